Context: an optimization exercise on an open-source flow, tuned for a short achievable clock period and few clock cycles. The choices shown serve that exercise and are no tape-out recipe.
Function was checked by simulation only, so behaviour that the tests miss may differ from the original.
The runs stand in the order in which they began. Some may have run side by side, so a run need not build on the results above it, and the first need not be the original design.
Some runs may be left out. An edit can pass the tests and still lose a function that they never use.
Power figures rest on the tool's default switching activity, not on a simulated workload.

[design/flow/design.v]
module ALU (
	input [3:0] exe_cmd,
	input c_in,
	input signed [31:0] val1 , val2,
	output reg [32:0] result_alu,
  output n, z, c, v
	);
	always @(*) begin
    case (exe_cmd)  
      4'b0001   : result_alu = val2;
      4'b1001   : result_alu = ~val2;
      4'b0010   : result_alu = val1 + val2;
      4'b0101   : result_alu = val1 - val2 - 1;
      4'b0110   : result_alu = val1 & val2;
      4'b0111   : result_alu = val1 | val2;
      4'b0011   : result_alu = val1 + val2 + c_in;
      4'b0100   : result_alu = val1 - val2;
      4'b1000   : result_alu = val1 ^ val2;
      default: 
        result_alu = 33'd0;
    endcase
		end
  assign n = result_alu[31];
	assign z = (result_alu == 33'd0);
	assign c = result_alu[32];
	assign v = result_alu[31] ^ c ;
endmodule
module Val2Generator (
  input [31:0]val_rm,
  input [11:0]shift_operand,
  input imm,
  input or_out,
  output reg[31:0] val2
);
  reg[63:0] temp_data;
  reg[63:0] shift_temp;
  wire[4:0] rotate_imm_mul2;
  assign rotate_imm_mul2 = (shift_operand[11:8] << 1);
  always @(*) begin
    temp_data = 64'd0;
    shift_temp = 64'd0;
    val2 = 32'd0;
    if(or_out == 1) begin
      val2 = {{20{shift_operand[11]}},shift_operand};
    end
    else if(imm == 1) begin
      val2 = {{24{1'b0}},shift_operand[7:0]};
      temp_data[63:32] = val2;
      shift_temp = temp_data >> rotate_imm_mul2;
      val2 = (shift_temp[63:32] | shift_temp[31:0]);
    end
    else if(imm == 0 && shift_operand[4] == 0) begin
      case(shift_operand[6:5])
        2'b00: val2 = val_rm << (shift_operand[11:7]);
        2'b01: val2 = val_rm >> (shift_operand[11:7]);
        2'b10: val2 = val_rm >>> (shift_operand[11:7]);
        2'b11: begin
          temp_data[63:32] = val_rm;
          shift_temp = temp_data >> shift_operand[11:7];
          val2 = (shift_temp[63:32] | shift_temp[31:0]);
        end
      endcase
    end
  end
endmodule 
module StatusRegister (
	input wr_en ,n, z, c, v, clk, rst,
  output[3:0] sr
);
	reg[31:0] status_reg;
	assign sr = status_reg[31:28];
	always @(negedge clk) begin
		if(rst == 1)
			status_reg <= 0;
		else if(wr_en == 1) begin
			status_reg[31  ] <= n;
			status_reg[30  ] <= z;
			status_reg[29  ] <= c;
			status_reg[28  ] <= v;
		end
	end
endmodule
module RegisterFile (
	input clk, rst, 
  input [3:0] src1, src2, dest_wb,
	input[31:0] result_wb,
  input write_back_en,
	output [31:0] reg1, reg2
);
  integer counter;
  reg[31:0] reg_file[0:14];
  assign reg1 = reg_file[src1];
  assign reg2 = reg_file[src2];
  always @(negedge clk, posedge rst) begin
    if (rst) begin
      for(counter=0; counter<15; counter=counter+1)
        reg_file[counter] <= counter;
    end
    else if (write_back_en) reg_file[dest_wb] <= result_wb;
	end
endmodule
module ConditionCheck (
	input[3:0] sr,
	input[3:0] condition,
	output reg cond_check
);
	always @(*) begin
		cond_check = 1'b1;
		case(condition) 
			4'd0   : begin
				if(sr[2 ] == 1'b1)
					cond_check = 1'b0;
			end
			4'd1   : begin
				if(sr[2 ] == 1'b0)
					cond_check = 1'b0;
			end
			4'd2  : begin
				if(sr[1 ] == 1'b1)
					cond_check = 1'b0;
			end
			4'd3   : begin
				if(sr[1 ] == 1'b0)
					cond_check = 1'b0;
			end
			4'd4   : begin
				if(sr[3 ] == 1'b1)
					cond_check = 1'b0;
			end
			4'd5   : begin
				if(sr[3 ] == 1'b0)
					cond_check = 1'b0;
			end
			4'd6   : begin
				if(sr[0 ] == 1'b1)
					cond_check = 1'b0;
			end
			4'd7   : begin
				if(sr[0 ] == 1'b0)
					cond_check = 1'b0;
			end
			4'd8   : begin
				if((sr[1 ] == 1'b1) && (sr[2 ] == 1'b0))
					cond_check = 1'b0;
			end
			4'd9   : begin
				if((sr[1 ] == 1'b0) || (sr[2 ] == 1'b1))
					cond_check = 1'b0;
			end
			4'd10   : begin
				if(sr[3 ] == sr[0 ])
					cond_check = 1'b0;
			end
			4'd11   : begin
				if(sr[3 ] != sr[0 ])
					cond_check = 1'b0;
			end
			4'd12   : begin
				if((sr[2 ] == 1'b0) && (sr[3 ] == sr[0 ]))
					cond_check = 1'b0;
			end
			4'd13   : begin
				if((sr[2 ] == 1'b1) || (sr[3 ] != sr[0 ]))
					cond_check = 1'b0;
			end
			4'd14   : begin
				cond_check = 1'b0;
			end
			default : 
				cond_check = 1'b1;
		endcase
	end
endmodule
module ControlUnitCore (
	input [1:0] mode,
	input [3:0] opcode,
	input s_in,
	output reg [3:0] cmd_exe,
	output reg mem_r_en,
	output reg mem_w_en,
	output reg wb_en,
	output reg b_out,
	output reg s_out
);
	always @(*) begin
		{wb_en,b_out,s_out,cmd_exe,mem_r_en,mem_w_en} = 0;
		case (mode)
			2'b00  	: begin 
				case (opcode)
					4'b1101	: begin 
						cmd_exe = 1 ;
						s_out = s_in ;
						wb_en = 1;
					end
					4'b0100	: begin 
						cmd_exe = 2 ;
						s_out = s_in ;
						wb_en = 1;
					end
					4'b0101	: begin 
						cmd_exe = 3 ;
						s_out = s_in ;
						wb_en = 1;
					end
					4'b0010	: begin 
						cmd_exe = 4 ;
						s_out = s_in ;
						wb_en = 1;
					end
					4'b1111	: begin 
						cmd_exe = 9 ;
						s_out = s_in ;
						wb_en = 1;
					end
					4'b0110	: begin 
						cmd_exe = 5 ;
						s_out = s_in ;
						wb_en = 1;
					end
					4'b0000	: begin 
						cmd_exe = 6 ;
						s_out = s_in ;
						wb_en = 1;
					end
					4'b1100	: begin 
						cmd_exe = 7 ;
						s_out = s_in ;
						wb_en = 1;
					end
					4'b0001	: begin 
						cmd_exe = 8 ;
						s_out = s_in ;
						wb_en = 1;
					end
					4'b1010	: begin 
						if (s_in) begin 
							cmd_exe = 4 ;
							s_out = 1 ;
							wb_en = 0;
						end
					end
					4'b1000	: begin 
						if (s_in) begin 
							cmd_exe = 6 ;
							s_out = 1 ;
							wb_en = 0;
						end
					end
					default : begin
						cmd_exe = 1 ;
						s_out = 1'b0 ;
						wb_en = 0;
					end
				endcase
			end
			2'b01	: begin 
				if (s_in) begin 
					cmd_exe = 2 ;
					s_out = 1'b1 ;
					mem_r_en = 1'b1 ;
					wb_en = 1'b1 ;
				end
				else if(~s_in) begin 
					cmd_exe = 2 ;
					s_out = 0;
					mem_w_en = 1;
				end	
			end
			2'b10	: begin 
				if (opcode[3] == 0) begin 
					b_out = 1;
				end
			end
		endcase
	end
endmodule
module ControlUnit (
	input sel_mux,
	input [1:0] mode,
	input [3:0] opcode,
	input s_in,
	output [3:0] cmd_exe,
	output memory_r_en,
	output memory_w_en,
	output wb_en,
	output b_out,
	output s_out
);
	wire [3:0] exe_cmd_temp ;
	ControlUnitCore Core (
		.mode(mode),
		.opcode(opcode),
		.s_in(s_in),
		.cmd_exe(exe_cmd_temp),
		.mem_r_en(mem_r_en_temp),
		.mem_w_en(mem_w_en_temp),
		.wb_en(wb_en_temp),
		.b_out(b_out_temp),
		.s_out(s_out_temp)
	);
	assign wb_en = sel_mux == 1 ? 0 : wb_en_temp ;
	assign b_out = sel_mux == 1 ? 0 : b_out_temp ;
	assign s_out = sel_mux == 1 ? 0 : s_out_temp ;
	assign cmd_exe = sel_mux == 1 ? 0 : exe_cmd_temp ;
	assign memory_r_en = sel_mux == 1 ? 0 : mem_r_en_temp ;
	assign memory_w_en = sel_mux == 1 ? 0 : mem_w_en_temp ;
endmodule
module HazardDetectionUnit(
	input[3:0] rn_ID, 
  input[3:0] src2_ID,
  input[3:0] dst_exe, 
  input[3:0] dst_memmory,
	input two_src_ID,
	input memory_read_en_exe,
	input wb_en_memory,
	input wb_en_exe,
	input forwarding_en,
	output reg freeze
);
	always @(*) begin
		freeze = 1'b0;
		if (memory_read_en_exe == 1'b1)begin
			if (dst_exe == rn_ID)
				freeze = 1'b1;
			else if (two_src_ID == 1'b1 && dst_exe==src2_ID) begin
				freeze = 1'b1;
			end
		end
		else if(forwarding_en == 1'b0) begin
			if(wb_en_exe == 1'b1) begin
				if(rn_ID == dst_exe)
					freeze = 1'b1;
			end
			if(wb_en_memory == 1'b1) begin
				if(rn_ID == dst_memmory)
					freeze = 1'b1;
			end
			if(two_src_ID == 1'b1) begin
				if(wb_en_exe == 1'b1) begin
					if(src2_ID == dst_exe)
						freeze = 1'b1;
				end
			end
			if(wb_en_memory == 1'b1) begin
					if(src2_ID == dst_memmory)
						freeze = 1'b1;
			end
	    end
	end
endmodule
module ForwardingUnit (
	input[3:0] dst_memmory, 
	input[3:0] dst_wb,
	input[3:0] src1,
	input[3:0] src2,
	input wb_en_memory, 
	input wb_en_wback, 
	output reg[1:0] select_src_1,
	output reg[1:0] select_src_2
);
	always @(*) begin
		select_src_1 = 2'd0;
		select_src_2 = 2'd0;
		case({wb_en_memory, wb_en_wback})
			2'b00 : begin
				select_src_1 = 2'd0;
				select_src_2 = 2'd0;
			end
			2'b01 : begin
				if(dst_wb == src1)
					select_src_1 = 2'd2;
				if(dst_wb == src2)
					select_src_2 = 2'd2;
			end
			2'b10 : begin
				if(dst_memmory == src1)
					select_src_1 = 2'd1;
				if(dst_memmory == src2)
					select_src_2 = 2'd1;
			end
			2'b11 : begin
				if(dst_memmory == src1)
					select_src_1 = 2'd1;
				else if(dst_wb == src1)
					select_src_1 = 2'd2;
				if(dst_memmory == src2)
					select_src_2 = 2'd1;
				else if(dst_wb == src2)
					select_src_2 = 2'd2;
			end
			default : begin
				select_src_1 = 2'd0;
				select_src_2 = 2'd0;
			end
		endcase
	end
endmodule
module IF_stage (
  input clk,
  input rst,
  input freeze,
  input branch_taken,
  input [31:0] branch_addr,
  input mem_freeze,
  input [31:0] imem_rdata,
  output [31:0] imem_addr,
  output [31:0] PC,
  output [31:0] instruction
);
  wire [31:0] mux_out;
  reg [31:0] pc_reg_out;
  assign mux_out = branch_taken ? branch_addr : PC;
  always @(posedge clk, posedge rst) begin
		if (rst)
			pc_reg_out <= 32'd0;
    else if(mem_freeze)
      pc_reg_out <= pc_reg_out;
		else if(~freeze)
			pc_reg_out <= mux_out;
	end
  assign PC = pc_reg_out + 32'd1;
  assign imem_addr = pc_reg_out;
  assign instruction = imem_rdata;
endmodule
module IF_ID_reg (
  input clk,
	input rst,
	input freeze,
	input flush,
  input [31:0] PC_in,
	input [31:0] instruction_in,
	input mem_freeze,
  output reg [31:0] PC,
	output reg [31:0] instruction
);
  always @(posedge clk, posedge rst) begin
		if(rst)
			PC <= 32'd0;
		else if(mem_freeze)
			PC <= PC;
    else if(flush)
    	PC <= 32'd0;
		else if(~freeze)
			PC <= PC_in;
	end
  always @(posedge clk, posedge rst) begin
		if (rst)
			instruction <= 32'hE0000000;
		else if (mem_freeze)
			instruction <= instruction;
    else if(flush)
    	instruction <= 32'hE0000000;
		else if(~freeze)
			instruction <= instruction_in;
	end
endmodule
module ID_stage (
  input clk, rst,
  input [31:0] pc_in,
  input [31:0] instruction,
  input [31:0] result_wb,
  input wb_en_in,
  input [3:0] dest_wb,
  input hazard,
  input [3:0] sr,
	output wb_en_out,
	output mem_write_en_out,
	output mem_read_en_out,
	output s_out,
	output b_out,
	output [3:0] exe_cmd_out,
	output [31:0] val_rn_out, val_rm_out,
	output imm_out,
	output [23:0] signed_imm_24_out,
	output [11:0] shift_operand_out,
  output [3:0] dst_out,
  output [3:0]	src1, src2,
	output two_src,
  output c_out,
  output [31:0] pc_out
);
	wire sel_mux;
	wire wb_en_temp;
	wire cond_check;
	wire s;
	wire b;
	wire mem_write_en;
	wire mem_read_en;
	wire[3:0] cmd_exe;
	wire[3:0] src2_regfile_addr;
	wire[31:0] val_rn;
	wire[31:0] val_rm;
	wire is_store = (instruction[27:26] == 2'b01) & ~instruction[20];
	assign src2_regfile_addr = (is_store == 1'b0) ? instruction[3:0] : instruction[15:12];
	assign two_src = (is_store | (~instruction[25]));
  RegisterFile register_file (
		.reg1(val_rn), 
		.reg2(val_rm),
		.src1(instruction[19:16]), 
		.src2(src2_regfile_addr),
		.result_wb(result_wb), 
		.dest_wb(dest_wb),
		.write_back_en(wb_en_in), 
		.clk(clk), 
		.rst(rst) 
	);
	ConditionCheck condition_check (
		.cond_check(cond_check),
		.sr(sr),
		.condition(instruction[31:28]) 
	);
	ControlUnit contorl_unit (
		.sel_mux(sel_mux),
		.mode(instruction[27:26]),
		.opcode(instruction[24:21]),
		.s_in(instruction[20]),
		.cmd_exe(cmd_exe),
		.memory_r_en(mem_read_en),
		.memory_w_en(mem_write_en),
		.wb_en(wb_en_temp),
		.b_out(b),
		.s_out(s)
	);
	assign sel_mux = cond_check | hazard;
	assign imm_out = instruction[25];
	assign  c_out = sr[1]; 
	assign src1 = instruction[19:16];
	assign src2 = src2_regfile_addr;
	assign pc_out = pc_in;
	assign val_rn_out = val_rn ;
	assign val_rm_out = val_rm ;
	assign signed_imm_24_out = instruction[23:0];
	assign shift_operand_out = instruction[11:0];
	assign exe_cmd_out = cmd_exe;
	assign dst_out = instruction[15:12]; 
	assign wb_en_out = wb_en_temp;
	assign mem_write_en_out = mem_write_en;
	assign mem_read_en_out = mem_read_en;
	assign s_out = s;
	assign b_out = b;
endmodule
module ID_EXE_reg (
  input clk, rst, flush,
  input wb_en, memory_r_en, memory_w_en,
  input b, s,
  input [3:0] cmd_exe,
  input [31:0] PC_in,
  input [31:0] val_rn, val_rm,
  input imm,
  input [11:0] shift_operand,
  input [23:0] signed_imm_24,
  input [3:0] dest,
  input c_in,
  input[3:0] src_1_i,
  input[3:0] src_2_i,
  input freeze_in,
  output reg[3:0] src_1_o,
  output reg[3:0] src_2_o,
  output reg c_out,
  output reg wb_en_out,
  output reg mem_r_en_out,
  output reg mem_w_en_out,
  output reg b_out,
  output reg s_out,
  output reg [3:0] exe_cmd_out,
  output reg [31:0] PC,
  output reg [31:0] val_rn_out,
  output reg [31:0] val_rm_out,
  output reg imm_out,
  output reg [11:0] shift_operand_out,
  output reg [23:0] signed_imm_24_out,
  output reg [3:0] dest_out
);
always @(posedge clk) begin
  if(rst) begin
    exe_cmd_out <= 0;
    b_out <= 0;
    s_out <= 0;
    PC <= 0;
    val_rn_out <= 0;
    val_rm_out <= 0;
    shift_operand_out <= 0;
    imm_out <= 0;
    signed_imm_24_out <= 0;
    dest_out <= 0;
    c_out <= 0;
    src_1_o <= 0;
    src_2_o <= 0;
    wb_en_out<=0;
    mem_r_en_out <= 0;
    mem_w_en_out <= 0;
  end
  else if(flush & ~freeze_in) begin
    exe_cmd_out <= 0;
    b_out <= 0;
    s_out <= 0;
    PC <= 0;
    val_rn_out <= 0;
    val_rm_out <= 0;
    shift_operand_out <= 0;
    imm_out <= 0;
    signed_imm_24_out <= 0;
    dest_out <= 0;
    c_out <= 0;
    src_1_o <= 0;
    src_2_o <= 0;
    wb_en_out<=0;
    mem_r_en_out <= 0;
    mem_w_en_out <= 0;
  end
  else if(~freeze_in) begin
    src_2_o <= src_2_i;
    src_1_o <= src_1_i;
    wb_en_out<= wb_en;
    mem_r_en_out <= memory_r_en;
    mem_w_en_out <= memory_w_en;
    exe_cmd_out <= cmd_exe;
    b_out <= b;
    s_out <= s;
    PC <= PC_in;
    val_rn_out <= val_rn;
    val_rm_out <= val_rm;
    shift_operand_out <= shift_operand;
    imm_out <= imm;
    signed_imm_24_out <= signed_imm_24;
    dest_out <= dest;
    c_out <= c_in;
  end
end
endmodule
module EXE_stage (
	input clk, rst,
  input[3:0] exe_cmd_ID_EXE,
	input mem_read_en_ID_EXE,
	input mem_write_en_ID_EXE,
  input[31:0] pc_ID_EXE,
  input[31:0] val_rn_ID_EXE,
	input[31:0] val_rm_ID_EXE,
  input imm_ID_EXE,
	input[11:0] shift_operand_ID_EXE,
	input[23:0] signed_imm_24_ID_EXE,
  input c_in,
	input wb_en_ID_EXE,
	input b_ID_EXE,
	input s_ID_EXE,
	input[31:0] alu_result_mem,
	input[31:0] data_wb_wb,
	input[1:0] select_src_1,
	input[1:0] select_src_2,
	input[3:0] dst_ID_EXE,
	input forwarding_en,
	output wb_en_EXE_MEM,
	output mem_read_en_EXE_MEM,
	output mem_write_en_EXE_MEM,
	output [31:0] alu_result_EXE_MEM,
	output [31:0] EXE_MEM_val_rm,
	output [31:0] EXE_IF_branch_addr,
	output [3:0] EXE_MEM_dst,
	output[3:0] exe_IF_sr
);
	wire or_out;
	wire signed [31:0] val1, val2;
	wire [31:0] imm_signed_extend;
	reg[31:0] src1_mux_out;
	reg[31:0] src2_mux_out;
	wire [32:0] result_alu;
	wire n, z, c, v;
	assign val1 = src1_mux_out;	
	always @(*) begin  
		if(forwarding_en == 0)
			src1_mux_out = val_rn_ID_EXE;
		else begin
			if (select_src_1 == 0)
				src1_mux_out = val_rn_ID_EXE;
			else if (select_src_1 == 1)
				src1_mux_out = alu_result_mem;
			else if (select_src_1 == 2)
				src1_mux_out = data_wb_wb;
			else
				src1_mux_out = val_rn_ID_EXE;
		end
	end
	always @(*) begin  
		if(forwarding_en == 0)
			src2_mux_out = val_rm_ID_EXE;
		else begin
			if (select_src_2 == 0)
				src2_mux_out = val_rm_ID_EXE;
			else if (select_src_2 == 1)
				src2_mux_out = alu_result_mem;
			else if (select_src_2 == 2)
				src2_mux_out = data_wb_wb;
			else
				src2_mux_out = val_rm_ID_EXE;
		end
	end
  assign imm_signed_extend = {{8{signed_imm_24_ID_EXE[23]}}, signed_imm_24_ID_EXE};
	assign EXE_IF_branch_addr = pc_ID_EXE + imm_signed_extend;
  assign or_out = mem_read_en_ID_EXE | mem_write_en_ID_EXE;
	Val2Generator val2_generator (
	  .val_rm(src2_mux_out),
    .shift_operand(shift_operand_ID_EXE),
    .imm(imm_ID_EXE),
    .or_out(or_out),
    .val2(val2)
	);
	ALU alu (
		.exe_cmd(exe_cmd_ID_EXE),
    .n(n), .z(z), .c(c), .v(v),
		.val1(val1),
		.val2(val2),
		.result_alu(result_alu),
		.c_in(c_in)
	);
	StatusRegister status_register (
		.sr(exe_IF_sr),
		.wr_en(s_ID_EXE),
		.n(n), 
		.z(z), 
		.c(c), 
		.v(v), 
		.clk(clk), 
		.rst(rst)
	);
  assign wb_en_EXE_MEM = wb_en_ID_EXE;
	assign mem_read_en_EXE_MEM = mem_read_en_ID_EXE;
	assign mem_write_en_EXE_MEM = mem_write_en_ID_EXE;
	assign alu_result_EXE_MEM = result_alu[31:0];
	assign EXE_MEM_val_rm = src2_mux_out;
	assign EXE_MEM_dst = dst_ID_EXE;
endmodule
module EXE_MEM_reg (
	input clk, rst,
	input wb_en_EXE_MEM_input,
	input mem_read_en_EXE_MEM_input,
	input mem_write_en_EXE_MEM_input,
	input[31:0] alu_result_EXE_MEM_input,
	input[31:0] val_rm_EXE_MEM_input,
	input[3:0] dst_EXE_MEM_input,
	input freeze_in,
	output reg wb_en_EXE_MEM_output,
	output reg mem_read_en_EXE_MEM_output,
	output reg mem_write_en_EXE_MEM_output,
	output reg [31:0] alu_result_EXE_MEM_output,
	output reg [31:0] val_rm_EXE_MEM_output,
	output reg [3:0] dst_EXE_MEM_ouput
);
	always @(posedge clk, posedge rst) begin
		if (rst == 1) begin
			wb_en_EXE_MEM_output <= 0;
			mem_write_en_EXE_MEM_output <= 0;
			mem_read_en_EXE_MEM_output <= 0;
		end
		else if(~freeze_in) begin
			{wb_en_EXE_MEM_output,mem_read_en_EXE_MEM_output,mem_write_en_EXE_MEM_output,alu_result_EXE_MEM_output,val_rm_EXE_MEM_output,dst_EXE_MEM_ouput} <= {wb_en_EXE_MEM_input,mem_read_en_EXE_MEM_input,mem_write_en_EXE_MEM_input,alu_result_EXE_MEM_input,val_rm_EXE_MEM_input,dst_EXE_MEM_input};
		end
	end
endmodule
module MEM_stage (
	input clk,
	input rst,
	input mem_w_en_input,
	input mem_r_en_input,
	input wb_en_input,
	input [31:0] val_rm_i,
	input [3:0] dest_input,
	input [31:0] alu_res_input,
	output wb_en_output,
	output mem_r_en_output,
	output [3:0] dest_output,
	output [31:0] alu_res_output,
	output [31:0] data_mem_output,
	output mem_freeze,
	output [31:0] dmem_addr,
	output [31:0] dmem_wdata,
	output dmem_rd_en,
	output dmem_wr_en,
	input [31:0] dmem_rdata,
	input dmem_ready
);
	wire [31:0] data_mem_w_in;
	wire ready;
	assign dmem_addr = alu_res_input;
	assign dmem_wdata = val_rm_i;
	assign dmem_rd_en = mem_r_en_input;
	assign dmem_wr_en = mem_w_en_input;
	assign data_mem_w_in = dmem_rdata;
	assign ready = dmem_ready | ~(mem_r_en_input | mem_w_en_input);
	assign wb_en_output = mem_freeze ? 1'b0 : wb_en_input;
	assign mem_r_en_output = mem_r_en_input;
	assign dest_output = dest_input;
	assign alu_res_output = alu_res_input;
	assign data_mem_output = data_mem_w_in;
	assign mem_freeze = ~ready;
endmodule 
module MEM_WB_reg(
  input clk,
	input rst,
	input [31:0] alu_res_input,
	input [31:0] data_mem_input,
	input [3:0] dst_input,
	input mem_read_en_input,
	input wb_en_input,
	input freeze_in,
	output reg wb_en_output,
	output reg mem_read_en_output,
	output reg [31:0] alu_res_output,
	output reg [31:0] data_mem_output,
	output reg [3:0] dst_output
);
	always @ (posedge clk, posedge rst)begin
		if (rst)
			{wb_en_output,mem_read_en_output,alu_res_output,data_mem_output,dst_output} <= 0;
		else if(~freeze_in)
			{wb_en_output, mem_read_en_output, alu_res_output, data_mem_output, dst_output} <= 
        {wb_en_input, mem_read_en_input, alu_res_input, data_mem_input, dst_input};
	end
endmodule
module WB_stage (
	input clk,
	input rst,
	input wb_en_input,
	input mem_r_en_input,
	input [3:0] dest_input,
	input [31:0] alu_res_input,
	input [31:0] data_mem_i,
	output wb_en_output,
	output [3:0] wb_dest_o,
	output [31:0] wb_val_o
);
  assign wb_val_o = mem_r_en_input ? data_mem_i : alu_res_input;
	assign wb_dest_o = dest_input;
	assign wb_en_output = wb_en_input;
endmodule
module ARM (
	input clk,
	input rst,
	output [31:0] imem_addr,
	input  [31:0] imem_rdata,
	output [31:0] dmem_addr,
	output [31:0] dmem_wdata,
	output dmem_rd_en,
	output dmem_wr_en,
	input  [31:0] dmem_rdata,
	input  dmem_ready
);
wire forwarding_en = 1'b1;
wire[31:0] pc_IF_ID;
wire[31:0] instruction_IF_ID;
wire freeze, mem_freeze;
wire final_freeze = freeze | mem_freeze;
wire c_ID_EXE;
wire wb_en_ID_EXE;
wire mem_write_en_ID_EXE;
wire mem_read_en_ID_EXE;
wire s_ID_EXE;
wire b_ID_EXE;
wire imm_ID_EXE;
wire two_src_ID;
wire[3:0] exe_cmd_ID_EXE;
wire[3:0] dst_ID_EXE;
wire[3:0] src2_ID;
wire[11:0] shift_operand_ID_EXE;
wire[23:0] signed_imm_24_ID_EXE;
wire[31:0] pc_ID_EXE;
wire[31:0] val_rn_ID_EXE;
wire[31:0] val_rm_ID_EXE;
wire[1:0] select_src_1;
wire[1:0] select_src_2;
wire[3:0] src_1_ID_forwarding;
wire[3:0] src_2_ID_forwarding;
wire[31:0] EXE_IF_branch_addr;
wire wb_en_EXE_MEM;
wire mem_read_en_EXE_MEM;
wire mem_write_en_EXE_MEM;
wire[3:0] EXE_MEM_dst;
wire[31:0] EXE_MEM_val_rm;
wire wb_en_MEM_WB;
wire mem_read_en_MEM_WB;
wire[3:0] dst_MEM_WB;
wire[31:0] result_MEM_WB;
wire[31:0] data_mem_MEM_WB;
wire wb_en_WB_ID;
wire[3:0] dst_WB_ID;
wire[31:0] result_WB_ID;
wire[3:0] sr_status_ID;
wire[31:0] alu_result_EXE_MEM;
wire[31:0] pc_IF_ID_to_reg;
wire[31:0] instruction_IF_ID_to_reg;
IF_stage IF_stage_instance (
	.clk(clk),
	.rst(rst),
	.freeze(freeze), 
	.branch_taken(b_ID_EXE),
	.branch_addr(EXE_IF_branch_addr),
	.mem_freeze(mem_freeze),
	.imem_rdata(imem_rdata),
	.imem_addr(imem_addr),
	.PC(pc_IF_ID_to_reg),
	.instruction(instruction_IF_ID_to_reg)
);
IF_ID_reg IF_ID_reg_instance (
	.clk(clk),
	.rst(rst),
	.freeze(freeze),
	.flush(b_ID_EXE),
	.PC_in(pc_IF_ID_to_reg),
	.instruction_in(instruction_IF_ID_to_reg),
	.mem_freeze(mem_freeze),
	.PC(pc_IF_ID),
	.instruction(instruction_IF_ID)
);
wire [31:0] pc_out_to_reg;
wire [31:0] val_rn_out_to_reg;
wire [31:0] val_rm_out_to_reg;
wire[23:0] signed_imm_24_out_to_reg;
wire [11:0] shift_operand_out_to_reg;
wire [3:0] exe_cmd_out_to_reg;
wire [3:0] dst_out_to_reg;
wire [3:0] src_1_to_reg;
wire [3:0] src_2_to_reg;
wire wb_en_out_to_reg;
wire mem_write_en_out_to_reg;
wire mem_read_en_out_to_reg;
wire s_out_to_reg;
wire b_out_to_reg;
wire imm_out_to_reg;
wire two_src_to_reg;
wire c_out_to_reg;
ID_stage ID_stage_instance (
	.clk(clk), 
	.rst(rst),
	.pc_in(pc_IF_ID),
	.instruction(instruction_IF_ID),
	.result_wb(result_WB_ID),
	.wb_en_in(wb_en_WB_ID), 
	.dest_wb(dst_WB_ID),
	.hazard(freeze), 
	.sr(sr_status_ID),
	.wb_en_out(wb_en_out_to_reg),
	.mem_write_en_out(mem_write_en_out_to_reg),
	.mem_read_en_out(mem_read_en_out_to_reg),
	.s_out(s_out_to_reg),
	.b_out(b_out_to_reg),
	.exe_cmd_out(exe_cmd_out_to_reg),
	.val_rn_out(val_rn_out_to_reg), 
	.val_rm_out(val_rm_out_to_reg),
	.imm_out(imm_out_to_reg),
	.signed_imm_24_out(signed_imm_24_out_to_reg),
	.shift_operand_out(shift_operand_out_to_reg),
	.dst_out(dst_out_to_reg), 
	.src1(src_1_to_reg),
	.src2(src_2_to_reg),
	.two_src(two_src_ID),
	.c_out(c_out_to_reg),
	.pc_out(pc_out_to_reg)
);
assign src2_ID = src_2_to_reg;
ID_EXE_reg ID_EXE_reg_instance ( 
	.clk(clk),
	.rst(rst),
	.flush(b_ID_EXE),
	.wb_en(wb_en_out_to_reg),
	.memory_r_en(mem_read_en_out_to_reg),
	.memory_w_en(mem_write_en_out_to_reg),
	.b(b_out_to_reg),
	.s(s_out_to_reg),
	.cmd_exe(exe_cmd_out_to_reg),
	.PC_in(pc_out_to_reg),
	.val_rn(val_rn_out_to_reg),
	.val_rm(val_rm_out_to_reg),
	.imm(imm_out_to_reg),
	.shift_operand(shift_operand_out_to_reg),
	.signed_imm_24(signed_imm_24_out_to_reg),
	.dest(dst_out_to_reg),
	.c_in(c_out_to_reg),
	.src_1_i(src_1_to_reg),
	.src_2_i(src_2_to_reg),
	.freeze_in(mem_freeze),
	.src_1_o(src_1_ID_forwarding),
	.src_2_o(src_2_ID_forwarding),
	.c_out(c_ID_EXE),
	.wb_en_out(wb_en_ID_EXE),
	.mem_r_en_out(mem_read_en_ID_EXE),
	.mem_w_en_out(mem_write_en_ID_EXE),
	.b_out(b_ID_EXE),
	.s_out(s_ID_EXE),
	.exe_cmd_out(exe_cmd_ID_EXE),
	.PC(pc_ID_EXE),
	.val_rn_out(val_rn_ID_EXE),
	.val_rm_out(val_rm_ID_EXE),
	.imm_out(imm_ID_EXE),
	.shift_operand_out(shift_operand_ID_EXE),
	.signed_imm_24_out(signed_imm_24_ID_EXE),
	.dest_out(dst_ID_EXE)
);
wire wb_en_EXE_MEM_to_reg;
wire mem_read_en_EXE_MEM_to_reg;
wire mem_write_en_EXE_MEM_to_reg;
wire [31:0] alu_result_EXE_MEM_to_reg;
wire [31:0] val_rm_EXE_MEM_to_reg;
wire [3:0] dst_EXE_MEM_to_reg;
EXE_stage EXE_stage_instance (
	.clk(clk),
	.rst(rst),
	.exe_cmd_ID_EXE(exe_cmd_ID_EXE),
	.mem_read_en_ID_EXE(mem_read_en_ID_EXE),
	.mem_write_en_ID_EXE(mem_write_en_ID_EXE),
	.pc_ID_EXE(pc_ID_EXE),
	.val_rn_ID_EXE(val_rn_ID_EXE),
	.val_rm_ID_EXE(val_rm_ID_EXE),
	.imm_ID_EXE(imm_ID_EXE), 
	.shift_operand_ID_EXE(shift_operand_ID_EXE),
	.signed_imm_24_ID_EXE(signed_imm_24_ID_EXE),
	.c_in(c_ID_EXE),
	.wb_en_ID_EXE(wb_en_ID_EXE),
	.b_ID_EXE(b_ID_EXE),
	.s_ID_EXE(s_ID_EXE),
	.alu_result_mem(alu_result_EXE_MEM),
	.data_wb_wb(result_WB_ID), 
	.select_src_1(select_src_1),
	.select_src_2(select_src_2),
	.dst_ID_EXE(dst_ID_EXE),
	.forwarding_en(forwarding_en),
	.wb_en_EXE_MEM(wb_en_EXE_MEM_to_reg),
	.mem_read_en_EXE_MEM(mem_read_en_EXE_MEM_to_reg),
	.mem_write_en_EXE_MEM(mem_write_en_EXE_MEM_to_reg),
	.alu_result_EXE_MEM(alu_result_EXE_MEM_to_reg),
	.EXE_MEM_val_rm(val_rm_EXE_MEM_to_reg),
	.EXE_IF_branch_addr(EXE_IF_branch_addr),
	.EXE_MEM_dst(dst_EXE_MEM_to_reg),
	.exe_IF_sr(sr_status_ID)
);
EXE_MEM_reg EXE_MEM_reg_instance (
	.clk(clk), 
	.rst(rst),
	.wb_en_EXE_MEM_input(wb_en_EXE_MEM_to_reg),
	.mem_read_en_EXE_MEM_input(mem_read_en_EXE_MEM_to_reg),
	.mem_write_en_EXE_MEM_input(mem_write_en_EXE_MEM_to_reg),
	.alu_result_EXE_MEM_input(alu_result_EXE_MEM_to_reg),
	.val_rm_EXE_MEM_input(val_rm_EXE_MEM_to_reg),
	.dst_EXE_MEM_input(dst_EXE_MEM_to_reg),
	.freeze_in(mem_freeze),
	.wb_en_EXE_MEM_output(wb_en_EXE_MEM),
	.mem_read_en_EXE_MEM_output(mem_read_en_EXE_MEM),
	.mem_write_en_EXE_MEM_output(mem_write_en_EXE_MEM),
	.alu_result_EXE_MEM_output(alu_result_EXE_MEM),
	.val_rm_EXE_MEM_output(EXE_MEM_val_rm),
	.dst_EXE_MEM_ouput(EXE_MEM_dst)
);
wire wb_en_MEM_WB_to_reg;
wire mem_read_en_MEM_WB_to_reg;
wire [31:0] result_MEM_WB_to_reg;
wire [31:0] data_mem_MEM_WB_to_reg;
wire [3:0] dst_MEM_WB_to_reg;
MEM_stage MEM_stage_instance (
	.clk(clk),
	.rst(rst),
	.mem_w_en_input(mem_write_en_EXE_MEM),
	.mem_r_en_input(mem_read_en_EXE_MEM),
	.wb_en_input(wb_en_EXE_MEM),
	.val_rm_i(EXE_MEM_val_rm),
	.dest_input(EXE_MEM_dst),
	.alu_res_input(alu_result_EXE_MEM),
	.wb_en_output(wb_en_MEM_WB_to_reg),
	.mem_r_en_output(mem_read_en_MEM_WB_to_reg),
	.dest_output(dst_MEM_WB_to_reg),
	.alu_res_output(result_MEM_WB_to_reg),
	.data_mem_output(data_mem_MEM_WB_to_reg),
	.mem_freeze(mem_freeze),
	.dmem_addr(dmem_addr),
	.dmem_wdata(dmem_wdata),
	.dmem_rd_en(dmem_rd_en),
	.dmem_wr_en(dmem_wr_en),
	.dmem_rdata(dmem_rdata),
	.dmem_ready(dmem_ready)
);
 MEM_WB_reg MEM_WB_reg_instance (
	.clk(clk),
	.rst(rst),
	.alu_res_input(result_MEM_WB_to_reg),
	.data_mem_input(data_mem_MEM_WB_to_reg),
	.dst_input(dst_MEM_WB_to_reg),
	.mem_read_en_input(mem_read_en_MEM_WB_to_reg),
	.wb_en_input(wb_en_MEM_WB_to_reg),
	.freeze_in(mem_freeze),
	.wb_en_output(wb_en_MEM_WB),
	.mem_read_en_output(mem_read_en_MEM_WB),
	.alu_res_output(result_MEM_WB),
	.data_mem_output(data_mem_MEM_WB),
	.dst_output(dst_MEM_WB)
);
WB_stage WB_stage_instance (
	.clk(clk),
	.rst(rst),
	.wb_en_input(wb_en_MEM_WB),
	.mem_r_en_input(mem_read_en_MEM_WB),
	.dest_input(dst_MEM_WB),
	.alu_res_input(result_MEM_WB),
	.data_mem_i(data_mem_MEM_WB),
	.wb_en_output(wb_en_WB_ID),
	.wb_dest_o(dst_WB_ID),
	.wb_val_o(result_WB_ID)
);
HazardDetectionUnit HazardDetectionUnit_instance (
	.rn_ID(instruction_IF_ID[19:16]), 
	.src2_ID(src2_ID),
	.dst_exe(dst_ID_EXE), 
	.dst_memmory(EXE_MEM_dst),
	.two_src_ID(two_src_ID), 
	.memory_read_en_exe(mem_read_en_ID_EXE),
	.wb_en_memory(wb_en_EXE_MEM), 
	.wb_en_exe(wb_en_ID_EXE),
	.forwarding_en(forwarding_en),
	.freeze(freeze)
);
ForwardingUnit ForwardingUnit_instance
(
	.dst_memmory(EXE_MEM_dst), 
	.dst_wb(dst_MEM_WB),
	.src1(src_1_ID_forwarding),
	.src2(src_2_ID_forwarding),
	.wb_en_memory(wb_en_EXE_MEM), 
	.wb_en_wback(wb_en_MEM_WB),
	.select_src_1(select_src_1),
	.select_src_2(select_src_2)
);
endmodule
[design/flow/run.sh]
#!/bin/bash
# synth_recipe.tcl (not shown) runs the flow's synth.tcl, then flattens the netlist and writes it again
# the make line also repeats each setting of config.mk as NAME=value (left out here)
make -C /OpenROAD-flow-scripts/flow DESIGN_CONFIG=/design/flow/config.mk WORK_HOME=/design/flow/orfs CLKGATE_MAP_FILE= SYNTH_SCRIPT=/design/flow/synth_recipe.tcl finish
[design/flow/config.mk]
export PLATFORM = sky130hd
export DESIGN_NAME = ARM
export DESIGN_NICKNAME = ARM
export VERILOG_FILES = /design/flow/design.v
export SDC_FILE = /design/flow/constraint.sdc
export NUM_CORES = 8
export LEC_CHECK = 0
export CAP_MARGIN = 20
export CORE_MARGIN = 2
export CORE_UTILIZATION = 40
export SETUP_SLACK_MARGIN = 0.4
export SLEW_MARGIN = 20
[design/flow/constraint.sdc]
create_clock -name core_clock -period 18.0 [get_ports {clk}]
set_input_delay 3.6000 -clock core_clock [delete_from_list [all_inputs] [get_ports {clk}]]
set_output_delay 3.6000 -clock core_clock [all_outputs]
set_load 0.01 [all_outputs]
==> impl_metrics.tcl, run 1 <==
set metrics [dict create \
    status "no timing/DRC/antenna violations" \
    setup_viol 0 \
    synth_area_sq_um 52640 \
    wl_per_cell_um 30.39 \
    cp_slowest_cell "a2111oi_1" \
    ys_seq_area_share_pct 40.09 \
    largest_reg_flops 480 \
    p_leak_nw 25.61 \
    maxCapViolCount 0 \
    worstPathRequired_ns 9.64 \
    crit_arrival_ns 9.06 \
    drcViolationCount 0 \
    yosysWarnings 20 \
    synthArstFlopShare_pct 75.82 \
    dr.pass1.iters 8 \
    stdcell_area_sq_um 61780 \
    cts-buffers-inserted 96 \
    skew_ns 0.08363 \
    mostFrequentLayoutCells "nand2_1, a21oi_1, nor2_1" \
    hpwl_mm 169.1 \
    num_io_pins 165 \
    numClockSinks 856 \
    grt_usage_pct 35.73 \
    gp_congestion 1.047 \
    placed_cell_area_sq_um 57490 \
    r2r_setup_slack_ns 0.59 \
    coreArea_sq_um 131000 \
    mostFrequentLayoutCell "nand2_1" \
    num_vias 53800 \
    vias_per_cell 6.563 \
    synth_edf_count 68 \
    drive_gt1_share_pct 13.10 \
    drt-total-wl_mm 249.2 \
    htree_levels 3 \
    grt_pass1_wl_mm 356.5 \
    synth_flop_cell "dfrtn_1" \
    hold_ws_ns 0.4374 \
    hold_start "ID_EXE_reg_instance.wb_en_out" \
    synth_cell_types 97 \
    finalHoldViolations 0 \
    initial_core_util_pct 40.19 \
    start_kind "register" \
    die_w_um 366.8 \
    avgSynthCellArea_sq_um 8.475 \
    ir_drop_uv 99.87 \
    grt_pass1_vias 50040 \
    clkTransAtPathRegs_ns 0.06 \
    drtIter0Drc 7727 \
    slew_headroom_pct 10.52 \
    crit_top_cell "buf_4" \
    area_growth_pct 17.37 \
    crit_fanout 19 \
    slowest_delay_ns 0.51 \
    num_rows 133 \
    worst-setup-path-type "register to register" \
    dieArea_sq_um 134500 \
    antenna_found_initial 18 \
    top_register "ID_stage_instance.register_file.reg_file" \
    timing.setup.tns_ns 0 \
    die_h_um 366.8 \
    endpoint_kind "register" \
    cts-root-buf "clkbuf_16" \
    grt_max_degree 185 \
    cts_tree "built" \
    r2r-start "MEM_WB_reg_instance.dst_output[0]" \
    nNetsFinal 6554 \
    hold_class "register to register" \
    io_buffers 164 \
    r2r_cells 34 \
    hold_depth 2 \
    slew_violations 0 \
    rsz0062_at_grt "false" \
    worst_pin_slew_ns 1.305 \
    clock_path_buffers 3 \
    min_to "EXE_MEM_reg_instance.wb_en_EXE_MEM_output" \
    grt-ovfl-total 0 \
    insertion_delay_ns 0.76 \
    synthCells 6211 \
    p_per_area_nw_per_um2 164.9 \
    ant_nets 0 \
    ys_ff_latch 856 \
]
## through the flow
step / cells / setup WS (ns) / power (mW) / utilization (%)
2_1_floorplan: 6211 / -4.549 / 5.757 / -
3_3_place_gp: 7947 / 0.1884 / 7.681 / 43.88
3_5_place_dp: 7948 / 0.2164 / 7.724 / 43.90
4_1_cts: 8169 / 0.4079 / 9.889 / 46.68
5_1_grt: 8192 / 0.3761 / 10.65 / 47.16
6_report: 8198 / 0.5870 / 10.19 / 47.18
## Yosys cell counts, types with 32 or more instances
| library cell | number | area share, % |
|---|---|---|
| o22ai_1 | 38 | 0.45 |
| nand2_1 | 881 | 6.3 |
| clkbuf_1 | 437 | 3.1 |
| dfrtp_1 | 166 | 7.9 |
| a22o_1 | 67 | 1.1 |
| mux2i_1 | 133 | 2.5 |
| nand4_1 | 87 | 1.0 |
| a222oi_1 | 67 | 1.3 |
| xnor2_1 | 75 | 1.2 |
| dfrtn_1 | 452 | 21 |
| a21oi_1 | 679 | 6.5 |
| nand3_1 | 187 | 1.8 |
| buf_1 | 42 | 0.30 |
| and4_1 | 39 | 0.65 |
| dfxtp_1 | 139 | 5.3 |
| ha_1 | 129 | 3.1 |
| o211ai_1 | 33 | 0.47 |
| a22oi_1 | 277 | 4.0 |
| o221ai_1 | 87 | 1.4 |
| nand2b_1 | 38 | 0.45 |
| a221oi_1 | 70 | 1.2 |
| xor2_1 | 52 | 0.87 |
| nor2_1 | 609 | 4.3 |
| mux4_2 | 66 | 2.8 |
| inv_1 | 153 | 1.1 |
| edfxtp_1 | 68 | 3.9 |
| o21ai_0 | 355 | 3.4 |
| a211oi_1 | 41 | 0.58 |
| nor3_1 | 104 | 0.99 |
| o31ai_1 | 59 | 0.84 |
| nor4_1 | 32 | 0.38 |
| a31oi_1 | 54 | 0.64 |
## power by group
part / internal, mW / leakage [nW] / switching [mW]
registers: 2.66 / 10.3 / 0.657
logic: 1.78 / 13.5 / 2.95
clock network: 1.22 / 1.83 / 0.928
total: 5.65 / 25.6 / 4.53
## layer usage
layer  global-route usage (%)  share of wire (%)  vias up
li1                         -                  -    23200
met1                    48.61                 41    26360
met2                    52.02                 42     3486
met3                    9.783                 12      748
met4                    17.78                5.8       10
met5                        0              0.026        -
## worst max-delay path by stage
stage,start,to,slack [ns]
5_1_grt,MEM_WB_reg_instance.dst_output[0],register,0.38
2_1_floorplan,rst,register,-4.55
3_5_place_dp,MEM_WB_reg_instance.dst_output[0],register,0.22
3_3_place_gp,MEM_WB_reg_instance.dst_output[0],register,0.19
4_1_cts,MEM_WB_reg_instance.dst_output[0],register,0.41
6_report,MEM_WB_reg_instance.dst_output[0],register,0.59
## final cells by class
type,instances,area (sq um)
sequential,856,21120
tap,1755,2196
timing repair buffer,523,4556
clock inverter,90,807.0
inverter,159,604.3
fill,12760,69180
multi-input combinational,4685,29780
antenna,6,15.01
clock buffer,124,2711
## what timing repair did
action	in CTS	in global routing
hold buffers	0	0
setup buffers	7	20
pin swaps	2	24
gates cloned	1	1
endpoints found under the setup margin	2	3
gates resized for setup	13	90
## worst max-delay path, delay by kind of cell (launching register included)
kind | cells | cell delay (ns)
AOI/OAI and AO/OA | 14 | 3.68
adders and majority gates | 1 | 0.24
buffers and inverters | 9 | 1.74
DFF | 1 | 0.36
muxes | 1 | 0.18
and+or+nand+nor | 9 | 2.09
## cells by family (layout without fill, tap and decap cells)
group                      Yosys count  count (layout)  synth area share (%)
AOI/OAI and AO/OA                 2084            2084                 25.99
xor gates and xnor gates           128             128                 2.144
adders and majority gates          135             135                 3.276
buffers and inverters              671             896                 4.947
DFF                                856             856                 40.09
muxes                              221             221                 5.824
other                                0               6                     0
and+or+nand+nor                   2116            2117                 17.73
Testbench counts, summed over its fixed seeds: cycles 56,359.
==> run 2, diff against run 1 <==
==> design/flow/design.v (replaced) <==
module ARM (
	input clk,
	input rst,
	output [31:0] imem_addr,
	input  [31:0] imem_rdata,
	output [31:0] dmem_addr,
	output [31:0] dmem_wdata,
	output dmem_rd_en,
	output dmem_wr_en,
	input  [31:0] dmem_rdata,
	input  dmem_ready
);
	reg  [9:0]  pc;
	reg         fd_v;
	reg  [31:0] fd_ins;
	reg  [14:0] fd_oha, fd_ohb;    
	reg         fd_pred;           
	reg         fd_zoff;           
	reg  [9:0]  fd_alt;            
	reg         de_v;
	reg  [3:0]  de_cond;
	reg         de_wr;             
	reg         de_ld, de_st, de_br, de_setf;
	reg  [3:0]  de_rd, de_ra, de_rm;
	reg         de_pred, de_zoff;
	reg  [9:0]  de_alt;
	reg         de_arith, de_invb, de_cin1, de_cinc, de_zext, de_linv;
	reg  [1:0]  de_lsel;
	reg  [31:0] de_a, de_b, de_sd;
	reg         de_fa, de_fb, de_fs;    
	reg         de_pa, de_pb, de_ps;    
	reg         de_pbs;                 
	reg  [6:0]  de_shf;                 
	reg         de_lch;                 
	reg         x_wr;
	reg  [3:0]  x_dst;
	reg  [31:0] x_val;
	reg  [3:0]  flg;
	reg  [31:0] rf [0:14];
	reg  [14:0] virgin;        
	reg  [14:0] pend;          
	reg  [3:0]  ptag [0:14];   
	reg  [3:0]  l_seq;         
	reg         o_rd, o_wr;
	reg  [31:0] o_addr, o_wdata;
	reg  [3:0]  o_dst, o_tag;
	reg         q_wr   [0:7];
	reg  [31:0] q_addr [0:7];
	reg  [31:0] q_data [0:7];
	reg  [3:0]  q_dst  [0:7];
	reg  [3:0]  q_tag  [0:7];
	reg  [2:0]  q_rp, q_wp;
	reg  [3:0]  q_cnt;
	reg         ld_v;              
	reg         ld_live;           
	reg  [3:0]  ld_dst;
	reg  [31:0] ld_q;
	reg  [31:0] ld_qs;             
	wire fN = flg[3], fZ = flg[2], fC = flg[1], fV = flg[0];
	wire [15:0] ctab = {
		1'b0,                       
		1'b1,                       
		fZ | (fN != fV),            
		~fZ & (fN == fV),           
		fN != fV,                   
		fN == fV,                   
		~fC | fZ,                   
		fC & ~fZ,                   
		~fV, fV, ~fN, fN, ~fC, fC, ~fZ, fZ };
	wire        ld_wr = ld_v & ld_live;
	wire        e_cond = ctab[de_cond];
	wire        e_go   = de_v & e_cond;           
	wire        ma = ld_wr & (ld_dst == de_ra);
	wire        mb = ld_wr & (ld_dst == de_rm);
	wire        ms = ld_wr & (ld_dst == de_rd);
	wire        e_hold = e_go & ((de_pa & ~ma) | (de_pb & ~mb) | (de_ps & ~ms));
	wire        e_ok   = e_go & ~e_hold;
	wire [31:0] ea = de_fa ? x_val : de_pa ? ld_q : de_a;
	wire [31:0] eb = de_fb ? x_val : de_pb ? (de_pbs ? ld_qs : ld_q) : de_b;
	wire [31:0] es = de_fs ? x_val : de_ps ? ld_q : de_sd;
	wire [32:0] A33 = {~de_zext & ea[31], ea};
	wire [32:0] Bs  = {~de_zext & eb[31], eb};
	wire [32:0] B33 = de_invb ? ~Bs : Bs;
	wire        cin = de_cin1 | (de_cinc & fC);
	wire [32:0] sum = A33 + B33 + {32'd0, cin};
	wire [32:0] zc  = {A33[31:0] | B33[31:0], cin};
	wire        zsum = &(~(A33 ^ B33 ^ zc));
	reg  [31:0] lres;
	always @(*) begin
		case (de_lsel)
			2'd0: lres = ea & eb;
			2'd1: lres = ea | eb;
			2'd2: lres = ea ^ eb;
			default: lres = eb;
		endcase
		if (de_linv) lres = ~lres;
	end
	wire [31:0] res  = de_arith ? sum[31:0] : lres;
	wire        nN   = res[31];
	wire        nC   = de_arith ? sum[32] : lres[31];
	wire        nZ   = de_arith ? zsum : ~|lres;
	wire        nV   = de_arith ? (sum[31] ^ sum[32]) : 1'b0;
	wire        e_qmem = e_go & (de_ld | de_st) & ~de_lch;    
	wire        e_mem  = e_qmem & ~e_hold;
	wire        e_ldw  = e_mem & de_ld;
	wire        e_aluw = e_ok & de_wr;
	wire        e_sets = e_go & de_setf;
	wire        mispredict = de_v & de_br & ~de_zoff & (e_cond != de_pred);
	wire [31:0] di   = fd_ins;
	wire [1:0]  dmode = di[27:26];
	wire        dI   = di[25];
	wire [3:0]  dop  = di[24:21];
	wire        dS   = di[20];
	wire [3:0]  drn  = di[19:16];
	wire [3:0]  drd  = di[15:12];
	wire [3:0]  drm  = di[3:0];
	wire d_dp    = dmode == 2'b00;
	wire d_mov   = dop == 4'b1101;
	wire d_mvn   = dop == 4'b1111;
	wire d_add   = dop == 4'b0100;
	wire d_adc   = dop == 4'b0101;
	wire d_sub   = dop == 4'b0010;
	wire d_sbc   = dop == 4'b0110;
	wire d_and   = dop == 4'b0000;
	wire d_orr   = dop == 4'b1100;
	wire d_eor   = dop == 4'b0001;
	wire d_cmp   = dop == 4'b1010;
	wire d_tst   = dop == 4'b1000;
	wire d_wrop  = d_mov | d_mvn | d_add | d_adc | d_sub | d_sbc | d_and | d_orr | d_eor;
	wire d_alu_w = d_dp & d_wrop;
	wire d_cmpt  = d_dp & dS & (d_cmp | d_tst);
	wire d_alu   = d_alu_w | d_cmpt;
	wire d_ld    = (dmode == 2'b01) & dS;
	wire d_st    = (dmode == 2'b01) & ~dS;
	wire d_mem   = dmode == 2'b01;
	wire d_br    = (dmode == 2'b10) & ~di[24];
	wire d_setf  = (d_alu_w & dS) | d_cmpt | d_ld;
	wire d_use_a = (d_alu & ~d_mov & ~d_mvn) | d_mem;
	wire d_use_b = d_alu & ~dI & ~di[4];
	wire d_shift = d_use_b & (di[11:7] != 5'd0);
	wire [3:0] d_rbsel = d_st ? drd : drm;
	reg  [31:0] rfv [0:14];
	integer i;
	always @(*)
		for (i = 0; i < 15; i = i + 1)
			rfv[i] = virgin[i] ? i : rf[i];
	function [31:0] rdreg(input [3:0] r, input [14:0] oh);
		integer j;
		begin
			if (x_wr && x_dst == r)
				rdreg = x_val;
			else if (ld_wr && ld_dst == r)
				rdreg = ld_q;
			else begin
				rdreg = 32'd0;
				for (j = 0; j < 15; j = j + 1)
					rdreg = rdreg | (rfv[j] & {32{oh[j]}});
			end
		end
	endfunction
	wire [31:0] d_va = rdreg(drn, fd_oha);
	wire [31:0] d_vb = rdreg(d_rbsel, fd_ohb);
	wire [4:0]  d_sh  = di[11:7];
	wire [1:0]  d_sty = di[6:5];
	wire [63:0] d_ror = {d_vb, d_vb} >> d_sh;
	wire [4:0]  d_rot = {di[11:8], 1'b0};
	wire [63:0] d_iror = {24'd0, di[7:0], 24'd0, di[7:0]} >> d_rot;
	reg  [31:0] d_op2;
	always @(*) begin
		if (d_mem)
			d_op2 = {{20{di[11]}}, di[11:0]};
		else if (dI)
			d_op2 = d_iror[31:0];
		else if (di[4])
			d_op2 = 32'd0;
		else case (d_sty)
			2'b00: d_op2 = d_vb << d_sh;
			2'b11: d_op2 = d_ror[31:0];
			default: d_op2 = d_vb >> d_sh;
		endcase
	end
	function fwd(input [3:0] r);
		fwd = e_go & de_wr & (de_rd == r);
	endfunction
	function pl(input [3:0] r, input [14:0] oh);
		pl = (|(pend & oh) & ~(ld_wr & (ld_dst == r)) & ~fwd(r)) |
		     (e_qmem & de_ld & (de_rd == r) & (r != 4'd15));
	endfunction
	wire d_pla = pl(drn, fd_oha);
	wire d_plb = pl(d_rbsel, fd_ohb);
	wire d_fwa = fwd(drn);
	wire d_fwb = fwd(d_rbsel);
	wire d_fa = d_use_a & d_fwa;
	wire d_fb = d_use_b & ~d_shift & d_fwb;
	wire d_fs = d_st & d_fwb;
	wire d_pa = d_use_a & d_pla;
	wire d_pb = d_use_b & d_plb;
	wire d_ps = d_st & d_plb;
	wire head_busy = o_rd | o_wr;
	wire served    = head_busy & dmem_ready;
	wire head_free = ~head_busy | served;
	wire q_nonempty = q_cnt != 4'd0;
	wire [4:0] q_tot = {1'b0, q_cnt} + {4'd0, head_busy} + {4'd0, e_qmem};
	wire stall = fd_v & (
		(d_shift & d_fwb) |
		(d_mem & (q_tot >= 5'd9)));
	wire [31:0] d_addr = d_va + {{20{di[11]}}, di[11:0]};
	wire d_ctrue = (di[31:28] == 4'd14) | (~e_sets & ctab[di[31:28]]);
	wire d_lok = fd_v & d_mem & d_ctrue & ~stall & ~mispredict &
	             ~d_pla & ~d_fwa & (d_ld | (~d_plb & ~d_fwb)) &
	             ~q_nonempty & ~e_qmem;
	wire launch = d_lok & ~e_hold & head_free;
	wire        ls_e = e_hold & de_pb & de_pbs & ~mb;
	wire [4:0]  ls_sh = ls_e ? de_shf[6:2] : di[11:7];
	wire [1:0]  ls_ty = ls_e ? de_shf[1:0] : di[6:5];
	wire [31:0] ls_in = dmem_rdata;
	wire [63:0] ls_ror = {ls_in, ls_in} >> ls_sh;
	reg  [31:0] ls_out;
	always @(*) begin
		case (ls_ty)
			2'b00: ls_out = ls_in << ls_sh;
			2'b11: ls_out = ls_ror[31:0];
			default: ls_out = ls_in >> ls_sh;
		endcase
	end
	wire launch_ld = launch & d_ld;
	wire [3:0] dcnd = di[31:28];
	wire zf = e_sets ? nZ : fZ;
	wire d_zcond = (dcnd == 4'd0) | (dcnd == 4'd1);
	wire d_known = ~e_sets | d_zcond;
	wire d_taken = d_zcond ? (zf ^ dcnd[0]) : ctab[dcnd];
	wire d_fix = fd_v & d_br & ~fd_zoff & d_known & (d_taken != fd_pred);
	wire [31:0] fi = imem_rdata;
	wire        f_br = (fi[27:26] == 2'b10) & ~fi[24];
	wire        d_sets = fd_v & d_setf;
	wire        stable = ~d_sets & ~e_sets;
	wire [3:0]  fc = fi[31:28];
	wire        f_guess = (fc == 4'd14) | ((fc != 4'd15) & fi[23]);
	wire        f_zcond = (fc == 4'd0) | (fc == 4'd1);
	wire        f_pred = f_br & ((f_zcond & ~d_sets) ? (zf ^ fc[0]) :
	                             stable ? ctab[fc] : f_guess);
	wire [9:0]  pc1 = pc + 10'd1;
	wire [9:0]  f_tgt = pc1 + fi[9:0];
	wire [9:0]  f_next = f_pred ? f_tgt : pc1;
	wire [9:0]  f_alt  = f_pred ? pc1 : f_tgt;
	wire        f_st = (fi[27:26] == 2'b01) & ~fi[20];
	wire [3:0]  f_rb = f_st ? fi[15:12] : fi[3:0];
	wire [15:0] f_oha = 16'd1 << fi[19:16];
	wire [15:0] f_ohb = 16'd1 << f_rb;
	assign imem_addr = {22'd0, pc};
	assign dmem_addr  = o_addr;
	assign dmem_wdata = o_wdata;
	assign dmem_rd_en = o_rd;
	assign dmem_wr_en = o_wr;
	wire bypass_q  = head_free & ~q_nonempty & e_mem;    
	wire q_push    = e_mem & ~bypass_q;
	wire q_pop     = head_free & q_nonempty;
	wire [15:0] o_oh = 16'd1 << o_dst;
	wire head_latest = |(pend & o_oh[14:0]) & (ptag[o_dst] == o_tag);
	wire head_kill = ((e_aluw | e_ldw) & (de_rd == o_dst)) | (launch_ld & (drd == o_dst));
	wire advance = ~e_hold;           
	wire f_hold  = e_hold | stall;
	always @(posedge clk or posedge rst) begin
		if (rst) begin
			pc <= 10'd0;
			fd_v <= 1'b0;
			de_v <= 1'b0;
			x_wr <= 1'b0;
			flg <= 4'd0;
			virgin <= 15'h7fff;
			pend <= 15'd0;
			l_seq <= 4'd0;
			o_rd <= 1'b0; o_wr <= 1'b0;
			q_rp <= 3'd0; q_wp <= 3'd0; q_cnt <= 4'd0;
			ld_v <= 1'b0;
		end else begin
			if (mispredict) begin
				pc <= de_alt;
				fd_v <= 1'b0;
			end else if (f_hold) begin
			end else if (d_fix) begin
				pc <= fd_alt;
				fd_v <= 1'b0;
			end else begin
				pc <= f_next;
				fd_v <= 1'b1;
			end
			if (advance)
				de_v <= fd_v & ~stall & ~mispredict;
			if (advance)
				x_wr <= e_aluw;
			if (e_ok & de_setf)
				flg <= {nN, nZ, nC, nV};
			if (x_wr && x_dst != 4'd15) virgin[x_dst] <= 1'b0;
			if (ld_wr) virgin[ld_dst] <= 1'b0;
			if (ld_wr) pend[ld_dst] <= 1'b0;
			if (e_aluw && de_rd != 4'd15) pend[de_rd] <= 1'b0;
			if (e_ldw && de_rd != 4'd15) pend[de_rd] <= 1'b1;
			if (launch_ld && drd != 4'd15) pend[drd] <= 1'b1;
			if (e_ldw | launch_ld) l_seq <= l_seq + 4'd1;
			if (head_free) begin
				if (q_nonempty) begin
					o_rd <= ~q_wr[q_rp];
					o_wr <= q_wr[q_rp];
				end else if (e_mem) begin
					o_rd <= de_ld;
					o_wr <= de_st;
				end else begin
					o_rd <= launch & d_ld;
					o_wr <= launch & d_st;
				end
			end
			if (q_push) q_wp <= q_wp + 3'd1;
			if (q_pop)  q_rp <= q_rp + 3'd1;
			q_cnt <= q_cnt + {3'd0, q_push} - {3'd0, q_pop};
			ld_v <= o_rd & dmem_ready;
		end
	end
	always @(posedge clk) begin
		if (~(f_hold | mispredict)) begin
			fd_ins  <= fi;
			fd_oha  <= f_oha[14:0];
			fd_ohb  <= f_ohb[14:0];
			fd_pred <= f_pred;
			fd_zoff <= fi[23:0] == 24'd0;
			fd_alt  <= f_alt;
		end
		if (advance) begin
			de_cond  <= di[31:28];
			de_wr    <= d_alu_w;
			de_ld    <= d_ld;
			de_st    <= d_st;
			de_br    <= d_br;
			de_setf  <= d_setf;
			de_rd    <= drd;
			de_ra    <= drn;
			de_rm    <= drm;
			de_pred  <= d_br & (fd_pred ^ d_fix);
			de_alt   <= fd_alt;
			de_zoff  <= fd_zoff;
			de_arith <= d_mem | (d_dp & (d_add | d_adc | d_sub | d_sbc | d_cmp));
			de_invb  <= d_dp & (d_sub | d_sbc | d_cmp);
			de_cin1  <= d_dp & (d_sub | d_cmp);
			de_cinc  <= d_dp & d_adc;
			de_zext  <= d_dp & d_adc;
			de_lsel  <= (d_and | d_tst) ? 2'd0 : d_orr ? 2'd1 : d_eor ? 2'd2 : 2'd3;
			de_linv  <= d_mvn;
			de_a     <= d_va;
			de_b     <= d_op2;
			de_sd    <= d_vb;
			de_fa    <= d_fa;
			de_fb    <= d_fb;
			de_fs    <= d_fs;
			de_pa    <= d_pa;
			de_pb    <= d_pb;
			de_ps    <= d_ps;
			de_pbs   <= d_shift;
			de_shf   <= di[11:5];
			de_lch   <= launch;
			x_dst    <= de_rd;
			x_val    <= res;
		end else begin
			if (de_pa & ma) begin de_a  <= ld_q; de_pa <= 1'b0; end
			if (de_pb & mb) begin de_b  <= de_pbs ? ld_qs : ld_q; de_pb <= 1'b0; end
			if (de_ps & ms) begin de_sd <= ld_q; de_ps <= 1'b0; end
		end
		if (x_wr) rf[x_dst] <= x_val;
		if (ld_wr) rf[ld_dst] <= ld_q;
		if (e_ldw) ptag[de_rd] <= l_seq;
		if (launch_ld) ptag[drd] <= l_seq;
		if (e_mem) begin
			q_wr[q_wp]   <= de_st;
			q_addr[q_wp] <= sum[31:0];
			q_data[q_wp] <= es;
			q_dst[q_wp]  <= de_rd;
			q_tag[q_wp]  <= l_seq;
		end
		if (head_free) begin
			o_addr  <= q_nonempty ? q_addr[q_rp] : e_mem ? sum[31:0] : d_addr;
			o_wdata <= q_nonempty ? q_data[q_rp] : e_mem ? es : d_vb;
			o_dst   <= q_nonempty ? q_dst[q_rp]  : e_mem ? de_rd : drd;
			o_tag   <= q_nonempty ? q_tag[q_rp]  : l_seq;
		end
		ld_dst  <= o_dst;
		ld_live <= head_latest & ~head_kill;
		ld_q    <= dmem_rdata;
		ld_qs   <= ls_out;
	end
endmodule
==> design/flow/flow/run.sh (new file) <==
#!/bin/bash
# Layout flow: the standard ORFS flow (standard.sh, unchanged synthesis),
# with repair_timing asked for a setup margin so that it optimises the layout
# for a shorter period than the constraint's 18 ns. The clock period, the SDC
# and every other setting stay the design's and config.mk's.
set -euo pipefail
cd "$(dirname "${BASH_SOURCE[0]}")/.."
bash standard.sh SETUP_SLACK_MARGIN=13.2 finish > flow_make.log 2>&1
==> design/flow/standard.sh (new file) <==
#!/bin/bash
# synth_recipe.tcl (not shown) runs the flow's synth.tcl, then flattens the netlist and writes it again
# the make line also repeats each setting of config.mk as NAME=value (left out here)
make -C /OpenROAD-flow-scripts/flow DESIGN_CONFIG=/design/flow/config.mk WORK_HOME=/design/flow/orfs CLKGATE_MAP_FILE= SYNTH_SCRIPT=/design/flow/synth_recipe.tcl "${@:-finish}"
removed: design/flow/run.sh
==> run 2 against run 1 <==
Effect of this change:
- still clean
- clock skew shrank 0.0076 ns
- setup slack better by 12 ns
- first-iteration DRC count increased by 80%
- hold slack better by 0.020 ns
- area after synthesis increased by 73%
- sequential share of layout area is 8.4 points higher
- die area rose by 72%
- clock-buffer cell count rose by 81
- final cell count is 37% higher
- via count rose by 42%
- wire length is 64% higher
- critical path type unchanged
==> impl_metrics.tcl, run 2 <==
set metrics [dict create \
    worst_pin_slew_ns 1.409 \
    die_h_um 481.5 \
    grt_pass1_wl_mm 554.9 \
    dr.pass1.iters 13 \
    synth_flop_cell "edfxtp_1" \
    r2r_cells 30 \
    synthCells 7774 \
    insertion_delay_ns 0.88 \
    slowest_delay_ns 0.44 \
    mostFrequentLayoutCell "edfxtp_1" \
    hold_depth 0 \
    num_vias 76590 \
    finalHoldViolations 0 \
    rsz0062_at_grt "true" \
    htree_levels 4 \
    drcViolationCount 0 \
    antenna_found_initial 37 \
    top_register "rf" \
    r2r_setup_slack_ns 12.59 \
    clock_path_buffers 3 \
    worst-setup-path-type "register to register" \
    synth_area_leaders "edfxtp_1, mux4_2, mux2_2" \
    wl_met3_mm 59.94 \
    yosysTopAreaCell "edfxtp_1" \
    mostFrequentLayoutCells "edfxtp_1, nand2_1, buf_4" \
    gp_congestion 1.036 \
    grt_max_degree 86 \
    drtIter0Drc 13940 \
    io_buffers 142 \
    endpoint_kind "register" \
    die_w_um 481.5 \
    hold_class "register to register" \
    crit_fanout 8 \
    slew_headroom_pct 5.613 \
    crit_top_cell "buf_4" \
    synthArstFlopShare_pct 4.015 \
    synth_edf_count 1457 \
    max_freq_mhz 184.9 \
    synthTopCellsByCount "edfxtp_1, nand2_1, o21ai_0" \
    synth_cell_types 104 \
    clkTransAtPathRegs_ns 0.06 \
    timing.rr.end "l_seq[1]" \
    hpwl_mm 259.3 \
    synth_area_sq_um 91190 \
    r2r-start "flg[3]" \
    fin_crit_ns 5.407 \
    drive_gt1_share_pct 28.37 \
    num_rows 175 \
    ys_ff_latch 1594 \
    ys_seq_area_share_pct 51.36 \
    fillers 19740 \
    grt_pass1_vias 70550 \
    cts-buffers-inserted 171 \
    ant_nets 0 \
    timing.setup.tns_ns 0 \
    nNetsFinal 8358 \
    wl_met2_mm 167.3 \
    avgSynthCellArea_sq_um 11.73 \
    top_regs "rf (480), q_addr (256), q_data (256)" \
    yosysWarnings 2 \
    grt_usage_pct 33.75 \
    yosys.cell_count.top_type "edfxtp_1" \
    dieArea_sq_um 231800 \
    wl_per_cell_um 36.32 \
    timing.final.crit_share_pct 30.04 \
    initial_core_util_pct 40.16 \
    coreArea_sq_um 227100 \
    grt-ovfl-total 0 \
    slew_violations 0 \
    status "no timing/DRC/antenna violations" \
    cp_slowest_cell "dfrtp_2" \
    hold_start "fd_alt[1]" \
    largest_reg_flops 480 \
    numClockSinks 1594 \
    skew_ns 0.07604 \
    synth_top_cell_area_share_pct 47.98 \
    setup_viol 0 \
    min_to "de_alt[1]" \
    maxCapViolCount 0 \
    highest_layer "met5" \
    area_growth_pct 20.76 \
    crit_arrival_ns 6.13 \
    cts-root-buf "clkbuf_16" \
    drt-met1-wl_mm 149.7 \
    num_io_pins 165 \
    worstPathRequired_ns 18.72 \
    start_kind "register" \
    drt-total-wl_mm 409.0 \
    vias_per_cell 6.802 \
    cts_tree "built" \
]
[run 2: cell count changes after synthesis, moves of 69 or more]
| cell | previous run | this run |
|---|---|---|
| mux4_2 | 66 | 249 |
| mux2_2 | 22 | 383 |
| ha_1 | 129 | 201 |
| buf_1 | 42 | 111 |
| nor2b_1 | 18 | 113 |
| edfxtp_1 | 68 | 1457 |
| o21ai_0 | 355 | 508 |
| xnor2_1 | 75 | 156 |
| nand2_1 | 881 | 712 |
| dfrtp_1 | 166 | 49 |
| dfrtn_1 | 452 | 0 |
| a21oi_1 | 679 | 288 |
| nor2_1 | 609 | 412 |
| mux2i_1 | 133 | 363 |
[run 2: critical path: cells and delay by family (launching register included)]
| kind | cells | cell delay, ns |
|---|---|---|
| simple gates | 7 | 1.35 |
| mux | 1 | 0.31 |
| compound gates | 3 | 0.82 |
| buf+inv | 19 | 2.26 |
| flops | 1 | 0.44 |
[run 2: kinds of logic after synthesis]
group	after synthesis	share of synthesized area (%)
buffers and inverters	887	3.936
flip-flops	1594	51.36
AND/OR/NAND/NOR	1794	9.094
XOR/XNOR	240	2.305
adder cells (fa/ha/maj)	206	2.868
multiplexers	1010	15.11
other	1	0.004112
AO/OA/AOI/OAI	2042	15.33
[run 2: final cells by class]
class                           instances  area, sq um  area share [%]
Tap cell                             3009         3765           3.419
Clock buffer                          205         4479           4.068
Clock inverter                        113         1167           1.060
Antenna cell                           21        52.55         0.04772
Sequential cell                      1594        46880           42.57
Timing Repair inverter                  2        15.01         0.01363
Timing Repair Buffer                  805         7690           6.983
Inverter                              194        777.0          0.7056
Multi-Input combinational cell       5317        45290           41.13
[run 2: routing by layer]
layer | GRT usage, % | vias up
li1 | - | 30690
met5 | 0 | -
met2 | 47.65 | 6500
met1 | 44.31 | 37780
met3 | 11.69 | 1586
met4 | 20.72 | 36
[run 2: repair_timing]
action / in CTS / in global routing
setup buffers: 171 / 177
hold buffers: 0 / 0
pin swaps: 117 / 164
cloned: 19 / 15
setup endpoints to repair: 1228 / 640
endpoints found under the hold margin: 0 / 0
resized for setup: 834 / 452
[run 2: worst max-delay path by stage]
stage | from | end | slack [ns] | cells past startpoint
after global placement | imem_rdata[29] | pc[1] | 11.15 | 14
after detailed placement | imem_rdata[29] | pc[5] | 11.12 | 14
final | flg[3] | l_seq[1] | 12.59 | 30
after global routing | de_cond[3] | fd_oha[5] | 12.47 | 23
after CTS | flg[3] | ptag[12][2] | 12.66 | 23
after floorplan | imem_rdata[30] | pc[1] | 12.18 | 14
[run 2: metrics by stage]
step           instances  worst slack, ns  utilization (%)  hold WS, ns  instance area (sq um)
3_5_place_dp       10540            11.12            42.72       0.4376                  97000
5_1_grt            11240            12.47            48.48       0.4646                 110100
6_report           11260            12.59            48.50       0.4570                 110100
2_1_floorplan       7795            12.18                -       0.3462                  92150
3_3_place_gp       10540            11.15            42.71       0.4349                  96990
4_1_cts            11050            12.66            46.83       0.4531                 106300
Testbench counts for the RTL of run 2, summed over its fixed seeds: cycles 39,559.
Power of run 2 is not shown: the default activity estimate is doubtful for this run.
==> run 3, diff against run 2 <==
--- a/design/flow/design.v
+++ b/design/flow/design.v
@@ -16,2 +16,4 @@
 	reg  [14:0] fd_oha, fd_ohb;    
+	reg         fd_xa, fd_xb;      
+	reg         fd_la, fd_lb;      
 	reg         fd_pred;           
@@ -28,4 +30,5 @@
 	reg  [1:0]  de_lsel;
-	reg  [31:0] de_a, de_b, de_sd;
-	reg         de_fa, de_fb, de_fs;    
+	reg  [32:0] de_a;              
+	reg  [32:0] de_b;              
+	reg  [31:0] de_sd;             
 	reg         de_pa, de_pb, de_ps;    
@@ -37,2 +40,6 @@
 	reg  [31:0] x_val;
+	reg         ld_v;
+	reg  [3:0]  ld_dst;
+	reg  [31:0] ld_q;
+	reg  [31:0] ld_qs;             
 	reg  [3:0]  flg;
@@ -46,14 +53,9 @@
 	reg  [3:0]  o_dst, o_tag;
-	reg         q_wr   [0:7];
-	reg  [31:0] q_addr [0:7];
-	reg  [31:0] q_data [0:7];
-	reg  [3:0]  q_dst  [0:7];
-	reg  [3:0]  q_tag  [0:7];
-	reg  [2:0]  q_rp, q_wp;
-	reg  [3:0]  q_cnt;
-	reg         ld_v;              
-	reg         ld_live;           
-	reg  [3:0]  ld_dst;
-	reg  [31:0] ld_q;
-	reg  [31:0] ld_qs;             
+	reg         q_wr   [0:3];
+	reg  [31:0] q_addr [0:3];
+	reg  [31:0] q_data [0:3];
+	reg  [3:0]  q_dst  [0:3];
+	reg  [3:0]  q_tag  [0:3];
+	reg  [1:0]  q_rp, q_wp;
+	reg  [2:0]  q_cnt;
 	wire fN = flg[3], fZ = flg[2], fC = flg[1], fV = flg[0];
@@ -69,20 +71,11 @@
 		~fV, fV, ~fN, fN, ~fC, fC, ~fZ, fZ };
-	wire        ld_wr = ld_v & ld_live;
 	wire        e_cond = ctab[de_cond];
 	wire        e_go   = de_v & e_cond;           
-	wire        ma = ld_wr & (ld_dst == de_ra);
-	wire        mb = ld_wr & (ld_dst == de_rm);
-	wire        ms = ld_wr & (ld_dst == de_rd);
-	wire        e_hold = e_go & ((de_pa & ~ma) | (de_pb & ~mb) | (de_ps & ~ms));
+	wire        e_hold = e_go & (de_pa | de_pb | de_ps);
 	wire        e_ok   = e_go & ~e_hold;
-	wire [31:0] ea = de_fa ? x_val : de_pa ? ld_q : de_a;
-	wire [31:0] eb = de_fb ? x_val : de_pb ? (de_pbs ? ld_qs : ld_q) : de_b;
-	wire [31:0] es = de_fs ? x_val : de_ps ? ld_q : de_sd;
-	wire [32:0] A33 = {~de_zext & ea[31], ea};
-	wire [32:0] Bs  = {~de_zext & eb[31], eb};
-	wire [32:0] B33 = de_invb ? ~Bs : Bs;
 	wire        cin = de_cin1 | (de_cinc & fC);
-	wire [32:0] sum = A33 + B33 + {32'd0, cin};
-	wire [32:0] zc  = {A33[31:0] | B33[31:0], cin};
-	wire        zsum = &(~(A33 ^ B33 ^ zc));
+	wire [33:0] sum34 = {de_a, 1'b1} + {de_b, cin};
+	wire [32:0] sum = sum34[33:1];
+	wire [32:0] zc  = {de_a[31:0] | de_b[31:0], cin};
+	wire        zsum = &(~(de_a ^ de_b ^ zc));
 	reg  [31:0] lres;
@@ -90,6 +83,6 @@
 		case (de_lsel)
-			2'd0: lres = ea & eb;
-			2'd1: lres = ea | eb;
-			2'd2: lres = ea ^ eb;
-			default: lres = eb;
+			2'd0: lres = de_a[31:0] & de_b[31:0];
+			2'd1: lres = de_a[31:0] | de_b[31:0];
+			2'd2: lres = de_a[31:0] ^ de_b[31:0];
+			default: lres = de_b[31:0];
 		endcase
@@ -137,2 +130,4 @@
 	wire d_setf  = (d_alu_w & dS) | d_cmpt | d_ld;
+	wire d_invb  = d_dp & (d_sub | d_sbc | d_cmp);
+	wire d_zext  = d_dp & d_adc;
 	wire d_use_a = (d_alu & ~d_mov & ~d_mvn) | d_mem;
@@ -146,18 +141,12 @@
 			rfv[i] = virgin[i] ? i : rf[i];
-	function [31:0] rdreg(input [3:0] r, input [14:0] oh);
+	function [31:0] rdreg(input [14:0] oh);
 		integer j;
 		begin
-			if (x_wr && x_dst == r)
-				rdreg = x_val;
-			else if (ld_wr && ld_dst == r)
-				rdreg = ld_q;
-			else begin
-				rdreg = 32'd0;
-				for (j = 0; j < 15; j = j + 1)
-					rdreg = rdreg | (rfv[j] & {32{oh[j]}});
-			end
+			rdreg = 32'd0;
+			for (j = 0; j < 15; j = j + 1)
+				rdreg = rdreg | (rfv[j] & {32{oh[j]}});
 		end
 	endfunction
-	wire [31:0] d_va = rdreg(drn, fd_oha);
-	wire [31:0] d_vb = rdreg(d_rbsel, fd_ohb);
+	wire [31:0] d_va = fd_xa ? x_val : fd_la ? ld_q : rdreg(fd_oha);
+	wire [31:0] d_vb = fd_xb ? x_val : fd_lb ? ld_q : rdreg(fd_ohb);
 	wire [4:0]  d_sh  = di[11:7];
@@ -185,3 +174,3 @@
 	function pl(input [3:0] r, input [14:0] oh);
-		pl = (|(pend & oh) & ~(ld_wr & (ld_dst == r)) & ~fwd(r)) |
+		pl = (|(pend & oh) & ~fwd(r)) |
 		     (e_qmem & de_ld & (de_rd == r) & (r != 4'd15));
@@ -201,9 +190,10 @@
 	wire head_free = ~head_busy | served;
-	wire q_nonempty = q_cnt != 4'd0;
-	wire [4:0] q_tot = {1'b0, q_cnt} + {4'd0, head_busy} + {4'd0, e_qmem};
+	wire q_nonempty = q_cnt != 3'd0;
+	wire [3:0] q_tot = {1'b0, q_cnt} + {3'd0, head_busy} + {3'd0, e_qmem};
 	wire stall = fd_v & (
 		(d_shift & d_fwb) |
-		(d_mem & (q_tot >= 5'd9)));
+		(d_mem & (q_tot >= 4'd5)));
 	wire [31:0] d_addr = d_va + {{20{di[11]}}, di[11:0]};
-	wire d_ctrue = (di[31:28] == 4'd14) | (~e_sets & ctab[di[31:28]]);
+	wire [3:0] dcnd = di[31:28];
+	wire d_ctrue = (dcnd == 4'd14) | (~e_sets & ctab[dcnd]);
 	wire d_lok = fd_v & d_mem & d_ctrue & ~stall & ~mispredict &
@@ -212,17 +202,3 @@
 	wire launch = d_lok & ~e_hold & head_free;
-	wire        ls_e = e_hold & de_pb & de_pbs & ~mb;
-	wire [4:0]  ls_sh = ls_e ? de_shf[6:2] : di[11:7];
-	wire [1:0]  ls_ty = ls_e ? de_shf[1:0] : di[6:5];
-	wire [31:0] ls_in = dmem_rdata;
-	wire [63:0] ls_ror = {ls_in, ls_in} >> ls_sh;
-	reg  [31:0] ls_out;
-	always @(*) begin
-		case (ls_ty)
-			2'b00: ls_out = ls_in << ls_sh;
-			2'b11: ls_out = ls_ror[31:0];
-			default: ls_out = ls_in >> ls_sh;
-		endcase
-	end
 	wire launch_ld = launch & d_ld;
-	wire [3:0] dcnd = di[31:28];
 	wire zf = e_sets ? nZ : fZ;
@@ -248,2 +224,4 @@
 	wire [15:0] f_oha = 16'd1 << fi[19:16];
+	wire [3:0]  n_ra = f_hold ? drn : fi[19:16];
+	wire [3:0]  n_rb = f_hold ? d_rbsel : f_rb;
 	wire [15:0] f_ohb = 16'd1 << f_rb;
@@ -259,34 +237,63 @@
 	wire head_latest = |(pend & o_oh[14:0]) & (ptag[o_dst] == o_tag);
-	wire head_kill = ((e_aluw | e_ldw) & (de_rd == o_dst)) | (launch_ld & (drd == o_dst));
+	wire launch_ldn = d_lok & ~e_hold & d_ld;
+	wire head_kill = ((e_aluw | e_ldw) & (de_rd == o_dst)) | (launch_ldn & (drd == o_dst));
+	wire head_wr = o_rd & head_latest & ~head_kill;    
+	wire ld_wr = dmem_ready & head_wr;                  
+	wire cap_da = dmem_ready & (head_wr & (o_dst == drn));
+	wire cap_db = dmem_ready & (head_wr & (o_dst == d_rbsel));
+	wire cap_ea = dmem_ready & (head_wr & (o_dst == de_ra));
+	wire cap_eb = dmem_ready & (head_wr & (o_dst == de_rm));
+	wire cap_es = dmem_ready & (head_wr & (o_dst == de_rd));
+	wire        ls_e = e_hold & de_pb & de_pbs;
+	wire [4:0]  ls_sh = ls_e ? de_shf[6:2] : di[11:7];
+	wire [1:0]  ls_ty = ls_e ? de_shf[1:0] : di[6:5];
+	wire [31:0] ls_in = dmem_rdata;
+	wire [63:0] ls_ror = {ls_in, ls_in} >> ls_sh;
+	reg  [31:0] ls_out;
+	always @(*) begin
+		case (ls_ty)
+			2'b00: ls_out = ls_in << ls_sh;
+			2'b11: ls_out = ls_ror[31:0];
+			default: ls_out = ls_in >> ls_sh;
+		endcase
+	end
+	function [32:0] xa(input [31:0] v, input zext);
+		xa = {~zext & v[31], v};
+	endfunction
+	function [32:0] xb(input [31:0] v, input zext, input invb);
+		xb = {33{invb}} ^ {~zext & v[31], v};
+	endfunction
+	wire        n_rd   = q_nonempty ? ~q_wr[q_rp] : e_mem ? de_ld : launch & d_ld;
+	wire        n_wr   = q_nonempty ?  q_wr[q_rp] : e_mem ? de_st : launch & d_st;
+	wire [31:0] n_addr = q_nonempty ? q_addr[q_rp] : e_mem ? sum[31:0] : d_addr;
+	wire [31:0] n_data = q_nonempty ? q_data[q_rp] : e_mem ? de_sd : d_vb;
+	wire        pc_upd = mispredict | ~f_hold;
+	wire [9:0]  pc_n   = mispredict ? de_alt : d_fix ? fd_alt : f_next;
 	wire advance = ~e_hold;           
 	wire f_hold  = e_hold | stall;
+	always @(posedge clk) begin
+		pc      <= rst ? 10'd0 : pc ^ ({10{pc_upd}} & (pc_n ^ pc));
+		o_rd    <= ~rst & (o_rd ^ (head_free & (n_rd ^ o_rd)));
+		o_wr    <= ~rst & (o_wr ^ (head_free & (n_wr ^ o_wr)));
+		o_addr  <= o_addr  ^ ({32{head_free}} & (n_addr ^ o_addr));
+		o_wdata <= o_wdata ^ ({32{head_free}} & (n_data ^ o_wdata));
+	end
 	always @(posedge clk or posedge rst) begin
 		if (rst) begin
-			pc <= 10'd0;
 			fd_v <= 1'b0;
 			de_v <= 1'b0;
-			x_wr <= 1'b0;
 			flg <= 4'd0;
 			virgin <= 15'h7fff;
+			x_wr <= 1'b0;
+			ld_v <= 1'b0;
 			pend <= 15'd0;
 			l_seq <= 4'd0;
-			o_rd <= 1'b0; o_wr <= 1'b0;
-			q_rp <= 3'd0; q_wp <= 3'd0; q_cnt <= 4'd0;
-			ld_v <= 1'b0;
+			q_rp <= 2'd0; q_wp <= 2'd0; q_cnt <= 3'd0;
 		end else begin
-			if (mispredict) begin
-				pc <= de_alt;
-				fd_v <= 1'b0;
-			end else if (f_hold) begin
-			end else if (d_fix) begin
-				pc <= fd_alt;
+			if (mispredict)
 				fd_v <= 1'b0;
-			end else begin
-				pc <= f_next;
-				fd_v <= 1'b1;
-			end
+			else if (!f_hold)
+				fd_v <= ~d_fix;
 			if (advance)
 				de_v <= fd_v & ~stall & ~mispredict;
-			if (advance)
-				x_wr <= e_aluw;
 			if (e_ok & de_setf)
@@ -294,4 +301,6 @@
 			if (x_wr && x_dst != 4'd15) virgin[x_dst] <= 1'b0;
-			if (ld_wr) virgin[ld_dst] <= 1'b0;
-			if (ld_wr) pend[ld_dst] <= 1'b0;
+			if (ld_v && ld_dst != 4'd15) virgin[ld_dst] <= 1'b0;
+			x_wr <= e_aluw;
+			ld_v <= ld_wr;
+			if (ld_wr && o_dst != 4'd15) pend[o_dst] <= 1'b0;
 			if (e_aluw && de_rd != 4'd15) pend[de_rd] <= 1'b0;
@@ -300,18 +309,5 @@
 			if (e_ldw | launch_ld) l_seq <= l_seq + 4'd1;
-			if (head_free) begin
-				if (q_nonempty) begin
-					o_rd <= ~q_wr[q_rp];
-					o_wr <= q_wr[q_rp];
-				end else if (e_mem) begin
-					o_rd <= de_ld;
-					o_wr <= de_st;
-				end else begin
-					o_rd <= launch & d_ld;
-					o_wr <= launch & d_st;
-				end
-			end
-			if (q_push) q_wp <= q_wp + 3'd1;
-			if (q_pop)  q_rp <= q_rp + 3'd1;
-			q_cnt <= q_cnt + {3'd0, q_push} - {3'd0, q_pop};
-			ld_v <= o_rd & dmem_ready;
+			if (q_push) q_wp <= q_wp + 2'd1;
+			if (q_pop)  q_rp <= q_rp + 2'd1;
+			q_cnt <= q_cnt + {2'd0, q_push} - {2'd0, q_pop};
 		end
@@ -319,2 +315,6 @@
 	always @(posedge clk) begin
+		fd_xa <= e_aluw & (de_rd == n_ra);
+		fd_xb <= e_aluw & (de_rd == n_rb);
+		fd_la <= ld_wr & (o_dst == n_ra);
+		fd_lb <= ld_wr & (o_dst == n_rb);
 		if (~(f_hold | mispredict)) begin
@@ -338,20 +338,19 @@
 			de_pred  <= d_br & (fd_pred ^ d_fix);
-			de_alt   <= fd_alt;
 			de_zoff  <= fd_zoff;
+			de_alt   <= fd_alt;
 			de_arith <= d_mem | (d_dp & (d_add | d_adc | d_sub | d_sbc | d_cmp));
-			de_invb  <= d_dp & (d_sub | d_sbc | d_cmp);
+			de_invb  <= d_invb;
 			de_cin1  <= d_dp & (d_sub | d_cmp);
 			de_cinc  <= d_dp & d_adc;
-			de_zext  <= d_dp & d_adc;
+			de_zext  <= d_zext;
 			de_lsel  <= (d_and | d_tst) ? 2'd0 : d_orr ? 2'd1 : d_eor ? 2'd2 : 2'd3;
 			de_linv  <= d_mvn;
-			de_a     <= d_va;
-			de_b     <= d_op2;
-			de_sd    <= d_vb;
-			de_fa    <= d_fa;
-			de_fb    <= d_fb;
-			de_fs    <= d_fs;
-			de_pa    <= d_pa;
-			de_pb    <= d_pb;
-			de_ps    <= d_ps;
+			de_a     <= d_fa ? xa(res, d_zext) :
+			            (d_pa & cap_da) ? xa(dmem_rdata, d_zext) : xa(d_va, d_zext);
+			de_b     <= d_fb ? xb(res, d_zext, d_invb) :
+			            (d_pb & ~d_shift & cap_db) ? xb(dmem_rdata, d_zext, d_invb) : xb(d_op2, d_zext, d_invb);
+			de_sd    <= d_fs ? res : (d_ps & cap_db) ? dmem_rdata : d_vb;
+			de_pa    <= d_pa & ~cap_da;
+			de_pb    <= d_pb & ~(cap_db & ~d_shift);
+			de_ps    <= d_ps & ~cap_db;
 			de_pbs   <= d_shift;
@@ -359,11 +358,15 @@
 			de_lch   <= launch;
-			x_dst    <= de_rd;
-			x_val    <= res;
 		end else begin
-			if (de_pa & ma) begin de_a  <= ld_q; de_pa <= 1'b0; end
-			if (de_pb & mb) begin de_b  <= de_pbs ? ld_qs : ld_q; de_pb <= 1'b0; end
-			if (de_ps & ms) begin de_sd <= ld_q; de_ps <= 1'b0; end
+			if (de_pa & cap_ea) begin de_a  <= xa(dmem_rdata, de_zext); de_pa <= 1'b0; end
+			if (de_pb & ~de_pbs & cap_eb) begin de_b  <= xb(dmem_rdata, de_zext, de_invb); de_pb <= 1'b0; end
+			if (de_pb & de_pbs & ld_v & (ld_dst == de_rm)) begin de_b <= xb(ld_qs, de_zext, de_invb); de_pb <= 1'b0; end
+			if (de_ps & cap_es) begin de_sd <= dmem_rdata; de_ps <= 1'b0; end
 		end
 		if (x_wr) rf[x_dst] <= x_val;
-		if (ld_wr) rf[ld_dst] <= ld_q;
+		if (ld_v) rf[ld_dst] <= ld_q;
+		x_dst  <= de_rd;
+		x_val  <= res;
+		ld_dst <= o_dst;
+		ld_q   <= dmem_rdata;
+		ld_qs  <= ls_out;
 		if (e_ldw) ptag[de_rd] <= l_seq;
@@ -373,3 +376,3 @@
 			q_addr[q_wp] <= sum[31:0];
-			q_data[q_wp] <= es;
+			q_data[q_wp] <= de_sd;
 			q_dst[q_wp]  <= de_rd;
@@ -378,4 +381,2 @@
 		if (head_free) begin
-			o_addr  <= q_nonempty ? q_addr[q_rp] : e_mem ? sum[31:0] : d_addr;
-			o_wdata <= q_nonempty ? q_data[q_rp] : e_mem ? es : d_vb;
 			o_dst   <= q_nonempty ? q_dst[q_rp]  : e_mem ? de_rd : drd;
@@ -383,6 +384,2 @@
 		end
-		ld_dst  <= o_dst;
-		ld_live <= head_latest & ~head_kill;
-		ld_q    <= dmem_rdata;
-		ld_qs   <= ls_out;
 	end
==> design/flow/flow/run.sh (replaced) <==
#!/bin/bash
# Layout flow: the standard ORFS flow (standard.sh, unchanged synthesis),
# with repair_timing asked for a setup margin so that it optimises the layout
# for a shorter period than the constraint's 18 ns, and the port buffers made
# with a regular buffer cell. The clock period and the SDC stay the design's.
set -euo pipefail
cd "$(dirname "${BASH_SOURCE[0]}")/.."
bash standard.sh SETUP_SLACK_MARGIN=13.5 \
  "BUFFER_PORTS_ARGS=-buffer_cell sky130_fd_sc_hd__buf_4" \
  finish > flow_make.log 2>&1
--- a/design/flow/config.mk
+++ b/design/flow/config.mk
@@ -10,2 +10,4 @@
 export CORE_UTILIZATION = 40
+export CTS_CLUSTER_DIAMETER = 150
+export CTS_CLUSTER_SIZE = 20
 export SETUP_SLACK_MARGIN = 0.4
==> run 3 against run 2 <==
Effect of this change:
- wire length down 0.12%
- global-route usage rose by 4.5 points
- via count shrank 1.6%
- clock-buffer cell count down 82
- setup slack improved by 0.17 ns
- final cell count is 6.0% lower
- still clean
- sequential share of layout area down 3.0 points
- sequential cell count decreased by 293
- hold slack worse by 0.0020 ns
- synthesized cell count fell by 0.44%
- non-clock buffer count fell by 111
- critical path depth fell by 7
==> impl_metrics.tcl, run 3 <==
set metrics [dict create \
    status "no timing/DRC/antenna violations" \
    largest_reg_flops 480 \
    slew_headroom_pct 6.100 \
    io_buffers 142 \
    num_io_pins 165 \
    start_kind "register" \
    drive_gt1_share_pct 23.79 \
    yosys.cell_count.top_type "edfxtp_1" \
    synth_cell_types 113 \
    r2r-start "virgin[1]" \
    placed_cell_area_sq_um 84920 \
    ys_seq_area_share_pct 46.82 \
    hold_class "register to register" \
    clock_path_buffers 3 \
    synthCells 7740 \
    slowest_delay_ns 0.51 \
    mostFrequentLayoutCells "edfxtp_1, nand2_1, o21ai_0" \
    area_growth_pct 18.54 \
    min_to "de_alt[4]" \
    crit_top_cell "buf_6" \
    finalHoldViolations 0 \
    cts-root-buf "clkbuf_16" \
    top_register "rf" \
    grt_max_degree 100 \
    stdcell_area_sq_um 95200 \
    fin_crit_ns 5.237 \
    dr.pass1.iters 14 \
    cp_slowest_cell "dfstp_4" \
    clkTransAtPathRegs_ns 0.09 \
    r2r_cells 23 \
    yosysTopAreaCell "edfxtp_1" \
    synthTopCellsByCount "edfxtp_1, nand2_1, o21ai_0" \
    coreArea_sq_um 199700 \
    worst-setup-path-type "register to register" \
    die_w_um 452.1 \
    drtIter0Drc 15000 \
    num_rows 164 \
    synth_area_leaders "edfxtp_1, mux4_2, o21ai_0" \
    hold_depth 0 \
    nNetsFinal 8059 \
    crit_arrival_ns 5.72 \
    grt-ovfl-total 0 \
    insertion_delay_ns 0.82 \
    worst_pin_slew_ns 1.409 \
    top_regs "rf (480), q_addr (128), q_data (128)" \
    hpwl_mm 261.2 \
    cts-buffers-inserted 76 \
    grt_usage_pct 38.23 \
    setup_viol 0 \
    crit_fanout 11 \
    crit_chain "buf_4, buf_6, o21ai_1, nand4_1, o32ai_4, o21ai_4, ha_4, fa_2, a21o_4, a21oi_4, o21ai_4, a2111oi_4, nor2_2, o32a_1, a41oi_2, a21oi_2, buf_4, buf_6, buf_6, xnor2_2, nor2_1, a21oi_1, o21ai_1" \
    cts_tree "built" \
    wl_per_cell_um 38.57 \
    initial_core_util_pct 40.22 \
    die_h_um 452.1 \
    synthArstFlopShare_pct 3.766 \
    drt-total-wl_mm 408.5 \
    r2r_setup_slack_ns 12.76 \
    gp_congestion 1.111 \
    numClockSinks 1301 \
    endpoint_kind "register" \
    worstPathRequired_ns 18.48 \
    yosysWarnings 2 \
    maxCapViolCount 0 \
    vias_per_cell 7.113 \
    timing.setup.tns_ns 0 \
    instances_no_fill 10590 \
    num_vias 75330 \
    slew_violations 0 \
    synth_area_sq_um 80310 \
    timing.final.crit_share_pct 29.09 \
    hold_ws_ns 0.4550 \
    antenna_found_initial 51 \
    htree_levels 3 \
    ys_ff_latch 1301 \
    hold_start "fd_alt[4]" \
    drcViolationCount 0 \
    max_freq_mhz 191.0 \
    synth_top_cell_area_share_pct 42.18 \
    mostFrequentLayoutCell "edfxtp_1" \
    dieArea_sq_um 204400 \
    place_inst 10090 \
    grt_pass1_vias 68750 \
    synth_flop_cell "edfxtp_1" \
    avgSynthCellArea_sq_um 10.38 \
    grt_pass1_wl_mm 551.2 \
    synth_edf_count 1128 \
    skew_ns 0.07922 \
    rsz0062_at_grt "true" \
    ant_nets 0 \
]
==> run 3: cell types whose count changed after synthesis, sizes merged, moves of 61 or more <==
cell     before   now
nand2       713   833
a2111oi       7   113
mux2i       368   207
and3b         3   287
edfxtp     1457  1128
o22ai        53   153
a21oi       288   374
nand3b        6    68
nor2b       113    47
o21ai       529   723
a22oi       289   224
mux2        393   194
a222oi       73    12
==> run 3: layout make-up <==
type                            instances  area, sq um
Antenna cell                           36        90.09
Multi-Input combinational cell       5547        43520
Timing Repair Buffer                  694         7421
Sequential cell                      1301        37700
Inverter                              223        884.6
Clock inverter                         10        152.6
Fill cell                           18110       104500
Clock buffer                          123         2100
Tap cell                             2656         3323
==> run 3: worst max path at each step <==
stage / end / cells after the start / from / slack, ns
3_3_place_gp: de_b[20] / 10 / dmem_ready / 11.43
5_1_grt: register / 24 / fd_oha[4] / 12.67
2_1_floorplan: fd_alt[0] / 10 / imem_rdata[30] / 12.42
4_1_cts: fd_alt[3] / 11 / imem_rdata[30] / 12.81
3_5_place_dp: de_b[20] / 10 / dmem_ready / 11.44
6_report: register / 23 / virgin[1] / 12.76
==> run 3: through the flow <==
step	setup slack, ns	utilization, %
floorplan	12.42	-
global placement	11.43	42.52
detailed placement	11.44	42.53
CTS	12.81	45.92
global route	12.67	47.64
finish	12.76	47.68
==> run 3: cell families (layout without fill, tap and decap cells) <==
group | count (synthesis) | count (layout) | synth area share, %
other cells | 1 | 58 | 0.004670
simple gates | 2317 | 2325 | 14.93
flops | 1301 | 1301 | 46.82
xor+xnor | 253 | 253 | 2.776
compound gates | 2204 | 2207 | 17.77
mux | 591 | 591 | 10.63
buf+inv | 924 | 1050 | 4.694
fa+ha+maj | 149 | 149 | 2.368
==> run 3: critical path, delay by kind of cell, from the launching register on <==
kind | cells | cell delay (ns)
flops | 1 | 0.51
fa+ha+maj | 2 | 0.60
xor+xnor | 1 | 0.14
compound gates | 12 | 2.57
buf+inv | 5 | 0.73
simple gates | 3 | 0.35
==> run 3: repair_timing <==
item	CTS	global route
resized for setup	501	486
cloned	25	6
setup buffers	184	115
hold buffers	0	0
pin swaps	150	202
setup endpoints to repair	810	706
==> run 3: routing by layer <==
layer / global-route usage (%) / routed length [um] / vias up
met4: 24.90 / 33260 / 42
met2: 51.50 / 159400 / 7021
met3: 15.62 / 65480 / 1694
met5: 0.6763 / 570 / -
li1: - / - / 29670
met1: 50.07 / 149800 / 36890
Testbench counts for the RTL of run 3, summed over its fixed seeds: cycles 39,840.
Power of run 3 is not shown: the default activity estimate is doubtful for this run.
==> run 4, diff against run 3 <==
--- a/design/flow/design.v
+++ b/design/flow/design.v
@@ -46,3 +46,2 @@
 	reg  [31:0] rf [0:14];
-	reg  [14:0] virgin;        
 	reg  [14:0] pend;          
@@ -140,3 +139,3 @@
 		for (i = 0; i < 15; i = i + 1)
-			rfv[i] = virgin[i] ? i : rf[i];
+			rfv[i] = rf[i];
 	function [31:0] rdreg(input [14:0] oh);
@@ -213,6 +212,18 @@
 	wire [3:0]  fc = fi[31:28];
-	wire        f_guess = (fc == 4'd14) | ((fc != 4'd15) & fi[23]);
-	wire        f_zcond = (fc == 4'd0) | (fc == 4'd1);
-	wire        f_pred = f_br & ((f_zcond & ~d_sets) ? (zf ^ fc[0]) :
-	                             stable ? ctab[fc] : f_guess);
+	reg  [15:0] pk_b, pk_f;
+	integer c;
+	always @(*) begin
+		for (c = 0; c < 14; c = c + 1) begin
+			if (c < 2) begin
+				pk_b[c] = d_sets | (zf ^ c[0]);
+				pk_f[c] = ~d_sets & (zf ^ c[0]);
+			end else begin
+				pk_b[c] = ~stable | ctab[c];
+				pk_f[c] = stable & ctab[c];
+			end
+		end
+		pk_b[14] = 1'b1; pk_f[14] = 1'b1;
+		pk_b[15] = 1'b0; pk_f[15] = 1'b0;
+	end
+	wire        f_pred = f_br & (fi[23] ? pk_b[fc] : pk_f[fc]);
 	wire [9:0]  pc1 = pc + 10'd1;
@@ -269,4 +280,4 @@
 	wire [31:0] n_data = q_nonempty ? q_data[q_rp] : e_mem ? de_sd : d_vb;
-	wire        pc_upd = mispredict | ~f_hold;
-	wire [9:0]  pc_n   = mispredict ? de_alt : d_fix ? fd_alt : f_next;
+	wire        f_take = f_pred & ~mispredict & ~f_hold & ~d_fix;
+	wire [9:0]  pc_alt = mispredict ? de_alt : f_hold ? pc : d_fix ? fd_alt : pc1;
 	wire advance = ~e_hold;           
@@ -274,3 +285,3 @@
 	always @(posedge clk) begin
-		pc      <= rst ? 10'd0 : pc ^ ({10{pc_upd}} & (pc_n ^ pc));
+		pc      <= rst ? 10'd0 : f_take ? f_tgt : pc_alt;
 		o_rd    <= ~rst & (o_rd ^ (head_free & (n_rd ^ o_rd)));
@@ -280,2 +291,3 @@
 	end
+	integer k;
 	always @(posedge clk or posedge rst) begin
@@ -285,3 +297,4 @@
 			flg <= 4'd0;
-			virgin <= 15'h7fff;
+			for (k = 0; k < 15; k = k + 1)
+				rf[k] <= k;
 			x_wr <= 1'b0;
@@ -300,4 +313,4 @@
 				flg <= {nN, nZ, nC, nV};
-			if (x_wr && x_dst != 4'd15) virgin[x_dst] <= 1'b0;
-			if (ld_v && ld_dst != 4'd15) virgin[ld_dst] <= 1'b0;
+			if (x_wr && x_dst != 4'd15) rf[x_dst] <= x_val;
+			if (ld_v && ld_dst != 4'd15) rf[ld_dst] <= ld_q;
 			x_wr <= e_aluw;
@@ -364,4 +377,2 @@
 		end
-		if (x_wr) rf[x_dst] <= x_val;
-		if (ld_v) rf[ld_dst] <= ld_q;
 		x_dst  <= de_rd;
--- a/design/flow/config.mk
+++ b/design/flow/config.mk
@@ -9,5 +9,4 @@
 export CORE_MARGIN = 2
-export CORE_UTILIZATION = 40
-export CTS_CLUSTER_DIAMETER = 150
-export CTS_CLUSTER_SIZE = 20
+export CORE_UTILIZATION = 55
+export PLACE_DENSITY = 0.68
 export SETUP_SLACK_MARGIN = 0.4
==> run 4 against run 3 <==
Effect of this change:
- still clean
- via count grew 2.9%
- non-clock buffer count decreased by 53
- maximum frequency is 2.4% lower
- register-to-register slack worse by 0.13 ns
- critical path depth down 9
- sequential cell count decreased by 15
- synthesized cell count is 5.8% higher
- hold slack better by 0.0012 ns
- global-route usage up 13 points
- clock-buffer cell count rose by 64
- cell area down 1.7%
- die area is 28% lower
- critical path type unchanged
- largest cell class unchanged
==> impl_metrics.tcl, run 4 <==
set metrics [dict create \
    status "no timing/DRC/antenna violations" \
    die_w_um 383.3 \
    finalHoldViolations 0 \
    mostFrequentLayoutCell "nand2_1" \
    rsz0062_at_grt "true" \
    gp_congestion 1.041 \
    grt_max_degree 93 \
    ys_seq_area_share_pct 44.02 \
    cts_hold_buf 0 \
    skew_ns 0.08033 \
    num_vias 77520 \
    grt_pass1_vias 70800 \
    area_growth_pct 18.26 \
    grt_pass1_wl_mm 533.1 \
    synthSimpleGateAreaFrac_pct 12.26 \
    wl_per_cell_um 37.97 \
    clock_path_buffers 3 \
    nNetsFinal 8425 \
    setup_ws_ns 12.63 \
    synth_area_leaders "edfxtp_1, dfrtp_1, mux2i_1" \
    yosysTopAreaCell "edfxtp_1" \
    initial_core_util_pct 55.29 \
    mostFrequentLayoutCells "nand2_1, nor2_1, mux2i_1" \
    synth_compound_area_share_pct 19.72 \
    worst-setup-path-type "register to register" \
    grt-ovfl-total 0 \
    maxCapViolCount 0 \
    synthMuxAreaShare_pct 14.14 \
    cts-root-buf "clkbuf_16" \
    drtIter0Drc 14870 \
    fin_crit_ns 5.366 \
    yosysWarnings 3 \
    coreArea_sq_um 143100 \
    synth-xor-area-share_pct 2.784 \
    grt_usage_pct 50.96 \
    dieArea_sq_um 146900 \
    ant_nets 0 \
    die_h_um 383.3 \
    worst_pin_slew_ns 1.409 \
    endpoint_kind "register" \
    drive_gt1_share_pct 19.38 \
    synth_top_family_by_area "compound AO/OA/AOI/OAI gates" \
    top_register "rf" \
    synthTopCellsByCount "nor2_1, nand2_1, mux2i_1" \
    synth_cell_types 104 \
    post-place-ws_ns 10.74 \
    synthCells 8187 \
    hold_class "register to register" \
    timing.final.crit_share_pct 29.81 \
    ys_ff_latch 1286 \
    synth_flop_cell "edfxtp_1" \
    io_buffers 142 \
    yosys.cell_count.top_type "nor2_1" \
    crit_fanout 19 \
    htree_levels 4 \
    drt-total-wl_mm 390.4 \
    max_freq_mhz 186.4 \
    vias_per_cell 7.541 \
    largest_reg_flops 480 \
    cts_tree "built" \
    hpwl_mm 247.7 \
    antenna_found_initial 37 \
    slew_violations 0 \
    numClockSinks 1286 \
    dr.pass1.iters 13 \
    clkTransAtPathRegs_ns 0.06 \
    num_io_pins 165 \
    setup_viol 0 \
    worstPathRequired_ns 18.49 \
    crit_arrival_ns 5.86 \
    top_regs "rf (480), q_addr (128), q_data (128)" \
    start_kind "register" \
    synthAdderAreaFrac_pct 2.204 \
    avgSynthCellArea_sq_um 9.667 \
    num_rows 139 \
    slew_headroom_pct 5.436 \
    synth_edf_count 648 \
    timing.setup.tns_ns 0 \
    cts-buffers-inserted 143 \
    drcViolationCount 0 \
    insertion_delay_ns 0.83 \
    synthArstFlopShare_pct 39.97 \
    synth_area_sq_um 79140 \
    synth_top_cell_area_share_pct 24.59 \
]
run 4: cell count changes after synthesis, sizes merged, moves of 50 or more:
cell	before	now
dfrtp	34	486
o21ai	723	445
and3b	287	2
mux2i	207	721
nor2	459	777
clkbuf	474	559
a22oi	224	493
nand3b	68	18
mux2	194	44
nand2	833	760
edfxtp	1128	648
a21oi	374	702
a2111oi	113	18
run 4: per-stage QoR:
step           hold slack (ns)  instances  area [sq um]  utilization, %
6_report                0.4562      10280         93590           65.39
4_1_cts                 0.4556      10110         90330           63.11
3_5_place_dp            0.4413       9689         81590           57.00
2_1_floorplan           0.3462       8208         79220               -
3_3_place_gp            0.4298       9687         81560           56.98
5_1_grt                 0.4685      10250         93520           65.34
run 4: kinds of logic after synthesis:
group	Yosys count
buffers and inverters	973
AND/OR/NAND/NOR	2195
flip-flops	1286
multiplexers	919
other	1
AO/OA/AOI/OAI	2426
XOR/XNOR	250
adder cells (fa/ha/maj)	137
run 4: cell type report:
| type | count | area [sq um] |
|---|---|---|
| clock inverters | 75 | 863.3 |
| well taps | 1903 | 2381 |
| fillers | 11080 | 49550 |
| repair buffers | 641 | 6983 |
| multi-input cells | 5961 | 43760 |
| inverters | 188 | 734.5 |
| flip-flops and latches | 1286 | 34890 |
| clock buffers | 187 | 3875 |
| diodes | 39 | 97.59 |
run 4: metal layers:
metal | global-route usage, % | part of all wire, % | vias to the layer above
met3 | 22.94 | 17 | 2056
met4 | 32.98 | 8.5 | 39
li1 | - | - | 30650
met2 | 69.31 | 40 | 7517
met5 | 2.177 | 0.21 | -
met1 | 65.12 | 35 | 37260
run 4: path summary, 6_finish.rpt:
path | from | end | slack (ns) | cells after the start
setup / recovery | fd_lb | de_b[25] | 12.63 | 14
hold / removal | fd_alt[0] | de_alt[0] | 0.46 | 0
setup reg to reg | fd_lb | de_b[25] | 12.63 | 14
hold reg to reg | fd_alt[0] | de_alt[0] | 0.46 | 0
max in group asynchronous | rst | rf[4][12] | 13.59 | 6
min in group asynchronous | rst | de_v | 3.07 | 3
run 4: repair_timing:
item | in CTS | in global routing
buffers inserted | 130 | 114
setup endpoints to repair | 1215 | 937
pin swaps | 127 | 158
resized for setup | 561 | 401
cloned | 27 | 18
run 4: worst max-delay path: stages, from the launching register on:
cell,delay (ns)
dfxtp_2,0.35
clkinvlp_4,0.60
buf_4,0.54
o21a_1,0.23
o31ai_1,0.08
buf_4,0.24
nand2_1,0.43
o21ai_0,0.58
a221oi_1,0.35
a221oi_1,0.79
o211ai_1,0.15
o21ai_0,0.26
o221ai_1,0.21
xnor2_1,0.17
a21oi_1,0.08
Testbench counts for the RTL of run 4, summed over its fixed seeds: cycles 39,840.
Power of run 4 is not shown: the default activity estimate is doubtful for this run.
==> run 5, diff against run 4 <==
--- a/design/flow/design.v
+++ b/design/flow/design.v
@@ -41,2 +41,3 @@
 	reg         ld_v;
+	reg         ld_vk;             
 	reg  [3:0]  ld_dst;
@@ -248,8 +249,9 @@
 	wire head_latest = |(pend & o_oh[14:0]) & (ptag[o_dst] == o_tag);
-	wire launch_ldn = d_lok & ~e_hold & d_ld;
-	wire head_kill = ((e_aluw | e_ldw) & (de_rd == o_dst)) | (launch_ldn & (drd == o_dst));
-	wire head_wr = o_rd & head_latest & ~head_kill;    
+	wire head_wr = o_rd & head_latest;                  
 	wire ld_wr = dmem_ready & head_wr;                  
-	wire cap_da = dmem_ready & (head_wr & (o_dst == drn));
-	wire cap_db = dmem_ready & (head_wr & (o_dst == d_rbsel));
+	wire e_ld_to = e_qmem & de_ld;                      
+	wire launch_ldn = d_lok & ~e_hold & d_ld;
+	wire ld_keep = ~(((e_aluw | e_ldw) & (de_rd == o_dst)) | (launch_ldn & (drd == o_dst)));
+	wire cap_da = dmem_ready & (head_wr & (o_dst == drn) & ~(e_ld_to & (de_rd == drn)));
+	wire cap_db = dmem_ready & (head_wr & (o_dst == d_rbsel) & ~(e_ld_to & (de_rd == d_rbsel)));
 	wire cap_ea = dmem_ready & (head_wr & (o_dst == de_ra));
@@ -301,2 +303,3 @@
 			ld_v <= 1'b0;
+			ld_vk <= 1'b0;
 			pend <= 15'd0;
@@ -313,6 +316,7 @@
 				flg <= {nN, nZ, nC, nV};
-			if (x_wr && x_dst != 4'd15) rf[x_dst] <= x_val;
 			if (ld_v && ld_dst != 4'd15) rf[ld_dst] <= ld_q;
+			if (x_wr && x_dst != 4'd15) rf[x_dst] <= x_val;    
 			x_wr <= e_aluw;
 			ld_v <= ld_wr;
+			ld_vk <= ld_wr & ld_keep;
 			if (ld_wr && o_dst != 4'd15) pend[o_dst] <= 1'b0;
@@ -328,51 +332,94 @@
 	always @(posedge clk) begin
-		fd_xa <= e_aluw & (de_rd == n_ra);
-		fd_xb <= e_aluw & (de_rd == n_rb);
-		fd_la <= ld_wr & (o_dst == n_ra);
-		fd_lb <= ld_wr & (o_dst == n_rb);
-		if (~(f_hold | mispredict)) begin
-			fd_ins  <= fi;
-			fd_oha  <= f_oha[14:0];
-			fd_ohb  <= f_ohb[14:0];
-			fd_pred <= f_pred;
-			fd_zoff <= fi[23:0] == 24'd0;
-			fd_alt  <= f_alt;
-		end
-		if (advance) begin
-			de_cond  <= di[31:28];
-			de_wr    <= d_alu_w;
-			de_ld    <= d_ld;
-			de_st    <= d_st;
-			de_br    <= d_br;
-			de_setf  <= d_setf;
-			de_rd    <= drd;
-			de_ra    <= drn;
-			de_rm    <= drm;
-			de_pred  <= d_br & (fd_pred ^ d_fix);
-			de_zoff  <= fd_zoff;
-			de_alt   <= fd_alt;
-			de_arith <= d_mem | (d_dp & (d_add | d_adc | d_sub | d_sbc | d_cmp));
-			de_invb  <= d_invb;
-			de_cin1  <= d_dp & (d_sub | d_cmp);
-			de_cinc  <= d_dp & d_adc;
-			de_zext  <= d_zext;
-			de_lsel  <= (d_and | d_tst) ? 2'd0 : d_orr ? 2'd1 : d_eor ? 2'd2 : 2'd3;
-			de_linv  <= d_mvn;
-			de_a     <= d_fa ? xa(res, d_zext) :
-			            (d_pa & cap_da) ? xa(dmem_rdata, d_zext) : xa(d_va, d_zext);
-			de_b     <= d_fb ? xb(res, d_zext, d_invb) :
-			            (d_pb & ~d_shift & cap_db) ? xb(dmem_rdata, d_zext, d_invb) : xb(d_op2, d_zext, d_invb);
-			de_sd    <= d_fs ? res : (d_ps & cap_db) ? dmem_rdata : d_vb;
-			de_pa    <= d_pa & ~cap_da;
-			de_pb    <= d_pb & ~(cap_db & ~d_shift);
-			de_ps    <= d_ps & ~cap_db;
-			de_pbs   <= d_shift;
-			de_shf   <= di[11:5];
-			de_lch   <= launch;
+		if (rst) begin
+			de_a <= 0;
+			de_alt <= 0;
+			de_arith <= 0;
+			de_b <= 0;
+			de_br <= 0;
+			de_cin1 <= 0;
+			de_cinc <= 0;
+			de_cond <= 0;
+			de_invb <= 0;
+			de_lch <= 0;
+			de_ld <= 0;
+			de_linv <= 0;
+			de_lsel <= 0;
+			de_pa <= 0;
+			de_pb <= 0;
+			de_pbs <= 0;
+			de_pred <= 0;
+			de_ps <= 0;
+			de_ra <= 0;
+			de_rd <= 0;
+			de_rm <= 0;
+			de_sd <= 0;
+			de_setf <= 0;
+			de_shf <= 0;
+			de_st <= 0;
+			de_wr <= 0;
+			de_zext <= 0;
+			de_zoff <= 0;
+			fd_alt <= 0;
+			fd_ins <= 0;
+			fd_la <= 0;
+			fd_lb <= 0;
+			fd_oha <= 0;
+			fd_ohb <= 0;
+			fd_pred <= 0;
+			fd_xa <= 0;
+			fd_xb <= 0;
+			fd_zoff <= 0;
 		end else begin
-			if (de_pa & cap_ea) begin de_a  <= xa(dmem_rdata, de_zext); de_pa <= 1'b0; end
-			if (de_pb & ~de_pbs & cap_eb) begin de_b  <= xb(dmem_rdata, de_zext, de_invb); de_pb <= 1'b0; end
-			if (de_pb & de_pbs & ld_v & (ld_dst == de_rm)) begin de_b <= xb(ld_qs, de_zext, de_invb); de_pb <= 1'b0; end
-			if (de_ps & cap_es) begin de_sd <= dmem_rdata; de_ps <= 1'b0; end
+			fd_xa <= e_aluw & (de_rd == n_ra);
+			fd_xb <= e_aluw & (de_rd == n_rb);
+			fd_la <= ld_wr & (o_dst == n_ra);
+			fd_lb <= ld_wr & (o_dst == n_rb);
+			if (~(f_hold | mispredict)) begin
+				fd_ins  <= fi;
+				fd_oha  <= f_oha[14:0];
+				fd_ohb  <= f_ohb[14:0];
+				fd_pred <= f_pred;
+				fd_zoff <= fi[23:0] == 24'd0;
+				fd_alt  <= f_alt;
+			end
+			if (advance) begin
+				de_cond  <= di[31:28];
+				de_wr    <= d_alu_w;
+				de_ld    <= d_ld;
+				de_st    <= d_st;
+				de_br    <= d_br;
+				de_setf  <= d_setf;
+				de_rd    <= drd;
+				de_ra    <= drn;
+				de_rm    <= drm;
+				de_pred  <= d_br & (fd_pred ^ d_fix);
+				de_zoff  <= fd_zoff;
+				de_alt   <= fd_alt;
+				de_arith <= d_mem | (d_dp & (d_add | d_adc | d_sub | d_sbc | d_cmp));
+				de_invb  <= d_invb;
+				de_cin1  <= d_dp & (d_sub | d_cmp);
+				de_cinc  <= d_dp & d_adc;
+				de_zext  <= d_zext;
+				de_lsel  <= (d_and | d_tst) ? 2'd0 : d_orr ? 2'd1 : d_eor ? 2'd2 : 2'd3;
+				de_linv  <= d_mvn;
+				de_a     <= d_fa ? xa(res, d_zext) :
+				            (d_pa & cap_da) ? xa(dmem_rdata, d_zext) : xa(d_va, d_zext);
+				de_b     <= d_fb ? xb(res, d_zext, d_invb) :
+				            (d_pb & ~d_shift & cap_db) ? xb(dmem_rdata, d_zext, d_invb) : xb(d_op2, d_zext, d_invb);
+				de_sd    <= d_fs ? res : (d_ps & cap_db) ? dmem_rdata : d_vb;
+				de_pa    <= d_pa & ~cap_da;
+				de_pb    <= d_pb & ~(cap_db & ~d_shift);
+				de_ps    <= d_ps & ~cap_db;
+				de_pbs   <= d_shift;
+				de_shf   <= di[11:5];
+				de_lch   <= launch;
+			end else begin
+				if (de_pa & cap_ea) begin de_a  <= xa(dmem_rdata, de_zext); de_pa <= 1'b0; end
+				if (de_pb & ~de_pbs & cap_eb) begin de_b  <= xb(dmem_rdata, de_zext, de_invb); de_pb <= 1'b0; end
+				if (de_pb & de_pbs & ld_vk & (ld_dst == de_rm)) begin de_b <= xb(ld_qs, de_zext, de_invb); de_pb <= 1'b0; end
+				if (de_ps & cap_es) begin de_sd <= dmem_rdata; de_ps <= 1'b0; end
+			end
 		end
+	end
+	always @(posedge clk) begin
 		x_dst  <= de_rd;
--- a/design/flow/config.mk
+++ b/design/flow/config.mk
@@ -9,4 +9,3 @@
 export CORE_MARGIN = 2
-export CORE_UTILIZATION = 55
-export PLACE_DENSITY = 0.68
+export CORE_UTILIZATION = 40
 export SETUP_SLACK_MARGIN = 0.4
==> run 5 against run 4 <==
Effect of this change:
- clock-buffer cell count is 34 higher
- clock skew down 0.037 ns
- global-route usage fell by 13 points
- critical endpoint is now de_b[23]
- still clean
- sequential cell count up 1
- via count rose by 2.0%
- cell area grew 2.5%
- core utilization fell by 18 points
==> impl_metrics.tcl, run 5 <==
set metrics [dict create \
    grt_usage_pct 38.13 \
    num_rows 165 \
    rsz0062_at_grt "true" \
    slew_violations 0 \
    num_io_pins 165 \
    synth_flop_cell "dfrtp_1" \
    synth_edf_count 424 \
    insertion_delay_ns 0.86 \
    timing.rr.end "de_b[23]" \
    status "no timing/DRC/antenna violations" \
    dr.pass1.iters 9 \
    htree_levels 4 \
    area_growth_pct 18.11 \
    gp_congestion 1.047 \
    grt_max_degree 152 \
    ir_drop_uv 119.6 \
    yosysTopAreaCell "edfxtp_1" \
    hold_ws_ns 0.4503 \
    antenna_found_initial 32 \
    synth_area_sq_um 81180 \
    cts_hold_buf 0 \
    die_h_um 454.5 \
    finalHoldViolations 0 \
    drt-total-wl_mm 408.2 \
    r2r_cells 13 \
    slew_headroom_pct 16.90 \
    die_w_um 454.5 \
    hold_start "de_alt[3]" \
    cts-root-buf "clkbuf_16" \
    initial_core_util_pct 40.21 \
    coreArea_sq_um 201900 \
    crit_arrival_ns 6.10 \
    grt-ovfl-total 0 \
    num_vias 79040 \
    wl_per_cell_um 34.86 \
    crit_fanout 18 \
    ff_latch_area_sq_um 32770 \
    drcViolationCount 0 \
    synthTopCellsByCount "a21oi_1, nand2_1, nor2_1" \
    max_freq_mhz 185.6 \
    stdcell_area_sq_um 95880 \
    maxCapViolCount 0 \
    start_kind "register" \
    fin_util_pct 47.49 \
    numClockSinks 1287 \
    top_regs "rf (480), q_addr (128), q_data (128)" \
    p_leak_nw 38.06 \
    synthCells 8967 \
    setup_ws_ns 12.61 \
    synthArstFlopShare_pct 40.02 \
    p_per_area_nw_per_um2 124.6 \
    post-place-ws_ns 10.97 \
    hpwl_mm 260.9 \
    hold_depth 2 \
    nNetsFinal 9099 \
    synth_cell_types 102 \
    mostFrequentLayoutCells "a21oi_1, nand2_1, nor2_1" \
    clkTransAtPathRegs_ns 0.06 \
    place_inst 11160 \
    instances_no_fill 11710 \
    vias_per_cell 6.749 \
    worstPathRequired_ns 18.72 \
    io_buffers 142 \
    ant_nets 0 \
    fin_crit_ns 5.388 \
    timing.final.crit_share_pct 29.93 \
    grt_pass1_wl_mm 566.1 \
    ys_ff_latch 1287 \
    min_to "de_alt[3]" \
    drtIter0Drc 12950 \
    avgSynthCellArea_sq_um 9.053 \
    multi_input_area_sq_um 46970 \
    largest_reg_flops 480 \
    skew_ns 0.04319 \
    r2r_setup_slack_ns 12.61 \
    worst_pin_slew_ns 1.238 \
    yosys.cell_count.top_type "a21oi_1" \
    timing.setup.tns_ns 0 \
    cts-buffers-inserted 149 \
    fillers 18720 \
    grt_pass1_vias 73580 \
    worst-setup-path-type "register to register" \
    drive_gt1_share_pct 18.47 \
    placed_cell_area_sq_um 84540 \
    synth_top_cell_area_share_pct 15.68 \
    r2r-start "fd_ohb[12]" \
    clock_path_buffers 3 \
    hold_class "register to register" \
    dieArea_sq_um 206600 \
    cts_tree "built" \
    synth_area_leaders "edfxtp_1, dfrtp_1, dfxtp_1" \
    top_register "rf" \
    power_mw 11.95 \
    ys_seq_area_share_pct 40.18 \
    yosysWarnings 3 \
    endpoint_kind "register" \
    setup_viol 0 \
]
run 5: cells by family after synthesis:
kind of cell	after synthesis	synth area share [%]
multiplexers	930	14.86
buffers and inverters	1103	5.459
flip-flops	1287	40.18
XOR/XNOR	237	2.575
AND/OR/NAND/NOR	2519	13.39
adder cells (fa/ha/maj)	137	2.148
other	1	0.004619
AO/OA/AOI/OAI	2753	21.38
run 5: repair_timing:
action | in CTS | in global routing
buffers inserted | 159 | 54
resized for setup | 526 | 287
cloned | 39 | 8
pin swaps | 173 | 155
endpoints found under the setup margin | 924 | 713
run 5: cell type report:
type,count,area share [%]
Inverter,223,0.9461
Timing Repair Buffer,626,7.246
Tap cell,2672,3.487
Sequential cell,1287,34.17
Clock inverter,54,0.5872
Multi-Input combinational cell,6606,48.99
Timing Repair inverter,2,0.02349
Antenna cell,19,0.04959
Clock buffer,221,4.498
run 5: how the worst max path moves through the flow:
| stage | cells past startpoint | start | end | slack [ns] |
|---|---|---|---|---|
| global route | 15 | dmem_ready | de_b[21] | 12.71 |
| finish | 13 | fd_ohb[12] | de_b[23] | 12.61 |
| detailed placement | 5 | rst | rf[9][17] | 10.97 |
| CTS | 1 | register | dmem_addr[28] | 12.82 |
| global placement | 5 | rst | rf[6][15] | 11.00 |
| floorplan | 7 | rst | de_b[27] | 12.42 |
run 5: power breakdown:
group	switching [mW]	internal, mW
combinational	2.87	1.69
clock	1.33	1.78
sequential	0.684	3.61
total	4.88	7.07
run 5: per-layer routing:
layer	global-route usage [%]	share of wire [%]	vias up	wire length, um
met3	13.20	13	1526	54660
met1	50.66	39	38780	158700
li1	-	-	32860	-
met5	0.06996	0.10	-	421
met2	53.60	41	5854	165400
met4	21.72	7.1	22	29020
run 5: critical path, stage by stage (launching register included):
cell and delay [ns]:
dfxtp_2 0.80, buf_4 0.53, a22oi_1 0.20, nand4_1 0.20, nor3_1 0.14, nor4_2 0.69, nor2_1 0.37, o211ai_1 0.51
o21ai_0 0.36, a31oi_1 0.39, o21ai_0 0.32, o21ai_1 0.30, a21oi_1 0.11, a311o_1 0.34
Testbench counts for the RTL of run 5, summed over its fixed seeds: cycles 39,840.
==> run 6, diff against run 5 <==
--- a/design/flow/design.v
+++ b/design/flow/design.v
@@ -35,4 +35,6 @@
 	reg         de_pbs;                 
+	reg         use_a, use_b, use_s;    
 	reg  [6:0]  de_shf;                 
 	reg         de_lch;                 
+	reg  [3:0]  de_tag;                 
 	reg         x_wr;
@@ -41,3 +43,2 @@
 	reg         ld_v;
-	reg         ld_vk;             
 	reg  [3:0]  ld_dst;
@@ -76,6 +77,9 @@
 	wire        cin = de_cin1 | (de_cinc & fC);
-	wire [33:0] sum34 = {de_a, 1'b1} + {de_b, cin};
+	wire [32:0] ea = use_a ? xa(ld_q, de_zext) : de_a;
+	wire [32:0] eb = use_b ? xb(de_pbs ? ld_qs : ld_q, de_zext, de_invb) : de_b;
+	wire [31:0] es = use_s ? ld_q : de_sd;
+	wire [33:0] sum34 = {ea, 1'b1} + {eb, cin};
 	wire [32:0] sum = sum34[33:1];
-	wire [32:0] zc  = {de_a[31:0] | de_b[31:0], cin};
-	wire        zsum = &(~(de_a ^ de_b ^ zc));
+	wire [32:0] zc  = {ea[31:0] | eb[31:0], cin};
+	wire        zsum = &(~(ea ^ eb ^ zc));
 	reg  [31:0] lres;
@@ -83,6 +87,6 @@
 		case (de_lsel)
-			2'd0: lres = de_a[31:0] & de_b[31:0];
-			2'd1: lres = de_a[31:0] | de_b[31:0];
-			2'd2: lres = de_a[31:0] ^ de_b[31:0];
-			default: lres = de_b[31:0];
+			2'd0: lres = ea[31:0] & eb[31:0];
+			2'd1: lres = ea[31:0] | eb[31:0];
+			2'd2: lres = ea[31:0] ^ eb[31:0];
+			default: lres = eb[31:0];
 		endcase
@@ -175,3 +179,3 @@
 		pl = (|(pend & oh) & ~fwd(r)) |
-		     (e_qmem & de_ld & (de_rd == r) & (r != 4'd15));
+		     (e_go & de_ld & (de_rd == r) & (r != 4'd15));
 	endfunction
@@ -248,3 +252,5 @@
 	wire [15:0] o_oh = 16'd1 << o_dst;
-	wire head_latest = |(pend & o_oh[14:0]) & (ptag[o_dst] == o_tag);
+	wire e_lld = e_go & de_lch & de_ld;
+	wire head_latest = (|(pend & o_oh[14:0]) & (ptag[o_dst] == o_tag)) |
+	                   (e_lld & (de_tag == o_tag));
 	wire head_wr = o_rd & head_latest;                  
@@ -252,4 +258,2 @@
 	wire e_ld_to = e_qmem & de_ld;                      
-	wire launch_ldn = d_lok & ~e_hold & d_ld;
-	wire ld_keep = ~(((e_aluw | e_ldw) & (de_rd == o_dst)) | (launch_ldn & (drd == o_dst)));
 	wire cap_da = dmem_ready & (head_wr & (o_dst == drn) & ~(e_ld_to & (de_rd == drn)));
@@ -259,3 +263,3 @@
 	wire cap_es = dmem_ready & (head_wr & (o_dst == de_rd));
-	wire        ls_e = e_hold & de_pb & de_pbs;
+	wire        ls_e = e_hold & de_pb;
 	wire [4:0]  ls_sh = ls_e ? de_shf[6:2] : di[11:7];
@@ -281,3 +285,3 @@
 	wire [31:0] n_addr = q_nonempty ? q_addr[q_rp] : e_mem ? sum[31:0] : d_addr;
-	wire [31:0] n_data = q_nonempty ? q_data[q_rp] : e_mem ? de_sd : d_vb;
+	wire [31:0] n_data = q_nonempty ? q_data[q_rp] : e_mem ? es : d_vb;
 	wire        f_take = f_pred & ~mispredict & ~f_hold & ~d_fix;
@@ -287,7 +291,18 @@
 	always @(posedge clk) begin
-		pc      <= rst ? 10'd0 : f_take ? f_tgt : pc_alt;
-		o_rd    <= ~rst & (o_rd ^ (head_free & (n_rd ^ o_rd)));
-		o_wr    <= ~rst & (o_wr ^ (head_free & (n_wr ^ o_wr)));
-		o_addr  <= o_addr  ^ ({32{head_free}} & (n_addr ^ o_addr));
-		o_wdata <= o_wdata ^ ({32{head_free}} & (n_data ^ o_wdata));
+		if (rst) begin
+			pc <= 10'd0;
+			o_rd <= 1'b0; o_wr <= 1'b0;
+			o_addr <= 32'd0; o_wdata <= 32'd0;
+			o_dst <= 4'd0; o_tag <= 4'd0;
+		end else begin
+			pc <= f_take ? f_tgt : pc_alt;
+			if (head_free) begin
+				o_rd    <= n_rd;
+				o_wr    <= n_wr;
+				o_addr  <= n_addr;
+				o_wdata <= n_data;
+				o_dst   <= q_nonempty ? q_dst[q_rp]  : e_mem ? de_rd : drd;
+				o_tag   <= q_nonempty ? q_tag[q_rp]  : l_seq;
+			end
+		end
 	end
@@ -303,3 +318,2 @@
 			ld_v <= 1'b0;
-			ld_vk <= 1'b0;
 			pend <= 15'd0;
@@ -320,3 +334,2 @@
 			ld_v <= ld_wr;
-			ld_vk <= ld_wr & ld_keep;
 			if (ld_wr && o_dst != 4'd15) pend[o_dst] <= 1'b0;
@@ -324,3 +337,3 @@
 			if (e_ldw && de_rd != 4'd15) pend[de_rd] <= 1'b1;
-			if (launch_ld && drd != 4'd15) pend[drd] <= 1'b1;
+			if (e_lld && !dmem_ready && de_rd != 4'd15) pend[de_rd] <= 1'b1;
 			if (e_ldw | launch_ld) l_seq <= l_seq + 4'd1;
@@ -343,2 +356,3 @@
 			de_lch <= 0;
+			de_tag <= 0;
 			de_ld <= 0;
@@ -347,2 +361,5 @@
 			de_pa <= 0;
+			use_a <= 0;
+			use_b <= 0;
+			use_s <= 0;
 			de_pb <= 0;
@@ -404,10 +421,12 @@
 				de_linv  <= d_mvn;
-				de_a     <= d_fa ? xa(res, d_zext) :
-				            (d_pa & cap_da) ? xa(dmem_rdata, d_zext) : xa(d_va, d_zext);
+				de_a     <= d_fa ? xa(res, d_zext) : xa(d_va, d_zext);
 				de_b     <= d_fb ? xb(res, d_zext, d_invb) :
-				            (d_pb & ~d_shift & cap_db) ? xb(dmem_rdata, d_zext, d_invb) : xb(d_op2, d_zext, d_invb);
-				de_sd    <= d_fs ? res : (d_ps & cap_db) ? dmem_rdata : d_vb;
+				            xb(d_op2, d_zext, d_invb);
+				de_sd    <= d_fs ? res : d_vb;
 				de_pa    <= d_pa & ~cap_da;
-				de_pb    <= d_pb & ~(cap_db & ~d_shift);
+				de_pb    <= d_pb & ~cap_db;
 				de_ps    <= d_ps & ~cap_db;
+				use_a    <= d_pa & cap_da;
+				use_b    <= d_pb & cap_db;
+				use_s    <= d_ps & cap_db;
 				de_pbs   <= d_shift;
@@ -415,7 +434,13 @@
 				de_lch   <= launch;
+				de_tag   <= l_seq;
 			end else begin
-				if (de_pa & cap_ea) begin de_a  <= xa(dmem_rdata, de_zext); de_pa <= 1'b0; end
-				if (de_pb & ~de_pbs & cap_eb) begin de_b  <= xb(dmem_rdata, de_zext, de_invb); de_pb <= 1'b0; end
-				if (de_pb & de_pbs & ld_vk & (ld_dst == de_rm)) begin de_b <= xb(ld_qs, de_zext, de_invb); de_pb <= 1'b0; end
-				if (de_ps & cap_es) begin de_sd <= dmem_rdata; de_ps <= 1'b0; end
+				if (use_a) de_a  <= ea;
+				if (use_b) de_b  <= eb;
+				if (use_s) de_sd <= es;
+				use_a <= de_pa & cap_ea;
+				use_b <= de_pb & cap_eb;
+				use_s <= de_ps & cap_es;
+				if (de_pa & cap_ea) de_pa <= 1'b0;
+				if (de_pb & cap_eb) de_pb <= 1'b0;
+				if (de_ps & cap_es) de_ps <= 1'b0;
 			end
@@ -430,3 +455,3 @@
 		if (e_ldw) ptag[de_rd] <= l_seq;
-		if (launch_ld) ptag[drd] <= l_seq;
+		if (e_lld) ptag[de_rd] <= de_tag;
 		if (e_mem) begin
@@ -434,3 +459,3 @@
 			q_addr[q_wp] <= sum[31:0];
-			q_data[q_wp] <= de_sd;
+			q_data[q_wp] <= es;
 			q_dst[q_wp]  <= de_rd;
@@ -438,6 +463,2 @@
 		end
-		if (head_free) begin
-			o_dst   <= q_nonempty ? q_dst[q_rp]  : e_mem ? de_rd : drd;
-			o_tag   <= q_nonempty ? q_tag[q_rp]  : l_seq;
-		end
 	end
==> run 6 against run 5 <==
Effect of this change:
- sequential power decreased by 1%
- still clean on timing, DRC and antenna
- clock-buffer cell count decreased by 25
- combinational power increased by 11%
- die area decreased by 0.44%
- maximum frequency increased by 8.7%
- register-to-register slack improved by 0.59 ns
- critical path type is now register to output port
- setup slack improved by 0.43 ns
- cell area increased by 1.4%
- non-clock buffer count increased by 58
- global-route usage increased by 0.69 points
- area after synthesis decreased by 0.44%
- first-iteration DRC count increased by 3.3%
==> impl_metrics.tcl, run 6 <==
set metrics [dict create \
    num_rows 164 \
    grt_max_degree 135 \
    skew_ns 0.06372 \
    ys_seq_area_share_pct 39.61 \
    mostFrequentLayoutCell "nand2_1" \
    p_per_area_nw_per_um2 130.7 \
    slew_violations 0 \
    cts-root-buf "clkbuf_16" \
    slowest_delay_ns 0.39 \
    hold_start "de_br" \
    p_leak_nw 38.42 \
    worst_pin_slew_ns 1.139 \
    wl_per_cell_um 35.73 \
    htree_levels 4 \
    drcViolationCount 0 \
    finalHoldViolations 0 \
    r2r_setup_slack_ns 13.20 \
    die_w_um 453.5 \
    critPathBufInv 1 \
    crit_chain "buf_6" \
    ir_drop_uv 124.7 \
    hpwl_mm 278.3 \
    dr.pass1.iters 11 \
    grt_pass1_vias 73120 \
    synth_edf_count 352 \
    r2r_cells 21 \
    worst-setup-path-type "register to output port" \
    synthCells 8875 \
    cp_slowest_cell "dfxtp_4" \
    timing.rr.end "pc[9]" \
    status "no timing/DRC/antenna violations" \
    synth_top_cell_area_share_pct 15.05 \
    cts-buffers-inserted 152 \
    drt-total-wl_mm 416.6 \
    synth_cell_types 121 \
    ys_ff_latch 1293 \
    stdcell_area_sq_um 97230 \
    insertion_delay_ns 0.86 \
    hold_class "register to register" \
    start_kind "register" \
    die_h_um 453.5 \
    nNetsFinal 9043 \
    maxCapViolCount 0 \
    worstPathRequired_ns 14.40 \
    setup_viol 0 \
    crit_arrival_ns 1.36 \
    endpoint_kind "output port" \
    grt_usage_pct 38.82 \
    cts_tree "built" \
    num_vias 79470 \
    top_regs "rf (480), q_addr (128), q_data (128)" \
    top_register "rf" \
    vias_per_cell 6.816 \
    clkTransAtPathRegs_ns 0.06 \
    yosysTopAreaCell "dfrtp_1" \
    timing.final.crit_share_pct 27.53 \
    drtIter0Drc 13370 \
    hold_depth 2 \
    num_io_pins 165 \
    io_buffers 142 \
    synth_area_leaders "dfrtp_1, edfxtp_1, dfxtp_1" \
    timing.setup.tns_ns 0 \
    max_freq_mhz 201.8 \
    numClockSinks 1293 \
    synth_area_sq_um 80820 \
    placed_cell_area_sq_um 85030 \
    ant_nets 0 \
    fin_crit_ns 4.956 \
    crit_fanout 3 \
    antenna_found_initial 39 \
    largest_reg_flops 480 \
    coreArea_sq_um 200300 \
    synthTopCellsByCount "nand2_1, a21oi_1, nor2_1" \
    grt-ovfl-total 0 \
    initial_core_util_pct 40.36 \
    clock_path_buffers 3 \
    min_to "de_br" \
    grt_pass1_wl_mm 570.5 \
    cts_hold_buf 0 \
    slew_headroom_pct 23.58 \
    hold_ws_ns 0.4512 \
    dieArea_sq_um 205700 \
    path_delay_family "flip-flops" \
    avgSynthCellArea_sq_um 9.107 \
    post-place-ws_ns 10.77 \
    fin_util_pct 48.55 \
    setup_ws_ns 13.04 \
    gp_congestion 1.061 \
    rsz0062_at_grt "true" \
    yosys.cell_count.top_type "nand2_1" \
    synthArstFlopShare_pct 39.75 \
    synth_flop_cell "dfrtp_1" \
    area_growth_pct 20.30 \
    yosysWarnings 3 \
    fillers 18630 \
    mostFrequentLayoutCells "nand2_1, a21oi_1, nor2_1" \
    drive_gt1_share_pct 22.01 \
    r2r-start "de_pbs" \
]
## run 6: kinds of logic (layout without fill, tap and decap cells)
kind of cell | Yosys count | in the layout | synth area share, %
AND/OR/NAND/NOR | 2406 | 2408 | 13.37
adder cells (fa/ha/maj) | 133 | 133 | 2.096
buffers and inverters | 1067 | 1143 | 5.338
other | 1 | 50 | 0.004640
flip-flops | 1293 | 1293 | 39.61
multiplexers | 946 | 946 | 14.10
XOR/XNOR | 232 | 232 | 2.531
AO/OA/AOI/OAI | 2797 | 2798 | 22.95
## run 6: layer usage
metal  share of wire [%]  GRT usage, %  up-vias  routed length (um)
met3                  13         13.36     1547               55980
li1                    -             -    32970                   -
met4                 7.2         23.11       28               30060
met2                  41         54.37     6015              168800
met5               0.041             0        -                 171
met1                  39         51.38    38900              161600
## run 6: how the worst max path moves through the flow
stage                     startpoint    endpoint  slack [ns]  depth (start not counted)
final                           o_wr  dmem_wr_en       13.04                          1
after global placement           rst  rf[10][15]       10.82                          6
after CTS                       o_wr  dmem_wr_en       12.99                          1
after detailed placement         rst   rf[8][15]       10.77                          6
after floorplan                  rst  o_addr[31]       12.20                          5
after global routing            o_wr  dmem_wr_en       13.03                          1
## run 6: timing repair
action | 4_1_cts | 5_1_grt
resized for setup | 616 | 334
cloned | 11 | 11
setup buffers | 130 | 98
pin swaps | 76 | 133
setup endpoints to repair | 840 | 395
## run 6: where the power goes
part	internal [mW]	total, mW	switching [mW]
combinational	1.93	5.07	3.14
clock	2.00	3.41	1.41
sequential	3.53	4.23	0.701
total	7.46	12.7	5.25
## run 6: layout make-up
class / instances / area (sq um) / share of cell area, %
Tap cell: 2656 / 3323 / 3.418
Multi-Input combinational cell: 6539 / 48560 / 49.94
Antenna cell: 28 / 70.07 / 0.07206
Inverter: 173 / 688.2 / 0.7078
Sequential cell: 1293 / 32290 / 33.21
Clock buffer: 196 / 4151 / 4.270
Timing Repair Buffer: 684 / 6834 / 7.029
Clock inverter: 90 / 1318 / 1.355
## run 6: stage by stage
step                total power [mW]  std cells
floorplan                      6.613       8896
global placement               8.427      11090
detailed placement             8.455      11100
CTS                            12.24      11520
global route                   13.06      11640
finish                         12.71      11660
Testbench counts for the RTL of run 6, summed over its fixed seeds: cycles 39,596.
==> run 7, diff against run 6 <==
--- a/design/flow/design.v
+++ b/design/flow/design.v
@@ -234,3 +234,6 @@
 	wire [9:0]  pc1 = pc + 10'd1;
-	wire [9:0]  f_tgt = pc1 + fi[9:0];
+	wire [5:0]  ft_lo  = {1'b0, pc1[4:0]} + {1'b0, fi[4:0]};
+	wire [4:0]  ft_hi0 = pc1[9:5] + fi[9:5];
+	wire [4:0]  ft_hi1 = pc1[9:5] + fi[9:5] + 5'd1;
+	wire [9:0]  f_tgt = {ft_lo[5] ? ft_hi1 : ft_hi0, ft_lo[4:0]};
 	wire [9:0]  f_next = f_pred ? f_tgt : pc1;
==> run 7 against run 6 <==
Effect of this change:
- sequential cell count is the same
- via count shrank 2.2%
- setup slack lost 0.055 ns
- non-clock buffer count grew 32
- highest routed layer unchanged
- sequential share of layout area grew 0.33 points
- critical path depth grew 18
- clock skew shrank 0.028 ns
==> impl_metrics.tcl, run 7 <==
set metrics [dict create \
    placed_cell_area_sq_um 83420 \
    synth_flop_cell "dfrtp_1" \
    slew_violations 0 \
    cts_hold_buf 0 \
    cts-root-buf "clkbuf_16" \
    hold_ws_ns 0.4543 \
    worstPathRequired_ns 18.75 \
    synth_top_cell_area_share_pct 15.28 \
    vias_per_cell 6.745 \
    worst_pin_slew_ns 1.354 \
    slew_headroom_pct 9.137 \
    nNetsFinal 8927 \
    start_kind "register" \
    p_per_area_nw_per_um2 134.5 \
    ir_drop_uv 105.2 \
    synthCells 8693 \
    stdcell_area_sq_um 96340 \
    ys_seq_area_share_pct 40.23 \
    fin_crit_ns 5.011 \
    crit_fanout 8 \
    num_io_pins 165 \
    worst-setup-path-type "register to register" \
    setup_viol 0 \
    gp_congestion 1.057 \
    hpwl_mm 252.6 \
    drt-met1-wl_mm 150.1 \
    yosys.cell_count.top_type "nand2_1" \
    clkTransAtPathRegs_ns 0.06 \
    yosysWarnings 3 \
    drt-total-wl_mm 393.5 \
    grt_pass1_vias 71560 \
    drive_gt1_share_pct 22.36 \
    post-place-ws_ns 10.88 \
    grt_max_degree 121 \
    insertion_delay_ns 0.86 \
    die_h_um 450.0 \
    die_w_um 450.0 \
    grt_pass1_wl_mm 543.4 \
    yosysTopAreaCell "dfrtp_1" \
    clock_path_buffers 3 \
    cts_tree "built" \
    drtIter0Drc 12990 \
    power_mw 12.96 \
    coreArea_sq_um 197600 \
    highest_layer "met5" \
    crit_arrival_ns 5.76 \
    mostFrequentLayoutCell "nand2_1" \
    drcViolationCount 0 \
    cts-buffers-inserted 147 \
    num_rows 163 \
    setup_ws_ns 12.99 \
    grt-ovfl-total 0 \
    synth_edf_count 352 \
    wl_per_cell_um 34.15 \
    avgSynthCellArea_sq_um 9.155 \
    synth_area_leaders "dfrtp_1, edfxtp_1, dfxtp_1" \
    status "no timing/DRC/antenna violations" \
    skew_ns 0.03559 \
    ant_nets 0 \
    area_growth_pct 21.06 \
    timing.final.crit_share_pct 27.84 \
    htree_levels 4 \
    mostFrequentLayoutCells "nand2_1, nor2_1, mux2i_1" \
    num_vias 77730 \
    top_register "rf" \
    grt_usage_pct 37.06 \
    synth_cell_types 99 \
    finalHoldViolations 0 \
    synthArstFlopShare_pct 39.75 \
    initial_core_util_pct 40.27 \
    wl_met3_mm 53.48 \
    io_buffers 142 \
    dr.pass1.iters 9 \
    largest_reg_flops 480 \
    max_freq_mhz 199.6 \
    maxCapViolCount 0 \
    hold_class "register to register" \
    timing.setup.tns_ns 0 \
    synth_area_sq_um 79580 \
    p_leak_nw 38.19 \
    wl_met2_mm 158.8 \
    antenna_found_initial 37 \
    endpoint_kind "register" \
    synthTopCellsByCount "nand2_1, mux2i_1, nor2_1" \
    ys_ff_latch 1293 \
    top_regs "rf (480), q_addr (128), q_data (128)" \
    numClockSinks 1293 \
    dieArea_sq_um 202500 \
    rsz0062_at_grt "true" \
]
## run 7: path summary, 6_finish.rpt
| kind | start | to | slack [ns] | cells past startpoint |
|---|---|---|---|---|
| hold reg to reg | de_alt[8] | de_alt[8] | 0.45 | 2 |
| setup reg to reg | de_pbs | pc[5] | 12.99 | 19 |
| setup / recovery | de_pbs | pc[5] | 12.99 | 19 |
| min in group asynchronous | rst | q_wp[0] | 3.08 | 3 |
| hold / removal | de_alt[8] | de_alt[8] | 0.45 | 2 |
| max in group asynchronous | rst | rf[4][18] | 13.61 | 4 |
## run 7: critical path, cell delays in order (launching register included)
cell and delay [ns]:
dfxtp_4 0.42, buf_12 0.13, buf_16 0.15, buf_4 0.12, mux2i_1 0.29, xnor2_1 0.13, mux2_2 0.34, inv_1 0.11
ha_1 0.29, xnor2_1 0.15, nor4_1 0.29, nand4_1 0.27, or4_4 0.51, a21oi_4 0.18, a21o_1 0.16, nor2_4 0.06
a2111o_1 0.38, and3_4 0.23, a311o_4 0.40, o32ai_2 0.28
## run 7: cell families after synthesis
kind of cell             count (synthesis)  share of synthesized area, %
flip-flops                            1293                         40.23
other                                    1                      0.004712
AND/OR/NAND/NOR                       2407                         13.07
adder cells (fa/ha/maj)                135                         2.170
buffers and inverters                 1064                         5.229
XOR/XNOR                               230                         2.531
multiplexers                          1079                         16.67
AO/OA/AOI/OAI                         2484                         20.10
## run 7: layout make-up
type,instances,area (sq um)
clock inverter,73,1035
tap,2640,3303
timing repair inverter,1,5.005
multi-input combinational,6362,47530
clock buffer,201,4125
fill,18010,101300
sequential,1293,32310
inverter,204,790.8
timing repair buffer,716,7166
antenna,33,82.58
## run 7: routing by layer
layer	GRT usage (%)	vias up
met1	49.02	37910
met5	0	-
met4	23.56	24
met2	51.98	6249
met3	11.91	1501
li1	-	32040
## run 7: through the flow
step / util [%] / instances
3_5_place_dp: 42.21 / 10900
3_3_place_gp: 42.19 / 10900
5_1_grt: 48.72 / 11500
4_1_cts: 47.40 / 11370
6_report: 48.75 / 11520
2_1_floorplan: - / 8714
## run 7: repair_timing
action	4_1_cts	5_1_grt
pin swaps	126	120
gates cloned	16	8
buffers inserted	185	108
resized for setup	756	290
setup endpoints to repair	1006	455
## run 7: report_power, final
group / internal [mW] / switching [mW]
combinational: 2.07 / 3.24
sequential: 3.61 / 0.771
clock: 1.90 / 1.37
Testbench counts for the RTL of run 7, summed over its fixed seeds: cycles 39,596.
==> run 8, diff against run 7 <==
--- a/design/flow/config.mk
+++ b/design/flow/config.mk
@@ -9,3 +9,6 @@
 export CORE_MARGIN = 2
-export CORE_UTILIZATION = 40
+export CORE_UTILIZATION = 55
+export CTS_CLUSTER_DIAMETER = 120
+export CTS_CLUSTER_SIZE = 18
+export PLACE_DENSITY = 0.68
 export SETUP_SLACK_MARGIN = 0.4
==> run 8 against run 7 <==
Effect of this change:
- combinational power is 2% higher
- via count is 0.60% higher
- still clean
- critical endpoint unchanged
- sequential power about the same
- largest power group unchanged
- clock-buffer cell count is 62 lower
- non-clock buffer count decreased by 33
- sequential cell count did not move
==> impl_metrics.tcl, run 8 <==
set metrics [dict create \
    status "no timing/DRC/antenna violations" \
    rsz0062_at_grt "true" \
    place_inst 10160 \
    timing.final.crit_share_pct 28.24 \
    timing.setup.tns_ns 0 \
    mostFrequentLayoutCell "nand2_1" \
    crit_fanout 20 \
    synth_top_family_by_area "compound AO/OA/AOI/OAI gates" \
    htree_levels 3 \
    largest_reg_flops 480 \
    synth_cell_types 99 \
    gp_congestion 1.089 \
    num_vias 78190 \
    insertion_delay_ns 0.77 \
    ir_drop_uv 82.79 \
    endpoint "pc[5]" \
    synth-xor-area-share_pct 2.531 \
    crit_top_cell "xnor2_1" \
    io_buffers 142 \
    setup_viol 0 \
    ant_nets 0 \
    worstPathRequired_ns 18.65 \
    drcViolationCount 0 \
    num_io_pins 165 \
    antenna_found_initial 35 \
    die_h_um 384.4 \
    die_w_um 384.4 \
    initial_core_util_pct 55.40 \
    avgSynthCellArea_sq_um 9.155 \
    wl_per_cell_um 35.33 \
    crit_arrival_ns 5.73 \
    synthSimpleGateAreaFrac_pct 13.07 \
    worst-setup-path-type "register to register" \
    grt-ovfl-total 0 \
    post-place-ws_ns 10.85 \
    r2r_cells 18 \
    synth_area_sq_um 79580 \
    nNetsFinal 8827 \
    r2r_setup_slack_ns 12.92 \
    hold_depth 2 \
    top_register "rf" \
    dr.pass1.iters 29 \
    synth_top_cell_area_share_pct 15.28 \
    yosysTopAreaCell "dfrtp_1" \
    hpwl_mm 240.2 \
    drt-total-wl_mm 375.6 \
    dieArea_sq_um 147800 \
    grt_pass1_vias 71040 \
    drive_gt1_share_pct 20.78 \
    skew_ns 0.06086 \
    grt_max_degree 90 \
    grt_pass1_wl_mm 520.2 \
    endpoint_kind "register" \
    vias_per_cell 7.355 \
    r2r-start "ld_q[24]" \
    cts_tree "built" \
    drtIter0Drc 14250 \
    mostFrequentLayoutCells "nand2_1, nor2_1, mux2i_1" \
    synthTopCellsByCount "nand2_1, mux2i_1, nor2_1" \
    num_rows 139 \
    finalHoldViolations 0 \
    ys_seq_area_share_pct 40.23 \
    synthAdderAreaFrac_pct 2.170 \
    p_per_area_nw_per_um2 127.2 \
    numClockSinks 1293 \
    cp_slowest_cell "or4_4" \
    clkTransAtPathRegs_ns 0.09 \
    yosys.cell_count.top_type "nand2_1" \
    fillers 11670 \
    top_regs "rf (480), q_addr (128), q_data (128)" \
    synth_edf_count 352 \
    fin_crit_ns 5.083 \
    hold_class "register to register" \
    synthArstFlopShare_pct 39.75 \
    synth_compound_area_share_pct 20.10 \
    synthCells 8693 \
    instances_no_fill 10630 \
    ys_ff_latch 1293 \
    setup_ws_ns 12.92 \
    cts-buffers-inserted 82 \
    cts-root-buf "clkbuf_16" \
    coreArea_sq_um 143700 \
    slew_headroom_pct 13.92 \
    worst_pin_slew_ns 1.255 \
    cp-startpoint "ld_q[24]" \
    maxCapViolCount 0 \
    grt_usage_pct 48.69 \
    area_growth_pct 16.45 \
    timing.rr.end "pc[5]" \
    hold_ws_ns 0.4578 \
    slowest_delay_ns 0.56 \
    max_freq_mhz 196.7 \
    slew_violations 0 \
    start_kind "register" \
    synthMuxAreaShare_pct 16.67 \
    synth_area_leaders "dfrtp_1, edfxtp_1, dfxtp_1" \
    crit_chain "buf_4, mux2i_2, xnor2_1, mux2_4, inv_1, ha_1, xnor2_1, nor4_2, nand4_1, or4_4, a21oi_2, a21o_1, nor2_4, a2111o_1, buf_6, nand3_4, mux2_2, o32ai_2" \
    p_leak_nw 36.65 \
    fin_util_pct 64.51 \
    clock_path_buffers 3 \
    synth_flop_cell "dfrtp_1" \
    yosysWarnings 3 \
]
-- run 8: cell count changes in the layout (fill, tap and decap cells not counted), sizes merged --
cell and delta:
bufbuf -1, clkbuf -59, nand2 -1, buf -35
nand3 -1, nor2 +1, clkinvlp -8, bufinv -19
diode +5, inv -5, clkinv -32
-- run 8: metal layers --
metal / wire length [um] / vias up / global-route usage, %
li1: - / 31780 / -
met1: 131800 / 37530 / 62.66
met2: 150400 / 6965 / 66.94
met3: 61430 / 1864 / 20.78
met4: 31290 / 50 / 30.64
met5: 680 / - / 0
-- run 8: critical path, delay by kind of cell, from the launching register on --
family | cells | cell delay, ns
xor+xnor | 2 | 0.63
buf+inv | 3 | 0.59
fa+ha+maj | 1 | 0.30
flops | 1 | 0.31
mux | 3 | 0.82
simple gates | 5 | 1.38
compound gates | 4 | 0.92
-- run 8: final cells by class --
type / count / area [sq um] / share of cell area, %
multi-input cells: 6361 / 47650 / 51.42
flip-flops and latches: 1293 / 32290 / 34.84
repair buffers: 683 / 7038 / 7.594
well taps: 1903 / 2381 / 2.569
clock buffers: 139 / 2287 / 2.468
inverters: 204 / 780.7 / 0.8425
clock inverters: 10 / 150.1 / 0.1620
diodes: 38 / 95.09 / 0.1026
-- run 8: cell families (layout without fill, tap and decap cells) --
logic type	after synthesis	after routing
adders and majority gates	135	135
DFF	1293	1293
muxes	1079	1079
other	1	60
AOI/OAI and AO/OA	2484	2486
and+or+nand+nor	2407	2409
xor gates and xnor gates	230	230
buffers and inverters	1064	1036
-- run 8: power by group --
| group | internal (mW) | leakage [nW] | switching, mW |
|---|---|---|---|
| Clock | 0.883 | 1.15 | 1.10 |
| Combinational | 2.11 | 21.7 | 3.29 |
| Sequential | 3.60 | 13.8 | 0.808 |
| Total | 6.59 | 36.7 | 5.20 |
-- run 8: worst min-delay path by stage --
| stage | start | endpoint | slack, ns |
|---|---|---|---|
| 2_1_floorplan | o_dst[2] | ld_dst[2] | 0.35 |
| 3_3_place_gp | de_alt[1] | de_alt[1] | 0.44 |
| 3_5_place_dp | de_alt[7] | de_alt[7] | 0.45 |
| 4_1_cts | fd_alt[2] | de_alt[2] | 0.46 |
| 5_1_grt | de_alt[6] | de_alt[6] | 0.48 |
| 6_report | de_alt[7] | de_alt[7] | 0.46 |
-- run 8: stage by stage --
stage	total power, mW	instance area, sq um
after global placement	8.630	82400
after CTS	11.13	89630
after global routing	12.07	92590
final	11.79	92670
after detailed placement	8.700	82450
after floorplan	6.856	80130
-- run 8: timing repair --
action	in CTS	in global routing
hold buffers	0	0
setup buffers	149	115
pin swaps	131	146
gates resized for setup	727	336
cloned	14	10
setup endpoints to repair	956	503
==> run 9, diff against run 8 <==
--- a/design/flow/design.v
+++ b/design/flow/design.v
@@ -36,2 +36,3 @@
 	reg         use_a, use_b, use_s;    
+	reg  [3:0]  de_stag;                
 	reg  [6:0]  de_shf;                 
@@ -43,2 +44,4 @@
 	reg         ld_v;
+	reg         ld_any;            
+	reg  [3:0]  ld_tag;
 	reg  [3:0]  ld_dst;
@@ -58,3 +61,4 @@
 	reg  [3:0]  q_dst  [0:3];
-	reg  [3:0]  q_tag  [0:3];
+	reg  [3:0]  q_tag  [0:3];      
+	reg         q_pd   [0:3];      
 	reg  [1:0]  q_rp, q_wp;
@@ -74,3 +78,3 @@
 	wire        e_go   = de_v & e_cond;           
-	wire        e_hold = e_go & (de_pa | de_pb | de_ps);
+	wire        e_hold = e_go & (de_pa | de_pb);
 	wire        e_ok   = e_go & ~e_hold;
@@ -99,2 +103,15 @@
 	wire        nV   = de_arith ? (sum[31] ^ sum[32]) : 1'b0;
+	wire [32:0] zcf  = {de_a[31:0] | de_b[31:0], cin};
+	wire        zsf  = &(~(de_a ^ de_b ^ zcf));
+	reg  [31:0] lrf;
+	always @(*) begin
+		case (de_lsel)
+			2'd0: lrf = de_a[31:0] & de_b[31:0];
+			2'd1: lrf = de_a[31:0] | de_b[31:0];
+			2'd2: lrf = de_a[31:0] ^ de_b[31:0];
+			default: lrf = de_b[31:0];
+		endcase
+	end
+	wire        nZf2 = de_arith ? zsf : (de_linv ? &lrf : ~|lrf);    
+	wire        zk   = ~(use_a | use_b);
 	wire        e_qmem = e_go & (de_ld | de_st) & ~de_lch;    
@@ -191,2 +208,9 @@
 	wire d_ps = d_st & d_plb;
+	reg  [3:0]  d_stag;
+	always @(*) begin
+		if (e_go & de_ld & (de_rd == drd))
+			d_stag = de_lch ? de_tag : l_seq;
+		else
+			d_stag = ptag[drd];
+	end
 	wire head_busy = o_rd | o_wr;
@@ -207,5 +231,6 @@
 	wire launch_ld = launch & d_ld;
-	wire zf = e_sets ? nZ : fZ;
+	wire zf = e_sets ? nZf2 : fZ;
+	wire zfk = ~e_sets | zk;           
 	wire d_zcond = (dcnd == 4'd0) | (dcnd == 4'd1);
-	wire d_known = ~e_sets | d_zcond;
+	wire d_known = ~e_sets | (d_zcond & zk);
 	wire d_taken = d_zcond ? (zf ^ dcnd[0]) : ctab[dcnd];
@@ -222,4 +247,4 @@
 			if (c < 2) begin
-				pk_b[c] = d_sets | (zf ^ c[0]);
-				pk_f[c] = ~d_sets & (zf ^ c[0]);
+				pk_b[c] = 1'b1;
+				pk_f[c] = 1'b0;
 			end else begin
@@ -232,3 +257,4 @@
 	end
-	wire        f_pred = f_br & (fi[23] ? pk_b[fc] : pk_f[fc]);
+	wire        f_zc   = f_br & ~d_sets & zfk & (fc[3:1] == 3'd0);
+	wire        f_pred = f_zc ? (zf ^ fc[0]) : f_br & (fi[23] ? pk_b[fc] : pk_f[fc]);
 	wire [9:0]  pc1 = pc + 10'd1;
@@ -288,5 +314,10 @@
 	wire [31:0] n_addr = q_nonempty ? q_addr[q_rp] : e_mem ? sum[31:0] : d_addr;
-	wire [31:0] n_data = q_nonempty ? q_data[q_rp] : e_mem ? es : d_vb;
-	wire        f_take = f_pred & ~mispredict & ~f_hold & ~d_fix;
-	wire [9:0]  pc_alt = mispredict ? de_alt : f_hold ? pc : d_fix ? fd_alt : pc1;
+	wire        n_pd   = q_nonempty ? q_pd[q_rp] : e_mem & de_st & de_ps;
+	wire [3:0]  n_ptg  = q_nonempty ? q_tag[q_rp] : de_stag;
+	wire [31:0] n_pdat = (o_rd & (o_tag == n_ptg)) ? dmem_rdata : ld_q;
+	wire [31:0] n_data = n_pd ? n_pdat : q_nonempty ? q_data[q_rp] : e_mem ? es : d_vb;
+	wire        d_fix_e = d_fix & ~mispredict & ~f_hold;
+	wire        f_take = f_pred & ~mispredict & ~f_hold;
+	wire [9:0]  pc_alt = mispredict ? de_alt : f_hold ? pc : pc1;
+	wire [9:0]  pc_o   = f_take ? f_tgt : pc_alt;
 	wire advance = ~e_hold;           
@@ -300,3 +331,3 @@
 		end else begin
-			pc <= f_take ? f_tgt : pc_alt;
+			pc <= d_fix_e ? fd_alt : pc_o;
 			if (head_free) begin
@@ -321,2 +352,3 @@
 			ld_v <= 1'b0;
+			ld_any <= 1'b0;
 			pend <= 15'd0;
@@ -337,2 +369,3 @@
 			ld_v <= ld_wr;
+			ld_any <= o_rd & dmem_ready;
 			if (ld_wr && o_dst != 4'd15) pend[o_dst] <= 1'b0;
@@ -367,2 +400,3 @@
 			use_s <= 0;
+			de_stag <= 0;
 			de_pb <= 0;
@@ -434,2 +468,3 @@
 				use_s    <= d_ps & cap_db;
+				de_stag  <= d_stag;
 				de_pbs   <= d_shift;
@@ -456,2 +491,3 @@
 		ld_q   <= dmem_rdata;
+		ld_tag <= o_tag;
 		ld_qs  <= ls_out;
@@ -459,2 +495,7 @@
 		if (e_lld) ptag[de_rd] <= de_tag;
+		for (k = 0; k < 4; k = k + 1)
+			if (q_pd[k] && ld_any && q_tag[k] == ld_tag) begin
+				q_data[k] <= ld_q;
+				q_pd[k]   <= 1'b0;
+			end
 		if (e_mem) begin
@@ -464,3 +505,4 @@
 			q_dst[q_wp]  <= de_rd;
-			q_tag[q_wp]  <= l_seq;
+			q_tag[q_wp]  <= de_st ? de_stag : l_seq;
+			q_pd[q_wp]   <= de_st & de_ps;
 		end
--- a/design/flow/config.mk
+++ b/design/flow/config.mk
@@ -9,6 +9,3 @@
 export CORE_MARGIN = 2
-export CORE_UTILIZATION = 55
-export CTS_CLUSTER_DIAMETER = 120
-export CTS_CLUSTER_SIZE = 18
-export PLACE_DENSITY = 0.68
+export CORE_UTILIZATION = 40
 export SETUP_SLACK_MARGIN = 0.4
==> run 9 against run 8 <==
Effect of this change:
- register-to-register slack better by 0.28 ns
- non-clock buffer count is 96 higher
- final cell count is 21% higher
- largest power group unchanged
- critical path type is now input port to register
- clock-buffer cell count is 93 higher
- global-route usage is 9.4 points lower
- first-iteration DRC count is 2.1% lower
- clock power is 67% higher
- via count is 11% higher
==> impl_metrics.tcl, run 9 <==
set metrics [dict create \
    die_w_um 464.7 \
    fin_crit_ns 4.972 \
    max_freq_mhz 201.1 \
    r2r_cells 13 \
    skew_ns 0.08089 \
    clock_path_buffers 3 \
    dr.pass1.iters 11 \
    yosys.cell_count.top_type "nor2_1" \
    htree_levels 4 \
    antenna_found_initial 39 \
    path_delay_family "simple AND/OR/NAND/NOR gates" \
    synth_edf_count 356 \
    dieArea_sq_um 215900 \
    synthArstFlopShare_pct 39.31 \
    drcViolationCount 0 \
    cts_tree "built" \
    finalHoldViolations 0 \
    synth_area_leaders "dfrtp_1, edfxtp_1, dfxtp_1" \
    clkPwrFrac_pct 25.6 \
    vias_per_cell 6.735 \
    fillers 19790 \
    rsz0062_at_grt "true" \
    path_depth 12 \
    gp_congestion 1.054 \
    drtIter0Drc 13950 \
    drt-total-wl_mm 442.5 \
    synth_area_sq_um 84890 \
    num_io_pins 165 \
    drive_gt1_share_pct 20.26 \
    ant_nets 0 \
    ys_ff_latch 1310 \
    grt_pass1_wl_mm 614.0 \
    timing.final.crit_share_pct 27.62 \
    worstPathRequired_ns 18.79 \
    ff_latch_area_sq_um 32690 \
    setup_viol 0 \
    maxCapViolCount 0 \
    status "no timing/DRC/antenna violations" \
    numClockSinks 1310 \
    insertion_delay_ns 0.89 \
    hpwl_mm 289.1 \
    slew_violations 0 \
    power_mw 12.91 \
    grt_pass1_vias 80540 \
    slew_headroom_pct 21.09 \
    p_int_mw 7.473 \
    top_regs "rf (480), q_addr (128), q_data (128)" \
    p_per_area_nw_per_um2 126.6 \
    avgSynthCellArea_sq_um 8.602 \
    synthTopCellsByCount "nor2_1, a21oi_1, nand2_1" \
    ys_seq_area_share_pct 38.17 \
    synth_top_cell_area_share_pct 14.36 \
    timing.setup.tns_ns 0 \
    num_vias 86550 \
    synth_flop_cell "dfrtp_1" \
    hold_class "register to register" \
    multi_input_area_sq_um 51570 \
    mostFrequentLayoutCell "nor2_1" \
    crit_fanout 5 \
    cts-buffers-inserted 153 \
    start_kind "input port" \
    num_rows 169 \
    yosysWarnings 3 \
    wl_per_cell_um 34.43 \
    p_sw_mw 5.436 \
    initial_core_util_pct 40.14 \
    die_h_um 464.7 \
    critPathBufInv 4 \
    grt_usage_pct 39.28 \
    endpoint_kind "register" \
    mostFrequentLayoutCells "nor2_1, a21oi_1, nand2_1" \
    timing.rr.end "pc[9]" \
    r2r_setup_slack_ns 13.20 \
    crit_arrival_ns 5.76 \
    r2r-start "de_lsel[0]" \
    nNetsFinal 10140 \
    clkTransAtPathRegs_ns 0.06 \
    worst_pin_slew_ns 1.182 \
    cp-startpoint "imem_rdata[26]" \
    slowest_delay_ns 0.35 \
    worst-setup-path-type "input port to register" \
    synth_cell_types 115 \
    ir_drop_uv 108.7 \
    cts-root-buf "clkbuf_16" \
    crit_chain "buf_8, nor3b_4, nor2b_4, buf_6, buf_6, buf_4, o2111ai_4, and3_4, o2bb2ai_4, or2_4, mux2_4, o21ai_2" \
    top_register "rf" \
    largest_reg_flops 480 \
    endpoint "pc[9]" \
    io_buffers 142 \
    p_leak_nw 39.48 \
    crit_top_cell "buf_6" \
    synthCells 9868 \
    area_growth_pct 20.13 \
    switching_share_pct 42.11 \
    grt-ovfl-total 0 \
    yosysTopAreaCell "dfrtp_1" \
    cts_hold_buf 0 \
    hold_depth 0 \
    cp_slowest_cell "or2_4" \
    pwr-share-seq_pct 32.9 \
    coreArea_sq_um 211500 \
    pwr-share-comb_pct 41.5 \
    grt_max_degree 84 \
]
-- run 9: routing by layer --
| layer | vias up | part of all wire (%) | GRT usage [%] |
|---|---|---|---|
| met5 | - | 0.094 | 0 |
| met4 | 30 | 8.5 | 27.81 |
| met3 | 1833 | 13 | 13.38 |
| met2 | 6684 | 42 | 56.95 |
| met1 | 41930 | 36 | 48.69 |
| li1 | 36070 | - | - |
-- run 9: cells by family (layout without fill, tap and decap cells) --
logic type	count (synthesis)	count (layout)	synth area share [%]
AOI/OAI and AO/OA	3146	3148	23.24
xor gates and xnor gates	306	306	3.173
adders and majority gates	199	199	2.977
buffers and inverters	1248	1355	5.802
DFF	1310	1310	38.17
muxes	826	826	12.38
other	1	46	0.004418
and+or+nand+nor	2832	2840	14.25
-- run 9: how the worst min path moves through the flow --
stage | to | from | slack, ns
final | ld_tag[2] | o_tag[2] | 0.45
after floorplan | ld_dst[2] | o_dst[2] | 0.35
after global placement | ld_tag[1] | o_tag[1] | 0.44
after CTS | ld_tag[3] | o_tag[3] | 0.45
after global routing | ld_tag[2] | o_tag[2] | 0.47
after detailed placement | ld_tag[3] | o_tag[3] | 0.45
-- run 9: repair_timing --
item                                    4_1_cts  5_1_grt
pin swaps                                   128      139
resized for setup                           724      261
buffers inserted                            212       86
cloned                                       23        4
endpoints found under the setup margin      840      327
-- run 9: power groups by stage --
stage	Combinational [mW]	Sequential, mW	Clock, mW
floorplan	2.96	3.85	0
global placement	4.46	4.22	0
detailed placement	4.49	4.23	0
CTS	4.98	4.20	3.32
global route	5.55	4.27	3.44
finish	5.36	4.25	3.30
-- run 9: final cells by class --
| cell class | instances | share of cell area [%] |
|---|---|---|
| repair buffers | 779 | 7.545 |
| multi-input cells | 7341 | 50.57 |
| repair inverters | 1 | 0.008589 |
| well taps | 2821 | 3.461 |
| diodes | 24 | 0.05890 |
| clock inverters | 54 | 0.7804 |
| flip-flops and latches | 1310 | 32.06 |
| inverters | 289 | 1.096 |
| clock buffers | 232 | 4.422 |
-- run 9: per-stage QoR --
stage | cell area [sq um] | cells | worst slack, ns | hold slack (ns) | utilization, %
final | 102000 | 12850 | 13.03 | 0.4525 | 48.22
after global routing | 101900 | 12830 | 12.98 | 0.4665 | 48.20
after CTS | 99880 | 12740 | 13.00 | 0.4546 | 47.24
after detailed placement | 89190 | 12220 | 11.01 | 0.4461 | 42.18
after global placement | 89170 | 12220 | 11.04 | 0.4384 | 42.17
after floorplan | 85750 | 9889 | 12.21 | 0.3540 | -
Testbench counts for the RTL of run 9, summed over its fixed seeds: cycles 39,140.
==> run 10, diff against run 9 <==
--- a/design/flow/flow/run.sh
+++ b/design/flow/flow/run.sh
@@ -7,3 +7,3 @@
 cd "$(dirname "${BASH_SOURCE[0]}")/.."
-bash standard.sh SETUP_SLACK_MARGIN=13.5 \
+bash standard.sh SETUP_SLACK_MARGIN=13.2 \
   "BUFFER_PORTS_ARGS=-buffer_cell sky130_fd_sc_hd__buf_4" \
==> run 10 against run 9 <==
Effect of this change:
- via count is 2.3% lower
- critical path type is now register to register
- global-route usage is 0.99 points lower
- clock skew is 0.013 ns lower
- largest power group unchanged
- hold slack better by 0.0027 ns
- critical path depth is 2 higher
==> impl_metrics.tcl, run 10 <==
set metrics [dict create \
    cts-root-buf "clkbuf_16" \
    initial_core_util_pct 40.14 \
    cts_tree "built" \
    wl_met3_mm 52.97 \
    area_growth_pct 15.38 \
    switching_share_pct 42.36 \
    drcViolationCount 0 \
    wl_per_cell_um 34.25 \
    ir_drop_uv 104.9 \
    drt-total-wl_mm 432.8 \
    synth_cell_types 115 \
    synthCells 9868 \
    grt-ovfl-total 0 \
    htree_levels 4 \
    io_buffers 142 \
    worst-setup-path-type "register to register" \
    status "no timing/DRC/antenna violations" \
    worstPathRequired_ns 18.73 \
    synth_top_cell_area_share_pct 14.36 \
    synthTopCellsByCount "nor2_1, a21oi_1, nand2_1" \
    cts-buffers-inserted 153 \
    pwr-share-comb_pct 39.2 \
    clkTransAtPathRegs_ns 0.06 \
    synth_area_sq_um 84890 \
    p_leak_nw 37.99 \
    fin_crit_ns 5.145 \
    grt_pass1_wl_mm 598.4 \
    top_regs "rf (480), q_addr (128), q_data (128)" \
    ys_seq_area_share_pct 38.17 \
    gp_congestion 1.042 \
    highest_layer "met5" \
    insertion_delay_ns 0.90 \
    mostFrequentLayoutCell "nor2_1" \
    skew_ns 0.06753 \
    dr.pass1.iters 10 \
    p_per_area_nw_per_um2 126.9 \
    ant_nets 0 \
    coreArea_sq_um 211500 \
    hpwl_mm 287.7 \
    p_int_mw 7.167 \
    top_register "rf" \
    clkPwrFrac_pct 26.2 \
    setup_viol 0 \
    antenna_found_initial 33 \
    ys_ff_latch 1310 \
    maxCapViolCount 0 \
    grt_usage_pct 38.29 \
    yosysTopAreaCell "dfrtp_1" \
    numClockSinks 1310 \
    hold_class "register to register" \
    clock_path_buffers 3 \
    post-place-ws_ns 10.26 \
    synth_edf_count 356 \
    nNetsFinal 9945 \
    die_w_um 464.7 \
    synth_area_leaders "dfrtp_1, edfxtp_1, dfxtp_1" \
    start_kind "register" \
    finalHoldViolations 0 \
    slew_violations 0 \
    endpoint_kind "register" \
    rsz0062_at_grt "true" \
    yosys.cell_count.top_type "nor2_1" \
    yosysWarnings 3 \
    crit_arrival_ns 5.88 \
    grt_max_degree 167 \
    drive_gt1_share_pct 16.46 \
    worst_pin_slew_ns 1.323 \
    p_sw_mw 5.266 \
    max_freq_mhz 194.4 \
    pwr-share-seq_pct 34.5 \
    dieArea_sq_um 215900 \
    stdcell_area_sq_um 97940 \
    drt-met1-wl_mm 160.8 \
    slew_headroom_pct 11.19 \
    avgSynthCellArea_sq_um 8.602 \
    grt_pass1_vias 78690 \
    hold_ws_ns 0.4552 \
    die_h_um 464.7 \
    wl_met2_mm 182.5 \
    synth_flop_cell "dfrtp_1" \
    timing.setup.tns_ns 0 \
    largest_reg_flops 480 \
    vias_per_cell 6.690 \
    synthArstFlopShare_pct 39.31 \
    num_vias 84540 \
    placed_cell_area_sq_um 88620 \
    setup_ws_ns 12.85 \
    mostFrequentLayoutCells "nor2_1, a21oi_1, nand2_1" \
    timing.final.crit_share_pct 28.59 \
    num_io_pins 165 \
    num_rows 169 \
    drtIter0Drc 13280 \
    crit_fanout 18 \
]
-- run 10: cell counts after synthesis --
No cell type changed its count.
-- run 10: power by group through the flow --
stage / logic (mW) / clock network [mW] / registers [mW]
floorplan: 2.90 / 0 / 3.85
global placement: 4.33 / 0 / 4.28
detailed placement: 4.35 / 0 / 4.29
CTS: 4.59 / 3.27 / 4.26
global route: 5.08 / 3.39 / 4.32
finish: 4.88 / 3.26 / 4.29
-- run 10: area by class of cell --
cell class | count | area (sq um)
inverters | 289 | 1104
multi-input cells | 7335 | 49730
fillers | 20110 | 113500
repair buffers | 590 | 5700
well taps | 2821 | 3530
clock buffers | 212 | 4250
clock inverters | 70 | 917.1
diodes | 11 | 27.53
flip-flops and latches | 1310 | 32690
-- run 10: routing by layer --
layer / up-vias / track usage (%)
met3: 1750 / 11.21
met1: 41020 / 48.18
met2: 6108 / 56.58
li1: 35630 / -
met5: - / 0.08913
met4: 34 / 25.95
-- run 10: kinds of logic (layout without fill, tap and decap cells) --
family	count (synthesis)	count (layout)	synth area share, %
compound gates	3146	3146	23.24
flops	1310	1310	38.17
simple gates	2832	2836	14.25
fa+ha+maj	199	199	2.977
other cells	1	33	0.004418
buf+inv	1248	1161	5.802
mux	826	826	12.38
xor+xnor	306	306	3.173
-- run 10: critical path: stages (launching register included) --
cell and delay (ns):
dfxtp_2 0.81, buf_4 0.53, a22oi_1 0.16, nand2_1 0.09
o31ai_1 0.09, buf_4 0.19, a32oi_1 0.65, o221ai_1 0.24
nor3_1 0.99, a21oi_1 0.25, mux2i_1 0.25, a311oi_1 0.17
a21oi_1 0.23, xnor2_1 0.21, a21oi_1 0.11
-- run 10: repair_timing --
action | CTS | global route
hold buffers | 0 | 0
pin swaps | 24 | 49
cloned | 4 | 9
setup buffers | 68 | 81
endpoints found under the setup margin | 821 | 450
resized for setup | 453 | 175
-- run 10: worst paths after layout --
check                                  end  slack (ns)  startpoint  cells past startpoint
worst max-delay path              de_b[12]       12.85   fd_ohb[4]                     14
worst min-delay path             de_alt[0]        0.46   de_alt[0]                      2
worst max register to register    de_b[12]       12.85   fd_ohb[4]                     14
worst min register to register   de_alt[0]        0.46   de_alt[0]                      2
max in group asynchronous       rf[10][10]       13.35         rst                      6
min in group asynchronous          q_rp[0]        2.89         rst                      2
-- run 10: per-stage QoR --
step                cells  total power [mW]  util, %
floorplan            9889             6.751        -
global placement    12180             8.609    41.89
detailed placement  12180             8.648    41.91
CTS                 12540             12.12    45.49
global route        12630             12.79    46.31
finish              12640             12.43    46.32
==> run 11, diff against run 10 <==
--- a/design/flow/design.v
+++ b/design/flow/design.v
@@ -248,6 +248,6 @@
 				pk_b[c] = 1'b1;
-				pk_f[c] = 1'b0;
+				pk_f[c] = c[0];
 			end else begin
 				pk_b[c] = ~stable | ctab[c];
-				pk_f[c] = stable & ctab[c];
+				pk_f[c] = stable ? ctab[c] : ((c < 10) ? c[0] : ~c[0]);
 			end
--- a/design/flow/flow/run.sh
+++ b/design/flow/flow/run.sh
@@ -7,3 +7,3 @@
 cd "$(dirname "${BASH_SOURCE[0]}")/.."
-bash standard.sh SETUP_SLACK_MARGIN=13.2 \
+bash standard.sh SETUP_SLACK_MARGIN=13.5 \
   "BUFFER_PORTS_ARGS=-buffer_cell sky130_fd_sc_hd__buf_4" \
==> run 11 against run 10 <==
Effect of this change:
- wire length grew 1.7%
- via count grew 2.0%
- cell area grew 4.8%
- non-clock buffer count grew 175
- still clean
- hold slack lost 0.012 ns
- maximum frequency grew 4.7%
- setup slack gained 0.23 ns
- clock-buffer cell count grew 5
- global-route usage grew 0.48 points
==> impl_metrics.tcl, run 11 <==
set metrics [dict create \
    antenna_found_initial 23 \
    die_w_um 465.2 \
    synth_cell_types 109 \
    max_freq_mhz 203.4 \
    fin_util_pct 48.48 \
    setup_viol 0 \
    num_io_pins 165 \
    yosysTopAreaCell "dfrtp_1" \
    p_leak_nw 39.84 \
    timing.final.crit_share_pct 27.31 \
    crit_chain "buf_6" \
    synth_top_cell_area_share_pct 14.33 \
    cts-root-buf "clkbuf_16" \
    num_vias 86280 \
    htree_levels 4 \
    timing.setup.tns_ns 0 \
    ys_ff_latch 1310 \
    vias_per_cell 6.712 \
    stdcell_area_sq_um 102600 \
    clock_path_buffers 3 \
    maxCapViolCount 0 \
    grt_usage_pct 38.77 \
    die_h_um 465.2 \
    wl_per_cell_um 34.24 \
    cp-startpoint "pc[7]" \
    worst-setup-path-type "register to output port" \
    avgSynthCellArea_sq_um 8.595 \
    numClockSinks 1310 \
    crit_fanout 2 \
    drt-total-wl_mm 440.0 \
    rsz0062_at_grt "true" \
    drive_gt1_share_pct 20.74 \
    fin_crit_ns 4.915 \
    r2r_setup_slack_ns 13.20 \
    placed_cell_area_sq_um 89030 \
    critPathBufInv 1 \
    gp_congestion 1.058 \
    ys_seq_area_share_pct 38.09 \
    post-place-ws_ns 11.08 \
    grt_max_degree 84 \
    endpoint_kind "output port" \
    worst_pin_slew_ns 1.236 \
    r2r-start "de_b[4]" \
    cts-buffers-inserted 153 \
    dieArea_sq_um 216400 \
    synth_edf_count 356 \
    setup_ws_ns 13.08 \
    mostFrequentLayoutCells "nor2_1, a21oi_1, nand2_1" \
    clkTransAtPathRegs_ns 0.06 \
    p_per_area_nw_per_um2 121.4 \
    area_growth_pct 20.61 \
    r2r_cells 15 \
    drtIter0Drc 13170 \
    finalHoldViolations 0 \
    cts_tree "built" \
    io_buffers 142 \
    path_depth 1 \
    grt_pass1_wl_mm 606.8 \
    endpoint "imem_addr[7]" \
    crit_arrival_ns 1.32 \
    path_delay_family "flip-flops" \
    slew_violations 0 \
    synth_area_leaders "dfrtp_1, edfxtp_1, dfxtp_1" \
    status "no timing/DRC/antenna violations" \
    synthCells 9898 \
    nNetsFinal 10160 \
    synth_flop_cell "dfrtp_1" \
    top_regs "rf (480), q_addr (128), q_data (128)" \
    hpwl_mm 284.7 \
    largest_reg_flops 480 \
    coreArea_sq_um 211700 \
    ir_drop_uv 126.6 \
    hold_class "register to register" \
    worstPathRequired_ns 14.40 \
    timing.rr.end "pc[4]" \
    slowest_delay_ns 0.36 \
    top_register "rf" \
    synth_area_sq_um 85070 \
    cp_slowest_cell "dfxtp_4" \
    slew_headroom_pct 17.31 \
    skew_ns 0.06363 \
    yosysWarnings 3 \
    num_rows 169 \
    start_kind "register" \
    initial_core_util_pct 40.19 \
    power_mw 12.46 \
    synthTopCellsByCount "nor2_1, a21oi_1, nand2_1" \
    grt_pass1_vias 80240 \
    synthArstFlopShare_pct 39.31 \
    drcViolationCount 0 \
    cts_hold_buf 0 \
    mostFrequentLayoutCell "nor2_1" \
    yosys.cell_count.top_type "nor2_1" \
    grt-ovfl-total 0 \
    dr.pass1.iters 9 \
    ant_nets 0 \
    insertion_delay_ns 0.87 \
]
run 11: cell count changes after synthesis, moves of 10 or more:
cell / delta
a22oi_1: -13
buf_1: -16
clkbuf_1: +25
inv_1: +12
mux2_2: -36
mux2i_1: +42
nand2_1: -10
nand3_1: +19
nand4_1: +11
o31ai_1: -10
xnor2_1: -77
xor2_1: +80
run 11: layout make-up:
type | count | area (sq um)
repair buffers | 765 | 7752
flip-flops and latches | 1310 | 32650
clock buffers | 217 | 4314
clock inverters | 68 | 760.7
well taps | 2821 | 3530
diodes | 10 | 25.02
fillers | 19760 | 109100
multi-input cells | 7365 | 52390
inverters | 297 | 1182
run 11: repair_timing:
action                     in CTS  in global routing
setup endpoints to repair    1125                769
buffers inserted              148                142
gates cloned                   23                  4
pin swaps                     124                208
resized for setup             701                510
run 11: worst min path at each step:
stage,cells past startpoint,start,endpoint,slack [ns]
after floorplan,0,o_dst[3],ld_dst[3],0.33
final,0,o_dst[3],ld_dst[3],0.44
after detailed placement,0,o_dst[3],ld_dst[3],0.42
after CTS,0,o_dst[3],ld_dst[3],0.43
after global routing,0,o_dst[3],ld_dst[3],0.45
after global placement,2,de_invb,de_invb,0.44
run 11: layer usage:
metal | vias up | part of all wire, % | GRT usage [%]
met5 | - | 0.040 | 0.1757
met4 | 24 | 8.5 | 26.79
met3 | 1871 | 14 | 11.97
met2 | 6533 | 42 | 57.00
met1 | 41720 | 36 | 48.49
li1 | 36120 | - | -
run 11: kinds of logic (layout without fill, tap and decap cells):
kind of cell | count (synthesis) | count (layout) | share of synthesized area, %
multiplexers | 836 | 836 | 12.46
adder cells (fa/ha/maj) | 199 | 199 | 2.971
AND/OR/NAND/NOR | 2845 | 2853 | 14.33
AO/OA/AOI/OAI | 3144 | 3146 | 23.18
buffers and inverters | 1254 | 1347 | 5.767
XOR/XNOR | 309 | 309 | 3.197
other | 1 | 32 | 0.004408
flip-flops | 1310 | 1310 | 38.09
run 11: through the flow:
| stage | instances | hold slack, ns |
|---|---|---|
| floorplan | 9919 | 0.3290 |
| CTS | 12700 | 0.4324 |
| global route | 12850 | 0.4475 |
| finish | 12850 | 0.4433 |
| detailed placement | 12240 | 0.4235 |
| global placement | 12240 | 0.4373 |
run 11: power breakdown:
| part | switching, mW | total, mW | internal [mW] | leakage, nW |
|---|---|---|---|---|
| registers | 0.655 | 4.14 | 3.48 | 13.9 |
| clock network | 1.39 | 3.23 | 1.84 | 2.47 |
| logic | 3.17 | 5.09 | 1.92 | 23.5 |
| total | 5.21 | 12.5 | 7.24 | 39.8 |
Testbench counts for the RTL of run 11, summed over its fixed seeds: cycles 38,991.
==> run 12, diff against run 11 <==
--- a/design/flow/flow/run.sh
+++ b/design/flow/flow/run.sh
@@ -7,3 +7,3 @@
 cd "$(dirname "${BASH_SOURCE[0]}")/.."
-bash standard.sh SETUP_SLACK_MARGIN=13.5 \
+bash standard.sh SETUP_SLACK_MARGIN=14 \
   "BUFFER_PORTS_ARGS=-buffer_cell sky130_fd_sc_hd__buf_4" \
==> run 12 against run 11 <==
Effect of this change:
- via count rose by 3.6%
- sequential share of layout area fell by 2.3 points
- clock skew fell by 0.00051 ns
- critical path depth rose by 14
- still clean on timing, DRC and antenna
- global-route usage rose by 1.4 points
- sequential power barely moved
- combinational power rose by 19%
- final cell count rose by 2.8%
- sequential cell count did not move
- largest power group unchanged
- non-clock buffer count rose by 342
- hold slack improved by 0.011 ns
==> impl_metrics.tcl, run 12 <==
set metrics [dict create \
    status "no timing/DRC/antenna violations" \
    area_growth_pct 29.94 \
    setup_ws_ns 13.07 \
    rsz0062_at_grt "true" \
    avgSynthCellArea_sq_um 8.595 \
    die_h_um 465.2 \
    top_register "rf" \
    fin_crit_ns 4.933 \
    ir_drop_uv 112.3 \
    gp_congestion 1.058 \
    yosysTopAreaCell "dfrtp_1" \
    crit_fanout 6 \
    ys_ff_latch 1310 \
    insertion_delay_ns 0.87 \
    p_per_area_nw_per_um2 121.5 \
    cts_hold_buf 0 \
    timing.final.crit_share_pct 27.41 \
    vias_per_cell 6.767 \
    cts_tree "built" \
    clkTransAtPathRegs_ns 0.06 \
    max_freq_mhz 202.7 \
    nNetsFinal 10510 \
    endpoint_kind "register" \
    finalHoldViolations 0 \
    setup_viol 0 \
    grt_usage_pct 40.19 \
    synth_cell_types 109 \
    yosys.cell_count.top_type "nor2_1" \
    io_buffers 142 \
    clock_path_buffers 3 \
    synth_area_sq_um 85070 \
    ys_seq_area_share_pct 38.09 \
    initial_core_util_pct 40.19 \
    mostFrequentLayoutCell "nor2_1" \
    synthCells 9898 \
    coreArea_sq_um 211700 \
    hold_class "register to register" \
    dr.pass1.iters 9 \
    synthTopCellsByCount "nor2_1, a21oi_1, nand2_1" \
    start_kind "register" \
    num_rows 169 \
    p_leak_nw 43.02 \
    grt_pass1_vias 83150 \
    synthArstFlopShare_pct 39.31 \
    synth_flop_cell "dfrtp_1" \
    num_io_pins 165 \
    dieArea_sq_um 216400 \
    min_to "ld_dst[3]" \
    hold_start "o_dst[3]" \
    synth_area_leaders "dfrtp_1, edfxtp_1, dfxtp_1" \
    synth_top_cell_area_share_pct 14.33 \
    fin_util_pct 52.22 \
    drcViolationCount 0 \
    grt-ovfl-total 0 \
    slew_violations 0 \
    mostFrequentLayoutCells "nor2_1, a21oi_1, nand2_1" \
    die_w_um 465.2 \
    r2r_cells 15 \
    drive_gt1_share_pct 27.57 \
    cts-buffers-inserted 153 \
    top_regs "rf (480), q_addr (128), q_data (128)" \
    skew_ns 0.06312 \
    maxCapViolCount 0 \
    post-place-ws_ns 11.08 \
    worst-setup-path-type "register to register" \
    slew_headroom_pct 12.30 \
    grt_max_degree 84 \
    drtIter0Drc 14510 \
    wl_per_cell_um 34.99 \
    htree_levels 4 \
    yosysWarnings 3 \
    numClockSinks 1310 \
    num_vias 89380 \
    power_mw 13.43 \
    ant_nets 0 \
    r2r_setup_slack_ns 13.07 \
    antenna_found_initial 25 \
    crit_arrival_ns 5.66 \
    worst_pin_slew_ns 1.312 \
    hold_depth 0 \
    worstPathRequired_ns 18.72 \
    timing.rr.end "pc[5]" \
    hpwl_mm 284.7 \
    largest_reg_flops 480 \
    drt-total-wl_mm 462.1 \
    grt_pass1_wl_mm 628.8 \
    timing.setup.tns_ns 0 \
    cts-root-buf "clkbuf_16" \
    r2r-start "de_b[4]" \
    synth_edf_count 356 \
]
## run 12: critical path, stage by stage (launching register included)
cell and delay [ns]:
dfxtp_1 0.51, inv_1 0.09, ha_1 0.32, xor2_1 0.36, nand4_1 0.15, or4_1 0.51
nor3_1 0.52, nand4_1 0.52, nand2_1 0.26, o221ai_1 0.13, a211o_1 0.37, a21oi_4 0.28
buf_12 0.17, mux2i_1 0.22, a211oi_1 0.09, a221o_1 0.27
## run 12: per-layer routing
layer | up-vias | GRT usage [%] | wire length [um]
met5 | - | 0 | 176
met4 | 20 | 29.46 | 41340
met3 | 1967 | 13.60 | 64500
met2 | 7047 | 58.37 | 191900
met1 | 43490 | 49.50 | 164100
li1 | 36860 | - | -
## run 12: worst max path at each step
stage | slack [ns] | to | depth (start not counted) | startpoint
after floorplan | 12.36 | de_b[21] | 5 | rst
after global placement | 11.13 | rf[0][20] | 5 | rst
after detailed placement | 11.08 | rf[12][20] | 5 | rst
after CTS | 13.05 | dmem_addr[23] | 1 | o_addr[23]
after global routing | 12.99 | pc[5] | 14 | imem_rdata[0]
final | 13.07 | pc[5] | 15 | de_b[4]
## run 12: metrics by stage
| stage | instance area [sq um] | instances | hold slack, ns |
|---|---|---|---|
| 2_1_floorplan | 85450 | 9919 | 0.3290 |
| 3_3_place_gp | 89020 | 12240 | 0.4373 |
| 3_5_place_dp | 89030 | 12240 | 0.4235 |
| 4_1_cts | 105700 | 12980 | 0.4324 |
| 5_1_grt | 110500 | 13200 | 0.4455 |
| 6_report | 110500 | 13210 | 0.4543 |
## run 12: where the power goes
part	internal [mW]	switching [mW]
sequential	3.48	0.659
clock	1.84	1.40
combinational	2.46	3.59
total	7.78	5.65
## run 12: repair_timing
action	4_1_cts	5_1_grt
endpoints found under the setup margin	1378	968
gates cloned	57	20
buffers inserted	396	193
pin swaps	383	391
resized for setup	1575	615
## run 12: cells by family (layout without fill, tap and decap cells)
kind of cell	count (synthesis)	in the layout	synth area share [%]
compound gates	3144	3146	23.18
simple gates	2845	2858	14.33
flops	1310	1310	38.09
buf+inv	1254	1690	5.767
mux	836	837	12.46
xor+xnor	309	309	3.197
fa+ha+maj	199	199	2.971
other cells	1	37	0.004408
## run 12: area by class of cell
cell class	instances	area, sq um
Fill cell	18900	101100
Multi-Input combinational cell	7371	55350
Sequential cell	1310	32670
Timing Repair Buffer	1107	12650
Clock buffer	217	4314
Tap cell	2821	3530
Inverter	297	1215
Clock inverter	68	760.7
Antenna cell	15	37.54
Timing Repair inverter	1	16.27
==> run 13, diff against run 12 <==
==> design/flow/flow/run.sh (replaced) <==
#!/bin/bash
# Layout flow: the standard ORFS flow (standard.sh, unchanged synthesis),
# with repair_timing asked for a setup margin so that it optimises the layout
# for a shorter period than the constraint's 18 ns, the port buffers made
# with a regular buffer cell, and clock tree synthesis with smaller sink
# clusters and no dummy loads (a shorter clock tree). The clock period and the
# SDC stay the design's.
set -euo pipefail
cd "$(dirname "${BASH_SOURCE[0]}")/.."
bash standard.sh SETUP_SLACK_MARGIN=13.5 \
  "BUFFER_PORTS_ARGS=-buffer_cell sky130_fd_sc_hd__buf_4" \
  "CTS_ARGS=-sink_clustering_enable -repair_clock_nets -dont_use_dummy_load -sink_clustering_size 18 -sink_clustering_max_diameter 100" \
  finish > flow_make.log 2>&1
==> run 13 against run 12 <==
Effect of this change:
- still clean on timing, DRC and antenna
- hold slack better by 0.0017 ns
- final cell count down 4.1%
- clock power shrank 39%
- core utilization fell by 5.2 points
- power shrank 17%
- synthesized cell count unchanged
- die area unchanged
- critical path type is now input port to register
- sequential power is essentially flat
- first-iteration DRC count down 10%
- setup slack worse by 0.034 ns
==> impl_metrics.tcl, run 13 <==
set metrics [dict create \
    clkTransAtPathRegs_ns 0.08 \
    grt-ovfl-total 0 \
    crit_chain "buf_12, ha_4, a21o_1, a21oi_2, o21bai_1, a21oi_2, buf_4, nor4b_4, xnor2_1, buf_4, nand2_2, mux2i_1, nor3_1, a221o_1" \
    cts-buffers-inserted 89 \
    rsz0062_at_grt "true" \
    status "no timing/DRC/antenna violations" \
    synthArstFlopShare_pct 39.31 \
    grt_max_degree 84 \
    drt-total-wl_mm 437.0 \
    cp_slowest_cell "a221o_1" \
    num_io_pins 165 \
    wl_per_cell_um 34.52 \
    slowest_delay_ns 0.27 \
    cts-root-buf "clkbuf_16" \
    worst_pin_slew_ns 1.259 \
    grt_usage_pct 38.45 \
    drcViolationCount 0 \
    largest_reg_flops 480 \
    crit_arrival_ns 5.63 \
    synth_cell_types 109 \
    yosysTopAreaCell "dfrtp_1" \
    p_per_area_nw_per_um2 112.3 \
    fillers 20080 \
    antenna_found_initial 20 \
    post-place-ws_ns 11.08 \
    r2r_setup_slack_ns 13.05 \
    hpwl_mm 284.7 \
    area_growth_pct 16.99 \
    timing.final.crit_share_pct 27.60 \
    grt_pass1_wl_mm 602.4 \
    setup_viol 0 \
    vias_per_cell 6.732 \
    ys_ff_latch 1310 \
    finalHoldViolations 0 \
    ir_drop_uv 118.0 \
    multi_input_area_sq_um 52130 \
    htree_levels 3 \
    avgSynthCellArea_sq_um 8.595 \
    die_h_um 465.2 \
    dieArea_sq_um 216400 \
    synth_area_sq_um 85070 \
    initial_core_util_pct 40.19 \
    drive_gt1_share_pct 19.59 \
    dr.pass1.iters 7 \
    mostFrequentLayoutCells "nor2_1, a21oi_1, nand2_1" \
    insertion_delay_ns 0.80 \
    cp-startpoint "imem_rdata[1]" \
    timing.setup.tns_ns 0 \
    endpoint "pc[8]" \
    num_vias 85240 \
    ff_latch_area_sq_um 32660 \
    synth_flop_cell "dfrtp_1" \
    worstPathRequired_ns 18.66 \
    worst-setup-path-type "input port to register" \
    synth_top_cell_area_share_pct 14.33 \
    r2r-start "fd_ins[8]" \
    grt_pass1_vias 79660 \
    maxCapViolCount 0 \
    cts_hold_buf 0 \
    nNetsFinal 10100 \
    top_regs "rf (480), q_addr (128), q_data (128)" \
    start_kind "input port" \
    slew_headroom_pct 15.77 \
    yosysWarnings 3 \
    gp_congestion 1.058 \
    io_buffers 142 \
    cts_tree "built" \
    p_leak_nw 38.44 \
    ys_seq_area_share_pct 38.09 \
    yosys.cell_count.top_type "nor2_1" \
    skew_ns 0.08136 \
    synthTopCellsByCount "nor2_1, a21oi_1, nand2_1" \
    timing.rr.end "de_b[14]" \
    max_freq_mhz 201.3 \
    hold_class "register to register" \
    setup_ws_ns 13.03 \
    numClockSinks 1310 \
    synth_edf_count 356 \
    top_register "rf" \
    r2r_cells 13 \
    mostFrequentLayoutCell "nor2_1" \
    ant_nets 0 \
    drtIter0Drc 13070 \
    synthCells 9898 \
    fin_crit_ns 4.967 \
    coreArea_sq_um 211700 \
    crit_fanout 4 \
    die_w_um 465.2 \
    synth_area_leaders "dfrtp_1, edfxtp_1, dfxtp_1" \
    clock_path_buffers 3 \
    num_rows 169 \
    endpoint_kind "register" \
    slew_violations 0 \
]
## run 13: worst min-delay path by stage
| stage | start | end | slack (ns) | depth (start not counted) |
|---|---|---|---|---|
| finish | de_alt[4] | de_alt[4] | 0.46 | 2 |
| global route | de_alt[3] | de_alt[3] | 0.47 | 2 |
| CTS | de_alt[4] | de_alt[4] | 0.46 | 2 |
| detailed placement | o_dst[3] | ld_dst[3] | 0.42 | 0 |
| global placement | de_invb | de_invb | 0.44 | 2 |
| floorplan | o_dst[3] | ld_dst[3] | 0.33 | 0 |
## run 13: layout make-up
| cell class | count | area share [%] |
|---|---|---|
| antenna | 13 | 0.03269 |
| clock buffer | 89 | 2.238 |
| inverter | 297 | 1.202 |
| multi-input combinational | 7365 | 52.38 |
| sequential | 1310 | 32.82 |
| tap | 2821 | 3.546 |
| timing repair buffer | 767 | 7.784 |
## run 13: worst max-delay path, delay by kind of cell
family                     cells  cell delay [ns]
buffers and inverters          3             0.43
adders and majority gates      1             0.22
xor gates and xnor gates       1             0.14
and+or+nand+nor                3             0.16
muxes                          1             0.14
AOI/OAI and AO/OA              5             0.93
## run 13: per-stage QoR
stage	power (mW)	hold WS, ns	instances	util, %	instance area, sq um
finish	11.17	0.4560	12660	47.02	99530
global route	11.50	0.4716	12650	47.01	99500
CTS	10.73	0.4550	12510	45.52	96350
detailed placement	8.326	0.4235	12240	42.06	89030
global placement	8.299	0.4373	12240	42.06	89020
floorplan	6.504	0.3290	9919	-	85450
## run 13: logic make-up after synthesis
logic type / after synthesis / share of synthesized area, %
AO/OA/AOI/OAI: 3144 / 23.18
AND/OR/NAND/NOR: 2845 / 14.33
flip-flops: 1310 / 38.09
buffers and inverters: 1254 / 5.767
multiplexers: 836 / 12.46
XOR/XNOR: 309 / 3.197
adder cells (fa/ha/maj): 199 / 2.971
other: 1 / 0.004408
## run 13: metal layers
metal  part of all wire (%)  track usage [%]  vias to the layer above
met5                  0.097          0.04392                        -
met4                    8.6            26.34                       22
met3                     13            12.72                     1751
met2                     42            56.36                     6255
met1                     37            47.79                    41360
li1                       -                -                    35850
## run 13: what timing repair did
| item | 4_1_cts | 5_1_grt |
|---|---|---|
| buffers inserted | 162 | 129 |
| pin swaps | 136 | 175 |
| gates resized for setup | 788 | 416 |
| setup endpoints to repair | 1124 | 633 |
| gates cloned | 17 | 11 |
## run 13: where the power goes
group | leakage (nW) | internal [mW] | switching (mW) | total (mW)
combinational | 23.5 | 1.91 | 3.16 | 5.07
clock | 1.10 | 0.873 | 1.10 | 1.98
sequential | 13.9 | 3.48 | 0.651 | 4.13
total | 38.4 | 6.26 | 4.91 | 11.2
==> run 14, diff against run 13 <==
--- a/design/flow/design.v
+++ b/design/flow/design.v
@@ -260,5 +260,15 @@
 	wire [9:0]  pc1 = pc + 10'd1;
-	wire [5:0]  ft_lo  = {1'b0, pc1[4:0]} + {1'b0, fi[4:0]};
-	wire [4:0]  ft_hi0 = pc1[9:5] + fi[9:5];
-	wire [4:0]  ft_hi1 = pc1[9:5] + fi[9:5] + 5'd1;
+	reg  [5:0]  ft_lo_t  [0:31];
+	reg  [4:0]  ft_hi0_t [0:31];
+	reg  [4:0]  ft_hi1_t [0:31];
+	integer t;
+	always @(*)
+		for (t = 0; t < 32; t = t + 1) begin
+			ft_lo_t[t]  = {1'b0, pc1[4:0]} + t;
+			ft_hi0_t[t] = pc1[9:5] + t;
+			ft_hi1_t[t] = pc1[9:5] + t + 1;
+		end
+	wire [5:0]  ft_lo  = ft_lo_t[fi[4:0]];
+	wire [4:0]  ft_hi0 = ft_hi0_t[fi[9:5]];
+	wire [4:0]  ft_hi1 = ft_hi1_t[fi[9:5]];
 	wire [9:0]  f_tgt = {ft_lo[5] ? ft_hi1 : ft_hi0, ft_lo[4:0]};
@@ -319,5 +329,4 @@
 	wire        d_fix_e = d_fix & ~mispredict & ~f_hold;
-	wire        f_take = f_pred & ~mispredict & ~f_hold;
-	wire [9:0]  pc_alt = mispredict ? de_alt : f_hold ? pc : pc1;
-	wire [9:0]  pc_o   = f_take ? f_tgt : pc_alt;
+	wire        f_take = f_pred & ~mispredict & ~f_hold & ~d_fix;
+	wire [9:0]  pc_alt = mispredict ? de_alt : f_hold ? pc : d_fix ? fd_alt : pc1;
 	wire advance = ~e_hold;           
@@ -331,3 +340,3 @@
 		end else begin
-			pc <= d_fix_e ? fd_alt : pc_o;
+			pc <= f_take ? f_tgt : pc_alt;
 			if (head_free) begin
==> design/flow/flow/run.sh (replaced) <==
#!/bin/bash
# Layout flow: the standard ORFS flow (standard.sh, unchanged synthesis),
# with repair_timing asked for a setup margin so that it optimises the layout
# for a shorter period than the constraint's 18 ns, and the port buffers made
# with a regular buffer cell. The clock period and the SDC stay the design's.
set -euo pipefail
cd "$(dirname "${BASH_SOURCE[0]}")/.."
bash standard.sh SETUP_SLACK_MARGIN=13.5 \
  "BUFFER_PORTS_ARGS=-buffer_cell sky130_fd_sc_hd__buf_4" \
  finish > flow_make.log 2>&1
==> run 14 against run 13 <==
Effect of this change:
- still clean on timing, DRC and antenna
- core utilization rose by 1.0 points
- clock skew decreased by 0.049 ns
- die area increased by 2.6%
- sequential cell count unchanged
- critical endpoint unchanged
- largest power group unchanged
==> impl_metrics.tcl, run 14 <==
set metrics [dict create \
    pwr-share-seq_pct 33.5 \
    clkTransAtPathRegs_ns 0.06 \
    worst-setup-path-type "input port to register" \
    cts_tree "built" \
    grt_use_met3_pct 12.02 \
    yosys.cell_count.top_type "nor2_1" \
    dr.pass1.iters 9 \
    setup_viol 0 \
    grt-ovfl-total 0 \
    yosysWarnings 6 \
    drive_gt1_share_pct 20.63 \
    cts_hold_buf 0 \
    synthArstFlopShare_pct 39.31 \
    synth_edf_count 356 \
    drcViolationCount 0 \
    hold_class "register to register" \
    ir_drop_uv 101.6 \
    synthCells 9830 \
    max_freq_mhz 184.8 \
    synth_area_sq_um 87310 \
    placed_cell_area_sq_um 90790 \
    top_regs "rf (480), q_addr (128), q_data (128)" \
    nNetsFinal 10060 \
    clkPwrFrac_pct 26.2 \
    drtIter0Drc 12920 \
    crit_arrival_ns 6.14 \
    ys_ff_latch 1310 \
    fillers 20250 \
    die_h_um 471.2 \
    endpoint_kind "register" \
    p_leak_nw 41.63 \
    hpwl_mm 276.5 \
    numClockSinks 1310 \
    htree_levels 4 \
    insertion_delay_ns 0.85 \
    coreArea_sq_um 217000 \
    fin_util_pct 48.03 \
    timing.final.crit_share_pct 30.07 \
    rsz0062_at_grt "true" \
    grt_usage_pct 36.61 \
    p_sw_mw 5.095 \
    start_kind "input port" \
    worst_pin_slew_ns 1.374 \
    drt-total-wl_mm 429.4 \
    num_rows 171 \
    p_int_mw 7.338 \
    cts-root-buf "clkbuf_16" \
    area_growth_pct 19.36 \
    initial_core_util_pct 40.24 \
    synth_flop_cell "dfrtp_1" \
    synth_cell_types 115 \
    synthTopCellsByCount "nor2_1, nand2_1, a21oi_1" \
    setup_ws_ns 12.59 \
    grt_pass1_wl_mm 593.7 \
    grt_pass1_vias 79350 \
    busiest_layer "met2" \
    slew_violations 0 \
    num_io_pins 165 \
    num_vias 85810 \
    yosysTopAreaCell "dfrtp_1" \
    grtUsageMet2_pct 53.60 \
    worstPathRequired_ns 18.73 \
    finalHoldViolations 0 \
    fin_crit_ns 5.412 \
    wl_per_cell_um 33.58 \
    cts-buffers-inserted 153 \
    stdcell_area_sq_um 104200 \
    die_w_um 471.2 \
    top_register "rf" \
    mostFrequentLayoutCells "nor2_1, nand2_1, a21oi_1" \
    pwr-share-comb_pct 40.3 \
    p_per_area_nw_per_um2 119.3 \
    ant_nets 0 \
    power_mw 12.43 \
    instances_no_fill 12790 \
    met1_usage_pct 46.51 \
    maxCapViolCount 0 \
    place_inst 12170 \
    antenna_found_initial 26 \
    switching_share_pct 40.98 \
    io_buffers 142 \
    avgSynthCellArea_sq_um 8.882 \
    gp_congestion 1.044 \
    largest_reg_flops 480 \
    skew_ns 0.03208 \
    mostFrequentLayoutCell "nor2_1" \
    status "no timing/DRC/antenna violations" \
    clock_path_buffers 3 \
    timing.setup.tns_ns 0 \
    synth_area_leaders "dfrtp_1, edfxtp_1, dfxtp_1" \
    slew_headroom_pct 7.768 \
    dieArea_sq_um 222000 \
    grt_max_degree 131 \
    ys_seq_area_share_pct 37.11 \
    synth_top_cell_area_share_pct 13.96 \
    post-place-ws_ns 11.19 \
    hold_ws_ns 0.4574 \
    vias_per_cell 6.711 \
    crit_fanout 13 \
]
-- run 14: cell types whose count changed in the layout (fill, tap and decap cells not counted), moves of 42 or more --
| cell | previous run | this run |
|---|---|---|
| nor2_1 | 1177 | 989 |
| xnor2_1 | 150 | 197 |
| nand2_1 | 890 | 936 |
| mux2i_1 | 554 | 797 |
| a21oi_1 | 1163 | 902 |
| clkbuf_1 | 0 | 42 |
| o22ai_1 | 122 | 80 |
| nand3_1 | 135 | 88 |
| clkbuf_16 | 98 | 168 |
-- run 14: kinds of logic (layout without fill, tap and decap cells) --
logic type      after synthesis  in the layout  synth area share [%]
xor+xnor                    346            346                 3.535
flops                      1310           1310                 37.11
compound gates             2870           2870                 20.93
buf+inv                    1254           1309                 5.751
mux                        1126           1126                 15.98
simple gates               2714           2722                 13.64
fa+ha+maj                   209            209                 3.047
other cells                   1             41              0.004295
-- run 14: area by class of cell --
cell class | count | area [sq um] | area share, %
multi-input combinational | 7295 | 53830 | 51.66
timing repair buffer | 760 | 7828 | 7.511
clock inverter | 65 | 790.8 | 0.7588
antenna | 19 | 47.55 | 0.04562
timing repair inverter | 1 | 11.26 | 0.01081
inverter | 265 | 1069 | 1.025
clock buffer | 218 | 4344 | 4.169
tap | 2854 | 3571 | 3.427
sequential | 1310 | 32720 | 31.39
-- run 14: final timing paths --
path / startpoint / depth (start not counted) / to / slack (ns)
worst max-delay path: imem_rdata[2] / 15 / pc[8] / 12.59
worst min-delay path: o_addr[12] / 2 / o_addr[12] / 0.46
worst max register to register: pc[4] / 18 / fd_alt[8] / 12.98
worst min register to register: o_addr[12] / 2 / o_addr[12] / 0.46
max in group asynchronous: rst / 4 / rf[4][15] / 13.65
min in group asynchronous: rst / 2 / rf[2][0] / 2.90
-- run 14: power groups by stage --
stage          registers [mW]  clock network, mW  logic [mW]
2_1_floorplan            3.77                  0        2.81
5_1_grt                  4.19               3.39        5.22
3_5_place_dp             4.16                  0        4.11
6_report                 4.16               3.26        5.01
4_1_cts                  4.11               3.27        4.55
3_3_place_gp             4.15                  0        4.09
-- run 14: timing repair --
action,CTS,global route
setup endpoints to repair,969,701
pin swaps,102,185
gates cloned,19,18
resized for setup,690,459
setup buffers,144,139
-- run 14: critical path, cell delays in order --
cell and delay [ns]:
buf_4 0.18, nand4b_1 0.20, fa_2 0.35, inv_2 0.06
a21oi_2 0.05, a221o_1 0.34, a32oi_4 0.22, buf_12 0.17
inv_8 0.03, o31ai_4 0.19, xnor2_1 0.10, nand2_1 0.09
o221a_4 0.19, o21ai_2 0.05, o221a_2 0.30
-- run 14: routing by layer --
metal | wire (um) | share of wire (%)
met1 | 159500 | 37
met2 | 181000 | 42
met3 | 56600 | 13
met4 | 32280 | 7.5
met5 | 137 | 0.032
Testbench counts for the RTL of run 14, summed over its fixed seeds: cycles 38,991.
==> run 15, diff against run 14 <==
--- a/design/flow/design.v
+++ b/design/flow/design.v
@@ -57,10 +57,10 @@
 	reg  [3:0]  o_dst, o_tag;
-	reg         q_wr   [0:3];
-	reg  [31:0] q_addr [0:3];
-	reg  [31:0] q_data [0:3];
-	reg  [3:0]  q_dst  [0:3];
-	reg  [3:0]  q_tag  [0:3];      
-	reg         q_pd   [0:3];      
-	reg  [1:0]  q_rp, q_wp;
-	reg  [2:0]  q_cnt;
+	reg         q_wr   [0:7];
+	reg  [31:0] q_addr [0:7];
+	reg  [31:0] q_data [0:7];
+	reg  [3:0]  q_dst  [0:7];
+	reg  [3:0]  q_tag  [0:7];      
+	reg         q_pd   [0:7];      
+	reg  [2:0]  q_rp, q_wp;
+	reg  [3:0]  q_cnt;
 	wire fN = flg[3], fZ = flg[2], fC = flg[1], fV = flg[0];
@@ -218,7 +218,7 @@
 	wire head_free = ~head_busy | served;
-	wire q_nonempty = q_cnt != 3'd0;
-	wire [3:0] q_tot = {1'b0, q_cnt} + {3'd0, head_busy} + {3'd0, e_qmem};
+	wire q_nonempty = q_cnt != 4'd0;
+	wire [4:0] q_tot = {1'b0, q_cnt} + {4'd0, head_busy} + {4'd0, e_qmem};
 	wire stall = fd_v & (
 		(d_shift & d_fwb) |
-		(d_mem & (q_tot >= 4'd5)));
+		(d_mem & (q_tot >= 5'd9)));
 	wire [31:0] d_addr = d_va + {{20{di[11]}}, di[11:0]};
@@ -260,15 +260,5 @@
 	wire [9:0]  pc1 = pc + 10'd1;
-	reg  [5:0]  ft_lo_t  [0:31];
-	reg  [4:0]  ft_hi0_t [0:31];
-	reg  [4:0]  ft_hi1_t [0:31];
-	integer t;
-	always @(*)
-		for (t = 0; t < 32; t = t + 1) begin
-			ft_lo_t[t]  = {1'b0, pc1[4:0]} + t;
-			ft_hi0_t[t] = pc1[9:5] + t;
-			ft_hi1_t[t] = pc1[9:5] + t + 1;
-		end
-	wire [5:0]  ft_lo  = ft_lo_t[fi[4:0]];
-	wire [4:0]  ft_hi0 = ft_hi0_t[fi[9:5]];
-	wire [4:0]  ft_hi1 = ft_hi1_t[fi[9:5]];
+	wire [5:0]  ft_lo  = {1'b0, pc1[4:0]} + {1'b0, fi[4:0]};
+	wire [4:0]  ft_hi0 = pc1[9:5] + fi[9:5];
+	wire [4:0]  ft_hi1 = pc1[9:5] + fi[9:5] + 5'd1;
 	wire [9:0]  f_tgt = {ft_lo[5] ? ft_hi1 : ft_hi0, ft_lo[4:0]};
@@ -329,4 +319,5 @@
 	wire        d_fix_e = d_fix & ~mispredict & ~f_hold;
-	wire        f_take = f_pred & ~mispredict & ~f_hold & ~d_fix;
-	wire [9:0]  pc_alt = mispredict ? de_alt : f_hold ? pc : d_fix ? fd_alt : pc1;
+	wire        f_take = f_pred & ~mispredict & ~f_hold;
+	wire [9:0]  pc_alt = mispredict ? de_alt : f_hold ? pc : pc1;
+	wire [9:0]  pc_o   = f_take ? f_tgt : pc_alt;
 	wire advance = ~e_hold;           
@@ -340,3 +331,3 @@
 		end else begin
-			pc <= f_take ? f_tgt : pc_alt;
+			pc <= d_fix_e ? fd_alt : pc_o;
 			if (head_free) begin
@@ -364,3 +355,3 @@
 			l_seq <= 4'd0;
-			q_rp <= 2'd0; q_wp <= 2'd0; q_cnt <= 3'd0;
+			q_rp <= 3'd0; q_wp <= 3'd0; q_cnt <= 4'd0;
 		end else begin
@@ -384,5 +375,5 @@
 			if (e_ldw | launch_ld) l_seq <= l_seq + 4'd1;
-			if (q_push) q_wp <= q_wp + 2'd1;
-			if (q_pop)  q_rp <= q_rp + 2'd1;
-			q_cnt <= q_cnt + {2'd0, q_push} - {2'd0, q_pop};
+			if (q_push) q_wp <= q_wp + 3'd1;
+			if (q_pop)  q_rp <= q_rp + 3'd1;
+			q_cnt <= q_cnt + {3'd0, q_push} - {3'd0, q_pop};
 		end
@@ -504,3 +495,3 @@
 		if (e_lld) ptag[de_rd] <= de_tag;
-		for (k = 0; k < 4; k = k + 1)
+		for (k = 0; k < 8; k = k + 1)
 			if (q_pd[k] && ld_any && q_tag[k] == ld_tag) begin
==> run 15 against run 14 <==
Effect of this change:
- via count is 10% higher
- sequential share of layout area rose by 4.5 points
- critical path depth is 14 lower
- wire length is 17% higher
- global-route usage grew 2.0 points
- clock power increased by 17%
- still clean on timing, DRC and antenna
- critical endpoint is now dmem_addr[27]
- die area grew 12%
- power increased by 28%
==> impl_metrics.tcl, run 15 <==
set metrics [dict create \
    status "no timing/DRC/antenna violations" \
    synth_edf_count 652 \
    mostFrequentLayoutCells "a21oi_1, nand2_1, nor2_1" \
    switching_share_pct 42.60 \
    highest_layer "met5" \
    synthArstFlopShare_pct 32.19 \
    nNetsFinal 10900 \
    synth_top_cell_area_share_pct 20.02 \
    antenna_found_initial 36 \
    grt_pass1_vias 88200 \
    worstPathRequired_ns 14.40 \
    slew_headroom_pct 15.95 \
    maxCapViolCount 0 \
    coreArea_sq_um 243200 \
    ys_ff_latch 1609 \
    clkPwrFrac_pct 24.1 \
    grt-ovfl-total 0 \
    largest_reg_flops 480 \
    ir_drop_uv 112.1 \
    drcViolationCount 0 \
    area_growth_pct 18.85 \
    num_rows 181 \
    dieArea_sq_um 248400 \
    fin_crit_ns 4.989 \
    hold_class "register to register" \
    die_h_um 498.4 \
    synth_cell_types 106 \
    r2r_cells 15 \
    synth_flop_cell "edfxtp_1" \
    drtIter0Drc 15850 \
    worst_pin_slew_ns 1.261 \
    yosysWarnings 3 \
    synthCells 10670 \
    timing.final.crit_share_pct 27.72 \
    ant_nets 0 \
    wl_met2_mm 208.9 \
    vias_per_cell 6.740 \
    skew_ns 0.06565 \
    p_per_area_nw_per_um2 136.7 \
    slowest_delay_ns 0.38 \
    p_sw_mw 6.767 \
    crit_arrival_ns 1.39 \
    top_register "rf" \
    mostFrequentLayoutCell "a21oi_1" \
    p_int_mw 9.117 \
    crit_chain "buf_6" \
    cts_tree "built" \
    top_regs "rf (480), q_addr (256), q_data (256)" \
    path_depth 1 \
    endpoint_kind "output port" \
    gp_congestion 1.060 \
    critPathBufInv 1 \
    numClockSinks 1609 \
    initial_core_util_pct 40.21 \
    synth_area_leaders "edfxtp_1, dfrtp_1, dfxtp_1" \
    htree_levels 4 \
    die_w_um 498.4 \
    crit_fanout 2 \
    yosys.cell_count.top_type "a21oi_1" \
    worst-setup-path-type "register to output port" \
    drt-total-wl_mm 500.8 \
    grt_max_degree 173 \
    start_kind "register" \
    avgSynthCellArea_sq_um 9.164 \
    cts-root-buf "clkbuf_16" \
    finalHoldViolations 0 \
    drt-met1-wl_mm 184.8 \
    wl_per_cell_um 35.76 \
    wl_met3_mm 70.40 \
    num_vias 94390 \
    p_leak_nw 44.10 \
    ys_seq_area_share_pct 42.30 \
    fin_util_pct 47.78 \
    timing.setup.tns_ns 0 \
    cts-buffers-inserted 180 \
    setup_viol 0 \
    rsz0062_at_grt "true" \
    grt_usage_pct 38.60 \
    grt_pass1_wl_mm 687.2 \
    drive_gt1_share_pct 19.75 \
    max_freq_mhz 200.4 \
    yosysTopAreaCell "edfxtp_1" \
    clock_path_buffers 3 \
    dr.pass1.iters 9 \
    path_delay_family "flip-flops" \
    num_io_pins 165 \
    io_buffers 142 \
    insertion_delay_ns 0.90 \
    clkTransAtPathRegs_ns 0.06 \
    power_mw 15.88 \
    hold_depth 2 \
    cp_slowest_cell "dfxtp_4" \
    slew_violations 0 \
    pwr-share-seq_pct 34.1 \
    hpwl_mm 328.5 \
    synth_area_sq_um 97790 \
    synthTopCellsByCount "a21oi_1, nand2_1, nor2_1" \
    pwr-share-comb_pct 41.7 \
]
## run 15: cell count changes after synthesis, moves of 30 or more
| cell | change |
|---|---|
| mux4_2 | +42 |
| o211ai_1 | +36 |
| clkbuf_1 | +69 |
| nor2_1 | +127 |
| o221ai_1 | +34 |
| nand2_1 | +211 |
| o21ai_0 | +135 |
| mux2i_1 | -182 |
| o22ai_1 | +30 |
| a211oi_1 | -78 |
| edfxtp_1 | +296 |
| a21oi_1 | +232 |
## run 15: cells by family (layout without fill, tap and decap cells)
kind of cell    Yosys count  in the layout  synth area share, %
simple gates           3024           3031                13.17
fa+ha+maj               201            201                2.618
compound gates         3238           3238                20.53
flops                  1609           1609                42.30
buf+inv                1294           1379                5.152
xor+xnor                309            310                2.789
other cells               1             39             0.003835
mux                     995            995                13.44
## run 15: path summary, 6_finish.rpt
kind	from	to	slack (ns)
worst min register to register	fd_alt[2]	de_alt[2]	0.44
min in group asynchronous	rst	rf[4][25]	2.76
worst max-delay path	o_addr[27]	dmem_addr[27]	13.01
worst min-delay path	fd_alt[2]	de_alt[2]	0.44
max in group asynchronous	rst	rf[2][6]	13.64
worst max register to register	de_b[27]	pc[1]	13.18
## run 15: final cells by class
class	instances	area, sq um
sequential	1609	41700
clock inverter	78	993.5
inverter	283	1120
antenna	17	42.54
tap	3202	4006
multi-input combinational	7797	55620
clock buffer	261	5087
timing repair inverter	1	16.27
fill	22620	127000
timing repair buffer	756	7634
## run 15: per-stage QoR
stage	cell area [sq um]	setup slack (ns)	instances	hold WS, ns
6_report	116200	13.01	14000	0.4389
5_1_grt	116200	12.99	13990	0.4690
3_3_place_gp	102600	11.34	13370	0.4424
4_1_cts	113600	12.98	13880	0.4217
2_1_floorplan	98530	12.21	10690	0.3290
3_5_place_dp	102700	11.42	13370	0.4475
## run 15: timing repair
action                                  4_1_cts  5_1_grt
endpoints found under the setup margin     1511      784
setup buffers                               153      100
gates cloned                                 12       10
pin swaps                                   105      108
hold buffers                                  0        0
resized for setup                           739      340
## run 15: worst min-delay path: stages (launching register included)
cell and delay, ns:
dfxtp_1 0.32, nand2_1 0.06, a21oi_1 0.06
## run 15: power groups by stage
stage               Sequential [mW]  Combinational [mW]  Clock, mW
finish                         5.42                6.63       3.83
global route                   5.44                6.88       3.99
CTS                            5.35                6.12       3.85
detailed placement             5.40                5.61          0
global placement               5.39                5.57          0
floorplan                      4.82                3.68          0
## run 15: routing by layer
layer,vias up,global-route usage [%]
li1,39090,-
met1,46190,49.48
met2,7248,55.66
met3,1838,13.35
met4,30,23.85
met5,-,0.05788
Testbench counts for the RTL of run 15, summed over its fixed seeds: cycles 38,892.
==> run 16, diff against run 15 <==
--- a/design/flow/design.v
+++ b/design/flow/design.v
@@ -20,2 +20,3 @@
 	reg         fd_zoff;           
+	reg  [31:0] fd_imm;            
 	reg  [9:0]  fd_alt;            
@@ -175,10 +176,6 @@
 	wire [63:0] d_ror = {d_vb, d_vb} >> d_sh;
-	wire [4:0]  d_rot = {di[11:8], 1'b0};
-	wire [63:0] d_iror = {24'd0, di[7:0], 24'd0, di[7:0]} >> d_rot;
 	reg  [31:0] d_op2;
 	always @(*) begin
-		if (d_mem)
-			d_op2 = {{20{di[11]}}, di[11:0]};
-		else if (dI)
-			d_op2 = d_iror[31:0];
+		if (d_mem | dI)
+			d_op2 = fd_imm;
 		else if (di[4])
@@ -226,2 +223,27 @@
 	wire d_ctrue = (dcnd == 4'd14) | (~e_sets & ctab[dcnd]);
+	wire        d_arith = d_mem | (d_dp & (d_add | d_adc | d_sub | d_sbc | d_cmp));
+	wire        dz_bimm = d_mem | dI;
+	wire [31:0] dz_b   = dz_bimm ? fd_imm : di[4] ? 32'd0 : d_vb;
+	wire        dz_eq  = d_va == dz_b;
+	wire [32:0] dz_sa  = {d_va[31], d_va};
+	wire [32:0] dz_sb  = {fd_imm[31], fd_imm};
+	wire        dz_neq = &(~(dz_sa ^ dz_sb ^ {dz_sa[31:0] | dz_sb[31:0], 1'b0}));
+	wire        dz_and = ~|(d_va & dz_b);
+	wire        dz_orr = ~|(d_va | dz_b);
+	wire        dz_mov = ~|dz_b;
+	wire        dz_mvn = &dz_b;
+	reg         dz, dz_ok;
+	always @(*) begin
+		dz = 1'b0; dz_ok = 1'b1;
+		if (d_mem | (d_dp & d_add)) begin dz = dz_neq; dz_ok = dz_bimm; end
+		else if (d_sub | d_cmp | d_eor) dz = dz_eq;
+		else if (d_and | d_tst) dz = dz_and;
+		else if (d_orr) dz = dz_orr;
+		else if (d_mov) dz = dz_mov;
+		else if (d_mvn) dz = dz_mvn;
+		else dz_ok = 1'b0;                     
+	end
+	wire        dz_known = dz_ok & d_ctrue & ~d_shift &
+	                       (~d_use_a | (~d_pla & ~d_fwa)) &
+	                       (~d_use_b | (~d_plb & ~d_fwb));
 	wire d_lok = fd_v & d_mem & d_ctrue & ~stall & ~mispredict &
@@ -242,2 +264,4 @@
 	wire [3:0]  fc = fi[31:28];
+	wire        f_zk   = d_sets ? dz_known : zfk;    
+	wire        f_zv   = d_sets ? dz : zf;
 	reg  [15:0] pk_b, pk_f;
@@ -247,4 +271,4 @@
 			if (c < 2) begin
-				pk_b[c] = 1'b1;
-				pk_f[c] = c[0];
+				pk_b[c] = f_zk ? (f_zv ^ c[0]) : 1'b1;
+				pk_f[c] = f_zk ? (f_zv ^ c[0]) : c[0];
 			end else begin
@@ -257,4 +281,3 @@
 	end
-	wire        f_zc   = f_br & ~d_sets & zfk & (fc[3:1] == 3'd0);
-	wire        f_pred = f_zc ? (zf ^ fc[0]) : f_br & (fi[23] ? pk_b[fc] : pk_f[fc]);
+	wire        f_pred = f_br & (fi[23] ? pk_b[fc] : pk_f[fc]);
 	wire [9:0]  pc1 = pc + 10'd1;
@@ -269,2 +292,4 @@
 	wire [15:0] f_oha = 16'd1 << fi[19:16];
+	wire [63:0] f_iror = {24'd0, fi[7:0], 24'd0, fi[7:0]} >> {fi[11:8], 1'b0};
+	wire [31:0] f_imm  = (fi[27:26] == 2'b01) ? {{20{fi[11]}}, fi[11:0]} : f_iror[31:0];
 	wire [3:0]  n_ra = f_hold ? drn : fi[19:16];
@@ -425,2 +450,3 @@
 			fd_zoff <= 0;
+			fd_imm <= 0;
 		end else begin
@@ -436,2 +462,3 @@
 				fd_zoff <= fi[23:0] == 24'd0;
+				fd_imm  <= f_imm;
 				fd_alt  <= f_alt;
@@ -451,3 +478,3 @@
 				de_alt   <= fd_alt;
-				de_arith <= d_mem | (d_dp & (d_add | d_adc | d_sub | d_sbc | d_cmp));
+				de_arith <= d_arith;
 				de_invb  <= d_invb;
==> run 16 against run 15 <==
Effect of this change:
- still clean
- non-clock buffer count rose by 35
- maximum frequency barely moved
- wire length fell by 3.0%
- clock power rose by 4%
- final cell count rose by 0.31%
- sequential share of layout area fell by 0.56 points
- clock skew rose by 0.0035 ns
- area after synthesis rose by 2.4%
- largest cell class unchanged
==> impl_metrics.tcl, run 16 <==
set metrics [dict create \
    initial_core_util_pct 40.23 \
    crit_arrival_ns 1.39 \
    drive_gt1_share_pct 21.46 \
    ys_ff_latch 1641 \
    synthArstFlopShare_pct 31.57 \
    slew_headroom_pct 17.96 \
    rsz0062_at_grt "true" \
    numClockSinks 1641 \
    die_w_um 504.3 \
    num_vias 93110 \
    top_regs "rf (480), q_addr (256), q_data (256)" \
    nNetsFinal 10860 \
    dr.pass1.iters 10 \
    cp_slowest_cell "dfxtp_4" \
    coreArea_sq_um 248900 \
    cts-root-buf "clkbuf_16" \
    setup_viol 0 \
    status "no timing/DRC/antenna violations" \
    synth_top_cell_area_share_pct 19.55 \
    gp_congestion 1.036 \
    hpwl_mm 307.6 \
    cts-buffers-inserted 184 \
    drcViolationCount 0 \
    grt_max_degree 124 \
    clkTransAtPathRegs_ns 0.06 \
    fin_crit_ns 4.990 \
    insertion_delay_ns 0.89 \
    yosysWarnings 3 \
    drt-total-wl_mm 485.9 \
    synth_edf_count 652 \
    grt_pass1_vias 86760 \
    htree_levels 4 \
    yosys.cell_count.top_type "nand2_1" \
    max_freq_mhz 200.4 \
    synth_cell_types 97 \
    crit_fanout 2 \
    largest_reg_flops 480 \
    p_per_area_nw_per_um2 126.8 \
    die_h_um 504.3 \
    stdcell_area_sq_um 119800 \
    worst-setup-path-type "register to output port" \
    synth_area_sq_um 100100 \
    placed_cell_area_sq_um 105100 \
    timing.final.crit_share_pct 27.72 \
    top_register "rf" \
    yosysTopAreaCell "edfxtp_1" \
    synthTopCellsByCount "nand2_1, nor2_1, a21oi_1" \
    crit_chain "buf_6" \
    hold_depth 2 \
    ant_nets 0 \
    vias_per_cell 6.628 \
    r2r_setup_slack_ns 13.11 \
    hold_class "register to register" \
    mostFrequentLayoutCell "nand2_1" \
    worstPathRequired_ns 14.40 \
    maxCapViolCount 0 \
    mostFrequentLayoutCells "nand2_1, nor2_1, a21oi_1" \
    fillers 22870 \
    antenna_found_initial 51 \
    synthCells 10530 \
    cts_tree "built" \
    area_growth_pct 19.65 \
    worst_pin_slew_ns 1.212 \
    num_io_pins 165 \
    skew_ns 0.06913 \
    p_leak_nw 46.43 \
    io_buffers 142 \
    slowest_delay_ns 0.39 \
    ir_drop_uv 117.7 \
    drtIter0Drc 14890 \
    path_depth 1 \
    r2r_cells 19 \
    path_delay_family "flip-flops" \
    synth_flop_cell "edfxtp_1" \
    avgSynthCellArea_sq_um 9.508 \
    grt_usage_pct 36.62 \
    wl_per_cell_um 34.59 \
    timing.setup.tns_ns 0 \
    num_rows 183 \
    critPathBufInv 1 \
    clock_path_buffers 3 \
    slew_violations 0 \
    grt-ovfl-total 0 \
    dieArea_sq_um 254300 \
    endpoint_kind "output port" \
    ys_seq_area_share_pct 41.95 \
    start_kind "register" \
    finalHoldViolations 0 \
    grt_pass1_wl_mm 671.0 \
    synth_area_leaders "edfxtp_1, dfrtp_1, dfxtp_1" \
]
==> run 16: final timing paths <==
kind | from | end
min | o_wdata[9] | o_wdata[9]
min reg2reg | o_wdata[9] | o_wdata[9]
max in group asynchronous | rst | rf[2][14]
max | o_addr[31] | dmem_addr[31]
max reg2reg | fd_ohb[3] | pc[0]
min in group asynchronous | rst | rf[3][17]
==> run 16: logic make-up (layout without fill, tap and decap cells) <==
logic type | Yosys count | count (layout) | share of synthesized area [%]
compound gates | 2881 | 2881 | 17.67
simple gates | 2822 | 2828 | 12.07
flops | 1641 | 1641 | 41.95
buf+inv | 1379 | 1512 | 5.333
mux | 1185 | 1185 | 16.50
xor+xnor | 357 | 357 | 3.123
fa+ha+maj | 265 | 265 | 3.356
other cells | 1 | 48 | 0.003745
==> run 16: metrics by stage <==
step / util (%) / worst slack, ns / cells / hold WS [ns] / power, mW
after floorplan: - / 12.31 / 10550 / 0.3700 / 8.259
after global placement: 42.22 / 10.36 / 13350 / 0.4394 / 10.31
after detailed placement: 42.24 / 10.26 / 13350 / 0.4449 / 10.38
after CTS: 47.00 / 12.97 / 13900 / 0.4531 / 14.77
after global routing: 48.12 / 12.97 / 14030 / 0.4707 / 15.64
final: 48.14 / 13.01 / 14050 / 0.4527 / 15.19
==> run 16: area by class of cell <==
type                            count  area [sq um]  share of cell area (%)
Multi-Input combinational cell   7538         57110                   47.66
Sequential cell                  1641         42310                   35.32
Timing Repair Buffer              791          8374                   6.990
Clock buffer                      270          5305                   4.428
Tap cell                         3330          4167                   3.478
Inverter                          371          1453                   1.212
Clock inverter                     79          1020                  0.8511
Antenna cell                       26         65.06                 0.05431
Timing Repair inverter              1         8.758                0.007310
==> run 16: timing repair <==
item	CTS	global route
resized for setup	796	366
setup buffers	174	118
pin swaps	111	157
setup endpoints to repair	1477	686
cloned	23	6
hold buffers	0	0
==> run 16: layer usage <==
| layer | global-route usage, % | wire length [um] |
|---|---|---|
| met1 | 47.19 | 180900 |
| met2 | 53.84 | 206100 |
| met3 | 11.60 | 63670 |
| met4 | 21.47 | 34880 |
| met5 | 0 | 345 |
==> run 16: report_power, final <==
group	total [mW]	internal, mW	leakage (nW)	switching (mW)
combinational	5.93	2.33	26.4	3.60
clock	3.97	2.25	3.08	1.72
sequential	5.28	4.49	17.0	0.789
Testbench counts for the RTL of run 16, summed over its fixed seeds: cycles 38,157.
==> run 17, diff against run 16 <==
--- a/design/flow/design.v
+++ b/design/flow/design.v
@@ -225,3 +225,3 @@
 	wire        dz_bimm = d_mem | dI;
-	wire [31:0] dz_b   = dz_bimm ? fd_imm : di[4] ? 32'd0 : d_vb;
+	wire [31:0] dz_b   = dz_bimm ? fd_imm : 32'd0;    
 	wire        dz_eq  = d_va == dz_b;
@@ -245,5 +245,4 @@
 	end
-	wire        dz_known = dz_ok & d_ctrue & ~d_shift &
-	                       (~d_use_a | (~d_pla & ~d_fwa)) &
-	                       (~d_use_b | (~d_plb & ~d_fwb));
+	wire        dz_known = dz_ok & d_ctrue & ~d_use_b &
+	                       (~d_use_a | (~d_pla & ~d_fwa));
 	wire d_lok = fd_v & d_mem & d_ctrue & ~stall & ~mispredict &
--- a/design/flow/config.mk
+++ b/design/flow/config.mk
@@ -9,3 +9,3 @@
 export CORE_MARGIN = 2
-export CORE_UTILIZATION = 40
+export CORE_UTILIZATION = 47
 export SETUP_SLACK_MARGIN = 0.4
==> run 17 against run 16 <==
Effect of this change:
- wire length is 1.7% lower
- die area is 14% lower
- synthesized cell count is 1.7% higher
==> impl_metrics.tcl, run 17 <==
set metrics [dict create \
    status "no timing/DRC/antenna violations" \
    mostFrequentLayoutCells "nand2_1, nor2_1, mux2i_1" \
    top_regs "rf (480), q_addr (256), q_data (256)" \
    fin_crit_ns 5.073 \
    drcViolationCount 0 \
    finalHoldViolations 0 \
    worst-setup-path-type "register to register" \
    crit_chain "buf_8, a22oi_1, nand4_1, nor3_2, o31ai_1, buf_4, inv_1, ha_1, nor4_1, nand3_1, nor3_1, a31oi_1, nand3_1, o221a_2, a311o_2, a31oi_2, nor3_4, buf_12, mux2_4, o22ai_1, a21oi_1" \
    yosys.cell_count.top_type "nand2_1" \
    die_w_um 467.4 \
    vias_per_cell 6.836 \
    clkPwrFrac_pct 26.6 \
    synth_area_leaders "edfxtp_1, dfrtp_1, dfxtp_1" \
    ys_ff_latch 1641 \
    grt_pass1_vias 87180 \
    top_register "rf" \
    ant_nets 0 \
    hold_ws_ns 0.4539 \
    timing.final.crit_share_pct 28.18 \
    stdcell_area_sq_um 118400 \
    fillers 18910 \
    grt_pass1_wl_mm 660.1 \
    dr.pass1.iters 9 \
    maxCapViolCount 0 \
    crit_arrival_ns 5.85 \
    drt-total-wl_mm 477.5 \
    p_int_mw 8.939 \
    drive_gt1_share_pct 19.71 \
    slew_violations 0 \
    nNetsFinal 10950 \
    setup_viol 0 \
    cts_hold_buf 0 \
    timing.setup.tns_ns 0 \
    insertion_delay_ns 0.91 \
    slew_headroom_pct 13.12 \
    ys_seq_area_share_pct 41.63 \
    gp_congestion 1.073 \
    critPathBufInv 4 \
    path_depth 21 \
    crit_fanout 25 \
    grt-ovfl-total 0 \
    io_buffers 142 \
    coreArea_sq_um 214000 \
    slowest_delay_ns 0.55 \
    clock_path_buffers 3 \
    rsz0062_at_grt "true" \
    p_leak_nw 47.04 \
    power_mw 14.89 \
    timing.rr.end "pc[3]" \
    wl_per_cell_um 34.93 \
    hold_depth 2 \
    r2r_setup_slack_ns 12.93 \
    numClockSinks 1641 \
    synth_top_cell_area_share_pct 19.40 \
    avgSynthCellArea_sq_um 9.423 \
    cts_tree "built" \
    crit_top_cell "nand3_1" \
    worstPathRequired_ns 18.78 \
    synth_flop_cell "edfxtp_1" \
    grt_max_degree 106 \
    cp_slowest_cell "nor3_2" \
    clkTransAtPathRegs_ns 0.07 \
    max_freq_mhz 197.1 \
    synthArstFlopShare_pct 31.57 \
    start_kind "register" \
    p_sw_mw 5.952 \
    synth_area_sq_um 100900 \
    cts-buffers-inserted 183 \
    synth_edf_count 652 \
    synth_cell_types 109 \
    mostFrequentLayoutCell "nand2_1" \
    hold_class "register to register" \
    cts-root-buf "clkbuf_16" \
    largest_reg_flops 480 \
    min_to "de_alt[9]" \
    hold_start "de_alt[9]" \
    antenna_found_initial 42 \
    drtIter0Drc 14230 \
    r2r-start "fd_oha[11]" \
    grt_usage_pct 42.14 \
    synthTopCellsByCount "nand2_1, nor2_1, mux2i_1" \
    yosysTopAreaCell "edfxtp_1" \
    skew_ns 0.08284 \
    num_io_pins 165 \
    num_vias 93450 \
    dieArea_sq_um 218400 \
    htree_levels 4 \
    endpoint_kind "register" \
    num_rows 170 \
    hpwl_mm 306.5 \
    r2r_cells 21 \
    area_growth_pct 17.31 \
    ir_drop_uv 118.0 \
    placed_cell_area_sq_um 104300 \
    switching_share_pct 39.97 \
    synthCells 10710 \
    yosysWarnings 3 \
    p_per_area_nw_per_um2 125.8 \
    initial_core_util_pct 47.16 \
    die_h_um 467.4 \
    path_delay_family "simple AND/OR/NAND/NOR gates" \
    pwr-share-comb_pct 38.3 \
    pwr-share-seq_pct 35.1 \
    worst_pin_slew_ns 1.301 \
]
run 17: cell type report:
class | instances | area, sq um | area share, %
antenna | 15 | 37.54 | 0.03171
clock inverter | 94 | 1219 | 1.029
sequential | 1641 | 42360 | 35.79
clock buffer | 251 | 5110 | 4.317
inverter | 360 | 1411 | 1.192
multi-input combinational | 7707 | 56880 | 48.05
timing repair buffer | 763 | 7809 | 6.597
tap | 2838 | 3551 | 3.000
run 17: power by group through the flow:
stage	clock [mW]	combinational [mW]	sequential, mW
final	3.96	5.70	5.23
after detailed placement	0	4.85	5.25
after global placement	0	4.81	5.24
after global routing	4.12	5.96	5.25
after CTS	3.97	5.32	5.19
after floorplan	0	3.30	4.80
run 17: timing repair:
| action | CTS | global route |
|---|---|---|
| pin swaps | 148 | 178 |
| hold endpoints to repair | 0 | 0 |
| setup buffers | 175 | 124 |
| resized for setup | 789 | 351 |
| cloned | 16 | 6 |
| setup endpoints to repair | 1452 | 898 |
run 17: logic make-up (layout without fill, tap and decap cells):
logic type	Yosys count	count (layout)	synth area share, %
xor gates and xnor gates	350	350	3.051
other	1	37	0.003716
DFF	1641	1641	41.63
buffers and inverters	1385	1468	5.602
adders and majority gates	236	236	2.960
AOI/OAI and AO/OA	2837	2837	17.51
and+or+nand+nor	2987	2990	12.64
muxes	1272	1272	16.61
run 17: stage by stage:
stage | utilization (%) | setup WS (ns) | instances
after floorplan | - | 12.36 | 10730
after global placement | 48.70 | 11.27 | 12980
after detailed placement | 48.73 | 11.46 | 12990
after CTS | 54.05 | 12.99 | 13520
after global routing | 55.31 | 12.86 | 13660
final | 55.32 | 12.93 | 13670
run 17: worst max path at each step:
stage | slack (ns) | start | endpoint
final | 12.93 | fd_oha[11] | pc[3]
after global routing | 12.86 | imem_rdata[29] | pc[5]
after CTS | 12.99 | o_addr[14] | dmem_addr[14]
after detailed placement | 11.46 | de_pbs | de_b[25]
after global placement | 11.27 | de_pbs | de_b[28]
after floorplan | 12.36 | imem_rdata[29] | pc[1]
run 17: worst reg2reg max path, stage by stage, from the launching register on:
cell and delay, ns:
dfxtp_2 0.44, buf_8 0.29, a22oi_1 0.22, nand4_1 0.13, nor3_2 0.55, o31ai_1 0.16
buf_4 0.23, inv_1 0.25, ha_1 0.30, nor4_1 0.32, nand3_1 0.19, nor3_1 0.24
a31oi_1 0.06, nand3_1 0.12, o221a_2 0.18, a311o_2 0.19, a31oi_2 0.14, nor3_4 0.30
buf_12 0.20, mux2_4 0.31, o22ai_1 0.11, a21oi_1 0.08
run 17: per-layer routing:
metal / vias up / global-route usage, % / part of all wire [%]
li1: 38850 / - / -
met1: 45640 / 55.12 / 37
met2: 7131 / 62.43 / 42
met3: 1784 / 12.27 / 13
met4: 36 / 23.66 / 7.2
met5: - / 0 / 0.057
Testbench counts for the RTL of run 17, summed over its fixed seeds: cycles 38,157.
==> run 18, diff against run 17 <==
--- a/design/flow/config.mk
+++ b/design/flow/config.mk
@@ -9,3 +9,3 @@
 export CORE_MARGIN = 2
-export CORE_UTILIZATION = 47
+export CORE_UTILIZATION = 40
 export SETUP_SLACK_MARGIN = 0.4
==> run 18 against run 17 <==
Effect of this change:
- core utilization decreased by 7.6 points
- first-iteration DRC count increased by 0.16%
- via count increased by 0.39%
==> impl_metrics.tcl, run 18 <==
set metrics [dict create \
    r2r_cells 25 \
    top_regs "rf (480), q_addr (256), q_data (256)" \
    dieArea_sq_um 256300 \
    synth_area_leaders "edfxtp_1, dfrtp_1, dfxtp_1" \
    synthCells 10710 \
    nNetsFinal 11000 \
    synthArstFlopShare_pct 31.57 \
    clock_path_buffers 3 \
    drt-total-wl_mm 480.6 \
    p_leak_nw 47.40 \
    initial_core_util_pct 40.18 \
    timing.setup.tns_ns 0 \
    finalHoldViolations 0 \
    antenna_found_initial 47 \
    slew_violations 0 \
    ys_seq_area_share_pct 41.63 \
    ant_nets 0 \
    max_freq_mhz 190.9 \
    insertion_delay_ns 0.90 \
    num_io_pins 165 \
    num_vias 93810 \
    fillers 23120 \
    grt_pass1_vias 87180 \
    yosysWarnings 3 \
    synth_flop_cell "edfxtp_1" \
    dr.pass1.iters 10 \
    hold_class "register to register" \
    area_growth_pct 18.86 \
    p_per_area_nw_per_um2 123.9 \
    setup_ws_ns 12.76 \
    hold_depth 2 \
    numClockSinks 1641 \
    ys_ff_latch 1641 \
    gp_congestion 1.030 \
    worst_pin_slew_ns 1.230 \
    fin_crit_ns 5.239 \
    synthTopCellsByCount "nand2_1, nor2_1, mux2i_1" \
    worstPathRequired_ns 18.76 \
    drcViolationCount 0 \
    htree_levels 4 \
    yosysTopAreaCell "edfxtp_1" \
    crit_arrival_ns 6.00 \
    io_buffers 142 \
    grt_usage_pct 35.69 \
    grt_max_degree 161 \
    grt_pass1_wl_mm 662.3 \
    synth_cell_types 109 \
    die_h_um 506.3 \
    yosys.cell_count.top_type "nand2_1" \
    coreArea_sq_um 251200 \
    maxCapViolCount 0 \
    mostFrequentLayoutCells "nand2_1, nor2_1, mux2i_1" \
    grt-ovfl-total 0 \
    largest_reg_flops 480 \
    num_rows 184 \
    power_mw 14.86 \
    drive_gt1_share_pct 20.57 \
    status "no timing/DRC/antenna violations" \
    cts-buffers-inserted 184 \
    post-place-ws_ns 11.10 \
    mostFrequentLayoutCell "nand2_1" \
    clkTransAtPathRegs_ns 0.06 \
    skew_ns 0.07695 \
    rsz0062_at_grt "true" \
    avgSynthCellArea_sq_um 9.423 \
    synth_top_cell_area_share_pct 19.40 \
    start_kind "register" \
    hpwl_mm 303.9 \
    synth_area_sq_um 100900 \
    slew_headroom_pct 17.89 \
    cts_tree "built" \
    timing.final.crit_share_pct 29.10 \
    drtIter0Drc 14250 \
    top_register "rf" \
    cts-root-buf "clkbuf_16" \
    endpoint_kind "register" \
    vias_per_cell 6.594 \
    setup_viol 0 \
    wl_per_cell_um 33.78 \
    die_w_um 506.3 \
    ir_drop_uv 105.2 \
    synth_edf_count 652 \
    crit_fanout 16 \
    worst-setup-path-type "register to register" \
]
## run 18: cell types whose count changed in the layout (fill, tap and decap cells not counted), moves of 14 or more
| cell | before | now |
|---|---|---|
| clkinv_2 | 35 | 21 |
| nor3_1 | 118 | 103 |
| buf_4 | 489 | 525 |
| o21ai_2 | 31 | 46 |
## run 18: cell type report
| class | count | area (sq um) | share of cell area [%] |
|---|---|---|---|
| inverter | 360 | 1418 | 1.182 |
| clock inverter | 74 | 824.5 | 0.6874 |
| multi-input combinational | 7709 | 57560 | 47.99 |
| antenna | 21 | 52.55 | 0.04381 |
| tap | 3348 | 4189 | 3.492 |
| timing repair inverter | 2 | 27.53 | 0.02295 |
| clock buffer | 269 | 5258 | 4.383 |
| timing repair buffer | 803 | 8280 | 6.904 |
| sequential | 1641 | 42330 | 35.29 |
## run 18: repair_timing
item,CTS,global route
hold endpoints to repair,0,0
pin swaps,145,247
resized for setup,785,435
hold buffers,0,0
endpoints found under the setup margin,1590,625
buffers inserted,176,148
gates cloned,21,14
## run 18: final timing paths
kind / start / endpoint / slack, ns
min in group asynchronous: rst / rf[9][22] / 2.75
worst max register to register: fd_oha[3] / fd_alt[4] / 12.76
max in group asynchronous: rst / rf[14][1] / 13.59
worst min register to register: o_wdata[7] / o_wdata[7] / 0.46
worst min-delay path: o_wdata[7] / o_wdata[7] / 0.46
worst max-delay path: fd_oha[3] / fd_alt[4] / 12.76
## run 18: stage by stage
stage	utilization, %	cell area, sq um	cells	hold WS (ns)
floorplan	-	101100	10730	0.3540
global placement	41.76	104900	13500	0.4378
detailed placement	41.79	105000	13500	0.4475
CTS	46.31	116300	14040	0.4568
global route	47.74	119900	14210	0.4735
finish	47.75	119900	14230	0.4583
## run 18: cells by family (layout without fill, tap and decap cells)
group,Yosys count,in the layout,synth area share (%)
buffers and inverters,1385,1508,5.602
AND/OR/NAND/NOR,2987,2992,12.64
flip-flops,1641,1641,41.63
adder cells (fa/ha/maj),236,236,2.960
XOR/XNOR,350,350,3.051
AO/OA/AOI/OAI,2837,2837,17.51
other,1,43,0.003716
multiplexers,1272,1272,16.61
## run 18: layer usage
layer / track usage [%] / wire, um / vias to the layer above
li1: - / - / 38960
met1: 45.90 / 178200 / 45840
met2: 52.67 / 204500 / 7081
met3: 11.29 / 63290 / 1878
met4: 20.74 / 34080 / 48
met5: 0 / 506 / -
## run 18: report_power, final
group          internal [mW]  switching (mW)
clock network           2.14            1.71
registers               4.47           0.785
logic                   2.30            3.45
## run 18: critical path: stages, from the launching register on
cell and delay [ns]:
dfxtp_4 0.42, buf_12 0.16, buf_16 0.16, a22oi_1 0.19, nand4_1 0.12, o32ai_1 0.60, a21oi_1 0.17, buf_4 0.26
inv_1 0.16, ha_1 0.25, nor4_1 0.40, nand4_1 0.16, nor3_2 0.17, a31oi_1 0.07, nand3_1 0.11, o221a_2 0.18
a311o_1 0.11, buf_4 0.15, a31oi_2 0.12, nor3_4 0.24, buf_12 0.16, buf_8 0.11, buf_16 0.13, buf_8 0.15
mux2i_2 0.24, a211oi_2 0.10
==> run 19, diff against run 18 <==
--- a/design/flow/design.v
+++ b/design/flow/design.v
@@ -20,3 +20,3 @@
 	reg         fd_zoff;           
-	reg  [31:0] fd_imm;            
+	reg         fd_imm1;           
 	reg  [9:0]  fd_alt;            
@@ -44,2 +44,4 @@
 	reg  [31:0] x_val;
+	reg         x_eq1, ld_eq1;     
+	reg  [14:0] eq1;               
 	reg         ld_v;
@@ -176,6 +178,10 @@
 	wire [63:0] d_ror = {d_vb, d_vb} >> d_sh;
+	wire [4:0]  d_rot = {di[11:8], 1'b0};
+	wire [63:0] d_iror = {24'd0, di[7:0], 24'd0, di[7:0]} >> d_rot;
 	reg  [31:0] d_op2;
 	always @(*) begin
-		if (d_mem | dI)
-			d_op2 = fd_imm;
+		if (d_mem)
+			d_op2 = {{20{di[11]}}, di[11:0]};
+		else if (dI)
+			d_op2 = d_iror[31:0];
 		else if (di[4])
@@ -223,26 +229,2 @@
 	wire d_ctrue = (dcnd == 4'd14) | (~e_sets & ctab[dcnd]);
-	wire        d_arith = d_mem | (d_dp & (d_add | d_adc | d_sub | d_sbc | d_cmp));
-	wire        dz_bimm = d_mem | dI;
-	wire [31:0] dz_b   = dz_bimm ? fd_imm : 32'd0;    
-	wire        dz_eq  = d_va == dz_b;
-	wire [32:0] dz_sa  = {d_va[31], d_va};
-	wire [32:0] dz_sb  = {fd_imm[31], fd_imm};
-	wire        dz_neq = &(~(dz_sa ^ dz_sb ^ {dz_sa[31:0] | dz_sb[31:0], 1'b0}));
-	wire        dz_and = ~|(d_va & dz_b);
-	wire        dz_orr = ~|(d_va | dz_b);
-	wire        dz_mov = ~|dz_b;
-	wire        dz_mvn = &dz_b;
-	reg         dz, dz_ok;
-	always @(*) begin
-		dz = 1'b0; dz_ok = 1'b1;
-		if (d_mem | (d_dp & d_add)) begin dz = dz_neq; dz_ok = dz_bimm; end
-		else if (d_sub | d_cmp | d_eor) dz = dz_eq;
-		else if (d_and | d_tst) dz = dz_and;
-		else if (d_orr) dz = dz_orr;
-		else if (d_mov) dz = dz_mov;
-		else if (d_mvn) dz = dz_mvn;
-		else dz_ok = 1'b0;                     
-	end
-	wire        dz_known = dz_ok & d_ctrue & ~d_use_b &
-	                       (~d_use_a | (~d_pla & ~d_fwa));
 	wire d_lok = fd_v & d_mem & d_ctrue & ~stall & ~mispredict &
@@ -263,4 +245,5 @@
 	wire [3:0]  fc = fi[31:28];
-	wire        f_zk   = d_sets ? dz_known : zfk;    
-	wire        f_zv   = d_sets ? dz : zf;
+	wire        dz1_val = fd_xa ? x_eq1 : fd_la ? ld_eq1 : |(fd_oha & eq1);
+	wire        dz1_known = d_sets & d_dp & (d_sub | d_cmp) & dI & fd_imm1 &
+	                        d_ctrue & ~d_pla & ~d_fwa;
 	reg  [15:0] pk_b, pk_f;
@@ -270,4 +253,4 @@
 			if (c < 2) begin
-				pk_b[c] = f_zk ? (f_zv ^ c[0]) : 1'b1;
-				pk_f[c] = f_zk ? (f_zv ^ c[0]) : c[0];
+				pk_b[c] = dz1_known ? (dz1_val ^ c[0]) : (~stable | ctab[c]);
+				pk_f[c] = dz1_known ? (dz1_val ^ c[0]) : stable ? ctab[c] : c[0];
 			end else begin
@@ -291,4 +274,2 @@
 	wire [15:0] f_oha = 16'd1 << fi[19:16];
-	wire [63:0] f_iror = {24'd0, fi[7:0], 24'd0, fi[7:0]} >> {fi[11:8], 1'b0};
-	wire [31:0] f_imm  = (fi[27:26] == 2'b01) ? {{20{fi[11]}}, fi[11:0]} : f_iror[31:0];
 	wire [3:0]  n_ra = f_hold ? drn : fi[19:16];
@@ -374,2 +355,3 @@
 				rf[k] <= k;
+			eq1 <= 15'd2;
 			x_wr <= 1'b0;
@@ -389,4 +371,4 @@
 				flg <= {nN, nZ, nC, nV};
-			if (ld_v && ld_dst != 4'd15) rf[ld_dst] <= ld_q;
-			if (x_wr && x_dst != 4'd15) rf[x_dst] <= x_val;    
+			if (ld_v && ld_dst != 4'd15) begin rf[ld_dst] <= ld_q; eq1[ld_dst] <= ld_eq1; end
+			if (x_wr && x_dst != 4'd15) begin rf[x_dst] <= x_val; eq1[x_dst] <= x_eq1; end    
 			x_wr <= e_aluw;
@@ -449,3 +431,3 @@
 			fd_zoff <= 0;
-			fd_imm <= 0;
+			fd_imm1 <= 0;
 		end else begin
@@ -461,3 +443,3 @@
 				fd_zoff <= fi[23:0] == 24'd0;
-				fd_imm  <= f_imm;
+				fd_imm1 <= (fi[27:25] == 3'b001) & (fi[11:0] == 12'd1);
 				fd_alt  <= f_alt;
@@ -477,3 +459,3 @@
 				de_alt   <= fd_alt;
-				de_arith <= d_arith;
+				de_arith <= d_mem | (d_dp & (d_add | d_adc | d_sub | d_sbc | d_cmp));
 				de_invb  <= d_invb;
@@ -515,4 +497,6 @@
 		x_val  <= res;
+		x_eq1  <= res == 32'd1;
 		ld_dst <= o_dst;
 		ld_q   <= dmem_rdata;
+		ld_eq1 <= dmem_rdata == 32'd1;
 		ld_tag <= o_tag;
==> run 19 against run 18 <==
Effect of this change:
- still clean
- core utilization increased by 0.48 points
- power up 11%
- register-to-register slack better by 0.36 ns
- clock-buffer cell count fell by 24
- wire length rose by 3.4%
- global-route usage grew 2.1 points
- non-clock buffer count down 7
- clock skew grew 0.019 ns
- sequential cell count fell by 14
- first-iteration DRC count rose by 12%
- highest routed layer unchanged
==> impl_metrics.tcl, run 19 <==
set metrics [dict create \
    skew_ns 0.09581 \
    grt_pass1_wl_mm 684.6 \
    grt_max_degree 83 \
    top_regs "rf (480), q_addr (256), q_data (256)" \
    gp_congestion 1.065 \
    p_per_area_nw_per_um2 137.8 \
    mostFrequentLayoutCell "nor2_1" \
    max_freq_mhz 198.4 \
    dr.pass1.iters 7 \
    p_int_mw 9.551 \
    htree_levels 4 \
    synthCells 11130 \
    num_vias 96740 \
    fillers 22810 \
    status "no timing/DRC/antenna violations" \
    synthArstFlopShare_pct 32.76 \
    synth_top_cell_area_share_pct 19.61 \
    antenna_found_initial 43 \
    hpwl_mm 327.9 \
    power_mw 16.51 \
    maxCapViolCount 0 \
    crit_fanout 2 \
    numClockSinks 1627 \
    clkTransAtPathRegs_ns 0.06 \
    drtIter0Drc 15970 \
    avgSynthCellArea_sq_um 8.968 \
    slowest_delay_ns 0.41 \
    initial_core_util_pct 40.18 \
    path_delay_family "flip-flops" \
    pwr-share-comb_pct 43.3 \
    ys_seq_area_share_pct 41.88 \
    timing.final.crit_share_pct 28.00 \
    cp_slowest_cell "dfxtp_4" \
    synth_cell_types 101 \
    grt-ovfl-total 0 \
    finalHoldViolations 0 \
    ff_latch_area_sq_um 42140 \
    num_rows 183 \
    yosys.cell_count.top_type "a21oi_1" \
    slew_headroom_pct 11.68 \
    timing.setup.tns_ns 0 \
    crit_chain "buf_6" \
    yosysTopAreaCell "edfxtp_1" \
    synth_flop_cell "edfxtp_1" \
    drt-total-wl_mm 497.0 \
    multi_input_area_sq_um 57540 \
    ir_drop_uv 112.1 \
    grtUsageMet2_pct 54.42 \
    p_sw_mw 6.962 \
    synth_area_leaders "edfxtp_1, dfrtp_1, dfxtp_1" \
    ant_nets 0 \
    synth_edf_count 652 \
    slew_violations 0 \
    pwr-share-seq_pct 32.4 \
    cts-buffers-inserted 181 \
    start_kind "register" \
    grt_pass1_vias 89380 \
    setup_viol 0 \
    busiest_layer "met2" \
    switching_share_pct 42.16 \
    endpoint_kind "output port" \
    worst-setup-path-type "register to output port" \
    largest_reg_flops 480 \
    worst_pin_slew_ns 1.316 \
    hold_class "register to register" \
    io_buffers 142 \
    yosysWarnings 3 \
    worstPathRequired_ns 14.40 \
    nNetsFinal 11330 \
    wl_per_cell_um 34.13 \
    drive_gt1_share_pct 21.12 \
    dieArea_sq_um 253600 \
    area_growth_pct 20.06 \
    clock_path_buffers 3 \
    cts-root-buf "clkbuf_16" \
    synthTopCellsByCount "a21oi_1, nor2_1, nand2_1" \
    drcViolationCount 0 \
    rsz0062_at_grt "true" \
    crit_arrival_ns 1.44 \
    coreArea_sq_um 248400 \
    vias_per_cell 6.643 \
    cts_tree "built" \
    insertion_delay_ns 0.92 \
    hold_ws_ns 0.4441 \
    met1_usage_pct 49.59 \
    die_h_um 503.5 \
    fin_crit_ns 5.040 \
    critPathBufInv 1 \
    grt_usage_pct 37.76 \
    die_w_um 503.5 \
    p_leak_nw 46.24 \
    grt_use_met3_pct 11.78 \
    clkPwrFrac_pct 24.2 \
    top_register "rf" \
    mostFrequentLayoutCells "nor2_1, a21oi_1, nand2_1" \
    ys_ff_latch 1627 \
    synth_area_sq_um 99820 \
    num_io_pins 165 \
]
[run 19: cell types whose count changed after synthesis, moves of 39 or more]
cell      before   now
o22ai_1       49   104
inv_1        348   306
xnor2_1      242   179
xor2_1       107   146
mux4_2       316   273
nand3_1      116   172
buf_2        117    63
a21oi_1      868  1389
nor2_1       955  1321
o21ai_0      697   637
clkbuf_1     741   857
nand2_1     1345  1213
mux2i_1      901   517
[run 19: worst paths after layout]
path | start | cells past startpoint | end | slack, ns
worst max-delay path | o_addr[31] | 1 | dmem_addr[31] | 12.96
worst min-delay path | de_alt[5] | 2 | de_alt[5] | 0.44
worst max register to register | de_pbs | 20 | x_eq1 | 13.12
worst min register to register | de_alt[5] | 2 | de_alt[5] | 0.44
max in group asynchronous | rst | 5 | rf[6][18] | 13.57
min in group asynchronous | rst | 2 | q_rp[1] | 2.82
[run 19: kinds of logic (layout without fill, tap and decap cells)]
logic type      after synthesis  in the layout  share of synthesized area, %
buf+inv                    1397           1449                         5.495
flops                      1627           1627                         41.88
compound gates             3428           3428                         20.91
mux                         864            864                         12.21
other cells                   1             46                      0.003757
fa+ha+maj                   213            213                         2.708
simple gates               3273           3279                         13.90
xor+xnor                    327            327                         2.897
[run 19: metal layers]
layer / vias up / share of wire, %
met5: - / 0.035
met1: 47290 / 38
li1: 40340 / -
met3: 1773 / 13
met2: 7322 / 42
met4: 26 / 7.2
[run 19: cell type report]
class	count	area share, %
antenna	24	0.05012
clock buffer	245	4.265
clock inverter	97	1.065
inverter	310	1.013
multi-input combinational	8133	48.02
sequential	1627	35.17
tap	3330	3.477
timing repair buffer	796	6.942
timing repair inverter	1	0.007309
[run 19: repair_timing]
item	4_1_cts	5_1_grt
hold buffers	0	0
pin swaps	156	158
cloned	31	4
setup buffers	176	111
resized for setup	906	401
endpoints found under the setup margin	1392	699
[run 19: stage by stage]
| step | cell area (sq um) | utilization, % | worst slack, ns | std cells |
|---|---|---|---|---|
| 6_report | 119800 | 48.24 | 12.96 | 14560 |
| 5_1_grt | 119800 | 48.22 | 12.92 | 14550 |
| 4_1_cts | 116700 | 46.99 | 12.93 | 14420 |
| 3_5_place_dp | 104300 | 42.00 | 11.14 | 13880 |
| 3_3_place_gp | 104300 | 41.98 | 11.23 | 13870 |
| 2_1_floorplan | 100700 | - | 11.69 | 11150 |
[run 19: power by group through the flow]
stage / clock [mW] / sequential, mW / combinational (mW)
detailed placement: 0 / 5.34 / 5.84
floorplan: 0 / 4.83 / 3.89
global placement: 0 / 5.34 / 5.79
CTS: 4.02 / 5.30 / 6.63
finish: 4.00 / 5.36 / 7.16
global route: 4.16 / 5.37 / 7.43
Testbench counts for the RTL of run 19, summed over its fixed seeds: cycles 38,163.
==> run 20, diff against run 19 <==
--- a/design/flow/design.v
+++ b/design/flow/design.v
@@ -106,15 +106,2 @@
 	wire        nV   = de_arith ? (sum[31] ^ sum[32]) : 1'b0;
-	wire [32:0] zcf  = {de_a[31:0] | de_b[31:0], cin};
-	wire        zsf  = &(~(de_a ^ de_b ^ zcf));
-	reg  [31:0] lrf;
-	always @(*) begin
-		case (de_lsel)
-			2'd0: lrf = de_a[31:0] & de_b[31:0];
-			2'd1: lrf = de_a[31:0] | de_b[31:0];
-			2'd2: lrf = de_a[31:0] ^ de_b[31:0];
-			default: lrf = de_b[31:0];
-		endcase
-	end
-	wire        nZf2 = de_arith ? zsf : (de_linv ? &lrf : ~|lrf);    
-	wire        zk   = ~(use_a | use_b);
 	wire        e_qmem = e_go & (de_ld | de_st) & ~de_lch;    
@@ -234,7 +221,4 @@
 	wire launch_ld = launch & d_ld;
-	wire zf = e_sets ? nZf2 : fZ;
-	wire zfk = ~e_sets | zk;           
-	wire d_zcond = (dcnd == 4'd0) | (dcnd == 4'd1);
-	wire d_known = ~e_sets | (d_zcond & zk);
-	wire d_taken = d_zcond ? (zf ^ dcnd[0]) : ctab[dcnd];
+	wire d_known = ~e_sets;
+	wire d_taken = ctab[dcnd];
 	wire d_fix = fd_v & d_br & ~fd_zoff & d_known & (d_taken != fd_pred);
==> run 20 against run 19 <==
Effect of this change:
- sequential power about the same
- critical endpoint unchanged
- hold slack improved by 0.010 ns
- area after synthesis fell by 2.7%
- largest power group unchanged
- cell area decreased by 2.1%
- still clean
- maximum frequency rose by 0.48%
==> impl_metrics.tcl, run 20 <==
set metrics [dict create \
    dieArea_sq_um 246800 \
    crit_fanout 2 \
    clock_path_buffers 3 \
    synth_edf_count 652 \
    drcViolationCount 0 \
    grt_max_degree 106 \
    switching_share_pct 42.38 \
    p_per_area_nw_per_um2 139.1 \
    area_growth_pct 20.80 \
    wl_met2_mm 208.5 \
    mostFrequentLayoutCell "nor2_1" \
    synth_top_cell_area_share_pct 20.15 \
    slew_headroom_pct 17.65 \
    fillers 22120 \
    stdcell_area_sq_um 117300 \
    die_h_um 496.8 \
    numClockSinks 1627 \
    synth_cell_types 94 \
    synthCells 10840 \
    clkPwrFrac_pct 24.5 \
    grt-ovfl-total 0 \
    path_delay_family "flip-flops" \
    critPathBufInv 1 \
    synth_flop_cell "edfxtp_1" \
    timing.setup.tns_ns 0 \
    endpoint "dmem_addr[31]" \
    fin_crit_ns 5.016 \
    synthAdderAreaFrac_pct 1.958 \
    r2r_setup_slack_ns 13.05 \
    post-place-ws_ns 11.54 \
    worst-setup-path-type "register to output port" \
    gp_congestion 1.035 \
    num_vias 94920 \
    skew_ns 0.08735 \
    io_buffers 142 \
    yosys.cell_count.top_type "a21oi_1" \
    yosysWarnings 3 \
    grt_usage_pct 38.72 \
    nNetsFinal 11030 \
    vias_per_cell 6.693 \
    cts-root-buf "clkbuf_16" \
    num_rows 180 \
    pwr-share-seq_pct 32.7 \
    grt_pass1_vias 87510 \
    ant_nets 0 \
    synth_top_family_by_area "compound AO/OA/AOI/OAI gates" \
    drt-met1-wl_mm 190.9 \
    ys_ff_latch 1627 \
    ys_seq_area_share_pct 43.03 \
    p_int_mw 9.402 \
    hold_class "register to register" \
    largest_reg_flops 480 \
    cts_tree "built" \
    slowest_delay_ns 0.40 \
    hpwl_mm 328.6 \
    p_leak_nw 44.81 \
    top_regs "rf (480), q_addr (256), q_data (256)" \
    synth_area_leaders "edfxtp_1, dfrtp_1, dfxtp_1" \
    timing.final.crit_share_pct 27.87 \
    htree_levels 4 \
    r2r-start "ld_q[0]" \
    dr.pass1.iters 8 \
    top_register "rf" \
    slew_violations 0 \
    max_freq_mhz 199.4 \
    yosysTopAreaCell "edfxtp_1" \
    p_sw_mw 6.916 \
    finalHoldViolations 0 \
    insertion_delay_ns 0.91 \
    placed_cell_area_sq_um 101700 \
    status "no timing/DRC/antenna violations" \
    ir_drop_uv 97.00 \
    r2r_cells 18 \
    die_w_um 496.8 \
    cp-startpoint "o_addr[31]" \
    setup_ws_ns 12.98 \
    pwr-share-comb_pct 42.9 \
    start_kind "register" \
    worst_pin_slew_ns 1.234 \
    crit_chain "buf_6" \
    synth_area_sq_um 97150 \
    synth-xor-area-share_pct 2.606 \
    worstPathRequired_ns 14.40 \
    clkTransAtPathRegs_ns 0.06 \
    synthArstFlopShare_pct 32.76 \
    drtIter0Drc 16690 \
    avgSynthCellArea_sq_um 8.962 \
    initial_core_util_pct 40.31 \
    coreArea_sq_um 241000 \
    drt-total-wl_mm 501.8 \
    drive_gt1_share_pct 21.06 \
    endpoint_kind "output port" \
    crit_arrival_ns 1.42 \
    cp_slowest_cell "dfxtp_4" \
    maxCapViolCount 0 \
    grt_pass1_wl_mm 687.6 \
    synthSimpleGateAreaFrac_pct 13.93 \
    synthMuxAreaShare_pct 11.43 \
    mostFrequentLayoutCells "nor2_1, a21oi_1, nand2_1" \
    antenna_found_initial 40 \
    synthTopCellsByCount "a21oi_1, nor2_1, nand2_1" \
    num_io_pins 165 \
    highest_layer "met5" \
    timing.rr.end "x_eq1" \
    synth_compound_area_share_pct 21.99 \
    cts-buffers-inserted 182 \
    wl_met3_mm 64.32 \
    rsz0062_at_grt "true" \
    setup_viol 0 \
    wl_per_cell_um 35.38 \
    path_depth 1 \
]
==> run 20: changes by cell type after synthesis, sizes merged, moves of 24 or more <==
| cell | delta |
|---|---|
| a21oi | -39 |
| ha | -64 |
| xor2 | -27 |
| nand3 | -36 |
| mux2 | +24 |
| a211oi | -32 |
| mux4 | -66 |
| a22oi | +45 |
| inv | -117 |
==> run 20: per-layer routing <==
metal | vias up | track usage, %
met3 | 1816 | 11.45
met5 | - | 0.4052
met2 | 7194 | 55.62
met1 | 46270 | 51.01
met4 | 30 | 23.94
li1 | 39610 | -
==> run 20: power by group through the flow <==
stage                     Combinational (mW)  Sequential (mW)  Clock (mW)
after floorplan                         3.67             4.81           0
after global placement                  5.60             5.31           0
final                                   6.99             5.33        3.99
after detailed placement                5.64             5.32           0
after CTS                               6.33             5.28        4.01
after global routing                    7.23             5.34        4.16
==> run 20: cell type report <==
class	count	area [sq um]	share of cell area [%]
Multi-Input combinational cell	7977	55530	47.32
Antenna cell	23	57.56	0.04905
Timing Repair Buffer	830	8467	7.215
Tap cell	3185	3985	3.396
Clock buffer	247	5090	4.337
Sequential cell	1627	42130	35.90
Clock inverter	97	1284	1.094
Inverter	196	799.5	0.6813
==> run 20: worst min-delay path by stage <==
stage	startpoint	end	slack, ns	cells past startpoint
2_1_floorplan	o_dst[3]	ld_dst[3]	0.33	0
3_3_place_gp	o_wdata[5]	o_wdata[5]	0.44	2
3_5_place_dp	de_alt[0]	de_alt[0]	0.45	2
4_1_cts	de_alt[0]	de_alt[0]	0.46	2
5_1_grt	de_alt[8]	de_alt[8]	0.47	2
6_report	de_alt[9]	de_alt[9]	0.45	2
==> run 20: metrics by stage <==
step | hold slack [ns] | util, % | instances | total power [mW]
after global routing | 0.4658 | 48.68 | 14170 | 16.73
final | 0.4542 | 48.70 | 14180 | 16.32
after detailed placement | 0.4461 | 42.22 | 13460 | 10.96
after global placement | 0.4401 | 42.20 | 13460 | 10.91
after floorplan | 0.3290 | - | 10860 | 8.474
after CTS | 0.4563 | 47.13 | 14000 | 15.62
==> run 20: cells by family (layout without fill, tap and decap cells) <==
kind of cell	count (synthesis)	count (layout)
AOI/OAI and AO/OA	3463	3465
xor gates and xnor gates	289	289
adders and majority gates	149	149
buffers and inverters	1261	1370
DFF	1627	1627
muxes	836	836
other	1	45
and+or+nand+nor	3214	3216
==> run 20: what timing repair did <==
item,CTS,global route
resized for setup,814,485
pin swaps,124,226
cloned,22,8
hold buffers,0,0
setup endpoints to repair,1170,741
setup buffers,166,155
Testbench counts for the RTL of run 20, summed over its fixed seeds: cycles 38,166.
==> run 21, diff against run 20 <==
--- a/design/flow/design.v
+++ b/design/flow/design.v
@@ -44,3 +44,3 @@
 	reg  [31:0] x_val;
-	reg         x_eq1, ld_eq1;     
+	reg         ld_eq1;            
 	reg  [14:0] eq1;               
@@ -209,6 +209,7 @@
 	wire q_nonempty = q_cnt != 4'd0;
-	wire [4:0] q_tot = {1'b0, q_cnt} + {4'd0, head_busy} + {4'd0, e_qmem};
+	wire q_full = ((q_cnt == 4'd8) & (head_busy | e_qmem)) |
+	              ((q_cnt == 4'd7) & head_busy & e_qmem);
 	wire stall = fd_v & (
 		(d_shift & d_fwb) |
-		(d_mem & (q_tot >= 5'd9)));
+		(d_mem & q_full));
 	wire [31:0] d_addr = d_va + {{20{di[11]}}, di[11:0]};
@@ -229,2 +230,3 @@
 	wire [3:0]  fc = fi[31:28];
+	wire        x_eq1 = x_val == 32'd1;
 	wire        dz1_val = fd_xa ? x_eq1 : fd_la ? ld_eq1 : |(fd_oha & eq1);
@@ -481,3 +483,2 @@
 		x_val  <= res;
-		x_eq1  <= res == 32'd1;
 		ld_dst <= o_dst;
==> run 21 against run 20 <==
Effect of this change:
- still clean on timing, DRC and antenna
- sequential power down 7.7%
- sequential share of layout area up 1.1 points
- wire length down 7.7%
- clock power about the same
- hold slack better by 0.0031 ns
- critical endpoint is now dmem_addr[2]
==> impl_metrics.tcl, run 21 <==
set metrics [dict create \
    cts_tree "built" \
    setup_ws_ns 12.98 \
    worstPathRequired_ns 14.40 \
    drtIter0Drc 14170 \
    grt_max_degree 121 \
    synth_area_sq_um 97300 \
    synth_edf_count 652 \
    fin_crit_ns 5.022 \
    mostFrequentLayoutCell "nand2_1" \
    place_inst 13330 \
    rsz0062_at_grt "true" \
    worst_pin_slew_ns 1.211 \
    timing.setup.tns_ns 0 \
    wl_per_cell_um 33.26 \
    crit_arrival_ns 1.42 \
    ys_seq_area_share_pct 42.94 \
    multi_input_area_sq_um 53670 \
    initial_core_util_pct 40.12 \
    pwr-share-comb_pct 31.3 \
    ys_ff_latch 1626 \
    area_growth_pct 16.98 \
    drive_gt1_share_pct 18.14 \
    switching_share_pct 36.38 \
    r2r_cells 20 \
    max_freq_mhz 199.1 \
    yosysTopAreaCell "edfxtp_1" \
    htree_levels 4 \
    synth_area_leaders "edfxtp_1, dfrtp_1, dfxtp_1" \
    cts_hold_buf 0 \
    mostFrequentLayoutCells "nand2_1, a21oi_1, nor2_1" \
    io_buffers 142 \
    skew_ns 0.07917 \
    yosysWarnings 3 \
    endpoint "dmem_addr[2]" \
    coreArea_sq_um 242500 \
    synthCells 10760 \
    hpwl_mm 299.5 \
    fin_util_pct 46.93 \
    p_per_area_nw_per_um2 114.1 \
    post-place-ws_ns 9.908 \
    ant_nets 0 \
    antenna_found_initial 42 \
    fillers 22450 \
    synth_flop_cell "edfxtp_1" \
    slew_violations 0 \
    p_leak_nw 43.68 \
    maxCapViolCount 0 \
    drcViolationCount 0 \
    synth_top_cell_area_share_pct 20.12 \
    dr.pass1.iters 7 \
    grt_usage_pct 35.66 \
    ir_drop_uv 119.3 \
    timing.final.crit_share_pct 27.90 \
    instances_no_fill 13930 \
    setup_viol 0 \
    synthArstFlopShare_pct 32.78 \
    r2r_setup_slack_ns 13.37 \
    worst-setup-path-type "register to output port" \
    crit_chain "buf_6" \
    nNetsFinal 10760 \
    clkTransAtPathRegs_ns 0.06 \
    hold_class "register to register" \
    path_depth 1 \
    critPathBufInv 1 \
    dieArea_sq_um 247200 \
    num_vias 92260 \
    numClockSinks 1626 \
    cts-root-buf "clkbuf_16" \
    cp-startpoint "o_addr[2]" \
    p_int_mw 8.259 \
    num_io_pins 165 \
    r2r-start "de_pbs" \
    slew_headroom_pct 18.74 \
    ff_latch_area_sq_um 42130 \
    synth_cell_types 110 \
    drt-total-wl_mm 463.3 \
    finalHoldViolations 0 \
    die_w_um 497.2 \
    grt_pass1_wl_mm 642.5 \
    timing.rr.end "de_b[32]" \
    path_delay_family "flip-flops" \
    pwr-share-seq_pct 37.9 \
    largest_reg_flops 480 \
    yosys.cell_count.top_type "nand2_1" \
    cts-buffers-inserted 181 \
    avgSynthCellArea_sq_um 9.040 \
    grt_pass1_vias 85820 \
    vias_per_cell 6.624 \
    start_kind "register" \
    slowest_delay_ns 0.40 \
    num_rows 181 \
    clock_path_buffers 3 \
    status "no timing/DRC/antenna violations" \
    insertion_delay_ns 0.92 \
    top_register "rf" \
    top_regs "rf (480), q_addr (256), q_data (256)" \
    synthTopCellsByCount "nand2_1, a21oi_1, nor2_1" \
    endpoint_kind "output port" \
    grt-ovfl-total 0 \
    p_sw_mw 4.723 \
    clkPwrFrac_pct 30.8 \
    crit_fanout 2 \
    gp_congestion 1.033 \
    cp_slowest_cell "dfxtp_4" \
    die_h_um 497.2 \
]
-- run 21: cell types whose count changed after synthesis, moves of 22 or more --
| cell | before | now |
|---|---|---|
| xor2_1 | 119 | 70 |
| nor2_1 | 1324 | 1166 |
| a211oi_1 | 95 | 128 |
| a21oi_1 | 1349 | 1220 |
| xnor2_1 | 170 | 224 |
| nand2_1 | 1195 | 1305 |
| buf_2 | 30 | 68 |
| clkbuf_1 | 855 | 817 |
| nor3_1 | 135 | 100 |
| mux4_2 | 207 | 229 |
| a22oi_1 | 541 | 511 |
| o21ai_0 | 645 | 746 |
-- run 21: power groups by stage --
stage                     registers [mW]  clock network [mW]  logic (mW)
final                               4.92                4.00        4.07
after floorplan                     4.61                   0        2.40
after detailed placement            4.94                   0        3.55
after global routing                4.94                4.16        4.27
after CTS                           4.89                4.02        3.81
after global placement              4.93                   0        3.51
-- run 21: final cells by class --
class	instances	share of cell area, %
Multi-Input combinational cell	7885	47.15
Sequential cell	1626	37.02
Timing Repair Buffer	649	5.920
Clock buffer	248	4.476
Tap cell	3202	3.520
Clock inverter	92	1.153
Inverter	206	0.7112
Antenna cell	19	0.04177
Timing Repair inverter	1	0.009893
-- run 21: cell families after synthesis --
family                     Yosys count  synth area share, %
AOI/OAI and AO/OA                 3404                21.63
xor gates and xnor gates           294                2.646
adders and majority gates          147                1.929
buffers and inverters             1280                5.230
DFF                               1626                42.94
muxes                              857                11.90
other                                1             0.003854
and+or+nand+nor                   3155                13.72
-- run 21: routing by layer --
layer	wire length [um]	vias up	track usage, %	share of wire, %
met1	173800	44960	45.93	38
met4	31880	40	19.99	6.9
met2	197600	6620	53.00	43
met5	437	-	0.4052	0.094
li1	-	38960	-	-
met3	59570	1677	11.06	13
-- run 21: how the worst min path moves through the flow --
stage,from,endpoint,cells after the start
after global placement,de_alt[5],de_alt[5],2
final,de_alt[5],de_alt[5],2
after detailed placement,de_alt[5],de_alt[5],2
after global routing,de_alt[2],de_alt[2],2
after floorplan,o_dst[3],ld_dst[3],0
after CTS,de_alt[5],de_alt[5],2
-- run 21: per-stage QoR --
stage | area, sq um | total power [mW] | hold WS, ns
6_report | 113800 | 12.98 | 0.4572
5_1_grt | 113800 | 13.37 | 0.4743
4_1_cts | 111100 | 12.72 | 0.4565
3_5_place_dp | 101200 | 8.494 | 0.4481
3_3_place_gp | 101200 | 8.443 | 0.4404
2_1_floorplan | 98210 | 7.007 | 0.3290
-- run 21: what timing repair did --
action                                  4_1_cts  5_1_grt
endpoints found under the setup margin     1716      640
resized for setup                           601      298
pin swaps                                    60       79
hold endpoints to repair                      0        0
gates cloned                                 14       12
setup buffers                                96      115
Testbench counts for the RTL of run 21, summed over its fixed seeds: cycles 38,166.
==> run 22, diff against run 21 <==
==> design/flow/flow/run.sh (replaced) <==
#!/bin/bash
# Layout flow: the standard ORFS flow (standard.sh, unchanged synthesis),
# with repair_timing asked for a setup margin so that it optimises the layout
# for a shorter period than the constraint's 18 ns, the port buffers made
# with a regular buffer cell, and clock tree synthesis with smaller sink
# clusters and no dummy loads (a shorter clock tree). The clock period and the
# SDC stay the design's.
set -euo pipefail
cd "$(dirname "${BASH_SOURCE[0]}")/.."
bash standard.sh SETUP_SLACK_MARGIN=13.5 \
  "BUFFER_PORTS_ARGS=-buffer_cell sky130_fd_sc_hd__buf_4" \
  "CTS_ARGS=-sink_clustering_enable -repair_clock_nets -dont_use_dummy_load -sink_clustering_size 18 -sink_clustering_max_diameter 100" \
  finish > flow_make.log 2>&1
==> run 22 against run 21 <==
Effect of this change:
- cell area shrank 3.5%
- maximum frequency grew 1.2%
- first-iteration DRC count shrank 2.1%
- critical path type unchanged
- power shrank 13%
- non-clock buffer count shrank 20
- final cell count shrank 1.9%
- global-route usage shrank 0.14 points
- highest routed layer unchanged
- critical path depth is the same
- sequential share of layout area grew 1.3 points
- core utilization shrank 1.6 points
- die area is the same
==> impl_metrics.tcl, run 22 <==
set metrics [dict create \
    synth_flop_cell "edfxtp_1" \
    synth_top_cell_area_share_pct 20.12 \
    critPathBufInv 1 \
    worst-setup-path-type "register to output port" \
    worst_pin_slew_ns 1.249 \
    slew_headroom_pct 16.76 \
    yosysWarnings 3 \
    grt_usage_pct 35.52 \
    dieArea_sq_um 247200 \
    ys_ff_latch 1626 \
    num_rows 181 \
    max_freq_mhz 201.5 \
    crit_arrival_ns 1.36 \
    drcViolationCount 0 \
    synthTopCellsByCount "nand2_1, a21oi_1, nor2_1" \
    cts-buffers-inserted 104 \
    hold_depth 2 \
    ant_nets 0 \
    mostFrequentLayoutCells "nand2_1, a21oi_1, nor2_1" \
    synth_area_sq_um 97300 \
    status "no timing/DRC/antenna violations" \
    min_to "o_wdata[11]" \
    synth_area_leaders "edfxtp_1, dfrtp_1, dfxtp_1" \
    finalHoldViolations 0 \
    grt_pass1_vias 84700 \
    area_growth_pct 12.88 \
    synth_cell_types 110 \
    grt_pass1_wl_mm 639.7 \
    nNetsFinal 10670 \
    multi_input_area_sq_um 53760 \
    synthAdderAreaFrac_pct 1.929 \
    htree_levels 3 \
    crit_fanout 2 \
    hpwl_mm 299.5 \
    timing.final.crit_share_pct 27.57 \
    wl_per_cell_um 33.70 \
    synthMuxAreaShare_pct 11.90 \
    ff_latch_area_sq_um 42120 \
    num_io_pins 165 \
    mostFrequentLayoutCell "nand2_1" \
    hold_start "o_wdata[11]" \
    synth_compound_area_share_pct 21.63 \
    r2r-start "fd_lb" \
    numClockSinks 1626 \
    gp_congestion 1.033 \
    drtIter0Drc 13870 \
    grt_max_degree 121 \
    cp-startpoint "o_addr[8]" \
    die_h_um 497.2 \
    timing.setup.tns_ns 0 \
    drt-total-wl_mm 460.6 \
    yosysTopAreaCell "edfxtp_1" \
    clock_path_buffers 3 \
    antenna_found_initial 33 \
    skew_ns 0.1336 \
    slew_violations 0 \
    cts-root-buf "clkbuf_16" \
    p_leak_nw 41.72 \
    ys_seq_area_share_pct 42.94 \
    endpoint_kind "output port" \
    initial_core_util_pct 40.12 \
    insertion_delay_ns 0.85 \
    die_w_um 497.2 \
    r2r_cells 15 \
    start_kind "register" \
    path_delay_family "flip-flops" \
    grt-ovfl-total 0 \
    num_vias 91240 \
    p_per_area_nw_per_um2 102.9 \
    synth_top_family_by_area "compound AO/OA/AOI/OAI gates" \
    slowest_delay_ns 0.40 \
    yosys.cell_count.top_type "nand2_1" \
    rsz0062_at_grt "true" \
    r2r_setup_slack_ns 13.43 \
    worstPathRequired_ns 14.40 \
    clkTransAtPathRegs_ns 0.08 \
    setup_viol 0 \
    drive_gt1_share_pct 16.72 \
    crit_chain "buf_6" \
    vias_per_cell 6.676 \
    top_regs "rf (480), q_addr (256), q_data (256)" \
    synthArstFlopShare_pct 32.78 \
    dr.pass1.iters 12 \
    fin_crit_ns 4.963 \
    power_mw 11.30 \
    largest_reg_flops 480 \
    fillers 22740 \
    top_register "rf" \
    avgSynthCellArea_sq_um 9.040 \
    coreArea_sq_um 242500 \
    synth-xor-area-share_pct 2.646 \
    ir_drop_uv 115.3 \
    maxCapViolCount 0 \
    cp_slowest_cell "dfxtp_4" \
    io_buffers 142 \
    synth_edf_count 652 \
    timing.rr.end "de_b[22]" \
    synthSimpleGateAreaFrac_pct 13.72 \
    cts_tree "built" \
    hold_class "register to register" \
    synthCells 10760 \
]
## run 22: cell counts after synthesis
Identical to the previous run, type by type.
## run 22: repair_timing
| action | CTS | global route |
|---|---|---|
| setup buffers | 89 | 106 |
| hold buffers | 0 | 0 |
| gates resized for setup | 616 | 293 |
| endpoints found under the setup margin | 1714 | 708 |
| gates cloned | 18 | 5 |
| pin swaps | 55 | 69 |
## run 22: worst reg2reg max path: cells and delay by family (launching register included)
kind / cells / cell delay, ns
multiplexers: 1 / 0.57
AO/OA/AOI/OAI: 7 / 1.91
AND/OR/NAND/NOR: 4 / 0.81
flip-flops: 1 / 0.51
buffers and inverters: 3 / 0.73
## run 22: layout make-up
type,instances,share of cell area (%)
diodes,14,0.03190
well taps,3202,3.648
clock buffers,104,2.369
multi-input cells,7886,48.95
repair buffers,629,5.901
flip-flops and latches,1626,38.35
repair inverters,1,0.01481
inverters,206,0.7370
## run 22: through the flow
stage | setup WS (ns) | cell area, sq um | utilization, % | hold WS, ns | cells
2_1_floorplan | 12.15 | 98210 | - | 0.3290 | 10790
3_3_place_gp | 9.973 | 101200 | 41.71 | 0.4404 | 13330
3_5_place_dp | 9.908 | 101200 | 41.72 | 0.4481 | 13330
4_1_cts | 12.99 | 107500 | 44.31 | 0.4573 | 13540
5_1_grt | 13.01 | 109800 | 45.28 | 0.4776 | 13660
6_report | 13.04 | 109800 | 45.28 | 0.4604 | 13670
## run 22: worst max-delay path by stage
stage / to / slack, ns / cells past startpoint
after floorplan: de_b[30] / 12.15 / 6
after global placement: rf[4][28] / 9.97 / 7
after detailed placement: rf[4][28] / 9.91 / 7
after CTS: dmem_addr[23] / 12.99 / 1
after global routing: dmem_addr[2] / 13.01 / 1
final: dmem_addr[8] / 13.04 / 1
## run 22: report_power, final
| group | internal (mW) | leakage [nW] | total (mW) | switching (mW) |
|---|---|---|---|---|
| Combinational | 1.62 | 23.5 | 4.08 | 2.46 |
| Clock | 1.02 | 1.28 | 2.32 | 1.30 |
| Sequential | 4.32 | 16.9 | 4.91 | 0.592 |
## run 22: cells by family after synthesis
group | Yosys count
simple gates | 3155
xor+xnor | 294
flops | 1626
compound gates | 3404
buf+inv | 1280
fa+ha+maj | 147
other cells | 1
mux | 857
## run 22: per-layer routing
metal / global-route usage [%] / share of wire (%) / up-vias
met5: 0 / 0.020 / -
met4: 19.99 / 7.0 / 14
met3: 11.42 / 13 / 1599
met2: 52.75 / 43 / 6498
met1: 45.54 / 38 / 44550
li1: - / - / 38580
==> run 23, diff against run 22 <==
--- a/design/flow/design.v
+++ b/design/flow/design.v
@@ -251,6 +251,4 @@
 	wire [9:0]  pc1 = pc + 10'd1;
-	wire [5:0]  ft_lo  = {1'b0, pc1[4:0]} + {1'b0, fi[4:0]};
-	wire [4:0]  ft_hi0 = pc1[9:5] + fi[9:5];
-	wire [4:0]  ft_hi1 = pc1[9:5] + fi[9:5] + 5'd1;
-	wire [9:0]  f_tgt = {ft_lo[5] ? ft_hi1 : ft_hi0, ft_lo[4:0]};
+	wire [10:0] ft_sum = {pc, 1'b1} + {fi[9:0], 1'b1};
+	wire [9:0]  f_tgt = ft_sum[10:1];
 	wire [9:0]  f_next = f_pred ? f_tgt : pc1;
==> run 23 against run 22 <==
Effect of this change:
- register-to-register slack worse by 0.18 ns
- via count rose by 5.1%
- sequential share of layout area decreased by 2.1 points
- largest power group is now combinational cells
- power is 15% higher
- critical path depth grew 15
- global-route usage increased by 3.5 points
- final cell count increased by 1.6%
- hold slack worse by 0.0040 ns
- wire length is 12% higher
- synthesized cell count shrank 1.2%
- first-iteration DRC count is 18% higher
==> impl_metrics.tcl, run 23 <==
set metrics [dict create \
    top_regs "rf (480), q_addr (256), q_data (256)" \
    synth_flop_cell "edfxtp_1" \
    initial_core_util_pct 40.25 \
    hold_class "register to register" \
    dr.pass1.iters 13 \
    slew_violations 0 \
    clock_path_buffers 3 \
    yosys.cell_count.top_type "nand2_1" \
    clkTransAtPathRegs_ns 0.08 \
    crit_fanout 2 \
    hpwl_mm 336.1 \
    yosysWarnings 3 \
    synthArstFlopShare_pct 32.78 \
    max_freq_mhz 199.9 \
    io_buffers 142 \
    slowest_delay_ns 0.34 \
    p_leak_nw 45.85 \
    ant_nets 0 \
    fillers 22690 \
    critPathBufInv 3 \
    p_per_area_nw_per_um2 111.8 \
    finalHoldViolations 0 \
    multi_input_area_sq_um 57680 \
    path_delay_family "compound AO/OA/AOI/OAI gates" \
    ys_ff_latch 1626 \
    cts-buffers-inserted 107 \
    grt-ovfl-total 0 \
    crit_chain "buf_12, inv_12, ha_4, inv_2, fa_2, nand2_1, nand2_1, a21oi_2, o21ai_2, a21oi_2, o21bai_1, a21oi_1, xor2_1, nand4_1, o21ai_1, o21ai_1" \
    avgSynthCellArea_sq_um 9.318 \
    switching_share_pct 42.22 \
    grt_max_degree 95 \
    setup_viol 0 \
    cp_slowest_cell "fa_2" \
    p_sw_mw 5.484 \
    fin_crit_ns 5.004 \
    yosysTopAreaCell "edfxtp_1" \
    skew_ns 0.1039 \
    timing.final.crit_share_pct 27.80 \
    pwr-share-seq_pct 39.9 \
    endpoint_kind "register" \
    num_vias 95860 \
    grt_pass1_vias 88470 \
    clkPwrFrac_pct 18.3 \
    worst_pin_slew_ns 1.296 \
    top_register "rf" \
    ff_latch_area_sq_um 42140 \
    status "no timing/DRC/antenna violations" \
    synth_cell_types 112 \
    insertion_delay_ns 0.85 \
    drt-total-wl_mm 513.6 \
    mostFrequentLayoutCells "nand2_1, nor2_1, a21oi_1" \
    slew_headroom_pct 13.63 \
    synth_edf_count 652 \
    ir_drop_uv 90.90 \
    grt_pass1_wl_mm 700.0 \
    cts_tree "built" \
    synth_top_cell_area_share_pct 19.76 \
    drcViolationCount 0 \
    synthTopCellsByCount "nand2_1, nor2_1, a21oi_1" \
    crit_arrival_ns 5.71 \
    worst-setup-path-type "input port to register" \
    synthCells 10630 \
    synth_area_leaders "edfxtp_1, dfrtp_1, dfxtp_1" \
    drive_gt1_share_pct 20.95 \
    mostFrequentLayoutCell "nand2_1" \
    numClockSinks 1626 \
    num_io_pins 165 \
    rsz0062_at_grt "true" \
    die_h_um 501.7 \
    wl_per_cell_um 37.00 \
    htree_levels 3 \
    num_rows 182 \
    largest_reg_flops 480 \
    nNetsFinal 10750 \
    area_growth_pct 17.20 \
    cts_hold_buf 0 \
    grt_usage_pct 39.05 \
    coreArea_sq_um 246200 \
    cts-root-buf "clkbuf_16" \
    fin_util_pct 47.18 \
    ys_seq_area_share_pct 42.16 \
    synth_area_sq_um 99090 \
    vias_per_cell 6.905 \
    drtIter0Drc 16420 \
    dieArea_sq_um 251700 \
    worstPathRequired_ns 18.70 \
    antenna_found_initial 45 \
    maxCapViolCount 0 \
    p_int_mw 7.506 \
    gp_congestion 1.053 \
    die_w_um 501.7 \
    start_kind "input port" \
    timing.setup.tns_ns 0 \
    pwr-share-comb_pct 41.9 \
]
-- run 23: changes by cell type after synthesis, sizes merged, moves of 33 or more --
| cell | before | now |
|---|---|---|
| buf | 257 | 300 |
| o211ai | 126 | 67 |
| xnor2 | 224 | 185 |
| a211oi | 132 | 197 |
| nor2 | 1168 | 906 |
| mux2i | 524 | 805 |
| o21a | 22 | 55 |
| a21oi | 1224 | 853 |
| clkbuf | 817 | 765 |
| nor3 | 103 | 161 |
| nand3 | 158 | 216 |
| nand2 | 1305 | 1230 |
-- run 23: power groups by stage --
stage	registers [mW]	clock network (mW)	logic, mW
detailed placement	5.19	0	4.63
global placement	5.17	0	4.58
floorplan	4.73	0	2.94
finish	5.18	2.38	5.44
CTS	5.12	2.39	5.01
global route	5.20	2.50	5.66
-- run 23: layout make-up --
class                   instances  area share (%)
diodes                         31         0.06679
repair buffers                840           7.418
repair inverters                1         0.01401
well taps                    3312           3.568
flip-flops and latches       1626           36.28
multi-input cells            7779           49.67
clock buffers                 107           2.305
inverters                     187          0.6776
-- run 23: worst reg2reg max path, delay by kind of cell (launching register included) --
family	cells	cell delay, ns
flip-flops	1	0.75
AO/OA/AOI/OAI	8	1.99
XOR/XNOR	1	0.22
buffers and inverters	3	0.81
AND/OR/NAND/NOR	2	0.90
-- run 23: metrics by stage --
| step | instances | power [mW] | worst slack (ns) | hold WS [ns] | cell area [sq um] |
|---|---|---|---|---|---|
| after floorplan | 10660 | 7.673 | 12.14 | 0.3845 | 100200 |
| after global placement | 13400 | 9.755 | 11.04 | 0.4397 | 104100 |
| after detailed placement | 13400 | 9.817 | 11.28 | 0.4464 | 104200 |
| after CTS | 13710 | 12.52 | 13.00 | 0.4573 | 112200 |
| after global routing | 13850 | 13.36 | 12.96 | 0.4731 | 116100 |
| final | 13880 | 12.99 | 13.00 | 0.4564 | 116100 |
-- run 23: worst paths after layout --
path,start,end,slack (ns),cells after the start
worst min register to register,de_alt[1],de_alt[1],0.46,2
worst min-delay path,de_alt[1],de_alt[1],0.46,2
min in group asynchronous,rst,rf[5][9],2.81,2
worst max register to register,fd_ohb[13],de_b[21],13.25,14
worst max-delay path,imem_rdata[0],pc[8],13.00,16
max in group asynchronous,rst,rf[2][18],13.65,5
-- run 23: kinds of logic after synthesis --
group                      after synthesis  share of synthesized area [%]
AOI/OAI and AO/OA                     3194                          20.91
muxes                                 1127                          14.28
adders and majority gates              145                          1.861
xor gates and xnor gates               279                          2.466
and+or+nand+nor                       3010                          13.33
DFF                                   1626                          42.16
other                                    1                       0.003784
buffers and inverters                 1252                          4.984
-- run 23: timing repair --
action	4_1_cts	5_1_grt
setup endpoints to repair	1414	992
setup buffers	188	126
cloned	11	14
pin swaps	133	185
resized for setup	811	475
-- run 23: per-layer routing --
layer | part of all wire, % | GRT usage, % | wire length [um]
met2 | 40 | 54.11 | 205800
met3 | 14 | 14.93 | 74450
met4 | 7.6 | 23.11 | 38850
met5 | 0.066 | 0.4052 | 338
met1 | 38 | 51.26 | 194200
Testbench counts for the RTL of run 23, summed over its fixed seeds: cycles 38,166.
==> run 24, diff against run 23 <==
--- a/design/flow/design.v
+++ b/design/flow/design.v
@@ -251,4 +251,6 @@
 	wire [9:0]  pc1 = pc + 10'd1;
-	wire [10:0] ft_sum = {pc, 1'b1} + {fi[9:0], 1'b1};
-	wire [9:0]  f_tgt = ft_sum[10:1];
+	wire [5:0]  ft_lo  = {1'b0, pc1[4:0]} + {1'b0, fi[4:0]};
+	wire [4:0]  ft_hi0 = pc1[9:5] + fi[9:5];
+	wire [4:0]  ft_hi1 = pc1[9:5] + fi[9:5] + 5'd1;
+	wire [9:0]  f_tgt = {ft_lo[5] ? ft_hi1 : ft_hi0, ft_lo[4:0]};
 	wire [9:0]  f_next = f_pred ? f_tgt : pc1;
--- a/design/flow/config.mk
+++ b/design/flow/config.mk
@@ -9,3 +9,3 @@
 export CORE_MARGIN = 2
-export CORE_UTILIZATION = 40
+export CORE_UTILIZATION = 45
 export SETUP_SLACK_MARGIN = 0.4
==> run 24 against run 23 <==
Effect of this change:
- critical endpoint is now dmem_addr[1]
- register-to-register slack barely moved
- still clean
- sequential cell count stayed put
- area after synthesis is 1.8% lower
- synthesized cell count up 1.2%
- highest routed layer unchanged
- clock power is essentially flat
- final cell count fell by 4.1%
==> impl_metrics.tcl, run 24 <==
set metrics [dict create \
    status "no timing/DRC/antenna violations" \
    cts-buffers-inserted 106 \
    avgSynthCellArea_sq_um 9.040 \
    yosysWarnings 3 \
    crit_arrival_ns 1.36 \
    largest_reg_flops 480 \
    fin_util_pct 50.80 \
    slew_violations 0 \
    grt_pass1_vias 84040 \
    numClockSinks 1626 \
    htree_levels 3 \
    crit_chain "buf_6" \
    skew_ns 0.09938 \
    yosysTopAreaCell "edfxtp_1" \
    timing.setup.tns_ns 0 \
    rsz0062_at_grt "true" \
    path_depth 1 \
    cts-root-buf "clkbuf_16" \
    io_buffers 142 \
    clkTransAtPathRegs_ns 0.08 \
    synth_area_sq_um 97300 \
    synth_top_cell_area_share_pct 20.12 \
    synth_edf_count 652 \
    mostFrequentLayoutCells "nand2_1, a21oi_1, nor2_1" \
    hpwl_mm 297.7 \
    die_h_um 469.0 \
    dr.pass1.iters 7 \
    post-place-ws_ns 10.74 \
    max_freq_mhz 201.5 \
    ys_ff_latch 1626 \
    ir_drop_uv 90.77 \
    worstPathRequired_ns 14.40 \
    p_per_area_nw_per_um2 103.6 \
    die_w_um 469.0 \
    synthArstFlopShare_pct 32.78 \
    setup_ws_ns 13.04 \
    grt_usage_pct 39.98 \
    ant_nets 0 \
    synthCells 10760 \
    power_mw 11.30 \
    fin_crit_ns 4.964 \
    worst_pin_slew_ns 1.307 \
    coreArea_sq_um 214800 \
    synthTopCellsByCount "nand2_1, a21oi_1, nor2_1" \
    placed_cell_area_sq_um 100800 \
    clock_path_buffers 3 \
    slowest_delay_ns 0.41 \
    drive_gt1_share_pct 16.68 \
    worst-setup-path-type "register to output port" \
    drcViolationCount 0 \
    top_regs "rf (480), q_addr (256), q_data (256)" \
    dieArea_sq_um 220000 \
    grt_max_degree 155 \
    nNetsFinal 10670 \
    drt-total-wl_mm 456.8 \
    slew_headroom_pct 12.83 \
    vias_per_cell 6.895 \
    cts_tree "built" \
    stdcell_area_sq_um 109100 \
    maxCapViolCount 0 \
    wl_per_cell_um 34.32 \
    num_rows 170 \
    insertion_delay_ns 0.84 \
    area_growth_pct 12.16 \
    synth_area_leaders "edfxtp_1, dfrtp_1, dfxtp_1" \
    gp_congestion 1.071 \
    crit_fanout 2 \
    antenna_found_initial 21 \
    path_delay_family "flip-flops" \
    r2r_cells 13 \
    setup_viol 0 \
    hold_depth 2 \
    yosys.cell_count.top_type "nand2_1" \
    hold_ws_ns 0.4594 \
    synth_flop_cell "edfxtp_1" \
    cp_slowest_cell "dfxtp_4" \
    instances_no_fill 13310 \
    timing.final.crit_share_pct 27.58 \
    critPathBufInv 1 \
    finalHoldViolations 0 \
    top_register "rf" \
    num_vias 91760 \
    hold_class "register to register" \
    synth_cell_types 110 \
    grt_pass1_wl_mm 633.1 \
    p_leak_nw 41.64 \
    ys_seq_area_share_pct 42.94 \
    num_io_pins 165 \
    mostFrequentLayoutCell "nand2_1" \
    cts_hold_buf 0 \
    initial_core_util_pct 45.29 \
    start_kind "register" \
    endpoint_kind "output port" \
    place_inst 12980 \
    drtIter0Drc 14330 \
    grt-ovfl-total 0 \
]
## run 24: changes by cell type in the layout (fill, tap and decap cells not counted), moves of 57 or more
| cell | before | now |
|---|---|---|
| a21oi_1 | 810 | 1185 |
| nor2_1 | 879 | 1148 |
| mux2i_1 | 727 | 462 |
| buf_4 | 572 | 412 |
| nand2_1 | 1154 | 1275 |
| o211ai_1 | 65 | 126 |
| xnor2_1 | 151 | 208 |
## run 24: what timing repair did
| action | in CTS | in global routing |
|---|---|---|
| buffers inserted | 101 | 95 |
| setup endpoints to repair | 1646 | 786 |
| gates cloned | 11 | 5 |
| pin swaps | 59 | 95 |
| gates resized for setup | 631 | 262 |
## run 24: worst paths after layout
path	from	slack [ns]	to
max	o_addr[1]	13.04	dmem_addr[1]
min	de_alt[0]	0.46	de_alt[0]
max reg2reg	fd_ohb[13]	13.26	de_b[32]
min reg2reg	de_alt[0]	0.46	de_alt[0]
max in group asynchronous	rst	13.62	rf[13][21]
min in group asynchronous	rst	2.86	rf[7][4]
## run 24: logic make-up after synthesis
family                   count (synthesis)  share of synthesized area [%]
adder cells (fa/ha/maj)                147                          1.929
XOR/XNOR                               294                          2.646
other                                    1                       0.003854
buffers and inverters                 1280                          5.230
AND/OR/NAND/NOR                       3155                          13.72
flip-flops                            1626                          42.94
AO/OA/AOI/OAI                         3404                          21.63
multiplexers                           857                          11.90
## run 24: layout make-up
cell class,count,area [sq um]
flip-flops and latches,1626,42120
clock buffers,106,2653
well taps,2838,3551
multi-input cells,7885,53630
fillers,19720,105700
inverters,206,824.5
repair inverters,2,32.53
diodes,13,32.53
repair buffers,633,6299
## run 24: where the power goes
part           internal (mW)  switching (mW)  total (mW)
clock                   1.04            1.32        2.36
sequential              4.31           0.580        4.89
combinational           1.60            2.45        4.05
total                   6.95            4.35        11.3
## run 24: layer usage
layer / share of wire, % / up-vias / global-route usage [%]
li1: - / 38600 / -
met1: 38 / 44980 / 53.30
met2: 42 / 6588 / 57.95
met3: 13 / 1574 / 11.38
met4: 6.8 / 18 / 23.03
met5: 0.058 / - / 0
Testbench counts for the RTL of run 24, summed over its fixed seeds: cycles 38,166.
==> run 25, diff against run 24 <==
--- a/design/flow/flow/run.sh
+++ b/design/flow/flow/run.sh
@@ -11,3 +11,3 @@
   "BUFFER_PORTS_ARGS=-buffer_cell sky130_fd_sc_hd__buf_4" \
-  "CTS_ARGS=-sink_clustering_enable -repair_clock_nets -dont_use_dummy_load -sink_clustering_size 18 -sink_clustering_max_diameter 100" \
+  "CTS_ARGS=-sink_clustering_enable -repair_clock_nets -dont_use_dummy_load -sink_clustering_size 15 -sink_clustering_max_diameter 80" \
   finish > flow_make.log 2>&1
--- a/design/flow/config.mk
+++ b/design/flow/config.mk
@@ -9,3 +9,3 @@
 export CORE_MARGIN = 2
-export CORE_UTILIZATION = 45
+export CORE_UTILIZATION = 40
 export SETUP_SLACK_MARGIN = 0.4
==> run 25 against run 24 <==
Effect of this change:
- synthesized cell count is the same
- still clean
- core utilization decreased by 5.2 points
- wire length increased by 0.86%
- die area is 12% higher
- cell area up 1.3%
- clock power is 14% higher
- setup slack lost 0.0021 ns
- critical path depth did not move
- via count fell by 0.68%
- critical endpoint is now dmem_addr[12]
- area after synthesis unchanged
- power rose by 3.2%
==> impl_metrics.tcl, run 25 <==
set metrics [dict create \
    status "no timing/DRC/antenna violations" \
    coreArea_sq_um 242500 \
    yosys.cell_count.top_type "nand2_1" \
    post-place-ws_ns 9.908 \
    ant_nets 0 \
    slew_headroom_pct 18.45 \
    numClockSinks 1626 \
    crit_chain "buf_6" \
    yosysTopAreaCell "edfxtp_1" \
    p_leak_nw 42.01 \
    grt_pass1_vias 84920 \
    synth_area_sq_um 97300 \
    multi_input_area_sq_um 53680 \
    grtUsageMet2_pct 53.00 \
    maxCapViolCount 0 \
    hold_class "register to register" \
    synthCells 10760 \
    drtIter0Drc 13740 \
    synth_flop_cell "edfxtp_1" \
    p_per_area_nw_per_um2 105.5 \
    top_register "rf" \
    path_delay_family "flip-flops" \
    grt_pass1_wl_mm 639.9 \
    finalHoldViolations 0 \
    hpwl_mm 299.5 \
    ys_seq_area_share_pct 42.94 \
    crit_arrival_ns 1.37 \
    worst_pin_slew_ns 1.223 \
    ys_ff_latch 1626 \
    drcViolationCount 0 \
    synthArstFlopShare_pct 32.78 \
    nNetsFinal 10690 \
    largest_reg_flops 480 \
    grt_use_met3_pct 11.08 \
    endpoint_kind "output port" \
    mostFrequentLayoutCell "nand2_1" \
    met1_usage_pct 45.72 \
    htree_levels 4 \
    fin_crit_ns 4.966 \
    setup_ws_ns 13.03 \
    ir_drop_uv 114.9 \
    insertion_delay_ns 0.86 \
    yosysWarnings 3 \
    wl_per_cell_um 33.66 \
    top_regs "rf (480), q_addr (256), q_data (256)" \
    grt_max_degree 121 \
    instances_no_fill 13690 \
    grt-ovfl-total 0 \
    area_growth_pct 13.59 \
    fillers 22720 \
    slowest_delay_ns 0.39 \
    busiest_layer "met2" \
    start_kind "register" \
    vias_per_cell 6.659 \
    gp_congestion 1.033 \
    ff_latch_area_sq_um 42130 \
    worst-setup-path-type "register to output port" \
    num_io_pins 165 \
    clock_path_buffers 3 \
    timing.setup.tns_ns 0 \
    slew_violations 0 \
    die_h_um 497.2 \
    drive_gt1_share_pct 16.79 \
    cp_slowest_cell "dfxtp_4" \
    synthTopCellsByCount "nand2_1, a21oi_1, nor2_1" \
    max_freq_mhz 201.4 \
    worstPathRequired_ns 14.40 \
    antenna_found_initial 36 \
    grt_usage_pct 35.57 \
    num_vias 91130 \
    rsz0062_at_grt "true" \
    clkTransAtPathRegs_ns 0.07 \
    initial_core_util_pct 40.12 \
    place_inst 13330 \
    timing.final.crit_share_pct 27.59 \
    synth_area_leaders "edfxtp_1, dfrtp_1, dfxtp_1" \
    dr.pass1.iters 9 \
    io_buffers 142 \
    mostFrequentLayoutCells "nand2_1, a21oi_1, nor2_1" \
    synth_top_cell_area_share_pct 20.12 \
    drt-total-wl_mm 460.7 \
    crit_fanout 2 \
    skew_ns 0.1461 \
    num_rows 181 \
    setup_viol 0 \
    die_w_um 497.2 \
    avgSynthCellArea_sq_um 9.040 \
    cts-buffers-inserted 135 \
    synth_edf_count 652 \
    cts_hold_buf 0 \
    cts-root-buf "clkbuf_16" \
    cts_tree "built" \
    critPathBufInv 1 \
    dieArea_sq_um 247200 \
    synth_cell_types 110 \
]
run 25: cell count changes in the layout (fill, tap and decap cells not counted), moves of 8 or more:
| cell | delta |
|---|---|
| o21ai_1 | -8 |
| clkbuf_16 | +31 |
| buf_4 | -16 |
| buf_12 | +11 |
| buf_6 | -15 |
run 25: path summary, 6_finish.rpt:
kind | slack, ns | start | depth (start not counted) | end
max | 13.03 | o_addr[12] | 1 | dmem_addr[12]
min | 0.45 | o_tag[1] | 0 | ld_tag[1]
max reg2reg | 13.39 | fd_ohb[10] | 16 | de_b[22]
min reg2reg | 0.45 | o_tag[1] | 0 | ld_tag[1]
max in group asynchronous | 13.58 | rst | 7 | rf[2][25]
min in group asynchronous | 2.92 | rst | 2 | ld_any
run 25: logic make-up (layout without fill, tap and decap cells):
| kind of cell | count (synthesis) | count (layout) | synth area share, % |
|---|---|---|---|
| compound gates | 3404 | 3407 | 21.63 |
| simple gates | 3155 | 3158 | 13.72 |
| flops | 1626 | 1626 | 42.94 |
| buf+inv | 1280 | 964 | 5.230 |
| mux | 857 | 857 | 11.90 |
| xor+xnor | 294 | 294 | 2.646 |
| fa+ha+maj | 147 | 147 | 1.929 |
| other cells | 1 | 31 | 0.003854 |
run 25: metal layers:
metal | share of wire, % | vias to the layer above | wire length, um
met5 | 0.10 | - | 475
met4 | 7.0 | 28 | 32380
met3 | 13 | 1677 | 59380
met2 | 42 | 6444 | 195500
met1 | 38 | 44380 | 172900
li1 | - | 38600 | -
run 25: area by class of cell:
type	count	share of cell area, %
inverter	206	0.7279
antenna	9	0.02038
sequential	1626	38.12
timing repair inverter	1	0.01472
timing repair buffer	622	5.871
tap	3202	3.625
clock buffer	135	3.057
multi-input combinational	7885	48.57
run 25: power breakdown:
group          switching, mW  leakage (nW)  internal (mW)
registers              0.595          16.9           4.32
clock network           1.37          1.66           1.32
logic                   2.45          23.4           1.61
run 25: through the flow:
step           hold WS, ns  util (%)  instance area, sq um  power [mW]
2_1_floorplan       0.3290         -                 98210       7.007
3_3_place_gp        0.4404     41.71                101200       8.443
3_5_place_dp        0.4481     41.72                101200       8.494
4_1_cts             0.4262     44.58                108100       11.41
5_1_grt             0.4442     45.56                110500       12.02
6_report            0.4516     45.57                110500       11.66
run 25: what timing repair did:
item                       in CTS  in global routing
cloned                         15                  7
setup endpoints to repair    1707                634
resized for setup             607                283
setup buffers                  94                 95
pin swaps                      53                 53
==> run 26, diff against run 25 <==
--- a/design/flow/design.v
+++ b/design/flow/design.v
@@ -13,2 +13,3 @@
 	reg  [9:0]  pc;
+	reg  [9:0]  pcn;               
 	reg         fd_v;
@@ -16,2 +17,3 @@
 	reg  [14:0] fd_oha, fd_ohb;    
+	reg  [14:0] fd_ohan, fd_ohbn;  
 	reg         fd_xa, fd_xb;      
@@ -21,3 +23,3 @@
 	reg         fd_imm1;           
-	reg  [9:0]  fd_alt;            
+	reg  [9:0]  fd_pc1;            
 	reg         de_v;
@@ -59,2 +61,4 @@
 	reg  [31:0] o_addr, o_wdata;
+	reg         o_rdn, o_wrn;
+	reg  [31:0] o_addrn, o_wdatan;
 	reg  [3:0]  o_dst, o_tag;
@@ -152,3 +156,3 @@
 			rfv[i] = rf[i];
-	function [31:0] rdreg(input [14:0] oh);
+	function [31:0] rdreg(input [14:0] oh, input [14:0] ohn);
 		integer j;
@@ -157,7 +161,7 @@
 			for (j = 0; j < 15; j = j + 1)
-				rdreg = rdreg | (rfv[j] & {32{oh[j]}});
+				rdreg = rdreg | (rfv[j] & {{16{~ohn[j]}}, {16{oh[j]}}});
 		end
 	endfunction
-	wire [31:0] d_va = fd_xa ? x_val : fd_la ? ld_q : rdreg(fd_oha);
-	wire [31:0] d_vb = fd_xb ? x_val : fd_lb ? ld_q : rdreg(fd_ohb);
+	wire [31:0] d_va = fd_xa ? x_val : fd_la ? ld_q : rdreg(fd_oha, fd_ohan);
+	wire [31:0] d_vb = fd_xb ? x_val : fd_lb ? ld_q : rdreg(fd_ohb, fd_ohbn);
 	wire [4:0]  d_sh  = di[11:7];
@@ -205,3 +209,4 @@
 	end
-	wire head_busy = o_rd | o_wr;
+	wire o_rdi = ~o_rdn, o_wri = ~o_wrn;
+	wire head_busy = o_rdi | o_wri;
 	wire served    = head_busy & dmem_ready;
@@ -222,2 +227,4 @@
 	wire launch_ld = launch & d_ld;
+	wire [9:0] d_tgt = fd_pc1 + di[9:0];
+	wire [9:0] d_alt = fd_pred ? fd_pc1 : d_tgt;
 	wire d_known = ~e_sets;
@@ -250,9 +257,11 @@
 	wire        f_pred = f_br & (fi[23] ? pk_b[fc] : pk_f[fc]);
-	wire [9:0]  pc1 = pc + 10'd1;
-	wire [5:0]  ft_lo  = {1'b0, pc1[4:0]} + {1'b0, fi[4:0]};
-	wire [4:0]  ft_hi0 = pc1[9:5] + fi[9:5];
-	wire [4:0]  ft_hi1 = pc1[9:5] + fi[9:5] + 5'd1;
-	wire [9:0]  f_tgt = {ft_lo[5] ? ft_hi1 : ft_hi0, ft_lo[4:0]};
-	wire [9:0]  f_next = f_pred ? f_tgt : pc1;
-	wire [9:0]  f_alt  = f_pred ? pc1 : f_tgt;
+	wire [9:0]  pci = ~pcn;
+	wire [9:0]  pc1 = pci + 10'd1;
+	wire        f_small = (fi[9:5] == 5'd0) | (fi[9:5] == 5'h1f);
+	wire [6:0]  ft_lo  = {1'b0, pc1[5:0]} + {1'b0, fi[5:0]};
+	wire [3:0]  ft_hp  = pc1[9:6] + 4'd1;
+	wire [3:0]  ft_hm  = pc1[9:6] - 4'd1;
+	wire [3:0]  ft_hi  = (fi[5] == ft_lo[6]) ? pc1[9:6] : ft_lo[6] ? ft_hp : ft_hm;
+	wire [9:0]  f_tgt  = {ft_hi, ft_lo[5:0]};
+	wire        f_tk   = f_pred & f_small;         
 	wire        f_st = (fi[27:26] == 2'b01) & ~fi[20];
@@ -275,3 +284,3 @@
 	                   (e_lld & (de_tag == o_tag));
-	wire head_wr = o_rd & head_latest;                  
+	wire head_wr = o_rdi & head_latest;                  
 	wire ld_wr = dmem_ready & head_wr;                  
@@ -307,7 +316,7 @@
 	wire [3:0]  n_ptg  = q_nonempty ? q_tag[q_rp] : de_stag;
-	wire [31:0] n_pdat = (o_rd & (o_tag == n_ptg)) ? dmem_rdata : ld_q;
+	wire [31:0] n_pdat = (o_rdi & (o_tag == n_ptg)) ? dmem_rdata : ld_q;
 	wire [31:0] n_data = n_pd ? n_pdat : q_nonempty ? q_data[q_rp] : e_mem ? es : d_vb;
 	wire        d_fix_e = d_fix & ~mispredict & ~f_hold;
-	wire        f_take = f_pred & ~mispredict & ~f_hold;
-	wire [9:0]  pc_alt = mispredict ? de_alt : f_hold ? pc : pc1;
+	wire        f_take = f_tk & ~mispredict & ~f_hold;
+	wire [9:0]  pc_alt = mispredict ? de_alt : f_hold ? pci : pc1;
 	wire [9:0]  pc_o   = f_take ? f_tgt : pc_alt;
@@ -318,12 +327,20 @@
 			pc <= 10'd0;
+			pcn <= ~10'd0;
 			o_rd <= 1'b0; o_wr <= 1'b0;
 			o_addr <= 32'd0; o_wdata <= 32'd0;
+			o_rdn <= 1'b1; o_wrn <= 1'b1;
+			o_addrn <= ~32'd0; o_wdatan <= ~32'd0;
 			o_dst <= 4'd0; o_tag <= 4'd0;
 		end else begin
-			pc <= d_fix_e ? fd_alt : pc_o;
+			pc <= d_fix_e ? d_alt : pc_o;
+			pcn <= ~(d_fix_e ? d_alt : pc_o);
+			o_rd    <= head_free ? n_rd   : ~o_rdn;
+			o_wr    <= head_free ? n_wr   : ~o_wrn;
+			o_addr  <= head_free ? n_addr : ~o_addrn;
+			o_wdata <= head_free ? n_data : ~o_wdatan;
 			if (head_free) begin
-				o_rd    <= n_rd;
-				o_wr    <= n_wr;
-				o_addr  <= n_addr;
-				o_wdata <= n_data;
+				o_rdn    <= ~n_rd;
+				o_wrn    <= ~n_wr;
+				o_addrn  <= ~n_addr;
+				o_wdatan <= ~n_data;
 				o_dst   <= q_nonempty ? q_dst[q_rp]  : e_mem ? de_rd : drd;
@@ -361,3 +378,3 @@
 			ld_v <= ld_wr;
-			ld_any <= o_rd & dmem_ready;
+			ld_any <= o_rdi & dmem_ready;
 			if (ld_wr && o_dst != 4'd15) pend[o_dst] <= 1'b0;
@@ -407,3 +424,3 @@
 			de_zoff <= 0;
-			fd_alt <= 0;
+			fd_pc1 <= 0;
 			fd_ins <= 0;
@@ -413,2 +430,4 @@
 			fd_ohb <= 0;
+			fd_ohan <= ~15'd0;
+			fd_ohbn <= ~15'd0;
 			fd_pred <= 0;
@@ -427,6 +446,8 @@
 				fd_ohb  <= f_ohb[14:0];
-				fd_pred <= f_pred;
+				fd_ohan <= ~f_oha[14:0];
+				fd_ohbn <= ~f_ohb[14:0];
+				fd_pred <= f_tk;
 				fd_zoff <= fi[23:0] == 24'd0;
 				fd_imm1 <= (fi[27:25] == 3'b001) & (fi[11:0] == 12'd1);
-				fd_alt  <= f_alt;
+				fd_pc1  <= pc1;
 			end
@@ -444,3 +465,3 @@
 				de_zoff  <= fd_zoff;
-				de_alt   <= fd_alt;
+				de_alt   <= d_alt;
 				de_arith <= d_mem | (d_dp & (d_add | d_adc | d_sub | d_sbc | d_cmp));
--- a/design/flow/flow/run.sh
+++ b/design/flow/flow/run.sh
@@ -11,3 +11,3 @@
   "BUFFER_PORTS_ARGS=-buffer_cell sky130_fd_sc_hd__buf_4" \
-  "CTS_ARGS=-sink_clustering_enable -repair_clock_nets -dont_use_dummy_load -sink_clustering_size 15 -sink_clustering_max_diameter 80" \
+  "CTS_ARGS=-sink_clustering_enable -repair_clock_nets -dont_use_dummy_load -sink_clustering_size 18 -sink_clustering_max_diameter 100" \
   finish > flow_make.log 2>&1
--- a/design/flow/config.mk
+++ b/design/flow/config.mk
@@ -9,3 +9,3 @@
 export CORE_MARGIN = 2
-export CORE_UTILIZATION = 40
+export CORE_UTILIZATION = 45
 export SETUP_SLACK_MARGIN = 0.4
==> run 26 against run 25 <==
Effect of this change:
- still clean on timing, DRC and antenna
- sequential power grew 6.5%
- synthesized cell count grew 0.38%
- critical path depth grew 17
- global-route usage grew 3.8 points
- sequential cell count grew 106
- via count grew 1.4%
- critical path type is now input port to register
- largest cell class unchanged
- highest routed layer unchanged
==> impl_metrics.tcl, run 26 <==
set metrics [dict create \
    status "no timing/DRC/antenna violations" \
    drtIter0Drc 13900 \
    hold_class "register to register" \
    synthTopCellsByCount "nand2_1, nor2_1, mux2i_1" \
    start_kind "input port" \
    numClockSinks 1732 \
    power_mw 12.24 \
    fillers 20190 \
    clock_path_buffers 3 \
    grt_pass1_vias 86330 \
    gp_congestion 1.033 \
    synthCells 10810 \
    grt_usage_pct 39.33 \
    timing.rr.end "pcn[3]" \
    synth_area_sq_um 101500 \
    initial_core_util_pct 45.23 \
    drcViolationCount 0 \
    hold_depth 2 \
    p_per_area_nw_per_um2 105.2 \
    insertion_delay_ns 0.86 \
    maxCapViolCount 0 \
    ant_nets 0 \
    yosysTopAreaCell "edfxtp_1" \
    cts_tree "built" \
    max_freq_mhz 180.6 \
    r2r_cells 14 \
    skew_ns 0.1313 \
    grt-ovfl-total 0 \
    endpoint_kind "register" \
    cts-root-buf "clkbuf_16" \
    worst_pin_slew_ns 1.284 \
    critPathBufInv 5 \
    multi_input_area_sq_um 57010 \
    stdcell_area_sq_um 116300 \
    cts-buffers-inserted 112 \
    htree_levels 3 \
    synthArstFlopShare_pct 30.77 \
    p_leak_nw 46.61 \
    setup_viol 0 \
    synth_edf_count 652 \
    synth_cell_types 99 \
    num_rows 174 \
    slew_violations 0 \
    timing.setup.tns_ns 0 \
    cp_slowest_cell "fa_2" \
    top_register "rf" \
    grt_pass1_wl_mm 652.4 \
    area_growth_pct 14.59 \
    grt_max_degree 178 \
    placed_cell_area_sq_um 105900 \
    crit_fanout 3 \
    top_regs "rf (480), q_addr (256), q_data (256)" \
    yosysWarnings 3 \
    num_vias 92390 \
    slowest_delay_ns 0.39 \
    timing.final.crit_share_pct 30.76 \
    num_io_pins 165 \
    rsz0062_at_grt "true" \
    clkTransAtPathRegs_ns 0.08 \
    ir_drop_uv 82.91 \
    coreArea_sq_um 224500 \
    hpwl_mm 306.6 \
    yosys.cell_count.top_type "nand2_1" \
    largest_reg_flops 480 \
    ys_ff_latch 1732 \
    avgSynthCellArea_sq_um 9.397 \
    wl_per_cell_um 34.53 \
    synth_area_leaders "edfxtp_1, dfrtp_1, dfxtp_1" \
    min_to "de_alt[9]" \
    path_delay_family "simple AND/OR/NAND/NOR gates" \
    ff_latch_area_sq_um 44110 \
    nNetsFinal 10920 \
    worst-setup-path-type "input port to register" \
    crit_chain "buf_12, ha_4, inv_2, fa_2, nor2b_2, o21ai_1, nand2_1, a21o_1, a21oi_4, buf_4, buf_4, buf_4, or3_4, nand2_4, xnor2_2, mux2i_1, mux2i_1, or2_4" \
    fin_crit_ns 5.537 \
    antenna_found_initial 34 \
    dr.pass1.iters 9 \
    synth_top_cell_area_share_pct 19.28 \
    hold_start "de_alt[9]" \
    slew_headroom_pct 14.28 \
    drive_gt1_share_pct 19.01 \
    dieArea_sq_um 229400 \
    worstPathRequired_ns 18.73 \
    drt-total-wl_mm 473.1 \
    ys_seq_area_share_pct 43.24 \
    die_h_um 479 \
    cts_hold_buf 0 \
    crit_top_cell "buf_4" \
    die_w_um 479 \
    finalHoldViolations 0 \
    mostFrequentLayoutCell "nand2_1" \
    io_buffers 142 \
    r2r_setup_slack_ns 13.26 \
    mostFrequentLayoutCells "nand2_1, nor2_1, mux2i_1" \
    synth_flop_cell "edfxtp_1" \
    vias_per_cell 6.744 \
    r2r-start "x_val[26]" \
    crit_arrival_ns 6.27 \
]
==> run 26: repair_timing <==
action	in CTS	in global routing
pin swaps	107	187
gates cloned	4	12
gates resized for setup	718	411
endpoints found under the setup margin	1492	823
buffers inserted	183	103
==> run 26: cell families (layout without fill, tap and decap cells) <==
kind of cell	Yosys count	count (layout)	synth area share (%)
simple gates	3125	3127	13.66
compound gates	3029	3029	19.05
flops	1732	1732	43.24
buf+inv	1261	1126	4.855
mux	1198	1199	14.62
xor+xnor	304	304	2.622
fa+ha+maj	155	155	1.954
other cells	1	35	0.003693
==> run 26: per-stage QoR <==
step	hold WS [ns]	std cells	util, %	setup slack, ns
finish	0.4578	13700	51.84	12.46
global route	0.4868	13690	51.83	12.39
CTS	0.4349	13570	50.51	12.57
detailed placement	0.4424	13270	47.18	10.79
global placement	0.4368	13270	47.16	10.84
floorplan	0.3787	10830	-	12.02
==> run 26: how the worst max path moves through the flow <==
stage / start / slack [ns] / to / depth (start not counted)
final: imem_rdata[0] / 12.46 / pcn[9] / 18
after global placement: rst / 10.84 / rf[3][16] / 5
after CTS: imem_rdata[0] / 12.57 / pcn[9] / 18
after detailed placement: rst / 10.79 / rf[0][21] / 5
after floorplan: imem_rdata[0] / 12.02 / pcn[9] / 17
after global routing: imem_rdata[0] / 12.39 / pcn[9] / 18
==> run 26: routing by layer <==
layer  wire (um)  vias up  GRT usage (%)
met3       56160     1567          10.09
met4       34630        8          23.30
met2      200700     6356          57.84
met1      181500    45320          52.17
met5         172        -              0
li1            -    39130              -
==> run 26: power by group <==
group | switching (mW) | internal [mW] | total, mW
combinational | 2.76 | 1.79 | 4.54
clock | 1.37 | 1.09 | 2.46
sequential | 0.632 | 4.60 | 5.23
==> run 26: tightest hold or removal path, stage by stage (launching register included) <==
cell and delay, ns:
dfxtp_1 0.32, nand2_1 0.05, a21oi_1 0.05
==> run 26: cell type report <==
class	count	area share [%]
antenna	13	0.02796
clock buffer	112	2.409
inverter	239	0.8184
multi-input combinational	7836	49.00
sequential	1732	37.91
tap	2992	3.218
timing repair buffer	773	6.593
timing repair inverter	2	0.01721
Testbench counts for the RTL of run 26, summed over its fixed seeds: cycles 38,166.
==> run 27, diff against run 26 <==
--- a/design/flow/design.v
+++ b/design/flow/design.v
@@ -13,3 +13,2 @@
 	reg  [9:0]  pc;
-	reg  [9:0]  pcn;               
 	reg         fd_v;
@@ -17,3 +16,2 @@
 	reg  [14:0] fd_oha, fd_ohb;    
-	reg  [14:0] fd_ohan, fd_ohbn;  
 	reg         fd_xa, fd_xb;      
@@ -23,3 +21,3 @@
 	reg         fd_imm1;           
-	reg  [9:0]  fd_pc1;            
+	reg  [9:0]  fd_alt;            
 	reg         de_v;
@@ -61,4 +59,2 @@
 	reg  [31:0] o_addr, o_wdata;
-	reg         o_rdn, o_wrn;
-	reg  [31:0] o_addrn, o_wdatan;
 	reg  [3:0]  o_dst, o_tag;
@@ -156,3 +152,3 @@
 			rfv[i] = rf[i];
-	function [31:0] rdreg(input [14:0] oh, input [14:0] ohn);
+	function [31:0] rdreg(input [14:0] oh);
 		integer j;
@@ -161,7 +157,7 @@
 			for (j = 0; j < 15; j = j + 1)
-				rdreg = rdreg | (rfv[j] & {{16{~ohn[j]}}, {16{oh[j]}}});
+				rdreg = rdreg | (rfv[j] & {32{oh[j]}});
 		end
 	endfunction
-	wire [31:0] d_va = fd_xa ? x_val : fd_la ? ld_q : rdreg(fd_oha, fd_ohan);
-	wire [31:0] d_vb = fd_xb ? x_val : fd_lb ? ld_q : rdreg(fd_ohb, fd_ohbn);
+	wire [31:0] d_va = fd_xa ? x_val : fd_la ? ld_q : rdreg(fd_oha);
+	wire [31:0] d_vb = fd_xb ? x_val : fd_lb ? ld_q : rdreg(fd_ohb);
 	wire [4:0]  d_sh  = di[11:7];
@@ -209,4 +205,3 @@
 	end
-	wire o_rdi = ~o_rdn, o_wri = ~o_wrn;
-	wire head_busy = o_rdi | o_wri;
+	wire head_busy = o_rd | o_wr;
 	wire served    = head_busy & dmem_ready;
@@ -227,4 +222,2 @@
 	wire launch_ld = launch & d_ld;
-	wire [9:0] d_tgt = fd_pc1 + di[9:0];
-	wire [9:0] d_alt = fd_pred ? fd_pc1 : d_tgt;
 	wire d_known = ~e_sets;
@@ -256,12 +249,9 @@
 	end
-	wire        f_pred = f_br & (fi[23] ? pk_b[fc] : pk_f[fc]);
-	wire [9:0]  pci = ~pcn;
-	wire [9:0]  pc1 = pci + 10'd1;
-	wire        f_small = (fi[9:5] == 5'd0) | (fi[9:5] == 5'h1f);
-	wire [6:0]  ft_lo  = {1'b0, pc1[5:0]} + {1'b0, fi[5:0]};
-	wire [3:0]  ft_hp  = pc1[9:6] + 4'd1;
-	wire [3:0]  ft_hm  = pc1[9:6] - 4'd1;
-	wire [3:0]  ft_hi  = (fi[5] == ft_lo[6]) ? pc1[9:6] : ft_lo[6] ? ft_hp : ft_hm;
-	wire [9:0]  f_tgt  = {ft_hi, ft_lo[5:0]};
-	wire        f_tk   = f_pred & f_small;         
+	wire        f_pred;
+	ARM_fpred fpred (.fi(fi[31:23]), .pk_b(pk_b), .pk_f(pk_f), .pred(f_pred));
+	wire [9:0]  pc1 = pc + 10'd1;
+	wire [9:0]  f_tgt;
+	ARM_ftgt ftgt (.pc(pc), .off(fi[9:0]), .tgt(f_tgt));
+	wire [9:0]  f_next = f_pred ? f_tgt : pc1;
+	wire [9:0]  f_alt  = f_pred ? pc1 : f_tgt;
 	wire        f_st = (fi[27:26] == 2'b01) & ~fi[20];
@@ -284,3 +274,3 @@
 	                   (e_lld & (de_tag == o_tag));
-	wire head_wr = o_rdi & head_latest;                  
+	wire head_wr = o_rd & head_latest;                  
 	wire ld_wr = dmem_ready & head_wr;                  
@@ -316,7 +306,7 @@
 	wire [3:0]  n_ptg  = q_nonempty ? q_tag[q_rp] : de_stag;
-	wire [31:0] n_pdat = (o_rdi & (o_tag == n_ptg)) ? dmem_rdata : ld_q;
+	wire [31:0] n_pdat = (o_rd & (o_tag == n_ptg)) ? dmem_rdata : ld_q;
 	wire [31:0] n_data = n_pd ? n_pdat : q_nonempty ? q_data[q_rp] : e_mem ? es : d_vb;
 	wire        d_fix_e = d_fix & ~mispredict & ~f_hold;
-	wire        f_take = f_tk & ~mispredict & ~f_hold;
-	wire [9:0]  pc_alt = mispredict ? de_alt : f_hold ? pci : pc1;
+	wire        f_take = f_pred & ~mispredict & ~f_hold;
+	wire [9:0]  pc_alt = mispredict ? de_alt : f_hold ? pc : pc1;
 	wire [9:0]  pc_o   = f_take ? f_tgt : pc_alt;
@@ -327,20 +317,12 @@
 			pc <= 10'd0;
-			pcn <= ~10'd0;
 			o_rd <= 1'b0; o_wr <= 1'b0;
 			o_addr <= 32'd0; o_wdata <= 32'd0;
-			o_rdn <= 1'b1; o_wrn <= 1'b1;
-			o_addrn <= ~32'd0; o_wdatan <= ~32'd0;
 			o_dst <= 4'd0; o_tag <= 4'd0;
 		end else begin
-			pc <= d_fix_e ? d_alt : pc_o;
-			pcn <= ~(d_fix_e ? d_alt : pc_o);
-			o_rd    <= head_free ? n_rd   : ~o_rdn;
-			o_wr    <= head_free ? n_wr   : ~o_wrn;
-			o_addr  <= head_free ? n_addr : ~o_addrn;
-			o_wdata <= head_free ? n_data : ~o_wdatan;
+			pc <= d_fix_e ? fd_alt : pc_o;
 			if (head_free) begin
-				o_rdn    <= ~n_rd;
-				o_wrn    <= ~n_wr;
-				o_addrn  <= ~n_addr;
-				o_wdatan <= ~n_data;
+				o_rd    <= n_rd;
+				o_wr    <= n_wr;
+				o_addr  <= n_addr;
+				o_wdata <= n_data;
 				o_dst   <= q_nonempty ? q_dst[q_rp]  : e_mem ? de_rd : drd;
@@ -378,3 +360,3 @@
 			ld_v <= ld_wr;
-			ld_any <= o_rdi & dmem_ready;
+			ld_any <= o_rd & dmem_ready;
 			if (ld_wr && o_dst != 4'd15) pend[o_dst] <= 1'b0;
@@ -424,3 +406,3 @@
 			de_zoff <= 0;
-			fd_pc1 <= 0;
+			fd_alt <= 0;
 			fd_ins <= 0;
@@ -430,4 +412,2 @@
 			fd_ohb <= 0;
-			fd_ohan <= ~15'd0;
-			fd_ohbn <= ~15'd0;
 			fd_pred <= 0;
@@ -446,8 +426,6 @@
 				fd_ohb  <= f_ohb[14:0];
-				fd_ohan <= ~f_oha[14:0];
-				fd_ohbn <= ~f_ohb[14:0];
-				fd_pred <= f_tk;
+				fd_pred <= f_pred;
 				fd_zoff <= fi[23:0] == 24'd0;
 				fd_imm1 <= (fi[27:25] == 3'b001) & (fi[11:0] == 12'd1);
-				fd_pc1  <= pc1;
+				fd_alt  <= f_alt;
 			end
@@ -465,3 +443,3 @@
 				de_zoff  <= fd_zoff;
-				de_alt   <= d_alt;
+				de_alt   <= fd_alt;
 				de_arith <= d_mem | (d_dp & (d_add | d_adc | d_sub | d_sbc | d_cmp));
@@ -526 +504,17 @@
 endmodule
+module ARM_fpred (
+	input  [31:23] fi,
+	input  [15:0]  pk_b, pk_f,
+	output         pred
+);
+	wire br = (fi[27:26] == 2'b10) & ~fi[24];
+	assign pred = br & (fi[23] ? pk_b[fi[31:28]] : pk_f[fi[31:28]]);
+endmodule
+module ARM_ftgt (
+	input  [9:0] pc,
+	input  [9:0] off,
+	output [9:0] tgt
+);
+	wire [10:0] sum = {pc, 1'b1} + {off, 1'b1};
+	assign tgt = sum[10:1];
+endmodule
--- a/design/flow/config.mk
+++ b/design/flow/config.mk
@@ -12 +12,2 @@
 export SLEW_MARGIN = 20
+export SYNTH_HIERARCHICAL = 1
==> run 27 against run 26 <==
Effect of this change:
- still clean on timing, DRC and antenna
- sequential share of layout area increased by 0.31 points
- first-iteration DRC count up 8.7%
- non-clock buffer count fell by 98
- maximum frequency grew 8.5%
==> impl_metrics.tcl, run 27 <==
set metrics [dict create \
    num_io_pins 165 \
    synth_flop_cell "edfxtp_1" \
    fillers 19660 \
    synth_area_leaders "edfxtp_1, dfrtp_1, dfxtp_1" \
    grt_pass1_wl_mm 656.7 \
    busiest_layer "met2" \
    dr.pass1.iters 8 \
    largest_reg_flops 480 \
    crit_chain "buf_12, mux4_2, mux4_2, o22ai_4, nor3_4, mux2i_1, nand2_1, a21oi_1, or3_1, o21ai_1" \
    synth_cell_types 111 \
    finalHoldViolations 0 \
    crit_fanout 7 \
    grt_max_degree 159 \
    grt_use_met3_pct 13.08 \
    ys_ff_latch 1626 \
    path_delay_family "multiplexers" \
    clkTransAtPathRegs_ns 0.09 \
    crit_arrival_ns 5.80 \
    slowest_delay_ns 0.51 \
    synthArstFlopShare_pct 32.78 \
    drtIter0Drc 15110 \
    gp_congestion 1.041 \
    mostFrequentLayoutCell "a21oi_1" \
    slew_violations 0 \
    rsz0062_at_grt "true" \
    synthCells 10830 \
    p_per_area_nw_per_um2 111.8 \
    cts-buffers-inserted 105 \
    worstPathRequired_ns 18.70 \
    htree_levels 3 \
    drive_gt1_share_pct 17.64 \
    numClockSinks 1626 \
    status "no timing/DRC/antenna violations" \
    endpoint_kind "register" \
    vias_per_cell 6.861 \
    grtUsageMet2_pct 59.51 \
    drt-total-wl_mm 473.9 \
    cp_slowest_cell "mux4_2" \
    ir_drop_uv 81.75 \
    instances_no_fill 13420 \
    cts_tree "built" \
    num_vias 92050 \
    worst-setup-path-type "input port to register" \
    hold_ws_ns 0.4538 \
    mostFrequentLayoutCells "a21oi_1, nor2_1, nand2_1" \
    top_register "rf" \
    ys_seq_area_share_pct 42.82 \
    place_inst 13060 \
    p_leak_nw 41.73 \
    antenna_found_initial 29 \
    synth_area_sq_um 97580 \
    setup_viol 0 \
    worst_pin_slew_ns 1.272 \
    hpwl_mm 310.9 \
    max_freq_mhz 195.9 \
    cts_hold_buf 0 \
    timing.final.crit_share_pct 28.35 \
    top_regs "rf (480), q_addr (256), q_data (256)" \
    insertion_delay_ns 0.82 \
    fin_util_pct 51.24 \
    critPathBufInv 1 \
    avgSynthCellArea_sq_um 9.011 \
    die_w_um 469.7 \
    slew_headroom_pct 14.28 \
    maxCapViolCount 0 \
    num_rows 170 \
    nNetsFinal 10770 \
    synth_edf_count 652 \
    synth_top_cell_area_share_pct 20.06 \
    coreArea_sq_um 215000 \
    setup_ws_ns 12.90 \
    ant_nets 0 \
    die_h_um 469.7 \
    fin_crit_ns 5.104 \
    grt_pass1_vias 85080 \
    power_mw 12.32 \
    synthTopCellsByCount "a21oi_1, nor2_1, nand2_1" \
    post-place-ws_ns 11.29 \
    met1_usage_pct 55.05 \
    drcViolationCount 0 \
    io_buffers 142 \
    placed_cell_area_sq_um 101300 \
    hold_class "register to register" \
    area_growth_pct 12.91 \
    cts-root-buf "clkbuf_16" \
    skew_ns 0.08190 \
    yosys.cell_count.top_type "a21oi_1" \
    yosysTopAreaCell "edfxtp_1" \
    grt_usage_pct 41.16 \
    yosysWarnings 9 \
    wl_per_cell_um 35.32 \
    crit_top_cell "mux4_2" \
    clock_path_buffers 3 \
    initial_core_util_pct 45.38 \
    timing.setup.tns_ns 0 \
    dieArea_sq_um 220600 \
    stdcell_area_sq_um 110200 \
    grt-ovfl-total 0 \
    start_kind "input port" \
]
==> run 27: cell count changes after synthesis, moves of 69 or more <==
cell	delta
a21oi_1	+475
mux2i_1	-356
nor2_1	+251
a22oi_1	+235
nor2b_1	-131
dfxtp_1	-106
o21ai_0	-84
nand2b_1	-69
==> run 27: routing by layer <==
layer | routed length, um | part of all wire (%) | up-vias
met4 | 29940 | 6.3 | 16
met3 | 61860 | 13 | 1536
met2 | 198300 | 42 | 6750
li1 | - | - | 38800
met1 | 183500 | 39 | 44950
met5 | 329 | 0.069 | -
==> run 27: logic make-up (layout without fill, tap and decap cells) <==
logic type | Yosys count | in the layout | synth area share (%)
buffers and inverters | 1291 | 987 | 5.440
other | 2 | 53 | 0.007696
adder cells (fa/ha/maj) | 145 | 145 | 1.890
AND/OR/NAND/NOR | 3185 | 3187 | 13.73
XOR/XNOR | 282 | 282 | 2.531
AO/OA/AOI/OAI | 3422 | 3422 | 21.52
multiplexers | 876 | 876 | 12.07
flip-flops | 1626 | 1626 | 42.82
==> run 27: tightest hold or removal path: cells and delay by family (launching register included) <==
family | cells | cell delay (ns)
and+or+nand+nor | 1 | 0.05
AOI/OAI and AO/OA | 1 | 0.05
DFF | 1 | 0.31
==> run 27: area by class of cell <==
| type | instances | area, sq um | area share (%) |
|---|---|---|---|
| tap | 2838 | 3551 | 3.223 |
| inverter | 206 | 845.8 | 0.7676 |
| clock buffer | 105 | 2628 | 2.385 |
| multi-input combinational | 7938 | 54300 | 49.28 |
| antenna | 27 | 67.56 | 0.06132 |
| timing repair buffer | 675 | 6661 | 6.046 |
| timing repair inverter | 1 | 16.27 | 0.01476 |
| sequential | 1626 | 42120 | 38.22 |
==> run 27: what timing repair did <==
item | CTS | global route
cloned | 5 | 5
buffers inserted | 118 | 96
pin swaps | 79 | 99
resized for setup | 687 | 274
setup endpoints to repair | 1275 | 384
==> run 27: final timing paths <==
check	cells past startpoint	slack (ns)	start	end
max	10	12.90	imem_rdata[28]	pc[2]
min	2	0.45	de_alt[7]	de_alt[7]
max reg2reg	14	13.00	x_val[14]	pc[2]
min reg2reg	2	0.45	de_alt[7]	de_alt[7]
max in group asynchronous	5	13.66	rst	rf[12][11]
min in group asynchronous	2	2.87	rst	pend[9]
==> run 27: per-module statistics from Yosys, one instance, submodules excluded <==
module | area, sq um | flip-flops and latches | cells inside
ARM | 96830 | 1626 | 10750
ARM_fpred | 291.5 | 0 | 19
ARM_ftgt | 455.4 | 0 | 61
==> run 27: where the power goes <==
part	total [mW]	internal (mW)	switching, mW	leakage, nW
registers	5.02	4.41	0.612	16.8
clock network	2.34	1.03	1.31	1.29
logic	4.96	1.87	3.09	23.6
Testbench counts for the RTL of run 27, summed over its fixed seeds: cycles 38,166.
==> run 28, diff against run 27 <==
--- a/design/flow/design.v
+++ b/design/flow/design.v
@@ -249,9 +249,5 @@
 	end
-	wire        f_pred;
-	ARM_fpred fpred (.fi(fi[31:23]), .pk_b(pk_b), .pk_f(pk_f), .pred(f_pred));
 	wire [9:0]  pc1 = pc + 10'd1;
-	wire [9:0]  f_tgt;
-	ARM_ftgt ftgt (.pc(pc), .off(fi[9:0]), .tgt(f_tgt));
-	wire [9:0]  f_next = f_pred ? f_tgt : pc1;
-	wire [9:0]  f_alt  = f_pred ? pc1 : f_tgt;
+	wire        f_pred;
+	wire [9:0]  f_alt, pc_d;
 	wire        f_st = (fi[27:26] == 2'b01) & ~fi[20];
@@ -309,5 +305,7 @@
 	wire        d_fix_e = d_fix & ~mispredict & ~f_hold;
-	wire        f_take = f_pred & ~mispredict & ~f_hold;
-	wire [9:0]  pc_alt = mispredict ? de_alt : f_hold ? pc : pc1;
-	wire [9:0]  pc_o   = f_take ? f_tgt : pc_alt;
+	wire [9:0]  pc_alt = rst ? 10'd0 : mispredict ? de_alt : f_hold ? pc : pc1;
+	ARM_fnext fnext (
+		.fi_c(fi[31:23]), .fi_off(fi[9:0]), .pc1(pc1), .pk_b(pk_b), .pk_f(pk_f),
+		.go(~rst & ~mispredict & ~f_hold), .fix(~rst & d_fix_e), .fix_pc(fd_alt),
+		.alt_pc(pc_alt), .pc_d(pc_d), .pred(f_pred), .alt(f_alt));
 	wire advance = ~e_hold;           
@@ -315,4 +313,4 @@
 	always @(posedge clk) begin
+		pc <= pc_d;                  
 		if (rst) begin
-			pc <= 10'd0;
 			o_rd <= 1'b0; o_wr <= 1'b0;
@@ -321,3 +319,2 @@
 		end else begin
-			pc <= d_fix_e ? fd_alt : pc_o;
 			if (head_free) begin
@@ -504,17 +501,20 @@
 endmodule
-module ARM_fpred (
-	input  [31:23] fi,
-	input  [15:0]  pk_b, pk_f,
-	output         pred
-);
-	wire br = (fi[27:26] == 2'b10) & ~fi[24];
-	assign pred = br & (fi[23] ? pk_b[fi[31:28]] : pk_f[fi[31:28]]);
-endmodule
-module ARM_ftgt (
-	input  [9:0] pc,
-	input  [9:0] off,
-	output [9:0] tgt
+module ARM_fnext (
+	input  [31:23] fi_c,       
+	input  [9:0]   fi_off,     
+	input  [9:0]   pc1,        
+	input  [15:0]  pk_b, pk_f, 
+	input          go,         
+	input          fix,        
+	input  [9:0]   fix_pc,
+	input  [9:0]   alt_pc,     
+	output [9:0]   pc_d,
+	output         pred,
+	output [9:0]   alt         
 );
-	wire [10:0] sum = {pc, 1'b1} + {off, 1'b1};
-	assign tgt = sum[10:1];
+	wire       br  = (fi_c[27:26] == 2'b10) & ~fi_c[24];
+	assign     pred = br & (fi_c[23] ? pk_b[fi_c[31:28]] : pk_f[fi_c[31:28]]);
+	wire [9:0] tgt = pc1 + fi_off;
+	assign     pc_d = fix ? fix_pc : (pred & go) ? tgt : alt_pc;
+	assign     alt  = pred ? pc1 : tgt;
 endmodule
==> run 28 against run 27 <==
Effect of this change:
- still clean
- sequential share of layout area decreased by 0.88 points
- critical endpoint is now dmem_rd_en
- area after synthesis up 1.3%
- final cell count shrank 2.2%
- highest routed layer unchanged
- synthesized cell count down 3.9%
- critical path type is now register to output port
- maximum frequency increased by 3.0%
- first-iteration DRC count shrank 2.2%
- clock skew up 0.050 ns
==> impl_metrics.tcl, run 28 <==
set metrics [dict create \
    status "no timing/DRC/antenna violations" \
    synth_area_sq_um 98820 \
    grt_usage_pct 41.85 \
    p_per_area_nw_per_um2 106.4 \
    worstPathRequired_ns 14.40 \
    synthSimpleGateAreaFrac_pct 12.21 \
    setup_ws_ns 13.04 \
    area_growth_pct 13.92 \
    synth_edf_count 652 \
    hpwl_mm 317.5 \
    path_delay_family "flip-flops" \
    cp_slowest_cell "dfxtp_4" \
    num_io_pins 165 \
    drtIter0Drc 14780 \
    critPathBufInv 1 \
    crit_chain "buf_6" \
    synth_compound_area_share_pct 20.46 \
    drt-total-wl_mm 485.1 \
    yosysWarnings 9 \
    mostFrequentLayoutCells "nand2_1, a21oi_1, nor2_1" \
    path_depth 1 \
    avgSynthCellArea_sq_um 9.497 \
    clkTransAtPathRegs_ns 0.09 \
    start_kind "register" \
    crit_arrival_ns 1.36 \
    dieArea_sq_um 223400 \
    num_vias 91760 \
    io_buffers 142 \
    p_leak_nw 44.56 \
    ys_ff_latch 1626 \
    grt_pass1_vias 84740 \
    die_h_um 472.6 \
    fin_util_pct 51.39 \
    numClockSinks 1626 \
    synth_area_leaders "edfxtp_1, dfrtp_1, dfxtp_1" \
    worst_pin_slew_ns 1.361 \
    initial_core_util_pct 45.11 \
    setup_viol 0 \
    finalHoldViolations 0 \
    synth_cell_types 122 \
    synth_flop_cell "edfxtp_1" \
    fillers 19810 \
    largest_reg_flops 480 \
    ir_drop_uv 127.4 \
    vias_per_cell 6.990 \
    endpoint_kind "output port" \
    rsz0062_at_grt "true" \
    hold_class "register to register" \
    grt-ovfl-total 0 \
    post-place-ws_ns 10.28 \
    coreArea_sq_um 219100 \
    dr.pass1.iters 9 \
    crit_fanout 2 \
    mostFrequentLayoutCell "nand2_1" \
    gp_congestion 1.082 \
    hold_start "fd_alt[0]" \
    endpoint "dmem_rd_en" \
    antenna_found_initial 48 \
    drive_gt1_share_pct 19.91 \
    ys_seq_area_share_pct 42.28 \
    timing.setup.tns_ns 0 \
    timing.final.crit_share_pct 27.53 \
    r2r_setup_slack_ns 13.36 \
    top_register "rf" \
    synth_top_family_by_area "compound AO/OA/AOI/OAI gates" \
    skew_ns 0.1323 \
    fin_crit_ns 4.955 \
    cts-root-buf "clkbuf_16" \
    synthArstFlopShare_pct 32.78 \
    drcViolationCount 0 \
    clock_path_buffers 3 \
    synth_top_cell_area_share_pct 19.81 \
    ant_nets 0 \
    cts_tree "built" \
    htree_levels 3 \
    wl_per_cell_um 36.96 \
    num_rows 172 \
    grt_max_degree 140 \
    slew_headroom_pct 8.666 \
    grt_pass1_wl_mm 666.8 \
    yosys.cell_count.top_type "nand2_1" \
    worst-setup-path-type "register to output port" \
    synthCells 10410 \
    synthAdderAreaFrac_pct 1.866 \
    timing.rr.end "fd_alt[5]" \
    yosysTopAreaCell "edfxtp_1" \
    die_w_um 472.6 \
    nNetsFinal 10440 \
    r2r-start "flg[3]" \
    r2r_cells 19 \
    top_regs "rf (480), q_addr (256), q_data (256)" \
    maxCapViolCount 0 \
    max_freq_mhz 201.8 \
    cp-startpoint "o_rd" \
    slew_violations 0 \
    synth-xor-area-share_pct 2.531 \
    cts-buffers-inserted 104 \
    insertion_delay_ns 0.86 \
    synthMuxAreaShare_pct 15.63 \
    synthTopCellsByCount "nand2_1, a21oi_1, nor2_1" \
    slowest_delay_ns 0.39 \
]
## run 28: cell count changes in the layout (fill, tap and decap cells not counted), sizes merged, moves of 15 or more
| cell | change |
|---|---|
| a32oi | +25 |
| mux2 | +27 |
| a22o | +21 |
| o21ai | +28 |
| nand3 | -17 |
| a22oi | -20 |
| nor2 | -418 |
| o21a | +33 |
| and2 | -20 |
| mux4 | +38 |
| mux2i | +252 |
| a21oi | -443 |
| o31ai | +15 |
| buf | +41 |
## run 28: worst min path at each step
| stage | to | cells past startpoint |
|---|---|---|
| 2_1_floorplan | ld_dst[2] | 0 |
| 3_3_place_gp | ld_tag[3] | 0 |
| 3_5_place_dp | ld_tag[3] | 0 |
| 4_1_cts | de_alt[0] | 2 |
| 5_1_grt | de_alt[0] | 2 |
| 6_report | de_alt[0] | 2 |
## run 28: layout make-up
class / count / area, sq um / share of cell area, %
Antenna cell: 26 / 65.06 / 0.05779
Clock buffer: 104 / 2603 / 2.312
Inverter: 199 / 767.0 / 0.6813
Multi-Input combinational cell: 7578 / 56240 / 49.95
Sequential cell: 1626 / 42040 / 37.34
Tap cell: 2871 / 3592 / 3.191
Timing Repair Buffer: 723 / 7274 / 6.462
## run 28: cells by family (layout without fill, tap and decap cells)
kind of cell,after synthesis,in the layout
compound gates,3143,3144
buf+inv,1229,1026
simple gates,2784,2786
fa+ha+maj,145,145
other cells,2,52
mux,1193,1193
flops,1626,1626
xor+xnor,284,284
## run 28: per-stage QoR
stage	area [sq um]	hold WS [ns]	cells	total power, mW
4_1_cts	109900	0.4216	12990	11.66
3_3_place_gp	102700	0.4356	12730	9.010
3_5_place_dp	102700	0.4402	12730	9.059
5_1_grt	112500	0.4558	13110	12.33
6_report	112600	0.4312	13130	11.98
2_1_floorplan	99650	0.3540	10430	7.352
## run 28: metal layers
metal	vias up	global-route usage, %	wire [um]
met3	1826	13.26	60990
met2	6746	60.17	201400
li1	38090	-	-
met5	-	0	177
met1	45080	52.76	178500
met4	22	30.71	44090
## run 28: power breakdown
| part | internal, mW | leakage, nW | switching, mW |
|---|---|---|---|
| clock | 1.02 | 1.28 | 1.32 |
| combinational | 1.81 | 26.4 | 2.89 |
| sequential | 4.35 | 16.9 | 0.592 |
## run 28: modules after synthesis, one instance, submodules excluded
module | copies in the design | cells inside
ARM | 1 | 10290
ARM_fnext | 1 | 117
## run 28: repair_timing
action | 4_1_cts | 5_1_grt
endpoints found under the setup margin | 1629 | 451
hold buffers | 0 | 0
gates resized for setup | 686 | 337
cloned | 16 | 4
pin swaps | 76 | 109
setup buffers | 144 | 104
Testbench counts for the RTL of run 28, summed over its fixed seeds: cycles 38,166.
==> run 29, diff against run 28 <==
--- a/design/flow/design.v
+++ b/design/flow/design.v
@@ -13,2 +13,3 @@
 	reg  [9:0]  pc;
+	reg  [9:0]  pcn;               
 	reg         fd_v;
@@ -59,2 +60,4 @@
 	reg  [31:0] o_addr, o_wdata;
+	reg         o_rdn, o_wrn;
+	reg  [31:0] o_addrn, o_wdatan;
 	reg  [3:0]  o_dst, o_tag;
@@ -205,3 +208,4 @@
 	end
-	wire head_busy = o_rd | o_wr;
+	wire o_rdi = ~o_rdn, o_wri = ~o_wrn;
+	wire head_busy = o_rdi | o_wri;
 	wire served    = head_busy & dmem_ready;
@@ -249,3 +253,4 @@
 	end
-	wire [9:0]  pc1 = pc + 10'd1;
+	wire [9:0]  pci = ~pcn;
+	wire [9:0]  pc1 = pci + 10'd1;
 	wire        f_pred;
@@ -270,3 +275,3 @@
 	                   (e_lld & (de_tag == o_tag));
-	wire head_wr = o_rd & head_latest;                  
+	wire head_wr = o_rdi & head_latest;                  
 	wire ld_wr = dmem_ready & head_wr;                  
@@ -302,6 +307,6 @@
 	wire [3:0]  n_ptg  = q_nonempty ? q_tag[q_rp] : de_stag;
-	wire [31:0] n_pdat = (o_rd & (o_tag == n_ptg)) ? dmem_rdata : ld_q;
+	wire [31:0] n_pdat = (o_rdi & (o_tag == n_ptg)) ? dmem_rdata : ld_q;
 	wire [31:0] n_data = n_pd ? n_pdat : q_nonempty ? q_data[q_rp] : e_mem ? es : d_vb;
 	wire        d_fix_e = d_fix & ~mispredict & ~f_hold;
-	wire [9:0]  pc_alt = rst ? 10'd0 : mispredict ? de_alt : f_hold ? pc : pc1;
+	wire [9:0]  pc_alt = rst ? 10'd0 : mispredict ? de_alt : f_hold ? pci : pc1;
 	ARM_fnext fnext (
@@ -313,3 +318,4 @@
 	always @(posedge clk) begin
-		pc <= pc_d;                  
+		pc  <= pc_d;                 
+		pcn <= ~pc_d;
 		if (rst) begin
@@ -317,9 +323,15 @@
 			o_addr <= 32'd0; o_wdata <= 32'd0;
+			o_rdn <= 1'b1; o_wrn <= 1'b1;
+			o_addrn <= ~32'd0; o_wdatan <= ~32'd0;
 			o_dst <= 4'd0; o_tag <= 4'd0;
 		end else begin
+			o_rd    <= head_free ? n_rd   : ~o_rdn;
+			o_wr    <= head_free ? n_wr   : ~o_wrn;
+			o_addr  <= head_free ? n_addr : ~o_addrn;
+			o_wdata <= head_free ? n_data : ~o_wdatan;
 			if (head_free) begin
-				o_rd    <= n_rd;
-				o_wr    <= n_wr;
-				o_addr  <= n_addr;
-				o_wdata <= n_data;
+				o_rdn    <= ~n_rd;
+				o_wrn    <= ~n_wr;
+				o_addrn  <= ~n_addr;
+				o_wdatan <= ~n_data;
 				o_dst   <= q_nonempty ? q_dst[q_rp]  : e_mem ? de_rd : drd;
@@ -357,3 +369,3 @@
 			ld_v <= ld_wr;
-			ld_any <= o_rd & dmem_ready;
+			ld_any <= o_rdi & dmem_ready;
 			if (ld_wr && o_dst != 4'd15) pend[o_dst] <= 1'b0;
==> run 29 against run 28 <==
Effect of this change:
- still clean on timing, DRC and antenna
- maximum frequency is 0.11% higher
- first-iteration DRC count is 5.8% lower
- largest cell class unchanged
- sequential share of layout area is 1.6 points higher
==> impl_metrics.tcl, run 29 <==
set metrics [dict create \
    top_register "rf" \
    switching_share_pct 38.66 \
    clkTransAtPathRegs_ns 0.09 \
    stdcell_area_sq_um 111900 \
    pwr-share-comb_pct 36.8 \
    num_rows 172 \
    synthCells 10980 \
    p_int_mw 7.439 \
    synth_flop_cell "edfxtp_1" \
    num_vias 91960 \
    insertion_delay_ns 0.85 \
    crit_chain "buf_6" \
    synth_cell_types 112 \
    nNetsFinal 10870 \
    clock_path_buffers 3 \
    numClockSinks 1702 \
    dr.pass1.iters 10 \
    num_io_pins 165 \
    hpwl_mm 286.8 \
    ant_nets 0 \
    synthTopCellsByCount "nor2_1, a21oi_1, nand2_1" \
    grt-ovfl-total 0 \
    synth_area_sq_um 99890 \
    p_sw_mw 4.688 \
    largest_reg_flops 480 \
    worst_pin_slew_ns 1.301 \
    synth_area_leaders "edfxtp_1, dfrtp_1, dfxtp_1" \
    status "no timing/DRC/antenna violations" \
    synthArstFlopShare_pct 31.32 \
    pwr-share-seq_pct 43.2 \
    slew_violations 0 \
    clkPwrFrac_pct 20.0 \
    slowest_delay_ns 0.38 \
    skew_ns 0.1232 \
    gp_congestion 1.042 \
    start_kind "register" \
    drcViolationCount 0 \
    cp_slowest_cell "dfxtp_4" \
    timing.final.crit_share_pct 27.50 \
    endpoint_kind "output port" \
    finalHoldViolations 0 \
    drive_gt1_share_pct 17.05 \
    rsz0062_at_grt "true" \
    yosys.cell_count.top_type "nor2_1" \
    avgSynthCellArea_sq_um 9.100 \
    crit_arrival_ns 1.35 \
    io_buffers 142 \
    ir_drop_uv 107.3 \
    power_mw 12.13 \
    top_regs "rf (480), q_addr (256), q_data (256)" \
    yosysTopAreaCell "edfxtp_1" \
    worst-setup-path-type "register to output port" \
    die_w_um 475.2 \
    cts_tree "built" \
    setup_viol 0 \
    drtIter0Drc 13930 \
    grt_pass1_vias 85550 \
    synth_top_cell_area_share_pct 19.60 \
    synth_edf_count 652 \
    hold_ws_ns 0.4406 \
    area_growth_pct 12.01 \
    ys_seq_area_share_pct 43.35 \
    grt_max_degree 91 \
    yosysWarnings 9 \
    initial_core_util_pct 45.37 \
    dieArea_sq_um 225800 \
    timing.setup.tns_ns 0 \
    cts-buffers-inserted 109 \
    cts_hold_buf 0 \
    max_freq_mhz 202.0 \
    p_per_area_nw_per_um2 108.4 \
    vias_per_cell 6.747 \
    mostFrequentLayoutCell "nor2_1" \
    grt_usage_pct 38.28 \
    coreArea_sq_um 220200 \
    worstPathRequired_ns 14.40 \
    drt-total-wl_mm 449.7 \
    die_h_um 475.2 \
    r2r_setup_slack_ns 13.22 \
    placed_cell_area_sq_um 103500 \
    path_delay_family "flip-flops" \
    slew_headroom_pct 13.12 \
    hold_class "register to register" \
    mostFrequentLayoutCells "nor2_1, a21oi_1, nand2_1" \
    p_leak_nw 42.96 \
    fin_crit_ns 4.950 \
    ys_ff_latch 1702 \
    maxCapViolCount 0 \
    wl_per_cell_um 32.99 \
    crit_fanout 1 \
    grt_pass1_wl_mm 627.4 \
    antenna_found_initial 37 \
    cts-root-buf "clkbuf_16" \
    htree_levels 3 \
    critPathBufInv 1 \
]
==> run 29: changes by cell type after synthesis, moves of 22 or more <==
cell,before,now
a21oi_1,914,1334
a22o_1,38,16
a32oi_1,58,32
buf_2,68,94
dfxtp_1,441,517
mux2_2,122,99
mux2i_1,801,586
nand3_1,139,117
nor2_1,848,1342
nor3_1,126,154
o211ai_1,137,67
o21a_1,54,26
or2_2,19,51
==> run 29: kinds of logic (layout without fill, tap and decap cells) <==
| kind of cell | after synthesis | after routing | synth area share, % |
|---|---|---|---|
| simple gates | 3326 | 3328 | 14.18 |
| compound gates | 3283 | 3284 | 20.10 |
| flops | 1702 | 1702 | 43.35 |
| buf+inv | 1292 | 939 | 5.382 |
| mux | 929 | 929 | 12.51 |
| xor+xnor | 298 | 298 | 2.620 |
| fa+ha+maj | 145 | 145 | 1.846 |
| other cells | 2 | 46 | 0.007518 |
==> run 29: layer usage <==
layer | GRT usage, % | part of all wire (%) | vias to the layer above
met5 | 1.237 | 0.13 | -
met4 | 22.81 | 7.5 | 33
met3 | 11.26 | 12 | 1706
met2 | 57.01 | 43 | 6413
met1 | 49.11 | 37 | 44810
li1 | - | - | 39000
==> run 29: path summary, 6_finish.rpt <==
check                             from            end  depth (start not counted)
max                         o_addr[30]  dmem_addr[30]                          1
min in group asynchronous          rst        q_rp[0]                          3
max in group asynchronous          rst       rf[5][1]                          6
min                        o_addrn[18]     o_addr[18]                          1
max reg2reg                  x_val[14]         pcn[6]                         16
min reg2reg                o_addrn[18]     o_addr[18]                          1
==> run 29: cell type report <==
cell class                      instances  area, sq um
Fill cell                           20190       108300
Multi-Input combinational cell       8010        54490
Sequential cell                      1702        43550
Timing Repair Buffer                  608         6480
Tap cell                             2958         3701
Clock buffer                          109         2728
Inverter                              222        877.1
Antenna cell                           20        50.05
==> run 29: timing repair <==
item | 4_1_cts | 5_1_grt
gates cloned | 11 | 14
setup buffers | 82 | 74
gates resized for setup | 606 | 282
setup endpoints to repair | 1893 | 960
pin swaps | 53 | 83
==> run 29: power groups by stage <==
stage | clock network [mW] | logic, mW | registers, mW
2_1_floorplan | 0 | 2.80 | 4.93
3_3_place_gp | 0 | 3.96 | 5.25
3_5_place_dp | 0 | 4.01 | 5.26
4_1_cts | 2.44 | 4.24 | 5.21
5_1_grt | 2.56 | 4.70 | 5.28
6_report | 2.42 | 4.46 | 5.24
==> run 29: per-stage QoR <==
stage | util (%) | instances | setup slack, ns
after detailed placement | 46.99 | 13320 | 10.58
final | 50.82 | 13630 | 13.05
after global placement | 46.97 | 13320 | 10.59
after floorplan | - | 11000 | 12.32
after CTS | 49.79 | 13520 | 13.01
after global routing | 50.80 | 13610 | 13.03
==> run 29: modules after synthesis, one instance, submodules excluded <==
| module | times used | flops+latches | cells |
|---|---|---|---|
| ARM | 1 | 1702 | 10860 |
| ARM_fnext | 1 | 0 | 117 |
Testbench counts for the RTL of run 29, summed over its fixed seeds: cycles 38,166.
==> run 30, diff against run 29 <==
--- a/design/flow/flow/run.sh
+++ b/design/flow/flow/run.sh
@@ -11,3 +11,3 @@
   "BUFFER_PORTS_ARGS=-buffer_cell sky130_fd_sc_hd__buf_4" \
-  "CTS_ARGS=-sink_clustering_enable -repair_clock_nets -dont_use_dummy_load -sink_clustering_size 18 -sink_clustering_max_diameter 100" \
+  "CTS_ARGS=-sink_clustering_enable -repair_clock_nets -dont_use_dummy_load -sink_clustering_size 15 -sink_clustering_max_diameter 80" \
   finish > flow_make.log 2>&1
==> run 30 against run 29 <==
Effect of this change:
- still clean
- wire length down 0.28%
- global-route usage grew 0.14 points
- combinational power about the same
- maximum frequency increased by 0.50%
- sequential cell count did not move
- sequential power about the same
- die area stayed put
- core utilization up 0.48 points
- hold slack better by 0.0073 ns
==> impl_metrics.tcl, run 30 <==
set metrics [dict create \
    r2r_cells 17 \
    largest_reg_flops 480 \
    yosysWarnings 9 \
    yosysTopAreaCell "edfxtp_1" \
    htree_levels 4 \
    crit_fanout 1 \
    start_kind "register" \
    ant_nets 0 \
    synth_edf_count 652 \
    slew_headroom_pct 13.86 \
    die_w_um 475.2 \
    path_delay_family "flip-flops" \
    worst_pin_slew_ns 1.284 \
    hold_class "register to register" \
    drcViolationCount 0 \
    synthCells 10980 \
    cts_hold_buf 0 \
    drt-total-wl_mm 448.4 \
    cts-root-buf "clkbuf_16" \
    numClockSinks 1702 \
    top_register "rf" \
    r2r-start "x_val[12]" \
    synth_area_leaders "edfxtp_1, dfrtp_1, dfxtp_1" \
    maxCapViolCount 0 \
    power_mw 12.51 \
    crit_arrival_ns 1.33 \
    synthArstFlopShare_pct 31.32 \
    p_leak_nw 43.44 \
    grt_max_degree 91 \
    cp_slowest_cell "dfxtp_4" \
    drtIter0Drc 13020 \
    io_buffers 142 \
    ir_drop_uv 88.69 \
    synth_cell_types 112 \
    num_vias 91530 \
    area_growth_pct 13.05 \
    avgSynthCellArea_sq_um 9.100 \
    num_io_pins 165 \
    num_rows 172 \
    synthTopCellsByCount "nor2_1, a21oi_1, nand2_1" \
    skew_ns 0.1081 \
    max_freq_mhz 203.0 \
    cts-buffers-inserted 143 \
    synth_area_sq_um 99890 \
    insertion_delay_ns 0.85 \
    slew_violations 0 \
    endpoint "dmem_wdata[0]" \
    timing.setup.tns_ns 0 \
    status "no timing/DRC/antenna violations" \
    top_regs "rf (480), q_addr (256), q_data (256)" \
    dr.pass1.iters 7 \
    worstPathRequired_ns 14.40 \
    cts_tree "built" \
    die_h_um 475.2 \
    r2r_setup_slack_ns 13.24 \
    place_inst 13320 \
    nNetsFinal 10910 \
    synth_top_cell_area_share_pct 19.60 \
    wl_per_cell_um 32.78 \
    vias_per_cell 6.692 \
    synth_flop_cell "edfxtp_1" \
    hold_ws_ns 0.4478 \
    hpwl_mm 286.8 \
    antenna_found_initial 32 \
    critPathBufInv 1 \
    ys_seq_area_share_pct 43.35 \
    ys_ff_latch 1702 \
    finalHoldViolations 0 \
    cp-startpoint "o_wdata[0]" \
    path_depth 1 \
    grt_pass1_wl_mm 628.7 \
    dieArea_sq_um 225800 \
    crit_chain "buf_6" \
    timing.rr.end "fd_alt[9]" \
    grt-ovfl-total 0 \
    gp_congestion 1.042 \
    coreArea_sq_um 220200 \
    drive_gt1_share_pct 17.61 \
    grt_usage_pct 38.43 \
    instances_no_fill 13680 \
    clock_path_buffers 3 \
    yosys.cell_count.top_type "nor2_1" \
    clkTransAtPathRegs_ns 0.07 \
    setup_viol 0 \
    p_per_area_nw_per_um2 110.8 \
    mostFrequentLayoutCells "nor2_1, a21oi_1, nand2_1" \
    timing.final.crit_share_pct 27.36 \
    grt_pass1_vias 86080 \
    mostFrequentLayoutCell "nor2_1" \
    initial_core_util_pct 45.37 \
    rsz0062_at_grt "true" \
    slowest_delay_ns 0.39 \
    worst-setup-path-type "register to output port" \
    endpoint_kind "output port" \
    fin_crit_ns 4.925 \
]
[run 30: worst min path at each step]
stage / from / endpoint / slack (ns) / cells after the start
2_1_floorplan: o_dst[1] / ld_dst[1] / 0.38 / 0
3_3_place_gp: o_addrn[18] / o_addr[18] / 0.42 / 1
3_5_place_dp: o_addrn[18] / o_addr[18] / 0.44 / 1
4_1_cts: o_tag[1] / ld_tag[1] / 0.44 / 0
5_1_grt: o_tag[1] / ld_tag[1] / 0.46 / 0
6_report: o_addrn[29] / o_addr[29] / 0.45 / 1
[run 30: repair_timing]
action,4_1_cts,5_1_grt
resized for setup,630,286
pin swaps,46,82
setup buffers,96,76
gates cloned,12,11
setup endpoints to repair,1868,787
[run 30: cell families (layout without fill, tap and decap cells)]
group | Yosys count | after routing | synth area share, %
fa+ha+maj | 145 | 145 | 1.846
compound gates | 3283 | 3284 | 20.10
xor+xnor | 298 | 298 | 2.620
simple gates | 3326 | 3328 | 14.18
mux | 929 | 929 | 12.51
buf+inv | 1292 | 988 | 5.382
flops | 1702 | 1702 | 43.35
other cells | 2 | 46 | 0.007518
[run 30: layout make-up]
class | instances | area (sq um)
well taps | 2958 | 3701
multi-input cells | 8010 | 54560
repair buffers | 623 | 6603
flip-flops and latches | 1702 | 43550
diodes | 20 | 50.05
fillers | 20090 | 107200
clock buffers | 143 | 3578
inverters | 222 | 880.8
[run 30: modules after synthesis (local to each module, per instance)]
module     cell area (sq um)  cells inside  copies in the design
ARM                    98820         10860                     1
ARM_fnext               1072           117                     1
[run 30: routing by layer]
layer	GRT usage [%]	vias to the layer above	share of wire, %
li1	-	39070	-
met1	49.24	44440	37
met2	57.06	6367	43
met3	11.30	1635	12
met4	23.67	24	7.3
met5	0	-	0.048
[run 30: through the flow]
step                      cell area, sq um  setup slack (ns)  utilization, %
final                               112900             13.07           51.30
after global routing                112900             13.03           51.28
after global placement              103400             10.59           46.97
after detailed placement            103500             10.58           46.99
after CTS                           110700             13.03           50.29
after floorplan                     100900             12.32               -
[run 30: power breakdown]
| part | internal (mW) | total [mW] | switching [mW] | leakage, nW |
|---|---|---|---|---|
| Combinational | 1.77 | 4.46 | 2.68 | 24.2 |
| Clock | 1.40 | 2.81 | 1.41 | 1.76 |
| Sequential | 4.60 | 5.25 | 0.640 | 17.5 |

-- re-timing with driven ports --
The flow's constraints put no driver on any port. The routed layouts listed below were extracted and timed again, unchanged, in two steps.
Step 1, drivers: a clkbuf_16 drives clk and a buf_2 each remaining input, both assumed.
Step 2 also shifts input and output timing later by t, the mid clock arrival at the registers, as if the neighbouring blocks saw the same clock.
a / b / c = ideal / step 1 / step 2; a / b = the first two.
| run | shift t [ns] | setup slack, ns | worst hold slack (ns) |
|---|---|---|---|
| run 2 | 0.938 | 12.593 / 12.593 / 12.063 | 0.457 / 0.457 / 0.457 |
| run 3 | 0.867 | 12.763 / 12.763 / 11.928 | 0.455 / 0.455 / 0.455 |
| run 4 | 0.887 | 12.634 / 12.542 / 11.656 | 0.456 / 0.456 / 0.456 |
| run 5 | 0.932 | 12.612 / 12.612 / 11.924 | 0.450 / 0.450 / 0.450 |
| run 6 | 0.912 | 13.044 / 12.958 / 12.237 | 0.451 / 0.451 / 0.451 |
| run 7 | 0.931 | 12.989 / 12.962 / 12.292 | 0.454 / 0.454 / 0.454 |
| run 8 | 0.825 | 12.917 / 12.917 / 12.241 | 0.458 / 0.458 / 0.458 |
| run 9 | 0.949 | 13.028 / 12.933 / 12.138 | 0.452 / 0.452 / 0.452 |
| run 10 | 0.972 | 12.855 / 12.855 / 12.042 | 0.455 / 0.455 / 0.455 |
| run 11 | 0.939 | 13.085 / 12.983 / 12.249 | 0.443 / 0.443 / 0.443 |
| run 12 | 0.945 | 13.067 / 12.968 / 12.187 | 0.454 / 0.454 / 0.454 |
| run 13 | 0.866 | 13.033 / 13.020 / 12.224 | 0.456 / 0.456 / 0.456 |
| run 14 | 0.925 | 12.588 / 12.610 / 11.684 | 0.457 / 0.457 / 0.457 |
| run 15 | 0.960 | 13.011 / 12.918 / 12.154 | 0.439 / 0.439 / 0.439 |
| run 16 | 0.954 | 13.010 / 12.916 / 12.074 | 0.453 / 0.453 / 0.453 |
| run 17 | 0.968 | 12.927 / 12.913 / 12.048 | 0.454 / 0.454 / 0.454 |
| run 18 | 0.965 | 12.761 / 12.762 / 11.868 | 0.458 / 0.458 / 0.458 |
| run 19 | 0.980 | 12.960 / 12.854 / 12.034 | 0.444 / 0.444 / 0.444 |
| run 20 | 0.956 | 12.984 / 12.891 / 12.092 | 0.454 / 0.454 / 0.454 |
| run 21 | 0.992 | 12.978 / 12.867 / 12.375 | 0.457 / 0.457 / 0.457 |
| run 22 | 0.897 | 13.037 / 12.926 / 12.325 | 0.460 / 0.460 / 0.460 |
| run 23 | 0.899 | 12.997 / 12.942 / 12.142 | 0.456 / 0.456 / 0.456 |
| run 24 | 0.886 | 13.036 / 12.945 / 12.323 | 0.459 / 0.459 / 0.459 |
| run 25 | 0.883 | 13.034 / 12.940 / 12.438 | 0.452 / 0.452 / 0.452 |
| run 26 | 0.897 | 12.463 / 12.502 / 11.604 | 0.458 / 0.458 / 0.458 |
| run 27 | 0.879 | 12.896 / 12.929 / 12.051 | 0.454 / 0.454 / 0.454 |
| run 28 | 0.885 | 13.045 / 12.949 / 12.261 | 0.431 / 0.431 / 0.431 |
| run 29 | 0.891 | 13.050 / 12.949 / 12.170 | 0.441 / 0.441 / 0.441 |
| run 30 | 0.885 | 13.075 / 12.977 / 12.123 | 0.448 / 0.448 / 0.448 |
After both steps setup and hold are still met in every run listed. For run 4, which loses most, drivers alone change the setup slack by -0.092 ns; drivers and shift together by -0.978 ns.
